This is an optimization exercise on Yosys and OpenROAD, whose aim is small area, a short achievable clock period and few clock cycles per item, not a production implementation. RTL that was checked went through simulation tests only; none was proved equivalent to the original. The runs stand in the order in which they began. Some may have run side by side, so a run need not build on the results above it, and the first need not be the original design. Not every run is shown, and edits may drop behaviour that the tests do not exercise. For runs 1 and 2, only the layout was checked, not whether the RTL still works.

## design/flow/design.v

```verilog
module rs_mul
#(
    parameter int RS_COUNT = 2,
    parameter ROB_DEPTH = 32,
    parameter TAG_LEN = $clog2(ROB_DEPTH) - 1
)(
    input logic clk,
    input logic rst,branch_mispredicted,
    input logic [TAG_LEN:0] cdb_tag1,cdb_tag2, cdb_tag3,cdb_tag4,
    input logic [31:0] cdb_result1,cdb_result2,cdb_result3,cdb_result4,
    input logic update_add,update_rob,update_lsq,update_bp,
    input logic dis_valid,
    input logic [1:0] dis_rs_type,
    input logic [4:0] dis_aluop,
    input logic dis_rs1_rdy, dis_rs2_rdy,
    input logic [TAG_LEN:0] dis_Qj, dis_Qk, dis_rob_num,
    input logic [31:0] dis_rs1_data, dis_rs2_data,
    output logic mul_rdy,mul_full,
    output logic [TAG_LEN:0] rob_num_mul,
    output  logic [31:0] rs1m,rs2m,
    output logic [31:0] result_mul
);
localparam int NE = RS_COUNT;
localparam int IW = (NE > 1) ? $clog2(NE) : 1;
wire flush = rst | branch_mispredicted;
logic [NE-1:0] busy, r1, r2, iss;
logic [2:0]  opc [NE];       
logic [4:0]  q1 [NE], q2 [NE], rob [NE];
logic [31:0] v1 [NE], v2 [NE];
logic          out_valid;
logic [IW-1:0] out_idx;
logic [31:0]   out_res;
assign mul_rdy     = out_valid;
assign rob_num_mul = rob[out_idx];
assign result_mul  = out_res;
assign rs1m        = v1[out_idx];
assign rs2m        = v2[out_idx];
function automatic logic [32:0] snoop(input logic [4:0] t);
    logic m0, m1, m2, m3, m4;
    m0 = out_valid  & (t == rob_num_mul);
    m1 = update_rob & (t == cdb_tag1);
    m2 = update_add & (t == cdb_tag2);
    m3 = update_lsq & (t == cdb_tag3);
    m4 = update_bp  & (t == cdb_tag4);
    snoop[32]   = m0 | m1 | m2 | m3 | m4;
    snoop[31:0] = ({32{m0}} & out_res) | ({32{m1}} & cdb_result1) | ({32{m2}} & cdb_result2)
                | ({32{m3}} & cdb_result3) | ({32{m4}} & cdb_result4);
endfunction
logic [NE-1:0] freeing;
always_comb for (int i = 0; i < NE; i++) freeing[i] = out_valid & (out_idx == IW'(i));
logic [NE-1:0] avail;
assign avail = ~busy | freeing;
assign mul_full = ~|avail;
logic accept;
assign accept = dis_valid & (dis_rs_type == 2'b01) & ~mul_full;
logic [NE-1:0] alloc;
always_comb begin
    alloc = '0;
    for (int i = NE-1; i >= 0; i--) if (avail[i]) alloc = NE'(1) << i;
end
logic [32:0] dsn1, dsn2;
assign dsn1 = snoop(dis_Qj);
assign dsn2 = snoop(dis_Qk);
logic [2:0] dis_opc;
assign dis_opc = (dis_aluop[4] | dis_aluop[2]) ? {1'b1, dis_aluop[4], dis_aluop[0]}
                                               : {1'b0, dis_aluop[1:0]};
logic          e_busy;       
logic [IW-1:0] e_idx;
logic          e_div;        
logic          e_first;      
logic          e_load;       
logic [5:0]    e_cnt;        
logic          e_swap;       
logic          e_hi;         
logic          e_neg;        
logic          e_dsub;       
logic          e_dz;         
logic          e_neg_a;      
logic [34:0]   D;            
logic [63:0]   acc;
logic e_last;
assign e_last = e_busy & ~e_load & (e_cnt == 6'd0);
logic [NE-1:0] rdy;
always_comb for (int i = 0; i < NE; i++) rdy[i] = busy[i] & r1[i] & r2[i] & ~iss[i];
logic          can_issue;
logic [IW-1:0] sel;
always_comb begin
    sel = '0;
    for (int i = NE-1; i >= 0; i--) if (rdy[i]) sel = IW'(i);
end
assign can_issue = (|rdy) & (~e_busy | e_last);
logic [31:0] pa, pb;
logic [2:0]  popc;
assign pa = v1[sel];
assign pb = v2[sel];
assign popc = opc[sel];
logic [31:0] xa, xb;
assign xa = v1[e_idx];
assign xb = v2[e_idx];
function automatic logic [3:0] ndig(input logic [32:0] x);
    logic [3:0] n;
    logic [32:0] t;
    n = 4'd8;
    for (int k = 7; k >= 1; k--) begin
        t = $signed(x) >>> (4*k);
        if ((t == 33'd0) || (t == {33{1'b1}})) n = k[3:0];
    end
    ndig = n;
endfunction
logic p_sa, p_sb;        
assign p_sa = (popc[1:0] != 2'b11);
assign p_sb = ~popc[1];
logic [32:0] pX, pY;
assign pX = {p_sa & pa[31], pa};
assign pY = {p_sb & pb[31], pb};
logic [3:0] pnX, pnY;
assign pnX = ndig(pX);
assign pnY = ndig(pY);
logic p_swap;
assign p_swap = (pnX < pnY);
logic [3:0] p_mn;
assign p_mn = p_swap ? pnX : pnY;
function automatic logic [5:0] blen(input logic [31:0] x);
    logic [5:0] n;
    n = 6'd0;
    for (int k = 0; k < 32; k++) if (x[k]) n = k[5:0] + 6'd1;
    blen = n;
endfunction
logic p_dsg;             
assign p_dsg = ~popc[0];
logic p_an, p_bn;
assign p_an = p_dsg & pa[31];
assign p_bn = p_dsg & pb[31];
logic p_dz;
assign p_dz = (pb == 32'd0);
logic [5:0] p_bla, p_blb;
assign p_bla = blen(pa ^ {32{p_an}}) + {5'd0, p_an};    
assign p_blb = blen(pb ^ {32{p_bn}});                   
logic [6:0] p_sd;
assign p_sd = {1'b0, p_bla} - {1'b0, p_blb};
logic [5:0] p_s;
assign p_s = (p_sd[6] | p_dz) ? 6'd0 : p_sd[5:0];
logic [34:0] p_D;
assign p_D = {{3{p_bn}}, pb} << p_s;
logic [2:0] xopc;
assign xopc = opc[e_idx];
logic x_sa, x_sb;
assign x_sa = xopc[2] ? ~xopc[0] : (xopc[1:0] != 2'b11);
assign x_sb = ~xopc[1];
logic [32:0] X, Y;
assign X = {x_sa & xa[31], xa};
assign Y = {x_sb & xb[31], xb};
logic [32:0] mM, mP;
assign mM = (e_swap & ~e_div) ? Y : X;
assign mP = e_swap ? X : Y;
logic [35:0] mPx;
assign mPx = {{3{mP[32]}}, mP};
logic [4:0] fld;
assign fld = mPx[4*e_cnt[2:0] +: 5];
logic [4:0] dg;
assign dg = e_div ? 5'b11111 : (e_first ? fld : {1'b0, fld[3:0]});
logic signed [37:0] pp;
assign pp = $signed(mM) * $signed(dg);
logic [63:0] hbase, hnext;
assign hbase = (e_first | e_div) ? 64'd0 : {acc[59:0], 4'b0};
assign hnext = hbase + {{26{pp[37]}}, pp};
logic [31:0] dR, dQ;
assign dR = (e_first & ~e_neg_a) ? xa : acc[31:0];
assign dQ = e_first ? {32{e_dz}} : acc[63:32];
logic [34:0] trial;
assign trial = {3'b0, dR} + (e_dsub ? ~D : D) + {34'd0, e_dsub};
logic dbit;
assign dbit = ~trial[34];
logic [63:0] dnext;
assign dnext = {dQ[30:0], dbit, dbit ? trial[31:0] : dR};
logic          w_valid, w_hi, w_neg;
logic [IW-1:0] w_idx;
always_ff @(posedge clk) begin
    if (flush) begin
        busy <= '0;
        iss <= '0;
        e_busy <= 1'b0;
        w_valid <= 1'b0;
        out_valid <= 1'b0;
    end else begin
        for (int i = 0; i < NE; i++) begin
            logic [32:0] s1, s2;
            s1 = snoop(q1[i]);
            s2 = snoop(q2[i]);
            if (!r1[i] && s1[32]) begin v1[i] <= s1[31:0]; r1[i] <= 1'b1; end
            if (!r2[i] && s2[32]) begin v2[i] <= s2[31:0]; r2[i] <= 1'b1; end
            if (freeing[i]) begin busy[i] <= 1'b0; iss[i] <= 1'b0; end
        end
        for (int i = 0; i < NE; i++) begin
            if (accept && alloc[i]) begin
                busy[i] <= 1'b1;
                iss[i]  <= 1'b0;
                opc[i]  <= dis_opc;
                rob[i]  <= dis_rob_num;
                q1[i]   <= dis_Qj;
                q2[i]   <= dis_Qk;
                r1[i]   <= dis_rs1_rdy | dsn1[32];
                r2[i]   <= dis_rs2_rdy | dsn2[32];
                v1[i]   <= dis_rs1_rdy ? dis_rs1_data : dsn1[31:0];
                v2[i]   <= dis_rs2_rdy ? dis_rs2_data : dsn2[31:0];
            end
        end
        out_valid <= w_valid;
        out_idx   <= w_idx;
        if (w_valid) out_res <= ((w_hi ? acc[63:32] : acc[31:0]) ^ {32{w_neg}}) + {31'd0, w_neg};
        w_valid <= e_last;
        if (e_last) begin
            w_idx <= e_idx;
            w_hi  <= e_hi;
            w_neg <= e_neg;
        end
        if (e_busy) begin
            if (e_div) begin
                if (e_load) begin
                    acc <= hnext;
                    e_load <= 1'b0;
                end else begin
                    acc <= dnext;
                    D <= {D[34], D[34:1]};
                    e_first <= 1'b0;
                    e_cnt <= e_cnt - 6'd1;
                end
            end else begin
                acc <= hnext;
                e_first <= 1'b0;
                e_cnt <= e_cnt - 6'd1;
            end
            if (e_last) e_busy <= 1'b0;
        end
        if (can_issue) begin
            iss[sel] <= 1'b1;
            e_busy <= 1'b1;
            e_idx <= sel;
            e_div <= popc[2];
            e_first <= 1'b1;
            if (popc[2]) begin
                e_load  <= p_an;
                e_neg_a <= p_an;
                e_cnt   <= p_s;
                e_swap  <= 1'b0;
                e_hi    <= ~popc[1];
                e_neg   <= popc[1] ? p_an : ((p_an ^ p_bn) & ~p_dz);
                e_dsub  <= ~p_bn;
                e_dz    <= p_dz;
                D       <= p_D;
            end else begin
                e_load  <= 1'b0;
                e_neg_a <= 1'b0;
                e_cnt   <= {2'b0, p_mn - 4'd1};
                e_swap  <= p_swap;
                e_hi    <= (popc[1:0] != 2'b00);
                e_neg   <= 1'b0;
                e_dsub  <= 1'b0;
                e_dz    <= 1'b0;
            end
        end
    end
end
endmodule
```

## design/flow/run.sh

```bash
#!/bin/bash
# synth_recipe.tcl (not shown) runs the flow's synth.tcl, then flattens the netlist and writes it again
# the make line also repeats each setting of config.mk as NAME=value (left out here)
make -C /OpenROAD-flow-scripts/flow DESIGN_CONFIG=/design/flow/config.mk WORK_HOME=/design/flow/orfs CLKGATE_MAP_FILE= SYNTH_SCRIPT=/design/flow/synth_recipe.tcl finish
```

## design/flow/config.mk

```make
export PLATFORM = sky130hd
export DESIGN_NAME = rs_mul
export DESIGN_NICKNAME = rs_mul
export VERILOG_FILES = /design/flow/design.v
export SDC_FILE = /design/flow/constraint.sdc
export NUM_CORES = 8
export LEC_CHECK = 0
export CAP_MARGIN = 40
export CORE_MARGIN = 2
export CORE_UTILIZATION = 40
export SLEW_MARGIN = 40
```

## design/flow/constraint.sdc

```tcl
create_clock -name core_clock -period 10.0 [get_ports {clk}]
set_input_delay 2.0000 -clock core_clock [delete_from_list [all_inputs] [get_ports {clk}]]
set_output_delay 2.0000 -clock core_clock [all_outputs]
set_load 0.01 [all_outputs]
```

==> impl_metrics.prom, run 1 <==
# TYPE chip_impl_metric gauge
chip_impl_info{name="synth_top_family_by_area",value="compound AO/OA/AOI/OAI gates"} 1
chip_impl_info{name="timing.critical_path.mode_cell",value="sky130_fd_sc_hd__buf_4"} 1
chip_impl_metric{name="detailed_place_hpwl",unit="µm"} 146900
chip_impl_metric{name="cts_max_path_buffers",unit=""} 3
chip_impl_metric{name="drt_iter0_markers",unit=""} 6387
chip_impl_metric{name="slew_headroom",unit=""} 0.3932
chip_impl_metric{name="synth_enable_flop_cells",unit=""} 319
chip_impl_info{name="path_class_of_the_lowest_slack_min_delay_path",value="flip-flop to flip-flop"} 1
chip_impl_metric{name="drtPass1Iterations",unit=""} 7
chip_impl_metric{name="area.growth.synth_to_final",unit="%"} 17.79
chip_impl_metric{name="critPathArrivalTime",unit="ns"} 9.93
chip_impl_metric{name="final_core_utilization",unit=""} 0.4758
chip_impl_metric{name="finalWirelength",unit="µm"} 192600
chip_impl_metric{name="synth_cell_type_count",unit=""} 101
chip_impl_metric{name="die_area",unit="mm²"} 0.1111
chip_impl_metric{name="post_synth_instance_area",unit="mm²"} 0.04336
chip_impl_metric{name="timing.max_cap.violations",unit=""} 0
chip_impl_metric{name="route.detailed.wl_per_inst",unit="µm"} 27.83
chip_impl_info{name="ys.flop_type",value="sky130_fd_sc_hd__edfxtp_1"} 1
chip_impl_metric{name="first_global_vias",unit=""} 43330
chip_impl_info{name="worst_path_max_delay_cell",value="sky130_fd_sc_hd__or4b_2"} 1
chip_impl_metric{name="layout-drive-gt1-share",unit=""} 0.1248
chip_impl_info{name="tritoncts",value="yes"} 1
chip_impl_metric{name="cp_slowest_stage_delay",unit="ns"} 0.65
chip_impl_metric{name="synth.area.mux_share",unit=""} 0.1086
chip_impl_metric{name="yosysWarnings",unit=""} 7
chip_impl_metric{name="floorplan.core_area",unit="mm²"} 0.1074
chip_impl_metric{name="final_max_slew_viols",unit=""} 0
chip_impl_metric{name="starting_utilization_of_the_core_area",unit=""} 0.4039
chip_impl_metric{name="globalplace.congestion",unit=""} 1.041
chip_impl_info{name="layout.cells.most_common_list",value="505 x sky130_fd_sc_hd__nand2_1, 354 x sky130_fd_sc_hd__nor2_1, 343 x sky130_fd_sc_hd__clkdlybuf4s50_1"} 1
chip_impl_info{name="critical_path.startpoint_type",value="flip-flop"} 1
chip_impl_metric{name="post_synth.cell_area_avg",unit="µm²"} 8.341
chip_impl_info{name="crit_path_end_kind",value="flip-flop"} 1
chip_impl_metric{name="port-buffer-count",unit=""} 345
chip_impl_metric{name="async_flop_share",unit=""} 0
chip_impl_metric{name="finalHoldViolations",unit=""} 0
chip_impl_metric{name="vias",unit=""} 45530
chip_impl_metric{name="finClkSkew",unit="ns"} 0.03875
chip_impl_metric{name="synth_xor_area_frac",unit=""} 0.07384
chip_impl_metric{name="global_route.overflow_total",unit=""} 0
chip_impl_metric{name="worstPathRequired",unit="ns"} 10.33
chip_impl_metric{name="grt_max_degree",unit=""} 86
chip_impl_metric{name="die_h",unit="µm"} 333.3
chip_impl_metric{name="time_the_final_worst_path_needs_with_i_o_delays_and_setup",unit="ns"} 9.609
chip_impl_metric{name="synth_compound_area_frac",unit=""} 0.2545
chip_impl_metric{name="worstSkewPairLatency",unit="ns"} 0.60
chip_impl_metric{name="wire_length_of_the_first_global_routing_pass",unit="µm"} 283600
chip_impl_metric{name="ant_nets",unit=""} 0
chip_impl_metric{name="overall_global_routing_resource_usage",unit=""} 0.3343
chip_impl_metric{name="syn-instance-count",unit=""} 5199
chip_impl_metric{name="io-pin-count",unit=""} 347
chip_impl_metric{name="via_per_inst",unit=""} 6.581
chip_impl_metric{name="die_w",unit="µm"} 333.3
chip_impl_metric{name="cts.sinks",unit=""} 326
chip_impl_metric{name="critical_path_peak_fanout",unit=""} 10
chip_impl_metric{name="fin_nets",unit=""} 6008
chip_impl_metric{name="final-setup-viol-count",unit=""} 0
chip_impl_metric{name="yosys_register_bits",unit=""} 326
chip_impl_metric{name="route.detailed.drc",unit=""} 0
chip_impl_info{name="layout_commonest_cell",value="sky130_fd_sc_hd__nand2_1"} 1
chip_impl_info{name="outcome",value="timing/DRC/antenna clean"} 1
chip_impl_info{name="setup.worst_path.class",value="flip-flop to flip-flop"} 1
chip_impl_metric{name="post_synth_fa_ha_maj_area_fraction",unit=""} 0.09926
chip_impl_metric{name="post-route-period-util",unit=""} 0.9609
chip_impl_metric{name="synth_simple_gate_area_share",unit=""} 0.1744
chip_impl_metric{name="seq_area_frac_synth",unit=""} 0.2241
chip_impl_metric{name="clock_tree.htree_level_count",unit=""} 2
chip_impl_metric{name="clkSlewWorstSetupHoldPaths",unit="ns"} 0.07
chip_impl_metric{name="net_count_synth",unit=""} 5724
chip_impl_metric{name="tritoncts.num_buffers",unit=""} 37
chip_impl_metric{name="max_freq",unit="MHz"} 104.1
chip_impl_metric{name="antenna_violations_before_repair",unit=""} 13
chip_impl_metric{name="timing_worst_slew_pin_value",unit="ns"} 0.9037
chip_impl_metric{name="std_cell_rows",unit=""} 120
chip_impl_info{name="clock-root-buffer",value="sky130_fd_sc_hd__clkbuf_16"} 1
## state kept, by name (all words and copies together), names as in the netlist, 2 cells and up
register and flops:
acc 64, v1 64, v2 64, D 35, out_res 32, q1 10, q2 10, rob 10
e_cnt 6, opc 6, busy 2, iss 2, r1 2, r2 2
## worst max-delay path, delay by kind of cell (launching register included)
kind / cells / cell delay, ns
AO/OA/AOI/OAI: 12 / 2.27
adder cells (fa/ha/maj): 5 / 2.00
buffers and inverters: 8 / 1.22
flip-flops: 1 / 0.37
multiplexers: 3 / 1.50
AND/OR/NAND/NOR: 11 / 1.96
## cell type report
cell class | count | area (µm²)
antenna | 5 | 12.51
clock buffer | 40 | 958.4
clock inverter | 27 | 216.5
fill | 10360 | 56280
inverter | 262 | 985.9
multi-input combinational | 4152 | 31120
sequential | 326 | 9719
tap | 1403 | 1755
timing repair buffer | 704 | 6307
## per-layer routing
layer  vias to the layer above  GRT usage  part of all wire
li1                      20000          -                 -
met1                     21890     0.4380              0.39
met2                      2999     0.5083              0.43
met3                       631    0.07710              0.11
met4                        14     0.1838             0.066
met5                         -          0           0.00048
## cell usage after synthesis, drive strengths merged (167+ instances only)
| library cell | count | area share |
|---|---|---|
| mux2i | 215 | 0.050 |
| edfxtp | 319 | 0.22 |
| nand2 | 507 | 0.044 |
| clkbuf | 364 | 0.032 |
| ha | 176 | 0.051 |
| a21oi | 306 | 0.035 |
| o21ai | 225 | 0.026 |
| inv | 261 | 0.023 |
| a22oi | 267 | 0.046 |
| nor2 | 358 | 0.031 |
| xnor2 | 167 | 0.034 |
| xor2 | 196 | 0.040 |
## per-stage QoR
step	cell area (µm²)	worst slack [ns]	hold WS [ns]	cells	TNS (ns)
2_1_floorplan	43370	0.08791	0.4003	5199	0
3_3_place_gp	49670	0.2001	0.4019	6842	0
3_5_place_dp	49710	0.1592	0.4054	6842	0
4_1_cts	50890	0.08194	0.4244	6909	0
5_1_grt	51070	-0.03801	0.4363	6915	-0.03801
6_report	51080	0.3907	0.4258	6919	0
## kinds of logic after synthesis
logic type | count (synthesis)
AOI/OAI and AO/OA | 1571
and+or+nand+nor | 1569
buffers and inverters | 721
muxes | 367
xor gates and xnor gates | 364
DFF | 326
adders and majority gates | 281
## worst paths after layout
check	from	to	slack (ns)	depth (start not counted)
worst max-delay path	e_idx	acc[62]	0.39	39
worst max register to register	e_idx	acc[62]	0.39	39
worst min register to register	e_hi	w_hi	0.43	0
worst min-delay path	e_hi	w_hi	0.43	0
## repair_timing
action                                  4_1_cts  5_1_grt
hold buffers                                  0        0
endpoints found under the setup margin        0       16
hold endpoints to repair                      0        0
setup buffers                                 0        2
resized for setup                             0       20
Power of run 1 is not shown: the default activity estimate is doubtful for this run.
==> run 2, diff against run 1 <==
==> design/flow/design.v (replaced) <==
module rs_mul
#(
    parameter int RS_COUNT = 2,
    parameter ROB_DEPTH = 32,
    parameter TAG_LEN = $clog2(ROB_DEPTH) - 1
)(
    input logic clk,
    input logic rst,branch_mispredicted,
    input logic [TAG_LEN:0] cdb_tag1,cdb_tag2, cdb_tag3,cdb_tag4,
    input logic [31:0] cdb_result1,cdb_result2,cdb_result3,cdb_result4,
    input logic update_add,update_rob,update_lsq,update_bp,
    input logic dis_valid,
    input logic [1:0] dis_rs_type,
    input logic [4:0] dis_aluop,
    input logic dis_rs1_rdy, dis_rs2_rdy,
    input logic [TAG_LEN:0] dis_Qj, dis_Qk, dis_rob_num,
    input logic [31:0] dis_rs1_data, dis_rs2_data,
    output logic mul_rdy,mul_full,
    output logic [TAG_LEN:0] rob_num_mul,
    output  logic [31:0] rs1m,rs2m,
    output logic [31:0] result_mul
);
localparam int NE = RS_COUNT;
localparam int IW = (NE > 1) ? $clog2(NE) : 1;
wire flush = rst | branch_mispredicted;
logic [NE-1:0] busy, r1, r2, iss;
logic [2:0]  opc [NE];       
logic [4:0]  q1 [NE], q2 [NE], rob [NE];
logic [31:0] v1 [NE], v2 [NE];
logic          nxt_any;      
logic [IW-1:0] nxt_sel;      
logic        out_valid;
logic [4:0]  out_rob;
logic [31:0] out_res, out_a, out_b;
logic          w_valid, w_div, w_hi, w_neg;
logic [IW-1:0] w_idx;
logic          e_busy;       
logic [IW-1:0] e_idx;
logic          e_div;
logic          e_first;      
logic          e_align;      
logic [5:0]    e_cnt;        
logic [14:0]   e_bc;         
logic          e_swap;       
logic          e_hi;         
logic          e_neg;        
logic          e_bn;         
logic          e_dz;         
logic [5:0]    e_bla, e_blb;  
logic [32:0]   M;            
logic [34:0]   D;            
logic [63:0]   S, C;         
assign mul_rdy     = out_valid;
assign rob_num_mul = out_rob;
assign result_mul  = out_res;
assign rs1m        = out_a;
assign rs2m        = out_b;
logic [NE-1:0] freeing;
always_comb for (int i = 0; i < NE; i++) freeing[i] = w_valid & (w_idx == IW'(i));
logic [NE-1:0] avail;
assign avail = ~busy | freeing;
assign mul_full = ~|avail;
logic [NE-1:0] alloc;
always_comb begin
    alloc = '0;
    for (int i = NE-1; i >= 0; i--) if (avail[i]) alloc = NE'(1) << i;
end
logic pres;      
assign pres = dis_valid & (dis_rs_type == 2'b01);
function automatic logic [4:0] tmatch(input logic [4:0] t);
    tmatch[0] = out_valid  & (t == out_rob);
    tmatch[1] = update_rob & (t == cdb_tag1);
    tmatch[2] = update_add & (t == cdb_tag2);
    tmatch[3] = update_lsq & (t == cdb_tag3);
    tmatch[4] = update_bp  & (t == cdb_tag4);
endfunction
function automatic logic [31:0] tval(input logic [4:0] m);
    tval = ({32{m[0]}} & out_res) | ({32{m[1]}} & cdb_result1) | ({32{m[2]}} & cdb_result2)
         | ({32{m[3]}} & cdb_result3) | ({32{m[4]}} & cdb_result4);
endfunction
logic [4:0] dm1, dm2;
assign dm1 = dis_rs1_rdy ? 5'd0 : tmatch(dis_Qj);
assign dm2 = dis_rs2_rdy ? 5'd0 : tmatch(dis_Qk);
logic [31:0] dval1, dval2;
assign dval1 = ({32{dis_rs1_rdy}} & dis_rs1_data) | tval(dm1);
assign dval2 = ({32{dis_rs2_rdy}} & dis_rs2_data) | tval(dm2);
logic [2:0] dis_opc;
assign dis_opc = (dis_aluop[4] | dis_aluop[2]) ? {1'b1, dis_aluop[4], dis_aluop[0]}
                                               : {1'b0, dis_aluop[1:0]};
logic can_issue;
assign can_issue = nxt_any & (~e_busy | (~e_align & (e_cnt == 6'd0)));
logic [NE-1:0] busy_n, r1_n, r2_n, iss_n, rdy_n, cap1, cap2;
logic [31:0]   cv1 [NE], cv2 [NE];
always_comb begin
    for (int i = 0; i < NE; i++) begin
        logic [4:0] m1, m2;
        m1 = r1[i] ? 5'd0 : tmatch(q1[i]);
        m2 = r2[i] ? 5'd0 : tmatch(q2[i]);
        cap1[i] = |m1;
        cap2[i] = |m2;
        cv1[i] = tval(m1);
        cv2[i] = tval(m2);
        if (alloc[i]) begin
            busy_n[i] = pres;
            iss_n[i]  = 1'b0;
            r1_n[i]   = dis_rs1_rdy | (|dm1);
            r2_n[i]   = dis_rs2_rdy | (|dm2);
        end else begin
            busy_n[i] = busy[i] & ~freeing[i];
            iss_n[i]  = iss[i] | (can_issue & (nxt_sel == IW'(i)));
            r1_n[i]   = r1[i] | cap1[i];
            r2_n[i]   = r2[i] | cap2[i];
        end
        rdy_n[i] = busy_n[i] & r1_n[i] & r2_n[i] & ~iss_n[i];
    end
end
logic [31:0] pa, pb;
logic [2:0]  popc;
assign pa = v1[nxt_sel];
assign pb = v2[nxt_sel];
assign popc = opc[nxt_sel];
function automatic logic [2:0] dfit(input logic [32:0] x);
    for (int k = 1; k <= 3; k++) begin
        logic [32:0] t;
        t = $signed(x) >>> (8*k);
        dfit[k-1] = (t == 33'd0) || (t == {33{1'b1}});
    end
endfunction
function automatic logic [14:0] benc(input logic [8:0] d);
    logic [9:0] e;
    e = {d, 1'b0};
    for (int i = 0; i < 5; i++) begin
        logic [2:0] g;
        g = (i == 4) ? {d[8], d[8], d[7]} : e[2*i +: 3];
        benc[3*i]   = g[0] ^ g[1];
        benc[3*i+1] = (g == 3'b011) | (g == 3'b100);
        benc[3*i+2] = g[2];
    end
endfunction
logic p_sa, p_sb;
assign p_sa = (popc[1:0] != 2'b11);
assign p_sb = ~popc[1];
logic [32:0] pX, pY;
assign pX = {p_sa & pa[31], pa};
assign pY = {p_sb & pb[31], pb};
logic [2:0] p_fx, p_fy, p_fm;
assign p_fx = dfit(pX);
assign p_fy = dfit(pY);
assign p_fm = p_fx | p_fy;
logic p_swap;        
assign p_swap = |(p_fx & ~p_fy);
logic [3:0] p_pos;   
assign p_pos = {~p_fm[2], p_fm[2] & ~p_fm[1], p_fm[1] & ~p_fm[0], p_fm[0]};
logic [1:0] p_mn1;
assign p_mn1 = {~p_fm[1], ~p_fm[2] | (p_fm[1] & ~p_fm[0])};
logic [8:0] p_dx, p_dy;
assign p_dx = ({9{p_pos[0]}} & pX[8:0])   | ({9{p_pos[1]}} & pX[16:8])
            | ({9{p_pos[2]}} & pX[24:16]) | ({9{p_pos[3]}} & pX[32:24]);
assign p_dy = ({9{p_pos[0]}} & pY[8:0])   | ({9{p_pos[1]}} & pY[16:8])
            | ({9{p_pos[2]}} & pY[24:16]) | ({9{p_pos[3]}} & pY[32:24]);
logic [14:0] p_bc;
assign p_bc = benc(p_swap ? p_dx : p_dy);
function automatic logic [5:0] blen(input logic [31:0] x);
    blen = 6'd0;
    for (int k = 0; k < 32; k++) if (x[k]) blen = k[5:0] + 6'd1;
endfunction
logic p_dsg, p_an, p_bn, p_dz;
assign p_dsg = ~popc[0];
assign p_an = p_dsg & pa[31];
assign p_bn = p_dsg & pb[31];
assign p_dz = (pb == 32'd0);
logic [5:0] p_bla, p_blb;
assign p_bla = blen(pa ^ {32{p_an}}) + {5'd0, p_an};    
assign p_blb = blen(pb ^ {32{p_bn}});                   
logic [31:0] p_amag;
assign p_amag = (pa ^ {32{p_an}}) + {31'd0, p_an};
logic [31:0] xa, xb;
assign xa = v1[e_idx];
assign xb = v2[e_idx];
logic [31:0] mP;
assign mP = e_swap ? xa : xb;
logic [7:0] nd;      
always_comb begin
    case (e_cnt[1:0])
        2'd1: nd = mP[7:0];
        2'd2: nd = mP[15:8];
        default: nd = mP[23:16];
    endcase
end
function automatic logic [34:0] brow(input logic [2:0] bc, input logic [32:0] m);
    logic [33:0] s;
    s = ({34{bc[0]}} & {m[32], m}) | ({34{bc[1]}} & {m, 1'b0});
    brow = {35{bc[2]}} ^ {s[33], s};
endfunction
function automatic logic [127:0] csa(input logic [63:0] a, input logic [63:0] b, input logic [63:0] c);
    csa[63:0]   = a ^ b ^ c;
    csa[127:64] = {(a[62:0] & b[62:0]) | (a[62:0] & c[62:0]) | (b[62:0] & c[62:0]), 1'b0};
endfunction
logic [34:0] bw [5];
logic [63:0] rw [5];
always_comb begin
    for (int i = 0; i < 5; i++) begin
        bw[i] = brow(e_bc[3*i +: 3], M);
        rw[i] = 64'($signed(bw[i])) << (2*i);
    end
end
logic [63:0] aS, aC;
assign aS = {(e_first ? 56'd0 : S[55:0]), e_bc[14], e_bc[11], 1'b0, e_bc[8], 1'b0, e_bc[5], 1'b0, e_bc[2]};
assign aC = {(e_first ? 56'd0 : C[55:0]), e_bc[14], 7'd0};
logic [127:0] l1a, l1b, l2, l3, l4;
assign l1a = csa(aS, aC, rw[0]);
assign l1b = csa(rw[1], rw[2], rw[3]);
assign l2  = csa(l1a[63:0], l1a[127:64], l1b[63:0]);
assign l3  = csa(l2[63:0], l2[127:64], l1b[127:64]);
assign l4  = csa(l3[63:0], l3[127:64], rw[4]);
logic [34:0] trial;
assign trial = {3'b0, S[31:0]} + (e_bn ? D : ~D) + {34'd0, ~e_bn};
logic dbit;
assign dbit = ~trial[34];
logic [6:0] a_sd;
assign a_sd = {1'b0, e_bla} - {1'b0, e_blb};
logic [5:0] a_s;
assign a_s = (a_sd[6] | e_dz) ? 6'd0 : a_sd[5:0];
logic [34:0] dsh;
assign dsh = {{3{e_bn & xb[31]}}, xb} << a_s;
logic [63:0] psum;
assign psum = S + C;
logic [31:0] wdiv;
assign wdiv = ((w_hi ? S[63:32] : S[31:0]) ^ {32{w_neg}}) + {31'd0, w_neg};
logic e_last;
assign e_last = e_busy & ~e_align & (e_cnt == 6'd0);
always_ff @(posedge clk) begin
    for (int i = 0; i < NE; i++) begin
        if (alloc[i]) begin
            opc[i] <= dis_opc;
            rob[i] <= dis_rob_num;
            q1[i]  <= dis_Qj;
            q2[i]  <= dis_Qk;
            v1[i]  <= dval1;
            v2[i]  <= dval2;
        end else begin
            if (cap1[i]) v1[i] <= cv1[i];
            if (cap2[i]) v2[i] <= cv2[i];
        end
    end
    r1 <= r1_n;
    r2 <= r2_n;
    if (w_valid) begin
        out_res <= w_div ? wdiv : (w_hi ? psum[63:32] : psum[31:0]);
        out_a   <= v1[w_idx];
        out_b   <= v2[w_idx];
        out_rob <= rob[w_idx];
    end
    if (e_last) begin
        w_idx <= e_idx;
        w_div <= e_div;
        w_hi  <= e_hi;
        w_neg <= e_neg;
    end
    if (e_busy) begin
        if (e_div) begin
            if (e_align) begin
                S <= {{32{e_dz}}, M[31:0]};
                D <= dsh;
                e_cnt <= a_s;
                e_align <= 1'b0;
            end else begin
                S <= {S[62:32], dbit, dbit ? trial[31:0] : S[31:0]};
                D <= {D[34], D[34:1]};
                e_cnt <= e_cnt - 6'd1;
            end
        end else begin
            S <= l4[63:0];
            C <= l4[127:64];
            e_bc <= benc({1'b0, nd});
            e_first <= 1'b0;
            e_cnt <= e_cnt - 6'd1;
        end
    end
    if (can_issue) begin
        e_idx   <= nxt_sel;
        e_div   <= popc[2];
        e_first <= 1'b1;
        e_align <= popc[2];
        if (popc[2]) begin
            M      <= {1'b0, p_amag};
            e_hi   <= ~popc[1];
            e_neg  <= popc[1] ? p_an : ((p_an ^ p_bn) & ~p_dz);
            e_bn   <= p_bn;
            e_dz   <= p_dz;
            e_bla  <= p_bla;
            e_blb  <= p_blb;
        end else begin
            M      <= p_swap ? pY : pX;
            e_cnt  <= {4'b0, p_mn1};
            e_bc   <= p_bc;
            e_swap <= p_swap;
            e_hi   <= (popc[1:0] != 2'b00);
        end
    end
    if (flush) begin
        busy <= '0;
        iss <= '0;
        nxt_any <= 1'b0;
        e_busy <= 1'b0;
        w_valid <= 1'b0;
        out_valid <= 1'b0;
    end else begin
        busy <= busy_n;
        iss <= iss_n;
        nxt_any <= |rdy_n;
        nxt_sel <= '0;
        for (int i = NE-1; i >= 0; i--) if (rdy_n[i]) nxt_sel <= IW'(i);
        e_busy <= can_issue | (e_busy & ~e_last);
        w_valid <= e_last;
        out_valid <= w_valid;
    end
end
endmodule
--- a/design/flow/config.mk
+++ b/design/flow/config.mk
@@ -8,4 +8,5 @@
 export CAP_MARGIN = 40
 export CORE_MARGIN = 2
 export CORE_UTILIZATION = 40
+export SETUP_SLACK_MARGIN = 5
 export SLEW_MARGIN = 40
==> run 2 against run 1 <==
  * Clock skew rose by 0.041 ns
  * Register-to-register slack better by 4.8 ns
  * Critical path depth down 28
  * Die area grew 19%
  * Sequential share of layout area is 6.8 points higher
  * Cell area rose by 15%
  * Via count up 5.6%
  * Routed wire length rose by 20%
  * Clock-buffer cell count is 34 higher
  * Non-clock buffer count is 244 lower
  * Hold slack better by 0.059 ns
  * Critical path type is now primary input to flip-flop
==> impl_metrics.prom, run 2 <==
# TYPE chip_impl_metric gauge
chip_impl_metric{name="floorplan.core_area",unit="mm²"} 0.1277
chip_impl_metric{name="register_area",unit="mm²"} 0.01517
chip_impl_info{name="synth.cells.most_frequent",value="492 x sky130_fd_sc_hd__a22oi_1, 482 x sky130_fd_sc_hd__edfxtp_1, 377 x sky130_fd_sc_hd__clkbuf_1, 359 x sky130_fd_sc_hd__nand2_1, 349 x sky130_fd_sc_hd__xnor2_1"} 1
chip_impl_metric{name="globalplace.congestion",unit=""} 1.033
chip_impl_metric{name="via_per_inst",unit=""} 6.644
chip_impl_metric{name="yosys_register_bits",unit=""} 516
chip_impl_metric{name="post-route-period-util",unit=""} 0.4861
chip_impl_metric{name="area_of_the_multi_input_gates",unit="mm²"} 0.03366
chip_impl_metric{name="overall_global_routing_resource_usage",unit=""} 0.3420
chip_impl_info{name="setup_repair_after_global_routing_missed_its_margin",value="false"} 1
chip_impl_metric{name="cts_hold_buf",unit=""} 0
chip_impl_metric{name="worstHoldPathCells",unit=""} 0
chip_impl_metric{name="worstPathRequired",unit="ns"} 10.51
chip_impl_metric{name="synth_cell_type_count",unit=""} 105
chip_impl_info{name="largest_registers",value="S (64), v1 (64), v2 (64)"} 1
chip_impl_metric{name="cts_max_path_buffers",unit=""} 3
chip_impl_metric{name="grt_util_met1",unit=""} 0.4337
chip_impl_metric{name="drtPass1Iterations",unit=""} 13
chip_impl_metric{name="post_synth_instance_area",unit="mm²"} 0.05150
chip_impl_metric{name="final-setup-viol-count",unit=""} 0
chip_impl_metric{name="starting_utilization_of_the_core_area",unit=""} 0.4034
chip_impl_metric{name="yosysWarnings",unit=""} 11
chip_impl_metric{name="antenna_violations_before_repair",unit=""} 21
chip_impl_metric{name="grt_max_degree",unit=""} 91
chip_impl_metric{name="async_flop_share",unit=""} 0
chip_impl_metric{name="synth_compound_area_frac",unit=""} 0.2270
chip_impl_metric{name="syn-instance-count",unit=""} 5470
chip_impl_metric{name="synth_enable_flop_cells",unit=""} 482
chip_impl_info{name="clock-root-buffer",value="sky130_fd_sc_hd__clkbuf_16"} 1
chip_impl_info{name="worst_hold_path.endpoint",value="w_hi"} 1
chip_impl_metric{name="layout.filler_cells",unit=""} 12100
chip_impl_metric{name="tritoncts.num_buffers",unit=""} 61
chip_impl_metric{name="max_freq",unit="MHz"} 205.7
chip_impl_metric{name="fin_nets",unit=""} 6158
chip_impl_metric{name="die_area",unit="mm²"} 0.1316
chip_impl_metric{name="finalHoldViolations",unit=""} 0
chip_impl_metric{name="area.growth.synth_to_final",unit="%"} 14.13
chip_impl_metric{name="time_the_final_worst_path_needs_with_i_o_delays_and_setup",unit="ns"} 4.861
chip_impl_metric{name="finClkSkew",unit="ns"} 0.08020
chip_impl_metric{name="post_synth_fa_ha_maj_area_fraction",unit=""} 0.1336
chip_impl_metric{name="ant_nets",unit=""} 0
chip_impl_metric{name="clkSlewWorstSetupHoldPaths",unit="ns"} 0.07
chip_impl_info{name="tritoncts",value="yes"} 1
chip_impl_metric{name="die_h",unit="µm"} 362.8
chip_impl_metric{name="met3_usage",unit=""} 0.07608
chip_impl_metric{name="clock_tree.htree_level_count",unit=""} 2
chip_impl_info{name="post-synth-top-count-cell",value="sky130_fd_sc_hd__a22oi_1"} 1
chip_impl_metric{name="place_ws",unit="ns"} 4.458
chip_impl_metric{name="synth.area.mux_share",unit=""} 0.07361
chip_impl_info{name="path_class_of_the_lowest_slack_min_delay_path",value="flip-flop to flip-flop"} 1
chip_impl_metric{name="worstSkewPairLatency",unit="ns"} 0.76
chip_impl_info{name="crit_path_end_kind",value="flip-flop"} 1
chip_impl_metric{name="met2_usage",unit=""} 0.5331
chip_impl_metric{name="critPathArrivalTime",unit="ns"} 5.37
chip_impl_info{name="global_routing_s_busiest_layer",value="met2"} 1
chip_impl_metric{name="worst-r2r-cell-count",unit=""} 12
chip_impl_metric{name="timing.max_cap.violations",unit=""} 0
chip_impl_metric{name="synth_simple_gate_area_share",unit=""} 0.1213
chip_impl_metric{name="route.detailed.drc",unit=""} 0
chip_impl_metric{name="critical_path_peak_fanout",unit=""} 33
chip_impl_info{name="synth_top_family_by_area",value="compound AO/OA/AOI/OAI gates"} 1
chip_impl_info{name="endpoint_of_the_worst_register_to_register_path",value="S[61]"} 1
chip_impl_info{name="synthDominantAreaCellType",value="sky130_fd_sc_hd__edfxtp_1"} 1
chip_impl_metric{name="route.detailed.wl_per_inst",unit="µm"} 31.99
chip_impl_metric{name="timing_worst_slew_pin_value",unit="ns"} 0.9305
chip_impl_info{name="worst_r2r_startpoint",value="e_bc[4]"} 1
chip_impl_metric{name="std_cell_rows",unit=""} 131
chip_impl_metric{name="setup_ws",unit="ns"} 5.139
chip_impl_info{name="outcome",value="timing/DRC/antenna clean"} 1
chip_impl_info{name="critical_path.startpoint_type",value="primary input"} 1
chip_impl_metric{name="detailed_place_hpwl",unit="µm"} 169300
chip_impl_metric{name="post_synth_top_area_share",unit=""} 0.2810
chip_impl_metric{name="port-buffer-count",unit=""} 345
chip_impl_metric{name="finalWirelength",unit="µm"} 231600
chip_impl_metric{name="placed_area",unit="mm²"} 0.05634
chip_impl_metric{name="final_core_utilization",unit=""} 0.4604
chip_impl_metric{name="vias",unit=""} 48100
chip_impl_metric{name="post-route-cell-area",unit="mm²"} 0.05878
chip_impl_metric{name="post_synth.cell_area_avg",unit="µm²"} 9.416
chip_impl_metric{name="io-pin-count",unit=""} 347
chip_impl_metric{name="net_count_synth",unit=""} 6109
chip_impl_metric{name="die_w",unit="µm"} 362.8
chip_impl_metric{name="slew_headroom",unit=""} 0.3744
chip_impl_metric{name="finalSetupTns",unit="ns"} 0
chip_impl_metric{name="final_max_slew_viols",unit=""} 0
chip_impl_info{name="yosys-top-cells-area",value="sky130_fd_sc_hd__edfxtp_1 28%, sky130_fd_sc_hd__fa_1 10%, sky130_fd_sc_hd__a22oi_1 7.2%"} 1
chip_impl_metric{name="first_global_vias",unit=""} 46160
chip_impl_metric{name="cts.sinks",unit=""} 516
chip_impl_info{name="layout.cells.most_common_list",value="492 x sky130_fd_sc_hd__a22oi_1, 482 x sky130_fd_sc_hd__edfxtp_1, 357 x sky130_fd_sc_hd__nand2_1"} 1
chip_impl_metric{name="layout-drive-gt1-share",unit=""} 0.09135
chip_impl_info{name="layout_commonest_cell",value="sky130_fd_sc_hd__a22oi_1"} 1
chip_impl_metric{name="global_route.overflow_total",unit=""} 0
chip_impl_info{name="ys.flop_type",value="sky130_fd_sc_hd__edfxtp_1"} 1
chip_impl_metric{name="synth_xor_area_frac",unit=""} 0.09134
chip_impl_info{name="timing.hold.worst.start",value="e_hi"} 1
chip_impl_metric{name="seq_area_frac_synth",unit=""} 0.2942
chip_impl_info{name="setup.worst_path.class",value="primary input to flip-flop"} 1
chip_impl_metric{name="drt_iter0_markers",unit=""} 7686
chip_impl_metric{name="regToRegSetupSlack",unit="ns"} 5.21
chip_impl_metric{name="wire_length_of_the_first_global_routing_pass",unit="µm"} 331200
-- run 2: worst max path at each step --
| stage | startpoint | endpoint | slack, ns | depth (start not counted) |
|---|---|---|---|---|
| after floorplan | cdb_tag4[2] | nxt_sel | 5.00 | 9 |
| after global placement | cdb_tag1[0] | nxt_sel | 4.44 | 11 |
| after detailed placement | cdb_tag1[0] | nxt_sel | 4.46 | 11 |
| after CTS | M[32] | S[61] | 5.00 | 11 |
| after global routing | e_bn | S[7] | 5.01 | 19 |
| final | cdb_tag1[0] | nxt_sel | 5.14 | 11 |
-- run 2: critical path, cell delays in order --
cell                              delay, ns
sky130_fd_sc_hd__clkdlybuf4s50_1       0.80
sky130_fd_sc_hd__xnor2_1               0.19
sky130_fd_sc_hd__nand4_1               0.13
sky130_fd_sc_hd__o41ai_2               0.22
sky130_fd_sc_hd__buf_4                 0.49
sky130_fd_sc_hd__nor3_1                0.09
sky130_fd_sc_hd__nand2_1               0.09
sky130_fd_sc_hd__buf_4                 0.49
sky130_fd_sc_hd__o22ai_1               0.23
sky130_fd_sc_hd__or3_1                 0.47
sky130_fd_sc_hd__nor2b_1               0.16
-- run 2: final cells by class --
type                            instances  share of cell area
Multi-Input combinational cell       4178              0.5727
Sequential cell                       516              0.2581
Timing Repair Buffer                  460             0.07567
Tap cell                             1662             0.03538
Clock buffer                           74             0.02748
Inverter                              302             0.01941
Clock inverter                         42             0.01105
Antenna cell                            5           0.0002129
-- run 2: cell families after synthesis --
logic type | count (synthesis)
fa+ha+maj | 395
simple gates | 1240
compound gates | 1690
xor+xnor | 534
buf+inv | 776
flops | 516
mux | 319
-- run 2: stage by stage --
step / std cells / hold WS [ns]
after detailed placement: 7113 / 0.4045
after global placement: 7110 / 0.4081
after global routing: 7235 / 0.4773
after CTS: 7232 / 0.4619
after floorplan: 5470 / 0.4003
final: 7239 / 0.4847
-- run 2: routing by layer --
| metal | part of all wire | up-vias |
|---|---|---|
| met2 | 0.44 | 3257 |
| met5 | 0.00092 | - |
| li1 | - | 20470 |
| met1 | 0.38 | 23530 |
| met4 | 0.075 | 30 |
| met3 | 0.10 | 805 |
-- run 2: what timing repair did --
item,in CTS,in global routing
resized for setup,3,12
setup endpoints to repair,7,39
buffers inserted,2,2
gates cloned,1,0
Power of run 2 is not shown: the default activity estimate is doubtful for this run.
==> run 3, diff against run 2 <==
--- a/design/flow/design.v
+++ b/design/flow/design.v
@@ -40,7 +40,7 @@
 logic          e_first;      
 logic          e_align;      
 logic [5:0]    e_cnt;        
-logic [14:0]   e_bc;         
+logic [17:0]   e_bc;         
 logic          e_swap;       
 logic          e_hi;         
 logic          e_neg;        
@@ -59,7 +59,8 @@
 always_comb for (int i = 0; i < NE; i++) freeing[i] = w_valid & (w_idx == IW'(i));
 logic [NE-1:0] avail;
 assign avail = ~busy | freeing;
-assign mul_full = ~|avail;
+logic full_r;        
+assign mul_full = full_r;
 logic [NE-1:0] alloc;
 always_comb begin
     alloc = '0;
@@ -119,19 +120,14 @@
 assign pa = v1[nxt_sel];
 assign pb = v2[nxt_sel];
 assign popc = opc[nxt_sel];
-function automatic logic [2:0] dfit(input logic [32:0] x);
-    for (int k = 1; k <= 3; k++) begin
-        logic [32:0] t;
-        t = $signed(x) >>> (8*k);
-        dfit[k-1] = (t == 33'd0) || (t == {33{1'b1}});
-    end
+function automatic logic [1:0] dfit(input logic [32:0] x);
+    dfit[0] = (x[32:11] == 22'd0) || (x[32:11] == {22{1'b1}});
+    dfit[1] = (x[32:23] == 10'd0) || (x[32:23] == {10{1'b1}});
 endfunction
-function automatic logic [14:0] benc(input logic [8:0] d);
-    logic [9:0] e;
-    e = {d, 1'b0};
-    for (int i = 0; i < 5; i++) begin
+function automatic logic [17:0] benc(input logic [12:0] w);
+    for (int i = 0; i < 6; i++) begin
         logic [2:0] g;
-        g = (i == 4) ? {d[8], d[8], d[7]} : e[2*i +: 3];
+        g = w[2*i +: 3];
         benc[3*i]   = g[0] ^ g[1];
         benc[3*i+1] = (g == 3'b011) | (g == 3'b100);
         benc[3*i+2] = g[2];
@@ -143,23 +139,23 @@
 logic [32:0] pX, pY;
 assign pX = {p_sa & pa[31], pa};
 assign pY = {p_sb & pb[31], pb};
-logic [2:0] p_fx, p_fy, p_fm;
+logic [1:0] p_fx, p_fy, p_fm;
 assign p_fx = dfit(pX);
 assign p_fy = dfit(pY);
 assign p_fm = p_fx | p_fy;
 logic p_swap;        
 assign p_swap = |(p_fx & ~p_fy);
-logic [3:0] p_pos;   
-assign p_pos = {~p_fm[2], p_fm[2] & ~p_fm[1], p_fm[1] & ~p_fm[0], p_fm[0]};
+logic [2:0] p_pos;   
+assign p_pos = {~p_fm[1], p_fm[1] & ~p_fm[0], p_fm[0]};
 logic [1:0] p_mn1;
-assign p_mn1 = {~p_fm[1], ~p_fm[2] | (p_fm[1] & ~p_fm[0])};
-logic [8:0] p_dx, p_dy;
-assign p_dx = ({9{p_pos[0]}} & pX[8:0])   | ({9{p_pos[1]}} & pX[16:8])
-            | ({9{p_pos[2]}} & pX[24:16]) | ({9{p_pos[3]}} & pX[32:24]);
-assign p_dy = ({9{p_pos[0]}} & pY[8:0])   | ({9{p_pos[1]}} & pY[16:8])
-            | ({9{p_pos[2]}} & pY[24:16]) | ({9{p_pos[3]}} & pY[32:24]);
-logic [14:0] p_bc;
-assign p_bc = benc(p_swap ? p_dx : p_dy);
+assign p_mn1 = {~p_fm[1], p_fm[1] & ~p_fm[0]};
+logic [12:0] p_wx, p_wy;
+assign p_wx = ({13{p_pos[0]}} & {pX[11:0], 1'b0}) | ({13{p_pos[1]}} & pX[23:11])
+            | ({13{p_pos[2]}} & {{3{pX[32]}}, pX[32:23]});
+assign p_wy = ({13{p_pos[0]}} & {pY[11:0], 1'b0}) | ({13{p_pos[1]}} & pY[23:11])
+            | ({13{p_pos[2]}} & {{3{pY[32]}}, pY[32:23]});
+logic [17:0] p_bc;
+assign p_bc = benc(p_swap ? p_wx : p_wy);
 function automatic logic [5:0] blen(input logic [31:0] x);
     blen = 6'd0;
     for (int k = 0; k < 32; k++) if (x[k]) blen = k[5:0] + 6'd1;
@@ -179,14 +175,8 @@
 assign xb = v2[e_idx];
 logic [31:0] mP;
 assign mP = e_swap ? xa : xb;
-logic [7:0] nd;      
-always_comb begin
-    case (e_cnt[1:0])
-        2'd1: nd = mP[7:0];
-        2'd2: nd = mP[15:8];
-        default: nd = mP[23:16];
-    endcase
-end
+logic [12:0] nw;     
+assign nw = (e_cnt[1:0] == 2'd2) ? mP[23:11] : {mP[11:0], 1'b0};
 function automatic logic [34:0] brow(input logic [2:0] bc, input logic [32:0] m);
     logic [33:0] s;
     s = ({34{bc[0]}} & {m[32], m}) | ({34{bc[1]}} & {m, 1'b0});
@@ -196,23 +186,26 @@
     csa[63:0]   = a ^ b ^ c;
     csa[127:64] = {(a[62:0] & b[62:0]) | (a[62:0] & c[62:0]) | (b[62:0] & c[62:0]), 1'b0};
 endfunction
-logic [34:0] bw [5];
-logic [63:0] rw [5];
+logic [34:0] bw [6];
+logic [63:0] rw [6];
 always_comb begin
-    for (int i = 0; i < 5; i++) begin
+    for (int i = 0; i < 6; i++) begin
         bw[i] = brow(e_bc[3*i +: 3], M);
-        rw[i] = 64'($signed(bw[i])) << (2*i);
+        rw[i] = {{29{bw[i][34]}}, bw[i]} << (2*i);
     end
 end
 logic [63:0] aS, aC;
-assign aS = {(e_first ? 56'd0 : S[55:0]), e_bc[14], e_bc[11], 1'b0, e_bc[8], 1'b0, e_bc[5], 1'b0, e_bc[2]};
-assign aC = {(e_first ? 56'd0 : C[55:0]), e_bc[14], 7'd0};
-logic [127:0] l1a, l1b, l2, l3, l4;
+assign aS = {(e_first ? 52'd0 : S[51:0]), 1'b0, e_bc[17], 1'b0, e_bc[14], 1'b0, e_bc[11],
+             1'b0, e_bc[8], 1'b0, e_bc[5], 1'b0, e_bc[2]};
+assign aC = {(e_first ? 52'd0 : C[51:0]), 12'd0};
+logic [127:0] l1a, l1b, l1c, l2a, l2b, l3, l4;
 assign l1a = csa(aS, aC, rw[0]);
 assign l1b = csa(rw[1], rw[2], rw[3]);
-assign l2  = csa(l1a[63:0], l1a[127:64], l1b[63:0]);
-assign l3  = csa(l2[63:0], l2[127:64], l1b[127:64]);
-assign l4  = csa(l3[63:0], l3[127:64], rw[4]);
+assign l1c = csa(rw[4], rw[5], 64'd0);
+assign l2a = csa(l1a[63:0], l1a[127:64], l1b[63:0]);
+assign l2b = csa(l1b[127:64], l1c[63:0], l1c[127:64]);
+assign l3  = csa(l2a[63:0], l2a[127:64], l2b[63:0]);
+assign l4  = csa(l3[63:0], l3[127:64], l2b[127:64]);
 logic [34:0] trial;
 assign trial = {3'b0, S[31:0]} + (e_bn ? D : ~D) + {34'd0, ~e_bn};
 logic dbit;
@@ -272,7 +265,7 @@
         end else begin
             S <= l4[63:0];
             C <= l4[127:64];
-            e_bc <= benc({1'b0, nd});
+            e_bc <= benc(nw);
             e_first <= 1'b0;
             e_cnt <= e_cnt - 6'd1;
         end
@@ -302,6 +295,7 @@
         busy <= '0;
         iss <= '0;
         nxt_any <= 1'b0;
+        full_r <= 1'b0;
         e_busy <= 1'b0;
         w_valid <= 1'b0;
         out_valid <= 1'b0;
@@ -309,6 +303,7 @@
         busy <= busy_n;
         iss <= iss_n;
         nxt_any <= |rdy_n;
+        full_r <= &(busy_n & ~({NE{e_last}} & (NE'(1) << e_idx)));
         nxt_sel <= '0;
         for (int i = NE-1; i >= 0; i--) if (rdy_n[i]) nxt_sel <= IW'(i);
         e_busy <= can_issue | (e_busy & ~e_last);
==> design/flow/flow/run.sh (new file) <==
#!/bin/bash
# Own layout flow: the standard synthesis unchanged, then the standard ORFS layout with
#  - port buffers of the plain sky130_fd_sc_hd__buf_2 cell.
# Each step's full output goes to a log file in this folder (ORFS's own logs are under orfs/logs).
set -euo pipefail
bash standard.sh synth > flow_synth.log 2>&1
bash standard.sh SETUP_SLACK_MARGIN=6 "BUFFER_PORTS_ARGS=-buffer_cell sky130_fd_sc_hd__buf_2" finish > flow_layout.log 2>&1
==> design/flow/standard.sh (new file) <==
#!/bin/bash
# synth_recipe.tcl (not shown) runs the flow's synth.tcl, then flattens the netlist and writes it again
# the make line also repeats each setting of config.mk as NAME=value (left out here)
make -C /OpenROAD-flow-scripts/flow DESIGN_CONFIG=/design/flow/config.mk WORK_HOME=/design/flow/orfs CLKGATE_MAP_FILE= SYNTH_SCRIPT=/design/flow/synth_recipe.tcl "${@:-finish}"
--- a/design/flow/config.mk
+++ b/design/flow/config.mk
@@ -5,8 +5,8 @@
 export SDC_FILE = /design/flow/constraint.sdc
 export NUM_CORES = 8
 export LEC_CHECK = 0
+export ABC_AREA = 1
 export CAP_MARGIN = 40
 export CORE_MARGIN = 2
 export CORE_UTILIZATION = 40
-export SETUP_SLACK_MARGIN = 5
 export SLEW_MARGIN = 40
removed: design/flow/run.sh
==> run 3 against run 2 <==
  * Clock-buffer cell count shrank 1
  * Setup slack gained 0.65 ns
  * First-iteration DRC count grew 5.9%
  * Cell count grew 23%
  * Utilization grew 2.4 points
  * Global-route usage grew 2.4 points
  * Fmax grew 16%
  * Sequential cell count grew 4
  * Clock skew shrank 0.033 ns
==> impl_metrics.prom, run 3 <==
# TYPE chip_impl_metric gauge
chip_impl_metric{name="globalplace.congestion",unit=""} 1.041
chip_impl_metric{name="worstPathRequired",unit="ns"} 10.33
chip_impl_metric{name="timing.max_cap.violations",unit=""} 0
chip_impl_info{name="tritoncts",value="yes"} 1
chip_impl_metric{name="finalSetupTns",unit="ns"} 0
chip_impl_metric{name="ant_nets",unit=""} 0
chip_impl_metric{name="vias",unit=""} 55290
chip_impl_metric{name="async_flop_share",unit=""} 0
chip_impl_metric{name="overall_global_routing_resource_usage",unit=""} 0.3663
chip_impl_metric{name="layout-drive-gt1-share",unit=""} 0.1841
chip_impl_info{name="synth.cells.most_frequent",value="1057 x sky130_fd_sc_hd__inv_1, 940 x sky130_fd_sc_hd__nand2_1, 684 x sky130_fd_sc_hd__o21ai_0, 511 x sky130_fd_sc_hd__o22ai_1, 482 x sky130_fd_sc_hd__edfxtp_1"} 1
chip_impl_metric{name="post_synth_top_area_share",unit=""} 0.2745
chip_impl_metric{name="finClkSkew",unit="ns"} 0.04712
chip_impl_metric{name="first_global_vias",unit=""} 51360
chip_impl_info{name="setup.worst_path.class",value="primary input to flip-flop"} 1
chip_impl_metric{name="cts.sinks",unit=""} 520
chip_impl_metric{name="critPathArrivalTime",unit="ns"} 4.53
chip_impl_metric{name="route.detailed.drc",unit=""} 0
chip_impl_metric{name="yosys_register_bits",unit=""} 520
chip_impl_metric{name="max_freq",unit="MHz"} 237.7
chip_impl_metric{name="floorplan.core_area",unit="mm²"} 0.1311
chip_impl_metric{name="critical_path_peak_fanout",unit=""} 37
chip_impl_metric{name="seq_area_frac_synth",unit=""} 0.2890
chip_impl_metric{name="fin_nets",unit=""} 7791
chip_impl_metric{name="yosysWarnings",unit=""} 11
chip_impl_metric{name="antenna_violations_before_repair",unit=""} 28
chip_impl_info{name="largest_registers",value="S (64), v1 (64), v2 (64)"} 1
chip_impl_metric{name="post_synth.cell_area_avg",unit="µm²"} 7.908
chip_impl_info{name="path_class_of_the_lowest_slack_min_delay_path",value="flip-flop to flip-flop"} 1
chip_impl_metric{name="worstSkewPairLatency",unit="ns"} 0.71
chip_impl_metric{name="starting_utilization_of_the_core_area",unit=""} 0.4021
chip_impl_metric{name="clkSlewWorstSetupHoldPaths",unit="ns"} 0.06
chip_impl_metric{name="std_cell_rows",unit=""} 133
chip_impl_metric{name="drtPass1Iterations",unit=""} 13
chip_impl_metric{name="timing_worst_slew_pin_value",unit="ns"} 0.9179
chip_impl_metric{name="cp_slowest_stage_delay",unit="ns"} 0.60
chip_impl_metric{name="syn-instance-count",unit=""} 6667
chip_impl_metric{name="drt_iter0_markers",unit=""} 8139
chip_impl_metric{name="clock_tree.htree_level_count",unit=""} 3
chip_impl_metric{name="cts_hold_buf",unit=""} 0
chip_impl_metric{name="cts_max_path_buffers",unit=""} 3
chip_impl_info{name="layout.cells.most_common_list",value="999 x sky130_fd_sc_hd__inv_1, 900 x sky130_fd_sc_hd__nand2_1, 567 x sky130_fd_sc_hd__o21ai_0"} 1
chip_impl_metric{name="final-setup-viol-count",unit=""} 0
chip_impl_metric{name="wire_length_of_the_first_global_routing_pass",unit="µm"} 361700
chip_impl_metric{name="tritoncts.num_buffers",unit=""} 67
chip_impl_metric{name="via_per_inst",unit=""} 6.217
chip_impl_info{name="critical_path.startpoint_type",value="primary input"} 1
chip_impl_metric{name="post_synth_instance_area",unit="mm²"} 0.05272
chip_impl_info{name="post-synth-top-count-cell",value="sky130_fd_sc_hd__inv_1"} 1
chip_impl_metric{name="finalWirelength",unit="µm"} 258800
chip_impl_metric{name="layout.filler_cells",unit=""} 12790
chip_impl_metric{name="die_area",unit="mm²"} 0.1347
chip_impl_metric{name="route.detailed.wl_per_inst",unit="µm"} 29.10
chip_impl_info{name="worst_path_max_delay_cell",value="sky130_fd_sc_hd__a2111oi_0"} 1
chip_impl_info{name="crit_path_end_kind",value="flip-flop"} 1
chip_impl_metric{name="area.growth.synth_to_final",unit="%"} 20.54
chip_impl_metric{name="detailed_place_hpwl",unit="µm"} 184700
chip_impl_metric{name="final_max_slew_viols",unit=""} 0
chip_impl_metric{name="net_count_synth",unit=""} 7389
chip_impl_metric{name="post-route-period-util",unit=""} 0.4207
chip_impl_info{name="synthDominantAreaCellType",value="sky130_fd_sc_hd__edfxtp_1"} 1
chip_impl_metric{name="finalHoldViolations",unit=""} 0
chip_impl_metric{name="io-pin-count",unit=""} 347
chip_impl_metric{name="die_h",unit="µm"} 367.1
chip_impl_info{name="yosys-top-cells-area",value="sky130_fd_sc_hd__edfxtp_1 27%, sky130_fd_sc_hd__fa_1 11%, sky130_fd_sc_hd__inv_1 7.5%"} 1
chip_impl_metric{name="synth_enable_flop_cells",unit=""} 482
chip_impl_metric{name="time_the_final_worst_path_needs_with_i_o_delays_and_setup",unit="ns"} 4.207
chip_impl_metric{name="port-buffer-count",unit=""} 345
chip_impl_metric{name="area_of_the_multi_input_gates",unit="mm²"} 0.03362
chip_impl_metric{name="global_route.overflow_total",unit=""} 0
chip_impl_info{name="layout_commonest_cell",value="sky130_fd_sc_hd__inv_1"} 1
chip_impl_metric{name="register_area",unit="mm²"} 0.01526
chip_impl_metric{name="synth_cell_type_count",unit=""} 68
chip_impl_info{name="clock-root-buffer",value="sky130_fd_sc_hd__clkbuf_16"} 1
chip_impl_metric{name="die_w",unit="µm"} 367.1
chip_impl_info{name="timing.critical_path.cells",value="buf_2 > buf_6 > inv_1 > nand4_1 > buf_4 > o22ai_1 > a2111oi_0 > o21ai_0"} 1
chip_impl_info{name="setup_repair_after_global_routing_missed_its_margin",value="true"} 1
chip_impl_info{name="outcome",value="timing/DRC/antenna clean"} 1
chip_impl_metric{name="grt_max_degree",unit=""} 98
chip_impl_metric{name="slew_headroom",unit=""} 0.3816
chip_impl_info{name="ys.flop_type",value="sky130_fd_sc_hd__edfxtp_1"} 1
==> run 3: critical path, delay by kind of cell <==
kind                   cells  cell delay [ns]
AOI/OAI and AO/OA          3             1.12
buffers and inverters      4             1.18
and+or+nand+nor            1             0.12
==> run 3: cells by family after synthesis <==
family / count (synthesis) / share of synthesized area
AOI/OAI and AO/OA: 2109 / 0.2470
xor gates and xnor gates: 442 / 0.07414
adders and majority gates: 478 / 0.1540
buffers and inverters: 1513 / 0.1094
DFF: 520 / 0.2890
muxes: 14 / 0.002895
and+or+nand+nor: 1591 / 0.1236
==> run 3: layout make-up <==
cell class	instances	area share
Antenna cell	17	0.0006694
Clock buffer	73	0.02723
Clock inverter	49	0.008013
Inverter	1097	0.06938
Multi-Input combinational cell	4638	0.5289
Sequential cell	520	0.2400
Tap cell	1755	0.03455
Timing Repair Buffer	732	0.08963
Timing Repair inverter	13	0.001536
==> run 3: worst paths after layout <==
kind,start,to,slack [ns],cells past startpoint
worst max-delay path,dis_rs2_rdy,v2[1][12],5.79,8
worst min-delay path,e_hi,w_hi,0.46,0
worst max register to register,nxt_sel,e_bc[3],5.79,24
worst min register to register,e_hi,w_hi,0.46,0
==> run 3: repair_timing <==
item,4_1_cts,5_1_grt
endpoints found under the setup margin,363,273
resized for setup,230,400
pin swaps,36,122
setup buffers,105,153
cloned,19,17
==> run 3: metal layers <==
metal  wire (µm)  track usage  vias up
met3       30020      0.09838     1096
met2      110400       0.5579     3871
met5         149            0        -
li1            -            -    23950
met1       95060       0.4579    26350
met4       23180       0.2362       24
==> run 3: metrics by stage <==
stage / setup slack [ns] / hold slack [ns] / util / instance area [µm²] / std cells
floorplan: 5.902 / 0.4003 / - / 53010 / 6667
global placement: 4.030 / 0.4044 / 0.4272 / 56030 / 8456
detailed placement: 4.042 / 0.4228 / 0.4280 / 56130 / 8461
CTS: 5.886 / 0.4603 / 0.4610 / 60450 / 8707
global route: 5.645 / 0.4628 / 0.4845 / 63530 / 8886
finish: 5.793 / 0.4645 / 0.4847 / 63550 / 8894
Testbench counts for the RTL of run 3, summed over its fixed seeds: cycles 7,036, items 1,840.
Power of run 3 is not shown: the default activity estimate is doubtful for this run.
==> run 4, diff against run 3 <==
--- a/design/flow/design.v
+++ b/design/flow/design.v
@@ -33,7 +33,8 @@
 logic [4:0]  out_rob;
 logic [31:0] out_res, out_a, out_b;
 logic          w_valid, w_div, w_hi, w_neg;
-logic [IW-1:0] w_idx;
+logic [4:0]    w_rob;
+logic [31:0]   w_a, w_b;
 logic          e_busy;       
 logic [IW-1:0] e_idx;
 logic          e_div;
@@ -46,17 +47,20 @@
 logic          e_neg;        
 logic          e_bn;         
 logic          e_dz;         
+logic          e_triv;       
 logic [5:0]    e_bla, e_blb;  
 logic [32:0]   M;            
+logic          e_an;         
 logic [34:0]   D;            
 logic [63:0]   S, C;         
+logic          e_last;       
 assign mul_rdy     = out_valid;
 assign rob_num_mul = out_rob;
 assign result_mul  = out_res;
 assign rs1m        = out_a;
 assign rs2m        = out_b;
 logic [NE-1:0] freeing;
-always_comb for (int i = 0; i < NE; i++) freeing[i] = w_valid & (w_idx == IW'(i));
+always_comb for (int i = 0; i < NE; i++) freeing[i] = e_last & (e_idx == IW'(i));
 logic [NE-1:0] avail;
 assign avail = ~busy | freeing;
 logic full_r;        
@@ -89,7 +93,7 @@
 assign dis_opc = (dis_aluop[4] | dis_aluop[2]) ? {1'b1, dis_aluop[4], dis_aluop[0]}
                                                : {1'b0, dis_aluop[1:0]};
 logic can_issue;
-assign can_issue = nxt_any & (~e_busy | (~e_align & (e_cnt == 6'd0)));
+assign can_issue = nxt_any & (~e_busy | e_last);
 logic [NE-1:0] busy_n, r1_n, r2_n, iss_n, rdy_n, cap1, cap2;
 logic [31:0]   cv1 [NE], cv2 [NE];
 always_comb begin
@@ -102,7 +106,7 @@
         cv1[i] = tval(m1);
         cv2[i] = tval(m2);
         if (alloc[i]) begin
-            busy_n[i] = pres;
+            busy_n[i] = pres & ~full_r;
             iss_n[i]  = 1'b0;
             r1_n[i]   = dis_rs1_rdy | (|dm1);
             r2_n[i]   = dis_rs2_rdy | (|dm2);
@@ -155,7 +159,10 @@
 assign p_wy = ({13{p_pos[0]}} & {pY[11:0], 1'b0}) | ({13{p_pos[1]}} & pY[23:11])
             | ({13{p_pos[2]}} & {{3{pY[32]}}, pY[32:23]});
 logic [17:0] p_bc;
-assign p_bc = benc(p_swap ? p_wx : p_wy);
+logic [17:0] p_bcx, p_bcy;
+assign p_bcx = benc(p_wx);
+assign p_bcy = benc(p_wy);
+assign p_bc = p_swap ? p_bcx : p_bcy;
 function automatic logic [5:0] blen(input logic [31:0] x);
     blen = 6'd0;
     for (int k = 0; k < 32; k++) if (x[k]) blen = k[5:0] + 6'd1;
@@ -166,10 +173,22 @@
 assign p_bn = p_dsg & pb[31];
 assign p_dz = (pb == 32'd0);
 logic [5:0] p_bla, p_blb;
-assign p_bla = blen(pa ^ {32{p_an}}) + {5'd0, p_an};    
+assign p_bla = blen(pa ^ {32{p_an}});                   
 assign p_blb = blen(pb ^ {32{p_bn}});                   
-logic [31:0] p_amag;
-assign p_amag = (pa ^ {32{p_an}}) + {31'd0, p_an};
+logic [31:0] p_ta, p_tb;
+always_comb begin
+    logic [31:0] xa_, xb_;
+    xa_ = pa ^ {32{p_an}};
+    xb_ = pb ^ {32{p_bn}};
+    for (int k = 0; k < 32; k++) begin
+        p_ta[k] = |(xa_ >> k);
+        p_tb[k] = |(xb_ >> k);
+    end
+end
+logic p_triv;
+assign p_triv = (p_an ? |(p_tb[31:1] & ~p_ta[30:0]) : |(p_tb & ~p_ta)) | p_dz;
+logic [31:0] p_amag;      
+assign p_amag = pa ^ {32{p_an}};
 logic [31:0] xa, xb;
 assign xa = v1[e_idx];
 assign xb = v2[e_idx];
@@ -211,7 +230,7 @@
 logic dbit;
 assign dbit = ~trial[34];
 logic [6:0] a_sd;
-assign a_sd = {1'b0, e_bla} - {1'b0, e_blb};
+assign a_sd = {1'b0, e_bla} + {6'd0, e_an} - {1'b0, e_blb};
 logic [5:0] a_s;
 assign a_s = (a_sd[6] | e_dz) ? 6'd0 : a_sd[5:0];
 logic [34:0] dsh;
@@ -220,8 +239,19 @@
 assign psum = S + C;
 logic [31:0] wdiv;
 assign wdiv = ((w_hi ? S[63:32] : S[31:0]) ^ {32{w_neg}}) + {31'd0, w_neg};
-logic e_last;
-assign e_last = e_busy & ~e_align & (e_cnt == 6'd0);
+assign e_last = e_busy & (e_align ? e_triv : (e_cnt == 6'd0));
+logic          el_n;
+logic [NE-1:0] freeing_n;
+always_comb begin
+    if (can_issue)
+        el_n = ~popc[2] & (p_mn1 == 2'd0);    
+    else if (e_busy & ~e_last)
+        el_n = e_align ? (a_s == 6'd0) : (e_cnt == 6'd1);
+    else
+        el_n = 1'b0;
+    for (int i = 0; i < NE; i++)
+        freeing_n[i] = el_n & ((can_issue ? nxt_sel : e_idx) == IW'(i));
+end
 always_ff @(posedge clk) begin
     for (int i = 0; i < NE; i++) begin
         if (alloc[i]) begin
@@ -232,20 +262,22 @@
             v1[i]  <= dval1;
             v2[i]  <= dval2;
         end else begin
-            if (cap1[i]) v1[i] <= cv1[i];
-            if (cap2[i]) v2[i] <= cv2[i];
+            if (!r1[i]) v1[i] <= cv1[i];
+            if (!r2[i]) v2[i] <= cv2[i];
         end
     end
     r1 <= r1_n;
     r2 <= r2_n;
     if (w_valid) begin
         out_res <= w_div ? wdiv : (w_hi ? psum[63:32] : psum[31:0]);
-        out_a   <= v1[w_idx];
-        out_b   <= v2[w_idx];
-        out_rob <= rob[w_idx];
+        out_a   <= w_a;
+        out_b   <= w_b;
+        out_rob <= w_rob;
     end
     if (e_last) begin
-        w_idx <= e_idx;
+        w_a   <= xa;
+        w_b   <= xb;
+        w_rob <= rob[e_idx];
         w_div <= e_div;
         w_hi  <= e_hi;
         w_neg <= e_neg;
@@ -253,7 +285,7 @@
     if (e_busy) begin
         if (e_div) begin
             if (e_align) begin
-                S <= {{32{e_dz}}, M[31:0]};
+                S <= {{32{e_dz}}, M[31:0] + {31'd0, e_an}};
                 D <= dsh;
                 e_cnt <= a_s;
                 e_align <= 1'b0;
@@ -279,8 +311,10 @@
             M      <= {1'b0, p_amag};
             e_hi   <= ~popc[1];
             e_neg  <= popc[1] ? p_an : ((p_an ^ p_bn) & ~p_dz);
+            e_an   <= p_an;
             e_bn   <= p_bn;
             e_dz   <= p_dz;
+            e_triv <= p_triv;
             e_bla  <= p_bla;
             e_blb  <= p_blb;
         end else begin
@@ -303,7 +337,7 @@
         busy <= busy_n;
         iss <= iss_n;
         nxt_any <= |rdy_n;
-        full_r <= &(busy_n & ~({NE{e_last}} & (NE'(1) << e_idx)));
+        full_r <= &(busy_n & ~freeing_n);
         nxt_sel <= '0;
         for (int i = NE-1; i >= 0; i--) if (rdy_n[i]) nxt_sel <= IW'(i);
         e_busy <= can_issue | (e_busy & ~e_last);
==> run 4 against run 3 <==
  * Fmax rose by 2.2%
  * Setup slack improved by 0.091 ns
  * Utilization rose by 0.59 points
  * Largest cell class unchanged
  * Critical path depth rose by 1
  * Highest routed layer unchanged
  * Still clean on timing, DRC and antenna
  * Critical path type unchanged
  * Via count rose by 7.2%
  * Cell area rose by 7.6%
  * Sequential cell count rose by 70
  * Cell count rose by 7.2%
==> impl_metrics.prom, run 4 <==
# TYPE chip_impl_metric gauge
chip_impl_info{name="layout.cells.most_common_list",value="1031 x sky130_fd_sc_hd__inv_1, 1019 x sky130_fd_sc_hd__nand2_1, 551 x sky130_fd_sc_hd__edfxtp_1, 551 x sky130_fd_sc_hd__nor2_1, 502 x sky130_fd_sc_hd__o22ai_1"} 1
chip_impl_info{name="crit_path_end_kind",value="flip-flop"} 1
chip_impl_metric{name="fin_nets",unit=""} 8302
chip_impl_metric{name="cts.sinks",unit=""} 590
chip_impl_info{name="yosys-top-cells-area",value="sky130_fd_sc_hd__edfxtp_1 29%, sky130_fd_sc_hd__fa_1 10%, sky130_fd_sc_hd__inv_1 7.3%"} 1
chip_impl_metric{name="area.growth.synth_to_final",unit="%"} 21.74
chip_impl_metric{name="die_area",unit="mm²"} 0.1434
chip_impl_metric{name="die_w",unit="µm"} 378.7
chip_impl_metric{name="route.detailed.drc",unit=""} 0
chip_impl_metric{name="wire_length_of_the_first_global_routing_pass",unit="µm"} 386200
chip_impl_metric{name="post-route-period-util",unit=""} 0.4116
chip_impl_info{name="setup_repair_after_global_routing_missed_its_margin",value="true"} 1
chip_impl_metric{name="post_synth.cell_area_avg",unit="µm²"} 7.935
chip_impl_metric{name="tritoncts.num_buffers",unit=""} 75
chip_impl_metric{name="worstSkewPairLatency",unit="ns"} 0.71
chip_impl_metric{name="global_route.overflow_total",unit=""} 0
chip_impl_metric{name="std_cell_rows",unit=""} 137
chip_impl_metric{name="syn-instance-count",unit=""} 7077
chip_impl_info{name="synthDominantAreaCellType",value="sky130_fd_sc_hd__edfxtp_1"} 1
chip_impl_info{name="timing.hold.worst.start",value="w_b[3]"} 1
chip_impl_info{name="critical_path.startpoint_type",value="primary input"} 1
chip_impl_metric{name="starting_utilization_of_the_core_area",unit=""} 0.4030
chip_impl_metric{name="finalHoldViolations",unit=""} 0
chip_impl_metric{name="vias",unit=""} 59270
chip_impl_metric{name="async_flop_share",unit=""} 0
chip_impl_info{name="synth.cells.most_frequent",value="1096 x sky130_fd_sc_hd__inv_1, 1064 x sky130_fd_sc_hd__nand2_1, 588 x sky130_fd_sc_hd__o21ai_0, 569 x sky130_fd_sc_hd__nor2_1, 551 x sky130_fd_sc_hd__edfxtp_1"} 1
chip_impl_metric{name="ant_nets",unit=""} 0
chip_impl_metric{name="drtPass1Iterations",unit=""} 8
chip_impl_metric{name="slew_headroom",unit=""} 0.3173
chip_impl_metric{name="timing_worst_slew_pin_value",unit="ns"} 1.017
chip_impl_metric{name="port-buffer-count",unit=""} 345
chip_impl_metric{name="floorplan.core_area",unit="mm²"} 0.1394
chip_impl_metric{name="antenna_violations_before_repair",unit=""} 37
chip_impl_metric{name="final_max_slew_viols",unit=""} 0
chip_impl_info{name="worst_hold_path.endpoint",value="out_b[3]"} 1
chip_impl_metric{name="seq_area_frac_synth",unit=""} 0.3085
chip_impl_metric{name="critPathArrivalTime",unit="ns"} 4.54
chip_impl_metric{name="worstPathRequired",unit="ns"} 10.42
chip_impl_metric{name="clock_tree.htree_level_count",unit=""} 3
chip_impl_metric{name="timing.max_cap.violations",unit=""} 0
chip_impl_info{name="layout_commonest_cell",value="sky130_fd_sc_hd__inv_1"} 1
chip_impl_metric{name="post_synth_top_area_share",unit=""} 0.2946
chip_impl_metric{name="finalSetupTns",unit="ns"} 0
chip_impl_metric{name="finClkSkew",unit="ns"} 0.04156
chip_impl_info{name="clock-root-buffer",value="sky130_fd_sc_hd__clkbuf_16"} 1
chip_impl_metric{name="worst-r2r-cell-count",unit=""} 15
chip_impl_metric{name="cp_slowest_stage_delay",unit="ns"} 0.62
chip_impl_info{name="timing.critical_path.mode_cell",value="sky130_fd_sc_hd__o21ai_0"} 1
chip_impl_metric{name="io-pin-count",unit=""} 347
chip_impl_metric{name="post_synth_instance_area",unit="mm²"} 0.05616
chip_impl_metric{name="critical_path_peak_fanout",unit=""} 38
chip_impl_metric{name="first_global_vias",unit=""} 54070
chip_impl_metric{name="detailed_place_hpwl",unit="µm"} 196900
chip_impl_metric{name="clkSlewWorstSetupHoldPaths",unit="ns"} 0.06
chip_impl_metric{name="yosysWarnings",unit=""} 11
chip_impl_metric{name="route.detailed.wl_per_inst",unit="µm"} 29.56
chip_impl_info{name="setup.worst_path.class",value="primary input to flip-flop"} 1
chip_impl_metric{name="drt_iter0_markers",unit=""} 8935
chip_impl_info{name="endpoint_of_the_worst_register_to_register_path",value="e_triv"} 1
chip_impl_info{name="tritoncts",value="yes"} 1
chip_impl_metric{name="final_core_utilization",unit=""} 0.4905
chip_impl_info{name="largest_registers",value="S (64), v1 (64), v2 (64)"} 1
chip_impl_metric{name="die_h",unit="µm"} 378.7
chip_impl_metric{name="time_the_final_worst_path_needs_with_i_o_delays_and_setup",unit="ns"} 4.116
chip_impl_metric{name="max_freq",unit="MHz"} 242.9
chip_impl_metric{name="cts_max_path_buffers",unit=""} 3
chip_impl_info{name="timing.critical_path.cells",value="buf_2 > buf_6 > or2_2 > nor3_1 > nand3_1 > buf_4 > o21ai_0 > a2111oi_2 > o21ai_0"} 1
chip_impl_info{name="outcome",value="timing/DRC/antenna clean"} 1
chip_impl_metric{name="grt_max_degree",unit=""} 88
chip_impl_info{name="worst_r2r_startpoint",value="nxt_sel"} 1
chip_impl_metric{name="overall_global_routing_resource_usage",unit=""} 0.3753
chip_impl_metric{name="regToRegSetupSlack",unit="ns"} 5.89
chip_impl_metric{name="net_count_synth",unit=""} 7815
chip_impl_metric{name="synth_enable_flop_cells",unit=""} 551
chip_impl_metric{name="via_per_inst",unit=""} 6.219
chip_impl_metric{name="globalplace.congestion",unit=""} 1.046
chip_impl_info{name="worst_path_max_delay_cell",value="sky130_fd_sc_hd__o21ai_0"} 1
chip_impl_metric{name="yosys_register_bits",unit=""} 590
chip_impl_info{name="path_class_of_the_lowest_slack_min_delay_path",value="flip-flop to flip-flop"} 1
chip_impl_info{name="post-synth-top-count-cell",value="sky130_fd_sc_hd__inv_1"} 1
chip_impl_metric{name="synth_cell_type_count",unit=""} 78
chip_impl_metric{name="final-setup-viol-count",unit=""} 0
chip_impl_info{name="ys.flop_type",value="sky130_fd_sc_hd__edfxtp_1"} 1
chip_impl_metric{name="finalWirelength",unit="µm"} 281800
chip_impl_metric{name="worstHoldPathCells",unit=""} 0
chip_impl_metric{name="layout-drive-gt1-share",unit=""} 0.1923
==> run 4: cell types whose count changed in the layout (fill, tap and decap cells not counted), sizes merged, moves of 46 or more <==
cell / delta
o21ai: -64
xor2: -46
a221oi: -85
inv: +46
nand2: +127
nor2: +167
edfxtp: +69
a22oi: -53
==> run 4: stage by stage <==
step	setup slack (ns)	std cells	area, µm²	hold slack [ns]
3_5_place_dp	4.421	9036	59890	0.4045
6_report	5.884	9531	68360	0.4168
3_3_place_gp	3.979	9032	59710	0.4010
5_1_grt	5.766	9523	68340	0.4215
4_1_cts	5.965	9292	64730	0.4114
2_1_floorplan	5.904	7077	56220	0.4003
==> run 4: cells by family (layout without fill, tap and decap cells) <==
logic type | after synthesis | in the layout | synth area share
muxes | 18 | 18 | 0.003208
AOI/OAI and AO/OA | 2013 | 2013 | 0.2193
adders and majority gates | 494 | 494 | 0.1482
and+or+nand+nor | 2009 | 2012 | 0.1504
DFF | 590 | 590 | 0.3085
buffers and inverters | 1536 | 2081 | 0.1051
other | 0 | 30 | 0
xor gates and xnor gates | 417 | 417 | 0.06531
==> run 4: timing repair <==
item | in CTS | in global routing
pin swaps | 40 | 129
buffers inserted | 100 | 186
gates resized for setup | 279 | 447
setup endpoints to repair | 406 | 258
gates cloned | 18 | 23
hold buffers | 0 | 0
==> run 4: area by class of cell <==
type | count | area (µm²)
Clock buffer | 89 | 1971
Tap cell | 1876 | 2347
Multi-Input combinational cell | 4954 | 34950
Sequential cell | 590 | 17350
Timing Repair Buffer | 777 | 6246
Clock inverter | 49 | 626.9
Antenna cell | 30 | 75.07
Inverter | 1150 | 4662
Timing Repair inverter | 16 | 130.1
Fill cell | 13520 | 71000
==> run 4: routing by layer <==
layer / track usage / part of all wire
met4: 0.2731 / 0.090
met1: 0.4862 / 0.37
met5: 0.004803 / 0.00053
met2: 0.5487 / 0.42
met3: 0.08432 / 0.12
==> run 4: worst max path at each step <==
| stage | startpoint | end | slack, ns | depth (start not counted) |
|---|---|---|---|---|
| floorplan | M[32] | S[44] | 5.90 | 12 |
| global route | nxt_sel | e_triv | 5.77 | 22 |
| detailed placement | e_busy | v2[1][30] | 4.42 | 12 |
| global placement | e_align | v2[1][15] | 3.98 | 15 |
| finish | dis_rs2_rdy | v2[0][25] | 5.88 | 9 |
| CTS | e_cnt[0] | v2[1][30] | 5.96 | 17 |
==> run 4: worst max-delay path, delay by kind of cell <==
kind | cells | cell delay, ns
buf+inv | 3 | 0.63
compound gates | 3 | 1.21
simple gates | 3 | 0.68
Testbench counts for the RTL of run 4, summed over its fixed seeds: cycles 6,453, items 1,840.
Power of run 4 is not shown: the default activity estimate is doubtful for this run.
==> run 5, diff against run 4 <==
--- a/design/flow/design.v
+++ b/design/flow/design.v
@@ -51,7 +51,7 @@
 logic [5:0]    e_bla, e_blb;  
 logic [32:0]   M;            
 logic          e_an;         
-logic [34:0]   D;            
+logic [36:0]   D;            
 logic [63:0]   S, C;         
 logic          e_last;       
 assign mul_rdy     = out_valid;
@@ -225,16 +225,25 @@
 assign l2b = csa(l1b[127:64], l1c[63:0], l1c[127:64]);
 assign l3  = csa(l2a[63:0], l2a[127:64], l2b[63:0]);
 assign l4  = csa(l3[63:0], l3[127:64], l2b[127:64]);
-logic [34:0] trial;
-assign trial = {3'b0, S[31:0]} + (e_bn ? D : ~D) + {34'd0, ~e_bn};
-logic dbit;
-assign dbit = ~trial[34];
+logic [36:0] dX, tR, t1, t2a, t2b, x3s, x3c;
+assign dX  = {D[35:0], ~e_bn};                     
+assign tR  = {5'b0, S[31:0]};
+assign x3s = tR ^ dX ^ D;
+assign x3c = {(tR[35:0] & dX[35:0]) | (tR[35:0] & D[35:0]) | (dX[35:0] & D[35:0]), ~e_bn};
+assign t1  = tR + dX + {36'd0, ~e_bn};             
+assign t2a = x3s + x3c + {36'd0, ~e_bn};           
+assign t2b = tR + D + {36'd0, ~e_bn};              
+logic qh, ql;
+assign qh = ~t1[36];
+assign ql = qh ? ~t2a[36] : ~t2b[36];
+logic [31:0] rnext;
+assign rnext = qh ? (ql ? t2a[31:0] : t1[31:0]) : (ql ? t2b[31:0] : S[31:0]);
 logic [6:0] a_sd;
 assign a_sd = {1'b0, e_bla} + {6'd0, e_an} - {1'b0, e_blb};
 logic [5:0] a_s;
-assign a_s = (a_sd[6] | e_dz) ? 6'd0 : a_sd[5:0];
-logic [34:0] dsh;
-assign dsh = {{3{e_bn & xb[31]}}, xb} << a_s;
+assign a_s = (a_sd[6] | e_dz) ? 6'd0 : {a_sd[5:1], 1'b0};    
+logic [36:0] dsh;
+assign dsh = {{5{e_bn & xb[31]}}, xb} << a_s;
 logic [63:0] psum;
 assign psum = S + C;
 logic [31:0] wdiv;
@@ -246,7 +255,7 @@
     if (can_issue)
         el_n = ~popc[2] & (p_mn1 == 2'd0);    
     else if (e_busy & ~e_last)
-        el_n = e_align ? (a_s == 6'd0) : (e_cnt == 6'd1);
+        el_n = e_align ? (a_s == 6'd0) : (e_cnt == (e_div ? 6'd2 : 6'd1));
     else
         el_n = 1'b0;
     for (int i = 0; i < NE; i++)
@@ -286,13 +295,13 @@
         if (e_div) begin
             if (e_align) begin
                 S <= {{32{e_dz}}, M[31:0] + {31'd0, e_an}};
-                D <= dsh;
+                D <= e_bn ? dsh : ~dsh;
                 e_cnt <= a_s;
                 e_align <= 1'b0;
             end else begin
-                S <= {S[62:32], dbit, dbit ? trial[31:0] : S[31:0]};
-                D <= {D[34], D[34:1]};
-                e_cnt <= e_cnt - 6'd1;
+                S <= {S[61:32], qh, ql, rnext};
+                D <= {{2{D[36]}}, D[36:2]};
+                e_cnt <= e_cnt - 6'd2;
             end
         end else begin
             S <= l4[63:0];
==> run 5 against run 4 <==
  * Die area up 7.7%
  * Hold slack worse by 0.0041 ns
  * Utilization up 1.3 points
  * Critical path type is now flip-flop to flip-flop
==> impl_metrics.prom, run 5 <==
# TYPE chip_impl_metric gauge
chip_impl_metric{name="place_ws",unit="ns"} 4.377
chip_impl_metric{name="synth_enable_flop_cells",unit=""} 553
chip_impl_metric{name="tritoncts.num_buffers",unit=""} 73
chip_impl_metric{name="yosys_register_bits",unit=""} 592
chip_impl_info{name="yosys-top-cells-area",value="sky130_fd_sc_hd__edfxtp_1 27%, sky130_fd_sc_hd__fa_1 11%, sky130_fd_sc_hd__nand2_1 7.3%"} 1
chip_impl_metric{name="worstSkewPairLatency",unit="ns"} 0.73
chip_impl_metric{name="synth.area.mux_share",unit=""} 0.0003307
chip_impl_metric{name="worst-r2r-cell-count",unit=""} 22
chip_impl_metric{name="first_global_vias",unit=""} 59050
chip_impl_metric{name="route.detailed.wl_per_inst",unit="µm"} 29.10
chip_impl_metric{name="post_synth_top_area_share",unit=""} 0.2744
chip_impl_info{name="tritoncts",value="yes"} 1
chip_impl_metric{name="starting_utilization_of_the_core_area",unit=""} 0.4032
chip_impl_metric{name="cts_max_path_buffers",unit=""} 3
chip_impl_metric{name="globalplace.congestion",unit=""} 1.017
chip_impl_info{name="synth.cells.most_frequent",value="1174 x sky130_fd_sc_hd__nand2_1, 1097 x sky130_fd_sc_hd__inv_1, 682 x sky130_fd_sc_hd__nor2_1, 618 x sky130_fd_sc_hd__o21ai_0, 588 x sky130_fd_sc_hd__o22ai_1"} 1
chip_impl_metric{name="vias",unit=""} 63870
chip_impl_metric{name="antenna_violations_before_repair",unit=""} 16
chip_impl_metric{name="final_max_slew_viols",unit=""} 0
chip_impl_metric{name="floorplan.core_area",unit="mm²"} 0.1501
chip_impl_info{name="synthDominantAreaCellType",value="sky130_fd_sc_hd__edfxtp_1"} 1
chip_impl_metric{name="worstPathRequired",unit="ns"} 10.45
chip_impl_metric{name="ant_nets",unit=""} 0
chip_impl_metric{name="post_synth.cell_area_avg",unit="µm²"} 7.815
chip_impl_metric{name="post_synth_fa_ha_maj_area_fraction",unit=""} 0.1640
chip_impl_metric{name="timing_worst_slew_pin_value",unit="ns"} 0.9369
chip_impl_info{name="setup.worst_path.class",value="flip-flop to flip-flop"} 1
chip_impl_metric{name="cts.sinks",unit=""} 592
chip_impl_metric{name="synth_xor_area_frac",unit=""} 0.07260
chip_impl_metric{name="synth_simple_gate_area_share",unit=""} 0.1614
chip_impl_metric{name="fin_nets",unit=""} 9247
chip_impl_metric{name="port-buffer-count",unit=""} 345
chip_impl_metric{name="route.detailed.drc",unit=""} 0
chip_impl_metric{name="std_cell_rows",unit=""} 142
chip_impl_metric{name="async_flop_share",unit=""} 0
chip_impl_metric{name="finClkSkew",unit="ns"} 0.05871
chip_impl_metric{name="detailed_place_hpwl",unit="µm"} 221700
chip_impl_metric{name="slew_headroom",unit=""} 0.3736
chip_impl_info{name="layout_commonest_cell",value="sky130_fd_sc_hd__nand2_1"} 1
chip_impl_metric{name="drt_iter0_markers",unit=""} 8361
chip_impl_info{name="worst_r2r_startpoint",value="S[15]"} 1
chip_impl_metric{name="clock_tree.htree_level_count",unit=""} 3
chip_impl_info{name="endpoint_of_the_worst_register_to_register_path",value="S[30]"} 1
chip_impl_info{name="path_class_of_the_lowest_slack_min_delay_path",value="flip-flop to flip-flop"} 1
chip_impl_info{name="outcome",value="timing/DRC/antenna clean"} 1
chip_impl_info{name="synth_top_family_by_area",value="compound AO/OA/AOI/OAI gates"} 1
chip_impl_metric{name="regToRegSetupSlack",unit="ns"} 5.76
chip_impl_info{name="clock-root-buffer",value="sky130_fd_sc_hd__clkbuf_16"} 1
chip_impl_metric{name="via_per_inst",unit=""} 6.092
chip_impl_metric{name="clkSlewWorstSetupHoldPaths",unit="ns"} 0.06
chip_impl_metric{name="critPathArrivalTime",unit="ns"} 4.68
chip_impl_metric{name="die_h",unit="µm"} 393
chip_impl_metric{name="setup_ws",unit="ns"} 5.763
chip_impl_metric{name="wire_length_of_the_first_global_routing_pass",unit="µm"} 422100
chip_impl_metric{name="post-route-period-util",unit=""} 0.4237
chip_impl_info{name="setup_repair_after_global_routing_missed_its_margin",value="true"} 1
chip_impl_metric{name="post_synth_instance_area",unit="mm²"} 0.06053
chip_impl_metric{name="grt_max_degree",unit=""} 90
chip_impl_info{name="crit_path_end_kind",value="flip-flop"} 1
chip_impl_metric{name="yosysWarnings",unit=""} 11
chip_impl_metric{name="die_w",unit="µm"} 393
chip_impl_metric{name="finalSetupTns",unit="ns"} 0
chip_impl_metric{name="overall_global_routing_resource_usage",unit=""} 0.3789
chip_impl_metric{name="synth_cell_type_count",unit=""} 76
chip_impl_metric{name="critical_path_peak_fanout",unit=""} 8
chip_impl_metric{name="final-setup-viol-count",unit=""} 0
chip_impl_metric{name="seq_area_frac_synth",unit=""} 0.2872
chip_impl_metric{name="drtPass1Iterations",unit=""} 6
chip_impl_metric{name="finalHoldViolations",unit=""} 0
chip_impl_info{name="timing.hold.worst.start",value="w_a[1]"} 1
chip_impl_metric{name="finalWirelength",unit="µm"} 305100
chip_impl_metric{name="time_the_final_worst_path_needs_with_i_o_delays_and_setup",unit="ns"} 4.237
chip_impl_info{name="worst_hold_path.endpoint",value="out_a[1]"} 1
chip_impl_info{name="layout.cells.most_common_list",value="1097 x sky130_fd_sc_hd__nand2_1, 1007 x sky130_fd_sc_hd__inv_1, 631 x sky130_fd_sc_hd__nor2_1"} 1
chip_impl_info{name="largest_registers",value="S (64), v1 (64), v2 (64)"} 1
chip_impl_metric{name="net_count_synth",unit=""} 8591
chip_impl_metric{name="worstHoldPathCells",unit=""} 0
chip_impl_metric{name="global_route.overflow_total",unit=""} 0
chip_impl_metric{name="synth_compound_area_frac",unit=""} 0.2150
chip_impl_metric{name="die_area",unit="mm²"} 0.1544
chip_impl_metric{name="layout-drive-gt1-share",unit=""} 0.2149
chip_impl_metric{name="timing.max_cap.violations",unit=""} 0
chip_impl_metric{name="io-pin-count",unit=""} 347
chip_impl_info{name="ys.flop_type",value="sky130_fd_sc_hd__edfxtp_1"} 1
chip_impl_metric{name="max_freq",unit="MHz"} 236.0
chip_impl_metric{name="area.growth.synth_to_final",unit="%"} 24.78
chip_impl_info{name="post-synth-top-count-cell",value="sky130_fd_sc_hd__nand2_1"} 1
chip_impl_metric{name="syn-instance-count",unit=""} 7745
chip_impl_info{name="critical_path.startpoint_type",value="flip-flop"} 1
==> run 5: cell types whose count changed after synthesis, moves of 30 or more <==
cell | before | now
sky130_fd_sc_hd__xor2_1 | 316 | 399
sky130_fd_sc_hd__o22ai_1 | 515 | 588
sky130_fd_sc_hd__fa_1 | 285 | 319
sky130_fd_sc_hd__clkbuf_1 | 301 | 331
sky130_fd_sc_hd__nand2_1 | 1064 | 1174
sky130_fd_sc_hd__nor4_1 | 54 | 117
sky130_fd_sc_hd__ha_1 | 209 | 283
sky130_fd_sc_hd__a221oi_1 | 84 | 36
sky130_fd_sc_hd__o21ai_0 | 588 | 618
sky130_fd_sc_hd__a21oi_1 | 348 | 489
sky130_fd_sc_hd__nor2_1 | 569 | 682
==> run 5: metrics by stage <==
step	hold WS [ns]	area [µm²]	util	cells
6_report	0.4127	75520	0.5031	10480
5_1_grt	0.4181	75510	0.5030	10480
4_1_cts	0.4148	71220	0.4744	10230
3_5_place_dp	0.4045	64420	0.4291	9832
3_3_place_gp	0.4008	64270	0.4281	9831
2_1_floorplan	0.4003	60620	-	7745
==> run 5: repair_timing <==
item / CTS / global route
endpoints found under the setup margin: 392 / 231
hold buffers: 0 / 0
resized for setup: 437 / 574
gates cloned: 25 / 15
pin swaps: 95 / 206
setup buffers: 240 / 229
==> run 5: cell families (layout without fill, tap and decap cells) <==
family | Yosys count | after routing
XOR/XNOR | 497 | 497
AND/OR/NAND/NOR | 2311 | 2317
adder cells (fa/ha/maj) | 602 | 602
other | 0 | 7
buffers and inverters | 1554 | 2264
multiplexers | 2 | 2
AO/OA/AOI/OAI | 2187 | 2187
flip-flops | 592 | 592
==> run 5: how the worst max path moves through the flow <==
stage,start,end,slack (ns),cells past startpoint
CTS,D[5],S[30],5.89,21
global placement,e_bn,S[29],4.45,23
finish,S[15],S[30],5.76,22
floorplan,M[32],S[44],5.90,12
global route,S[15],S[30],5.65,22
detailed placement,e_bn,S[29],4.38,23
==> run 5: layout make-up <==
cell class,count,area (µm²)
antenna,7,17.52
clock buffer,90,1911
clock inverter,45,578.1
fill,14490,74610
inverter,1137,4576
multi-input combinational,5605,40530
sequential,592,17410
tap,2016,2522
timing repair buffer,980,7884
timing repair inverter,12,95.09
==> run 5: layer usage <==
layer | global-route usage | vias up | part of all wire
met2 | 0.5755 | 4172 | 0.43
met5 | 0 | - | 0.00031
met3 | 0.08695 | 1088 | 0.10
met4 | 0.2728 | 16 | 0.094
li1 | - | 28080 | -
met1 | 0.4733 | 30510 | 0.38
==> run 5: critical path, stage by stage (launching register included) <==
cell and delay (ns):
sky130_fd_sc_hd__edfxtp_1 0.38, sky130_fd_sc_hd__buf_4 0.16, sky130_fd_sc_hd__fa_1 0.54, sky130_fd_sc_hd__ha_4 0.33, sky130_fd_sc_hd__nand2_2 0.09, sky130_fd_sc_hd__nor2_4 0.13
sky130_fd_sc_hd__nand2_4 0.07, sky130_fd_sc_hd__o21ai_4 0.17, sky130_fd_sc_hd__a21oi_4 0.07, sky130_fd_sc_hd__o311ai_4 0.27, sky130_fd_sc_hd__nand2_1 0.11, sky130_fd_sc_hd__nand3_1 0.10
sky130_fd_sc_hd__nand2_1 0.06, sky130_fd_sc_hd__nand2_2 0.08, sky130_fd_sc_hd__buf_12 0.12, sky130_fd_sc_hd__nor2_4 0.04, sky130_fd_sc_hd__nor2_4 0.17, sky130_fd_sc_hd__buf_12 0.17
sky130_fd_sc_hd__inv_16 0.04, sky130_fd_sc_hd__o211ai_1 0.25, sky130_fd_sc_hd__o211ai_1 0.28, sky130_fd_sc_hd__o211ai_1 0.23, sky130_fd_sc_hd__nand2_1 0.09
Testbench counts for the RTL of run 5, summed over its fixed seeds: cycles 5,405, items 1,840.
Power of run 5 is not shown: the default activity estimate is doubtful for this run.
==> run 6, diff against run 5 <==
==> design/flow/flow/run.sh (replaced) <==
#!/bin/bash
# Own layout flow: the standard synthesis unchanged, then the standard ORFS layout with
#  - port buffers of the plain sky130_fd_sc_hd__buf_2 cell.
# Each step's full output goes to a log file in this folder (ORFS's own logs are under orfs/logs).
set -euo pipefail
B="BUFFER_PORTS_ARGS=-buffer_cell sky130_fd_sc_hd__buf_2"
bash standard.sh synth > flow_synth.log 2>&1
bash standard.sh SETUP_SLACK_MARGIN=6 "$B" cts > flow_cts.log 2>&1
bash standard.sh SETUP_SLACK_MARGIN=5.5 "$B" finish > flow_finish.log 2>&1
==> run 6 against run 5 <==
  * Sequential cell count is the same
  * Clock-buffer cell count stayed put
  * Cell count fell by 2.3%
  * Register-to-register slack worse by 0.02 ns
  * Via count decreased by 2.6%
  * Utilization down 2.8 points
  * Synthesized cell count is the same
  * Critical endpoint is now v2[0][13]
  * Highest routed layer unchanged
==> impl_metrics.prom, run 6 <==
# TYPE chip_impl_metric gauge
chip_impl_info{name="outcome",value="timing/DRC/antenna clean"} 1
chip_impl_metric{name="finalWirelength",unit="µm"} 298300
chip_impl_metric{name="layout-drive-gt1-share",unit=""} 0.1549
chip_impl_metric{name="antenna_violations_before_repair",unit=""} 16
chip_impl_metric{name="worst-path-buf-inv",unit=""} 4
chip_impl_metric{name="post_synth_top_area_share",unit=""} 0.2744
chip_impl_metric{name="synth_cell_type_count",unit=""} 76
chip_impl_info{name="critical_path.startpoint_type",value="primary input"} 1
chip_impl_metric{name="area.growth.synth_to_final",unit="%"} 17.76
chip_impl_info{name="synth_top_family_by_area",value="compound AO/OA/AOI/OAI gates"} 1
chip_impl_metric{name="final-setup-viol-count",unit=""} 0
chip_impl_metric{name="worst-r2r-cell-count",unit=""} 21
chip_impl_metric{name="die_h",unit="µm"} 393
chip_impl_info{name="clock-root-buffer",value="sky130_fd_sc_hd__clkbuf_16"} 1
chip_impl_metric{name="clkSlewWorstSetupHoldPaths",unit="ns"} 0.06
chip_impl_info{name="setup_repair_after_global_routing_missed_its_margin",value="false"} 1
chip_impl_metric{name="critPathArrivalTime",unit="ns"} 4.80
chip_impl_metric{name="post_synth.cell_area_avg",unit="µm²"} 7.815
chip_impl_metric{name="drt_iter0_markers",unit=""} 7950
chip_impl_metric{name="io-pin-count",unit=""} 347
chip_impl_info{name="setup.worst_path.class",value="primary input to flip-flop"} 1
chip_impl_metric{name="synth.area.mux_share",unit=""} 0.0003307
chip_impl_metric{name="wire_length_of_the_first_global_routing_pass",unit="µm"} 422100
chip_impl_metric{name="worstSkewPairLatency",unit="ns"} 0.73
chip_impl_info{name="synthDominantAreaCellType",value="sky130_fd_sc_hd__edfxtp_1"} 1
chip_impl_info{name="synth.cells.most_frequent",value="1174 x sky130_fd_sc_hd__nand2_1, 1097 x sky130_fd_sc_hd__inv_1, 682 x sky130_fd_sc_hd__nor2_1, 618 x sky130_fd_sc_hd__o21ai_0, 588 x sky130_fd_sc_hd__o22ai_1"} 1
chip_impl_metric{name="synth_enable_flop_cells",unit=""} 553
chip_impl_info{name="endpoint_of_the_worst_register_to_register_path",value="S[30]"} 1
chip_impl_metric{name="floorplan.core_area",unit="mm²"} 0.1501
chip_impl_info{name="worst_path_max_delay_cell",value="sky130_fd_sc_hd__a2111oi_0"} 1
chip_impl_metric{name="max_freq",unit="MHz"} 225.6
chip_impl_metric{name="via_per_inst",unit=""} 6.076
chip_impl_info{name="layout.cells.most_common_list",value="1146 x sky130_fd_sc_hd__nand2_1, 1051 x sky130_fd_sc_hd__inv_1, 657 x sky130_fd_sc_hd__nor2_1"} 1
chip_impl_metric{name="placed_cells_incl_taps",unit=""} 9832
chip_impl_info{name="yosys-top-cells-area",value="sky130_fd_sc_hd__edfxtp_1 27%, sky130_fd_sc_hd__fa_1 11%, sky130_fd_sc_hd__nand2_1 7.3%"} 1
chip_impl_metric{name="tritoncts.num_buffers",unit=""} 73
chip_impl_metric{name="overall_global_routing_resource_usage",unit=""} 0.3789
chip_impl_metric{name="net_count_synth",unit=""} 8591
chip_impl_metric{name="final_max_slew_viols",unit=""} 0
chip_impl_metric{name="route.detailed.drc",unit=""} 0
chip_impl_metric{name="route.detailed.wl_per_inst",unit="µm"} 29.14
chip_impl_metric{name="seq_area_frac_synth",unit=""} 0.2872
chip_impl_metric{name="clock_tree.htree_level_count",unit=""} 3
chip_impl_info{name="layout_commonest_cell",value="sky130_fd_sc_hd__nand2_1"} 1
chip_impl_metric{name="yosys_register_bits",unit=""} 592
chip_impl_info{name="timing.critical_path.cells",value="buf_2 > buf_6 > inv_1 > nand2_1 > nor4_1 > nand3_1 > buf_4 > o22ai_1 > a2111oi_0 > o21ai_0"} 1
chip_impl_metric{name="time_the_final_worst_path_needs_with_i_o_delays_and_setup",unit="ns"} 4.433
chip_impl_metric{name="detailed_place_hpwl",unit="µm"} 221700
chip_impl_info{name="worst_r2r_startpoint",value="S[0]"} 1
chip_impl_metric{name="grt_max_degree",unit=""} 90
chip_impl_metric{name="port-buffer-count",unit=""} 345
chip_impl_metric{name="fin_nets",unit=""} 9003
chip_impl_metric{name="globalplace.congestion",unit=""} 1.017
chip_impl_metric{name="die_w",unit="µm"} 393
chip_impl_metric{name="post_layout_nonfiller_instances",unit=""} 10240
chip_impl_metric{name="cp_num_cells",unit=""} 10
chip_impl_metric{name="cp_slowest_stage_delay",unit="ns"} 0.73
chip_impl_metric{name="cts.sinks",unit=""} 592
chip_impl_metric{name="post-route-period-util",unit=""} 0.4433
chip_impl_metric{name="starting_utilization_of_the_core_area",unit=""} 0.4032
chip_impl_metric{name="std_cell_rows",unit=""} 142
chip_impl_metric{name="syn-instance-count",unit=""} 7745
chip_impl_info{name="post-synth-top-count-cell",value="sky130_fd_sc_hd__nand2_1"} 1
chip_impl_metric{name="die_area",unit="mm²"} 0.1544
chip_impl_metric{name="regToRegSetupSlack",unit="ns"} 5.74
chip_impl_info{name="largest_registers",value="S (64), v1 (64), v2 (64)"} 1
chip_impl_metric{name="synth_compound_area_frac",unit=""} 0.2150
chip_impl_info{name="timing.critical_path.max_delay_family",value="compound AO/OA/AOI/OAI gates"} 1
chip_impl_metric{name="timing_worst_slew_pin_value",unit="ns"} 0.9044
chip_impl_metric{name="cts_max_path_buffers",unit=""} 3
chip_impl_metric{name="ant_nets",unit=""} 0
chip_impl_info{name="ys.flop_type",value="sky130_fd_sc_hd__edfxtp_1"} 1
chip_impl_info{name="crit_path_end_kind",value="flip-flop"} 1
chip_impl_metric{name="yosysWarnings",unit=""} 11
chip_impl_metric{name="async_flop_share",unit=""} 0
chip_impl_info{name="timing.hold.worst.start",value="w_rob[2]"} 1
chip_impl_metric{name="worstPathRequired",unit="ns"} 10.37
chip_impl_metric{name="vias",unit=""} 62220
chip_impl_metric{name="critical_path_peak_fanout",unit=""} 37
chip_impl_metric{name="finalSetupTns",unit="ns"} 0
chip_impl_info{name="tritoncts",value="yes"} 1
chip_impl_info{name="path_class_of_the_lowest_slack_min_delay_path",value="flip-flop to flip-flop"} 1
chip_impl_metric{name="finClkSkew",unit="ns"} 0.06139
chip_impl_metric{name="first_global_vias",unit=""} 59050
chip_impl_metric{name="drtPass1Iterations",unit=""} 7
chip_impl_metric{name="slew_headroom",unit=""} 0.3954
chip_impl_metric{name="global_route.overflow_total",unit=""} 0
chip_impl_metric{name="post_synth_instance_area",unit="mm²"} 0.06053
chip_impl_metric{name="post_synth_fa_ha_maj_area_fraction",unit=""} 0.1640
chip_impl_info{name="worst_hold_path.endpoint",value="out_rob[2]"} 1
chip_impl_metric{name="worstHoldPathCells",unit=""} 0
chip_impl_metric{name="synth_simple_gate_area_share",unit=""} 0.1614
chip_impl_metric{name="finalHoldViolations",unit=""} 0
chip_impl_metric{name="timing.max_cap.violations",unit=""} 0
chip_impl_metric{name="synth_xor_area_frac",unit=""} 0.07260
-- run 6: metal layers --
layer  up-vias  part of all wire  GRT usage
li1      27560                 -          -
met1     29740              0.38     0.4733
met2      3949              0.43     0.5755
met3       953             0.098    0.08695
met4        16             0.091     0.2728
met5         -           0.00032          0
-- run 6: what timing repair did --
item,CTS,global route
endpoints found under the setup margin,392,2
setup buffers,240,0
cloned,25,0
resized for setup,437,2
pin swaps,95,0
hold buffers,0,0
-- run 6: worst max-delay path by stage --
| stage | startpoint | to | slack [ns] |
|---|---|---|---|
| floorplan | M[32] | S[44] | 5.90 |
| global placement | e_bn | S[29] | 4.45 |
| detailed placement | e_bn | S[29] | 4.38 |
| CTS | D[5] | S[30] | 5.89 |
| global route | S[6] | out_res[1] | 5.51 |
| finish | dis_rs2_rdy | v2[0][13] | 5.57 |
-- run 6: cells by family after synthesis --
logic type | Yosys count
simple gates | 2311
mux | 2
flops | 592
buf+inv | 1554
compound gates | 2187
xor+xnor | 497
fa+ha+maj | 602
-- run 6: stage by stage --
step / worst slack (ns) / utilization / area (µm²) / hold slack, ns
6_report: 5.567 / 0.4748 / 71280 / 0.4108
5_1_grt: 5.508 / 0.4747 / 71270 / 0.4181
4_1_cts: 5.895 / 0.4744 / 71220 / 0.4148
3_5_place_dp: 4.377 / 0.4291 / 64420 / 0.4045
3_3_place_gp: 4.450 / 0.4281 / 64270 / 0.4008
2_1_floorplan: 5.902 / - / 60620 / 0.4003
-- run 6: area by class of cell --
| class | instances | area (µm²) |
|---|---|---|
| inverter | 1137 | 4469 |
| fill | 14830 | 78850 |
| timing repair buffer | 742 | 5439 |
| antenna | 6 | 15.01 |
| timing repair inverter | 7 | 55.05 |
| clock buffer | 90 | 1911 |
| multi-input combinational | 5604 | 38880 |
| sequential | 592 | 17410 |
| tap | 2016 | 2522 |
| clock inverter | 45 | 578.1 |
Power of run 6 is not shown: the default activity estimate is doubtful for this run.
==> run 7, diff against run 6 <==
--- a/design/flow/design.v
+++ b/design/flow/design.v
@@ -51,8 +51,9 @@
 logic [5:0]    e_bla, e_blb;  
 logic [32:0]   M;            
 logic          e_an;         
-logic [36:0]   D;            
 logic [63:0]   S, C;         
+logic [36:0]   D;            
+assign D = C[36:0];
 logic          e_last;       
 assign mul_rdy     = out_valid;
 assign rob_num_mul = out_rob;
@@ -201,38 +202,516 @@
     s = ({34{bc[0]}} & {m[32], m}) | ({34{bc[1]}} & {m, 1'b0});
     brow = {35{bc[2]}} ^ {s[33], s};
 endfunction
-function automatic logic [127:0] csa(input logic [63:0] a, input logic [63:0] b, input logic [63:0] c);
-    csa[63:0]   = a ^ b ^ c;
-    csa[127:64] = {(a[62:0] & b[62:0]) | (a[62:0] & c[62:0]) | (b[62:0] & c[62:0]), 1'b0};
-endfunction
-logic [34:0] bw [6];
-logic [63:0] rw [6];
+logic [34:0] bw0, bw1, bw2, bw3, bw4, bw5;
+assign bw0 = brow(e_bc[2:0], M);
+assign bw1 = brow(e_bc[5:3], M);
+assign bw2 = brow(e_bc[8:6], M);
+assign bw3 = brow(e_bc[11:9], M);
+assign bw4 = brow(e_bc[14:12], M);
+assign bw5 = brow(e_bc[17:15], M);
+logic [51:0] corr;
 always_comb begin
-    for (int i = 0; i < 6; i++) begin
-        bw[i] = brow(e_bc[3*i +: 3], M);
-        rw[i] = {{29{bw[i][34]}}, bw[i]} << (2*i);
-    end
+    case (e_cnt[1:0])
+        2'd0:    corr = 52'hffffe00000000;
+        2'd1:    corr = 52'hffffdffe00000;
+        default: corr = 52'hffffdffdffe00;
+    endcase
 end
 logic [63:0] aS, aC;
-assign aS = {(e_first ? 52'd0 : S[51:0]), 1'b0, e_bc[17], 1'b0, e_bc[14], 1'b0, e_bc[11],
+assign aS = {(e_first ? corr : S[51:0]), 1'b0, e_bc[17], 1'b0, e_bc[14], 1'b0, e_bc[11],
              1'b0, e_bc[8], 1'b0, e_bc[5], 1'b0, e_bc[2]};
 assign aC = {(e_first ? 52'd0 : C[51:0]), 12'd0};
-logic [127:0] l1a, l1b, l1c, l2a, l2b, l3, l4;
-assign l1a = csa(aS, aC, rw[0]);
-assign l1b = csa(rw[1], rw[2], rw[3]);
-assign l1c = csa(rw[4], rw[5], 64'd0);
-assign l2a = csa(l1a[63:0], l1a[127:64], l1b[63:0]);
-assign l2b = csa(l1b[127:64], l1c[63:0], l1c[127:64]);
-assign l3  = csa(l2a[63:0], l2a[127:64], l2b[63:0]);
-assign l4  = csa(l3[63:0], l3[127:64], l2b[127:64]);
+logic [63:0] dS, dC;
+wire dd_s1 = aS[10] ^ bw0[10];
+wire dd_c2 = aS[10] & bw0[10];
+wire dd_s3 = aS[11] ^ bw0[11] ^ bw1[9];
+wire dd_c4 = (aS[11] & bw0[11]) | (aS[11] & bw1[9]) | (bw0[11] & bw1[9]);
+wire dd_s5 = aS[12] ^ aC[12] ^ bw0[12];
+wire dd_c6 = (aS[12] & aC[12]) | (aS[12] & bw0[12]) | (aC[12] & bw0[12]);
+wire dd_s7 = bw1[10] ^ bw2[8];
+wire dd_c8 = bw1[10] & bw2[8];
+wire dd_s9 = aS[13] ^ aC[13] ^ bw0[13];
+wire dd_c10 = (aS[13] & aC[13]) | (aS[13] & bw0[13]) | (aC[13] & bw0[13]);
+wire dd_s11 = bw1[11] ^ bw2[9] ^ bw3[7];
+wire dd_c12 = (bw1[11] & bw2[9]) | (bw1[11] & bw3[7]) | (bw2[9] & bw3[7]);
+wire dd_s13 = aS[14] ^ aC[14] ^ bw0[14];
+wire dd_c14 = (aS[14] & aC[14]) | (aS[14] & bw0[14]) | (aC[14] & bw0[14]);
+wire dd_s15 = bw1[12] ^ bw2[10] ^ bw3[8];
+wire dd_c16 = (bw1[12] & bw2[10]) | (bw1[12] & bw3[8]) | (bw2[10] & bw3[8]);
+wire dd_s17 = aS[15] ^ aC[15] ^ bw0[15];
+wire dd_c18 = (aS[15] & aC[15]) | (aS[15] & bw0[15]) | (aC[15] & bw0[15]);
+wire dd_s19 = bw1[13] ^ bw2[11] ^ bw3[9];
+wire dd_c20 = (bw1[13] & bw2[11]) | (bw1[13] & bw3[9]) | (bw2[11] & bw3[9]);
+wire dd_s21 = aS[16] ^ aC[16] ^ bw0[16];
+wire dd_c22 = (aS[16] & aC[16]) | (aS[16] & bw0[16]) | (aC[16] & bw0[16]);
+wire dd_s23 = bw1[14] ^ bw2[12] ^ bw3[10];
+wire dd_c24 = (bw1[14] & bw2[12]) | (bw1[14] & bw3[10]) | (bw2[12] & bw3[10]);
+wire dd_s25 = aS[17] ^ aC[17] ^ bw0[17];
+wire dd_c26 = (aS[17] & aC[17]) | (aS[17] & bw0[17]) | (aC[17] & bw0[17]);
+wire dd_s27 = bw1[15] ^ bw2[13] ^ bw3[11];
+wire dd_c28 = (bw1[15] & bw2[13]) | (bw1[15] & bw3[11]) | (bw2[13] & bw3[11]);
+wire dd_s29 = aS[18] ^ aC[18] ^ bw0[18];
+wire dd_c30 = (aS[18] & aC[18]) | (aS[18] & bw0[18]) | (aC[18] & bw0[18]);
+wire dd_s31 = bw1[16] ^ bw2[14] ^ bw3[12];
+wire dd_c32 = (bw1[16] & bw2[14]) | (bw1[16] & bw3[12]) | (bw2[14] & bw3[12]);
+wire dd_s33 = aS[19] ^ aC[19] ^ bw0[19];
+wire dd_c34 = (aS[19] & aC[19]) | (aS[19] & bw0[19]) | (aC[19] & bw0[19]);
+wire dd_s35 = bw1[17] ^ bw2[15] ^ bw3[13];
+wire dd_c36 = (bw1[17] & bw2[15]) | (bw1[17] & bw3[13]) | (bw2[15] & bw3[13]);
+wire dd_s37 = aS[20] ^ aC[20] ^ bw0[20];
+wire dd_c38 = (aS[20] & aC[20]) | (aS[20] & bw0[20]) | (aC[20] & bw0[20]);
+wire dd_s39 = bw1[18] ^ bw2[16] ^ bw3[14];
+wire dd_c40 = (bw1[18] & bw2[16]) | (bw1[18] & bw3[14]) | (bw2[16] & bw3[14]);
+wire dd_s41 = aS[21] ^ aC[21] ^ bw0[21];
+wire dd_c42 = (aS[21] & aC[21]) | (aS[21] & bw0[21]) | (aC[21] & bw0[21]);
+wire dd_s43 = bw1[19] ^ bw2[17] ^ bw3[15];
+wire dd_c44 = (bw1[19] & bw2[17]) | (bw1[19] & bw3[15]) | (bw2[17] & bw3[15]);
+wire dd_s45 = aS[22] ^ aC[22] ^ bw0[22];
+wire dd_c46 = (aS[22] & aC[22]) | (aS[22] & bw0[22]) | (aC[22] & bw0[22]);
+wire dd_s47 = bw1[20] ^ bw2[18] ^ bw3[16];
+wire dd_c48 = (bw1[20] & bw2[18]) | (bw1[20] & bw3[16]) | (bw2[18] & bw3[16]);
+wire dd_s49 = aS[23] ^ aC[23] ^ bw0[23];
+wire dd_c50 = (aS[23] & aC[23]) | (aS[23] & bw0[23]) | (aC[23] & bw0[23]);
+wire dd_s51 = bw1[21] ^ bw2[19] ^ bw3[17];
+wire dd_c52 = (bw1[21] & bw2[19]) | (bw1[21] & bw3[17]) | (bw2[19] & bw3[17]);
+wire dd_s53 = aS[24] ^ aC[24] ^ bw0[24];
+wire dd_c54 = (aS[24] & aC[24]) | (aS[24] & bw0[24]) | (aC[24] & bw0[24]);
+wire dd_s55 = bw1[22] ^ bw2[20] ^ bw3[18];
+wire dd_c56 = (bw1[22] & bw2[20]) | (bw1[22] & bw3[18]) | (bw2[20] & bw3[18]);
+wire dd_s57 = aS[25] ^ aC[25] ^ bw0[25];
+wire dd_c58 = (aS[25] & aC[25]) | (aS[25] & bw0[25]) | (aC[25] & bw0[25]);
+wire dd_s59 = bw1[23] ^ bw2[21] ^ bw3[19];
+wire dd_c60 = (bw1[23] & bw2[21]) | (bw1[23] & bw3[19]) | (bw2[21] & bw3[19]);
+wire dd_s61 = aS[26] ^ aC[26] ^ bw0[26];
+wire dd_c62 = (aS[26] & aC[26]) | (aS[26] & bw0[26]) | (aC[26] & bw0[26]);
+wire dd_s63 = bw1[24] ^ bw2[22] ^ bw3[20];
+wire dd_c64 = (bw1[24] & bw2[22]) | (bw1[24] & bw3[20]) | (bw2[22] & bw3[20]);
+wire dd_s65 = aS[27] ^ aC[27] ^ bw0[27];
+wire dd_c66 = (aS[27] & aC[27]) | (aS[27] & bw0[27]) | (aC[27] & bw0[27]);
+wire dd_s67 = bw1[25] ^ bw2[23] ^ bw3[21];
+wire dd_c68 = (bw1[25] & bw2[23]) | (bw1[25] & bw3[21]) | (bw2[23] & bw3[21]);
+wire dd_s69 = aS[28] ^ aC[28] ^ bw0[28];
+wire dd_c70 = (aS[28] & aC[28]) | (aS[28] & bw0[28]) | (aC[28] & bw0[28]);
+wire dd_s71 = bw1[26] ^ bw2[24] ^ bw3[22];
+wire dd_c72 = (bw1[26] & bw2[24]) | (bw1[26] & bw3[22]) | (bw2[24] & bw3[22]);
+wire dd_s73 = aS[29] ^ aC[29] ^ bw0[29];
+wire dd_c74 = (aS[29] & aC[29]) | (aS[29] & bw0[29]) | (aC[29] & bw0[29]);
+wire dd_s75 = bw1[27] ^ bw2[25] ^ bw3[23];
+wire dd_c76 = (bw1[27] & bw2[25]) | (bw1[27] & bw3[23]) | (bw2[25] & bw3[23]);
+wire dd_s77 = aS[30] ^ aC[30] ^ bw0[30];
+wire dd_c78 = (aS[30] & aC[30]) | (aS[30] & bw0[30]) | (aC[30] & bw0[30]);
+wire dd_s79 = bw1[28] ^ bw2[26] ^ bw3[24];
+wire dd_c80 = (bw1[28] & bw2[26]) | (bw1[28] & bw3[24]) | (bw2[26] & bw3[24]);
+wire dd_s81 = aS[31] ^ aC[31] ^ bw0[31];
+wire dd_c82 = (aS[31] & aC[31]) | (aS[31] & bw0[31]) | (aC[31] & bw0[31]);
+wire dd_s83 = bw1[29] ^ bw2[27] ^ bw3[25];
+wire dd_c84 = (bw1[29] & bw2[27]) | (bw1[29] & bw3[25]) | (bw2[27] & bw3[25]);
+wire dd_s85 = aS[32] ^ aC[32] ^ bw0[32];
+wire dd_c86 = (aS[32] & aC[32]) | (aS[32] & bw0[32]) | (aC[32] & bw0[32]);
+wire dd_s87 = bw1[30] ^ bw2[28] ^ bw3[26];
+wire dd_c88 = (bw1[30] & bw2[28]) | (bw1[30] & bw3[26]) | (bw2[28] & bw3[26]);
+wire dd_s89 = aS[33] ^ aC[33] ^ bw0[33];
+wire dd_c90 = (aS[33] & aC[33]) | (aS[33] & bw0[33]) | (aC[33] & bw0[33]);
+wire dd_s91 = bw1[31] ^ bw2[29] ^ bw3[27];
+wire dd_c92 = (bw1[31] & bw2[29]) | (bw1[31] & bw3[27]) | (bw2[29] & bw3[27]);
+wire dd_s93 = aS[34] ^ aC[34] ^ bw0[34];
+wire dd_c94 = (aS[34] & aC[34]) | (aS[34] & bw0[34]) | (aC[34] & bw0[34]);
+wire dd_s95 = bw1[32] ^ bw2[30] ^ bw3[28];
+wire dd_c96 = (bw1[32] & bw2[30]) | (bw1[32] & bw3[28]) | (bw2[30] & bw3[28]);
+wire dd_s97 = aS[35] ^ aC[35] ^ bw0[34];
+wire dd_c98 = (aS[35] & aC[35]) | (aS[35] & bw0[34]) | (aC[35] & bw0[34]);
+wire dd_s99 = bw1[33] ^ bw2[31] ^ bw3[29];
+wire dd_c100 = (bw1[33] & bw2[31]) | (bw1[33] & bw3[29]) | (bw2[31] & bw3[29]);
+wire dd_s101 = aS[36] ^ aC[36] ^ ~bw0[34];
+wire dd_c102 = (aS[36] & aC[36]) | (aS[36] & ~bw0[34]) | (aC[36] & ~bw0[34]);
+wire dd_s103 = ~bw1[34] ^ bw2[32] ^ bw3[30];
+wire dd_c104 = (~bw1[34] & bw2[32]) | (~bw1[34] & bw3[30]) | (bw2[32] & bw3[30]);
+wire dd_s105 = aS[37] ^ aC[37] ^ bw2[33];
+wire dd_c106 = (aS[37] & aC[37]) | (aS[37] & bw2[33]) | (aC[37] & bw2[33]);
+wire dd_s107 = bw3[31] ^ bw4[29];
+wire dd_c108 = bw3[31] & bw4[29];
+wire dd_s109 = aS[38] ^ aC[38] ^ ~bw2[34];
+wire dd_c110 = (aS[38] & aC[38]) | (aS[38] & ~bw2[34]) | (aC[38] & ~bw2[34]);
+wire dd_s111 = aS[39] ^ aC[39];
+wire dd_c112 = aS[39] & aC[39];
+wire dd_s113 = aS[6] ^ bw0[6];
+wire dd_c114 = aS[6] & bw0[6];
+wire dd_s115 = aS[7] ^ bw0[7] ^ bw1[5];
+wire dd_c116 = (aS[7] & bw0[7]) | (aS[7] & bw1[5]) | (bw0[7] & bw1[5]);
+wire dd_s117 = aS[8] ^ bw0[8] ^ bw1[6];
+wire dd_c118 = (aS[8] & bw0[8]) | (aS[8] & bw1[6]) | (bw0[8] & bw1[6]);
+wire dd_s119 = bw2[4] ^ bw3[2];
+wire dd_c120 = bw2[4] & bw3[2];
+wire dd_s121 = aS[9] ^ bw0[9] ^ bw1[7];
+wire dd_c122 = (aS[9] & bw0[9]) | (aS[9] & bw1[7]) | (bw0[9] & bw1[7]);
+wire dd_s123 = bw2[5] ^ bw3[3] ^ bw4[1];
+wire dd_c124 = (bw2[5] & bw3[3]) | (bw2[5] & bw4[1]) | (bw3[3] & bw4[1]);
+wire dd_s125 = bw1[8] ^ bw2[6] ^ bw3[4];
+wire dd_c126 = (bw1[8] & bw2[6]) | (bw1[8] & bw3[4]) | (bw2[6] & bw3[4]);
+wire dd_s127 = bw4[2] ^ bw5[0] ^ dd_s1;
+wire dd_c128 = (bw4[2] & bw5[0]) | (bw4[2] & dd_s1) | (bw5[0] & dd_s1);
+wire dd_s129 = bw2[7] ^ bw3[5] ^ bw4[3];
+wire dd_c130 = (bw2[7] & bw3[5]) | (bw2[7] & bw4[3]) | (bw3[5] & bw4[3]);
+wire dd_s131 = bw5[1] ^ dd_s3 ^ dd_c2;
+wire dd_c132 = (bw5[1] & dd_s3) | (bw5[1] & dd_c2) | (dd_s3 & dd_c2);
+wire dd_s133 = bw3[6] ^ bw4[4] ^ bw5[2];
+wire dd_c134 = (bw3[6] & bw4[4]) | (bw3[6] & bw5[2]) | (bw4[4] & bw5[2]);
+wire dd_s135 = dd_s5 ^ dd_s7 ^ dd_c4;
+wire dd_c136 = (dd_s5 & dd_s7) | (dd_s5 & dd_c4) | (dd_s7 & dd_c4);
+wire dd_s137 = bw4[5] ^ bw5[3] ^ dd_s9;
+wire dd_c138 = (bw4[5] & bw5[3]) | (bw4[5] & dd_s9) | (bw5[3] & dd_s9);
+wire dd_s139 = dd_s11 ^ dd_c6 ^ dd_c8;
+wire dd_c140 = (dd_s11 & dd_c6) | (dd_s11 & dd_c8) | (dd_c6 & dd_c8);
+wire dd_s141 = bw4[6] ^ bw5[4] ^ dd_s13;
+wire dd_c142 = (bw4[6] & bw5[4]) | (bw4[6] & dd_s13) | (bw5[4] & dd_s13);
+wire dd_s143 = dd_s15 ^ dd_c10 ^ dd_c12;
+wire dd_c144 = (dd_s15 & dd_c10) | (dd_s15 & dd_c12) | (dd_c10 & dd_c12);
+wire dd_s145 = bw4[7] ^ bw5[5] ^ dd_s17;
+wire dd_c146 = (bw4[7] & bw5[5]) | (bw4[7] & dd_s17) | (bw5[5] & dd_s17);
+wire dd_s147 = dd_s19 ^ dd_c14 ^ dd_c16;
+wire dd_c148 = (dd_s19 & dd_c14) | (dd_s19 & dd_c16) | (dd_c14 & dd_c16);
+wire dd_s149 = bw4[8] ^ bw5[6] ^ dd_s21;
+wire dd_c150 = (bw4[8] & bw5[6]) | (bw4[8] & dd_s21) | (bw5[6] & dd_s21);
+wire dd_s151 = dd_s23 ^ dd_c18 ^ dd_c20;
+wire dd_c152 = (dd_s23 & dd_c18) | (dd_s23 & dd_c20) | (dd_c18 & dd_c20);
+wire dd_s153 = bw4[9] ^ bw5[7] ^ dd_s25;
+wire dd_c154 = (bw4[9] & bw5[7]) | (bw4[9] & dd_s25) | (bw5[7] & dd_s25);
+wire dd_s155 = dd_s27 ^ dd_c22 ^ dd_c24;
+wire dd_c156 = (dd_s27 & dd_c22) | (dd_s27 & dd_c24) | (dd_c22 & dd_c24);
+wire dd_s157 = bw4[10] ^ bw5[8] ^ dd_s29;
+wire dd_c158 = (bw4[10] & bw5[8]) | (bw4[10] & dd_s29) | (bw5[8] & dd_s29);
+wire dd_s159 = dd_s31 ^ dd_c26 ^ dd_c28;
+wire dd_c160 = (dd_s31 & dd_c26) | (dd_s31 & dd_c28) | (dd_c26 & dd_c28);
+wire dd_s161 = bw4[11] ^ bw5[9] ^ dd_s33;
+wire dd_c162 = (bw4[11] & bw5[9]) | (bw4[11] & dd_s33) | (bw5[9] & dd_s33);
+wire dd_s163 = dd_s35 ^ dd_c30 ^ dd_c32;
+wire dd_c164 = (dd_s35 & dd_c30) | (dd_s35 & dd_c32) | (dd_c30 & dd_c32);
+wire dd_s165 = bw4[12] ^ bw5[10] ^ dd_s37;
+wire dd_c166 = (bw4[12] & bw5[10]) | (bw4[12] & dd_s37) | (bw5[10] & dd_s37);
+wire dd_s167 = dd_s39 ^ dd_c34 ^ dd_c36;
+wire dd_c168 = (dd_s39 & dd_c34) | (dd_s39 & dd_c36) | (dd_c34 & dd_c36);
+wire dd_s169 = bw4[13] ^ bw5[11] ^ dd_s41;
+wire dd_c170 = (bw4[13] & bw5[11]) | (bw4[13] & dd_s41) | (bw5[11] & dd_s41);
+wire dd_s171 = dd_s43 ^ dd_c38 ^ dd_c40;
+wire dd_c172 = (dd_s43 & dd_c38) | (dd_s43 & dd_c40) | (dd_c38 & dd_c40);
+wire dd_s173 = bw4[14] ^ bw5[12] ^ dd_s45;
+wire dd_c174 = (bw4[14] & bw5[12]) | (bw4[14] & dd_s45) | (bw5[12] & dd_s45);
+wire dd_s175 = dd_s47 ^ dd_c42 ^ dd_c44;
+wire dd_c176 = (dd_s47 & dd_c42) | (dd_s47 & dd_c44) | (dd_c42 & dd_c44);
+wire dd_s177 = bw4[15] ^ bw5[13] ^ dd_s49;
+wire dd_c178 = (bw4[15] & bw5[13]) | (bw4[15] & dd_s49) | (bw5[13] & dd_s49);
+wire dd_s179 = dd_s51 ^ dd_c46 ^ dd_c48;
+wire dd_c180 = (dd_s51 & dd_c46) | (dd_s51 & dd_c48) | (dd_c46 & dd_c48);
+wire dd_s181 = bw4[16] ^ bw5[14] ^ dd_s53;
+wire dd_c182 = (bw4[16] & bw5[14]) | (bw4[16] & dd_s53) | (bw5[14] & dd_s53);
+wire dd_s183 = dd_s55 ^ dd_c50 ^ dd_c52;
+wire dd_c184 = (dd_s55 & dd_c50) | (dd_s55 & dd_c52) | (dd_c50 & dd_c52);
+wire dd_s185 = bw4[17] ^ bw5[15] ^ dd_s57;
+wire dd_c186 = (bw4[17] & bw5[15]) | (bw4[17] & dd_s57) | (bw5[15] & dd_s57);
+wire dd_s187 = dd_s59 ^ dd_c54 ^ dd_c56;
+wire dd_c188 = (dd_s59 & dd_c54) | (dd_s59 & dd_c56) | (dd_c54 & dd_c56);
+wire dd_s189 = bw4[18] ^ bw5[16] ^ dd_s61;
+wire dd_c190 = (bw4[18] & bw5[16]) | (bw4[18] & dd_s61) | (bw5[16] & dd_s61);
+wire dd_s191 = dd_s63 ^ dd_c58 ^ dd_c60;
+wire dd_c192 = (dd_s63 & dd_c58) | (dd_s63 & dd_c60) | (dd_c58 & dd_c60);
+wire dd_s193 = bw4[19] ^ bw5[17] ^ dd_s65;
+wire dd_c194 = (bw4[19] & bw5[17]) | (bw4[19] & dd_s65) | (bw5[17] & dd_s65);
+wire dd_s195 = dd_s67 ^ dd_c62 ^ dd_c64;
+wire dd_c196 = (dd_s67 & dd_c62) | (dd_s67 & dd_c64) | (dd_c62 & dd_c64);
+wire dd_s197 = bw4[20] ^ bw5[18] ^ dd_s69;
+wire dd_c198 = (bw4[20] & bw5[18]) | (bw4[20] & dd_s69) | (bw5[18] & dd_s69);
+wire dd_s199 = dd_s71 ^ dd_c66 ^ dd_c68;
+wire dd_c200 = (dd_s71 & dd_c66) | (dd_s71 & dd_c68) | (dd_c66 & dd_c68);
+wire dd_s201 = bw4[21] ^ bw5[19] ^ dd_s73;
+wire dd_c202 = (bw4[21] & bw5[19]) | (bw4[21] & dd_s73) | (bw5[19] & dd_s73);
+wire dd_s203 = dd_s75 ^ dd_c70 ^ dd_c72;
+wire dd_c204 = (dd_s75 & dd_c70) | (dd_s75 & dd_c72) | (dd_c70 & dd_c72);
+wire dd_s205 = bw4[22] ^ bw5[20] ^ dd_s77;
+wire dd_c206 = (bw4[22] & bw5[20]) | (bw4[22] & dd_s77) | (bw5[20] & dd_s77);
+wire dd_s207 = dd_s79 ^ dd_c74 ^ dd_c76;
+wire dd_c208 = (dd_s79 & dd_c74) | (dd_s79 & dd_c76) | (dd_c74 & dd_c76);
+wire dd_s209 = bw4[23] ^ bw5[21] ^ dd_s81;
+wire dd_c210 = (bw4[23] & bw5[21]) | (bw4[23] & dd_s81) | (bw5[21] & dd_s81);
+wire dd_s211 = dd_s83 ^ dd_c78 ^ dd_c80;
+wire dd_c212 = (dd_s83 & dd_c78) | (dd_s83 & dd_c80) | (dd_c78 & dd_c80);
+wire dd_s213 = bw4[24] ^ bw5[22] ^ dd_s85;
+wire dd_c214 = (bw4[24] & bw5[22]) | (bw4[24] & dd_s85) | (bw5[22] & dd_s85);
+wire dd_s215 = dd_s87 ^ dd_c82 ^ dd_c84;
+wire dd_c216 = (dd_s87 & dd_c82) | (dd_s87 & dd_c84) | (dd_c82 & dd_c84);
+wire dd_s217 = bw4[25] ^ bw5[23] ^ dd_s89;
+wire dd_c218 = (bw4[25] & bw5[23]) | (bw4[25] & dd_s89) | (bw5[23] & dd_s89);
+wire dd_s219 = dd_s91 ^ dd_c86 ^ dd_c88;
+wire dd_c220 = (dd_s91 & dd_c86) | (dd_s91 & dd_c88) | (dd_c86 & dd_c88);
+wire dd_s221 = bw4[26] ^ bw5[24] ^ dd_s93;
+wire dd_c222 = (bw4[26] & bw5[24]) | (bw4[26] & dd_s93) | (bw5[24] & dd_s93);
+wire dd_s223 = dd_s95 ^ dd_c90 ^ dd_c92;
+wire dd_c224 = (dd_s95 & dd_c90) | (dd_s95 & dd_c92) | (dd_c90 & dd_c92);
+wire dd_s225 = bw4[27] ^ bw5[25] ^ dd_s97;
+wire dd_c226 = (bw4[27] & bw5[25]) | (bw4[27] & dd_s97) | (bw5[25] & dd_s97);
+wire dd_s227 = dd_s99 ^ dd_c94 ^ dd_c96;
+wire dd_c228 = (dd_s99 & dd_c94) | (dd_s99 & dd_c96) | (dd_c94 & dd_c96);
+wire dd_s229 = bw4[28] ^ bw5[26] ^ dd_s101;
+wire dd_c230 = (bw4[28] & bw5[26]) | (bw4[28] & dd_s101) | (bw5[26] & dd_s101);
+wire dd_s231 = dd_s103 ^ dd_c98 ^ dd_c100;
+wire dd_c232 = (dd_s103 & dd_c98) | (dd_s103 & dd_c100) | (dd_c98 & dd_c100);
+wire dd_s233 = bw5[27] ^ 1'b1 ^ dd_s105;
+wire dd_c234 = (bw5[27] & 1'b1) | (bw5[27] & dd_s105) | (1'b1 & dd_s105);
+wire dd_s235 = dd_s107 ^ dd_c102 ^ dd_c104;
+wire dd_c236 = (dd_s107 & dd_c102) | (dd_s107 & dd_c104) | (dd_c102 & dd_c104);
+wire dd_s237 = bw3[32] ^ bw4[30] ^ bw5[28];
+wire dd_c238 = (bw3[32] & bw4[30]) | (bw3[32] & bw5[28]) | (bw4[30] & bw5[28]);
+wire dd_s239 = dd_s109 ^ dd_c106 ^ dd_c108;
+wire dd_c240 = (dd_s109 & dd_c106) | (dd_s109 & dd_c108) | (dd_c106 & dd_c108);
+wire dd_s241 = bw3[33] ^ bw4[31] ^ bw5[29];
+wire dd_c242 = (bw3[33] & bw4[31]) | (bw3[33] & bw5[29]) | (bw4[31] & bw5[29]);
+wire dd_s243 = 1'b1 ^ dd_s111 ^ dd_c110;
+wire dd_c244 = (1'b1 & dd_s111) | (1'b1 & dd_c110) | (dd_s111 & dd_c110);
+wire dd_s245 = aS[40] ^ aC[40] ^ ~bw3[34];
+wire dd_c246 = (aS[40] & aC[40]) | (aS[40] & ~bw3[34]) | (aC[40] & ~bw3[34]);
+wire dd_s247 = bw4[32] ^ bw5[30] ^ dd_c112;
+wire dd_c248 = (bw4[32] & bw5[30]) | (bw4[32] & dd_c112) | (bw5[30] & dd_c112);
+wire dd_s249 = aS[41] ^ aC[41] ^ bw4[33];
+wire dd_c250 = (aS[41] & aC[41]) | (aS[41] & bw4[33]) | (aC[41] & bw4[33]);
+wire dd_s251 = bw5[31] ^ 1'b1;
+wire dd_c252 = bw5[31] & 1'b1;
+wire dd_s253 = aS[42] ^ aC[42] ^ ~bw4[34];
+wire dd_c254 = (aS[42] & aC[42]) | (aS[42] & ~bw4[34]) | (aC[42] & ~bw4[34]);
+wire dd_s255 = aS[43] ^ aC[43];
+wire dd_c256 = aS[43] & aC[43];
+wire dd_s257 = aS[4] ^ bw0[4];
+wire dd_c258 = aS[4] & bw0[4];
+wire dd_s259 = aS[5] ^ bw0[5] ^ bw1[3];
+wire dd_c260 = (aS[5] & bw0[5]) | (aS[5] & bw1[3]) | (bw0[5] & bw1[3]);
+wire dd_s261 = bw1[4] ^ bw2[2] ^ bw3[0];
+wire dd_c262 = (bw1[4] & bw2[2]) | (bw1[4] & bw3[0]) | (bw2[2] & bw3[0]);
+wire dd_s263 = bw2[3] ^ bw3[1] ^ dd_s115;
+wire dd_c264 = (bw2[3] & bw3[1]) | (bw2[3] & dd_s115) | (bw3[1] & dd_s115);
+wire dd_s265 = bw4[0] ^ dd_s117 ^ dd_s119;
+wire dd_c266 = (bw4[0] & dd_s117) | (bw4[0] & dd_s119) | (dd_s117 & dd_s119);
+wire dd_s267 = dd_s121 ^ dd_s123 ^ dd_c118;
+wire dd_c268 = (dd_s121 & dd_s123) | (dd_s121 & dd_c118) | (dd_s123 & dd_c118);
+wire dd_s269 = dd_s125 ^ dd_s127 ^ dd_c122;
+wire dd_c270 = (dd_s125 & dd_s127) | (dd_s125 & dd_c122) | (dd_s127 & dd_c122);
+wire dd_s271 = dd_s129 ^ dd_s131 ^ dd_c126;
+wire dd_c272 = (dd_s129 & dd_s131) | (dd_s129 & dd_c126) | (dd_s131 & dd_c126);
+wire dd_s273 = dd_s133 ^ dd_s135 ^ dd_c130;
+wire dd_c274 = (dd_s133 & dd_s135) | (dd_s133 & dd_c130) | (dd_s135 & dd_c130);
+wire dd_s275 = dd_s137 ^ dd_s139 ^ dd_c134;
+wire dd_c276 = (dd_s137 & dd_s139) | (dd_s137 & dd_c134) | (dd_s139 & dd_c134);
+wire dd_s277 = dd_s141 ^ dd_s143 ^ dd_c138;
+wire dd_c278 = (dd_s141 & dd_s143) | (dd_s141 & dd_c138) | (dd_s143 & dd_c138);
+wire dd_s279 = dd_s145 ^ dd_s147 ^ dd_c142;
+wire dd_c280 = (dd_s145 & dd_s147) | (dd_s145 & dd_c142) | (dd_s147 & dd_c142);
+wire dd_s281 = dd_s149 ^ dd_s151 ^ dd_c146;
+wire dd_c282 = (dd_s149 & dd_s151) | (dd_s149 & dd_c146) | (dd_s151 & dd_c146);
+wire dd_s283 = dd_s153 ^ dd_s155 ^ dd_c150;
+wire dd_c284 = (dd_s153 & dd_s155) | (dd_s153 & dd_c150) | (dd_s155 & dd_c150);
+wire dd_s285 = dd_s157 ^ dd_s159 ^ dd_c154;
+wire dd_c286 = (dd_s157 & dd_s159) | (dd_s157 & dd_c154) | (dd_s159 & dd_c154);
+wire dd_s287 = dd_s161 ^ dd_s163 ^ dd_c158;
+wire dd_c288 = (dd_s161 & dd_s163) | (dd_s161 & dd_c158) | (dd_s163 & dd_c158);
+wire dd_s289 = dd_s165 ^ dd_s167 ^ dd_c162;
+wire dd_c290 = (dd_s165 & dd_s167) | (dd_s165 & dd_c162) | (dd_s167 & dd_c162);
+wire dd_s291 = dd_s169 ^ dd_s171 ^ dd_c166;
+wire dd_c292 = (dd_s169 & dd_s171) | (dd_s169 & dd_c166) | (dd_s171 & dd_c166);
+wire dd_s293 = dd_s173 ^ dd_s175 ^ dd_c170;
+wire dd_c294 = (dd_s173 & dd_s175) | (dd_s173 & dd_c170) | (dd_s175 & dd_c170);
+wire dd_s295 = dd_s177 ^ dd_s179 ^ dd_c174;
+wire dd_c296 = (dd_s177 & dd_s179) | (dd_s177 & dd_c174) | (dd_s179 & dd_c174);
+wire dd_s297 = dd_s181 ^ dd_s183 ^ dd_c178;
+wire dd_c298 = (dd_s181 & dd_s183) | (dd_s181 & dd_c178) | (dd_s183 & dd_c178);
+wire dd_s299 = dd_s185 ^ dd_s187 ^ dd_c182;
+wire dd_c300 = (dd_s185 & dd_s187) | (dd_s185 & dd_c182) | (dd_s187 & dd_c182);
+wire dd_s301 = dd_s189 ^ dd_s191 ^ dd_c186;
+wire dd_c302 = (dd_s189 & dd_s191) | (dd_s189 & dd_c186) | (dd_s191 & dd_c186);
+wire dd_s303 = dd_s193 ^ dd_s195 ^ dd_c190;
+wire dd_c304 = (dd_s193 & dd_s195) | (dd_s193 & dd_c190) | (dd_s195 & dd_c190);
+wire dd_s305 = dd_s197 ^ dd_s199 ^ dd_c194;
+wire dd_c306 = (dd_s197 & dd_s199) | (dd_s197 & dd_c194) | (dd_s199 & dd_c194);
+wire dd_s307 = dd_s201 ^ dd_s203 ^ dd_c198;
+wire dd_c308 = (dd_s201 & dd_s203) | (dd_s201 & dd_c198) | (dd_s203 & dd_c198);
+wire dd_s309 = dd_s205 ^ dd_s207 ^ dd_c202;
+wire dd_c310 = (dd_s205 & dd_s207) | (dd_s205 & dd_c202) | (dd_s207 & dd_c202);
+wire dd_s311 = dd_s209 ^ dd_s211 ^ dd_c206;
+wire dd_c312 = (dd_s209 & dd_s211) | (dd_s209 & dd_c206) | (dd_s211 & dd_c206);
+wire dd_s313 = dd_s213 ^ dd_s215 ^ dd_c210;
+wire dd_c314 = (dd_s213 & dd_s215) | (dd_s213 & dd_c210) | (dd_s215 & dd_c210);
+wire dd_s315 = dd_s217 ^ dd_s219 ^ dd_c214;
+wire dd_c316 = (dd_s217 & dd_s219) | (dd_s217 & dd_c214) | (dd_s219 & dd_c214);
+wire dd_s317 = dd_s221 ^ dd_s223 ^ dd_c218;
+wire dd_c318 = (dd_s221 & dd_s223) | (dd_s221 & dd_c218) | (dd_s223 & dd_c218);
+wire dd_s319 = dd_s225 ^ dd_s227 ^ dd_c222;
+wire dd_c320 = (dd_s225 & dd_s227) | (dd_s225 & dd_c222) | (dd_s227 & dd_c222);
+wire dd_s321 = dd_s229 ^ dd_s231 ^ dd_c226;
+wire dd_c322 = (dd_s229 & dd_s231) | (dd_s229 & dd_c226) | (dd_s231 & dd_c226);
+wire dd_s323 = dd_s233 ^ dd_s235 ^ dd_c230;
+wire dd_c324 = (dd_s233 & dd_s235) | (dd_s233 & dd_c230) | (dd_s235 & dd_c230);
+wire dd_s325 = dd_s237 ^ dd_s239 ^ dd_c234;
+wire dd_c326 = (dd_s237 & dd_s239) | (dd_s237 & dd_c234) | (dd_s239 & dd_c234);
+wire dd_s327 = dd_s241 ^ dd_s243 ^ dd_c238;
+wire dd_c328 = (dd_s241 & dd_s243) | (dd_s241 & dd_c238) | (dd_s243 & dd_c238);
+wire dd_s329 = dd_s245 ^ dd_s247 ^ dd_c242;
+wire dd_c330 = (dd_s245 & dd_s247) | (dd_s245 & dd_c242) | (dd_s247 & dd_c242);
+wire dd_s331 = dd_s249 ^ dd_s251 ^ dd_c246;
+wire dd_c332 = (dd_s249 & dd_s251) | (dd_s249 & dd_c246) | (dd_s251 & dd_c246);
+wire dd_s333 = bw5[32] ^ dd_s253 ^ dd_c250;
+wire dd_c334 = (bw5[32] & dd_s253) | (bw5[32] & dd_c250) | (dd_s253 & dd_c250);
+wire dd_s335 = bw5[33] ^ 1'b1 ^ dd_s255;
+wire dd_c336 = (bw5[33] & 1'b1) | (bw5[33] & dd_s255) | (1'b1 & dd_s255);
+wire dd_s337 = aS[44] ^ aC[44] ^ ~bw5[34];
+wire dd_c338 = (aS[44] & aC[44]) | (aS[44] & ~bw5[34]) | (aC[44] & ~bw5[34]);
+wire dd_s339 = aS[2] ^ bw0[2];
+wire dd_c340 = aS[2] & bw0[2];
+wire dd_s341 = aS[3] ^ bw0[3] ^ bw1[1];
+wire dd_c342 = (aS[3] & bw0[3]) | (aS[3] & bw1[1]) | (bw0[3] & bw1[1]);
+wire dd_s343 = bw1[2] ^ bw2[0] ^ dd_s257;
+wire dd_c344 = (bw1[2] & bw2[0]) | (bw1[2] & dd_s257) | (bw2[0] & dd_s257);
+wire dd_s345 = bw2[1] ^ dd_s259 ^ dd_c258;
+wire dd_c346 = (bw2[1] & dd_s259) | (bw2[1] & dd_c258) | (dd_s259 & dd_c258);
+wire dd_s347 = dd_s113 ^ dd_s261 ^ dd_c260;
+wire dd_c348 = (dd_s113 & dd_s261) | (dd_s113 & dd_c260) | (dd_s261 & dd_c260);
+wire dd_s349 = dd_c114 ^ dd_s263 ^ dd_c262;
+wire dd_c350 = (dd_c114 & dd_s263) | (dd_c114 & dd_c262) | (dd_s263 & dd_c262);
+wire dd_s351 = dd_c116 ^ dd_s265 ^ dd_c264;
+wire dd_c352 = (dd_c116 & dd_s265) | (dd_c116 & dd_c264) | (dd_s265 & dd_c264);
+wire dd_s353 = dd_c120 ^ dd_s267 ^ dd_c266;
+wire dd_c354 = (dd_c120 & dd_s267) | (dd_c120 & dd_c266) | (dd_s267 & dd_c266);
+wire dd_s355 = dd_c124 ^ dd_s269 ^ dd_c268;
+wire dd_c356 = (dd_c124 & dd_s269) | (dd_c124 & dd_c268) | (dd_s269 & dd_c268);
+wire dd_s357 = dd_c128 ^ dd_s271 ^ dd_c270;
+wire dd_c358 = (dd_c128 & dd_s271) | (dd_c128 & dd_c270) | (dd_s271 & dd_c270);
+wire dd_s359 = dd_c132 ^ dd_s273 ^ dd_c272;
+wire dd_c360 = (dd_c132 & dd_s273) | (dd_c132 & dd_c272) | (dd_s273 & dd_c272);
+wire dd_s361 = dd_c136 ^ dd_s275 ^ dd_c274;
+wire dd_c362 = (dd_c136 & dd_s275) | (dd_c136 & dd_c274) | (dd_s275 & dd_c274);
+wire dd_s363 = dd_c140 ^ dd_s277 ^ dd_c276;
+wire dd_c364 = (dd_c140 & dd_s277) | (dd_c140 & dd_c276) | (dd_s277 & dd_c276);
+wire dd_s365 = dd_c144 ^ dd_s279 ^ dd_c278;
+wire dd_c366 = (dd_c144 & dd_s279) | (dd_c144 & dd_c278) | (dd_s279 & dd_c278);
+wire dd_s367 = dd_c148 ^ dd_s281 ^ dd_c280;
+wire dd_c368 = (dd_c148 & dd_s281) | (dd_c148 & dd_c280) | (dd_s281 & dd_c280);
+wire dd_s369 = dd_c152 ^ dd_s283 ^ dd_c282;
+wire dd_c370 = (dd_c152 & dd_s283) | (dd_c152 & dd_c282) | (dd_s283 & dd_c282);
+wire dd_s371 = dd_c156 ^ dd_s285 ^ dd_c284;
+wire dd_c372 = (dd_c156 & dd_s285) | (dd_c156 & dd_c284) | (dd_s285 & dd_c284);
+wire dd_s373 = dd_c160 ^ dd_s287 ^ dd_c286;
+wire dd_c374 = (dd_c160 & dd_s287) | (dd_c160 & dd_c286) | (dd_s287 & dd_c286);
+wire dd_s375 = dd_c164 ^ dd_s289 ^ dd_c288;
+wire dd_c376 = (dd_c164 & dd_s289) | (dd_c164 & dd_c288) | (dd_s289 & dd_c288);
+wire dd_s377 = dd_c168 ^ dd_s291 ^ dd_c290;
+wire dd_c378 = (dd_c168 & dd_s291) | (dd_c168 & dd_c290) | (dd_s291 & dd_c290);
+wire dd_s379 = dd_c172 ^ dd_s293 ^ dd_c292;
+wire dd_c380 = (dd_c172 & dd_s293) | (dd_c172 & dd_c292) | (dd_s293 & dd_c292);
+wire dd_s381 = dd_c176 ^ dd_s295 ^ dd_c294;
+wire dd_c382 = (dd_c176 & dd_s295) | (dd_c176 & dd_c294) | (dd_s295 & dd_c294);
+wire dd_s383 = dd_c180 ^ dd_s297 ^ dd_c296;
+wire dd_c384 = (dd_c180 & dd_s297) | (dd_c180 & dd_c296) | (dd_s297 & dd_c296);
+wire dd_s385 = dd_c184 ^ dd_s299 ^ dd_c298;
+wire dd_c386 = (dd_c184 & dd_s299) | (dd_c184 & dd_c298) | (dd_s299 & dd_c298);
+wire dd_s387 = dd_c188 ^ dd_s301 ^ dd_c300;
+wire dd_c388 = (dd_c188 & dd_s301) | (dd_c188 & dd_c300) | (dd_s301 & dd_c300);
+wire dd_s389 = dd_c192 ^ dd_s303 ^ dd_c302;
+wire dd_c390 = (dd_c192 & dd_s303) | (dd_c192 & dd_c302) | (dd_s303 & dd_c302);
+wire dd_s391 = dd_c196 ^ dd_s305 ^ dd_c304;
+wire dd_c392 = (dd_c196 & dd_s305) | (dd_c196 & dd_c304) | (dd_s305 & dd_c304);
+wire dd_s393 = dd_c200 ^ dd_s307 ^ dd_c306;
+wire dd_c394 = (dd_c200 & dd_s307) | (dd_c200 & dd_c306) | (dd_s307 & dd_c306);
+wire dd_s395 = dd_c204 ^ dd_s309 ^ dd_c308;
+wire dd_c396 = (dd_c204 & dd_s309) | (dd_c204 & dd_c308) | (dd_s309 & dd_c308);
+wire dd_s397 = dd_c208 ^ dd_s311 ^ dd_c310;
+wire dd_c398 = (dd_c208 & dd_s311) | (dd_c208 & dd_c310) | (dd_s311 & dd_c310);
+wire dd_s399 = dd_c212 ^ dd_s313 ^ dd_c312;
+wire dd_c400 = (dd_c212 & dd_s313) | (dd_c212 & dd_c312) | (dd_s313 & dd_c312);
+wire dd_s401 = dd_c216 ^ dd_s315 ^ dd_c314;
+wire dd_c402 = (dd_c216 & dd_s315) | (dd_c216 & dd_c314) | (dd_s315 & dd_c314);
+wire dd_s403 = dd_c220 ^ dd_s317 ^ dd_c316;
+wire dd_c404 = (dd_c220 & dd_s317) | (dd_c220 & dd_c316) | (dd_s317 & dd_c316);
+wire dd_s405 = dd_c224 ^ dd_s319 ^ dd_c318;
+wire dd_c406 = (dd_c224 & dd_s319) | (dd_c224 & dd_c318) | (dd_s319 & dd_c318);
+wire dd_s407 = dd_c228 ^ dd_s321 ^ dd_c320;
+wire dd_c408 = (dd_c228 & dd_s321) | (dd_c228 & dd_c320) | (dd_s321 & dd_c320);
+wire dd_s409 = dd_c232 ^ dd_s323 ^ dd_c322;
+wire dd_c410 = (dd_c232 & dd_s323) | (dd_c232 & dd_c322) | (dd_s323 & dd_c322);
+wire dd_s411 = dd_c236 ^ dd_s325 ^ dd_c324;
+wire dd_c412 = (dd_c236 & dd_s325) | (dd_c236 & dd_c324) | (dd_s325 & dd_c324);
+wire dd_s413 = dd_c240 ^ dd_s327 ^ dd_c326;
+wire dd_c414 = (dd_c240 & dd_s327) | (dd_c240 & dd_c326) | (dd_s327 & dd_c326);
+wire dd_s415 = dd_c244 ^ dd_s329 ^ dd_c328;
+wire dd_c416 = (dd_c244 & dd_s329) | (dd_c244 & dd_c328) | (dd_s329 & dd_c328);
+wire dd_s417 = dd_c248 ^ dd_s331 ^ dd_c330;
+wire dd_c418 = (dd_c248 & dd_s331) | (dd_c248 & dd_c330) | (dd_s331 & dd_c330);
+wire dd_s419 = dd_c252 ^ dd_s333 ^ dd_c332;
+wire dd_c420 = (dd_c252 & dd_s333) | (dd_c252 & dd_c332) | (dd_s333 & dd_c332);
+wire dd_s421 = dd_c254 ^ dd_s335 ^ dd_c334;
+wire dd_c422 = (dd_c254 & dd_s335) | (dd_c254 & dd_c334) | (dd_s335 & dd_c334);
+wire dd_s423 = dd_c256 ^ dd_s337 ^ dd_c336;
+wire dd_c424 = (dd_c256 & dd_s337) | (dd_c256 & dd_c336) | (dd_s337 & dd_c336);
+wire dd_s425 = aS[45] ^ aC[45] ^ dd_c338;
+wire dd_c426 = (aS[45] & aC[45]) | (aS[45] & dd_c338) | (aC[45] & dd_c338);
+wire dd_s427 = aS[46] ^ aC[46];
+wire dd_c428 = aS[46] & aC[46];
+wire dd_s429 = aS[47] ^ aC[47];
+wire dd_c430 = aS[47] & aC[47];
+wire dd_s431 = aS[48] ^ aC[48];
+wire dd_c432 = aS[48] & aC[48];
+wire dd_s433 = aS[49] ^ aC[49];
+wire dd_c434 = aS[49] & aC[49];
+wire dd_s435 = aS[50] ^ aC[50];
+wire dd_c436 = aS[50] & aC[50];
+wire dd_s437 = aS[51] ^ aC[51];
+wire dd_c438 = aS[51] & aC[51];
+wire dd_s439 = aS[52] ^ aC[52];
+wire dd_c440 = aS[52] & aC[52];
+wire dd_s441 = aS[53] ^ aC[53];
+wire dd_c442 = aS[53] & aC[53];
+wire dd_s443 = aS[54] ^ aC[54];
+wire dd_c444 = aS[54] & aC[54];
+wire dd_s445 = aS[55] ^ aC[55];
+wire dd_c446 = aS[55] & aC[55];
+wire dd_s447 = aS[56] ^ aC[56];
+wire dd_c448 = aS[56] & aC[56];
+wire dd_s449 = aS[57] ^ aC[57];
+wire dd_c450 = aS[57] & aC[57];
+wire dd_s451 = aS[58] ^ aC[58];
+wire dd_c452 = aS[58] & aC[58];
+wire dd_s453 = aS[59] ^ aC[59];
+wire dd_c454 = aS[59] & aC[59];
+wire dd_s455 = aS[60] ^ aC[60];
+wire dd_c456 = aS[60] & aC[60];
+wire dd_s457 = aS[61] ^ aC[61];
+wire dd_c458 = aS[61] & aC[61];
+wire dd_s459 = aS[62] ^ aC[62];
+wire dd_c460 = aS[62] & aC[62];
+wire dd_s461 = aS[63] ^ aC[63];
+wire dd_c462 = aS[63] & aC[63];
+assign dS = {dd_s461, dd_s459, dd_s457, dd_s455, dd_s453, dd_s451, dd_s449, dd_s447, dd_s445, dd_s443, dd_s441, dd_s439, dd_s437, dd_s435, dd_s433, dd_s431, dd_s429, dd_s427, dd_s425, dd_s423, dd_s421, dd_s419, dd_s417, dd_s415, dd_s413, dd_s411, dd_s409, dd_s407, dd_s405, dd_s403, dd_s401, dd_s399, dd_s397, dd_s395, dd_s393, dd_s391, dd_s389, dd_s387, dd_s385, dd_s383, dd_s381, dd_s379, dd_s377, dd_s375, dd_s373, dd_s371, dd_s369, dd_s367, dd_s365, dd_s363, dd_s361, dd_s359, dd_s357, dd_s355, dd_s353, dd_s351, dd_s349, dd_s347, dd_s345, dd_s343, dd_s341, bw1[0], aS[1], aS[0]};
+assign dC = {dd_c460, dd_c458, dd_c456, dd_c454, dd_c452, dd_c450, dd_c448, dd_c446, dd_c444, dd_c442, dd_c440, dd_c438, dd_c436, dd_c434, dd_c432, dd_c430, dd_c428, dd_c426, dd_c424, dd_c422, dd_c420, dd_c418, dd_c416, dd_c414, dd_c412, dd_c410, dd_c408, dd_c406, dd_c404, dd_c402, dd_c400, dd_c398, dd_c396, dd_c394, dd_c392, dd_c390, dd_c388, dd_c386, dd_c384, dd_c382, dd_c380, dd_c378, dd_c376, dd_c374, dd_c372, dd_c370, dd_c368, dd_c366, dd_c364, dd_c362, dd_c360, dd_c358, dd_c356, dd_c354, dd_c352, dd_c350, dd_c348, dd_c346, dd_c344, dd_c342, dd_c340, dd_s339, bw0[1], bw0[0]};
+function automatic logic [36:0] ksadd(input logic [36:0] a, input logic [36:0] b, input logic ci);
+    logic [36:0] g, p, gg, pp, gn, pn;
+    g = a & b;
+    p = a ^ b;
+    gg = {g[36:1], g[0] | (p[0] & ci)};
+    pp = p;
+    for (int d = 1; d < 37; d = d * 2) begin
+        gn = gg;
+        pn = pp;
+        for (int k = d; k < 37; k++) begin
+            gn[k] = gg[k] | (pp[k] & gg[k-d]);
+            pn[k] = pp[k] & pp[k-d];
+        end
+        gg = gn;
+        pp = pn;
+    end
+    ksadd = p ^ {gg[35:0], ci};
+endfunction
 logic [36:0] dX, tR, t1, t2a, t2b, x3s, x3c;
 assign dX  = {D[35:0], ~e_bn};                     
 assign tR  = {5'b0, S[31:0]};
 assign x3s = tR ^ dX ^ D;
 assign x3c = {(tR[35:0] & dX[35:0]) | (tR[35:0] & D[35:0]) | (dX[35:0] & D[35:0]), ~e_bn};
-assign t1  = tR + dX + {36'd0, ~e_bn};             
-assign t2a = x3s + x3c + {36'd0, ~e_bn};           
-assign t2b = tR + D + {36'd0, ~e_bn};              
+assign t1  = ksadd(tR, dX, ~e_bn);                  
+assign t2a = ksadd(x3s, x3c, ~e_bn);                
+assign t2b = ksadd(tR, D, ~e_bn);                   
 logic qh, ql;
 assign qh = ~t1[36];
 assign ql = qh ? ~t2a[36] : ~t2b[36];
@@ -243,7 +722,13 @@
 logic [5:0] a_s;
 assign a_s = (a_sd[6] | e_dz) ? 6'd0 : {a_sd[5:1], 1'b0};    
 logic [36:0] dsh;
-assign dsh = {{5{e_bn & xb[31]}}, xb} << a_s;
+always_comb begin
+    logic fill;
+    fill = ~e_bn;
+    dsh = {{5{e_bn & xb[31]}}, xb} ^ {37{fill}};
+    for (int k = 1; k < 6; k++)
+        if (a_s[k]) dsh = (dsh << (1 << k)) | ({37{fill}} & ((37'd1 << (1 << k)) - 37'd1));
+end
 logic [63:0] psum;
 assign psum = S + C;
 logic [31:0] wdiv;
@@ -295,17 +780,17 @@
         if (e_div) begin
             if (e_align) begin
                 S <= {{32{e_dz}}, M[31:0] + {31'd0, e_an}};
-                D <= e_bn ? dsh : ~dsh;
+                C[36:0] <= dsh;
                 e_cnt <= a_s;
                 e_align <= 1'b0;
             end else begin
                 S <= {S[61:32], qh, ql, rnext};
-                D <= {{2{D[36]}}, D[36:2]};
+                C[36:0] <= {{2{D[36]}}, D[36:2]};
                 e_cnt <= e_cnt - 6'd2;
             end
         end else begin
-            S <= l4[63:0];
-            C <= l4[127:64];
+            S <= dS;
+            C <= dC;
             e_bc <= benc(nw);
             e_first <= 1'b0;
             e_cnt <= e_cnt - 6'd1;
==> design/flow/flow/run.sh (replaced) <==
#!/bin/bash
# Own layout flow: the standard synthesis unchanged, then the standard ORFS layout with
#  - port buffers of the plain sky130_fd_sc_hd__buf_2 cell.
# Each step's full output goes to a log file in this folder (ORFS's own logs are under orfs/logs).
set -euo pipefail
bash standard.sh synth > flow_synth.log 2>&1
bash standard.sh SETUP_SLACK_MARGIN=6 "BUFFER_PORTS_ARGS=-buffer_cell sky130_fd_sc_hd__buf_2" finish > flow_layout.log 2>&1
==> run 7 against run 6 <==
  * Critical endpoint is now S[20]
  * Register-to-register slack better by 0.04 ns
  * First-iteration DRC count is 15% higher
  * Clock skew is 0.0088 ns higher
  * Non-clock buffer count increased by 152
  * Sequential cell count is 33 lower
  * Still clean
  * Setup slack better by 0.21 ns
  * Fmax is 4.9% higher
==> impl_metrics.prom, run 7 <==
# TYPE chip_impl_metric gauge
chip_impl_metric{name="timing.hold.ws",unit="ns"} 0.4162
chip_impl_info{name="synthDominantAreaCellType",value="sky130_fd_sc_hd__edfxtp_1"} 1
chip_impl_info{name="path_class_of_the_lowest_slack_min_delay_path",value="flip-flop to flip-flop"} 1
chip_impl_metric{name="seq_area_frac_synth",unit=""} 0.2885
chip_impl_metric{name="final_max_slew_viols",unit=""} 0
chip_impl_metric{name="layout.filler_cells",unit=""} 14010
chip_impl_metric{name="finalWirelength",unit="µm"} 314600
chip_impl_metric{name="worstHoldPathCells",unit=""} 0
chip_impl_info{name="worst_path_max_delay_cell",value="sky130_fd_sc_hd__edfxtp_1"} 1
chip_impl_info{name="crit_path_end_kind",value="flip-flop"} 1
chip_impl_metric{name="final-setup-viol-count",unit=""} 0
chip_impl_info{name="tritoncts",value="yes"} 1
chip_impl_metric{name="wire_length_of_the_first_global_routing_pass",unit="µm"} 434200
chip_impl_metric{name="antenna_violations_before_repair",unit=""} 14
chip_impl_metric{name="post-route-period-util",unit=""} 0.4225
chip_impl_metric{name="timing.max_cap.violations",unit=""} 0
chip_impl_metric{name="register_area",unit="mm²"} 0.01642
chip_impl_info{name="timing.critical_path.cells",value="fa_1 > ha_1 > a21oi_1 > o21ai_0 > nand3_1 > a21oi_1 > a211oi_1 > nand2_1 > or2_1 > nand2_4 > nor2_4 > nor2_4 > buf_12 > buf_12 > buf_16 > a21oi_2 > o21ai_1 > o211ai_1 > o211ai_1 > nand2_1"} 1
chip_impl_metric{name="timing_worst_slew_pin_value",unit="ns"} 1.070
chip_impl_metric{name="detailed_place_hpwl",unit="µm"} 225500
chip_impl_metric{name="critPathArrivalTime",unit="ns"} 4.65
chip_impl_metric{name="fin_nets",unit=""} 8658
chip_impl_metric{name="clock_tree.htree_level_count",unit=""} 3
chip_impl_metric{name="finalHoldViolations",unit=""} 0
chip_impl_metric{name="cts.sinks",unit=""} 559
chip_impl_metric{name="post_synth_top_area_share",unit=""} 0.2747
chip_impl_metric{name="cts_max_path_buffers",unit=""} 3
chip_impl_metric{name="time_the_final_worst_path_needs_with_i_o_delays_and_setup",unit="ns"} 4.225
chip_impl_metric{name="worstSkewPairLatency",unit="ns"} 0.72
chip_impl_info{name="setup.worst_path.class",value="flip-flop to flip-flop"} 1
chip_impl_metric{name="std_cell_rows",unit=""} 138
chip_impl_metric{name="synth_cell_type_count",unit=""} 79
chip_impl_metric{name="route.detailed.drc",unit=""} 0
chip_impl_metric{name="io-pin-count",unit=""} 347
chip_impl_info{name="ys.flop_type",value="sky130_fd_sc_hd__edfxtp_1"} 1
chip_impl_metric{name="critical_path_peak_fanout",unit=""} 7
chip_impl_metric{name="finClkSkew",unit="ns"} 0.07019
chip_impl_metric{name="floorplan.core_area",unit="mm²"} 0.1412
chip_impl_metric{name="die_area",unit="mm²"} 0.1451
chip_impl_metric{name="drtPass1Iterations",unit=""} 9
chip_impl_metric{name="post_synth.cell_area_avg",unit="µm²"} 7.690
chip_impl_metric{name="globalplace.congestion",unit=""} 1.031
chip_impl_metric{name="worstPathRequired",unit="ns"} 10.42
chip_impl_metric{name="placed_area",unit="mm²"} 0.06064
chip_impl_metric{name="cp_slowest_stage_delay",unit="ns"} 0.60
chip_impl_metric{name="die_w",unit="µm"} 381.0
chip_impl_info{name="layout_commonest_cell",value="sky130_fd_sc_hd__nand2_1"} 1
chip_impl_metric{name="die_h",unit="µm"} 381.0
chip_impl_info{name="layout.cells.most_common_list",value="1086 x sky130_fd_sc_hd__nand2_1, 905 x sky130_fd_sc_hd__inv_1, 550 x sky130_fd_sc_hd__nor2_1"} 1
chip_impl_info{name="setup_repair_after_global_routing_missed_its_margin",value="true"} 1
chip_impl_metric{name="port-buffer-count",unit=""} 345
chip_impl_metric{name="worst-r2r-cell-count",unit=""} 20
chip_impl_metric{name="starting_utilization_of_the_core_area",unit=""} 0.4024
chip_impl_metric{name="area.growth.synth_to_final",unit="%"} 23.33
chip_impl_metric{name="max_freq",unit="MHz"} 236.7
chip_impl_metric{name="tritoncts.num_buffers",unit=""} 69
chip_impl_metric{name="finalSetupTns",unit="ns"} 0
chip_impl_info{name="critical_path.startpoint_type",value="flip-flop"} 1
chip_impl_info{name="outcome",value="timing/DRC/antenna clean"} 1
chip_impl_metric{name="async_flop_share",unit=""} 0
chip_impl_metric{name="drt_iter0_markers",unit=""} 9119
chip_impl_metric{name="global_route.overflow_total",unit=""} 0
chip_impl_metric{name="synth_enable_flop_cells",unit=""} 520
chip_impl_metric{name="post-route-cell-area",unit="mm²"} 0.07010
chip_impl_metric{name="yosys_register_bits",unit=""} 559
chip_impl_metric{name="route.detailed.wl_per_inst",unit="µm"} 31.76
chip_impl_metric{name="clkSlewWorstSetupHoldPaths",unit="ns"} 0.08
chip_impl_info{name="clock-root-buffer",value="sky130_fd_sc_hd__clkbuf_16"} 1
chip_impl_metric{name="net_count_synth",unit=""} 8095
chip_impl_info{name="yosys-top-cells-area",value="sky130_fd_sc_hd__edfxtp_1 27%, sky130_fd_sc_hd__fa_1 8.2%, sky130_fd_sc_hd__nand2_1 7.5%"} 1
chip_impl_metric{name="ant_nets",unit=""} 0
chip_impl_metric{name="area_of_the_multi_input_gates",unit="mm²"} 0.03786
chip_impl_info{name="synth.cells.most_frequent",value="1142 x sky130_fd_sc_hd__nand2_1, 964 x sky130_fd_sc_hd__inv_1, 602 x sky130_fd_sc_hd__o21ai_0, 600 x sky130_fd_sc_hd__nor2_1, 554 x sky130_fd_sc_hd__o22ai_1"} 1
chip_impl_metric{name="layout-drive-gt1-share",unit=""} 0.2119
chip_impl_metric{name="vias",unit=""} 63010
chip_impl_metric{name="grt_max_degree",unit=""} 74
chip_impl_metric{name="overall_global_routing_resource_usage",unit=""} 0.4141
chip_impl_metric{name="syn-instance-count",unit=""} 7391
chip_impl_metric{name="via_per_inst",unit=""} 6.362
chip_impl_metric{name="yosysWarnings",unit=""} 9
chip_impl_metric{name="first_global_vias",unit=""} 58840
chip_impl_metric{name="post_synth_instance_area",unit="mm²"} 0.05684
chip_impl_info{name="post-synth-top-count-cell",value="sky130_fd_sc_hd__nand2_1"} 1
chip_impl_metric{name="slew_headroom",unit=""} 0.2789
-- run 7: changes by cell type in the layout (fill, tap and decap cells not counted), moves of 38 or more --
cell,previous run,this run
sky130_fd_sc_hd__inv_1,1051,905
sky130_fd_sc_hd__nor2_1,657,550
sky130_fd_sc_hd__buf_4,336,435
sky130_fd_sc_hd__fa_1,312,220
sky130_fd_sc_hd__nor4_1,112,33
sky130_fd_sc_hd__ha_1,248,181
sky130_fd_sc_hd__nand2_1,1146,1086
sky130_fd_sc_hd__o21ai_0,513,456
sky130_fd_sc_hd__mux2i_1,2,58
sky130_fd_sc_hd__a211oi_1,7,53
sky130_fd_sc_hd__a21oi_2,20,66
sky130_fd_sc_hd__a21oi_1,467,423
sky130_fd_sc_hd__o22ai_1,587,544
sky130_fd_sc_hd__o21ai_2,45,83
-- run 7: logic make-up (layout without fill, tap and decap cells) --
family / count (synthesis) / after routing / share of synthesized area
XOR/XNOR: 485 / 485 / 0.07500
flip-flops: 559 / 559 / 0.2885
multiplexers: 64 / 64 / 0.01127
other: 0 / 5 / 0
buffers and inverters: 1435 / 2050 / 0.09774
adder cells (fa/ha/maj): 460 / 460 / 0.1319
AND/OR/NAND/NOR: 2164 / 2167 / 0.1601
AO/OA/AOI/OAI: 2224 / 2224 / 0.2355
-- run 7: area by class of cell --
class / instances / share of cell area
Antenna cell: 5 / 0.0001785
Multi-Input combinational cell: 5400 / 0.5401
Clock inverter: 38 / 0.006819
Clock buffer: 88 / 0.02699
Tap cell: 1890 / 0.03374
Timing Repair Buffer: 894 / 0.09878
Timing Repair inverter: 7 / 0.0007497
Sequential cell: 559 / 0.2342
Inverter: 1023 / 0.05842
-- run 7: final timing paths --
kind | slack (ns) | end | from
min reg2reg | 0.42 | out_b[5] | w_b[5]
max | 5.78 | S[20] | S[28]
max reg2reg | 5.78 | S[20] | S[28]
min | 0.42 | out_b[5] | w_b[5]
-- run 7: routing by layer --
layer | vias up | track usage | routed length, µm | share of wire
met3 | 1227 | 0.1052 | 37410 | 0.12
met4 | 10 | 0.2895 | 28380 | 0.090
met1 | 30170 | 0.5243 | 117000 | 0.37
li1 | 26900 | - | - | -
met5 | - | 0 | 71 | 0.00023
met2 | 4709 | 0.6163 | 131700 | 0.42
-- run 7: timing repair --
| action | in CTS | in global routing |
|---|---|---|
| endpoints found under the setup margin | 370 | 219 |
| pin swaps | 87 | 143 |
| buffers inserted | 239 | 134 |
| hold buffers | 0 | 0 |
| gates resized for setup | 502 | 462 |
| cloned | 18 | 10 |
-- run 7: worst max-delay path: cells and delay by family, from the launching register on --
kind                     cells  cell delay [ns]
buffers and inverters        3             0.38
adder cells (fa/ha/maj)      2             0.85
AO/OA/AOI/OAI                8             1.33
AND/OR/NAND/NOR              7             0.78
flip-flops                   1             0.60
-- run 7: through the flow --
step / utilization / std cells / setup slack, ns
after floorplan: - / 7391 / 6.003
after CTS: 0.4751 / 9755 / 5.857
after global routing: 0.4963 / 9902 / 5.654
final: 0.4963 / 9904 / 5.776
after detailed placement: 0.4293 / 9372 / 3.981
after global placement: 0.4286 / 9369 / 3.975
Testbench counts for the RTL of run 7, summed over its fixed seeds: cycles 5,405, items 1,840.
Power of run 7 is not shown: the default activity estimate is doubtful for this run.
==> run 8, diff against run 7 <==
--- a/design/flow/design.v
+++ b/design/flow/design.v
@@ -55,13 +55,15 @@
 logic [36:0]   D;            
 assign D = C[36:0];
 logic          e_last;       
+logic          e_freed;      
+logic          e_fr;         
 assign mul_rdy     = out_valid;
 assign rob_num_mul = out_rob;
 assign result_mul  = out_res;
 assign rs1m        = out_a;
 assign rs2m        = out_b;
 logic [NE-1:0] freeing;
-always_comb for (int i = 0; i < NE; i++) freeing[i] = e_last & (e_idx == IW'(i));
+always_comb for (int i = 0; i < NE; i++) freeing[i] = e_fr & (e_idx == IW'(i));
 logic [NE-1:0] avail;
 assign avail = ~busy | freeing;
 logic full_r;        
@@ -734,13 +736,14 @@
 logic [31:0] wdiv;
 assign wdiv = ((w_hi ? S[63:32] : S[31:0]) ^ {32{w_neg}}) + {31'd0, w_neg};
 assign e_last = e_busy & (e_align ? e_triv : (e_cnt == 6'd0));
+assign e_fr = e_busy & ~e_freed & (e_last | e_align | (~e_div & (e_cnt == 6'd1)));
 logic          el_n;
 logic [NE-1:0] freeing_n;
 always_comb begin
     if (can_issue)
-        el_n = ~popc[2] & (p_mn1 == 2'd0);    
+        el_n = popc[2] | ~p_mn1[1];
     else if (e_busy & ~e_last)
-        el_n = e_align ? (a_s == 6'd0) : (e_cnt == (e_div ? 6'd2 : 6'd1));
+        el_n = ~e_div & (e_cnt == 6'd2);
     else
         el_n = 1'b0;
     for (int i = 0; i < NE; i++)
@@ -768,10 +771,14 @@
         out_b   <= w_b;
         out_rob <= w_rob;
     end
-    if (e_last) begin
+    if (e_fr) begin
         w_a   <= xa;
         w_b   <= xb;
         w_rob <= rob[e_idx];
+    end
+    if (e_fr) e_freed <= 1'b1;
+    if (can_issue) e_freed <= 1'b0;
+    if (e_last) begin
         w_div <= e_div;
         w_hi  <= e_hi;
         w_neg <= e_neg;
==> run 8 against run 7 <==
  * Synthesized cell count rose by 1.8%
  * Fmax is 6.0% lower
  * Critical endpoint is now S[3]
  * Clock skew shrank 0.0080 ns
  * Global-route usage is 2.2 points lower
  * First-iteration DRC count rose by 7.9%
  * Sequential cell count is 1 higher
  * Setup slack lost 0.27 ns
  * Cell area is 1.1% lower
  * Cell count up 0.91%
  * Routed wire length down 4.5%
  * Still clean
==> impl_metrics.prom, run 8 <==
# TYPE chip_impl_metric gauge
chip_impl_metric{name="cts_max_path_buffers",unit=""} 3
chip_impl_metric{name="via_per_inst",unit=""} 6.371
chip_impl_metric{name="finalSetupTns",unit="ns"} 0
chip_impl_metric{name="async_flop_share",unit=""} 0
chip_impl_metric{name="finalHoldViolations",unit=""} 0
chip_impl_metric{name="worst-path-buf-inv",unit=""} 5
chip_impl_info{name="path_class_of_the_lowest_slack_min_delay_path",value="flip-flop to flip-flop"} 1
chip_impl_metric{name="cts.sinks",unit=""} 560
chip_impl_info{name="worst_r2r_startpoint",value="S[31]"} 1
chip_impl_metric{name="worst-r2r-cell-count",unit=""} 19
chip_impl_metric{name="globalplace.congestion",unit=""} 1.050
chip_impl_info{name="crit_path_end_kind",value="flip-flop"} 1
chip_impl_metric{name="route.detailed.drc",unit=""} 0
chip_impl_info{name="timing.hold.worst.start",value="w_b[25]"} 1
chip_impl_metric{name="grt_max_degree",unit=""} 87
chip_impl_info{name="critical_path.startpoint_type",value="flip-flop"} 1
chip_impl_metric{name="io-pin-count",unit=""} 347
chip_impl_metric{name="drtPass1Iterations",unit=""} 9
chip_impl_metric{name="synth_enable_flop_cells",unit=""} 520
chip_impl_metric{name="syn-instance-count",unit=""} 7527
chip_impl_info{name="timing.critical_path.cells",value="fa_1 > ha_1 > nand2_1 > o21ai_0 > nand4_1 > o2111ai_4 > buf_4 > nand2_2 > nand2_4 > buf_12 > nand2_4 > nand2_4 > buf_12 > clkinvlp_4 > buf_6 > o22ai_1 > nand2_1 > o211ai_1 > a31oi_1"} 1
chip_impl_metric{name="ant_nets",unit=""} 0
chip_impl_metric{name="finalWirelength",unit="µm"} 300500
chip_impl_metric{name="slew_headroom",unit=""} 0.3869
chip_impl_metric{name="post-route-period-util",unit=""} 0.4497
chip_impl_metric{name="net_count_synth",unit=""} 8231
chip_impl_metric{name="seq_area_frac_synth",unit=""} 0.2882
chip_impl_metric{name="die_w",unit="µm"} 381.3
chip_impl_metric{name="starting_utilization_of_the_core_area",unit=""} 0.4027
chip_impl_metric{name="layout-drive-gt1-share",unit=""} 0.1889
chip_impl_info{name="synthDominantAreaCellType",value="sky130_fd_sc_hd__edfxtp_1"} 1
chip_impl_metric{name="post_synth_top_area_share",unit=""} 0.2742
chip_impl_info{name="setup_repair_after_global_routing_missed_its_margin",value="true"} 1
chip_impl_info{name="timing.critical_path.max_delay_family",value="compound AO/OA/AOI/OAI gates"} 1
chip_impl_metric{name="timing.max_cap.violations",unit=""} 0
chip_impl_info{name="worst_hold_path.endpoint",value="out_b[25]"} 1
chip_impl_metric{name="global_route.overflow_total",unit=""} 0
chip_impl_metric{name="post_synth.cell_area_avg",unit="µm²"} 7.566
chip_impl_metric{name="vias",unit=""} 63670
chip_impl_metric{name="port-buffer-count",unit=""} 345
chip_impl_metric{name="yosysWarnings",unit=""} 9
chip_impl_metric{name="max_freq",unit="MHz"} 222.4
chip_impl_metric{name="worstPathRequired",unit="ns"} 10.42
chip_impl_metric{name="detailed_place_hpwl",unit="µm"} 209000
chip_impl_metric{name="time_the_final_worst_path_needs_with_i_o_delays_and_setup",unit="ns"} 4.497
chip_impl_info{name="post-synth-top-count-cell",value="sky130_fd_sc_hd__nand2_1"} 1
chip_impl_info{name="ys.flop_type",value="sky130_fd_sc_hd__edfxtp_1"} 1
chip_impl_info{name="outcome",value="timing/DRC/antenna clean"} 1
chip_impl_info{name="tritoncts",value="yes"} 1
chip_impl_metric{name="clock_tree.htree_level_count",unit=""} 3
chip_impl_metric{name="finClkSkew",unit="ns"} 0.06220
chip_impl_info{name="layout.cells.most_common_list",value="1166 x sky130_fd_sc_hd__nand2_1, 923 x sky130_fd_sc_hd__inv_1, 621 x sky130_fd_sc_hd__nor2_1"} 1
chip_impl_metric{name="cp_slowest_stage_delay",unit="ns"} 0.69
chip_impl_metric{name="overall_global_routing_resource_usage",unit=""} 0.3925
chip_impl_metric{name="worstSkewPairLatency",unit="ns"} 0.71
chip_impl_metric{name="timing_worst_slew_pin_value",unit="ns"} 0.9100
chip_impl_metric{name="tritoncts.num_buffers",unit=""} 68
chip_impl_info{name="worst_path_max_delay_cell",value="sky130_fd_sc_hd__edfxtp_1"} 1
chip_impl_metric{name="area.growth.synth_to_final",unit="%"} 21.78
chip_impl_metric{name="synth_cell_type_count",unit=""} 75
chip_impl_info{name="setup.worst_path.class",value="flip-flop to flip-flop"} 1
chip_impl_metric{name="layout.filler_cells",unit=""} 13790
chip_impl_metric{name="clkSlewWorstSetupHoldPaths",unit="ns"} 0.06
chip_impl_metric{name="worstHoldPathCells",unit=""} 0
chip_impl_info{name="layout_commonest_cell",value="sky130_fd_sc_hd__nand2_1"} 1
chip_impl_metric{name="drt_iter0_markers",unit=""} 9837
chip_impl_metric{name="first_global_vias",unit=""} 57590
chip_impl_metric{name="floorplan.core_area",unit="mm²"} 0.1414
chip_impl_metric{name="critPathArrivalTime",unit="ns"} 4.92
chip_impl_metric{name="std_cell_rows",unit=""} 138
chip_impl_metric{name="yosys_register_bits",unit=""} 560
chip_impl_metric{name="final-setup-viol-count",unit=""} 0
chip_impl_metric{name="regToRegSetupSlack",unit="ns"} 5.50
chip_impl_info{name="endpoint_of_the_worst_register_to_register_path",value="S[3]"} 1
chip_impl_metric{name="route.detailed.wl_per_inst",unit="µm"} 30.07
chip_impl_info{name="timing.critical_path.mode_cell",value="sky130_fd_sc_hd__nand2_4"} 1
chip_impl_info{name="clock-root-buffer",value="sky130_fd_sc_hd__clkbuf_16"} 1
chip_impl_info{name="yosys-top-cells-area",value="sky130_fd_sc_hd__edfxtp_1 27%, sky130_fd_sc_hd__fa_1 8.2%, sky130_fd_sc_hd__nand2_1 8.0%"} 1
chip_impl_metric{name="wire_length_of_the_first_global_routing_pass",unit="µm"} 415700
chip_impl_metric{name="die_h",unit="µm"} 381.3
chip_impl_metric{name="critical_path_peak_fanout",unit=""} 7
chip_impl_info{name="synth.cells.most_frequent",value="1212 x sky130_fd_sc_hd__nand2_1, 974 x sky130_fd_sc_hd__inv_1, 669 x sky130_fd_sc_hd__nor2_1, 639 x sky130_fd_sc_hd__o21ai_0, 553 x sky130_fd_sc_hd__o22ai_1"} 1
chip_impl_metric{name="final_max_slew_viols",unit=""} 0
chip_impl_metric{name="post_synth_instance_area",unit="mm²"} 0.05695
chip_impl_metric{name="die_area",unit="mm²"} 0.1454
chip_impl_metric{name="antenna_violations_before_repair",unit=""} 17
chip_impl_metric{name="fin_nets",unit=""} 8738
-- run 8: cell types whose count changed in the layout (fill, tap and decap cells not counted), moves of 16 or more --
cell | previous run | this run
sky130_fd_sc_hd__nor2_1 | 550 | 621
sky130_fd_sc_hd__a211oi_1 | 53 | 32
sky130_fd_sc_hd__inv_1 | 905 | 923
sky130_fd_sc_hd__mux2i_1 | 58 | 30
sky130_fd_sc_hd__nor4_1 | 33 | 139
sky130_fd_sc_hd__inv_2 | 40 | 21
sky130_fd_sc_hd__a21oi_2 | 66 | 48
sky130_fd_sc_hd__o21ai_2 | 83 | 67
sky130_fd_sc_hd__buf_4 | 435 | 394
sky130_fd_sc_hd__a21oi_1 | 423 | 454
sky130_fd_sc_hd__o31ai_1 | 35 | 9
sky130_fd_sc_hd__o21ai_0 | 456 | 492
sky130_fd_sc_hd__nand2_1 | 1086 | 1166
sky130_fd_sc_hd__a2111oi_0 | 57 | 24
-- run 8: final cells by class --
class,instances,area (µm²),area share
tap,1890,2365,0.03410
clock buffer,80,1757,0.02533
clock inverter,46,540.5,0.007794
sequential,560,16450,0.2372
antenna,14,35.03,0.0005051
timing repair inverter,9,60.06,0.0008660
inverter,1015,4031,0.05813
multi-input combinational,5534,37520,0.5410
timing repair buffer,846,6596,0.09511
-- run 8: metrics by stage --
stage | setup slack (ns) | std cells | area (µm²) | hold slack, ns | util
after floorplan | 5.780 | 7527 | 56990 | 0.4003 | -
after global placement | 4.138 | 9479 | 60460 | 0.4030 | 0.4276
after detailed placement | 4.074 | 9480 | 60530 | 0.4045 | 0.4280
after CTS | 5.638 | 9829 | 66600 | 0.4174 | 0.4710
after global routing | 5.475 | 9982 | 69320 | 0.4255 | 0.4902
final | 5.503 | 9994 | 69350 | 0.4167 | 0.4904
-- run 8: how the worst max path moves through the flow --
stage / slack (ns) / end / start / cells after the start
2_1_floorplan: 5.78 / v2[1][0] / e_cnt[1] / 15
3_3_place_gp: 4.14 / S[31] / C[16] / 23
3_5_place_dp: 4.07 / S[31] / C[13] / 23
4_1_cts: 5.64 / S[3] / C[15] / 23
5_1_grt: 5.47 / S[23] / C[5] / 26
6_report: 5.50 / S[3] / S[31] / 19
-- run 8: kinds of logic after synthesis --
| kind of cell | after synthesis | synth area share |
|---|---|---|
| XOR/XNOR | 481 | 0.07443 |
| flip-flops | 560 | 0.2882 |
| AO/OA/AOI/OAI | 2166 | 0.2245 |
| multiplexers | 32 | 0.005624 |
| AND/OR/NAND/NOR | 2389 | 0.1781 |
| adder cells (fa/ha/maj) | 460 | 0.1316 |
| buffers and inverters | 1439 | 0.09741 |
-- run 8: what timing repair did --
action | CTS | global route
hold buffers | 0 | 0
hold endpoints to repair | 0 | 0
endpoints found under the setup margin | 477 | 296
pin swaps | 66 | 122
gates resized for setup | 417 | 395
gates cloned | 22 | 11
setup buffers | 201 | 139
-- run 8: layer usage --
layer / global-route usage / up-vias / share of wire
met1: 0.5012 / 29970 / 0.36
met5: 0 / - / 0.00017
met3: 0.1082 / 1376 / 0.14
met2: 0.5676 / 5181 / 0.40
met4: 0.2859 / 8 / 0.098
li1: - / 27140 / -
Testbench counts for the RTL of run 8, summed over its fixed seeds: cycles 5,196, items 1,840.
Power of run 8 is not shown: the default activity estimate is doubtful for this run.
==> run 9, diff against run 8 <==
==> design/flow/flow/run.sh (replaced) <==
#!/bin/bash
set -euo pipefail
B="BUFFER_PORTS_ARGS=-buffer_cell sky130_fd_sc_hd__buf_2"
bash standard.sh synth > flow_synth.log 2>&1
bash standard.sh SETUP_SLACK_MARGIN=6 "$B" cts > flow_cts.log 2>&1
bash standard.sh SETUP_SLACK_MARGIN=5.75 "$B" finish > flow_finish.log 2>&1
==> run 9 against run 8 <==
  * Clock-buffer cell count unchanged
  * Clock skew down 0.0021 ns
  * Routed wire length down 0.90%
  * Utilization down 1.2 points
  * Sequential share of layout area up 0.59 points
  * Cell count down 0.97%
  * Sequential cell count unchanged
  * Cell area down 2.5%
  * Critical path depth unchanged
  * Critical endpoint unchanged
  * Largest cell class unchanged
  * Highest routed layer unchanged
==> impl_metrics.prom, run 9 <==
# TYPE chip_impl_metric gauge
chip_impl_info{name="outcome",value="timing/DRC/antenna clean"} 1
chip_impl_metric{name="global_route.overflow_total",unit=""} 0
chip_impl_metric{name="overall_global_routing_resource_usage",unit=""} 0.3925
chip_impl_metric{name="fin_nets",unit=""} 8642
chip_impl_metric{name="finalSetupTns",unit="ns"} 0
chip_impl_info{name="ys.flop_type",value="sky130_fd_sc_hd__edfxtp_1"} 1
chip_impl_metric{name="port-buffer-count",unit=""} 345
chip_impl_info{name="setup.worst_path.class",value="flip-flop to flip-flop"} 1
chip_impl_info{name="endpoint_of_the_worst_register_to_register_path",value="S[3]"} 1
chip_impl_metric{name="cts_max_path_buffers",unit=""} 3
chip_impl_metric{name="critical_path_peak_fanout",unit=""} 7
chip_impl_metric{name="starting_utilization_of_the_core_area",unit=""} 0.4027
chip_impl_metric{name="layout-drive-gt1-share",unit=""} 0.1605
chip_impl_info{name="clock-root-buffer",value="sky130_fd_sc_hd__clkbuf_16"} 1
chip_impl_info{name="synth.cells.most_frequent",value="1212 x sky130_fd_sc_hd__nand2_1, 974 x sky130_fd_sc_hd__inv_1, 669 x sky130_fd_sc_hd__nor2_1, 639 x sky130_fd_sc_hd__o21ai_0, 553 x sky130_fd_sc_hd__o22ai_1"} 1
chip_impl_metric{name="finClkSkew",unit="ns"} 0.06007
chip_impl_metric{name="ant_nets",unit=""} 0
chip_impl_metric{name="final-setup-viol-count",unit=""} 0
chip_impl_metric{name="net_count_synth",unit=""} 8231
chip_impl_metric{name="worstPathRequired",unit="ns"} 10.42
chip_impl_info{name="layout.cells.most_common_list",value="1182 x sky130_fd_sc_hd__nand2_1, 941 x sky130_fd_sc_hd__inv_1, 640 x sky130_fd_sc_hd__nor2_1"} 1
chip_impl_metric{name="globalplace.congestion",unit=""} 1.050
chip_impl_metric{name="antenna_violations_before_repair",unit=""} 17
chip_impl_info{name="synthDominantAreaCellType",value="sky130_fd_sc_hd__edfxtp_1"} 1
chip_impl_info{name="worst_hold_path.endpoint",value="out_b[25]"} 1
chip_impl_metric{name="met2_usage",unit=""} 0.5676
chip_impl_metric{name="via_per_inst",unit=""} 6.375
chip_impl_metric{name="slew_headroom",unit=""} 0.3904
chip_impl_metric{name="regToRegSetupSlack",unit="ns"} 5.47
chip_impl_metric{name="time_the_final_worst_path_needs_with_i_o_delays_and_setup",unit="ns"} 4.528
chip_impl_metric{name="tritoncts.num_buffers",unit=""} 68
chip_impl_metric{name="timing_worst_slew_pin_value",unit="ns"} 0.9048
chip_impl_metric{name="finalHoldViolations",unit=""} 0
chip_impl_metric{name="post_synth.cell_area_avg",unit="µm²"} 7.566
chip_impl_metric{name="post-route-period-util",unit=""} 0.4528
chip_impl_metric{name="cts.sinks",unit=""} 560
chip_impl_info{name="tritoncts",value="yes"} 1
chip_impl_metric{name="max_freq",unit="MHz"} 220.8
chip_impl_metric{name="wire_length_of_the_first_global_routing_pass",unit="µm"} 415700
chip_impl_metric{name="yosys_register_bits",unit=""} 560
chip_impl_metric{name="synth_cell_type_count",unit=""} 75
chip_impl_info{name="layout_commonest_cell",value="sky130_fd_sc_hd__nand2_1"} 1
chip_impl_metric{name="placed_area",unit="mm²"} 0.06053
chip_impl_metric{name="yosysWarnings",unit=""} 9
chip_impl_metric{name="worstSkewPairLatency",unit="ns"} 0.71
chip_impl_metric{name="area.growth.synth_to_final",unit="%"} 18.77
chip_impl_metric{name="std_cell_rows",unit=""} 138
chip_impl_metric{name="post-route-cell-area",unit="mm²"} 0.06764
chip_impl_info{name="critical_path.startpoint_type",value="flip-flop"} 1
chip_impl_metric{name="vias",unit=""} 63100
chip_impl_metric{name="seq_area_frac_synth",unit=""} 0.2882
chip_impl_metric{name="clock_tree.htree_level_count",unit=""} 3
chip_impl_info{name="post-synth-top-count-cell",value="sky130_fd_sc_hd__nand2_1"} 1
chip_impl_info{name="crit_path_end_kind",value="flip-flop"} 1
chip_impl_metric{name="cp_slowest_stage_delay",unit="ns"} 0.71
chip_impl_metric{name="io-pin-count",unit=""} 347
chip_impl_metric{name="critPathArrivalTime",unit="ns"} 4.95
chip_impl_info{name="global_routing_s_busiest_layer",value="met2"} 1
chip_impl_metric{name="cts_hold_buf",unit=""} 0
chip_impl_info{name="timing.critical_path.mode_cell",value="sky130_fd_sc_hd__nand2_4"} 1
chip_impl_info{name="timing.critical_path.cells",value="fa_1 > ha_1 > nand2_1 > o21ai_0 > nand4_1 > o2111ai_4 > buf_4 > nand2_2 > nand2_4 > buf_12 > nand2_4 > nand2_4 > buf_12 > clkinvlp_4 > buf_6 > o22ai_1 > nand2_1 > o211ai_1 > a31oi_1"} 1
chip_impl_metric{name="post_synth_top_area_share",unit=""} 0.2742
chip_impl_info{name="path_class_of_the_lowest_slack_min_delay_path",value="flip-flop to flip-flop"} 1
chip_impl_metric{name="floorplan.core_area",unit="mm²"} 0.1414
chip_impl_metric{name="met3_usage",unit=""} 0.1082
chip_impl_metric{name="worst-r2r-cell-count",unit=""} 19
chip_impl_metric{name="first_global_vias",unit=""} 57590
chip_impl_info{name="worst_path_max_delay_cell",value="sky130_fd_sc_hd__edfxtp_1"} 1
chip_impl_metric{name="setup_ws",unit="ns"} 5.472
chip_impl_metric{name="timing.max_cap.violations",unit=""} 0
chip_impl_metric{name="final_core_utilization",unit=""} 0.4783
chip_impl_metric{name="die_h",unit="µm"} 381.3
chip_impl_metric{name="post_synth_instance_area",unit="mm²"} 0.05695
chip_impl_metric{name="place_ws",unit="ns"} 4.074
chip_impl_metric{name="layout.filler_cells",unit=""} 13930
chip_impl_metric{name="die_area",unit="mm²"} 0.1454
chip_impl_metric{name="die_w",unit="µm"} 381.3
chip_impl_metric{name="route.detailed.drc",unit=""} 0
chip_impl_metric{name="grt_util_met1",unit=""} 0.5012
chip_impl_info{name="setup_repair_after_global_routing_missed_its_margin",value="true"} 1
chip_impl_metric{name="worstHoldPathCells",unit=""} 0
chip_impl_metric{name="async_flop_share",unit=""} 0
chip_impl_metric{name="grt_max_degree",unit=""} 87
chip_impl_metric{name="clkSlewWorstSetupHoldPaths",unit="ns"} 0.06
chip_impl_info{name="timing.hold.worst.start",value="w_b[25]"} 1
chip_impl_metric{name="route.detailed.wl_per_inst",unit="µm"} 30.09
chip_impl_metric{name="finalWirelength",unit="µm"} 297800
chip_impl_info{name="worst_r2r_startpoint",value="S[31]"} 1
chip_impl_metric{name="drt_iter0_markers",unit=""} 9742
chip_impl_metric{name="final_max_slew_viols",unit=""} 0
chip_impl_metric{name="synth_enable_flop_cells",unit=""} 520
chip_impl_metric{name="syn-instance-count",unit=""} 7527
chip_impl_metric{name="drtPass1Iterations",unit=""} 8
chip_impl_metric{name="detailed_place_hpwl",unit="µm"} 209000
chip_impl_info{name="yosys-top-cells-area",value="sky130_fd_sc_hd__edfxtp_1 27%, sky130_fd_sc_hd__fa_1 8.2%, sky130_fd_sc_hd__nand2_1 8.0%"} 1
-- run 9: worst max path at each step --
stage | start | end | slack (ns) | depth (start not counted)
CTS | C[15] | S[3] | 5.64 | 23
global route | C[5] | S[23] | 5.47 | 26
global placement | C[16] | S[31] | 4.14 | 23
floorplan | e_cnt[1] | v2[1][0] | 5.78 | 15
detailed placement | C[13] | S[31] | 4.07 | 23
finish | S[31] | S[3] | 5.47 | 19
-- run 9: area by class of cell --
| class | instances | area (µm²) | share of cell area |
|---|---|---|---|
| diodes | 13 | 32.53 | 0.0004809 |
| clock buffers | 80 | 1757 | 0.02597 |
| clock inverters | 46 | 540.5 | 0.007991 |
| inverters | 1015 | 3944 | 0.05831 |
| multi-input cells | 5533 | 36850 | 0.5447 |
| flip-flops and latches | 560 | 16440 | 0.2430 |
| well taps | 1890 | 2365 | 0.03496 |
| repair buffers | 756 | 5693 | 0.08417 |
| repair inverters | 4 | 25.02 | 0.0003700 |
-- run 9: stage by stage --
step | instances | hold slack [ns]
CTS | 9829 | 0.4174
floorplan | 7527 | 0.4003
finish | 9897 | 0.4160
detailed placement | 9480 | 0.4045
global placement | 9479 | 0.4030
global route | 9886 | 0.4255
-- run 9: worst max-delay path: cells and delay by family (launching register included) --
kind / cells / cell delay [ns]
simple gates: 7 / 0.66
buf+inv: 5 / 0.76
compound gates: 5 / 1.17
flops: 1 / 0.71
fa+ha+maj: 2 / 0.94
-- run 9: routing by layer --
layer / vias to the layer above / wire, µm
met3: 1378 / 40410
met4: 10 / 28750
met5: - / 61
li1: 26930 / -
met1: 29580 / 108300
met2: 5196 / 120300
-- run 9: cells by family (layout without fill, tap and decap cells) --
| family | after synthesis | count (layout) | share of synthesized area |
|---|---|---|---|
| AO/OA/AOI/OAI | 2166 | 2166 | 0.2245 |
| XOR/XNOR | 481 | 481 | 0.07443 |
| adder cells (fa/ha/maj) | 460 | 460 | 0.1316 |
| buffers and inverters | 1439 | 1901 | 0.09741 |
| flip-flops | 560 | 560 | 0.2882 |
| multiplexers | 32 | 32 | 0.005624 |
| other | 0 | 13 | 0 |
| AND/OR/NAND/NOR | 2389 | 2394 | 0.1781 |
-- run 9: what timing repair did --
action | CTS | global route
pin swaps | 66 | 58
gates resized for setup | 417 | 132
setup endpoints to repair | 477 | 98
buffers inserted | 201 | 51
cloned | 22 | 3
Power of run 9 is not shown: the default activity estimate is doubtful for this run.
==> run 10, diff against run 9 <==
--- a/design/flow/design.v
+++ b/design/flow/design.v
@@ -718,7 +718,8 @@
 assign qh = ~t1[36];
 assign ql = qh ? ~t2a[36] : ~t2b[36];
 logic [31:0] rnext;
-assign rnext = qh ? (ql ? t2a[31:0] : t1[31:0]) : (ql ? t2b[31:0] : S[31:0]);
+assign rnext = ({32{qh & ql}} & t2a[31:0]) | ({32{qh & ~ql}} & t1[31:0])
+             | ({32{~qh & ql}} & t2b[31:0]) | ({32{~qh & ~ql}} & S[31:0]);
 logic [6:0] a_sd;
 assign a_sd = {1'b0, e_bla} + {6'd0, e_an} - {1'b0, e_blb};
 logic [5:0] a_s;
@@ -756,21 +757,18 @@
             rob[i] <= dis_rob_num;
             q1[i]  <= dis_Qj;
             q2[i]  <= dis_Qk;
-            v1[i]  <= dval1;
-            v2[i]  <= dval2;
-        end else begin
-            if (!r1[i]) v1[i] <= cv1[i];
-            if (!r2[i]) v2[i] <= cv2[i];
         end
+        v1[i] <= ({32{alloc[i]}} & dval1) | ({32{~alloc[i] & r1[i]}} & v1[i])
+               | ({32{~alloc[i] & ~r1[i]}} & cv1[i]);
+        v2[i] <= ({32{alloc[i]}} & dval2) | ({32{~alloc[i] & r2[i]}} & v2[i])
+               | ({32{~alloc[i] & ~r2[i]}} & cv2[i]);
     end
     r1 <= r1_n;
     r2 <= r2_n;
-    if (w_valid) begin
-        out_res <= w_div ? wdiv : (w_hi ? psum[63:32] : psum[31:0]);
-        out_a   <= w_a;
-        out_b   <= w_b;
-        out_rob <= w_rob;
-    end
+    out_res <= w_div ? wdiv : (w_hi ? psum[63:32] : psum[31:0]);
+    out_a   <= w_a;
+    out_b   <= w_b;
+    out_rob <= w_rob;
     if (e_fr) begin
         w_a   <= xa;
         w_b   <= xb;
@@ -778,31 +776,38 @@
     end
     if (e_fr) e_freed <= 1'b1;
     if (can_issue) e_freed <= 1'b0;
-    if (e_last) begin
-        w_div <= e_div;
-        w_hi  <= e_hi;
-        w_neg <= e_neg;
+    w_div <= e_div;
+    w_hi  <= e_hi;
+    w_neg <= e_neg;
+    if (!e_div) begin
+        S <= dS;
+        C <= dC;
+    end else if (e_align) begin
+        S <= {{32{e_dz}}, M[31:0] + {31'd0, e_an}};
+        C <= {dC[63:37], dsh};
+    end else begin
+        S <= {S[61:32], qh, ql, rnext};
+        C <= {dC[63:37], {2{D[36]}}, D[36:2]};
     end
+    e_bc <= benc(nw);
     if (e_busy) begin
         if (e_div) begin
             if (e_align) begin
-                S <= {{32{e_dz}}, M[31:0] + {31'd0, e_an}};
-                C[36:0] <= dsh;
                 e_cnt <= a_s;
                 e_align <= 1'b0;
             end else begin
-                S <= {S[61:32], qh, ql, rnext};
-                C[36:0] <= {{2{D[36]}}, D[36:2]};
                 e_cnt <= e_cnt - 6'd2;
             end
         end else begin
-            S <= dS;
-            C <= dC;
-            e_bc <= benc(nw);
             e_first <= 1'b0;
             e_cnt <= e_cnt - 6'd1;
         end
     end
+    e_an   <= p_an;
+    e_dz   <= p_dz;
+    e_triv <= p_triv;
+    e_bla  <= p_bla;
+    e_blb  <= p_blb;
     if (can_issue) begin
         e_idx   <= nxt_sel;
         e_div   <= popc[2];
@@ -812,12 +817,7 @@
             M      <= {1'b0, p_amag};
             e_hi   <= ~popc[1];
             e_neg  <= popc[1] ? p_an : ((p_an ^ p_bn) & ~p_dz);
-            e_an   <= p_an;
             e_bn   <= p_bn;
-            e_dz   <= p_dz;
-            e_triv <= p_triv;
-            e_bla  <= p_bla;
-            e_blb  <= p_blb;
         end else begin
             M      <= p_swap ? pY : pX;
             e_cnt  <= {4'b0, p_mn1};
@@ -830,6 +830,7 @@
         busy <= '0;
         iss <= '0;
         nxt_any <= 1'b0;
+        nxt_sel <= '0;
         full_r <= 1'b0;
         e_busy <= 1'b0;
         w_valid <= 1'b0;
==> design/flow/flow/run.sh (replaced) <==
#!/bin/bash
# Own layout flow: the standard synthesis unchanged, then the standard ORFS layout with
#  - port buffers of the plain sky130_fd_sc_hd__buf_2 cell.
# Each step's full output goes to a log file in this folder (ORFS's own logs are under orfs/logs).
set -euo pipefail
bash standard.sh synth > flow_synth.log 2>&1
bash standard.sh SETUP_SLACK_MARGIN=6 "BUFFER_PORTS_ARGS=-buffer_cell sky130_fd_sc_hd__buf_2" finish > flow_layout.log 2>&1
==> run 10 against run 9 <==
  * Highest routed layer unchanged
  * Utilization rose by 0.45 points
  * Setup slack improved by 0.22 ns
  * Cell area fell by 3.5%
  * Critical endpoint is now S[14]
  * Clock skew fell by 0.013 ns
  * Sequential cell count did not move
  * Die area fell by 4.5%
  * Sequential share of layout area fell by 4.7 points
  * Synthesized area fell by 4.5%
  * Cell count rose by 1.1%
  * Non-clock buffer count fell by 26
  * Register-to-register slack improved by 0.22 ns
==> impl_metrics.prom, run 10 <==
# TYPE chip_impl_metric gauge
chip_impl_metric{name="area.growth.synth_to_final",unit="%"} 19.98
chip_impl_info{name="layout.cells.most_common_list",value="1429 x sky130_fd_sc_hd__nand2_1, 936 x sky130_fd_sc_hd__inv_1, 600 x sky130_fd_sc_hd__nor2_1"} 1
chip_impl_info{name="path_class_of_the_lowest_slack_min_delay_path",value="flip-flop to flip-flop"} 1
chip_impl_metric{name="worstSkewPairLatency",unit="ns"} 0.73
chip_impl_metric{name="met3_usage",unit=""} 0.1026
chip_impl_metric{name="drt_iter0_markers",unit=""} 8625
chip_impl_metric{name="antenna_violations_before_repair",unit=""} 31
chip_impl_info{name="clock-root-buffer",value="sky130_fd_sc_hd__clkbuf_16"} 1
chip_impl_metric{name="detailed_place_hpwl",unit="µm"} 222300
chip_impl_metric{name="globalplace.congestion",unit=""} 1.041
chip_impl_metric{name="cts_max_path_buffers",unit=""} 3
chip_impl_metric{name="route.detailed.wl_per_inst",unit="µm"} 30.28
chip_impl_metric{name="overall_global_routing_resource_usage",unit=""} 0.4146
chip_impl_info{name="setup.worst_path.class",value="flip-flop to flip-flop"} 1
chip_impl_info{name="ys.flop_type",value="sky130_fd_sc_hd__dfxtp_1"} 1
chip_impl_metric{name="critical_path_peak_fanout",unit=""} 6
chip_impl_metric{name="ant_nets",unit=""} 0
chip_impl_info{name="setup_repair_after_global_routing_missed_its_margin",value="true"} 1
chip_impl_info{name="crit_path_end_kind",value="flip-flop"} 1
chip_impl_metric{name="worstHoldPathCells",unit=""} 0
chip_impl_metric{name="final_max_slew_viols",unit=""} 0
chip_impl_info{name="layout_commonest_cell",value="sky130_fd_sc_hd__nand2_1"} 1
chip_impl_metric{name="fin_nets",unit=""} 8851
chip_impl_metric{name="post_synth_instance_area",unit="mm²"} 0.05437
chip_impl_info{name="critical_path.startpoint",value="S[2]"} 1
chip_impl_metric{name="tritoncts.num_buffers",unit=""} 71
chip_impl_metric{name="post_synth_top_area_share",unit=""} 0.1528
chip_impl_metric{name="layout-drive-gt1-share",unit=""} 0.1724
chip_impl_info{name="synthDominantAreaCellType",value="sky130_fd_sc_hd__dfxtp_1"} 1
chip_impl_info{name="tritoncts",value="yes"} 1
chip_impl_info{name="worst_r2r_startpoint",value="S[2]"} 1
chip_impl_info{name="worst_path_max_delay_cell",value="sky130_fd_sc_hd__dfxtp_2"} 1
chip_impl_metric{name="route.detailed.drc",unit=""} 0
chip_impl_metric{name="std_cell_rows",unit=""} 135
chip_impl_metric{name="port-buffer-count",unit=""} 345
chip_impl_metric{name="slew_headroom",unit=""} 0.3717
chip_impl_metric{name="yosys_register_bits",unit=""} 560
chip_impl_metric{name="syn-instance-count",unit=""} 7764
chip_impl_metric{name="wire_length_of_the_first_global_routing_pass",unit="µm"} 419800
chip_impl_info{name="outcome",value="timing/DRC/antenna clean"} 1
chip_impl_metric{name="grt_max_degree",unit=""} 81
chip_impl_metric{name="die_area",unit="mm²"} 0.1389
chip_impl_metric{name="finalSetupTns",unit="ns"} 0
chip_impl_metric{name="max_freq",unit="MHz"} 231.9
chip_impl_metric{name="io-pin-count",unit=""} 347
chip_impl_metric{name="synth_cell_type_count",unit=""} 75
chip_impl_info{name="timing.critical_path.mode_cell",value="sky130_fd_sc_hd__nand2_2"} 1
chip_impl_metric{name="post-route-period-util",unit=""} 0.4313
chip_impl_metric{name="timing.max_cap.violations",unit=""} 0
chip_impl_metric{name="global_route.overflow_total",unit=""} 0
chip_impl_info{name="yosys-top-cells-area",value="sky130_fd_sc_hd__dfxtp_1 15%, sky130_fd_sc_hd__nand2_1 10%, sky130_fd_sc_hd__fa_1 8.5%"} 1
chip_impl_metric{name="worst-path-buf-inv",unit=""} 2
chip_impl_metric{name="vias",unit=""} 62720
chip_impl_metric{name="met2_usage",unit=""} 0.6169
chip_impl_metric{name="cp_slowest_stage_delay",unit="ns"} 0.52
chip_impl_metric{name="first_global_vias",unit=""} 57780
chip_impl_metric{name="time_the_final_worst_path_needs_with_i_o_delays_and_setup",unit="ns"} 4.313
chip_impl_info{name="timing.hold.worst.start",value="w_b[19]"} 1
chip_impl_info{name="synth.cells.most_frequent",value="1464 x sky130_fd_sc_hd__nand2_1, 975 x sky130_fd_sc_hd__inv_1, 638 x sky130_fd_sc_hd__nor2_1, 558 x sky130_fd_sc_hd__o22ai_1, 478 x sky130_fd_sc_hd__o21ai_0"} 1
chip_impl_metric{name="layout.filler_cells",unit=""} 13800
chip_impl_metric{name="die_w",unit="µm"} 372.7
chip_impl_metric{name="drtPass1Iterations",unit=""} 7
chip_impl_metric{name="finClkSkew",unit="ns"} 0.04741
chip_impl_metric{name="async_flop_share",unit=""} 0
chip_impl_metric{name="post_synth.cell_area_avg",unit="µm²"} 7.003
chip_impl_metric{name="starting_utilization_of_the_core_area",unit=""} 0.4024
chip_impl_metric{name="cts.sinks",unit=""} 560
chip_impl_metric{name="cp_num_cells",unit=""} 23
chip_impl_info{name="timing.critical_path.cells",value="fa_2 > ha_1 > inv_1 > nor2_4 > nand2_2 > nor2_4 > nor2_4 > o21ai_4 > a21oi_4 > o21ai_2 > a21oi_2 > o21bai_2 > a21oi_4 > o21ai_4 > nand2_2 > nand2_2 > nand2_2 > nand2_4 > nand2_8 > buf_12 > o211ai_1 > o211ai_1 > nand2_1"} 1
chip_impl_metric{name="grt_util_met1",unit=""} 0.5213
chip_impl_metric{name="synth_enable_flop_cells",unit=""} 145
chip_impl_metric{name="worstPathRequired",unit="ns"} 10.64
chip_impl_metric{name="final-setup-viol-count",unit=""} 0
chip_impl_metric{name="timing_worst_slew_pin_value",unit="ns"} 0.9380
chip_impl_metric{name="critPathArrivalTime",unit="ns"} 4.95
chip_impl_metric{name="clock_tree.htree_level_count",unit=""} 3
chip_impl_metric{name="die_h",unit="µm"} 372.7
chip_impl_metric{name="cts_hold_buf",unit=""} 0
chip_impl_metric{name="clkSlewWorstSetupHoldPaths",unit="ns"} 0.06
chip_impl_info{name="critical_path.startpoint_type",value="flip-flop"} 1
chip_impl_info{name="global_routing_s_busiest_layer",value="met2"} 1
chip_impl_metric{name="floorplan.core_area",unit="mm²"} 0.1351
chip_impl_metric{name="net_count_synth",unit=""} 8468
chip_impl_metric{name="via_per_inst",unit=""} 6.270
chip_impl_metric{name="seq_area_frac_synth",unit=""} 0.2329
chip_impl_info{name="post-synth-top-count-cell",value="sky130_fd_sc_hd__nand2_1"} 1
chip_impl_metric{name="worst-r2r-cell-count",unit=""} 23
chip_impl_metric{name="finalHoldViolations",unit=""} 0
chip_impl_info{name="timing.critical_path.max_delay_family",value="compound AO/OA/AOI/OAI gates"} 1
chip_impl_metric{name="yosysWarnings",unit=""} 9
chip_impl_metric{name="finalWirelength",unit="µm"} 302900
## run 10: cell count changes in the layout (fill, tap and decap cells not counted), sizes merged, moves of 95 or more
cell	previous run	this run
nor4	146	51
nand2	1227	1483
edfxtp	520	145
nand3	155	331
dfxtp	40	415
o21ai	674	531
## run 10: path summary, 6_finish.rpt
kind | endpoint | slack, ns
setup reg to reg | S[14] | 5.69
setup / recovery | S[14] | 5.69
hold reg to reg | out_b[19] | 0.34
hold / removal | out_b[19] | 0.34
## run 10: timing repair
item | in CTS | in global routing
gates cloned | 14 | 9
endpoints found under the setup margin | 261 | 186
resized for setup | 381 | 318
setup buffers | 85 | 145
pin swaps | 62 | 104
## run 10: metrics by stage
stage               instance area (µm²)  hold slack (ns)  cells  utilization  setup slack [ns]
finish                            65240           0.3388  10000       0.4828             5.687
global route                      65210           0.3441   9989       0.4825             5.553
CTS                               62610           0.3390   9831       0.4633             5.692
detailed placement                57860           0.3269   9602       0.4282             4.082
global placement                  57730           0.3242   9597       0.4272             3.718
floorplan                         54380           0.3233   7764            -             6.101
## run 10: routing by layer
metal  wire length [µm]  vias to the layer above
li1                   -                    27250
met1             113500                    29760
met2             126000                     4539
met3              35760                     1161
met4              27580                       12
met5                 78                        -
## run 10: worst reg2reg max path, cell delays in order (launching register included)
cell	delay [ns]
sky130_fd_sc_hd__dfxtp_2	0.52
sky130_fd_sc_hd__fa_2	0.51
sky130_fd_sc_hd__ha_1	0.32
sky130_fd_sc_hd__inv_1	0.08
sky130_fd_sc_hd__nor2_4	0.13
sky130_fd_sc_hd__nand2_2	0.08
sky130_fd_sc_hd__nor2_4	0.11
sky130_fd_sc_hd__nor2_4	0.05
sky130_fd_sc_hd__o21ai_4	0.18
sky130_fd_sc_hd__a21oi_4	0.09
sky130_fd_sc_hd__o21ai_2	0.17
sky130_fd_sc_hd__a21oi_2	0.10
sky130_fd_sc_hd__o21bai_2	0.19
sky130_fd_sc_hd__a21oi_4	0.12
sky130_fd_sc_hd__o21ai_4	0.20
sky130_fd_sc_hd__nand2_2	0.10
sky130_fd_sc_hd__nand2_2	0.08
sky130_fd_sc_hd__nand2_2	0.06
sky130_fd_sc_hd__nand2_4	0.12
sky130_fd_sc_hd__nand2_8	0.09
sky130_fd_sc_hd__buf_12	0.15
sky130_fd_sc_hd__o211ai_1	0.52
sky130_fd_sc_hd__o211ai_1	0.17
sky130_fd_sc_hd__nand2_1	0.09
## run 10: cells by family (layout without fill, tap and decap cells)
logic type      after synthesis  count (layout)  share of synthesized area
fa+ha+maj                   460             460                     0.1379
xor+xnor                    476             476                    0.07722
buf+inv                    1452            1887                     0.1027
flops                       560             560                     0.2329
mux                          23              23                   0.004602
other cells                   0              18                          0
compound gates             2078            2078                     0.2333
simple gates               2715            2720                     0.2115
## run 10: final cells by class
type / instances / area (µm²) / share of cell area
clock buffer: 91 / 1984 / 0.03042
timing repair inverter: 6 / 51.30 / 0.0007863
multi-input combinational: 5757 / 38400 / 0.5886
tap: 1781 / 2228 / 0.03416
inverter: 1021 / 4030 / 0.06177
sequential: 560 / 12790 / 0.1960
timing repair buffer: 730 / 5355 / 0.08208
antenna: 18 / 45.04 / 0.0006904
clock inverter: 39 / 360.3 / 0.005523
Testbench counts for the RTL of run 10, summed over its fixed seeds: cycles 5,196, items 1,840.
Power of run 10 is not shown: the default activity estimate is doubtful for this run.
==> run 11, diff against run 10 <==
==> design/flow/flow/run.sh (replaced) <==
#!/bin/bash
set -euo pipefail
B="BUFFER_PORTS_ARGS=-buffer_cell sky130_fd_sc_hd__buf_2"
bash standard.sh synth > flow_synth.log 2>&1
bash standard.sh SETUP_SLACK_MARGIN=6 "$B" cts > flow_cts.log 2>&1
bash standard.sh SETUP_SLACK_MARGIN=5.75 "$B" finish > flow_finish.log 2>&1
==> run 11 against run 10 <==
  * Highest routed layer unchanged
  * Fmax shrank 0.58%
  * Global-route usage is the same
  * Clock skew shrank 0.0041 ns
  * Via count shrank 1.0%
  * Critical path depth is the same
  * Setup slack lost 0.025 ns
==> impl_metrics.prom, run 11 <==
# TYPE chip_impl_metric gauge
chip_impl_metric{name="drt_iter0_markers",unit=""} 8713
chip_impl_metric{name="ant_nets",unit=""} 0
chip_impl_metric{name="synth_xor_area_frac",unit=""} 0.07722
chip_impl_metric{name="die_h",unit="µm"} 372.7
chip_impl_metric{name="clkSlewWorstSetupHoldPaths",unit="ns"} 0.06
chip_impl_info{name="outcome",value="timing/DRC/antenna clean"} 1
chip_impl_metric{name="route.detailed.wl_per_inst",unit="µm"} 30.40
chip_impl_metric{name="worstSkewPairLatency",unit="ns"} 0.72
chip_impl_metric{name="yosysWarnings",unit=""} 9
chip_impl_info{name="worst_path_max_delay_cell",value="sky130_fd_sc_hd__dfxtp_2"} 1
chip_impl_metric{name="synth.area.mux_share",unit=""} 0.004602
chip_impl_metric{name="synth_compound_area_frac",unit=""} 0.2333
chip_impl_metric{name="cts_hold_buf",unit=""} 0
chip_impl_metric{name="cp_slowest_stage_delay",unit="ns"} 0.53
chip_impl_metric{name="timing.max_cap.violations",unit=""} 0
chip_impl_metric{name="floorplan.core_area",unit="mm²"} 0.1351
chip_impl_metric{name="starting_utilization_of_the_core_area",unit=""} 0.4024
chip_impl_metric{name="fin_nets",unit=""} 8731
chip_impl_metric{name="synth_cell_type_count",unit=""} 75
chip_impl_metric{name="worst-r2r-cell-count",unit=""} 23
chip_impl_metric{name="via_per_inst",unit=""} 6.284
chip_impl_metric{name="regToRegSetupSlack",unit="ns"} 5.66
chip_impl_metric{name="antenna_violations_before_repair",unit=""} 33
chip_impl_metric{name="net_count_synth",unit=""} 8468
chip_impl_metric{name="worstHoldPathCells",unit=""} 0
chip_impl_info{name="timing.hold.worst.start",value="w_a[22]"} 1
chip_impl_metric{name="cts_max_path_buffers",unit=""} 3
chip_impl_info{name="endpoint_of_the_worst_register_to_register_path",value="S[14]"} 1
chip_impl_info{name="tritoncts",value="yes"} 1
chip_impl_info{name="worst_r2r_startpoint",value="S[2]"} 1
chip_impl_metric{name="globalplace.congestion",unit=""} 1.041
chip_impl_info{name="timing.critical_path.max_delay_family",value="compound AO/OA/AOI/OAI gates"} 1
chip_impl_metric{name="route.detailed.drc",unit=""} 0
chip_impl_metric{name="post-route-cell-area",unit="mm²"} 0.06337
chip_impl_metric{name="post_synth.cell_area_avg",unit="µm²"} 7.003
chip_impl_metric{name="time_the_final_worst_path_needs_with_i_o_delays_and_setup",unit="ns"} 4.338
chip_impl_metric{name="die_area",unit="mm²"} 0.1389
chip_impl_metric{name="synth_enable_flop_cells",unit=""} 145
chip_impl_metric{name="setup_ws",unit="ns"} 5.662
chip_impl_metric{name="finalWirelength",unit="µm"} 300300
chip_impl_metric{name="worstPathRequired",unit="ns"} 10.64
chip_impl_metric{name="finalSetupTns",unit="ns"} 0
chip_impl_metric{name="post_synth_top_area_share",unit=""} 0.1528
chip_impl_metric{name="slew_headroom",unit=""} 0.3783
chip_impl_metric{name="worst-path-buf-inv",unit=""} 2
chip_impl_info{name="path_class_of_the_lowest_slack_min_delay_path",value="flip-flop to flip-flop"} 1
chip_impl_info{name="synthDominantAreaCellType",value="sky130_fd_sc_hd__dfxtp_1"} 1
chip_impl_metric{name="overall_global_routing_resource_usage",unit=""} 0.4146
chip_impl_metric{name="std_cell_rows",unit=""} 135
chip_impl_info{name="ys.flop_type",value="sky130_fd_sc_hd__dfxtp_1"} 1
chip_impl_metric{name="first_global_vias",unit=""} 57780
chip_impl_metric{name="wire_length_of_the_first_global_routing_pass",unit="µm"} 419800
chip_impl_metric{name="post-route-period-util",unit=""} 0.4338
chip_impl_info{name="setup.worst_path.class",value="flip-flop to flip-flop"} 1
chip_impl_metric{name="finClkSkew",unit="ns"} 0.04333
chip_impl_metric{name="post_synth_instance_area",unit="mm²"} 0.05437
chip_impl_info{name="timing.critical_path.cells",value="fa_2 > ha_1 > inv_1 > nor2_4 > nand2_2 > nor2_4 > nor2_4 > o21ai_4 > a21oi_4 > o21ai_2 > a21oi_2 > o21bai_2 > a21oi_4 > o21ai_4 > nand2_2 > nand2_2 > nand2_2 > nand2_4 > nand2_8 > buf_12 > o211ai_1 > o211ai_1 > nand2_1"} 1
chip_impl_info{name="yosys-top-cells-area",value="sky130_fd_sc_hd__dfxtp_1 15%, sky130_fd_sc_hd__nand2_1 10%, sky130_fd_sc_hd__fa_1 8.5%"} 1
chip_impl_metric{name="final-setup-viol-count",unit=""} 0
chip_impl_metric{name="placed_area",unit="mm²"} 0.05786
chip_impl_metric{name="final_max_slew_viols",unit=""} 0
chip_impl_metric{name="critical_path_peak_fanout",unit=""} 6
chip_impl_metric{name="die_w",unit="µm"} 372.7
chip_impl_info{name="timing.critical_path.mode_cell",value="sky130_fd_sc_hd__nand2_2"} 1
chip_impl_metric{name="global_route.overflow_total",unit=""} 0
chip_impl_metric{name="io-pin-count",unit=""} 347
chip_impl_metric{name="syn-instance-count",unit=""} 7764
chip_impl_info{name="clock-root-buffer",value="sky130_fd_sc_hd__clkbuf_16"} 1
chip_impl_metric{name="tritoncts.num_buffers",unit=""} 71
chip_impl_metric{name="finalHoldViolations",unit=""} 0
chip_impl_metric{name="yosys_register_bits",unit=""} 560
chip_impl_info{name="worst_hold_path.endpoint",value="out_a[22]"} 1
chip_impl_info{name="layout_commonest_cell",value="sky130_fd_sc_hd__nand2_1"} 1
chip_impl_info{name="layout.cells.most_common_list",value="1440 x sky130_fd_sc_hd__nand2_1, 956 x sky130_fd_sc_hd__inv_1, 609 x sky130_fd_sc_hd__nor2_1"} 1
chip_impl_metric{name="post_synth_fa_ha_maj_area_fraction",unit=""} 0.1379
chip_impl_metric{name="timing_worst_slew_pin_value",unit="ns"} 0.9208
chip_impl_metric{name="vias",unit=""} 62080
chip_impl_metric{name="layout-drive-gt1-share",unit=""} 0.1467
chip_impl_metric{name="grt_max_degree",unit=""} 81
chip_impl_metric{name="critPathArrivalTime",unit="ns"} 4.98
chip_impl_info{name="critical_path.startpoint_type",value="flip-flop"} 1
chip_impl_info{name="synth.cells.most_frequent",value="1464 x sky130_fd_sc_hd__nand2_1, 975 x sky130_fd_sc_hd__inv_1, 638 x sky130_fd_sc_hd__nor2_1, 558 x sky130_fd_sc_hd__o22ai_1, 478 x sky130_fd_sc_hd__o21ai_0"} 1
chip_impl_info{name="crit_path_end_kind",value="flip-flop"} 1
chip_impl_metric{name="port-buffer-count",unit=""} 345
chip_impl_metric{name="async_flop_share",unit=""} 0
chip_impl_metric{name="clock_tree.htree_level_count",unit=""} 3
chip_impl_metric{name="final_core_utilization",unit=""} 0.4690
chip_impl_info{name="synth_top_family_by_area",value="compound AO/OA/AOI/OAI gates"} 1
chip_impl_metric{name="area.growth.synth_to_final",unit="%"} 16.54
chip_impl_metric{name="place_ws",unit="ns"} 4.082
chip_impl_metric{name="max_freq",unit="MHz"} 230.5
chip_impl_metric{name="cts.sinks",unit=""} 560
chip_impl_info{name="setup_repair_after_global_routing_missed_its_margin",value="true"} 1
chip_impl_info{name="post-synth-top-count-cell",value="sky130_fd_sc_hd__nand2_1"} 1
chip_impl_metric{name="synth_simple_gate_area_share",unit=""} 0.2115
chip_impl_metric{name="seq_area_frac_synth",unit=""} 0.2329
chip_impl_metric{name="drtPass1Iterations",unit=""} 7
chip_impl_metric{name="detailed_place_hpwl",unit="µm"} 222300
==> run 11: repair_timing <==
item | 4_1_cts | 5_1_grt
resized for setup | 381 | 109
cloned | 14 | 2
endpoints found under the setup margin | 261 | 76
setup buffers | 85 | 32
pin swaps | 62 | 43
==> run 11: how the worst max path moves through the flow <==
stage                 end  slack (ns)  start  cells past startpoint
finish              S[14]        5.66   S[2]                     23
global placement     S[3]        3.72   C[4]                     24
CTS                 S[14]        5.69   e_bn                     23
global route         S[7]        5.55   C[1]                     25
detailed placement   S[3]        4.08   C[4]                     24
floorplan           S[29]        6.10   e_bn                     19
==> run 11: per-layer routing <==
layer	GRT usage	vias to the layer above	wire, µm	part of all wire
li1	-	27000	-	-
met1	0.5213	29490	113200	0.38
met2	0.6169	4453	125200	0.42
met3	0.1026	1117	34960	0.12
met4	0.3011	20	26910	0.090
met5	0	-	138	0.00046
==> run 11: kinds of logic after synthesis <==
| kind of cell | after synthesis |
|---|---|
| XOR/XNOR | 476 |
| multiplexers | 23 |
| flip-flops | 560 |
| AND/OR/NAND/NOR | 2715 |
| buffers and inverters | 1452 |
| adder cells (fa/ha/maj) | 460 |
| AO/OA/AOI/OAI | 2078 |
==> run 11: final cells by class <==
type                            count  area (µm²)
Antenna cell                       14       35.03
Clock buffer                       91        1984
Clock inverter                     39       360.3
Fill cell                       13910       71760
Inverter                         1021        3953
Multi-Input combinational cell   5757       37780
Sequential cell                   560       12770
Tap cell                         1781        2228
Timing Repair Buffer              612        4232
Timing Repair inverter              4       28.78
==> run 11: through the flow <==
step	hold slack, ns	instances
3_3_place_gp	0.3242	9597
4_1_cts	0.3390	9831
3_5_place_dp	0.3269	9602
6_report	0.3378	9879
5_1_grt	0.3445	9869
2_1_floorplan	0.3233	7764
Power of run 11 is not shown: the default activity estimate is doubtful for this run.
==> run 12, diff against run 11 <==
--- a/design/flow/flow/run.sh
+++ b/design/flow/flow/run.sh
@@ -1,4 +1,7 @@
 #!/bin/bash
+# Own layout flow: the standard synthesis unchanged, then the standard ORFS layout with
+#  - port buffers of the plain sky130_fd_sc_hd__buf_2 cell.
+# Each step's full output goes to a log file in this folder (ORFS's own logs are under orfs/logs).
 set -euo pipefail
 B="BUFFER_PORTS_ARGS=-buffer_cell sky130_fd_sc_hd__buf_2"
 bash standard.sh synth > flow_synth.log 2>&1
==> run 12 against run 11 <==
  * Still clean on timing, DRC and antenna
  * Via count is the same
  * Non-clock buffer count unchanged
  * Critical path type unchanged
  * Sequential share of layout area unchanged
  * Register-to-register slack about the same
  * Cell area did not move
  * Hold slack is the same
  * Cell count stayed put
  * Global-route usage did not move
  * Die area stayed put
==> impl_metrics.prom, run 12 <==
# TYPE chip_impl_metric gauge
chip_impl_info{name="path_class_of_the_lowest_slack_min_delay_path",value="flip-flop to flip-flop"} 1
chip_impl_metric{name="timing.max_cap.violations",unit=""} 0
chip_impl_metric{name="grt_max_degree",unit=""} 81
chip_impl_info{name="critical_path.startpoint_type",value="flip-flop"} 1
chip_impl_metric{name="first_global_vias",unit=""} 57780
chip_impl_metric{name="net_count_synth",unit=""} 8468
chip_impl_metric{name="overall_global_routing_resource_usage",unit=""} 0.4146
chip_impl_metric{name="finalHoldViolations",unit=""} 0
chip_impl_metric{name="register_area",unit="mm²"} 0.01277
chip_impl_info{name="synth_top_family_by_area",value="compound AO/OA/AOI/OAI gates"} 1
chip_impl_metric{name="synth_compound_area_frac",unit=""} 0.2333
chip_impl_metric{name="global_route.overflow_total",unit=""} 0
chip_impl_metric{name="cts_hold_buf",unit=""} 0
chip_impl_metric{name="post_synth_fa_ha_maj_area_fraction",unit=""} 0.1379
chip_impl_metric{name="final-setup-viol-count",unit=""} 0
chip_impl_metric{name="ant_nets",unit=""} 0
chip_impl_metric{name="post_synth.cell_area_avg",unit="µm²"} 7.003
chip_impl_metric{name="starting_utilization_of_the_core_area",unit=""} 0.4024
chip_impl_info{name="synthDominantAreaCellType",value="sky130_fd_sc_hd__dfxtp_1"} 1
chip_impl_metric{name="synth.area.mux_share",unit=""} 0.004602
chip_impl_metric{name="worstPathRequired",unit="ns"} 10.64
chip_impl_metric{name="post-route-period-util",unit=""} 0.4338
chip_impl_metric{name="synth_xor_area_frac",unit=""} 0.07722
chip_impl_metric{name="io-pin-count",unit=""} 347
chip_impl_metric{name="yosys_register_bits",unit=""} 560
chip_impl_metric{name="timing_worst_slew_pin_value",unit="ns"} 0.9208
chip_impl_metric{name="clkSlewWorstSetupHoldPaths",unit="ns"} 0.06
chip_impl_info{name="crit_path_end_kind",value="flip-flop"} 1
chip_impl_metric{name="post_synth_top_area_share",unit=""} 0.1528
chip_impl_metric{name="cp_slowest_stage_delay",unit="ns"} 0.53
chip_impl_metric{name="async_flop_share",unit=""} 0
chip_impl_metric{name="via_per_inst",unit=""} 6.284
chip_impl_info{name="layout.cells.most_common_list",value="1440 x sky130_fd_sc_hd__nand2_1, 956 x sky130_fd_sc_hd__inv_1, 609 x sky130_fd_sc_hd__nor2_1"} 1
chip_impl_metric{name="time_the_final_worst_path_needs_with_i_o_delays_and_setup",unit="ns"} 4.338
chip_impl_metric{name="synth_simple_gate_area_share",unit=""} 0.2115
chip_impl_metric{name="die_area",unit="mm²"} 0.1389
chip_impl_info{name="clock-root-buffer",value="sky130_fd_sc_hd__clkbuf_16"} 1
chip_impl_metric{name="layout-drive-gt1-share",unit=""} 0.1467
chip_impl_metric{name="route.detailed.wl_per_inst",unit="µm"} 30.40
chip_impl_metric{name="syn-instance-count",unit=""} 7764
chip_impl_metric{name="tritoncts.num_buffers",unit=""} 71
chip_impl_metric{name="die_w",unit="µm"} 372.7
chip_impl_info{name="tritoncts",value="yes"} 1
chip_impl_metric{name="finClkSkew",unit="ns"} 0.04333
chip_impl_info{name="layout_commonest_cell",value="sky130_fd_sc_hd__nand2_1"} 1
chip_impl_info{name="post-synth-top-count-cell",value="sky130_fd_sc_hd__nand2_1"} 1
chip_impl_metric{name="area.growth.synth_to_final",unit="%"} 16.54
chip_impl_metric{name="cts_max_path_buffers",unit=""} 3
chip_impl_info{name="synth.cells.most_frequent",value="1464 x sky130_fd_sc_hd__nand2_1, 975 x sky130_fd_sc_hd__inv_1, 638 x sky130_fd_sc_hd__nor2_1, 558 x sky130_fd_sc_hd__o22ai_1, 478 x sky130_fd_sc_hd__o21ai_0"} 1
chip_impl_metric{name="final_max_slew_viols",unit=""} 0
chip_impl_metric{name="vias",unit=""} 62080
chip_impl_info{name="setup_repair_after_global_routing_missed_its_margin",value="true"} 1
chip_impl_info{name="setup.worst_path.class",value="flip-flop to flip-flop"} 1
chip_impl_metric{name="yosysWarnings",unit=""} 9
chip_impl_metric{name="globalplace.congestion",unit=""} 1.041
chip_impl_metric{name="detailed_place_hpwl",unit="µm"} 222300
chip_impl_metric{name="finalSetupTns",unit="ns"} 0
chip_impl_metric{name="slew_headroom",unit=""} 0.3783
chip_impl_metric{name="port-buffer-count",unit=""} 345
chip_impl_metric{name="cts.sinks",unit=""} 560
chip_impl_metric{name="clock_tree.htree_level_count",unit=""} 3
chip_impl_info{name="yosys-top-cells-area",value="sky130_fd_sc_hd__dfxtp_1 15%, sky130_fd_sc_hd__nand2_1 10%, sky130_fd_sc_hd__fa_1 8.5%"} 1
chip_impl_info{name="timing.critical_path.mode_cell",value="sky130_fd_sc_hd__nand2_2"} 1
chip_impl_info{name="worst_path_max_delay_cell",value="sky130_fd_sc_hd__dfxtp_2"} 1
chip_impl_info{name="outcome",value="timing/DRC/antenna clean"} 1
chip_impl_info{name="timing.critical_path.cells",value="fa_2 > ha_1 > inv_1 > nor2_4 > nand2_2 > nor2_4 > nor2_4 > o21ai_4 > a21oi_4 > o21ai_2 > a21oi_2 > o21bai_2 > a21oi_4 > o21ai_4 > nand2_2 > nand2_2 > nand2_2 > nand2_4 > nand2_8 > buf_12 > o211ai_1 > o211ai_1 > nand2_1"} 1
chip_impl_metric{name="finalWirelength",unit="µm"} 300300
chip_impl_metric{name="critPathArrivalTime",unit="ns"} 4.98
chip_impl_metric{name="antenna_violations_before_repair",unit=""} 33
chip_impl_metric{name="fin_nets",unit=""} 8731
chip_impl_metric{name="area_of_the_multi_input_gates",unit="mm²"} 0.03778
chip_impl_metric{name="synth_enable_flop_cells",unit=""} 145
chip_impl_metric{name="max_freq",unit="MHz"} 230.5
chip_impl_metric{name="synth_cell_type_count",unit=""} 75
chip_impl_metric{name="route.detailed.drc",unit=""} 0
chip_impl_metric{name="worstSkewPairLatency",unit="ns"} 0.72
chip_impl_metric{name="post_synth_instance_area",unit="mm²"} 0.05437
chip_impl_metric{name="drtPass1Iterations",unit=""} 7
chip_impl_metric{name="std_cell_rows",unit=""} 135
chip_impl_metric{name="wire_length_of_the_first_global_routing_pass",unit="µm"} 419800
chip_impl_metric{name="critical_path_peak_fanout",unit=""} 6
chip_impl_metric{name="drt_iter0_markers",unit=""} 8713
chip_impl_info{name="ys.flop_type",value="sky130_fd_sc_hd__dfxtp_1"} 1
chip_impl_metric{name="die_h",unit="µm"} 372.7
chip_impl_metric{name="floorplan.core_area",unit="mm²"} 0.1351
chip_impl_metric{name="layout.filler_cells",unit=""} 13910
chip_impl_metric{name="seq_area_frac_synth",unit=""} 0.2329
-- run 12: cell counts in the layout (fill, tap and decap cells not counted) --
Identical to the previous run, type by type.
-- run 12: kinds of logic after synthesis --
| family | count (synthesis) |
|---|---|
| adders and majority gates | 460 |
| DFF | 560 |
| AOI/OAI and AO/OA | 2078 |
| muxes | 23 |
| and+or+nand+nor | 2715 |
| xor gates and xnor gates | 476 |
| buffers and inverters | 1452 |
-- run 12: through the flow --
step	setup WS [ns]	instance area (µm²)	util	hold WS [ns]	instances
floorplan	6.101	54380	-	0.3233	7764
global placement	3.718	57730	0.4272	0.3242	9597
detailed placement	4.082	57860	0.4282	0.3269	9602
CTS	5.692	62610	0.4633	0.3390	9831
global route	5.551	63340	0.4688	0.3445	9869
finish	5.662	63370	0.4690	0.3378	9879
-- run 12: path summary, 6_finish.rpt --
check	startpoint	slack, ns	cells after the start	to
max	S[2]	5.66	23	S[14]
min	w_a[22]	0.34	0	out_a[22]
max reg2reg	S[2]	5.66	23	S[14]
min reg2reg	w_a[22]	0.34	0	out_a[22]
-- run 12: area by class of cell --
type,count,share of cell area
clock buffer,91,0.03131
inverter,1021,0.06237
timing repair buffer,612,0.06678
multi-input combinational,5757,0.5962
clock inverter,39,0.005686
tap,1781,0.03517
timing repair inverter,4,0.0004541
sequential,560,0.2015
antenna,14,0.0005528
-- run 12: critical path: cells and delay by family (launching register included) --
| kind | cells | cell delay [ns] |
|---|---|---|
| adder cells (fa/ha/maj) | 2 | 0.83 |
| flip-flops | 1 | 0.53 |
| buffers and inverters | 2 | 0.23 |
| AND/OR/NAND/NOR | 10 | 0.91 |
| AO/OA/AOI/OAI | 9 | 1.75 |
-- run 12: metal layers --
metal / GRT usage / wire length, µm / vias up
li1: - / - / 27000
met4: 0.3011 / 26910 / 20
met1: 0.5213 / 113200 / 29490
met2: 0.6169 / 125200 / 4453
met3: 0.1026 / 34960 / 1117
met5: 0 / 138 / -
-- run 12: timing repair --
item / in CTS / in global routing
pin swaps: 62 / 43
resized for setup: 381 / 109
setup endpoints to repair: 261 / 76
setup buffers: 85 / 32
cloned: 14 / 2
Power of run 12 is not shown: the default activity estimate is doubtful for this run.
==> run 13, diff against run 12 <==
--- a/design/flow/config.mk
+++ b/design/flow/config.mk
@@ -5,7 +5,6 @@
 export SDC_FILE = /design/flow/constraint.sdc
 export NUM_CORES = 8
 export LEC_CHECK = 0
-export ABC_AREA = 1
 export CAP_MARGIN = 40
 export CORE_MARGIN = 2
 export CORE_UTILIZATION = 40
==> run 13 against run 12 <==
  * Via count shrank 4.4%
  * Hold slack lost 0.0047 ns
  * Clock skew grew 0.039 ns
  * Critical endpoint is now S[11]
  * Critical path type unchanged
  * Cell area grew 1.5%
  * Still clean
==> impl_metrics.prom, run 13 <==
# TYPE chip_impl_metric gauge
chip_impl_info{name="outcome",value="timing/DRC/antenna clean"} 1
chip_impl_metric{name="fin_nets",unit=""} 7578
chip_impl_info{name="post-synth-top-count-cell",value="sky130_fd_sc_hd__nand2_1"} 1
chip_impl_metric{name="worstHoldPathCells",unit=""} 0
chip_impl_info{name="synthDominantAreaCellType",value="sky130_fd_sc_hd__dfxtp_1"} 1
chip_impl_metric{name="io-pin-count",unit=""} 347
chip_impl_info{name="endpoint_of_the_worst_register_to_register_path",value="S[11]"} 1
chip_impl_metric{name="timing_worst_slew_pin_value",unit="ns"} 0.9586
chip_impl_metric{name="post-route-period-util",unit=""} 0.4239
chip_impl_metric{name="regToRegSetupSlack",unit="ns"} 5.76
chip_impl_metric{name="floorplan.core_area",unit="mm²"} 0.1395
chip_impl_metric{name="antenna_violations_before_repair",unit=""} 73
chip_impl_metric{name="syn-instance-count",unit=""} 6795
chip_impl_metric{name="critPathArrivalTime",unit="ns"} 4.78
chip_impl_metric{name="met2_usage",unit=""} 0.5989
chip_impl_info{name="critical_path.startpoint_type",value="flip-flop"} 1
chip_impl_metric{name="area.growth.synth_to_final",unit="%"} 14.54
chip_impl_metric{name="grt_max_degree",unit=""} 88
chip_impl_metric{name="finalWirelength",unit="µm"} 294100
chip_impl_metric{name="die_h",unit="µm"} 378.8
chip_impl_metric{name="globalplace.congestion",unit=""} 1.013
chip_impl_metric{name="finalSetupTns",unit="ns"} 0
chip_impl_metric{name="worst-path-buf-inv",unit=""} 2
chip_impl_metric{name="worstPathRequired",unit="ns"} 10.54
chip_impl_metric{name="synth_enable_flop_cells",unit=""} 145
chip_impl_info{name="synth.cells.most_frequent",value="544 x sky130_fd_sc_hd__nand2_1, 522 x sky130_fd_sc_hd__a22oi_1, 494 x sky130_fd_sc_hd__a21oi_1, 435 x sky130_fd_sc_hd__clkbuf_1, 415 x sky130_fd_sc_hd__dfxtp_1"} 1
chip_impl_metric{name="async_flop_share",unit=""} 0
chip_impl_metric{name="net_count_synth",unit=""} 7499
chip_impl_info{name="global_routing_s_busiest_layer",value="met2"} 1
chip_impl_metric{name="timing.max_cap.violations",unit=""} 0
chip_impl_metric{name="worst-r2r-cell-count",unit=""} 16
chip_impl_info{name="setup.worst_path.class",value="flip-flop to flip-flop"} 1
chip_impl_metric{name="finalHoldViolations",unit=""} 0
chip_impl_metric{name="std_cell_rows",unit=""} 137
chip_impl_metric{name="cts.sinks",unit=""} 560
chip_impl_info{name="clock-root-buffer",value="sky130_fd_sc_hd__clkbuf_16"} 1
chip_impl_metric{name="layout.filler_cells",unit=""} 13810
chip_impl_info{name="worst_r2r_startpoint",value="C[12]"} 1
chip_impl_metric{name="cp_slowest_stage_delay",unit="ns"} 0.47
chip_impl_info{name="timing.critical_path.cells",value="fa_1 > ha_2 > or2_2 > a21oi_1 > o21bai_1 > o31a_1 > a311o_2 > o21ai_4 > a31oi_4 > xnor2_4 > buf_12 > buf_12 > nor2_1 > a211oi_2 > nor2_2 > a221o_1"} 1
chip_impl_metric{name="time_the_final_worst_path_needs_with_i_o_delays_and_setup",unit="ns"} 4.239
chip_impl_metric{name="die_area",unit="mm²"} 0.1435
chip_impl_metric{name="post_synth_instance_area",unit="mm²"} 0.05618
chip_impl_info{name="crit_path_end_kind",value="flip-flop"} 1
chip_impl_metric{name="slew_headroom",unit=""} 0.3571
chip_impl_metric{name="cts_hold_buf",unit=""} 0
chip_impl_metric{name="route.detailed.wl_per_inst",unit="µm"} 33.20
chip_impl_metric{name="max_freq",unit="MHz"} 235.9
chip_impl_info{name="layout_commonest_cell",value="sky130_fd_sc_hd__nand2_1"} 1
chip_impl_metric{name="seq_area_frac_synth",unit=""} 0.2254
chip_impl_info{name="timing.hold.worst.start",value="w_a[24]"} 1
chip_impl_metric{name="overall_global_routing_resource_usage",unit=""} 0.3991
chip_impl_metric{name="yosysWarnings",unit=""} 9
chip_impl_info{name="ys.flop_type",value="sky130_fd_sc_hd__dfxtp_1"} 1
chip_impl_metric{name="global_route.overflow_total",unit=""} 0
chip_impl_info{name="setup_repair_after_global_routing_missed_its_margin",value="true"} 1
chip_impl_info{name="path_class_of_the_lowest_slack_min_delay_path",value="flip-flop to flip-flop"} 1
chip_impl_metric{name="clkSlewWorstSetupHoldPaths",unit="ns"} 0.07
chip_impl_metric{name="via_per_inst",unit=""} 6.696
chip_impl_metric{name="worstSkewPairLatency",unit="ns"} 0.74
chip_impl_metric{name="finClkSkew",unit="ns"} 0.08271
chip_impl_metric{name="drt_iter0_markers",unit=""} 9287
chip_impl_metric{name="route.detailed.drc",unit=""} 0
chip_impl_info{name="layout.cells.most_common_list",value="536 x sky130_fd_sc_hd__nand2_1, 520 x sky130_fd_sc_hd__a22oi_1, 478 x sky130_fd_sc_hd__a21oi_1"} 1
chip_impl_metric{name="critical_path_peak_fanout",unit=""} 8
chip_impl_metric{name="port-buffer-count",unit=""} 345
chip_impl_info{name="critical_path.startpoint",value="C[12]"} 1
chip_impl_info{name="timing.critical_path.mode_cell",value="sky130_fd_sc_hd__buf_12"} 1
chip_impl_metric{name="met3_usage",unit=""} 0.1057
chip_impl_info{name="worst_hold_path.endpoint",value="out_a[24]"} 1
chip_impl_metric{name="final_max_slew_viols",unit=""} 0
chip_impl_metric{name="post_synth_top_area_share",unit=""} 0.1479
chip_impl_metric{name="detailed_place_hpwl",unit="µm"} 211500
chip_impl_metric{name="post_synth.cell_area_avg",unit="µm²"} 8.267
chip_impl_info{name="worst_path_max_delay_cell",value="sky130_fd_sc_hd__dfxtp_4"} 1
chip_impl_info{name="timing.critical_path.max_delay_family",value="compound AO/OA/AOI/OAI gates"} 1
chip_impl_metric{name="die_w",unit="µm"} 378.8
chip_impl_metric{name="tritoncts.num_buffers",unit=""} 70
chip_impl_info{name="yosys-top-cells-area",value="sky130_fd_sc_hd__dfxtp_1 15%, sky130_fd_sc_hd__fa_1 8.3%, sky130_fd_sc_hd__edfxtp_1 7.8%"} 1
chip_impl_metric{name="ant_nets",unit=""} 0
chip_impl_metric{name="drtPass1Iterations",unit=""} 17
chip_impl_metric{name="wire_length_of_the_first_global_routing_pass",unit="µm"} 413900
chip_impl_metric{name="vias",unit=""} 59320
chip_impl_metric{name="grt_util_met1",unit=""} 0.4908
chip_impl_metric{name="first_global_vias",unit=""} 56190
chip_impl_metric{name="starting_utilization_of_the_core_area",unit=""} 0.4026
chip_impl_metric{name="yosys_register_bits",unit=""} 560
chip_impl_metric{name="cts_max_path_buffers",unit=""} 3
chip_impl_metric{name="layout-drive-gt1-share",unit=""} 0.1746
chip_impl_metric{name="synth_cell_type_count",unit=""} 118
chip_impl_metric{name="clock_tree.htree_level_count",unit=""} 3
chip_impl_info{name="tritoncts",value="yes"} 1
chip_impl_metric{name="final-setup-viol-count",unit=""} 0
-- run 13: cells by family (layout without fill, tap and decap cells) --
| family | count (synthesis) | count (layout) | synth area share |
|---|---|---|---|
| AOI/OAI and AO/OA | 2153 | 2153 | 0.2591 |
| xor gates and xnor gates | 642 | 642 | 0.1019 |
| adders and majority gates | 460 | 460 | 0.1335 |
| buffers and inverters | 915 | 1049 | 0.06515 |
| DFF | 560 | 560 | 0.2254 |
| muxes | 340 | 340 | 0.06648 |
| other | 0 | 53 | 0 |
| and+or+nand+nor | 1725 | 1727 | 0.1485 |
-- run 13: worst register-to-register path, stage by stage, from the launching register on --
cell and delay [ns]:
sky130_fd_sc_hd__dfxtp_4 0.47, sky130_fd_sc_hd__fa_1 0.47, sky130_fd_sc_hd__ha_2 0.42, sky130_fd_sc_hd__or2_2 0.13
sky130_fd_sc_hd__a21oi_1 0.05, sky130_fd_sc_hd__o21bai_1 0.19, sky130_fd_sc_hd__o31a_1 0.34, sky130_fd_sc_hd__a311o_2 0.46
sky130_fd_sc_hd__o21ai_4 0.23, sky130_fd_sc_hd__a31oi_4 0.15, sky130_fd_sc_hd__xnor2_4 0.20, sky130_fd_sc_hd__buf_12 0.17
sky130_fd_sc_hd__buf_12 0.16, sky130_fd_sc_hd__nor2_1 0.08, sky130_fd_sc_hd__a211oi_2 0.18, sky130_fd_sc_hd__nor2_2 0.10
sky130_fd_sc_hd__a221o_1 0.32
-- run 13: worst max path at each step --
stage | endpoint | slack [ns] | cells after the start
after floorplan | out_res[22] | 6.02 | 19
after global placement | S[6] | 4.60 | 17
after detailed placement | e_bc[16] | 4.56 | 13
after CTS | S[12] | 5.77 | 17
after global routing | S[12] | 5.70 | 17
final | S[11] | 5.76 | 16
-- run 13: cell type report --
cell class              count  area, µm²  share of cell area
clock inverters            38      544.3            0.008459
multi-input cells        5322      41030              0.6376
flip-flops and latches    560      12850              0.1996
diodes                     53      132.6            0.002061
well taps                1876       2347             0.03648
repair buffers            585       4253             0.06609
clock buffers              91       1922             0.02987
inverters                 335       1271             0.01976
-- run 13: metrics by stage --
step	area (µm²)	worst slack, ns	hold WS [ns]	instances	util
2_1_floorplan	56190	6.015	0.3233	6795	-
3_3_place_gp	58980	4.598	0.3263	8560	0.4227
3_5_place_dp	59140	4.561	0.3269	8565	0.4239
4_1_cts	63850	5.769	0.3338	8791	0.4576
5_1_grt	64300	5.696	0.3419	8843	0.4608
6_report	64350	5.761	0.3331	8860	0.4612
-- run 13: what timing repair did --
action,CTS,global route
endpoints found under the setup margin,197,38
gates resized for setup,303,45
pin swaps,53,15
cloned,14,2
setup buffers,83,12
-- run 13: layer usage --
| layer | vias up | part of all wire |
|---|---|---|
| met1 | 28670 | 0.37 |
| li1 | 25090 | - |
| met4 | 30 | 0.093 |
| met2 | 4406 | 0.42 |
| met5 | - | 0.00077 |
| met3 | 1124 | 0.11 |
Power of run 13 is not shown: the default activity estimate is doubtful for this run.
==> run 14, diff against run 13 <==
--- a/design/flow/config.mk
+++ b/design/flow/config.mk
@@ -5,7 +5,8 @@
 export SDC_FILE = /design/flow/constraint.sdc
 export NUM_CORES = 8
 export LEC_CHECK = 0
+export ABC_AREA = 1
 export CAP_MARGIN = 40
 export CORE_MARGIN = 2
-export CORE_UTILIZATION = 40
+export CORE_UTILIZATION = 72
 export SLEW_MARGIN = 40
==> run 14 against run 13 <==
  * The flow now stops in global routing (5_1_grt)
  * Synthesized area decreased by 3.2%
  * Synthesized cell count increased by 14%
==> impl_metrics.prom, run 14 <==
# TYPE chip_impl_metric gauge
chip_impl_info{name="outcome",value="aborted with a tool error"} 1
chip_impl_info{name="stop_stage",value="global routing (5_1_grt)"} 1
chip_impl_info{name="tool_error",value="[ERROR GRT-0232] Routing congestion too high. Check the congestion heatmap in the GUI."} 1
chip_impl_metric{name="seq_area_frac_synth",unit=""} 0.2329
chip_impl_metric{name="port-buffer-count",unit=""} 345
chip_impl_metric{name="starting_utilization_of_the_core_area",unit=""} 0.7292
chip_impl_metric{name="synth_enable_flop_cells",unit=""} 145
chip_impl_metric{name="globalplace.congestion",unit=""} 1.167
chip_impl_info{name="endpoint_type",value="sequential cell input"} 1
chip_impl_metric{name="synth_cell_type_count",unit=""} 75
chip_impl_metric{name="global_route.overflow_total",unit=""} 5
chip_impl_metric{name="placed_cells_incl_taps",unit=""} 8757
chip_impl_info{name="yosys-top-cells-area",value="sky130_fd_sc_hd__dfxtp_1 15%, sky130_fd_sc_hd__nand2_1 10%, sky130_fd_sc_hd__fa_1 8.5%"} 1
chip_impl_metric{name="yosysWarnings",unit=""} 9
chip_impl_metric{name="tritoncts.num_buffers",unit=""} 60
chip_impl_info{name="worstEndpointGrtRepair",value="S[8]$_DFF_P_/D"} 1
chip_impl_metric{name="post_synth_top_area_share",unit=""} 0.1528
chip_impl_info{name="synth.cells.most_frequent",value="1464 x sky130_fd_sc_hd__nand2_1, 975 x sky130_fd_sc_hd__inv_1, 638 x sky130_fd_sc_hd__nor2_1, 558 x sky130_fd_sc_hd__o22ai_1, 478 x sky130_fd_sc_hd__o21ai_0"} 1
chip_impl_metric{name="cts.sinks",unit=""} 560
chip_impl_info{name="clock-root-buffer",value="sky130_fd_sc_hd__clkbuf_16"} 1
chip_impl_metric{name="std_cell_rows",unit=""} 100
chip_impl_metric{name="overall_global_routing_resource_usage",unit=""} 0.7701
chip_impl_info{name="synthDominantAreaCellType",value="sky130_fd_sc_hd__dfxtp_1"} 1
chip_impl_info{name="post-synth-top-count-cell",value="sky130_fd_sc_hd__nand2_1"} 1
chip_impl_metric{name="post_synth_instance_area",unit="mm²"} 0.05437
chip_impl_metric{name="cts_max_path_buffers",unit=""} 3
chip_impl_metric{name="die_w",unit="µm"} 278.8
chip_impl_metric{name="async_flop_share",unit=""} 0
chip_impl_metric{name="detailed_place_hpwl",unit="µm"} 181600
chip_impl_metric{name="net_count_synth",unit=""} 8468
chip_impl_metric{name="io-pin-count",unit=""} 347
chip_impl_metric{name="post_synth.cell_area_avg",unit="µm²"} 7.003
chip_impl_metric{name="yosys_register_bits",unit=""} 560
chip_impl_metric{name="die_h",unit="µm"} 278.8
chip_impl_metric{name="syn-instance-count",unit=""} 7764
chip_impl_metric{name="clock_tree.htree_level_count",unit=""} 2
chip_impl_info{name="ys.flop_type",value="sky130_fd_sc_hd__dfxtp_1"} 1
chip_impl_metric{name="grt_max_degree",unit=""} 95
run 14: changes by cell type after synthesis, sizes merged, moves of 93 or more:
cell / change
xor2: +141
mux2i: -191
inv: +669
nand2: +934
mux2: -114
nand2b: -93
a22oi: -469
nor2: +256
o22ai: +505
o21ai: +188
nand3: +150
xnor2: -302
a21o: -101
clkbuf: -102
run 14: cell families after synthesis:
logic type / Yosys count / synth area share
buffers and inverters: 1452 / 0.1027
flip-flops: 560 / 0.2329
XOR/XNOR: 476 / 0.07722
AND/OR/NAND/NOR: 2715 / 0.2115
AO/OA/AOI/OAI: 2078 / 0.2333
adder cells (fa/ha/maj): 460 / 0.1379
multiplexers: 23 / 0.004602
run 14: stage by stage:
stage / util / area [µm²] / setup WS, ns
floorplan: - / 54380 / 6.101
global placement: 0.7569 / 56450 / 4.675
detailed placement: 0.7597 / 56650 / 4.608
CTS: 0.8151 / 60780 / 5.739
run 14: repair_timing:
action | in CTS
setup endpoints to repair | 229
setup buffers | 87
resized for setup | 298
pin swaps | 51
hold buffers | 0
gates cloned | 15
run 14: layer usage:
metal / overflow / GRT usage
met1: 1 / 0.7857
met5: 0 / 0.3702
met2: 2 / 0.9133
met3: 0 / 0.6247
met4: 2 / 0.7491
run 14: worst max path at each step:
| stage | end | depth (start not counted) |
|---|---|---|
| CTS | S[13] | 25 |
| detailed placement | C[9] | 23 |
| global placement | C[9] | 23 |
| floorplan | S[29] | 19 |
==> run 15, diff against run 14 <==
--- a/design/flow/config.mk
+++ b/design/flow/config.mk
@@ -8,5 +8,5 @@
 export ABC_AREA = 1
 export CAP_MARGIN = 40
 export CORE_MARGIN = 2
-export CORE_UTILIZATION = 72
+export CORE_UTILIZATION = 50
 export SLEW_MARGIN = 40
==> run 15 against run 14 <==
  * The run now finishes clean
  * Synthesized area unchanged
  * Synthesized cell count is the same
==> impl_metrics.prom, run 15 <==
# TYPE chip_impl_metric gauge
chip_impl_info{name="setup_repair_after_global_routing_missed_its_margin",value="true"} 1
chip_impl_info{name="synthDominantAreaCellType",value="sky130_fd_sc_hd__dfxtp_1"} 1
chip_impl_metric{name="post_layout_nonfiller_instances",unit=""} 9435
chip_impl_metric{name="area.growth.synth_to_final",unit="%"} 14.19
chip_impl_metric{name="globalplace.congestion",unit=""} 1.079
chip_impl_metric{name="regToRegSetupSlack",unit="ns"} 5.79
chip_impl_metric{name="cts_max_path_buffers",unit=""} 3
chip_impl_metric{name="post-route-period-util",unit=""} 0.4260
chip_impl_metric{name="overall_global_routing_resource_usage",unit=""} 0.5030
chip_impl_metric{name="die_w",unit="µm"} 333.8
chip_impl_metric{name="fin_nets",unit=""} 8670
chip_impl_info{name="outcome",value="timing/DRC/antenna clean"} 1
chip_impl_metric{name="critical_path_peak_fanout",unit=""} 20
chip_impl_metric{name="critPathArrivalTime",unit="ns"} 4.87
chip_impl_metric{name="die_h",unit="µm"} 333.8
chip_impl_metric{name="worstSkewPairLatency",unit="ns"} 0.70
chip_impl_metric{name="post_synth_top_area_share",unit=""} 0.1528
chip_impl_metric{name="final_max_slew_viols",unit=""} 0
chip_impl_metric{name="yosys_register_bits",unit=""} 560
chip_impl_metric{name="route.detailed.drc",unit=""} 0
chip_impl_metric{name="post_synth_instance_area",unit="mm²"} 0.05437
chip_impl_info{name="layout_commonest_cell",value="sky130_fd_sc_hd__nand2_1"} 1
chip_impl_info{name="synth.cells.most_frequent",value="1464 x sky130_fd_sc_hd__nand2_1, 975 x sky130_fd_sc_hd__inv_1, 638 x sky130_fd_sc_hd__nor2_1, 558 x sky130_fd_sc_hd__o22ai_1, 478 x sky130_fd_sc_hd__o21ai_0"} 1
chip_impl_info{name="post-synth-top-count-cell",value="sky130_fd_sc_hd__nand2_1"} 1
chip_impl_metric{name="starting_utilization_of_the_core_area",unit=""} 0.5058
chip_impl_metric{name="cts.sinks",unit=""} 560
chip_impl_metric{name="synth_cell_type_count",unit=""} 75
chip_impl_metric{name="final-setup-viol-count",unit=""} 0
chip_impl_metric{name="route.detailed.wl_per_inst",unit="µm"} 30.69
chip_impl_metric{name="cts_hold_buf",unit=""} 0
chip_impl_info{name="crit_path_end_kind",value="flip-flop"} 1
chip_impl_metric{name="finalWirelength",unit="µm"} 289500
chip_impl_metric{name="clock_tree.htree_level_count",unit=""} 3
chip_impl_info{name="yosys-top-cells-area",value="sky130_fd_sc_hd__dfxtp_1 15%, sky130_fd_sc_hd__nand2_1 10%, sky130_fd_sc_hd__fa_1 8.5%"} 1
chip_impl_metric{name="syn-instance-count",unit=""} 7764
chip_impl_metric{name="detailed_place_hpwl",unit="µm"} 208400
chip_impl_metric{name="layout-drive-gt1-share",unit=""} 0.1379
chip_impl_metric{name="global_route.overflow_total",unit=""} 0
chip_impl_info{name="layout.cells.most_common_list",value="1449 x sky130_fd_sc_hd__nand2_1, 955 x sky130_fd_sc_hd__inv_1, 609 x sky130_fd_sc_hd__nor2_1"} 1
chip_impl_info{name="ys.flop_type",value="sky130_fd_sc_hd__dfxtp_1"} 1
chip_impl_metric{name="antenna_violations_before_repair",unit=""} 25
chip_impl_metric{name="slew_headroom",unit=""} 0.2842
chip_impl_metric{name="worstPathRequired",unit="ns"} 10.61
chip_impl_metric{name="seq_area_frac_synth",unit=""} 0.2329
chip_impl_info{name="tritoncts",value="yes"} 1
chip_impl_metric{name="vias",unit=""} 62830
chip_impl_info{name="setup.worst_path.class",value="primary input to flip-flop"} 1
chip_impl_metric{name="via_per_inst",unit=""} 6.660
chip_impl_metric{name="clkSlewWorstSetupHoldPaths",unit="ns"} 0.06
chip_impl_metric{name="placed_area",unit="mm²"} 0.05724
chip_impl_metric{name="time_the_final_worst_path_needs_with_i_o_delays_and_setup",unit="ns"} 4.260
chip_impl_metric{name="tritoncts.num_buffers",unit=""} 69
chip_impl_metric{name="die_area",unit="mm²"} 0.1114
chip_impl_metric{name="io-pin-count",unit=""} 347
chip_impl_metric{name="timing.hold.ws",unit="ns"} 0.3383
chip_impl_metric{name="net_count_synth",unit=""} 8468
chip_impl_metric{name="async_flop_share",unit=""} 0
chip_impl_metric{name="yosysWarnings",unit=""} 9
chip_impl_info{name="path_class_of_the_lowest_slack_min_delay_path",value="flip-flop to flip-flop"} 1
chip_impl_metric{name="ant_nets",unit=""} 0
chip_impl_metric{name="drtPass1Iterations",unit=""} 13
chip_impl_metric{name="std_cell_rows",unit=""} 120
chip_impl_info{name="clock-root-buffer",value="sky130_fd_sc_hd__clkbuf_16"} 1
chip_impl_metric{name="placed_cells_incl_taps",unit=""} 9203
chip_impl_metric{name="timing.max_cap.violations",unit=""} 0
chip_impl_info{name="critical_path.startpoint_type",value="primary input"} 1
chip_impl_metric{name="drt_iter0_markers",unit=""} 10550
chip_impl_metric{name="first_global_vias",unit=""} 58240
chip_impl_metric{name="finClkSkew",unit="ns"} 0.03770
chip_impl_metric{name="post-route-cell-area",unit="mm²"} 0.06209
chip_impl_metric{name="port-buffer-count",unit=""} 345
chip_impl_metric{name="floorplan.core_area",unit="mm²"} 0.1075
chip_impl_metric{name="finalSetupTns",unit="ns"} 0
chip_impl_metric{name="timing_worst_slew_pin_value",unit="ns"} 1.062
chip_impl_metric{name="max_freq",unit="MHz"} 234.8
chip_impl_metric{name="wire_length_of_the_first_global_routing_pass",unit="µm"} 408700
chip_impl_metric{name="synth_enable_flop_cells",unit=""} 145
chip_impl_metric{name="finalHoldViolations",unit=""} 0
chip_impl_metric{name="post_synth.cell_area_avg",unit="µm²"} 7.003
chip_impl_metric{name="grt_max_degree",unit=""} 79
run 15: area by class of cell:
| type | instances | area [µm²] |
|---|---|---|
| Fill cell | 10380 | 45410 |
| Multi-Input combinational cell | 5757 | 37400 |
| Sequential cell | 560 | 12770 |
| Inverter | 1021 | 3940 |
| Timing Repair Buffer | 549 | 3736 |
| Clock buffer | 84 | 1884 |
| Tap cell | 1403 | 1755 |
| Clock inverter | 40 | 509.2 |
| Timing Repair inverter | 8 | 58.81 |
| Antenna cell | 13 | 32.53 |
run 15: repair_timing:
| item | in CTS | in global routing |
|---|---|---|
| setup endpoints to repair | 304 | 65 |
| buffers inserted | 63 | 11 |
| cloned | 19 | 1 |
| resized for setup | 335 | 107 |
| pin swaps | 52 | 26 |
run 15: path summary, 6_finish.rpt:
| kind | start | endpoint | cells past startpoint |
|---|---|---|---|
| min reg2reg | w_rob[0] | out_rob[0] | 0 |
| min | w_rob[0] | out_rob[0] | 0 |
| max reg2reg | e_align | nxt_sel | 17 |
| max | cdb_tag4[4] | v1[1][24] | 10 |
run 15: cells by family after synthesis:
kind of cell / Yosys count / share of synthesized area
muxes: 23 / 0.004602
adders and majority gates: 460 / 0.1379
AOI/OAI and AO/OA: 2078 / 0.2333
DFF: 560 / 0.2329
xor gates and xnor gates: 476 / 0.07722
buffers and inverters: 1452 / 0.1027
and+or+nand+nor: 2715 / 0.2115
run 15: per-stage QoR:
| stage | worst slack (ns) | utilization |
|---|---|---|
| floorplan | 6.101 | - |
| global placement | 4.120 | 0.5313 |
| detailed placement | 4.472 | 0.5324 |
| CTS | 5.756 | 0.5730 |
| global route | 5.614 | 0.5773 |
| finish | 5.740 | 0.5776 |
run 15: worst max-delay path: stages:
cell and delay (ns):
sky130_fd_sc_hd__buf_2 0.14, sky130_fd_sc_hd__clkinvlp_4 0.34, sky130_fd_sc_hd__a2111oi_0 0.58, sky130_fd_sc_hd__nand3_2 0.42, sky130_fd_sc_hd__clkinv_1 0.33, sky130_fd_sc_hd__buf_4 0.40
sky130_fd_sc_hd__a22oi_1 0.20, sky130_fd_sc_hd__o211ai_1 0.25, sky130_fd_sc_hd__nand2_1 0.09, sky130_fd_sc_hd__nand3_1 0.09
run 15: layer usage:
layer / vias to the layer above / GRT usage / part of all wire / routed length (µm)
met5: - / 0.01563 / 0.0011 / 327
met3: 1552 / 0.1884 / 0.14 / 40960
met2: 5131 / 0.7197 / 0.40 / 115700
met4: 20 / 0.4044 / 0.11 / 30910
met1: 29250 / 0.6018 / 0.35 / 101700
li1: 26880 / - / - / -
Power of run 15 is not shown: the default activity estimate is doubtful for this run.
==> run 16, diff against run 15 <==
--- a/design/flow/config.mk
+++ b/design/flow/config.mk
@@ -8,5 +8,5 @@
 export ABC_AREA = 1
 export CAP_MARGIN = 40
 export CORE_MARGIN = 2
-export CORE_UTILIZATION = 50
+export CORE_UTILIZATION = 55
 export SLEW_MARGIN = 40
==> run 16 against run 15 <==
  * Sequential cell count is the same
  * First-iteration DRC count increased by 6.2%
  * Still clean on timing, DRC and antenna
  * Via count up 1.0%
  * Die area shrank 9.0%
  * Fmax shrank 0.24%
  * Non-clock buffer count decreased by 4
  * Synthesized cell count stayed put
  * Sequential share of layout area grew 0.066 points
==> impl_metrics.prom, run 16 <==
# TYPE chip_impl_metric gauge
chip_impl_info{name="synthDominantAreaCellType",value="sky130_fd_sc_hd__dfxtp_1"} 1
chip_impl_info{name="crit_path_end_kind",value="flip-flop"} 1
chip_impl_info{name="setup_repair_after_global_routing_missed_its_margin",value="true"} 1
chip_impl_metric{name="io-pin-count",unit=""} 347
chip_impl_info{name="clock-root-buffer",value="sky130_fd_sc_hd__clkbuf_16"} 1
chip_impl_metric{name="slew_headroom",unit=""} 0.3002
chip_impl_info{name="ys.flop_type",value="sky130_fd_sc_hd__dfxtp_1"} 1
chip_impl_metric{name="fin_nets",unit=""} 8664
chip_impl_metric{name="drtPass1Iterations",unit=""} 13
chip_impl_metric{name="post_layout_nonfiller_instances",unit=""} 9314
chip_impl_info{name="endpoint_of_the_worst_register_to_register_path",value="C[19]"} 1
chip_impl_metric{name="synth_cell_type_count",unit=""} 75
chip_impl_metric{name="route.detailed.drc",unit=""} 0
chip_impl_metric{name="post_synth_top_area_share",unit=""} 0.1528
chip_impl_metric{name="area.growth.synth_to_final",unit="%"} 14.00
chip_impl_metric{name="worst-path-buf-inv",unit=""} 4
chip_impl_metric{name="ant_nets",unit=""} 0
chip_impl_metric{name="tritoncts.num_buffers",unit=""} 66
chip_impl_metric{name="time_the_final_worst_path_needs_with_i_o_delays_and_setup",unit="ns"} 4.270
chip_impl_info{name="worst_r2r_startpoint",value="e_first"} 1
chip_impl_metric{name="cts_hold_buf",unit=""} 0
chip_impl_metric{name="wire_length_of_the_first_global_routing_pass",unit="µm"} 401000
chip_impl_metric{name="die_w",unit="µm"} 318.4
chip_impl_metric{name="cp_slowest_stage_delay",unit="ns"} 0.51
chip_impl_info{name="setup.worst_path.class",value="flip-flop to flip-flop"} 1
chip_impl_info{name="timing.critical_path.cells",value="buf_6 > inv_1 > buf_12 > nand2_1 > fa_1 > fa_1 > fa_1 > inv_1 > fa_1 > o21ai_0 > o221ai_1"} 1
chip_impl_info{name="critical_path.startpoint_type",value="flip-flop"} 1
chip_impl_metric{name="floorplan.core_area",unit="mm²"} 0.09813
chip_impl_metric{name="worstHoldPathCells",unit=""} 0
chip_impl_metric{name="detailed_place_hpwl",unit="µm"} 201100
chip_impl_metric{name="layout-drive-gt1-share",unit=""} 0.1363
chip_impl_metric{name="via_per_inst",unit=""} 6.815
chip_impl_metric{name="timing.hold.ws",unit="ns"} 0.3295
chip_impl_metric{name="yosys_register_bits",unit=""} 560
chip_impl_metric{name="finalHoldViolations",unit=""} 0
chip_impl_metric{name="starting_utilization_of_the_core_area",unit=""} 0.5541
chip_impl_metric{name="post_synth.cell_area_avg",unit="µm²"} 7.003
chip_impl_info{name="post-synth-top-count-cell",value="sky130_fd_sc_hd__nand2_1"} 1
chip_impl_metric{name="critPathArrivalTime",unit="ns"} 4.83
chip_impl_info{name="path_class_of_the_lowest_slack_min_delay_path",value="flip-flop to flip-flop"} 1
chip_impl_metric{name="synth_enable_flop_cells",unit=""} 145
chip_impl_metric{name="final-setup-viol-count",unit=""} 0
chip_impl_info{name="yosys-top-cells-area",value="sky130_fd_sc_hd__dfxtp_1 15%, sky130_fd_sc_hd__nand2_1 10%, sky130_fd_sc_hd__fa_1 8.5%"} 1
chip_impl_metric{name="seq_area_frac_synth",unit=""} 0.2329
chip_impl_metric{name="worstPathRequired",unit="ns"} 10.56
chip_impl_metric{name="yosysWarnings",unit=""} 9
chip_impl_metric{name="worst-r2r-cell-count",unit=""} 11
chip_impl_metric{name="grt_max_degree",unit=""} 83
chip_impl_metric{name="die_area",unit="mm²"} 0.1014
chip_impl_metric{name="vias",unit=""} 63470
chip_impl_metric{name="layout.filler_cells",unit=""} 9048
chip_impl_info{name="layout.cells.most_common_list",value="1446 x sky130_fd_sc_hd__nand2_1, 954 x sky130_fd_sc_hd__inv_1, 610 x sky130_fd_sc_hd__nor2_1"} 1
chip_impl_metric{name="final_max_slew_viols",unit=""} 0
chip_impl_metric{name="post-route-period-util",unit=""} 0.4270
chip_impl_metric{name="die_h",unit="µm"} 318.4
chip_impl_metric{name="cts_max_path_buffers",unit=""} 3
chip_impl_metric{name="net_count_synth",unit=""} 8468
chip_impl_metric{name="drt_iter0_markers",unit=""} 11200
chip_impl_metric{name="clock_tree.htree_level_count",unit=""} 3
chip_impl_metric{name="antenna_violations_before_repair",unit=""} 24
chip_impl_info{name="timing.critical_path.mode_cell",value="sky130_fd_sc_hd__fa_1"} 1
chip_impl_metric{name="std_cell_rows",unit=""} 115
chip_impl_info{name="outcome",value="timing/DRC/antenna clean"} 1
chip_impl_metric{name="finalWirelength",unit="µm"} 283000
chip_impl_metric{name="first_global_vias",unit=""} 58620
chip_impl_metric{name="timing.max_cap.violations",unit=""} 0
chip_impl_metric{name="placed_cells_incl_taps",unit=""} 9083
chip_impl_info{name="worst_path_max_delay_cell",value="sky130_fd_sc_hd__fa_1"} 1
chip_impl_metric{name="regToRegSetupSlack",unit="ns"} 5.73
chip_impl_info{name="synth.cells.most_frequent",value="1464 x sky130_fd_sc_hd__nand2_1, 975 x sky130_fd_sc_hd__inv_1, 638 x sky130_fd_sc_hd__nor2_1, 558 x sky130_fd_sc_hd__o22ai_1, 478 x sky130_fd_sc_hd__o21ai_0"} 1
chip_impl_metric{name="worstSkewPairLatency",unit="ns"} 0.73
chip_impl_metric{name="global_route.overflow_total",unit=""} 0
chip_impl_metric{name="timing_worst_slew_pin_value",unit="ns"} 1.039
chip_impl_metric{name="globalplace.congestion",unit=""} 1.110
chip_impl_metric{name="clkSlewWorstSetupHoldPaths",unit="ns"} 0.06
chip_impl_metric{name="max_freq",unit="MHz"} 234.2
chip_impl_info{name="timing.critical_path.max_delay_family",value="adder cells"} 1
chip_impl_info{name="layout_commonest_cell",value="sky130_fd_sc_hd__nand2_1"} 1
chip_impl_metric{name="overall_global_routing_resource_usage",unit=""} 0.5391
chip_impl_metric{name="port-buffer-count",unit=""} 345
chip_impl_metric{name="cts.sinks",unit=""} 560
chip_impl_info{name="tritoncts",value="yes"} 1
chip_impl_metric{name="post_synth_instance_area",unit="mm²"} 0.05437
chip_impl_metric{name="route.detailed.wl_per_inst",unit="µm"} 30.38
chip_impl_metric{name="finClkSkew",unit="ns"} 0.02933
chip_impl_metric{name="syn-instance-count",unit=""} 7764
chip_impl_info{name="timing.hold.worst.start",value="w_a[31]"} 1
chip_impl_metric{name="async_flop_share",unit=""} 0
chip_impl_metric{name="finalSetupTns",unit="ns"} 0
chip_impl_metric{name="critical_path_peak_fanout",unit=""} 56
chip_impl_info{name="worst_hold_path.endpoint",value="out_a[31]"} 1
[run 16: metrics by stage]
step / worst slack, ns / cell area (µm²) / utilization
detailed placement: 4.418 / 57080 / 0.5817
CTS: 5.763 / 61280 / 0.6245
finish: 5.730 / 61990 / 0.6317
floorplan: 6.101 / 54380 / -
global route: 5.662 / 61960 / 0.6314
global placement: 4.563 / 56940 / 0.5802
[run 16: layout make-up]
class                           instances  area, µm²  area share
Clock inverter                         39      355.3    0.005732
Timing Repair Buffer                  545       3842     0.06199
Antenna cell                           13      32.53   0.0005248
Multi-Input combinational cell       5757      37500      0.6049
Inverter                             1021       3954     0.06378
Tap cell                             1287       1610     0.02598
Timing Repair inverter                  9      68.82    0.001110
Clock buffer                           83       1839     0.02967
Sequential cell                       560      12790      0.2063
[run 16: metal layers]
| metal | GRT usage | vias up | share of wire |
|---|---|---|---|
| met3 | 0.2235 | 1769 | 0.16 |
| met4 | 0.4637 | 14 | 0.12 |
| li1 | - | 26850 | - |
| met2 | 0.7471 | 5751 | 0.39 |
| met1 | 0.6414 | 29090 | 0.34 |
| met5 | 0.003783 | - | 0.00036 |
[run 16: worst max-delay path by stage]
stage	slack, ns	to	cells after the start	from
after floorplan	6.10	S[29]	19	e_bn
final	5.73	C[19]	11	e_first
after global routing	5.66	C[23]	27	e_an
after global placement	4.56	v1[1][26]	17	e_align
after CTS	5.76	S[14]	23	C[1]
after detailed placement	4.42	e_triv	22	nxt_sel
[run 16: what timing repair did]
item | 4_1_cts | 5_1_grt
pin swaps | 41 | 28
setup buffers | 61 | 9
endpoints found under the hold margin | 0 | 0
setup endpoints to repair | 292 | 96
gates cloned | 20 | 5
gates resized for setup | 324 | 136
[run 16: kinds of logic after synthesis]
family                   after synthesis  synth area share
AND/OR/NAND/NOR                     2715            0.2115
multiplexers                          23          0.004602
flip-flops                           560            0.2329
AO/OA/AOI/OAI                       2078            0.2333
buffers and inverters               1452            0.1027
XOR/XNOR                             476           0.07722
adder cells (fa/ha/maj)              460            0.1379
[run 16: worst reg2reg max path, cell delays in order, from the launching register on]
cell	delay (ns)
sky130_fd_sc_hd__dfxtp_2	0.32
sky130_fd_sc_hd__buf_6	0.36
sky130_fd_sc_hd__inv_1	0.21
sky130_fd_sc_hd__buf_12	0.22
sky130_fd_sc_hd__nand2_1	0.37
sky130_fd_sc_hd__fa_1	0.52
sky130_fd_sc_hd__fa_1	0.51
sky130_fd_sc_hd__fa_1	0.49
sky130_fd_sc_hd__inv_1	0.06
sky130_fd_sc_hd__fa_1	0.42
sky130_fd_sc_hd__o21ai_0	0.42
sky130_fd_sc_hd__o221ai_1	0.23
Power of run 16 is not shown: the default activity estimate is doubtful for this run.
==> run 17, diff against run 16 <==
--- a/design/flow/config.mk
+++ b/design/flow/config.mk
@@ -9,4 +9,5 @@
 export CAP_MARGIN = 40
 export CORE_MARGIN = 2
 export CORE_UTILIZATION = 55
+export PLACE_DENSITY = 0.7
 export SLEW_MARGIN = 40
==> run 17 against run 16 <==
  * Critical endpoint is now v1[0][20]
  * Utilization about the same
  * Hold slack barely moved
  * Still clean
  * Sequential share of layout area barely moved
  * Cell area about the same
  * First-iteration DRC count is 3.7% lower
==> impl_metrics.prom, run 17 <==
# TYPE chip_impl_metric gauge
chip_impl_metric{name="syn-instance-count",unit=""} 7764
chip_impl_metric{name="vias",unit=""} 63920
chip_impl_metric{name="synth_enable_flop_cells",unit=""} 145
chip_impl_metric{name="finClkSkew",unit="ns"} 0.03678
chip_impl_metric{name="layout-drive-gt1-share",unit=""} 0.1402
chip_impl_metric{name="clock_tree.htree_level_count",unit=""} 3
chip_impl_metric{name="ant_nets",unit=""} 0
chip_impl_metric{name="floorplan.core_area",unit="mm²"} 0.09813
chip_impl_metric{name="global_route.overflow_total",unit=""} 0
chip_impl_metric{name="post_synth.cell_area_avg",unit="µm²"} 7.003
chip_impl_metric{name="wire_length_of_the_first_global_routing_pass",unit="µm"} 399500
chip_impl_metric{name="post_synth_instance_area",unit="mm²"} 0.05437
chip_impl_info{name="worst_path_max_delay_cell",value="sky130_fd_sc_hd__a2111oi_0"} 1
chip_impl_metric{name="post_synth_top_area_share",unit=""} 0.1528
chip_impl_metric{name="time_the_final_worst_path_needs_with_i_o_delays_and_setup",unit="ns"} 4.291
chip_impl_metric{name="overall_global_routing_resource_usage",unit=""} 0.5351
chip_impl_info{name="clock-root-buffer",value="sky130_fd_sc_hd__clkbuf_16"} 1
chip_impl_info{name="layout_commonest_cell",value="sky130_fd_sc_hd__nand2_1"} 1
chip_impl_info{name="layout.cells.most_common_list",value="1449 x sky130_fd_sc_hd__nand2_1, 952 x sky130_fd_sc_hd__inv_1, 611 x sky130_fd_sc_hd__nor2_1"} 1
chip_impl_metric{name="std_cell_rows",unit=""} 115
chip_impl_metric{name="cts_max_path_buffers",unit=""} 3
chip_impl_metric{name="seq_area_frac_synth",unit=""} 0.2329
chip_impl_info{name="yosys-top-cells-area",value="sky130_fd_sc_hd__dfxtp_1 15%, sky130_fd_sc_hd__nand2_1 10%, sky130_fd_sc_hd__fa_1 8.5%"} 1
chip_impl_metric{name="worstSkewPairLatency",unit="ns"} 0.68
chip_impl_metric{name="grt_max_degree",unit=""} 86
chip_impl_metric{name="routedLengthMet1",unit="µm"} 96610
chip_impl_metric{name="route.detailed.drc",unit=""} 0
chip_impl_metric{name="clkSlewWorstSetupHoldPaths",unit="ns"} 0.06
chip_impl_metric{name="finalSetupTns",unit="ns"} 0
chip_impl_info{name="tritoncts",value="yes"} 1
chip_impl_info{name="synthDominantAreaCellType",value="sky130_fd_sc_hd__dfxtp_1"} 1
chip_impl_metric{name="drt_iter0_markers",unit=""} 10790
chip_impl_metric{name="finalHoldViolations",unit=""} 0
chip_impl_metric{name="met3_routed_wirelength",unit="µm"} 43680
chip_impl_metric{name="yosysWarnings",unit=""} 9
chip_impl_metric{name="globalplace.congestion",unit=""} 1.134
chip_impl_metric{name="die_h",unit="µm"} 318.4
chip_impl_info{name="timing.critical_path.cells",value="buf_2 > inv_1 > a2111oi_0 > nand3_2 > clkinv_2 > buf_4 > a22oi_2 > o211ai_1 > nand2_1 > nand3_1"} 1
chip_impl_metric{name="first_global_vias",unit=""} 58390
chip_impl_metric{name="net_count_synth",unit=""} 8468
chip_impl_metric{name="critical_path_peak_fanout",unit=""} 15
chip_impl_metric{name="synth_cell_type_count",unit=""} 75
chip_impl_metric{name="timing_worst_slew_pin_value",unit="ns"} 0.9501
chip_impl_info{name="dr.max_layer_used",value="met5"} 1
chip_impl_metric{name="max_freq",unit="MHz"} 233.1
chip_impl_metric{name="tritoncts.num_buffers",unit=""} 69
chip_impl_metric{name="slew_headroom",unit=""} 0.3599
chip_impl_metric{name="post-route-period-util",unit=""} 0.4291
chip_impl_metric{name="cp_slowest_stage_delay",unit="ns"} 0.60
chip_impl_metric{name="port-buffer-count",unit=""} 345
chip_impl_metric{name="die_area",unit="mm²"} 0.1014
chip_impl_info{name="setup_repair_after_global_routing_missed_its_margin",value="true"} 1
chip_impl_metric{name="io-pin-count",unit=""} 347
chip_impl_metric{name="finalWirelength",unit="µm"} 283300
chip_impl_metric{name="wl_met2",unit="µm"} 110200
chip_impl_metric{name="drtPass1Iterations",unit=""} 21
chip_impl_metric{name="critPathArrivalTime",unit="ns"} 4.91
chip_impl_metric{name="worstPathRequired",unit="ns"} 10.62
chip_impl_info{name="path_class_of_the_lowest_slack_min_delay_path",value="flip-flop to flip-flop"} 1
chip_impl_metric{name="antenna_violations_before_repair",unit=""} 28
chip_impl_metric{name="via_per_inst",unit=""} 6.832
chip_impl_info{name="ys.flop_type",value="sky130_fd_sc_hd__dfxtp_1"} 1
chip_impl_metric{name="area.growth.synth_to_final",unit="%"} 13.96
chip_impl_info{name="outcome",value="timing/DRC/antenna clean"} 1
chip_impl_metric{name="cts.sinks",unit=""} 560
chip_impl_info{name="post-synth-top-count-cell",value="sky130_fd_sc_hd__nand2_1"} 1
chip_impl_metric{name="final-setup-viol-count",unit=""} 0
chip_impl_metric{name="detailed_place_hpwl",unit="µm"} 203500
chip_impl_metric{name="timing.max_cap.violations",unit=""} 0
chip_impl_metric{name="final_max_slew_viols",unit=""} 0
chip_impl_metric{name="starting_utilization_of_the_core_area",unit=""} 0.5541
chip_impl_metric{name="fin_nets",unit=""} 8699
chip_impl_metric{name="yosys_register_bits",unit=""} 560
chip_impl_metric{name="die_w",unit="µm"} 318.4
chip_impl_metric{name="cts_hold_buf",unit=""} 0
chip_impl_info{name="critical_path.startpoint_type",value="primary input"} 1
chip_impl_info{name="setup.worst_path.class",value="primary input to flip-flop"} 1
chip_impl_metric{name="async_flop_share",unit=""} 0
chip_impl_info{name="crit_path_end_kind",value="flip-flop"} 1
chip_impl_metric{name="route.detailed.wl_per_inst",unit="µm"} 30.27
chip_impl_info{name="synth.cells.most_frequent",value="1464 x sky130_fd_sc_hd__nand2_1, 975 x sky130_fd_sc_hd__inv_1, 638 x sky130_fd_sc_hd__nor2_1, 558 x sky130_fd_sc_hd__o22ai_1, 478 x sky130_fd_sc_hd__o21ai_0"} 1
-- run 17: cell counts after synthesis --
No cell type changed its count.
-- run 17: layout make-up --
type                            instances  area, µm²
Clock buffer                           84       1898
Fill cell                            8961      36160
Antenna cell                           19      47.55
Timing Repair Buffer                  581       3943
Timing Repair inverter                  7      50.05
Tap cell                             1287       1610
Clock inverter                         42      411.6
Multi-Input combinational cell       5755      37280
Sequential cell                       560      12760
Inverter                             1021       3966
-- run 17: worst paths after layout --
| kind | to | slack (ns) | cells past startpoint | start |
|---|---|---|---|---|
| min | out_rob[0] | 0.33 | 0 | w_rob[0] |
| max | v1[0][20] | 5.71 | 10 | cdb_tag4[4] |
| max reg2reg | S[17] | 5.75 | 12 | e_first |
| min reg2reg | out_rob[0] | 0.33 | 0 | w_rob[0] |
-- run 17: stage by stage --
step / cell area, µm² / setup WS [ns] / hold WS, ns / instances / util
floorplan: 54380 / 6.101 / 0.3233 / 7764 / -
CTS: 61040 / 5.715 / 0.3330 / 9284 / 0.6220
global route: 61930 / 5.623 / 0.3365 / 9341 / 0.6311
global placement: 57020 / 4.609 / 0.3255 / 9089 / 0.5810
finish: 61970 / 5.709 / 0.3296 / 9356 / 0.6315
detailed placement: 57200 / 4.587 / 0.3269 / 9097 / 0.5829
-- run 17: timing repair --
| action | 4_1_cts | 5_1_grt |
|---|---|---|
| pin swaps | 37 | 34 |
| endpoints found under the setup margin | 247 | 120 |
| cloned | 13 | 4 |
| gates resized for setup | 291 | 130 |
| setup buffers | 48 | 48 |
-- run 17: kinds of logic after synthesis --
| kind of cell | after synthesis | synth area share |
|---|---|---|
| muxes | 23 | 0.004602 |
| and+or+nand+nor | 2715 | 0.2115 |
| buffers and inverters | 1452 | 0.1027 |
| DFF | 560 | 0.2329 |
| xor gates and xnor gates | 476 | 0.07722 |
| adders and majority gates | 460 | 0.1379 |
| AOI/OAI and AO/OA | 2078 | 0.2333 |
-- run 17: critical path, delay by kind of cell --
family / cells / cell delay (ns)
buffers and inverters: 4 / 1.20
AOI/OAI and AO/OA: 3 / 1.08
and+or+nand+nor: 3 / 0.60
-- run 17: metal layers --
| metal | GRT usage | vias to the layer above |
|---|---|---|
| met4 | 0.4626 | 14 |
| met1 | 0.6415 | 29380 |
| met2 | 0.7434 | 5862 |
| met5 | 0.003783 | - |
| met3 | 0.2104 | 1724 |
| li1 | - | 26940 |
Power of run 17 is not shown: the default activity estimate is doubtful for this run.
==> run 18, diff against run 17 <==
==> design/flow/design.v (replaced) <==
module rs_mul
#(
    parameter int RS_COUNT = 2,
    parameter ROB_DEPTH = 32,
    parameter TAG_LEN = $clog2(ROB_DEPTH) - 1
)(
    input logic clk,
    input logic rst,branch_mispredicted,
    input logic [TAG_LEN:0] cdb_tag1,cdb_tag2, cdb_tag3,cdb_tag4,
    input logic [31:0] cdb_result1,cdb_result2,cdb_result3,cdb_result4,
    input logic update_add,update_rob,update_lsq,update_bp,
    input logic dis_valid,
    input logic [1:0] dis_rs_type,
    input logic [4:0] dis_aluop,
    input logic dis_rs1_rdy, dis_rs2_rdy,
    input logic [TAG_LEN:0] dis_Qj, dis_Qk, dis_rob_num,
    input logic [31:0] dis_rs1_data, dis_rs2_data,
    output logic mul_rdy,mul_full,
    output logic [TAG_LEN:0] rob_num_mul,
    output  logic [31:0] rs1m,rs2m,
    output logic [31:0] result_mul
);
localparam int NE = RS_COUNT;
localparam int IW = (NE > 1) ? $clog2(NE) : 1;
wire flush = rst | branch_mispredicted;
logic [NE-1:0] busy, r1, r2, iss;
logic [2:0]  opc [NE];       
logic [4:0]  q1 [NE], q2 [NE], rob [NE];
logic [31:0] v1 [NE], v2 [NE];
logic          nxt_any;      
logic [IW-1:0] nxt_sel;      
logic        out_valid;
logic [4:0]  out_rob;
logic [31:0] out_res, out_a, out_b;
logic          w_valid, w_div, w_hi, w_neg;
logic [4:0]    w_rob;
logic [31:0]   w_a, w_b;
logic          e_busy;       
logic [IW-1:0] e_idx;
logic          e_div;
logic          e_first;      
logic          e_align;      
logic [5:0]    e_cnt;        
logic [23:0]   e_bc;         
logic          e_swap;       
logic          e_hi;         
logic          e_neg;        
logic          e_bn;         
logic          e_dz;         
logic          e_triv;       
logic [5:0]    e_bla, e_blb;  
logic [32:0]   M;            
logic          e_an;         
logic [63:0]   S, C;         
logic [36:0]   D;            
assign D = C[36:0];
logic          e_last;       
logic          e_freed;      
logic          e_fr;         
assign mul_rdy     = out_valid;
assign rob_num_mul = out_rob;
assign result_mul  = out_res;
assign rs1m        = out_a;
assign rs2m        = out_b;
logic [NE-1:0] freeing;
always_comb for (int i = 0; i < NE; i++) freeing[i] = e_fr & (e_idx == IW'(i));
logic [NE-1:0] avail;
assign avail = ~busy | freeing;
logic full_r;        
assign mul_full = full_r;
logic [NE-1:0] alloc;
always_comb begin
    alloc = '0;
    for (int i = NE-1; i >= 0; i--) if (avail[i]) alloc = NE'(1) << i;
end
logic pres;      
assign pres = dis_valid & (dis_rs_type == 2'b01);
function automatic logic [4:0] tmatch(input logic [4:0] t);
    tmatch[0] = out_valid  & (t == out_rob);
    tmatch[1] = update_rob & (t == cdb_tag1);
    tmatch[2] = update_add & (t == cdb_tag2);
    tmatch[3] = update_lsq & (t == cdb_tag3);
    tmatch[4] = update_bp  & (t == cdb_tag4);
endfunction
function automatic logic [31:0] tval(input logic [4:0] m);
    tval = ({32{m[0]}} & out_res) | ({32{m[1]}} & cdb_result1) | ({32{m[2]}} & cdb_result2)
         | ({32{m[3]}} & cdb_result3) | ({32{m[4]}} & cdb_result4);
endfunction
logic [4:0] dm1, dm2;
assign dm1 = dis_rs1_rdy ? 5'd0 : tmatch(dis_Qj);
assign dm2 = dis_rs2_rdy ? 5'd0 : tmatch(dis_Qk);
logic [31:0] dval1, dval2;
assign dval1 = ({32{dis_rs1_rdy}} & dis_rs1_data) | tval(dm1);
assign dval2 = ({32{dis_rs2_rdy}} & dis_rs2_data) | tval(dm2);
logic [2:0] dis_opc;
assign dis_opc = (dis_aluop[4] | dis_aluop[2]) ? {1'b1, dis_aluop[4], dis_aluop[0]}
                                               : {1'b0, dis_aluop[1:0]};
logic can_issue;
assign can_issue = nxt_any & (~e_busy | e_last);
logic [NE-1:0] busy_n, r1_n, r2_n, iss_n, rdy_n, cap1, cap2;
logic [31:0]   cv1 [NE], cv2 [NE];
always_comb begin
    for (int i = 0; i < NE; i++) begin
        logic [4:0] m1, m2;
        m1 = r1[i] ? 5'd0 : tmatch(q1[i]);
        m2 = r2[i] ? 5'd0 : tmatch(q2[i]);
        cap1[i] = |m1;
        cap2[i] = |m2;
        cv1[i] = tval(m1);
        cv2[i] = tval(m2);
        if (alloc[i]) begin
            busy_n[i] = pres & ~full_r;
            iss_n[i]  = 1'b0;
            r1_n[i]   = dis_rs1_rdy | (|dm1);
            r2_n[i]   = dis_rs2_rdy | (|dm2);
        end else begin
            busy_n[i] = busy[i] & ~freeing[i];
            iss_n[i]  = iss[i] | (can_issue & (nxt_sel == IW'(i)));
            r1_n[i]   = r1[i] | cap1[i];
            r2_n[i]   = r2[i] | cap2[i];
        end
        rdy_n[i] = busy_n[i] & r1_n[i] & r2_n[i] & ~iss_n[i];
    end
end
logic [31:0] pa, pb;
logic [2:0]  popc;
assign pa = v1[nxt_sel];
assign pb = v2[nxt_sel];
assign popc = opc[nxt_sel];
function automatic logic [1:0] dfit(input logic [32:0] x);
    dfit[0] = (x[32:15] == 18'd0) || (x[32:15] == {18{1'b1}});
    dfit[1] = (x[32:31] == 2'd0) || (x[32:31] == 2'b11);
endfunction
function automatic logic [23:0] benc(input logic [16:0] w);
    for (int i = 0; i < 8; i++) begin
        logic [2:0] g;
        g = w[2*i +: 3];
        benc[3*i]   = g[0] ^ g[1];
        benc[3*i+1] = (g == 3'b011) | (g == 3'b100);
        benc[3*i+2] = g[2];
    end
endfunction
logic p_sa, p_sb;
assign p_sa = (popc[1:0] != 2'b11);
assign p_sb = ~popc[1];
logic [32:0] pX, pY;
assign pX = {p_sa & pa[31], pa};
assign pY = {p_sb & pb[31], pb};
logic [1:0] p_fx, p_fy, p_fm;
assign p_fx = dfit(pX);
assign p_fy = dfit(pY);
assign p_fm = p_fx | p_fy;
logic p_swap;        
assign p_swap = |(p_fx & ~p_fy);
logic [2:0] p_pos;   
assign p_pos = {~p_fm[1], p_fm[1] & ~p_fm[0], p_fm[0]};
logic [1:0] p_mn1;
assign p_mn1 = {~p_fm[1], p_fm[1] & ~p_fm[0]};
logic [16:0] p_wx, p_wy;
assign p_wx = ({17{p_pos[0]}} & {pX[15:0], 1'b0}) | ({17{p_pos[1]}} & pX[31:15])
            | ({17{p_pos[2]}} & {{15{pX[32]}}, pX[32:31]});
assign p_wy = ({17{p_pos[0]}} & {pY[15:0], 1'b0}) | ({17{p_pos[1]}} & pY[31:15])
            | ({17{p_pos[2]}} & {{15{pY[32]}}, pY[32:31]});
logic [23:0] p_bcx, p_bcy, p_bc;
assign p_bcx = benc(p_wx);
assign p_bcy = benc(p_wy);
assign p_bc = p_swap ? p_bcx : p_bcy;
function automatic logic [5:0] blen(input logic [31:0] x);
    blen = 6'd0;
    for (int k = 0; k < 32; k++) if (x[k]) blen = k[5:0] + 6'd1;
endfunction
logic p_dsg, p_an, p_bn, p_dz;
assign p_dsg = ~popc[0];
assign p_an = p_dsg & pa[31];
assign p_bn = p_dsg & pb[31];
assign p_dz = (pb == 32'd0);
logic [5:0] p_bla, p_blb;
assign p_bla = blen(pa ^ {32{p_an}});                   
assign p_blb = blen(pb ^ {32{p_bn}});                   
logic [31:0] p_ta, p_tb;
always_comb begin
    logic [31:0] xa_, xb_;
    xa_ = pa ^ {32{p_an}};
    xb_ = pb ^ {32{p_bn}};
    for (int k = 0; k < 32; k++) begin
        p_ta[k] = |(xa_ >> k);
        p_tb[k] = |(xb_ >> k);
    end
end
logic p_triv;
assign p_triv = (p_an ? |(p_tb[31:1] & ~p_ta[30:0]) : |(p_tb & ~p_ta)) | p_dz;
logic [31:0] p_amag;      
assign p_amag = pa ^ {32{p_an}};
logic [31:0] xa, xb;
assign xa = v1[e_idx];
assign xb = v2[e_idx];
logic [31:0] mP;
assign mP = e_swap ? xa : xb;
logic [16:0] nw;     
assign nw = (e_cnt[1:0] == 2'd2) ? mP[31:15] : {mP[15:0], 1'b0};
function automatic logic [34:0] brow(input logic [2:0] bc, input logic [32:0] m);
    logic [33:0] s;
    s = ({34{bc[0]}} & {m[32], m}) | ({34{bc[1]}} & {m, 1'b0});
    brow = {35{bc[2]}} ^ {s[33], s};
endfunction
logic [34:0] bw0, bw1, bw2, bw3, bw4, bw5, bw6, bw7;
assign bw0 = brow(e_bc[2:0], M);
assign bw1 = brow(e_bc[5:3], M);
assign bw2 = brow(e_bc[8:6], M);
assign bw3 = brow(e_bc[11:9], M);
assign bw4 = brow(e_bc[14:12], M);
assign bw5 = brow(e_bc[17:15], M);
assign bw6 = brow(e_bc[20:18], M);
assign bw7 = brow(e_bc[23:21], M);
logic [63:0] corr;
always_comb begin
    case (e_cnt[1:0])
        2'd0:    corr = 64'hfffeaaac00000000;
        2'd1:    corr = 64'hfffeaaaaaaac0000;
        default: corr = 64'hfffeaaaaaaaaaaac;
    endcase
end
logic [63:0] aS, aC;
assign aS = {(e_first ? 48'd0 : S[47:0]), 1'b0, e_bc[23], 1'b0, e_bc[20], 1'b0, e_bc[17],
             1'b0, e_bc[14], 1'b0, e_bc[11], 1'b0, e_bc[8], 1'b0, e_bc[5], 1'b0, e_bc[2]};
assign aC = e_first ? corr : {C[47:0], 16'd0};
logic [63:0] dS, dC;
wire dd_s1 = aS[14] ^ aC[14];
wire dd_c2 = aS[14] & aC[14];
wire dd_s3 = aS[15] ^ aC[15] ^ bw0[15];
wire dd_c4 = (aS[15] & aC[15]) | (aS[15] & bw0[15]) | (aC[15] & bw0[15]);
wire dd_s5 = aS[16] ^ aC[16] ^ bw0[16];
wire dd_c6 = (aS[16] & aC[16]) | (aS[16] & bw0[16]) | (aC[16] & bw0[16]);
wire dd_s7 = aS[17] ^ aC[17] ^ bw0[17];
wire dd_c8 = (aS[17] & aC[17]) | (aS[17] & bw0[17]) | (aC[17] & bw0[17]);
wire dd_s9 = aS[18] ^ aC[18] ^ bw0[18];
wire dd_c10 = (aS[18] & aC[18]) | (aS[18] & bw0[18]) | (aC[18] & bw0[18]);
wire dd_s11 = aS[19] ^ aC[19] ^ bw0[19];
wire dd_c12 = (aS[19] & aC[19]) | (aS[19] & bw0[19]) | (aC[19] & bw0[19]);
wire dd_s13 = aS[20] ^ aC[20] ^ bw0[20];
wire dd_c14 = (aS[20] & aC[20]) | (aS[20] & bw0[20]) | (aC[20] & bw0[20]);
wire dd_s15 = aS[21] ^ aC[21] ^ bw0[21];
wire dd_c16 = (aS[21] & aC[21]) | (aS[21] & bw0[21]) | (aC[21] & bw0[21]);
wire dd_s17 = aS[22] ^ aC[22] ^ bw0[22];
wire dd_c18 = (aS[22] & aC[22]) | (aS[22] & bw0[22]) | (aC[22] & bw0[22]);
wire dd_s19 = aS[23] ^ aC[23] ^ bw0[23];
wire dd_c20 = (aS[23] & aC[23]) | (aS[23] & bw0[23]) | (aC[23] & bw0[23]);
wire dd_s21 = aS[24] ^ aC[24] ^ bw0[24];
wire dd_c22 = (aS[24] & aC[24]) | (aS[24] & bw0[24]) | (aC[24] & bw0[24]);
wire dd_s23 = aS[25] ^ aC[25] ^ bw0[25];
wire dd_c24 = (aS[25] & aC[25]) | (aS[25] & bw0[25]) | (aC[25] & bw0[25]);
wire dd_s25 = aS[26] ^ aC[26] ^ bw0[26];
wire dd_c26 = (aS[26] & aC[26]) | (aS[26] & bw0[26]) | (aC[26] & bw0[26]);
wire dd_s27 = aS[27] ^ aC[27] ^ bw0[27];
wire dd_c28 = (aS[27] & aC[27]) | (aS[27] & bw0[27]) | (aC[27] & bw0[27]);
wire dd_s29 = aS[28] ^ aC[28] ^ bw0[28];
wire dd_c30 = (aS[28] & aC[28]) | (aS[28] & bw0[28]) | (aC[28] & bw0[28]);
wire dd_s31 = aS[29] ^ aC[29] ^ bw0[29];
wire dd_c32 = (aS[29] & aC[29]) | (aS[29] & bw0[29]) | (aC[29] & bw0[29]);
wire dd_s33 = aS[30] ^ aC[30] ^ bw0[30];
wire dd_c34 = (aS[30] & aC[30]) | (aS[30] & bw0[30]) | (aC[30] & bw0[30]);
wire dd_s35 = aS[31] ^ aC[31] ^ bw0[31];
wire dd_c36 = (aS[31] & aC[31]) | (aS[31] & bw0[31]) | (aC[31] & bw0[31]);
wire dd_s37 = aS[32] ^ aC[32] ^ bw0[32];
wire dd_c38 = (aS[32] & aC[32]) | (aS[32] & bw0[32]) | (aC[32] & bw0[32]);
wire dd_s39 = aS[33] ^ aC[33] ^ bw0[33];
wire dd_c40 = (aS[33] & aC[33]) | (aS[33] & bw0[33]) | (aC[33] & bw0[33]);
wire dd_s41 = aS[34] ^ aC[34] ^ ~bw0[34];
wire dd_c42 = (aS[34] & aC[34]) | (aS[34] & ~bw0[34]) | (aC[34] & ~bw0[34]);
wire dd_s43 = aS[35] ^ aC[35];
wire dd_c44 = aS[35] & aC[35];
wire dd_s45 = aS[36] ^ aC[36];
wire dd_c46 = aS[36] & aC[36];
wire dd_s47 = aS[8] ^ aC[8];
wire dd_c48 = aS[8] & aC[8];
wire dd_s49 = aS[9] ^ aC[9] ^ bw0[9];
wire dd_c50 = (aS[9] & aC[9]) | (aS[9] & bw0[9]) | (aC[9] & bw0[9]);
wire dd_s51 = aS[10] ^ aC[10] ^ bw0[10];
wire dd_c52 = (aS[10] & aC[10]) | (aS[10] & bw0[10]) | (aC[10] & bw0[10]);
wire dd_s53 = bw1[8] ^ bw2[6];
wire dd_c54 = bw1[8] & bw2[6];
wire dd_s55 = aS[11] ^ aC[11] ^ bw0[11];
wire dd_c56 = (aS[11] & aC[11]) | (aS[11] & bw0[11]) | (aC[11] & bw0[11]);
wire dd_s57 = bw1[9] ^ bw2[7] ^ bw3[5];
wire dd_c58 = (bw1[9] & bw2[7]) | (bw1[9] & bw3[5]) | (bw2[7] & bw3[5]);
wire dd_s59 = aS[12] ^ aC[12] ^ bw0[12];
wire dd_c60 = (aS[12] & aC[12]) | (aS[12] & bw0[12]) | (aC[12] & bw0[12]);
wire dd_s61 = bw1[10] ^ bw2[8] ^ bw3[6];
wire dd_c62 = (bw1[10] & bw2[8]) | (bw1[10] & bw3[6]) | (bw2[8] & bw3[6]);
wire dd_s63 = bw4[4] ^ bw5[2];
wire dd_c64 = bw4[4] & bw5[2];
wire dd_s65 = aS[13] ^ aC[13] ^ bw0[13];
wire dd_c66 = (aS[13] & aC[13]) | (aS[13] & bw0[13]) | (aC[13] & bw0[13]);
wire dd_s67 = bw1[11] ^ bw2[9] ^ bw3[7];
wire dd_c68 = (bw1[11] & bw2[9]) | (bw1[11] & bw3[7]) | (bw2[9] & bw3[7]);
wire dd_s69 = bw4[5] ^ bw5[3] ^ bw6[1];
wire dd_c70 = (bw4[5] & bw5[3]) | (bw4[5] & bw6[1]) | (bw5[3] & bw6[1]);
wire dd_s71 = bw0[14] ^ bw1[12] ^ bw2[10];
wire dd_c72 = (bw0[14] & bw1[12]) | (bw0[14] & bw2[10]) | (bw1[12] & bw2[10]);
wire dd_s73 = bw3[8] ^ bw4[6] ^ bw5[4];
wire dd_c74 = (bw3[8] & bw4[6]) | (bw3[8] & bw5[4]) | (bw4[6] & bw5[4]);
wire dd_s75 = bw6[2] ^ bw7[0] ^ dd_s1;
wire dd_c76 = (bw6[2] & bw7[0]) | (bw6[2] & dd_s1) | (bw7[0] & dd_s1);
wire dd_s77 = bw1[13] ^ bw2[11] ^ bw3[9];
wire dd_c78 = (bw1[13] & bw2[11]) | (bw1[13] & bw3[9]) | (bw2[11] & bw3[9]);
wire dd_s79 = bw4[7] ^ bw5[5] ^ bw6[3];
wire dd_c80 = (bw4[7] & bw5[5]) | (bw4[7] & bw6[3]) | (bw5[5] & bw6[3]);
wire dd_s81 = bw7[1] ^ dd_s3 ^ dd_c2;
wire dd_c82 = (bw7[1] & dd_s3) | (bw7[1] & dd_c2) | (dd_s3 & dd_c2);
wire dd_s83 = bw1[14] ^ bw2[12] ^ bw3[10];
wire dd_c84 = (bw1[14] & bw2[12]) | (bw1[14] & bw3[10]) | (bw2[12] & bw3[10]);
wire dd_s85 = bw4[8] ^ bw5[6] ^ bw6[4];
wire dd_c86 = (bw4[8] & bw5[6]) | (bw4[8] & bw6[4]) | (bw5[6] & bw6[4]);
wire dd_s87 = bw7[2] ^ dd_s5 ^ dd_c4;
wire dd_c88 = (bw7[2] & dd_s5) | (bw7[2] & dd_c4) | (dd_s5 & dd_c4);
wire dd_s89 = bw1[15] ^ bw2[13] ^ bw3[11];
wire dd_c90 = (bw1[15] & bw2[13]) | (bw1[15] & bw3[11]) | (bw2[13] & bw3[11]);
wire dd_s91 = bw4[9] ^ bw5[7] ^ bw6[5];
wire dd_c92 = (bw4[9] & bw5[7]) | (bw4[9] & bw6[5]) | (bw5[7] & bw6[5]);
wire dd_s93 = bw7[3] ^ dd_s7 ^ dd_c6;
wire dd_c94 = (bw7[3] & dd_s7) | (bw7[3] & dd_c6) | (dd_s7 & dd_c6);
wire dd_s95 = bw1[16] ^ bw2[14] ^ bw3[12];
wire dd_c96 = (bw1[16] & bw2[14]) | (bw1[16] & bw3[12]) | (bw2[14] & bw3[12]);
wire dd_s97 = bw4[10] ^ bw5[8] ^ bw6[6];
wire dd_c98 = (bw4[10] & bw5[8]) | (bw4[10] & bw6[6]) | (bw5[8] & bw6[6]);
wire dd_s99 = bw7[4] ^ dd_s9 ^ dd_c8;
wire dd_c100 = (bw7[4] & dd_s9) | (bw7[4] & dd_c8) | (dd_s9 & dd_c8);
wire dd_s101 = bw1[17] ^ bw2[15] ^ bw3[13];
wire dd_c102 = (bw1[17] & bw2[15]) | (bw1[17] & bw3[13]) | (bw2[15] & bw3[13]);
wire dd_s103 = bw4[11] ^ bw5[9] ^ bw6[7];
wire dd_c104 = (bw4[11] & bw5[9]) | (bw4[11] & bw6[7]) | (bw5[9] & bw6[7]);
wire dd_s105 = bw7[5] ^ dd_s11 ^ dd_c10;
wire dd_c106 = (bw7[5] & dd_s11) | (bw7[5] & dd_c10) | (dd_s11 & dd_c10);
wire dd_s107 = bw1[18] ^ bw2[16] ^ bw3[14];
wire dd_c108 = (bw1[18] & bw2[16]) | (bw1[18] & bw3[14]) | (bw2[16] & bw3[14]);
wire dd_s109 = bw4[12] ^ bw5[10] ^ bw6[8];
wire dd_c110 = (bw4[12] & bw5[10]) | (bw4[12] & bw6[8]) | (bw5[10] & bw6[8]);
wire dd_s111 = bw7[6] ^ dd_s13 ^ dd_c12;
wire dd_c112 = (bw7[6] & dd_s13) | (bw7[6] & dd_c12) | (dd_s13 & dd_c12);
wire dd_s113 = bw1[19] ^ bw2[17] ^ bw3[15];
wire dd_c114 = (bw1[19] & bw2[17]) | (bw1[19] & bw3[15]) | (bw2[17] & bw3[15]);
wire dd_s115 = bw4[13] ^ bw5[11] ^ bw6[9];
wire dd_c116 = (bw4[13] & bw5[11]) | (bw4[13] & bw6[9]) | (bw5[11] & bw6[9]);
wire dd_s117 = bw7[7] ^ dd_s15 ^ dd_c14;
wire dd_c118 = (bw7[7] & dd_s15) | (bw7[7] & dd_c14) | (dd_s15 & dd_c14);
wire dd_s119 = bw1[20] ^ bw2[18] ^ bw3[16];
wire dd_c120 = (bw1[20] & bw2[18]) | (bw1[20] & bw3[16]) | (bw2[18] & bw3[16]);
wire dd_s121 = bw4[14] ^ bw5[12] ^ bw6[10];
wire dd_c122 = (bw4[14] & bw5[12]) | (bw4[14] & bw6[10]) | (bw5[12] & bw6[10]);
wire dd_s123 = bw7[8] ^ dd_s17 ^ dd_c16;
wire dd_c124 = (bw7[8] & dd_s17) | (bw7[8] & dd_c16) | (dd_s17 & dd_c16);
wire dd_s125 = bw1[21] ^ bw2[19] ^ bw3[17];
wire dd_c126 = (bw1[21] & bw2[19]) | (bw1[21] & bw3[17]) | (bw2[19] & bw3[17]);
wire dd_s127 = bw4[15] ^ bw5[13] ^ bw6[11];
wire dd_c128 = (bw4[15] & bw5[13]) | (bw4[15] & bw6[11]) | (bw5[13] & bw6[11]);
wire dd_s129 = bw7[9] ^ dd_s19 ^ dd_c18;
wire dd_c130 = (bw7[9] & dd_s19) | (bw7[9] & dd_c18) | (dd_s19 & dd_c18);
wire dd_s131 = bw1[22] ^ bw2[20] ^ bw3[18];
wire dd_c132 = (bw1[22] & bw2[20]) | (bw1[22] & bw3[18]) | (bw2[20] & bw3[18]);
wire dd_s133 = bw4[16] ^ bw5[14] ^ bw6[12];
wire dd_c134 = (bw4[16] & bw5[14]) | (bw4[16] & bw6[12]) | (bw5[14] & bw6[12]);
wire dd_s135 = bw7[10] ^ dd_s21 ^ dd_c20;
wire dd_c136 = (bw7[10] & dd_s21) | (bw7[10] & dd_c20) | (dd_s21 & dd_c20);
wire dd_s137 = bw1[23] ^ bw2[21] ^ bw3[19];
wire dd_c138 = (bw1[23] & bw2[21]) | (bw1[23] & bw3[19]) | (bw2[21] & bw3[19]);
wire dd_s139 = bw4[17] ^ bw5[15] ^ bw6[13];
wire dd_c140 = (bw4[17] & bw5[15]) | (bw4[17] & bw6[13]) | (bw5[15] & bw6[13]);
wire dd_s141 = bw7[11] ^ dd_s23 ^ dd_c22;
wire dd_c142 = (bw7[11] & dd_s23) | (bw7[11] & dd_c22) | (dd_s23 & dd_c22);
wire dd_s143 = bw1[24] ^ bw2[22] ^ bw3[20];
wire dd_c144 = (bw1[24] & bw2[22]) | (bw1[24] & bw3[20]) | (bw2[22] & bw3[20]);
wire dd_s145 = bw4[18] ^ bw5[16] ^ bw6[14];
wire dd_c146 = (bw4[18] & bw5[16]) | (bw4[18] & bw6[14]) | (bw5[16] & bw6[14]);
wire dd_s147 = bw7[12] ^ dd_s25 ^ dd_c24;
wire dd_c148 = (bw7[12] & dd_s25) | (bw7[12] & dd_c24) | (dd_s25 & dd_c24);
wire dd_s149 = bw1[25] ^ bw2[23] ^ bw3[21];
wire dd_c150 = (bw1[25] & bw2[23]) | (bw1[25] & bw3[21]) | (bw2[23] & bw3[21]);
wire dd_s151 = bw4[19] ^ bw5[17] ^ bw6[15];
wire dd_c152 = (bw4[19] & bw5[17]) | (bw4[19] & bw6[15]) | (bw5[17] & bw6[15]);
wire dd_s153 = bw7[13] ^ dd_s27 ^ dd_c26;
wire dd_c154 = (bw7[13] & dd_s27) | (bw7[13] & dd_c26) | (dd_s27 & dd_c26);
wire dd_s155 = bw1[26] ^ bw2[24] ^ bw3[22];
wire dd_c156 = (bw1[26] & bw2[24]) | (bw1[26] & bw3[22]) | (bw2[24] & bw3[22]);
wire dd_s157 = bw4[20] ^ bw5[18] ^ bw6[16];
wire dd_c158 = (bw4[20] & bw5[18]) | (bw4[20] & bw6[16]) | (bw5[18] & bw6[16]);
wire dd_s159 = bw7[14] ^ dd_s29 ^ dd_c28;
wire dd_c160 = (bw7[14] & dd_s29) | (bw7[14] & dd_c28) | (dd_s29 & dd_c28);
wire dd_s161 = bw1[27] ^ bw2[25] ^ bw3[23];
wire dd_c162 = (bw1[27] & bw2[25]) | (bw1[27] & bw3[23]) | (bw2[25] & bw3[23]);
wire dd_s163 = bw4[21] ^ bw5[19] ^ bw6[17];
wire dd_c164 = (bw4[21] & bw5[19]) | (bw4[21] & bw6[17]) | (bw5[19] & bw6[17]);
wire dd_s165 = bw7[15] ^ dd_s31 ^ dd_c30;
wire dd_c166 = (bw7[15] & dd_s31) | (bw7[15] & dd_c30) | (dd_s31 & dd_c30);
wire dd_s167 = bw1[28] ^ bw2[26] ^ bw3[24];
wire dd_c168 = (bw1[28] & bw2[26]) | (bw1[28] & bw3[24]) | (bw2[26] & bw3[24]);
wire dd_s169 = bw4[22] ^ bw5[20] ^ bw6[18];
wire dd_c170 = (bw4[22] & bw5[20]) | (bw4[22] & bw6[18]) | (bw5[20] & bw6[18]);
wire dd_s171 = bw7[16] ^ dd_s33 ^ dd_c32;
wire dd_c172 = (bw7[16] & dd_s33) | (bw7[16] & dd_c32) | (dd_s33 & dd_c32);
wire dd_s173 = bw1[29] ^ bw2[27] ^ bw3[25];
wire dd_c174 = (bw1[29] & bw2[27]) | (bw1[29] & bw3[25]) | (bw2[27] & bw3[25]);
wire dd_s175 = bw4[23] ^ bw5[21] ^ bw6[19];
wire dd_c176 = (bw4[23] & bw5[21]) | (bw4[23] & bw6[19]) | (bw5[21] & bw6[19]);
wire dd_s177 = bw7[17] ^ dd_s35 ^ dd_c34;
wire dd_c178 = (bw7[17] & dd_s35) | (bw7[17] & dd_c34) | (dd_s35 & dd_c34);
wire dd_s179 = bw1[30] ^ bw2[28] ^ bw3[26];
wire dd_c180 = (bw1[30] & bw2[28]) | (bw1[30] & bw3[26]) | (bw2[28] & bw3[26]);
wire dd_s181 = bw4[24] ^ bw5[22] ^ bw6[20];
wire dd_c182 = (bw4[24] & bw5[22]) | (bw4[24] & bw6[20]) | (bw5[22] & bw6[20]);
wire dd_s183 = bw7[18] ^ dd_s37 ^ dd_c36;
wire dd_c184 = (bw7[18] & dd_s37) | (bw7[18] & dd_c36) | (dd_s37 & dd_c36);
wire dd_s185 = bw1[31] ^ bw2[29] ^ bw3[27];
wire dd_c186 = (bw1[31] & bw2[29]) | (bw1[31] & bw3[27]) | (bw2[29] & bw3[27]);
wire dd_s187 = bw4[25] ^ bw5[23] ^ bw6[21];
wire dd_c188 = (bw4[25] & bw5[23]) | (bw4[25] & bw6[21]) | (bw5[23] & bw6[21]);
wire dd_s189 = bw7[19] ^ dd_s39 ^ dd_c38;
wire dd_c190 = (bw7[19] & dd_s39) | (bw7[19] & dd_c38) | (dd_s39 & dd_c38);
wire dd_s191 = bw1[32] ^ bw2[30] ^ bw3[28];
wire dd_c192 = (bw1[32] & bw2[30]) | (bw1[32] & bw3[28]) | (bw2[30] & bw3[28]);
wire dd_s193 = bw4[26] ^ bw5[24] ^ bw6[22];
wire dd_c194 = (bw4[26] & bw5[24]) | (bw4[26] & bw6[22]) | (bw5[24] & bw6[22]);
wire dd_s195 = bw7[20] ^ dd_s41 ^ dd_c40;
wire dd_c196 = (bw7[20] & dd_s41) | (bw7[20] & dd_c40) | (dd_s41 & dd_c40);
wire dd_s197 = bw1[33] ^ bw2[31] ^ bw3[29];
wire dd_c198 = (bw1[33] & bw2[31]) | (bw1[33] & bw3[29]) | (bw2[31] & bw3[29]);
wire dd_s199 = bw4[27] ^ bw5[25] ^ bw6[23];
wire dd_c200 = (bw4[27] & bw5[25]) | (bw4[27] & bw6[23]) | (bw5[25] & bw6[23]);
wire dd_s201 = bw7[21] ^ dd_s43 ^ dd_c42;
wire dd_c202 = (bw7[21] & dd_s43) | (bw7[21] & dd_c42) | (dd_s43 & dd_c42);
wire dd_s203 = ~bw1[34] ^ bw2[32] ^ bw3[30];
wire dd_c204 = (~bw1[34] & bw2[32]) | (~bw1[34] & bw3[30]) | (bw2[32] & bw3[30]);
wire dd_s205 = bw4[28] ^ bw5[26] ^ bw6[24];
wire dd_c206 = (bw4[28] & bw5[26]) | (bw4[28] & bw6[24]) | (bw5[26] & bw6[24]);
wire dd_s207 = bw7[22] ^ dd_s45 ^ dd_c44;
wire dd_c208 = (bw7[22] & dd_s45) | (bw7[22] & dd_c44) | (dd_s45 & dd_c44);
wire dd_s209 = aS[37] ^ aC[37] ^ bw2[33];
wire dd_c210 = (aS[37] & aC[37]) | (aS[37] & bw2[33]) | (aC[37] & bw2[33]);
wire dd_s211 = bw3[31] ^ bw4[29] ^ bw5[27];
wire dd_c212 = (bw3[31] & bw4[29]) | (bw3[31] & bw5[27]) | (bw4[29] & bw5[27]);
wire dd_s213 = bw6[25] ^ bw7[23] ^ dd_c46;
wire dd_c214 = (bw6[25] & bw7[23]) | (bw6[25] & dd_c46) | (bw7[23] & dd_c46);
wire dd_s215 = aS[38] ^ aC[38] ^ ~bw2[34];
wire dd_c216 = (aS[38] & aC[38]) | (aS[38] & ~bw2[34]) | (aC[38] & ~bw2[34]);
wire dd_s217 = bw3[32] ^ bw4[30] ^ bw5[28];
wire dd_c218 = (bw3[32] & bw4[30]) | (bw3[32] & bw5[28]) | (bw4[30] & bw5[28]);
wire dd_s219 = bw6[26] ^ bw7[24];
wire dd_c220 = bw6[26] & bw7[24];
wire dd_s221 = aS[39] ^ aC[39] ^ bw3[33];
wire dd_c222 = (aS[39] & aC[39]) | (aS[39] & bw3[33]) | (aC[39] & bw3[33]);
wire dd_s223 = bw4[31] ^ bw5[29] ^ bw6[27];
wire dd_c224 = (bw4[31] & bw5[29]) | (bw4[31] & bw6[27]) | (bw5[29] & bw6[27]);
wire dd_s225 = aS[40] ^ aC[40] ^ ~bw3[34];
wire dd_c226 = (aS[40] & aC[40]) | (aS[40] & ~bw3[34]) | (aC[40] & ~bw3[34]);
wire dd_s227 = bw4[32] ^ bw5[30];
wire dd_c228 = bw4[32] & bw5[30];
wire dd_s229 = aS[41] ^ aC[41] ^ bw4[33];
wire dd_c230 = (aS[41] & aC[41]) | (aS[41] & bw4[33]) | (aC[41] & bw4[33]);
wire dd_s231 = aS[42] ^ aC[42];
wire dd_c232 = aS[42] & aC[42];
wire dd_s233 = aS[4] ^ aC[4];
wire dd_c234 = aS[4] & aC[4];
wire dd_s235 = aS[5] ^ aC[5] ^ bw0[5];
wire dd_c236 = (aS[5] & aC[5]) | (aS[5] & bw0[5]) | (aC[5] & bw0[5]);
wire dd_s237 = aS[6] ^ aC[6] ^ bw0[6];
wire dd_c238 = (aS[6] & aC[6]) | (aS[6] & bw0[6]) | (aC[6] & bw0[6]);
wire dd_s239 = bw1[4] ^ bw2[2];
wire dd_c240 = bw1[4] & bw2[2];
wire dd_s241 = aS[7] ^ aC[7] ^ bw0[7];
wire dd_c242 = (aS[7] & aC[7]) | (aS[7] & bw0[7]) | (aC[7] & bw0[7]);
wire dd_s243 = bw1[5] ^ bw2[3] ^ bw3[1];
wire dd_c244 = (bw1[5] & bw2[3]) | (bw1[5] & bw3[1]) | (bw2[3] & bw3[1]);
wire dd_s245 = bw0[8] ^ bw1[6] ^ bw2[4];
wire dd_c246 = (bw0[8] & bw1[6]) | (bw0[8] & bw2[4]) | (bw1[6] & bw2[4]);
wire dd_s247 = bw3[2] ^ bw4[0] ^ dd_s47;
wire dd_c248 = (bw3[2] & bw4[0]) | (bw3[2] & dd_s47) | (bw4[0] & dd_s47);
wire dd_s249 = bw1[7] ^ bw2[5] ^ bw3[3];
wire dd_c250 = (bw1[7] & bw2[5]) | (bw1[7] & bw3[3]) | (bw2[5] & bw3[3]);
wire dd_s251 = bw4[1] ^ dd_s49 ^ dd_c48;
wire dd_c252 = (bw4[1] & dd_s49) | (bw4[1] & dd_c48) | (dd_s49 & dd_c48);
wire dd_s253 = bw3[4] ^ bw4[2] ^ bw5[0];
wire dd_c254 = (bw3[4] & bw4[2]) | (bw3[4] & bw5[0]) | (bw4[2] & bw5[0]);
wire dd_s255 = dd_s51 ^ dd_s53 ^ dd_c50;
wire dd_c256 = (dd_s51 & dd_s53) | (dd_s51 & dd_c50) | (dd_s53 & dd_c50);
wire dd_s257 = bw4[3] ^ bw5[1] ^ dd_s55;
wire dd_c258 = (bw4[3] & bw5[1]) | (bw4[3] & dd_s55) | (bw5[1] & dd_s55);
wire dd_s259 = dd_s57 ^ dd_c52 ^ dd_c54;
wire dd_c260 = (dd_s57 & dd_c52) | (dd_s57 & dd_c54) | (dd_c52 & dd_c54);
wire dd_s261 = bw6[0] ^ dd_s59 ^ dd_s61;
wire dd_c262 = (bw6[0] & dd_s59) | (bw6[0] & dd_s61) | (dd_s59 & dd_s61);
wire dd_s263 = dd_s63 ^ dd_c56 ^ dd_c58;
wire dd_c264 = (dd_s63 & dd_c56) | (dd_s63 & dd_c58) | (dd_c56 & dd_c58);
wire dd_s265 = dd_s65 ^ dd_s67 ^ dd_s69;
wire dd_c266 = (dd_s65 & dd_s67) | (dd_s65 & dd_s69) | (dd_s67 & dd_s69);
wire dd_s267 = dd_c60 ^ dd_c62 ^ dd_c64;
wire dd_c268 = (dd_c60 & dd_c62) | (dd_c60 & dd_c64) | (dd_c62 & dd_c64);
wire dd_s269 = dd_s71 ^ dd_s73 ^ dd_s75;
wire dd_c270 = (dd_s71 & dd_s73) | (dd_s71 & dd_s75) | (dd_s73 & dd_s75);
wire dd_s271 = dd_c66 ^ dd_c68 ^ dd_c70;
wire dd_c272 = (dd_c66 & dd_c68) | (dd_c66 & dd_c70) | (dd_c68 & dd_c70);
wire dd_s273 = dd_s77 ^ dd_s79 ^ dd_s81;
wire dd_c274 = (dd_s77 & dd_s79) | (dd_s77 & dd_s81) | (dd_s79 & dd_s81);
wire dd_s275 = dd_c72 ^ dd_c74 ^ dd_c76;
wire dd_c276 = (dd_c72 & dd_c74) | (dd_c72 & dd_c76) | (dd_c74 & dd_c76);
wire dd_s277 = dd_s83 ^ dd_s85 ^ dd_s87;
wire dd_c278 = (dd_s83 & dd_s85) | (dd_s83 & dd_s87) | (dd_s85 & dd_s87);
wire dd_s279 = dd_c78 ^ dd_c80 ^ dd_c82;
wire dd_c280 = (dd_c78 & dd_c80) | (dd_c78 & dd_c82) | (dd_c80 & dd_c82);
wire dd_s281 = dd_s89 ^ dd_s91 ^ dd_s93;
wire dd_c282 = (dd_s89 & dd_s91) | (dd_s89 & dd_s93) | (dd_s91 & dd_s93);
wire dd_s283 = dd_c84 ^ dd_c86 ^ dd_c88;
wire dd_c284 = (dd_c84 & dd_c86) | (dd_c84 & dd_c88) | (dd_c86 & dd_c88);
wire dd_s285 = dd_s95 ^ dd_s97 ^ dd_s99;
wire dd_c286 = (dd_s95 & dd_s97) | (dd_s95 & dd_s99) | (dd_s97 & dd_s99);
wire dd_s287 = dd_c90 ^ dd_c92 ^ dd_c94;
wire dd_c288 = (dd_c90 & dd_c92) | (dd_c90 & dd_c94) | (dd_c92 & dd_c94);
wire dd_s289 = dd_s101 ^ dd_s103 ^ dd_s105;
wire dd_c290 = (dd_s101 & dd_s103) | (dd_s101 & dd_s105) | (dd_s103 & dd_s105);
wire dd_s291 = dd_c96 ^ dd_c98 ^ dd_c100;
wire dd_c292 = (dd_c96 & dd_c98) | (dd_c96 & dd_c100) | (dd_c98 & dd_c100);
wire dd_s293 = dd_s107 ^ dd_s109 ^ dd_s111;
wire dd_c294 = (dd_s107 & dd_s109) | (dd_s107 & dd_s111) | (dd_s109 & dd_s111);
wire dd_s295 = dd_c102 ^ dd_c104 ^ dd_c106;
wire dd_c296 = (dd_c102 & dd_c104) | (dd_c102 & dd_c106) | (dd_c104 & dd_c106);
wire dd_s297 = dd_s113 ^ dd_s115 ^ dd_s117;
wire dd_c298 = (dd_s113 & dd_s115) | (dd_s113 & dd_s117) | (dd_s115 & dd_s117);
wire dd_s299 = dd_c108 ^ dd_c110 ^ dd_c112;
wire dd_c300 = (dd_c108 & dd_c110) | (dd_c108 & dd_c112) | (dd_c110 & dd_c112);
wire dd_s301 = dd_s119 ^ dd_s121 ^ dd_s123;
wire dd_c302 = (dd_s119 & dd_s121) | (dd_s119 & dd_s123) | (dd_s121 & dd_s123);
wire dd_s303 = dd_c114 ^ dd_c116 ^ dd_c118;
wire dd_c304 = (dd_c114 & dd_c116) | (dd_c114 & dd_c118) | (dd_c116 & dd_c118);
wire dd_s305 = dd_s125 ^ dd_s127 ^ dd_s129;
wire dd_c306 = (dd_s125 & dd_s127) | (dd_s125 & dd_s129) | (dd_s127 & dd_s129);
wire dd_s307 = dd_c120 ^ dd_c122 ^ dd_c124;
wire dd_c308 = (dd_c120 & dd_c122) | (dd_c120 & dd_c124) | (dd_c122 & dd_c124);
wire dd_s309 = dd_s131 ^ dd_s133 ^ dd_s135;
wire dd_c310 = (dd_s131 & dd_s133) | (dd_s131 & dd_s135) | (dd_s133 & dd_s135);
wire dd_s311 = dd_c126 ^ dd_c128 ^ dd_c130;
wire dd_c312 = (dd_c126 & dd_c128) | (dd_c126 & dd_c130) | (dd_c128 & dd_c130);
wire dd_s313 = dd_s137 ^ dd_s139 ^ dd_s141;
wire dd_c314 = (dd_s137 & dd_s139) | (dd_s137 & dd_s141) | (dd_s139 & dd_s141);
wire dd_s315 = dd_c132 ^ dd_c134 ^ dd_c136;
wire dd_c316 = (dd_c132 & dd_c134) | (dd_c132 & dd_c136) | (dd_c134 & dd_c136);
wire dd_s317 = dd_s143 ^ dd_s145 ^ dd_s147;
wire dd_c318 = (dd_s143 & dd_s145) | (dd_s143 & dd_s147) | (dd_s145 & dd_s147);
wire dd_s319 = dd_c138 ^ dd_c140 ^ dd_c142;
wire dd_c320 = (dd_c138 & dd_c140) | (dd_c138 & dd_c142) | (dd_c140 & dd_c142);
wire dd_s321 = dd_s149 ^ dd_s151 ^ dd_s153;
wire dd_c322 = (dd_s149 & dd_s151) | (dd_s149 & dd_s153) | (dd_s151 & dd_s153);
wire dd_s323 = dd_c144 ^ dd_c146 ^ dd_c148;
wire dd_c324 = (dd_c144 & dd_c146) | (dd_c144 & dd_c148) | (dd_c146 & dd_c148);
wire dd_s325 = dd_s155 ^ dd_s157 ^ dd_s159;
wire dd_c326 = (dd_s155 & dd_s157) | (dd_s155 & dd_s159) | (dd_s157 & dd_s159);
wire dd_s327 = dd_c150 ^ dd_c152 ^ dd_c154;
wire dd_c328 = (dd_c150 & dd_c152) | (dd_c150 & dd_c154) | (dd_c152 & dd_c154);
wire dd_s329 = dd_s161 ^ dd_s163 ^ dd_s165;
wire dd_c330 = (dd_s161 & dd_s163) | (dd_s161 & dd_s165) | (dd_s163 & dd_s165);
wire dd_s331 = dd_c156 ^ dd_c158 ^ dd_c160;
wire dd_c332 = (dd_c156 & dd_c158) | (dd_c156 & dd_c160) | (dd_c158 & dd_c160);
wire dd_s333 = dd_s167 ^ dd_s169 ^ dd_s171;
wire dd_c334 = (dd_s167 & dd_s169) | (dd_s167 & dd_s171) | (dd_s169 & dd_s171);
wire dd_s335 = dd_c162 ^ dd_c164 ^ dd_c166;
wire dd_c336 = (dd_c162 & dd_c164) | (dd_c162 & dd_c166) | (dd_c164 & dd_c166);
wire dd_s337 = dd_s173 ^ dd_s175 ^ dd_s177;
wire dd_c338 = (dd_s173 & dd_s175) | (dd_s173 & dd_s177) | (dd_s175 & dd_s177);
wire dd_s339 = dd_c168 ^ dd_c170 ^ dd_c172;
wire dd_c340 = (dd_c168 & dd_c170) | (dd_c168 & dd_c172) | (dd_c170 & dd_c172);
wire dd_s341 = dd_s179 ^ dd_s181 ^ dd_s183;
wire dd_c342 = (dd_s179 & dd_s181) | (dd_s179 & dd_s183) | (dd_s181 & dd_s183);
wire dd_s343 = dd_c174 ^ dd_c176 ^ dd_c178;
wire dd_c344 = (dd_c174 & dd_c176) | (dd_c174 & dd_c178) | (dd_c176 & dd_c178);
wire dd_s345 = dd_s185 ^ dd_s187 ^ dd_s189;
wire dd_c346 = (dd_s185 & dd_s187) | (dd_s185 & dd_s189) | (dd_s187 & dd_s189);
wire dd_s347 = dd_c180 ^ dd_c182 ^ dd_c184;
wire dd_c348 = (dd_c180 & dd_c182) | (dd_c180 & dd_c184) | (dd_c182 & dd_c184);
wire dd_s349 = dd_s191 ^ dd_s193 ^ dd_s195;
wire dd_c350 = (dd_s191 & dd_s193) | (dd_s191 & dd_s195) | (dd_s193 & dd_s195);
wire dd_s351 = dd_c186 ^ dd_c188 ^ dd_c190;
wire dd_c352 = (dd_c186 & dd_c188) | (dd_c186 & dd_c190) | (dd_c188 & dd_c190);
wire dd_s353 = dd_s197 ^ dd_s199 ^ dd_s201;
wire dd_c354 = (dd_s197 & dd_s199) | (dd_s197 & dd_s201) | (dd_s199 & dd_s201);
wire dd_s355 = dd_c192 ^ dd_c194 ^ dd_c196;
wire dd_c356 = (dd_c192 & dd_c194) | (dd_c192 & dd_c196) | (dd_c194 & dd_c196);
wire dd_s357 = dd_s203 ^ dd_s205 ^ dd_s207;
wire dd_c358 = (dd_s203 & dd_s205) | (dd_s203 & dd_s207) | (dd_s205 & dd_s207);
wire dd_s359 = dd_c198 ^ dd_c200 ^ dd_c202;
wire dd_c360 = (dd_c198 & dd_c200) | (dd_c198 & dd_c202) | (dd_c200 & dd_c202);
wire dd_s361 = dd_s209 ^ dd_s211 ^ dd_s213;
wire dd_c362 = (dd_s209 & dd_s211) | (dd_s209 & dd_s213) | (dd_s211 & dd_s213);
wire dd_s363 = dd_c204 ^ dd_c206 ^ dd_c208;
wire dd_c364 = (dd_c204 & dd_c206) | (dd_c204 & dd_c208) | (dd_c206 & dd_c208);
wire dd_s365 = dd_s215 ^ dd_s217 ^ dd_s219;
wire dd_c366 = (dd_s215 & dd_s217) | (dd_s215 & dd_s219) | (dd_s217 & dd_s219);
wire dd_s367 = dd_c210 ^ dd_c212 ^ dd_c214;
wire dd_c368 = (dd_c210 & dd_c212) | (dd_c210 & dd_c214) | (dd_c212 & dd_c214);
wire dd_s369 = bw7[25] ^ dd_s221 ^ dd_s223;
wire dd_c370 = (bw7[25] & dd_s221) | (bw7[25] & dd_s223) | (dd_s221 & dd_s223);
wire dd_s371 = dd_c216 ^ dd_c218 ^ dd_c220;
wire dd_c372 = (dd_c216 & dd_c218) | (dd_c216 & dd_c220) | (dd_c218 & dd_c220);
wire dd_s373 = bw6[28] ^ bw7[26] ^ dd_s225;
wire dd_c374 = (bw6[28] & bw7[26]) | (bw6[28] & dd_s225) | (bw7[26] & dd_s225);
wire dd_s375 = dd_s227 ^ dd_c222 ^ dd_c224;
wire dd_c376 = (dd_s227 & dd_c222) | (dd_s227 & dd_c224) | (dd_c222 & dd_c224);
wire dd_s377 = bw5[31] ^ bw6[29] ^ bw7[27];
wire dd_c378 = (bw5[31] & bw6[29]) | (bw5[31] & bw7[27]) | (bw6[29] & bw7[27]);
wire dd_s379 = dd_s229 ^ dd_c226 ^ dd_c228;
wire dd_c380 = (dd_s229 & dd_c226) | (dd_s229 & dd_c228) | (dd_c226 & dd_c228);
wire dd_s381 = ~bw4[34] ^ bw5[32] ^ bw6[30];
wire dd_c382 = (~bw4[34] & bw5[32]) | (~bw4[34] & bw6[30]) | (bw5[32] & bw6[30]);
wire dd_s383 = bw7[28] ^ dd_s231 ^ dd_c230;
wire dd_c384 = (bw7[28] & dd_s231) | (bw7[28] & dd_c230) | (dd_s231 & dd_c230);
wire dd_s385 = aS[43] ^ aC[43] ^ bw5[33];
wire dd_c386 = (aS[43] & aC[43]) | (aS[43] & bw5[33]) | (aC[43] & bw5[33]);
wire dd_s387 = bw6[31] ^ bw7[29] ^ dd_c232;
wire dd_c388 = (bw6[31] & bw7[29]) | (bw6[31] & dd_c232) | (bw7[29] & dd_c232);
wire dd_s389 = aS[44] ^ aC[44] ^ ~bw5[34];
wire dd_c390 = (aS[44] & aC[44]) | (aS[44] & ~bw5[34]) | (aC[44] & ~bw5[34]);
wire dd_s391 = bw6[32] ^ bw7[30];
wire dd_c392 = bw6[32] & bw7[30];
wire dd_s393 = aS[45] ^ aC[45] ^ bw6[33];
wire dd_c394 = (aS[45] & aC[45]) | (aS[45] & bw6[33]) | (aC[45] & bw6[33]);
wire dd_s395 = aS[46] ^ aC[46];
wire dd_c396 = aS[46] & aC[46];
wire dd_s397 = aS[2] ^ aC[2];
wire dd_c398 = aS[2] & aC[2];
wire dd_s399 = aS[3] ^ aC[3] ^ bw0[3];
wire dd_c400 = (aS[3] & aC[3]) | (aS[3] & bw0[3]) | (aC[3] & bw0[3]);
wire dd_s401 = bw0[4] ^ bw1[2] ^ bw2[0];
wire dd_c402 = (bw0[4] & bw1[2]) | (bw0[4] & bw2[0]) | (bw1[2] & bw2[0]);
wire dd_s403 = bw1[3] ^ bw2[1] ^ dd_s235;
wire dd_c404 = (bw1[3] & bw2[1]) | (bw1[3] & dd_s235) | (bw2[1] & dd_s235);
wire dd_s405 = bw3[0] ^ dd_s237 ^ dd_s239;
wire dd_c406 = (bw3[0] & dd_s237) | (bw3[0] & dd_s239) | (dd_s237 & dd_s239);
wire dd_s407 = dd_s241 ^ dd_s243 ^ dd_c238;
wire dd_c408 = (dd_s241 & dd_s243) | (dd_s241 & dd_c238) | (dd_s243 & dd_c238);
wire dd_s409 = dd_s245 ^ dd_s247 ^ dd_c242;
wire dd_c410 = (dd_s245 & dd_s247) | (dd_s245 & dd_c242) | (dd_s247 & dd_c242);
wire dd_s411 = dd_s249 ^ dd_s251 ^ dd_c246;
wire dd_c412 = (dd_s249 & dd_s251) | (dd_s249 & dd_c246) | (dd_s251 & dd_c246);
wire dd_s413 = dd_s253 ^ dd_s255 ^ dd_c250;
wire dd_c414 = (dd_s253 & dd_s255) | (dd_s253 & dd_c250) | (dd_s255 & dd_c250);
wire dd_s415 = dd_s257 ^ dd_s259 ^ dd_c254;
wire dd_c416 = (dd_s257 & dd_s259) | (dd_s257 & dd_c254) | (dd_s259 & dd_c254);
wire dd_s417 = dd_s261 ^ dd_s263 ^ dd_c258;
wire dd_c418 = (dd_s261 & dd_s263) | (dd_s261 & dd_c258) | (dd_s263 & dd_c258);
wire dd_s419 = dd_s265 ^ dd_s267 ^ dd_c262;
wire dd_c420 = (dd_s265 & dd_s267) | (dd_s265 & dd_c262) | (dd_s267 & dd_c262);
wire dd_s421 = dd_s269 ^ dd_s271 ^ dd_c266;
wire dd_c422 = (dd_s269 & dd_s271) | (dd_s269 & dd_c266) | (dd_s271 & dd_c266);
wire dd_s423 = dd_s273 ^ dd_s275 ^ dd_c270;
wire dd_c424 = (dd_s273 & dd_s275) | (dd_s273 & dd_c270) | (dd_s275 & dd_c270);
wire dd_s425 = dd_s277 ^ dd_s279 ^ dd_c274;
wire dd_c426 = (dd_s277 & dd_s279) | (dd_s277 & dd_c274) | (dd_s279 & dd_c274);
wire dd_s427 = dd_s281 ^ dd_s283 ^ dd_c278;
wire dd_c428 = (dd_s281 & dd_s283) | (dd_s281 & dd_c278) | (dd_s283 & dd_c278);
wire dd_s429 = dd_s285 ^ dd_s287 ^ dd_c282;
wire dd_c430 = (dd_s285 & dd_s287) | (dd_s285 & dd_c282) | (dd_s287 & dd_c282);
wire dd_s431 = dd_s289 ^ dd_s291 ^ dd_c286;
wire dd_c432 = (dd_s289 & dd_s291) | (dd_s289 & dd_c286) | (dd_s291 & dd_c286);
wire dd_s433 = dd_s293 ^ dd_s295 ^ dd_c290;
wire dd_c434 = (dd_s293 & dd_s295) | (dd_s293 & dd_c290) | (dd_s295 & dd_c290);
wire dd_s435 = dd_s297 ^ dd_s299 ^ dd_c294;
wire dd_c436 = (dd_s297 & dd_s299) | (dd_s297 & dd_c294) | (dd_s299 & dd_c294);
wire dd_s437 = dd_s301 ^ dd_s303 ^ dd_c298;
wire dd_c438 = (dd_s301 & dd_s303) | (dd_s301 & dd_c298) | (dd_s303 & dd_c298);
wire dd_s439 = dd_s305 ^ dd_s307 ^ dd_c302;
wire dd_c440 = (dd_s305 & dd_s307) | (dd_s305 & dd_c302) | (dd_s307 & dd_c302);
wire dd_s441 = dd_s309 ^ dd_s311 ^ dd_c306;
wire dd_c442 = (dd_s309 & dd_s311) | (dd_s309 & dd_c306) | (dd_s311 & dd_c306);
wire dd_s443 = dd_s313 ^ dd_s315 ^ dd_c310;
wire dd_c444 = (dd_s313 & dd_s315) | (dd_s313 & dd_c310) | (dd_s315 & dd_c310);
wire dd_s445 = dd_s317 ^ dd_s319 ^ dd_c314;
wire dd_c446 = (dd_s317 & dd_s319) | (dd_s317 & dd_c314) | (dd_s319 & dd_c314);
wire dd_s447 = dd_s321 ^ dd_s323 ^ dd_c318;
wire dd_c448 = (dd_s321 & dd_s323) | (dd_s321 & dd_c318) | (dd_s323 & dd_c318);
wire dd_s449 = dd_s325 ^ dd_s327 ^ dd_c322;
wire dd_c450 = (dd_s325 & dd_s327) | (dd_s325 & dd_c322) | (dd_s327 & dd_c322);
wire dd_s451 = dd_s329 ^ dd_s331 ^ dd_c326;
wire dd_c452 = (dd_s329 & dd_s331) | (dd_s329 & dd_c326) | (dd_s331 & dd_c326);
wire dd_s453 = dd_s333 ^ dd_s335 ^ dd_c330;
wire dd_c454 = (dd_s333 & dd_s335) | (dd_s333 & dd_c330) | (dd_s335 & dd_c330);
wire dd_s455 = dd_s337 ^ dd_s339 ^ dd_c334;
wire dd_c456 = (dd_s337 & dd_s339) | (dd_s337 & dd_c334) | (dd_s339 & dd_c334);
wire dd_s457 = dd_s341 ^ dd_s343 ^ dd_c338;
wire dd_c458 = (dd_s341 & dd_s343) | (dd_s341 & dd_c338) | (dd_s343 & dd_c338);
wire dd_s459 = dd_s345 ^ dd_s347 ^ dd_c342;
wire dd_c460 = (dd_s345 & dd_s347) | (dd_s345 & dd_c342) | (dd_s347 & dd_c342);
wire dd_s461 = dd_s349 ^ dd_s351 ^ dd_c346;
wire dd_c462 = (dd_s349 & dd_s351) | (dd_s349 & dd_c346) | (dd_s351 & dd_c346);
wire dd_s463 = dd_s353 ^ dd_s355 ^ dd_c350;
wire dd_c464 = (dd_s353 & dd_s355) | (dd_s353 & dd_c350) | (dd_s355 & dd_c350);
wire dd_s465 = dd_s357 ^ dd_s359 ^ dd_c354;
wire dd_c466 = (dd_s357 & dd_s359) | (dd_s357 & dd_c354) | (dd_s359 & dd_c354);
wire dd_s467 = dd_s361 ^ dd_s363 ^ dd_c358;
wire dd_c468 = (dd_s361 & dd_s363) | (dd_s361 & dd_c358) | (dd_s363 & dd_c358);
wire dd_s469 = dd_s365 ^ dd_s367 ^ dd_c362;
wire dd_c470 = (dd_s365 & dd_s367) | (dd_s365 & dd_c362) | (dd_s367 & dd_c362);
wire dd_s471 = dd_s369 ^ dd_s371 ^ dd_c366;
wire dd_c472 = (dd_s369 & dd_s371) | (dd_s369 & dd_c366) | (dd_s371 & dd_c366);
wire dd_s473 = dd_s373 ^ dd_s375 ^ dd_c370;
wire dd_c474 = (dd_s373 & dd_s375) | (dd_s373 & dd_c370) | (dd_s375 & dd_c370);
wire dd_s475 = dd_s377 ^ dd_s379 ^ dd_c374;
wire dd_c476 = (dd_s377 & dd_s379) | (dd_s377 & dd_c374) | (dd_s379 & dd_c374);
wire dd_s477 = dd_s381 ^ dd_s383 ^ dd_c378;
wire dd_c478 = (dd_s381 & dd_s383) | (dd_s381 & dd_c378) | (dd_s383 & dd_c378);
wire dd_s479 = dd_s385 ^ dd_s387 ^ dd_c382;
wire dd_c480 = (dd_s385 & dd_s387) | (dd_s385 & dd_c382) | (dd_s387 & dd_c382);
wire dd_s481 = dd_s389 ^ dd_s391 ^ dd_c386;
wire dd_c482 = (dd_s389 & dd_s391) | (dd_s389 & dd_c386) | (dd_s391 & dd_c386);
wire dd_s483 = bw7[31] ^ dd_s393 ^ dd_c390;
wire dd_c484 = (bw7[31] & dd_s393) | (bw7[31] & dd_c390) | (dd_s393 & dd_c390);
wire dd_s485 = ~bw6[34] ^ bw7[32] ^ dd_s395;
wire dd_c486 = (~bw6[34] & bw7[32]) | (~bw6[34] & dd_s395) | (bw7[32] & dd_s395);
wire dd_s487 = aS[47] ^ aC[47] ^ bw7[33];
wire dd_c488 = (aS[47] & aC[47]) | (aS[47] & bw7[33]) | (aC[47] & bw7[33]);
wire dd_s489 = aS[48] ^ aC[48];
wire dd_c490 = aS[48] & aC[48];
wire dd_s491 = aS[0] ^ aC[0];
wire dd_c492 = aS[0] & aC[0];
wire dd_s493 = aS[1] ^ aC[1] ^ bw0[1];
wire dd_c494 = (aS[1] & aC[1]) | (aS[1] & bw0[1]) | (aC[1] & bw0[1]);
wire dd_s495 = bw0[2] ^ bw1[0] ^ dd_s397;
wire dd_c496 = (bw0[2] & bw1[0]) | (bw0[2] & dd_s397) | (bw1[0] & dd_s397);
wire dd_s497 = bw1[1] ^ dd_s399 ^ dd_c398;
wire dd_c498 = (bw1[1] & dd_s399) | (bw1[1] & dd_c398) | (dd_s399 & dd_c398);
wire dd_s499 = dd_s233 ^ dd_s401 ^ dd_c400;
wire dd_c500 = (dd_s233 & dd_s401) | (dd_s233 & dd_c400) | (dd_s401 & dd_c400);
wire dd_s501 = dd_c234 ^ dd_s403 ^ dd_c402;
wire dd_c502 = (dd_c234 & dd_s403) | (dd_c234 & dd_c402) | (dd_s403 & dd_c402);
wire dd_s503 = dd_c236 ^ dd_s405 ^ dd_c404;
wire dd_c504 = (dd_c236 & dd_s405) | (dd_c236 & dd_c404) | (dd_s405 & dd_c404);
wire dd_s505 = dd_c240 ^ dd_s407 ^ dd_c406;
wire dd_c506 = (dd_c240 & dd_s407) | (dd_c240 & dd_c406) | (dd_s407 & dd_c406);
wire dd_s507 = dd_c244 ^ dd_s409 ^ dd_c408;
wire dd_c508 = (dd_c244 & dd_s409) | (dd_c244 & dd_c408) | (dd_s409 & dd_c408);
wire dd_s509 = dd_c248 ^ dd_s411 ^ dd_c410;
wire dd_c510 = (dd_c248 & dd_s411) | (dd_c248 & dd_c410) | (dd_s411 & dd_c410);
wire dd_s511 = dd_c252 ^ dd_s413 ^ dd_c412;
wire dd_c512 = (dd_c252 & dd_s413) | (dd_c252 & dd_c412) | (dd_s413 & dd_c412);
wire dd_s513 = dd_c256 ^ dd_s415 ^ dd_c414;
wire dd_c514 = (dd_c256 & dd_s415) | (dd_c256 & dd_c414) | (dd_s415 & dd_c414);
wire dd_s515 = dd_c260 ^ dd_s417 ^ dd_c416;
wire dd_c516 = (dd_c260 & dd_s417) | (dd_c260 & dd_c416) | (dd_s417 & dd_c416);
wire dd_s517 = dd_c264 ^ dd_s419 ^ dd_c418;
wire dd_c518 = (dd_c264 & dd_s419) | (dd_c264 & dd_c418) | (dd_s419 & dd_c418);
wire dd_s519 = dd_c268 ^ dd_s421 ^ dd_c420;
wire dd_c520 = (dd_c268 & dd_s421) | (dd_c268 & dd_c420) | (dd_s421 & dd_c420);
wire dd_s521 = dd_c272 ^ dd_s423 ^ dd_c422;
wire dd_c522 = (dd_c272 & dd_s423) | (dd_c272 & dd_c422) | (dd_s423 & dd_c422);
wire dd_s523 = dd_c276 ^ dd_s425 ^ dd_c424;
wire dd_c524 = (dd_c276 & dd_s425) | (dd_c276 & dd_c424) | (dd_s425 & dd_c424);
wire dd_s525 = dd_c280 ^ dd_s427 ^ dd_c426;
wire dd_c526 = (dd_c280 & dd_s427) | (dd_c280 & dd_c426) | (dd_s427 & dd_c426);
wire dd_s527 = dd_c284 ^ dd_s429 ^ dd_c428;
wire dd_c528 = (dd_c284 & dd_s429) | (dd_c284 & dd_c428) | (dd_s429 & dd_c428);
wire dd_s529 = dd_c288 ^ dd_s431 ^ dd_c430;
wire dd_c530 = (dd_c288 & dd_s431) | (dd_c288 & dd_c430) | (dd_s431 & dd_c430);
wire dd_s531 = dd_c292 ^ dd_s433 ^ dd_c432;
wire dd_c532 = (dd_c292 & dd_s433) | (dd_c292 & dd_c432) | (dd_s433 & dd_c432);
wire dd_s533 = dd_c296 ^ dd_s435 ^ dd_c434;
wire dd_c534 = (dd_c296 & dd_s435) | (dd_c296 & dd_c434) | (dd_s435 & dd_c434);
wire dd_s535 = dd_c300 ^ dd_s437 ^ dd_c436;
wire dd_c536 = (dd_c300 & dd_s437) | (dd_c300 & dd_c436) | (dd_s437 & dd_c436);
wire dd_s537 = dd_c304 ^ dd_s439 ^ dd_c438;
wire dd_c538 = (dd_c304 & dd_s439) | (dd_c304 & dd_c438) | (dd_s439 & dd_c438);
wire dd_s539 = dd_c308 ^ dd_s441 ^ dd_c440;
wire dd_c540 = (dd_c308 & dd_s441) | (dd_c308 & dd_c440) | (dd_s441 & dd_c440);
wire dd_s541 = dd_c312 ^ dd_s443 ^ dd_c442;
wire dd_c542 = (dd_c312 & dd_s443) | (dd_c312 & dd_c442) | (dd_s443 & dd_c442);
wire dd_s543 = dd_c316 ^ dd_s445 ^ dd_c444;
wire dd_c544 = (dd_c316 & dd_s445) | (dd_c316 & dd_c444) | (dd_s445 & dd_c444);
wire dd_s545 = dd_c320 ^ dd_s447 ^ dd_c446;
wire dd_c546 = (dd_c320 & dd_s447) | (dd_c320 & dd_c446) | (dd_s447 & dd_c446);
wire dd_s547 = dd_c324 ^ dd_s449 ^ dd_c448;
wire dd_c548 = (dd_c324 & dd_s449) | (dd_c324 & dd_c448) | (dd_s449 & dd_c448);
wire dd_s549 = dd_c328 ^ dd_s451 ^ dd_c450;
wire dd_c550 = (dd_c328 & dd_s451) | (dd_c328 & dd_c450) | (dd_s451 & dd_c450);
wire dd_s551 = dd_c332 ^ dd_s453 ^ dd_c452;
wire dd_c552 = (dd_c332 & dd_s453) | (dd_c332 & dd_c452) | (dd_s453 & dd_c452);
wire dd_s553 = dd_c336 ^ dd_s455 ^ dd_c454;
wire dd_c554 = (dd_c336 & dd_s455) | (dd_c336 & dd_c454) | (dd_s455 & dd_c454);
wire dd_s555 = dd_c340 ^ dd_s457 ^ dd_c456;
wire dd_c556 = (dd_c340 & dd_s457) | (dd_c340 & dd_c456) | (dd_s457 & dd_c456);
wire dd_s557 = dd_c344 ^ dd_s459 ^ dd_c458;
wire dd_c558 = (dd_c344 & dd_s459) | (dd_c344 & dd_c458) | (dd_s459 & dd_c458);
wire dd_s559 = dd_c348 ^ dd_s461 ^ dd_c460;
wire dd_c560 = (dd_c348 & dd_s461) | (dd_c348 & dd_c460) | (dd_s461 & dd_c460);
wire dd_s561 = dd_c352 ^ dd_s463 ^ dd_c462;
wire dd_c562 = (dd_c352 & dd_s463) | (dd_c352 & dd_c462) | (dd_s463 & dd_c462);
wire dd_s563 = dd_c356 ^ dd_s465 ^ dd_c464;
wire dd_c564 = (dd_c356 & dd_s465) | (dd_c356 & dd_c464) | (dd_s465 & dd_c464);
wire dd_s565 = dd_c360 ^ dd_s467 ^ dd_c466;
wire dd_c566 = (dd_c360 & dd_s467) | (dd_c360 & dd_c466) | (dd_s467 & dd_c466);
wire dd_s567 = dd_c364 ^ dd_s469 ^ dd_c468;
wire dd_c568 = (dd_c364 & dd_s469) | (dd_c364 & dd_c468) | (dd_s469 & dd_c468);
wire dd_s569 = dd_c368 ^ dd_s471 ^ dd_c470;
wire dd_c570 = (dd_c368 & dd_s471) | (dd_c368 & dd_c470) | (dd_s471 & dd_c470);
wire dd_s571 = dd_c372 ^ dd_s473 ^ dd_c472;
wire dd_c572 = (dd_c372 & dd_s473) | (dd_c372 & dd_c472) | (dd_s473 & dd_c472);
wire dd_s573 = dd_c376 ^ dd_s475 ^ dd_c474;
wire dd_c574 = (dd_c376 & dd_s475) | (dd_c376 & dd_c474) | (dd_s475 & dd_c474);
wire dd_s575 = dd_c380 ^ dd_s477 ^ dd_c476;
wire dd_c576 = (dd_c380 & dd_s477) | (dd_c380 & dd_c476) | (dd_s477 & dd_c476);
wire dd_s577 = dd_c384 ^ dd_s479 ^ dd_c478;
wire dd_c578 = (dd_c384 & dd_s479) | (dd_c384 & dd_c478) | (dd_s479 & dd_c478);
wire dd_s579 = dd_c388 ^ dd_s481 ^ dd_c480;
wire dd_c580 = (dd_c388 & dd_s481) | (dd_c388 & dd_c480) | (dd_s481 & dd_c480);
wire dd_s581 = dd_c392 ^ dd_s483 ^ dd_c482;
wire dd_c582 = (dd_c392 & dd_s483) | (dd_c392 & dd_c482) | (dd_s483 & dd_c482);
wire dd_s583 = dd_c394 ^ dd_s485 ^ dd_c484;
wire dd_c584 = (dd_c394 & dd_s485) | (dd_c394 & dd_c484) | (dd_s485 & dd_c484);
wire dd_s585 = dd_c396 ^ dd_s487 ^ dd_c486;
wire dd_c586 = (dd_c396 & dd_s487) | (dd_c396 & dd_c486) | (dd_s487 & dd_c486);
wire dd_s587 = ~bw7[34] ^ dd_s489 ^ dd_c488;
wire dd_c588 = (~bw7[34] & dd_s489) | (~bw7[34] & dd_c488) | (dd_s489 & dd_c488);
wire dd_s589 = aS[49] ^ aC[49] ^ dd_c490;
wire dd_c590 = (aS[49] & aC[49]) | (aS[49] & dd_c490) | (aC[49] & dd_c490);
wire dd_s591 = aS[50] ^ aC[50];
wire dd_c592 = aS[50] & aC[50];
wire dd_s593 = aS[51] ^ aC[51];
wire dd_c594 = aS[51] & aC[51];
wire dd_s595 = aS[52] ^ aC[52];
wire dd_c596 = aS[52] & aC[52];
wire dd_s597 = aS[53] ^ aC[53];
wire dd_c598 = aS[53] & aC[53];
wire dd_s599 = aS[54] ^ aC[54];
wire dd_c600 = aS[54] & aC[54];
wire dd_s601 = aS[55] ^ aC[55];
wire dd_c602 = aS[55] & aC[55];
wire dd_s603 = aS[56] ^ aC[56];
wire dd_c604 = aS[56] & aC[56];
wire dd_s605 = aS[57] ^ aC[57];
wire dd_c606 = aS[57] & aC[57];
wire dd_s607 = aS[58] ^ aC[58];
wire dd_c608 = aS[58] & aC[58];
wire dd_s609 = aS[59] ^ aC[59];
wire dd_c610 = aS[59] & aC[59];
wire dd_s611 = aS[60] ^ aC[60];
wire dd_c612 = aS[60] & aC[60];
wire dd_s613 = aS[61] ^ aC[61];
wire dd_c614 = aS[61] & aC[61];
wire dd_s615 = aS[62] ^ aC[62];
wire dd_c616 = aS[62] & aC[62];
wire dd_s617 = aS[63] ^ aC[63];
wire dd_c618 = aS[63] & aC[63];
assign dS = {dd_s617, dd_s615, dd_s613, dd_s611, dd_s609, dd_s607, dd_s605, dd_s603, dd_s601, dd_s599, dd_s597, dd_s595, dd_s593, dd_s591, dd_s589, dd_s587, dd_s585, dd_s583, dd_s581, dd_s579, dd_s577, dd_s575, dd_s573, dd_s571, dd_s569, dd_s567, dd_s565, dd_s563, dd_s561, dd_s559, dd_s557, dd_s555, dd_s553, dd_s551, dd_s549, dd_s547, dd_s545, dd_s543, dd_s541, dd_s539, dd_s537, dd_s535, dd_s533, dd_s531, dd_s529, dd_s527, dd_s525, dd_s523, dd_s521, dd_s519, dd_s517, dd_s515, dd_s513, dd_s511, dd_s509, dd_s507, dd_s505, dd_s503, dd_s501, dd_s499, dd_s497, dd_s495, dd_s493, bw0[0]};
assign dC = {dd_c616, dd_c614, dd_c612, dd_c610, dd_c608, dd_c606, dd_c604, dd_c602, dd_c600, dd_c598, dd_c596, dd_c594, dd_c592, dd_c590, dd_c588, dd_c586, dd_c584, dd_c582, dd_c580, dd_c578, dd_c576, dd_c574, dd_c572, dd_c570, dd_c568, dd_c566, dd_c564, dd_c562, dd_c560, dd_c558, dd_c556, dd_c554, dd_c552, dd_c550, dd_c548, dd_c546, dd_c544, dd_c542, dd_c540, dd_c538, dd_c536, dd_c534, dd_c532, dd_c530, dd_c528, dd_c526, dd_c524, dd_c522, dd_c520, dd_c518, dd_c516, dd_c514, dd_c512, dd_c510, dd_c508, dd_c506, dd_c504, dd_c502, dd_c500, dd_c498, dd_c496, dd_c494, dd_c492, dd_s491};
function automatic logic [36:0] ksadd(input logic [36:0] a, input logic [36:0] b, input logic ci);
    logic [36:0] g, p, gg, pp, gn, pn;
    g = a & b;
    p = a ^ b;
    gg = {g[36:1], g[0] | (p[0] & ci)};
    pp = p;
    for (int d = 1; d < 37; d = d * 2) begin
        gn = gg;
        pn = pp;
        for (int k = d; k < 37; k++) begin
            gn[k] = gg[k] | (pp[k] & gg[k-d]);
            pn[k] = pp[k] & pp[k-d];
        end
        gg = gn;
        pp = pn;
    end
    ksadd = p ^ {gg[35:0], ci};
endfunction
logic [36:0] dX, tR, t1, t2a, t2b, x3s, x3c;
assign dX  = {D[35:0], ~e_bn};                     
assign tR  = {5'b0, S[31:0]};
assign x3s = tR ^ dX ^ D;
assign x3c = {(tR[35:0] & dX[35:0]) | (tR[35:0] & D[35:0]) | (dX[35:0] & D[35:0]), ~e_bn};
assign t1  = ksadd(tR, dX, ~e_bn);                  
assign t2a = ksadd(x3s, x3c, ~e_bn);                
assign t2b = ksadd(tR, D, ~e_bn);                   
logic qh, ql;
assign qh = ~t1[36];
assign ql = qh ? ~t2a[36] : ~t2b[36];
logic [31:0] rnext;
assign rnext = ({32{qh & ql}} & t2a[31:0]) | ({32{qh & ~ql}} & t1[31:0])
             | ({32{~qh & ql}} & t2b[31:0]) | ({32{~qh & ~ql}} & S[31:0]);
logic [6:0] a_sd;
assign a_sd = {1'b0, e_bla} + {6'd0, e_an} - {1'b0, e_blb};
logic [5:0] a_s;
assign a_s = (a_sd[6] | e_dz) ? 6'd0 : {a_sd[5:1], 1'b0};    
logic [36:0] dsh;
always_comb begin
    logic fill;
    fill = ~e_bn;
    dsh = {{5{e_bn & xb[31]}}, xb} ^ {37{fill}};
    for (int k = 1; k < 6; k++)
        if (a_s[k]) dsh = (dsh << (1 << k)) | ({37{fill}} & ((37'd1 << (1 << k)) - 37'd1));
end
logic [63:0] psum;
assign psum = S + C;
logic [31:0] wdiv;
assign wdiv = ((w_hi ? S[63:32] : S[31:0]) ^ {32{w_neg}}) + {31'd0, w_neg};
assign e_last = e_busy & (e_align ? e_triv : (e_cnt == 6'd0));
assign e_fr = e_busy & ~e_freed & (e_last | e_align | (~e_div & (e_cnt == 6'd1)));
logic          el_n;
logic [NE-1:0] freeing_n;
always_comb begin
    if (can_issue)
        el_n = popc[2] | ~p_mn1[1];
    else if (e_busy & ~e_last)
        el_n = ~e_div & (e_cnt == 6'd2);
    else
        el_n = 1'b0;
    for (int i = 0; i < NE; i++)
        freeing_n[i] = el_n & ((can_issue ? nxt_sel : e_idx) == IW'(i));
end
always_ff @(posedge clk) begin
    for (int i = 0; i < NE; i++) begin
        if (alloc[i]) begin
            opc[i] <= dis_opc;
            rob[i] <= dis_rob_num;
            q1[i]  <= dis_Qj;
            q2[i]  <= dis_Qk;
        end
        v1[i] <= ({32{alloc[i]}} & dval1) | ({32{~alloc[i] & r1[i]}} & v1[i])
               | ({32{~alloc[i] & ~r1[i]}} & cv1[i]);
        v2[i] <= ({32{alloc[i]}} & dval2) | ({32{~alloc[i] & r2[i]}} & v2[i])
               | ({32{~alloc[i] & ~r2[i]}} & cv2[i]);
    end
    r1 <= r1_n;
    r2 <= r2_n;
    out_res <= w_div ? wdiv : (w_hi ? psum[63:32] : psum[31:0]);
    out_a   <= w_a;
    out_b   <= w_b;
    out_rob <= w_rob;
    if (e_fr) begin
        w_a   <= xa;
        w_b   <= xb;
        w_rob <= rob[e_idx];
    end
    if (e_fr) e_freed <= 1'b1;
    if (can_issue) e_freed <= 1'b0;
    w_div <= e_div;
    w_hi  <= e_hi;
    w_neg <= e_neg;
    if (!e_div) begin
        S <= dS;
        C <= dC;
    end else if (e_align) begin
        S <= {{32{e_dz}}, M[31:0] + {31'd0, e_an}};
        C <= {dC[63:37], dsh};
    end else begin
        S <= {S[61:32], qh, ql, rnext};
        C <= {dC[63:37], {2{D[36]}}, D[36:2]};
    end
    e_bc <= benc(nw);
    if (e_busy) begin
        if (e_div) begin
            if (e_align) begin
                e_cnt <= a_s;
                e_align <= 1'b0;
            end else begin
                e_cnt <= e_cnt - 6'd2;
            end
        end else begin
            e_first <= 1'b0;
            e_cnt <= e_cnt - 6'd1;
        end
    end
    e_an   <= p_an;
    e_dz   <= p_dz;
    e_triv <= p_triv;
    e_bla  <= p_bla;
    e_blb  <= p_blb;
    if (can_issue) begin
        e_idx   <= nxt_sel;
        e_div   <= popc[2];
        e_first <= 1'b1;
        e_align <= popc[2];
        if (popc[2]) begin
            M      <= {1'b0, p_amag};
            e_hi   <= ~popc[1];
            e_neg  <= popc[1] ? p_an : ((p_an ^ p_bn) & ~p_dz);
            e_bn   <= p_bn;
        end else begin
            M      <= p_swap ? pY : pX;
            e_cnt  <= {4'b0, p_mn1};
            e_bc   <= p_bc;
            e_swap <= p_swap;
            e_hi   <= (popc[1:0] != 2'b00);
        end
    end
    if (flush) begin
        busy <= '0;
        iss <= '0;
        nxt_any <= 1'b0;
        nxt_sel <= '0;
        full_r <= 1'b0;
        e_busy <= 1'b0;
        w_valid <= 1'b0;
        out_valid <= 1'b0;
    end else begin
        busy <= busy_n;
        iss <= iss_n;
        nxt_any <= |rdy_n;
        full_r <= &(busy_n & ~freeing_n);
        nxt_sel <= '0;
        for (int i = NE-1; i >= 0; i--) if (rdy_n[i]) nxt_sel <= IW'(i);
        e_busy <= can_issue | (e_busy & ~e_last);
        w_valid <= e_last;
        out_valid <= w_valid;
    end
end
endmodule
--- a/design/flow/config.mk
+++ b/design/flow/config.mk
@@ -9,5 +9,4 @@
 export CAP_MARGIN = 40
 export CORE_MARGIN = 2
 export CORE_UTILIZATION = 55
-export PLACE_DENSITY = 0.7
 export SLEW_MARGIN = 40
==> run 18 against run 17 <==
  * Critical endpoint is now S[4]
  * Sequential share of layout area is 1.0 points lower
  * Hold slack worse by 0.0095 ns
  * Global-route usage increased by 1.8 points
  * Synthesized cell count increased by 4.1%
  * Still clean on timing, DRC and antenna
  * First-iteration DRC count grew 13%
  * Synthesized area is 5.3% higher
  * Non-clock buffer count grew 58
  * Clock skew down 0.0065 ns
  * Cell area grew 6.4%
==> impl_metrics.prom, run 18 <==
# TYPE chip_impl_metric gauge
chip_impl_metric{name="synth_compound_area_frac",unit=""} 0.2331
chip_impl_metric{name="route.detailed.drc",unit=""} 0
chip_impl_info{name="clock-root-buffer",value="sky130_fd_sc_hd__clkbuf_16"} 1
chip_impl_metric{name="critPathArrivalTime",unit="ns"} 4.78
chip_impl_metric{name="tritoncts.num_buffers",unit=""} 67
chip_impl_info{name="setup_repair_after_global_routing_missed_its_margin",value="true"} 1
chip_impl_metric{name="synth_cell_type_count",unit=""} 70
chip_impl_metric{name="cts_max_path_buffers",unit=""} 3
chip_impl_metric{name="synth_xor_area_frac",unit=""} 0.08258
chip_impl_metric{name="grt_max_degree",unit=""} 97
chip_impl_metric{name="post_synth_fa_ha_maj_area_fraction",unit=""} 0.1580
chip_impl_metric{name="drt_iter0_markers",unit=""} 12140
chip_impl_metric{name="synth_enable_flop_cells",unit=""} 145
chip_impl_metric{name="post_synth_instance_area",unit="mm²"} 0.05726
chip_impl_metric{name="die_h",unit="µm"} 326.7
chip_impl_metric{name="clock_tree.htree_level_count",unit=""} 3
chip_impl_info{name="synthDominantAreaCellType",value="sky130_fd_sc_hd__dfxtp_1"} 1
chip_impl_metric{name="cp_slowest_stage_delay",unit="ns"} 0.43
chip_impl_info{name="critical_path.startpoint",value="e_bn"} 1
chip_impl_info{name="path_class_of_the_lowest_slack_min_delay_path",value="flip-flop to flip-flop"} 1
chip_impl_metric{name="async_flop_share",unit=""} 0
chip_impl_metric{name="synth.area.mux_share",unit=""} 0.002447
chip_impl_info{name="synth.cells.most_frequent",value="1611 x sky130_fd_sc_hd__nand2_1, 1007 x sky130_fd_sc_hd__inv_1, 606 x sky130_fd_sc_hd__o21ai_0, 555 x sky130_fd_sc_hd__o22ai_1, 538 x sky130_fd_sc_hd__nor2_1"} 1
chip_impl_metric{name="synth_simple_gate_area_share",unit=""} 0.1966
chip_impl_info{name="tritoncts",value="yes"} 1
chip_impl_metric{name="post_synth_top_area_share",unit=""} 0.1472
chip_impl_metric{name="timing.max_cap.violations",unit=""} 0
chip_impl_metric{name="vias",unit=""} 67300
chip_impl_metric{name="route.detailed.wl_per_inst",unit="µm"} 31.12
chip_impl_metric{name="timing_worst_slew_pin_value",unit="ns"} 1.059
chip_impl_metric{name="floorplan.core_area",unit="mm²"} 0.1033
chip_impl_metric{name="post_synth.cell_area_avg",unit="µm²"} 7.087
chip_impl_metric{name="finClkSkew",unit="ns"} 0.03024
chip_impl_info{name="worst_path_max_delay_cell",value="sky130_fd_sc_hd__edfxtp_1"} 1
chip_impl_metric{name="ant_nets",unit=""} 0
chip_impl_metric{name="layout-drive-gt1-share",unit=""} 0.1475
chip_impl_metric{name="globalplace.congestion",unit=""} 1.116
chip_impl_metric{name="yosysWarnings",unit=""} 9
chip_impl_metric{name="first_global_vias",unit=""} 62750
chip_impl_info{name="layout_commonest_cell",value="sky130_fd_sc_hd__nand2_1"} 1
chip_impl_info{name="outcome",value="timing/DRC/antenna clean"} 1
chip_impl_info{name="synth_top_family_by_area",value="compound AO/OA/AOI/OAI gates"} 1
chip_impl_info{name="layout.cells.most_common_list",value="1584 x sky130_fd_sc_hd__nand2_1, 978 x sky130_fd_sc_hd__inv_1, 546 x sky130_fd_sc_hd__o22ai_1"} 1
chip_impl_metric{name="starting_utilization_of_the_core_area",unit=""} 0.5540
chip_impl_metric{name="net_count_synth",unit=""} 8866
chip_impl_metric{name="worstPathRequired",unit="ns"} 10.51
chip_impl_metric{name="seq_area_frac_synth",unit=""} 0.2232
chip_impl_info{name="setup.worst_path.class",value="flip-flop to flip-flop"} 1
chip_impl_info{name="timing.hold.worst.start",value="w_a[0]"} 1
chip_impl_metric{name="detailed_place_hpwl",unit="µm"} 211500
chip_impl_metric{name="finalWirelength",unit="µm"} 304800
chip_impl_metric{name="final-setup-viol-count",unit=""} 0
chip_impl_metric{name="slew_headroom",unit=""} 0.2862
chip_impl_metric{name="die_w",unit="µm"} 326.7
chip_impl_metric{name="cts_hold_buf",unit=""} 0
chip_impl_info{name="worst_r2r_startpoint",value="e_bn"} 1
chip_impl_metric{name="worstSkewPairLatency",unit="ns"} 0.69
chip_impl_metric{name="yosys_register_bits",unit=""} 566
chip_impl_metric{name="time_the_final_worst_path_needs_with_i_o_delays_and_setup",unit="ns"} 4.263
chip_impl_metric{name="final_max_slew_viols",unit=""} 0
chip_impl_metric{name="area.growth.synth_to_final",unit="%"} 15.17
chip_impl_metric{name="port-buffer-count",unit=""} 345
chip_impl_info{name="timing.critical_path.mode_cell",value="sky130_fd_sc_hd__nand2_2"} 1
chip_impl_metric{name="die_area",unit="mm²"} 0.1067
chip_impl_metric{name="finalHoldViolations",unit=""} 0
chip_impl_metric{name="drtPass1Iterations",unit=""} 13
chip_impl_metric{name="fin_nets",unit=""} 9112
chip_impl_metric{name="global_route.overflow_total",unit=""} 0
chip_impl_info{name="crit_path_end_kind",value="flip-flop"} 1
chip_impl_metric{name="clkSlewWorstSetupHoldPaths",unit="ns"} 0.06
chip_impl_info{name="yosys-top-cells-area",value="sky130_fd_sc_hd__dfxtp_1 15%, sky130_fd_sc_hd__nand2_1 11%, sky130_fd_sc_hd__fa_1 10%"} 1
chip_impl_metric{name="io-pin-count",unit=""} 347
chip_impl_metric{name="std_cell_rows",unit=""} 118
chip_impl_metric{name="overall_global_routing_resource_usage",unit=""} 0.5528
chip_impl_metric{name="post-route-period-util",unit=""} 0.4263
chip_impl_info{name="post-synth-top-count-cell",value="sky130_fd_sc_hd__nand2_1"} 1
chip_impl_metric{name="via_per_inst",unit=""} 6.870
chip_impl_metric{name="syn-instance-count",unit=""} 8079
chip_impl_info{name="ys.flop_type",value="sky130_fd_sc_hd__dfxtp_1"} 1
chip_impl_metric{name="cts.sinks",unit=""} 566
chip_impl_metric{name="max_freq",unit="MHz"} 234.6
chip_impl_info{name="critical_path.startpoint_type",value="flip-flop"} 1
chip_impl_metric{name="finalSetupTns",unit="ns"} 0
chip_impl_metric{name="wire_length_of_the_first_global_routing_pass",unit="µm"} 430900
chip_impl_metric{name="critical_path_peak_fanout",unit=""} 6
chip_impl_metric{name="antenna_violations_before_repair",unit=""} 53
run 18: cells by family after synthesis:
group                      after synthesis
AOI/OAI and AO/OA                     2181
xor gates and xnor gates               539
adders and majority gates              543
buffers and inverters                 1545
DFF                                    566
muxes                                   14
and+or+nand+nor                       2691
run 18: path summary, 6_finish.rpt:
check | slack [ns] | depth (start not counted) | to
worst max-delay path | 5.74 | 28 | S[4]
worst max register to register | 5.74 | 28 | S[4]
worst min register to register | 0.32 | 0 | out_a[0]
worst min-delay path | 0.32 | 0 | out_a[0]
run 18: timing repair:
item | in CTS | in global routing
buffers inserted | 133 | 19
resized for setup | 442 | 102
cloned | 22 | 1
setup endpoints to repair | 252 | 62
pin swaps | 76 | 46
run 18: stage by stage:
| stage | cells | hold WS [ns] | area (µm²) | setup WS (ns) | util |
|---|---|---|---|---|---|
| 5_1_grt | 9778 | 0.3261 | 65900 | 5.642 | 0.6376 |
| 6_report | 9796 | 0.3201 | 65940 | 5.737 | 0.6380 |
| 3_3_place_gp | 9455 | 0.3234 | 59820 | 4.265 | 0.5788 |
| 4_1_cts | 9740 | 0.3175 | 65300 | 5.847 | 0.6318 |
| 3_5_place_dp | 9461 | 0.3269 | 60020 | 4.276 | 0.5808 |
| 2_1_floorplan | 8079 | 0.3233 | 57280 | 6.017 | - |
run 18: cell type report:
cell class | instances | area, µm²
diodes | 36 | 90.09
flip-flops and latches | 566 | 12910
repair inverters | 6 | 37.54
clock buffers | 88 | 1879
well taps | 1380 | 1727
fillers | 9304 | 37410
repair buffers | 639 | 4715
multi-input cells | 5971 | 39860
inverters | 1074 | 4217
clock inverters | 36 | 500.5
run 18: worst max-delay path, delay by kind of cell, from the launching register on:
family | cells | cell delay (ns)
buffers and inverters | 3 | 0.45
AO/OA/AOI/OAI | 4 | 0.53
adder cells (fa/ha/maj) | 2 | 0.80
flip-flops | 1 | 0.43
AND/OR/NAND/NOR | 19 | 1.86
run 18: per-layer routing:
layer	part of all wire	global-route usage	up-vias
met2	0.39	0.7806	6229
met1	0.33	0.6364	30970
li1	-	-	27950
met5	0.00065	0.01642	-
met4	0.12	0.4936	30
met3	0.16	0.2304	2126
Testbench counts for the RTL of run 18, summed over its fixed seeds: cycles 4,795, items 1,840.
Power of run 18 is not shown: the default activity estimate is doubtful for this run.
==> run 19, diff against run 18 <==
--- a/design/flow/config.mk
+++ b/design/flow/config.mk
@@ -8,5 +8,5 @@
 export ABC_AREA = 1
 export CAP_MARGIN = 40
 export CORE_MARGIN = 2
-export CORE_UTILIZATION = 55
+export CORE_UTILIZATION = 50
 export SLEW_MARGIN = 40
==> run 19 against run 18 <==
  * Still clean on timing, DRC and antenna
  * Cell area is 0.76% higher
  * Clock-buffer cell count is 5 lower
  * Register-to-register slack worse by 0.26 ns
  * Sequential share of layout area is 0.15 points lower
  * Global-route usage is 4.4 points lower
  * Utilization is 5.5 points lower
  * First-iteration DRC count is 17% lower
  * Synthesized cell count stayed put
  * Synthesized area stayed put
  * Sequential cell count stayed put
  * Cell count is 1.5% higher
  * Die area is 9.9% higher
  * Critical endpoint unchanged
  * Largest cell class unchanged
==> impl_metrics.prom, run 19 <==
# TYPE chip_impl_metric gauge
chip_impl_metric{name="fin_nets",unit=""} 9140
chip_impl_info{name="timing.critical_path.to",value="S[4]"} 1
chip_impl_info{name="ys.flop_type",value="sky130_fd_sc_hd__dfxtp_1"} 1
chip_impl_metric{name="overall_global_routing_resource_usage",unit=""} 0.5090
chip_impl_metric{name="cp_slowest_stage_delay",unit="ns"} 0.62
chip_impl_metric{name="seq_area_frac_synth",unit=""} 0.2232
chip_impl_metric{name="finalHoldViolations",unit=""} 0
chip_impl_info{name="clock-root-buffer",value="sky130_fd_sc_hd__clkbuf_16"} 1
chip_impl_metric{name="async_flop_share",unit=""} 0
chip_impl_info{name="outcome",value="timing/DRC/antenna clean"} 1
chip_impl_metric{name="first_global_vias",unit=""} 60460
chip_impl_metric{name="net_count_synth",unit=""} 8866
chip_impl_metric{name="worst-r2r-cell-count",unit=""} 28
chip_impl_metric{name="die_h",unit="µm"} 342.4
chip_impl_metric{name="globalplace.congestion",unit=""} 1.066
chip_impl_metric{name="post_synth_instance_area",unit="mm²"} 0.05726
chip_impl_metric{name="syn-instance-count",unit=""} 8079
chip_impl_metric{name="finClkSkew",unit="ns"} 0.04038
chip_impl_metric{name="io-pin-count",unit=""} 347
chip_impl_info{name="synthDominantAreaCellType",value="sky130_fd_sc_hd__dfxtp_1"} 1
chip_impl_metric{name="final-setup-viol-count",unit=""} 0
chip_impl_metric{name="max_freq",unit="MHz"} 221.3
chip_impl_info{name="timing.critical_path.mode_cell",value="sky130_fd_sc_hd__nand2_2"} 1
chip_impl_metric{name="synth_cell_type_count",unit=""} 70
chip_impl_metric{name="finalWirelength",unit="µm"} 305800
chip_impl_metric{name="regToRegSetupSlack",unit="ns"} 5.48
chip_impl_metric{name="yosys_register_bits",unit=""} 566
chip_impl_metric{name="layout.filler_cells",unit=""} 10910
chip_impl_metric{name="via_per_inst",unit=""} 6.593
chip_impl_metric{name="grt_max_degree",unit=""} 86
chip_impl_metric{name="final_max_slew_viols",unit=""} 0
chip_impl_metric{name="timing_worst_slew_pin_value",unit="ns"} 1.045
chip_impl_metric{name="tritoncts.num_buffers",unit=""} 69
chip_impl_metric{name="cp_num_cells",unit=""} 28
chip_impl_metric{name="place_ws",unit="ns"} 4.264
chip_impl_metric{name="clock_tree.htree_level_count",unit=""} 3
chip_impl_metric{name="cts_hold_buf",unit=""} 0
chip_impl_metric{name="worstPathRequired",unit="ns"} 10.53
chip_impl_info{name="worst_path_max_delay_cell",value="sky130_fd_sc_hd__fa_1"} 1
chip_impl_metric{name="yosysWarnings",unit=""} 9
chip_impl_metric{name="std_cell_rows",unit=""} 124
chip_impl_info{name="path_class_of_the_lowest_slack_min_delay_path",value="flip-flop to flip-flop"} 1
chip_impl_metric{name="finalSetupTns",unit="ns"} 0
chip_impl_metric{name="synth_enable_flop_cells",unit=""} 145
chip_impl_metric{name="post_synth.cell_area_avg",unit="µm²"} 7.087
chip_impl_metric{name="global_route.overflow_total",unit=""} 0
chip_impl_metric{name="clkSlewWorstSetupHoldPaths",unit="ns"} 0.07
chip_impl_metric{name="timing.max_cap.violations",unit=""} 0
chip_impl_metric{name="time_the_final_worst_path_needs_with_i_o_delays_and_setup",unit="ns"} 4.519
chip_impl_info{name="worst_r2r_startpoint",value="C[0]"} 1
chip_impl_metric{name="critPathArrivalTime",unit="ns"} 5.05
chip_impl_info{name="tritoncts",value="yes"} 1
chip_impl_metric{name="drt_iter0_markers",unit=""} 10120
chip_impl_info{name="layout.cells.most_common_list",value="1570 x sky130_fd_sc_hd__nand2_1, 972 x sky130_fd_sc_hd__inv_1, 545 x sky130_fd_sc_hd__o22ai_1"} 1
chip_impl_metric{name="floorplan.core_area",unit="mm²"} 0.1140
chip_impl_info{name="critical_path.startpoint",value="C[0]"} 1
chip_impl_metric{name="route.detailed.wl_per_inst",unit="µm"} 30.76
chip_impl_info{name="timing.hold.worst.start",value="w_rob[4]"} 1
chip_impl_metric{name="slew_headroom",unit=""} 0.2958
chip_impl_metric{name="worst-path-buf-inv",unit=""} 3
chip_impl_metric{name="starting_utilization_of_the_core_area",unit=""} 0.5021
chip_impl_metric{name="detailed_place_hpwl",unit="µm"} 218600
chip_impl_metric{name="route.detailed.drc",unit=""} 0
chip_impl_metric{name="setup_ws",unit="ns"} 5.481
chip_impl_metric{name="drtPass1Iterations",unit=""} 13
chip_impl_metric{name="vias",unit=""} 65550
chip_impl_metric{name="post_synth_top_area_share",unit=""} 0.1472
chip_impl_metric{name="worstSkewPairLatency",unit="ns"} 0.72
chip_impl_info{name="post-synth-top-count-cell",value="sky130_fd_sc_hd__nand2_1"} 1
chip_impl_metric{name="wire_length_of_the_first_global_routing_pass",unit="µm"} 431000
chip_impl_info{name="synth.cells.most_frequent",value="1611 x sky130_fd_sc_hd__nand2_1, 1007 x sky130_fd_sc_hd__inv_1, 606 x sky130_fd_sc_hd__o21ai_0, 555 x sky130_fd_sc_hd__o22ai_1, 538 x sky130_fd_sc_hd__nor2_1"} 1
chip_impl_info{name="layout_commonest_cell",value="sky130_fd_sc_hd__nand2_1"} 1
chip_impl_metric{name="layout-drive-gt1-share",unit=""} 0.1538
chip_impl_info{name="timing.critical_path.max_delay_family",value="simple AND/OR/NAND/NOR gates"} 1
chip_impl_metric{name="antenna_violations_before_repair",unit=""} 56
chip_impl_info{name="crit_path_end_kind",value="flip-flop"} 1
chip_impl_metric{name="cts.sinks",unit=""} 566
chip_impl_info{name="setup_repair_after_global_routing_missed_its_margin",value="true"} 1
chip_impl_metric{name="port-buffer-count",unit=""} 345
chip_impl_info{name="setup.worst_path.class",value="flip-flop to flip-flop"} 1
chip_impl_metric{name="timing.hold.ws",unit="ns"} 0.3284
chip_impl_metric{name="cts_max_path_buffers",unit=""} 3
chip_impl_metric{name="post-route-period-util",unit=""} 0.4519
chip_impl_info{name="critical_path.startpoint_type",value="flip-flop"} 1
chip_impl_metric{name="die_w",unit="µm"} 342.4
chip_impl_metric{name="ant_nets",unit=""} 0
chip_impl_metric{name="area.growth.synth_to_final",unit="%"} 16.05
chip_impl_metric{name="critical_path_peak_fanout",unit=""} 5
chip_impl_metric{name="die_area",unit="mm²"} 0.1172
chip_impl_info{name="endpoint_of_the_worst_register_to_register_path",value="S[4]"} 1
chip_impl_info{name="yosys-top-cells-area",value="sky130_fd_sc_hd__dfxtp_1 15%, sky130_fd_sc_hd__nand2_1 11%, sky130_fd_sc_hd__fa_1 10%"} 1
run 19: cell count changes in the layout (fill, tap and decap cells not counted), sizes merged:
cell      change
clkinv        +8
nand3         -1
nand2         +2
bufinv        -1
inv           -4
bufbuf        -3
buf          +28
diode        -11
clkbuf        -4
clkinvlp      +1
run 19: kinds of logic (layout without fill, tap and decap cells):
kind of cell	Yosys count	count (layout)	synth area share
other cells	0	25	0
simple gates	2691	2695	0.1966
mux	14	14	0.002447
buf+inv	1545	1868	0.1040
compound gates	2181	2181	0.2331
fa+ha+maj	543	543	0.1580
xor+xnor	539	539	0.08258
flops	566	566	0.2232
run 19: cell type report:
| class | instances | area, µm² | area share |
|---|---|---|---|
| diodes | 25 | 62.56 | 0.0009415 |
| clock buffers | 83 | 1852 | 0.02787 |
| clock inverters | 41 | 457.9 | 0.006892 |
| inverters | 1074 | 4230 | 0.06367 |
| multi-input cells | 5972 | 40080 | 0.6033 |
| flip-flops and latches | 566 | 12910 | 0.1943 |
| well taps | 1512 | 1892 | 0.02847 |
| repair buffers | 665 | 4923 | 0.07410 |
| repair inverters | 5 | 31.28 | 0.0004708 |
run 19: worst min-delay path by stage:
stage               cells after the start         end  slack, ns
CTS                                     0   out_b[26]       0.33
global placement                        0   out_a[19]       0.32
global route                            0  out_rob[1]       0.34
floorplan                               0    out_a[0]       0.32
finish                                  0  out_rob[4]       0.33
detailed placement                      0   out_a[29]       0.33
run 19: timing repair:
item / in CTS / in global routing
endpoints found under the setup margin: 264 / 83
resized for setup: 483 / 135
setup buffers: 139 / 33
gates cloned: 17 / 2
pin swaps: 116 / 66
run 19: per-layer routing:
layer,wire length (µm),GRT usage
met3,41730,0.1745
met5,382,0.003676
met2,122100,0.7177
met4,33030,0.4235
met1,108500,0.6229
run 19: through the flow:
stage               instance area [µm²]  cells  utilization
floorplan                         57280   8079            -
finish                            66450   9943       0.5827
detailed placement                60260   9602       0.5284
CTS                               65620   9882       0.5755
global placement                  60030   9592       0.5264
global route                      66410   9930       0.5824
run 19: worst reg2reg max path: cells and delay by family, from the launching register on:
family / cells / cell delay, ns
AO/OA/AOI/OAI: 4 / 0.56
adder cells (fa/ha/maj): 2 / 1.00
buffers and inverters: 3 / 0.39
flip-flops: 1 / 0.38
AND/OR/NAND/NOR: 19 / 2.01
Power of run 19 is not shown: the default activity estimate is doubtful for this run.

port drivers added, routing unchanged:
The results above use ideal ports. As a check the final layouts listed here were re-extracted and re-timed, cells and wires unchanged.
Step 1 (the two cells are an assumption about what drives the block):
set clk [get_ports {clk}]
set_driving_cell -lib_cell sky130_fd_sc_hd__clkbuf_16 $clk
set_driving_cell -lib_cell sky130_fd_sc_hd__buf_2 [delete_from_list [all_inputs] $clk]
Step 2, shift: input delay + t, output delay - t, t = (earliest + latest rising clock arrival at the registers) / 2. This alone moves slack from input paths to output paths.
a / b / c = ideal ports / drivers / drivers and shift; a / b = the first two.
| run | t, ns | setup slack, ns | worst setup path after step 2 |
|---|---|---|---|
| run 1 | 0.651 | 0.391 / 0.391 / 0.391 | register to register |
| run 2 | 0.814 | 5.139 / 5.051 / 4.386 | input to register |
| run 3 | 0.770 | 5.793 / 5.793 / 5.080 | input to register |
| run 4 | 0.780 | 5.884 / 5.891 / 5.176 | input to register |
| run 5 | 0.793 | 5.763 / 5.763 / 5.190 | input to register |
| run 6 | 0.789 | 5.567 / 5.637 / 4.848 | input to register |
| run 7 | 0.763 | 5.776 / 5.776 / 5.272 | input to register |
| run 8 | 0.760 | 5.503 / 5.503 / 5.248 | input to register |
| run 9 | 0.758 | 5.472 / 5.472 / 5.045 | input to register |
| run 10 | 0.786 | 5.687 / 5.687 / 5.293 | input to register |
| run 11 | 0.781 | 5.662 / 5.662 / 5.077 | input to register |
| run 12 | 0.781 | 5.662 / 5.662 / 5.077 | input to register |
| run 13 | 0.774 | 5.761 / 5.761 / 5.058 | input to register |
| run 15 | 0.753 | 5.740 / 5.781 / 5.028 | input to register |
| run 16 | 0.794 | 5.730 / 5.730 / 5.016 | input to register |
| run 17 | 0.746 | 5.709 / 5.746 / 5.011 | input to register |
| run 18 | 0.756 | 5.737 / 5.737 / 5.037 | input to register |
| run 19 | 0.778 | 5.481 / 5.481 / 4.973 | input to register |
After both steps every run listed still meets setup and hold. For run 2, which loses most, drivers alone change the setup slack by -0.088 ns; drivers and shift together by -0.753 ns.
